This is an optimization exercise on Yosys and OpenROAD, whose aim is small area, a short achievable clock period and few clock cycles, not a production implementation. Where RTL was checked, it was by simulation tests only, not by an equivalence proof against the original. Runs are listed by start time; runs that overlapped did not see each other's results, and the first one shown may already differ from the original design. The series may have gaps, and a smaller design here may also do less where the tests do not look. No functional check of the RTL was part of runs 1 to 7, 12, 14 to 16 and 23 to 26. No activity file was given, so power comes from the tool's default toggle rates.

## flow/run.sh

```bash
#!/bin/bash
# synth_recipe.tcl (not shown) runs the flow's synth.tcl, then flattens the netlist and writes it again
# the make line also repeats each setting of config.mk as NAME=value (left out here)
make -C /OpenROAD-flow-scripts/flow DESIGN_CONFIG=/design/flow/config.mk WORK_HOME=/design/flow/orfs CLKGATE_MAP_FILE= SYNTH_SCRIPT=/design/flow/synth_recipe.tcl finish
```

## flow/config.mk

```make
export PLATFORM = sky130hd
export DESIGN_NAME = main
export DESIGN_NICKNAME = main
export VERILOG_FILES = /design/flow/design.v
export SDC_FILE = /design/flow/constraint.sdc
export NUM_CORES = 4
export LEC_CHECK = 0
export CAP_MARGIN = 20
export CORE_MARGIN = 2
export CORE_UTILIZATION = 40
export SLEW_MARGIN = 20
```

## flow/constraint.sdc

```tcl
create_clock -name core_clock -period 8.0 [get_ports {clk}]
set_input_delay 1.6000 -clock core_clock [delete_from_list [all_inputs] [get_ports {clk}]]
set_output_delay 1.6000 -clock core_clock [all_outputs]
set_load 0.01 [all_outputs]
```

## flow/design.v

```verilog
`timescale 1ns / 1ps
module GCD(input [31:0] a, input [31:0] b, input reset, input clk, output reg [31:0] gcd, output reg isDone
    );
	reg [31:0] nextInputA;
	reg [31:0] nextInputB;
	reg [31:0] inputA;
	reg [31:0] inputB;
	reg [31:0] nextExponent;
	reg [31:0] exponent;
	reg [31:0] nextGcd;
	reg nextIsDone;
	always @(posedge clk) begin
		inputA <= nextInputA;
		inputB <= nextInputB;
		exponent <= nextExponent;
		isDone <= nextIsDone;
		gcd <= nextGcd;
	end
	always @(*) begin
		nextInputA = inputA;
		nextInputB = inputB;
		nextIsDone = isDone;
		nextExponent = exponent;
		nextGcd = gcd;
		if (reset == 1) begin
			nextInputA = 0;
			nextInputB = 0;
			nextExponent = 0;
			nextIsDone = 0;
		end
		else begin
			if (inputA == 0) begin
				nextInputA = a;
				nextInputB = (b == 0) ? a : b;
			end
			else begin
				if ((inputA == inputB) & isDone == 0 & inputA > 0) begin
					nextGcd = inputA << exponent;
					nextIsDone = 1;
				end
				else begin
					if ((inputA[0] == 0) & (inputB [0] == 0)) begin
						nextExponent = exponent + 1;
						nextInputA = inputA >> 1;
						nextInputB = inputB >> 1;
					end
					else begin
						nextExponent = exponent;
						if (inputA[0] == 0) begin
							nextInputA = inputA >> 1;
						end
						else begin
							if (inputB[0] ==  0) begin
								nextInputB = inputB >> 1;
							end
							else begin
								if (inputA > inputB) begin
									nextInputA = (inputA - inputB) >> 1;
								end
								else begin
									nextInputB = (inputB - inputA) >> 1;
								end
							end
						end
					end
				end
			end
		end
	end
endmodule
`timescale 1ns / 1ps
module modBigNumbers(input reset, input clk, input start, input [63:0] exponent, input [31:0] number,
    output reg [31:0] result, output reg isDone
    );
	localparam S_IDLE = 2'd0;
	localparam S_MUL  = 2'd1;  
	localparam S_SQR  = 2'd2;  
	reg [1:0]  state;
	reg [5:0]  bitIndex;
	reg [4:0]  step;
	reg [63:0] exp_r;
	reg [31:0] base;
	reg [31:0] mulX;
	reg [31:0] mulY;
	reg [31:0] acc;
	wire [33:0] n34   = {2'b00, number};
	wire [33:0] t     = {1'b0, acc, 1'b0} + (mulY[31] ? {2'b00, mulX} : 34'd0);
	wire [33:0] t_n   = t - n34;
	wire [33:0] t_2n  = t - {n34[32:0], 1'b0};
	wire [31:0] red   = !t_2n[33] ? t_2n[31:0] : (!t_n[33] ? t_n[31:0] : t[31:0]);
	always @(posedge clk) begin
		if (reset) begin
			state  <= S_IDLE;
			isDone <= 0;
		end
		else begin
			isDone <= 0;
			case (state)
				S_IDLE: begin
					if (start) begin
						result   <= 32'd1;
						base     <= 32'd2;
						exp_r    <= exponent;
						bitIndex <= 0;
						step     <= 0;
						acc      <= 0;
						mulX     <= exponent[0] ? 32'd1 : 32'd2;
						mulY     <= 32'd2;
						state    <= exponent[0] ? S_MUL : S_SQR;
					end
				end
				S_MUL: begin
					acc  <= red;
					mulY <= mulY << 1;
					step <= step + 1;
					if (step == 5'd31) begin
						result <= red;
						acc    <= 0;
						mulX   <= base;
						mulY   <= base;
						state  <= S_SQR;
					end
				end
				S_SQR: begin
					acc  <= red;
					mulY <= mulY << 1;
					step <= step + 1;
					if (step == 5'd31) begin
						base  <= red;
						acc   <= 0;
						exp_r <= exp_r >> 1;
						bitIndex <= bitIndex + 1;
						if (bitIndex == 6'd63) begin
							isDone <= 1;
							state  <= S_IDLE;
						end
						else begin
							mulX  <= exp_r[1] ? result : red;
							mulY  <= red;
							state <= exp_r[1] ? S_MUL : S_SQR;
						end
					end
				end
				default: state <= S_IDLE;
			endcase
		end
	end
endmodule
`timescale 1ns / 1ps
module main(input clk, input rst, input start, input [31:0] n, input [63:0] exponent,
    output ready, output done, output [31:0] prime1
    );
	localparam S_IDLE = 2'd0;
	localparam S_MOD  = 2'd1;
	localparam S_GCD  = 2'd2;
	reg [1:0]  state;
	reg [31:0] n_r;
	wire        isModCalculatorDone;
	wire        isGcdCalculatorDone;
	wire [31:0] modResult;
	wire startMod = (state == S_IDLE) & start;
	wire resetGcd = rst | (state != S_GCD);
	modBigNumbers modCalculator (.reset(rst), .clk(clk), .start(startMod), .exponent(exponent), .number(n_r),
		.result(modResult), .isDone(isModCalculatorDone));
	GCD gcdCalculator (.a(n_r), .b(modResult - 32'd1), .reset(resetGcd), .clk(clk), .gcd(prime1),
		.isDone(isGcdCalculatorDone));
	assign ready = (state == S_IDLE);
	assign done  = (state == S_GCD) & isGcdCalculatorDone;
	always @(posedge clk) begin
		if (rst) begin
			state <= S_IDLE;
		end
		else begin
			case (state)
				S_IDLE: if (start) begin
					n_r   <= n;
					state <= S_MOD;
				end
				S_MOD: if (isModCalculatorDone) state <= S_GCD;
				S_GCD: if (isGcdCalculatorDone) state <= S_IDLE;
				default: state <= S_IDLE;
			endcase
		end
	end
endmodule
```

==> results of run 1 <==
layout make-up:
type | instances | area share (%)
clock inverters | 18 | 0.9002
flip-flops and latches | 400 | 33.80
well taps | 950 | 3.655
repair buffers | 179 | 5.148
clock buffers | 62 | 3.882
inverters | 167 | 1.927
multi-input cells | 2412 | 50.69
state kept, by name (all words and copies together), names as in the netlist:
register,cells
gcdCalculator.isDone,1
modCalculator.acc,32
gcdCalculator.inputA,32
gcdCalculator.gcd,32
modCalculator.result,32
modCalculator.step,5
state,2
n_r,32
gcdCalculator.exponent,32
modCalculator.state,2
modCalculator.isDone,1
modCalculator.mulX,32
modCalculator.base,32
modCalculator.bitIndex,6
modCalculator.mulY,32
modCalculator.exp_r,63
gcdCalculator.inputB,32
placed cells by master (no fill, tap or decap), types with 23 or more instances in the layout:
| cell type | count |
|---|---|
| a211oi_1 | 54 |
| a21o_1 | 82 |
| a21oi_1 | 250 |
| a222oi_1 | 29 |
| a22oi_1 | 23 |
| a31oi_1 | 28 |
| a32oi_1 | 48 |
| and2_1 | 58 |
| and3_1 | 23 |
| buf_4 | 47 |
| clkbuf_16 | 47 |
| clkdlybuf4s50_1 | 132 |
| dfxtp_1 | 100 |
| edfxtp_1 | 298 |
| ha_1 | 168 |
| inv_1 | 165 |
| mux2_2 | 81 |
| mux2i_1 | 61 |
| nand2_1 | 218 |
| nand2b_1 | 23 |
| nand3_1 | 76 |
| nand4_1 | 34 |
| nor2_1 | 343 |
| nor3_1 | 45 |
| nor4_1 | 30 |
| o21a_1 | 25 |
| o21ai_0 | 203 |
| o21bai_1 | 28 |
| xnor2_1 | 112 |
| xor2_1 | 78 |
Yosys cell counts (11+ instances only):
master | count | area, um^2
nor2_1 | 347 | 1303
edfxtp_1 | 298 | 8949
a21oi_1 | 252 | 1261
nand2_1 | 218 | 818.3
o21ai_0 | 203 | 1016
clkbuf_1 | 170 | 638.1
ha_1 | 169 | 2115
inv_1 | 165 | 619.3
xnor2_1 | 113 | 989.7
dfxtp_1 | 102 | 2042
a21o_1 | 82 | 615.6
mux2_2 | 81 | 912.1
xor2_1 | 79 | 691.9
nand3_1 | 76 | 380.4
mux2i_1 | 61 | 610.6
and2_1 | 59 | 369.1
a211oi_1 | 55 | 412.9
a32oi_1 | 48 | 420.4
nor3_1 | 47 | 235.2
nand4_1 | 34 | 212.7
nor4_1 | 30 | 187.7
a222oi_1 | 29 | 290.3
a31oi_1 | 28 | 175.2
o21bai_1 | 28 | 210.2
o21a_1 | 25 | 187.7
nand2b_1 | 24 | 150.1
a22oi_1 | 23 | 172.7
and3_1 | 23 | 143.9
o31ai_1 | 22 | 165.2
nor2b_1 | 20 | 125.1
o211ai_1 | 19 | 142.6
buf_1 | 16 | 60.06
a221oi_1 | 15 | 131.4
or3_1 | 13 | 81.33
o22ai_1 | 12 | 75.07
or2_2 | 12 | 75.07
and4_1 | 11 | 96.34
routing by layer:
layer / up-vias / wire length, um / global-route usage, %
met3: 172 / 5705 / 2.839
met1: 11916 / 40020 / 32.58
met5: - / 0 / 0
met2: 832 / 42840 / 40.02
li1: 11831 / - / -
met4: 0 / 3787 / 9.832
worst min-delay path, stage by stage, from the launching register on:
cell and delay, ns:
dfxtp_1 0.32, nand2_1 0.06, a21oi_1 0.05
logic make-up (layout without fill, tap and decap cells):
kind of cell / Yosys count / in the layout / share of synthesized area (%)
AND/OR/NAND/NOR: 949 / 949 / 15.79
XOR/XNOR: 192 / 192 / 5.853
multiplexers: 151 / 151 / 6.005
adder cells (fa/ha/maj): 174 / 174 / 7.708
buffers and inverters: 364 / 426 / 4.834
AO/OA/AOI/OAI: 946 / 946 / 21.56
flip-flops: 400 / 400 / 38.25
stage by stage:
stage | total power, mW | hold WS (ns) | instances | utilization, %
floorplan | 8.290 | 0.4492 | 3176 | -
global placement | 10.48 | 0.4645 | 4108 | 43.47
detailed placement | 10.45 | 0.4663 | 4108 | 43.47
CTS | 12.72 | 0.4719 | 4188 | 45.65
global route | 13.63 | 0.5083 | 4188 | 45.65
finish | 12.83 | 0.4739 | 4188 | 45.65
power by group through the flow:
stage | Clock, mW | Combinational (mW) | Sequential, mW
2_1_floorplan | 0 | 5.18 | 3.11
3_3_place_gp | 0 | 7.25 | 3.23
3_5_place_dp | 0 | 7.22 | 3.23
4_1_cts | 2.25 | 7.28 | 3.19
5_1_grt | 2.32 | 8.07 | 3.24
6_report | 2.21 | 7.42 | 3.20
worst max path at each step:
stage | slack (ns) | to | depth (start not counted)
after floorplan | 0.54 | modCalculator.base[0]$_SDFFCE_PN0P_ | 3
after global placement | 0.81 | modCalculator.mulY[20]$_SDFFCE_PP0P_ | 23
after detailed placement | 0.78 | modCalculator.mulY[20]$_SDFFCE_PP0P_ | 23
final | 0.63 | modCalculator.mulY[20]$_SDFFCE_PP0P_ | 23
after global routing | 0.27 | modCalculator.mulY[20]$_SDFFCE_PP0P_ | 23
after CTS | 0.79 | modCalculator.mulY[20]$_SDFFCE_PP0P_ | 23
==> run summary, run 1 <==
- Post-route clock period utilization: 92.12%
- DP HPWL: 68660 um
- Largest net degree at the start of global routing: 79
- # H-tree levels: 2
- # diodes: 0
- CP most frequent cell: a21oi_1
- Hold Crit Depth: 2
- Crit. Startpoint: modCalculator.mulY[31]$_SDFFCE_PP0P_
- Comb power frac: 57.8%
- GPL Wtd Cong: 0.9881
- Post-synthesis cell area: 28730 um^2
- DP Area: 30970 um^2
- Post-cts gate resize count: 0
- Relative slew slack: 27.84%
- Die Wd: 272.0 um
- R2R depth: 23
- RSZ-0062 raised after global routing: no
- Int Power: 6.853 mW
- CP endpoint kind: register
- Worst hold endpoint: gcdCalculator.inputB[10]$_SDFFE_PP0P_
- Worst path bufs/invs: 2
- Layout Nets: 3480
- Finished Cell Area: 32520 um^2
- Top-Level Pins: 133
- Wire per inst: 22.05 um
- Pwr dens: 394.5 nW/um^2
- Number of synthesis warnings: 3
- Cells after Synth: 3176
- Global-route wire length before repair: 141000 um
- CTS Buf Count: 47
- Max Slew Vio Count: 0
- Filler cell count: 6836
- Clk Latency, worst-skew pair: 0.62 ns
- Crit-path max FO: 33
- Required @ worst endpoint: 8.34 ns
- CP Class: register to register
- CTS tree: yes
- Drt drc: 0
- Final WS setup: 0.6304 ns
- Crit path time final: 7.370 ns
- GR Overflow Total: 0
- Mean Syn Cell Area: 9.046 um^2
- Top Family by Delay on Critical Path: compound AO/OA/AOI/OAI gates
- Worst Setup Start Kind: register
- Post-CTS setup buffers: 0
- Switching Fraction: 46.58%
- Post-synthesis register bit count: 400
- Longest Clk Path Bufs: 3
- Class of the worst hold path: register to register
- Flop pwr share: 24.9%
- CTS clk-pin slew, worst paths: 0.06 ns
- First-pass iteration count of the detailed router: 9
- Setup violators final: 0
- Maximum VDD drop: 185.5 uV
- Status: timing/DRC/antenna clean
- Full die area: 73990 um^2
- Post-synth ARST share: 0%
- Worst Max-Slew Pin Slew: 1.080 ns
- Starting Density: 40.33%
- Cell chosen for the clock root: clkbuf_16
- Leakage power figure: 12.23 nW
- Core Region: 71240 um^2
- DR iter-0 viols: 2713
- Vias in the first global route: 23657
- Worst-case clock skew: 0.03706 ns
- Sequential area share after synthesis: 38.25%
- Layout area overhead: 13.19%
- Die height: 272.0 um
- Fmax: 0.1357 GHz
- Synth Flop Type: edfxtp_1
- Buffers on Ports: 132
- Vias/cell: 5.910
- Post-route ant nets: 0
- Worst r2r dst: modCalculator.mulY[20]$_SDFFCE_PP0P_
- Reported max-cap violation count: 0
- Via count: 24751
- Clock network fraction of total power: 17.3%
- GRT Overall Usage: 24.32%
- Pre-CTS WS: 0.7826 ns
- Post-CTS Hold Buffers: 0
- Share of cells above drive strength 1: 7.597%
- Origin of the critical flop-to-flop path: modCalculator.mulY[31]$_SDFFCE_PP0P_
- Netlist cell types: 85
- Syn_nets: 3449
- Antenna violations before repair: 1
- FF+latch area: 10990 um^2
- Setup TNS Final: 0 ns
- Arr. time, crit path: 7.71 ns
- Final Hold Vio Count: 0
- Largest stage delay on the critical path: 0.59 ns
- Area of the multi-input gates: 16480 um^2
- Site row count: 98
- Sw Pwr: 5.977 mW
- HP Start: gcdCalculator.inputB[10]$_SDFFE_PP0P_
- Post-Route WL: 92350 um
- R2r setup slk: 0.63 ns
- CP Cell Sequence: and2_1 -> ha_1 -> inv_1 -> fa_1 -> nand2b_1 -> a21oi_1 -> o31ai_1 -> a21oi_1 -> or2_2 -> a21oi_1 -> xnor2_1 -> ha_1 -> and3_1 -> and4_1 -> or3b_1 -> a22oi_1 -> a21oi_1 -> o21ai_1 -> xor2_4 -> buf_4 -> o21ai_0 -> o22ai_1 -> o21ai_0
- Sink Count: 400
- Slowest cell on crit path: o31ai_1
- Post-synth EDFFs: 298
==> inputs of run 2 (changes only) <==
==> flow/design.v (replaced) <==
`timescale 1ns / 1ps
`timescale 1ns / 1ps
module modBigNumbers(input [35:0] s, input [35:0] c, input xi, input [33:0] y, input [31:0] number,
    output [35:0] so, output [35:0] co
    );
	wire [35:0] xy = xi ? {2'b00, y} : 36'd0;
	wire        q  = s[0] ^ c[0] ^ (xi & y[0]);
	wire [35:0] qn = q ? {4'b0000, number} : 36'd0;
	wire [35:0] t1 = s ^ c ^ xy;
	wire [36:0] c1 = {((s & c) | (s & xy) | (c & xy)), 1'b0};
	wire [36:0] t1e = {1'b0, t1};
	wire [36:0] qne = {1'b0, qn};
	wire [36:0] t2 = t1e ^ c1 ^ qne;
	wire [37:0] c2 = {((t1e & c1) | (t1e & qne) | (c1 & qne)), 1'b0};
	assign so = t2[36:1];
	assign co = c2[36:1];
endmodule
`timescale 1ns / 1ps
module main(input clk, input rst, input start, input [31:0] n, input [63:0] exponent,
    output ready, output done, output [31:0] prime1
    );
	localparam ITER = 2;
	localparam K    = 36 / ITER;      
	localparam S_IDLE = 3'd0;
	localparam S_NORM = 3'd1;
	localparam S_DBL  = 3'd2;
	localparam S_MUL  = 3'd3;
	localparam S_CONV = 3'd4;
	localparam S_FIN  = 3'd5;
	localparam S_GCD  = 3'd6;
	reg [2:0]  state;
	reg        ready_r, done_r;
	reg [31:0] a;         
	reg [63:0] er;        
	reg [6:0]  bl;        
	reg [6:0]  cnt;
	reg [33:0] v;
	reg [35:0] S, C;      
	reg [ITER-1:0] xb;    
	assign ready  = ready_r;
	assign done   = done_r;
	assign prime1 = a;
	wire [35:0] ss [0:ITER];
	wire [35:0] cc [0:ITER];
	assign ss[0] = S;
	assign cc[0] = C;
	genvar gi;
	generate for (gi = 0; gi < ITER; gi = gi + 1) begin : it
		modBigNumbers step (.s(ss[gi]), .c(cc[gi]), .xi(xb[gi]), .y(v), .number(a),
			.so(ss[gi+1]), .co(cc[gi+1]));
	end endgenerate
	reg  [36:0] pa, pb;
	reg         pc;
	wire [36:0] sum = pa + pb + {37'd0, pc};
	always @(*) begin
		case (state)
			S_CONV:  begin pa = {1'b0, S};           pb = {1'b0, C};           pc = 1'b0; end
			S_FIN:   begin pa = 37'd0;               pb = {1'b1, ~{2'b00, v}}; pc = 1'b1; end
			S_GCD:   begin pa = {1'b0, S};           pb = ~{5'd0, a};          pc = 1'b1; end
			default: begin pa = {2'b00, v, 1'b0};    pb = ~{5'd0, a};          pc = 1'b1; end  
		endcase
	end
	wire        neg = sum[36];
	wire [33:0] v_dbl  = neg ? {v[32:0], 1'b0} : sum[33:0];
	wire [33:0] v_conv = er[63] ? {sum[32:0], 1'b0} : sum[33:0];
	wire        normdone = er[63] | (bl == 7'd5);
	wire [4:0]  P = er[63:59];
	wire [35:0] vpad = {2'b00, v};
	always @(posedge clk) begin
		if (rst) begin
			state   <= S_IDLE;
			ready_r <= 1'b1;
			done_r  <= 1'b0;
		end
		else begin
			done_r <= 1'b0;
			case (state)
				S_IDLE: begin
					a  <= n;
					er <= exponent;
					bl <= 7'd64;
					v  <= 34'd1;
					cnt <= 7'd36;
					if (start) begin
						ready_r <= 1'b0;
						state   <= S_NORM;
					end
				end
				S_NORM: begin
					if (cnt != 0) begin
						v   <= v_dbl;
						cnt <= cnt - 7'd1;
					end
					if (!normdone) begin
						er <= {er[62:0], 1'b0};
						bl <= bl - 7'd1;
					end
					else begin
						er  <= {er[58:0], 5'd0};
						bl  <= bl - 7'd5;
						cnt <= cnt - {6'd0, cnt != 0} + {2'b00, P};
						state <= S_DBL;
					end
				end
				S_DBL: begin
					if (cnt != 0) begin
						v   <= v_dbl;
						cnt <= cnt - 7'd1;
					end
					else begin
						S  <= 37'd0;
						C  <= 37'd0;
						xb <= v[ITER-1:0];
						state <= (bl == 0) ? S_FIN : S_MUL;
					end
				end
				S_MUL: begin
					S   <= ss[ITER];
					C   <= cc[ITER];
					xb  <= vpad[ITER*(cnt+1) +: ITER];
					cnt <= cnt + 7'd1;
					if (cnt == K - 1) state <= S_CONV;
				end
				S_CONV: begin
					v   <= v_conv;
					er  <= {er[62:0], 1'b0};
					bl  <= bl - 7'd1;
					S   <= 37'd0;
					C   <= 37'd0;
					cnt <= 7'd0;
					xb  <= v_conv[ITER-1:0];
					state <= (bl == 7'd1) ? S_FIN : S_MUL;
				end
				S_FIN: begin
					S <= sum[35:0];       
					state <= S_GCD;
				end
				S_GCD: begin
					if (S == 37'd0) begin
						done_r  <= 1'b1;
						ready_r <= 1'b1;
						state   <= S_IDLE;
					end
					else if (!S[0]) begin
						S <= S[1] ? {1'b0, S[35:1]} : {2'b00, S[35:2]};
					end
					else if (neg) begin           
						a <= S[31:0];
						S <= {4'd0, a};
					end
					else begin
						S <= sum[1] ? sum[36:1] : {1'b0, sum[36:2]};
					end
				end
				default: state <= S_IDLE;
			endcase
		end
	end
endmodule
==> run 2 against run 1 <==
Against the previous run:
- still clean on timing, DRC and antenna
- synthesized cell count down 37%
- sequential share of layout area shrank 4.2 points
- area after synthesis decreased by 32%
- power down 23%
- critical path depth is 6 lower
- die area decreased by 31%
- non-clock buffer count fell by 16
==> run summary, run 2 <==
- Dominant cells by area after synthesis: edfxtp_1 33%, fa_1 14%, inv_1 4.3%
- CTS Buf Count: 29
- RSZ-0062 raised after global routing: no
- Arr. time, crit path: 6.59 ns
- Reported max-cap violation count: 0
- Fin cells: 2760
- Die height: 225.7 um
- Post-route ant nets: 0
- Mean Syn Cell Area: 9.762 um^2
- Pwr dens: 440.8 nW/um^2
- Post-Route WL: 64690 um
- CP Class: register to register
- CP endpoint kind: register
- Final WS setup: 1.791 ns
- Sink Count: 223
- Most frequent cells in the layout: 225 x inv_1, 218 x edfxtp_1, 202 x nand2_1
- Setup TNS Final: 0 ns
- Post-layout util: 46.07%
- Cells after Synth: 2013
- Cell chosen for the clock root: clkbuf_16
- Post-synth ARST share: 0%
- Setup violators final: 0
- Area of the multi-input gates: 11700 um^2
- Longest Clk Path Bufs: 3
- GRT Overall Usage: 25.46%
- Slowest cell on crit path: dfxtp_1
- Fmax: 0.1611 GHz
- Largest Register: er
- Count leader, synth: inv_1
- Global-route wire length before repair: 100300 um
- Sequential area share after synthesis: 33.82%
- Most common cell after layout, fill and taps aside: inv_1
- Maximum VDD drop: 256.8 uV
- Clk Latency, worst-skew pair: 0.59 ns
- Status: timing/DRC/antenna clean
- Pre-CTS WS: 1.973 ns
- Starting Density: 40.31%
- Vias in the first global route: 16955
- Share of cells above drive strength 1: 7.777%
- Hold Crit Depth: 2
- Worst path bufs/invs: 4
- Full die area: 50920 um^2
- Worst-case clock skew: 0.02783 ns
- Die Wd: 225.7 um
- Relative slew slack: 24.67%
- Buffers on Ports: 132
- FF+latch area: 6649 um^2
- # diodes: 0
- Number of synthesis warnings: 1
- Synth top area share: 33.31%
- Layout area overhead: 14.29%
- Class of the worst hold path: register to register
- Post-CTS setup buffers: 0
- Regs by FF count: er: 64 flops, C: 36 flops, S: 36 flops
- Post-synthesis cell area: 19650 um^2
- # H-tree levels: 1
- Worst Setup Start Kind: register
- Crit path time final: 6.209 ns
- Antenna violations before repair: 1
- Post-synth EDFFs: 218
- GR Overflow Total: 0
- Core Region: 48750 um^2
- Syn_nets: 2309
- Synth Flop Type: edfxtp_1
- Max FFs per register: 64
- Netlist cell types: 78
- Layout Nets: 2370
- Post-route clock period utilization: 77.62%
- Placed Cells: 2707
- Post-cts gate resize count: 0
- Required @ worst endpoint: 8.38 ns
- Max Slew Vio Count: 0
- Leading area contributor after synthesis: edfxtp_1
- Top-Level Pins: 133
- Largest net degree at the start of global routing: 73
- DR iter-0 viols: 1506
- Post-CTS Hold Buffers: 0
- Top Family by Delay on Critical Path: compound AO/OA/AOI/OAI gates
- Leakage power figure: 9.199 nW
- R2R depth: 17
- CTS tree: yes
- CP Cell Sequence: nor2b_4 -> nand2_1 -> buf_4 -> inv_1 -> fa_1 -> inv_1 -> fa_2 -> a21o_1 -> a311o_1 -> a32oi_4 -> o31ai_2 -> a21o_1 -> o211ai_4 -> buf_4 -> nand2_4 -> or3_1 -> o311ai_1
- Hold Slack: 0.5167 ns
- Wire per inst: 23.44 um
- Largest stage delay on the critical path: 0.83 ns
- Crit-path max FO: 72
- Final Hold Vio Count: 0
- Site row count: 81
- Post-synth top cells: 225 x inv_1, 218 x edfxtp_1, 203 x nand2_1
- First-pass iteration count of the detailed router: 9
- Via count: 16610
- Drt drc: 0
- Worst Max-Slew Pin Slew: 1.127 ns
- GPL Wtd Cong: 0.9342
- DP HPWL: 44870 um
- Crit. path cell count: 17
- Post-synthesis register bit count: 223
- CTS clk-pin slew, worst paths: 0.06 ns
- Vias/cell: 6.018
- Filler cell count: 4723
## run 2: cell type report
| cell class | count | share of cell area, % |
|---|---|---|
| multi-input combinational | 1430 | 52.11 |
| sequential | 223 | 29.60 |
| timing repair buffer | 163 | 6.919 |
| inverter | 227 | 3.794 |
| tap | 664 | 3.699 |
| clock buffer | 33 | 3.298 |
| clock inverter | 20 | 0.5794 |
## run 2: final timing paths
path | slack (ns) | endpoint | start
worst max-delay path | 1.79 | S[33]$_DFFE_PP_ | state[2]$_SDFFE_PP0P_
worst min register to register | 0.52 | ready_r$_SDFFE_PP1P_ | ready_r$_SDFFE_PP1P_
worst min-delay path | 0.52 | ready_r$_SDFFE_PP1P_ | ready_r$_SDFFE_PP1P_
worst max register to register | 1.79 | S[33]$_DFFE_PP_ | state[2]$_SDFFE_PP0P_
## run 2: per-layer routing
layer / track usage (%) / part of all wire [%] / routed length (um)
met5: 0 / 0.042 / 27
met2: 42.79 / 48 / 30950
met3: 4.866 / 8.1 / 5208
met1: 33.31 / 41 / 26700
met4: 7.669 / 2.8 / 1808
## run 2: worst register-to-register path: stages, from the launching register on
cell	delay, ns
dfxtp_1	0.83
nor2b_4	0.71
nand2_1	0.12
buf_4	0.31
inv_1	0.22
fa_1	0.23
inv_1	0.07
fa_2	0.40
a21o_1	0.20
a311o_1	0.45
a32oi_4	0.33
o31ai_2	0.12
a21o_1	0.21
o211ai_4	0.18
buf_4	0.82
nand2_4	0.31
or3_1	0.43
o311ai_1	0.10
## run 2: report_power, final
| part | switching, mW | total (mW) | internal (mW) |
|---|---|---|---|
| clock | 0.567 | 1.26 | 0.693 |
| combinational | 3.96 | 6.44 | 2.48 |
| sequential | 0.453 | 2.20 | 1.75 |
| total | 4.98 | 9.90 | 4.92 |
## run 2: kinds of logic (layout without fill, tap and decap cells)
logic type / after synthesis / in the layout / share of synthesized area (%)
AND/OR/NAND/NOR: 526 / 526 / 12.72
buffers and inverters: 360 / 443 / 7.137
flip-flops: 223 / 223 / 33.82
AO/OA/AOI/OAI: 534 / 534 / 19.18
adder cells (fa/ha/maj): 198 / 198 / 17.71
XOR/XNOR: 48 / 48 / 2.216
multiplexers: 124 / 124 / 7.214
## run 2: through the flow
step	instance area (um^2)	power, mW
global placement	21590	8.395
detailed placement	21590	8.527
global route	22460	10.70
floorplan	19650	6.671
finish	22460	9.902
CTS	22460	9.851
==> inputs of run 3 (changes only) <==
==> flow/design.v (replaced) <==
`timescale 1ns / 1ps
`timescale 1ns / 1ps
module modBigNumbers(input [35:0] s, input [35:0] c, input xi, input [33:0] y, input [31:0] number,
    output [35:0] so, output [35:0] co
    );
	wire [35:0] xy = xi ? {2'b00, y} : 36'd0;
	wire        q  = s[0] ^ c[0] ^ (xi & y[0]);
	wire [35:0] qn = q ? {4'b0000, number} : 36'd0;
	wire [35:0] t1 = s ^ c ^ xy;
	wire [36:0] c1 = {((s & c) | (s & xy) | (c & xy)), 1'b0};
	wire [36:0] t1e = {1'b0, t1};
	wire [36:0] qne = {1'b0, qn};
	wire [36:0] t2 = t1e ^ c1 ^ qne;
	wire [37:0] c2 = {((t1e & c1) | (t1e & qne) | (c1 & qne)), 1'b0};
	assign so = t2[36:1];
	assign co = c2[36:1];
endmodule
`timescale 1ns / 1ps
module main(input clk, input rst, input start, input [31:0] n, input [63:0] exponent,
    output ready, output done, output [31:0] prime1
    );
	localparam ITER = 4;
	localparam K    = 36 / ITER;      
	reg st_idle, st_norm, st_dbl, st_mul, st_conv, st_fin, st_gcd;
	reg        done_r;
	reg [31:0] a;         
	reg [63:0] er;        
	reg [6:0]  bl;        
	reg [6:0]  cnt;
	reg [33:0] v;
	reg [35:0] S, C;      
	reg [ITER-1:0] xb;    
	assign ready  = st_idle;
	assign done   = done_r;
	assign prime1 = a;
	wire [35:0] ss [0:ITER];
	wire [35:0] cc [0:ITER];
	assign ss[0] = S;
	assign cc[0] = C;
	genvar gi;
	generate for (gi = 0; gi < ITER; gi = gi + 1) begin : it
		modBigNumbers step (.s(ss[gi]), .c(cc[gi]), .xi(xb[gi]), .y(v), .number(a),
			.so(ss[gi+1]), .co(cc[gi+1]));
	end endgenerate
	wire [36:0] pa = st_conv ? {1'b0, S} :
	                 st_fin  ? 37'd0 :
	                 st_gcd  ? {1'b0, S} : {2'b00, v, 1'b0};
	wire [36:0] pb = st_conv ? {1'b0, C} :
	                 st_fin  ? {1'b1, ~{2'b00, v}} : ~{5'd0, a};
	wire        pc = !st_conv;
	wire [37:0] sum2 = {pa, 1'b1} + {pb, pc};
	wire [36:0] sum  = sum2[37:1];
	wire        neg = sum[36];
	wire [33:0] v_dbl  = neg ? {v[32:0], 1'b0} : sum[33:0];
	wire [33:0] v_conv = er[63] ? {sum[32:0], 1'b0} : sum[33:0];
	wire        normdone = er[63] | (bl == 7'd5);
	wire [4:0]  P = er[63:59];
	wire [35:0] vpad = {2'b00, v};
	wire        b_eq_a = (S == {4'd0, a});
	always @(posedge clk) begin
		S <= 36'd0;
		C <= 36'd0;
		if (st_mul) begin
			S <= ss[ITER];
			C <= cc[ITER];
		end
		if (st_fin) S <= sum[35:0];       
		if (st_gcd) begin
			if (!S[0])
				S <= S[1] ? {1'b0, S[35:1]} : {2'b00, S[35:2]};
			else if (neg)                  
				S <= {4'd0, a};
			else
				S <= sum[1] ? sum[36:1] : {1'b0, sum[36:2]};
		end
		if (st_idle) begin
			a   <= n;
			er  <= exponent;
			bl  <= 7'd64;
			v   <= 34'd1;
			cnt <= 7'd36;
		end
		if (st_norm) begin
			if (cnt != 0) begin
				v   <= v_dbl;
				cnt <= cnt - 7'd1;
			end
			if (!normdone) begin
				er <= {er[62:0], 1'b0};
				bl <= bl - 7'd1;
			end
			else begin
				er  <= {er[58:0], 5'd0};
				bl  <= bl - 7'd5;
				cnt <= cnt - {6'd0, cnt != 0} + {2'b00, P};
			end
		end
		if (st_dbl) begin
			if (cnt != 0) begin
				v   <= v_dbl;
				cnt <= cnt - 7'd1;
			end
			else
				xb <= v[ITER-1:0];
		end
		if (st_mul) begin
			xb  <= vpad[ITER*(cnt+1) +: ITER];
			cnt <= cnt + 7'd1;
		end
		if (st_conv) begin
			v   <= v_conv;
			er  <= {er[62:0], 1'b0};
			bl  <= bl - 7'd1;
			cnt <= 7'd0;
			xb  <= v_conv[ITER-1:0];
		end
		if (st_gcd && S[0] && !b_eq_a && neg)
			a <= S[31:0];
		done_r <= 1'b0;
		if (rst) begin
			st_idle <= 1'b1;
			st_norm <= 1'b0;
			st_dbl  <= 1'b0;
			st_mul  <= 1'b0;
			st_conv <= 1'b0;
			st_fin  <= 1'b0;
			st_gcd  <= 1'b0;
		end
		else begin
			if (st_idle && start) begin
				st_idle <= 1'b0;
				st_norm <= 1'b1;
			end
			if (st_norm && normdone) begin
				st_norm <= 1'b0;
				st_dbl  <= 1'b1;
			end
			if (st_dbl && cnt == 0) begin
				st_dbl <= 1'b0;
				if (bl == 0) st_fin <= 1'b1;
				else         st_mul <= 1'b1;
			end
			if (st_mul && cnt == K - 1) begin
				st_mul  <= 1'b0;
				st_conv <= 1'b1;
			end
			if (st_conv) begin
				st_conv <= 1'b0;
				if (bl == 7'd1) st_fin <= 1'b1;
				else            st_mul <= 1'b1;
			end
			if (st_fin) begin
				st_fin <= 1'b0;
				st_gcd <= 1'b1;
			end
			if (st_gcd && S[0] && b_eq_a) begin
				st_gcd  <= 1'b0;
				st_idle <= 1'b1;
				done_r  <= 1'b1;
			end
		end
	end
endmodule
==> run 3 against run 2 <==
Against the previous run:
- largest cell class unchanged
- wire length is 16% higher
- via count up 19%
- largest power group unchanged
- still clean
- clock power is 12% higher
- core utilization shrank 0.82 points
- synthesized cell count rose by 31%
- fmax is 14% lower
- sequential power decreased by 23%
- die area grew 21%
- global-route usage fell by 0.94 points
- first-iteration DRC count rose by 9.6%
- area after synthesis increased by 21%
==> run summary, run 3 <==
- Status: timing/DRC/antenna clean
- First-pass iteration count of the detailed router: 6
- Worst r2r dst: S[29]$_DFF_P_
- Full die area: 61620 um^2
- GR met3 Demand/Resource: 2.543%
- Arr. time, crit path: 7.70 ns
- Switching Fraction: 50.32%
- # H-tree levels: 1
- # diodes: 0
- Synth Flop Type: dfxtp_1
- Hold Crit Depth: 2
- Flop pwr share: 17.5%
- Vias/cell: 5.723
- CP most frequent cell: fa_1
- Clk Latency, worst-skew pair: 0.60 ns
- Largest net degree at the start of global routing: 129
- Post-CTS Hold Buffers: 0
- Mean Syn Cell Area: 9.045 um^2
- Drt drc: 0
- Sink Count: 228
- R2r setup slk: 0.79 ns
- Origin of the critical flop-to-flop path: xb[0]$_DFFE_PP_
- Post-Route WL: 74760 um
- Int Power: 4.795 mW
- Grt peak-use layer: met2
- Worst Setup Start Kind: register
- Netlist cell types: 84
- Regs by FF count: er: 64 flops, C: 36 flops, S: 36 flops
- Most common cell after layout, fill and taps aside: nand2_1
- Layout area overhead: 11.92%
- Class of the worst hold path: register to register
- Relative slew slack: 20.24%
- Fmax: 0.1387 GHz
- GR Overflow Total: 0
- Via count: 19737
- CP Class: register to register
- Sequential area share after synthesis: 23.58%
- Hold Slack: 0.5466 ns
- Buffers on Ports: 132
- Filler cell count: 5762
- Worst hold endpoint: er[0]$_SDFFE_PP0P_
- HP Start: er[0]$_SDFFE_PP0P_
- Vias in the first global route: 20322
- Post-cts gate resize count: 0
- Largest stage delay on the critical path: 0.99 ns
- Worst-case clock skew: 0.01712 ns
- Die Wd: 248.2 um
- GPL Wtd Cong: 0.9644
- Longest Clk Path Bufs: 3
- Post-route clock period utilization: 90.13%
- Layout Nets: 3091
- Cell chosen for the clock root: clkbuf_16
- CP endpoint kind: register
- Sw Pwr: 4.857 mW
- Post-synth top cells: 389 x nand2_1, 265 x fa_1, 200 x o21ai_0
- Required @ worst endpoint: 8.48 ns
- Share of cells above drive strength 1: 7.362%
- Pwr dens: 361.4 nW/um^2
- Comb power frac: 67.9%
- Post-synthesis register bit count: 228
- Leakage power figure: 10.19 nW
- Maximum VDD drop: 301.7 uV
- DR iter-0 viols: 1651
- Global-route wire length before repair: 118400 um
- Post-synthesis cell area: 23860 um^2
- Most frequent cells in the layout: 387 x nand2_1, 265 x fa_1, 200 x o21ai_0
- Met2 usage: 41.38%
- GRT Overall Usage: 24.52%
- Post-synth EDFFs: 106
- Syn_nets: 3077
- CTS Buf Count: 30
- Wire per inst: 21.67 um
- Clock network fraction of total power: 14.6%
- Max Slew Vio Count: 0
- Cells after Synth: 2638
- Max FFs per register: 64
- Post-synth ARST share: 0%
- Dominant cells by area after synthesis: fa_1 22%, edfxtp_1 13%, dfxtp_1 10%
- Site row count: 89
- Slowest cell on crit path: fa_1
- DP HPWL: 53570 um
- Count leader, synth: nand2_1
- Starting Density: 40.43%
- CP Cell Sequence: buf_4 -> nand2_1 -> fa_1 -> nor2b_1 -> fa_1 -> inv_1 -> fa_1 -> nor2b_1 -> fa_1 -> inv_1 -> fa_1 -> nand2b_1 -> fa_1 -> fa_1 -> buf_4 -> nor2b_1 -> fa_1 -> a221o_1 -> a221o_1
- Number of synthesis warnings: 1
- Crit-path max FO: 34
- CTS clk-pin slew, worst paths: 0.06 ns
- Post-CTS setup buffers: 0
- Synth top area share: 22.23%
- Die height: 248.2 um
- Crit path time final: 7.211 ns
- RSZ-0062 raised after global routing: no
- Largest Register: er
- Worst Max-Slew Pin Slew: 1.191 ns
- Leading area contributor after synthesis: fa_1
- Final Hold Vio Count: 0
- Met1 Use GR: 33.17%
- Setup TNS Final: 0 ns
- Reported max-cap violation count: 0
- Antenna violations before repair: 0
- Post-route ant nets: 0
- Setup violators final: 0
- Top-Level Pins: 133
- Core Region: 59020 um^2
- R2R depth: 19
- CTS tree: yes
run 3: cell types whose count changed after synthesis, sizes merged, moves of 32 or more:
cell / before / now
edfxtp: 218 / 106
a222oi: 74 / 4
fa: 134 / 265
clkbuf: 96 / 150
and2: 41 / 86
o21ai: 110 / 204
mux2: 41 / 77
a221oi: 3 / 44
dfxtp: 5 / 122
a22o: 33 / 1
nand2b: 10 / 99
nand2: 204 / 391
run 3: how the worst max path moves through the flow:
stage | startpoint | to | depth (start not counted)
finish | xb[0]$_DFFE_PP_ | S[29]$_DFF_P_ | 19
global route | xb[0]$_DFFE_PP_ | S[14]$_DFF_P_ | 21
CTS | xb[0]$_DFFE_PP_ | S[29]$_DFF_P_ | 19
detailed placement | xb[0]$_DFFE_PP_ | S[29]$_DFF_P_ | 19
global placement | xb[0]$_DFFE_PP_ | S[29]$_DFF_P_ | 19
floorplan | S[0]$_DFF_P_ | S[29]$_DFF_P_ | 20
run 3: critical path, delay by kind of cell, from the launching register on:
family	cells	cell delay, ns
buffers and inverters	4	0.91
AO/OA/AOI/OAI	2	0.56
flip-flops	1	0.32
adder cells (fa/ha/maj)	8	4.56
AND/OR/NAND/NOR	5	0.69
run 3: through the flow:
stage / power, mW / instances / setup slack, ns / utilization (%) / instance area [um^2]
floorplan: 6.426 / 2638 / 1.548 / - / 23860
global placement: 8.083 / 3392 / 0.9330 / 43.53 / 25690
detailed placement: 8.210 / 3392 / 0.7938 / 43.53 / 25690
CTS: 9.731 / 3448 / 0.7932 / 45.19 / 26670
global route: 10.66 / 3449 / 0.4213 / 45.25 / 26710
finish: 9.651 / 3449 / 0.7894 / 45.25 / 26710
run 3: final cells by class:
type                    count  area, um^2  area share [%]
clock inverters            16       172.7          0.6465
clock buffers              40       808.3           3.026
multi-input cells        2020       16740           62.70
flip-flops and latches    228        5633           21.09
inverters                 202       758.2           2.839
repair buffers            170        1623           6.076
well taps                 773       967.2           3.621
run 3: cell families after synthesis:
family,Yosys count,share of synthesized area [%]
mux,187,9.003
xor+xnor,84,3.083
simple gates,831,16.57
fa+ha+maj,340,26.17
compound gates,578,15.10
flops,228,23.58
buf+inv,390,6.502
run 3: power groups by stage:
stage	sequential [mW]	combinational [mW]	clock [mW]
after floorplan	1.48	4.95	0
after global placement	1.70	6.38	0
after detailed placement	1.71	6.50	0
after CTS	1.68	6.62	1.43
after global routing	1.71	7.49	1.46
final	1.69	6.56	1.41
run 3: per-layer routing:
metal	up-vias	share of wire, %
met4	0	3.0
met5	-	0
met2	748	48
met1	9830	43
li1	9026	-
met3	133	6.0
==> inputs of run 4 (changes only) <==
--- a/flow/config.mk
+++ b/flow/config.mk
@@ -7,2 +7,3 @@
 export LEC_CHECK = 0
+export ABC_CLOCK_PERIOD_IN_PS = 4000
 export CAP_MARGIN = 20
@@ -10,2 +11,3 @@
 export CORE_UTILIZATION = 40
+export SETUP_SLACK_MARGIN = 3
 export SLEW_MARGIN = 20
==> run 4 against run 3 <==
Against the previous run:
- first-iteration DRC count grew 8.9%
- fmax is 15% higher
- flip-flop and latch count is the same
- wire length grew 6.8%
- via count increased by 1.3%
- area after synthesis unchanged
- synthesized cell count unchanged
- core utilization rose by 1.8 points
- hold slack improved by 0.00086 ns
==> run summary, run 4 <==
- Status: timing/DRC/antenna clean
- RSZ-0062 raised after global routing: yes
- Sequential area share after synthesis: 23.58%
- R2r setup slk: 1.71 ns
- Share of cells above drive strength 1: 11.52%
- Flop pwr share: 13.9%
- Sw Pwr: 5.952 mW
- Clock network fraction of total power: 13.1%
- CTS Buf Count: 34
- Worst hold endpoint: er[0]$_SDFFE_PP0P_
- Full die area: 61620 um^2
- Layout Nets: 3129
- Setup violators final: 0
- First-pass iteration count of the detailed router: 6
- Drt drc: 0
- Largest Register: er
- GRT Overall Usage: 26.17%
- Arr. time, crit path: 6.72 ns
- GR Overflow Total: 0
- Filler cell count: 5665
- Vias in the first global route: 20643
- CP Class: register to register
- Mean Syn Cell Area: 9.045 um^2
- CTS tree: yes
- Origin of the critical flop-to-flop path: xb[0]$_DFFE_PP_
- Antenna violations before repair: 1
- Post-CTS Hold Buffers: 0
- Synth Flop Type: dfxtp_1
- Largest net degree at the start of global routing: 129
- Crit path time final: 6.287 ns
- Regs by FF count: er: 64 flops, C: 36 flops, S: 36 flops
- Leading area contributor after synthesis: fa_1
- Post-synthesis cell area: 23860 um^2
- R2R depth: 19
- CTS clk-pin slew, worst paths: 0.06 ns
- Layout area overhead: 16.42%
- Worst-case clock skew: 0.02599 ns
- Pwr dens: 439.5 nW/um^2
- Count leader, synth: nand2_1
- Clk Latency, worst-skew pair: 0.56 ns
- Core Region: 59020 um^2
- Setup TNS Final: 0 ns
- HP Start: er[0]$_SDFFE_PP0P_
- Pre-CTS WS: 1.006 ns
- # diodes: 0
- Post-synth EDFFs: 106
- Die height: 248.2 um
- Synth top area share: 22.23%
- Maximum VDD drop: 1014 uV
- Post-layout util: 47.07%
- Most frequent cells in the layout: 385 x nand2_1, 243 x fa_1, 198 x inv_1
- Post-route ant nets: 0
- Top-Level Pins: 133
- Buffers on Ports: 132
- Vias/cell: 5.729
- Cells after Synth: 2638
- Longest Clk Path Bufs: 3
- Sink Count: 228
- Starting Density: 40.43%
- Class of the worst hold path: register to register
- Post-route clock period utilization: 78.58%
- GPL Wtd Cong: 0.9509
- Final WS setup: 1.713 ns
- Post-synth ARST share: 0%
- Die Wd: 248.2 um
- Switching Fraction: 48.75%
- Global-route wire length before repair: 123600 um
- Post-Route WL: 79800 um
- Syn_nets: 3077
- Reported max-cap violation count: 0
- Max FFs per register: 64
- Total power: 12.21 mW
- Worst r2r dst: S[29]$_DFF_P_
- Fmax: 0.1591 GHz
- DP HPWL: 54200 um
- Hold Slack: 0.5474 ns
- Most common cell after layout, fill and taps aside: nand2_1
- Cell chosen for the clock root: clkbuf_16
- Crit-path max FO: 8
- Int Power: 6.258 mW
- Post-synthesis register bit count: 228
- Worst Max-Slew Pin Slew: 1.161 ns
- Netlist cell types: 84
- Crit. Startpoint: xb[0]$_DFFE_PP_
- Post-synth top cells: 389 x nand2_1, 265 x fa_1, 200 x o21ai_0
- Comb power frac: 73.1%
- DR iter-0 viols: 1798
- Number of synthesis warnings: 1
- Wire per inst: 22.87 um
- Site row count: 89
- Final Hold Vio Count: 0
- CP endpoint kind: register
- Max Slew Vio Count: 0
- Worst Setup Start Kind: register
- Dominant cells by area after synthesis: fa_1 22%, edfxtp_1 13%, dfxtp_1 10%
- Relative slew slack: 22.25%
- # H-tree levels: 2
- Hold Crit Depth: 2
- Via count: 19988
- Leakage power figure: 10.67 nW
- Required @ worst endpoint: 8.44 ns
==> run 4: stage by stage <==
step           instances  area (um^2)
6_report            3489        27780
3_5_place_dp        3393        25740
4_1_cts             3476        27520
3_3_place_gp        3393        25740
5_1_grt             3489        27780
2_1_floorplan       2638        23930
==> run 4: how the worst max path moves through the flow <==
stage	cells past startpoint	to
after floorplan	20	S[29]$_DFF_P_
final	19	S[29]$_DFF_P_
after global routing	21	S[23]$_DFF_P_
after CTS	19	S[29]$_DFF_P_
after detailed placement	21	S[14]$_DFF_P_
after global placement	21	S[14]$_DFF_P_
==> run 4: area by class of cell <==
cell class | count | area, um^2 | share of cell area (%)
well taps | 773 | 967.2 | 3.482
clock inverters | 14 | 214.0 | 0.7702
multi-input cells | 2021 | 17130 | 61.67
flip-flops and latches | 228 | 5640 | 20.30
clock buffers | 48 | 923.4 | 3.324
inverters | 202 | 762.0 | 2.743
repair buffers | 203 | 2141 | 7.706
==> run 4: kinds of logic after synthesis <==
| kind of cell | Yosys count | share of synthesized area (%) |
|---|---|---|
| and+or+nand+nor | 831 | 16.57 |
| DFF | 228 | 23.58 |
| muxes | 187 | 9.003 |
| adders and majority gates | 340 | 26.17 |
| buffers and inverters | 390 | 6.502 |
| xor gates and xnor gates | 84 | 3.083 |
| AOI/OAI and AO/OA | 578 | 15.10 |
==> run 4: per-layer routing <==
metal	wire, um	track usage (%)	vias up
met1	32980	34.10	9889
met2	38000	44.00	832
li1	-	-	9117
met4	2958	8.894	0
met5	0	0	-
met3	5864	4.374	150
==> run 4: timing repair <==
| item | CTS | global route |
|---|---|---|
| hold endpoints to repair | 0 | 0 |
| endpoints found under the setup margin | 146 | 132 |
| pin swaps | 37 | 9 |
| buffers inserted | 16 | 11 |
| gates cloned | 5 | 1 |
| resized for setup | 104 | 23 |
==> run 4: worst max-delay path, stage by stage, from the launching register on <==
cell and delay, ns:
edfxtp_1 0.49, buf_12 0.18, and2_4 0.15, fa_1 0.45, fa_1 0.50, inv_1 0.05
fa_2 0.59, nor2b_2 0.07, fa_1 0.52, inv_1 0.06, fa_2 0.55, nand2b_4 0.13
fa_1 0.43, fa_2 0.64, buf_12 0.18, buf_4 0.14, nor2b_4 0.04, fa_1 0.43
a221o_1 0.32, a221o_1 0.26
==> run 4: power groups by stage <==
stage | Clock, mW | Combinational [mW] | Sequential, mW
after floorplan | 0 | 5.10 | 1.48
after global placement | 0 | 6.48 | 1.70
after detailed placement | 0 | 6.60 | 1.71
after CTS | 1.62 | 8.19 | 1.69
after global routing | 1.66 | 9.85 | 1.71
final | 1.59 | 8.92 | 1.69
==> inputs of run 5 (changes only) <==
--- a/flow/config.mk
+++ b/flow/config.mk
@@ -7,3 +7,2 @@
 export LEC_CHECK = 0
-export ABC_CLOCK_PERIOD_IN_PS = 4000
 export CAP_MARGIN = 20
==> run 5 against run 4 <==
Against the previous run:
- wire length unchanged
- first-iteration DRC count unchanged
- hold slack stayed put
- register-to-register slack barely moved
- critical endpoint unchanged
- highest routed layer unchanged
==> run summary, run 5 <==
- Class of the worst hold path: register to register
- Post-CTS Hold Buffers: 0
- Cells after Synth: 2638
- Post-layout util: 47.07%
- Share of cells above drive strength 1: 11.52%
- Antenna violations before repair: 1
- GPL Wtd Cong: 0.9509
- Max Slew Vio Count: 0
- GRT Overall Usage: 26.17%
- Arr. time, crit path: 6.72 ns
- Layout Nets: 3129
- Count leader, synth: nand2_1
- CTS clk-pin slew, worst paths: 0.06 ns
- First-pass iteration count of the detailed router: 6
- Largest net degree at the start of global routing: 129
- CP Class: register to register
- Max FFs per register: 64
- Regs by FF count: er: 64 flops, C: 36 flops, S: 36 flops
- RSZ-0062 raised after global routing: yes
- Global-route wire length before repair: 123600 um
- Sink Count: 228
- Mean Syn Cell Area: 9.045 um^2
- Worst Max-Slew Pin Slew: 1.161 ns
- Post-synthesis register bit count: 228
- Top-Level Pins: 133
- Relative slew slack: 22.25%
- GR Overflow Total: 0
- Worst Setup Start Kind: register
- Buffers on Ports: 132
- Drt drc: 0
- Post-Route WL: 79800 um
- Number of synthesis warnings: 1
- Post-synth EDFFs: 106
- Setup TNS Final: 0 ns
- Post-synth top cells: 389 x nand2_1, 265 x fa_1, 200 x o21ai_0
- Status: timing/DRC/antenna clean
- Via count: 19988
- Reported max-cap violation count: 0
- Site row count: 89
- Die height: 248.2 um
- # H-tree levels: 2
- Longest Clk Path Bufs: 3
- DP Area: 25740 um^2
- CTS Buf Count: 34
- Post-synth ARST share: 0%
- Post-route ant nets: 0
- Clk Latency, worst-skew pair: 0.56 ns
- Setup violators final: 0
- Worst-case clock skew: 0.02599 ns
- CP endpoint kind: register
- CTS tree: yes
- Wire per inst: 22.87 um
- Most common cell after layout, fill and taps aside: nand2_1
- Crit path time final: 6.287 ns
- Sequential area share after synthesis: 23.58%
- Vias in the first global route: 20643
- Largest Register: er
- Dominant cells by area after synthesis: fa_1 22%, edfxtp_1 13%, dfxtp_1 10%
- DP HPWL: 54200 um
- DR iter-0 viols: 1798
- Required @ worst endpoint: 8.44 ns
- # diodes: 0
- Pwr dens: 439.5 nW/um^2
- Post-route clock period utilization: 78.58%
- Starting Density: 40.43%
- Leakage power figure: 10.67 nW
- Leading area contributor after synthesis: fa_1
- Most frequent cells in the layout: 385 x nand2_1, 243 x fa_1, 198 x inv_1
- Synth Flop Type: dfxtp_1
- Die Wd: 248.2 um
- Syn_nets: 3077
- Crit-path max FO: 8
- Layout area overhead: 16.42%
- Final Hold Vio Count: 0
- Fmax: 0.1591 GHz
- Full die area: 61620 um^2
- Netlist cell types: 84
- Maximum VDD drop: 1014 uV
- Core Region: 59020 um^2
- Post-synthesis cell area: 23860 um^2
- Finished Cell Area: 27780 um^2
- Synth top area share: 22.23%
- Vias/cell: 5.729
- Cell chosen for the clock root: clkbuf_16
run 5: cell counts after synthesis:
No cell type changed its count.
run 5: per-layer routing:
| metal | up-vias | part of all wire [%] | GRT usage, % | wire length (um) |
|---|---|---|---|---|
| met5 | - | 0 | 0 | 0 |
| met4 | 0 | 3.7 | 8.894 | 2958 |
| met3 | 150 | 7.3 | 4.374 | 5864 |
| met2 | 832 | 48 | 44.00 | 38000 |
| met1 | 9889 | 41 | 34.10 | 32980 |
| li1 | 9117 | - | - | - |
run 5: final cells by class:
cell class / count / area, um^2
Tap cell: 773 / 967.2
Clock inverter: 14 / 214.0
Fill cell: 5665 / 31240
Timing Repair Buffer: 203 / 2141
Multi-Input combinational cell: 2021 / 17130
Sequential cell: 228 / 5640
Inverter: 202 / 762.0
Clock buffer: 48 / 923.4
run 5: kinds of logic (layout without fill, tap and decap cells):
logic type,after synthesis,count (layout),synth area share [%]
AO/OA/AOI/OAI,578,578,15.10
AND/OR/NAND/NOR,831,832,16.57
flip-flops,228,228,23.58
buffers and inverters,390,467,6.502
multiplexers,187,187,9.003
adder cells (fa/ha/maj),340,340,26.17
XOR/XNOR,84,84,3.083
run 5: critical path, stage by stage, from the launching register on:
cell	delay, ns
edfxtp_1	0.49
buf_12	0.18
and2_4	0.15
fa_1	0.45
fa_1	0.50
inv_1	0.05
fa_2	0.59
nor2b_2	0.07
fa_1	0.52
inv_1	0.06
fa_2	0.55
nand2b_4	0.13
fa_1	0.43
fa_2	0.64
buf_12	0.18
buf_4	0.14
nor2b_4	0.04
fa_1	0.43
a221o_1	0.32
a221o_1	0.26
run 5: repair_timing:
item | in CTS | in global routing
cloned | 5 | 1
buffers inserted | 16 | 11
resized for setup | 104 | 23
pin swaps | 37 | 9
setup endpoints to repair | 146 | 132
run 5: path summary, 6_finish.rpt:
| kind | startpoint | to | slack (ns) | cells after the start |
|---|---|---|---|---|
| worst max-delay path | xb[0]$_DFFE_PP_ | S[29]$_DFF_P_ | 1.71 | 19 |
| worst min register to register | er[0]$_SDFFE_PP0P_ | er[0]$_SDFFE_PP0P_ | 0.55 | 2 |
| worst min-delay path | er[0]$_SDFFE_PP0P_ | er[0]$_SDFFE_PP0P_ | 0.55 | 2 |
| worst max register to register | xb[0]$_DFFE_PP_ | S[29]$_DFF_P_ | 1.71 | 19 |
run 5: metrics by stage:
stage	cells	power (mW)	worst slack, ns	hold slack [ns]
global placement	3393	8.185	1.156	0.5193
floorplan	2638	6.574	1.804	0.4826
global route	3489	13.22	1.595	0.5685
detailed placement	3393	8.312	1.006	0.5476
finish	3489	12.21	1.713	0.5474
CTS	3476	11.50	1.850	0.5471
run 5: power breakdown:
group	switching (mW)	total, mW	internal, mW
registers	0.314	1.69	1.38
clock network	0.622	1.59	0.972
logic	5.02	8.92	3.91
total	5.95	12.2	6.26
==> inputs of run 6 (changes only) <==
--- a/flow/design.v
+++ b/flow/design.v
@@ -2,16 +2,46 @@
 `timescale 1ns / 1ps
-module modBigNumbers(input [35:0] s, input [35:0] c, input xi, input [33:0] y, input [31:0] number,
-    output [35:0] so, output [35:0] co
+module modBigNumbers(input [35:0] s, input [35:0] c, input cin, input [3:0] x, input [33:0] y,
+    input [31:0] number, output [35:0] so, output [35:0] co, output cout
     );
-	wire [35:0] xy = xi ? {2'b00, y} : 36'd0;
-	wire        q  = s[0] ^ c[0] ^ (xi & y[0]);
-	wire [35:0] qn = q ? {4'b0000, number} : 36'd0;
-	wire [35:0] t1 = s ^ c ^ xy;
-	wire [36:0] c1 = {((s & c) | (s & xy) | (c & xy)), 1'b0};
-	wire [36:0] t1e = {1'b0, t1};
-	wire [36:0] qne = {1'b0, qn};
-	wire [36:0] t2 = t1e ^ c1 ^ qne;
-	wire [37:0] c2 = {((t1e & c1) | (t1e & qne) | (c1 & qne)), 1'b0};
-	assign so = t2[36:1];
-	assign co = c2[36:1];
+	reg [3:0] t;
+	reg [3:0] q;
+	integer j;
+	always @(*) begin
+		t = s[3:0] + c[3:0] + {3'd0, cin};
+		for (j = 0; j < 4; j = j + 1)
+			if (x[j]) t = t + (y[3:0] << j);
+		for (j = 0; j < 4; j = j + 1) begin
+			q[j] = t[j];
+			if (t[j]) t = t + (number[3:0] << j);
+		end
+	end
+	wire [38:0] yr0 = x[0] ? ({5'd0, y} << 0) : 39'd0;
+	wire [38:0] yr1 = x[1] ? ({4'd0, y, 1'b0}) | {38'd0, cin} : {38'd0, cin};
+	wire [38:0] yr2 = x[2] ? ({5'd0, y} << 2) : 39'd0;
+	wire [38:0] yr3 = x[3] ? ({5'd0, y} << 3) : 39'd0;
+	wire [38:0] nr0 = q[0] ? ({7'd0, number} << 0) : 39'd0;
+	wire [38:0] nr1 = q[1] ? ({7'd0, number} << 1) : 39'd0;
+	wire [38:0] nr2 = q[2] ? ({7'd0, number} << 2) : 39'd0;
+	wire [38:0] nr3 = q[3] ? ({7'd0, number} << 3) : 39'd0;
+	wire [38:0] v1 = {3'd0, s} ^ {3'd0, c} ^ yr0;
+	wire [38:0] v2 = {(({3'd0, s} & {3'd0, c}) | ({3'd0, s} & yr0) | ({3'd0, c} & yr0)), 1'b0};
+	wire [38:0] v3 = yr1 ^ yr2 ^ yr3;
+	wire [38:0] v4 = {((yr1 & yr2) | (yr1 & yr3) | (yr2 & yr3)), 1'b0};
+	wire [38:0] v5 = v1 ^ v2 ^ v3;
+	wire [38:0] v6 = {((v1 & v2) | (v1 & v3) | (v2 & v3)), 1'b0};
+	wire [38:0] v7 = v4 ^ v5 ^ v6;
+	wire [38:0] v8 = {((v4 & v5) | (v4 & v6) | (v5 & v6)), 1'b0};
+	wire [38:0] v9 = nr0 ^ nr1 ^ nr2;
+	wire [38:0] v10 = {((nr0 & nr1) | (nr0 & nr2) | (nr1 & nr2)), 1'b0};
+	wire [38:0] v11 = nr3 ^ v7 ^ v8;
+	wire [38:0] v12 = {((nr3 & v7) | (nr3 & v8) | (v7 & v8)), 1'b0};
+	wire [38:0] v13 = v9 ^ v10 ^ v11;
+	wire [38:0] v14 = {((v9 & v10) | (v9 & v11) | (v10 & v11)), 1'b0};
+	wire [38:0] v15 = v12 ^ v13 ^ v14;
+	wire [38:0] v16 = {((v12 & v13) | (v12 & v14) | (v13 & v14)), 1'b0};
+	wire [38:0] sf = v15;
+	wire [38:0] cf = v16;
+	assign cout = |{sf[3:0], cf[3:0]};
+	assign so = {1'd0, sf[38:4]};
+	assign co = {1'd0, cf[38:4]};
 endmodule
@@ -29,2 +59,3 @@
 	reg [6:0]  cnt;
+	reg        first;     
 	reg [33:0] v;
@@ -35,13 +66,9 @@
 	assign prime1 = a;
-	wire [35:0] ss [0:ITER];
-	wire [35:0] cc [0:ITER];
-	assign ss[0] = S;
-	assign cc[0] = C;
-	genvar gi;
-	generate for (gi = 0; gi < ITER; gi = gi + 1) begin : it
-		modBigNumbers step (.s(ss[gi]), .c(cc[gi]), .xi(xb[gi]), .y(v), .number(a),
-			.so(ss[gi+1]), .co(cc[gi+1]));
-	end endgenerate
+	reg         cin;      
+	wire [35:0] s_nx, c_nx;
+	wire        cin_nx;
+	modBigNumbers mont (.s(S), .c(C), .cin(cin), .x(xb), .y(v), .number(a),
+		.so(s_nx), .co(c_nx), .cout(cin_nx));
 	wire [36:0] pa = st_conv ? {1'b0, S} :
-	                 st_fin  ? 37'd0 :
+	                 (st_fin | first) ? 37'd0 :
 	                 st_gcd  ? {1'b0, S} : {2'b00, v, 1'b0};
@@ -49,3 +76,3 @@
 	                 st_fin  ? {1'b1, ~{2'b00, v}} : ~{5'd0, a};
-	wire        pc = !st_conv;
+	wire        pc = st_conv ? cin : 1'b1;
 	wire [37:0] sum2 = {pa, 1'b1} + {pb, pc};
@@ -59,8 +86,25 @@
 	wire        b_eq_a = (S == {4'd0, a});
+	reg  [31:0] mask;
+	reg  [6:0]  cnt0;     
+	integer     bi;
+	always @(*) begin
+		mask = 32'd0;
+		cnt0 = 7'd36;
+		for (bi = 0; bi < 32; bi = bi + 1)
+			if (a[bi]) begin
+				mask = {32{1'b1}} >> (31 - bi);
+				cnt0 = 7'd35 - bi[6:0];
+			end
+	end
+	wire [33:0] v_init = {2'b00, sum[31:0] & mask};
+	wire        dbl_now = !first && cnt != 0;
+	wire [6:0]  cnt_cur = first ? cnt0 : cnt;
 	always @(posedge clk) begin
-		S <= 36'd0;
-		C <= 36'd0;
+		S   <= 36'd0;
+		C   <= 36'd0;
+		cin <= 1'b0;
 		if (st_mul) begin
-			S <= ss[ITER];
-			C <= cc[ITER];
+			S   <= s_nx;
+			C   <= c_nx;
+			cin <= cin_nx;
 		end
@@ -79,7 +123,11 @@
 			bl  <= 7'd64;
-			v   <= 34'd1;
-			cnt <= 7'd36;
+			first <= 1'b1;
 		end
 		if (st_norm) begin
-			if (cnt != 0) begin
+			first <= 1'b0;
+			if (first) begin
+				v   <= v_init;
+				cnt <= cnt0;
+			end
+			else if (cnt != 0) begin
 				v   <= v_dbl;
@@ -94,3 +142,3 @@
 				bl  <= bl - 7'd5;
-				cnt <= cnt - {6'd0, cnt != 0} + {2'b00, P};
+				cnt <= cnt_cur - {6'd0, dbl_now} + {2'b00, P};
 			end
--- a/flow/config.mk
+++ b/flow/config.mk
@@ -10,3 +10,2 @@
 export CORE_UTILIZATION = 40
-export SETUP_SLACK_MARGIN = 3
 export SLEW_MARGIN = 20
==> run 6 against run 5 <==
Against the previous run:
- still clean on timing, DRC and antenna
- via count is 13% higher
- design area grew 5.2%
- register-to-register slack worse by 1.6 ns
- sequential share of layout area shrank 0.95 points
- fmax fell by 20%
- sequential power increased by 9%
- first-iteration DRC count is 23% higher
- power decreased by 9.8%
- critical endpoint is now S[18]$_DFF_P_
- largest cell class unchanged
- largest power group unchanged
==> run summary, run 6 <==
- Finished Cell Area: 29230 um^2
- Largest stage delay on the critical path: 0.55 ns
- Starting Density: 40.22%
- Synth Area in Adders: 24.71%
- CTS Buf Count: 34
- Post-synth ARST share: 0%
- Origin of the critical flop-to-flop path: S[0]$_DFF_P_
- Worst Setup Start Kind: register
- GR Overflow Total: 0
- Die Wd: 257.7 um
- Syn_nets: 3420
- Post-synthesis cell area: 25740 um^2
- Max Slew Vio Count: 0
- Maximum VDD drop: 544.1 uV
- Synth Area in Compound Gates: 16.70%
- Largest Register: er
- Most frequent cells in the layout: 374 x nand2_1, 257 x fa_1, 241 x inv_1
- Fin cells: 3876
- Longest Clk Path Bufs: 3
- DR iter-0 viols: 2219
- Top-Level Pins: 133
- Netlist cell types: 85
- First-pass iteration count of the detailed router: 6
- Via count: 22647
- Core Region: 64000 um^2
- CP endpoint: S[18]$_DFF_P_
- Post-CTS Hold Buffers: 0
- Crit. Startpoint: S[0]$_DFF_P_
- Final WS setup: 0.1489 ns
- Wire per inst: 23.36 um
- CP Class: register to register
- Post-synth top cells: 383 x nand2_1, 269 x fa_1, 243 x inv_1
- Clk Latency, worst-skew pair: 0.60 ns
- Post-synthesis xor/xnor area fraction: 3.504%
- Layout area overhead: 13.54%
- Largest net degree at the start of global routing: 71
- Pwr dens: 377.0 nW/um^2
- GPL Wtd Cong: 0.9893
- Layout Nets: 3441
- Reported max-cap violation count: 0
- Required @ worst endpoint: 8.49 ns
- Full die area: 66400 um^2
- Crit-path max FO: 7
- Fmax: 0.1274 GHz
- Worst Max-Slew Pin Slew: 1.147 ns
- Buffers on Ports: 132
- Synth top area share: 20.92%
- Global-route wire length before repair: 138700 um
- Die height: 257.7 um
- Dominant cells by area after synthesis: fa_1 21%, edfxtp_1 12%, dfxtp_1 9.6%
- Cells after Synth: 2974
- Pre-CTS WS: 0.02295 ns
- Slowest cell on crit path: fa_2
- DP HPWL: 63970 um
- R2R depth: 32
- Count leader, synth: nand2_1
- Cell chosen for the clock root: clkbuf_16
- Sink Count: 229
- R2r setup slk: 0.15 ns
- Worst r2r dst: S[18]$_DFF_P_
- Area share of and/or/nand/nor cells after synthesis: 17.66%
- Most common cell after layout, fill and taps aside: nand2_1
- RSZ-0062 raised after global routing: yes
- Vias in the first global route: 23173
- CP endpoint kind: register
- # H-tree levels: 2
- Synth Flop Type: dfxtp_1
- Post-route ant nets: 0
- Placed Cells: 3803
- Post-Route WL: 90540 um
- Regs by FF count: er: 64 flops, S: 36 flops, C: 35 flops
- Post-route clock period utilization: 98.14%
- Relative slew slack: 22.57%
- GRT Overall Usage: 26.90%
- Number of synthesis warnings: 2
- Post-synth EDFFs: 106
- Post-synthesis mux area share: 8.457%
- Mean Syn Cell Area: 8.656 um^2
- Final Hold Vio Count: 0
- Max FFs per register: 64
- Vias/cell: 5.843
- Drt drc: 0
- DP Area: 27830 um^2
- Leading area contributor after synthesis: fa_1
- Setup violators final: 0
- Post-layout util: 45.67%
- Antenna violations before repair: 1
- Class of the worst hold path: register to register
- Sequential area share after synthesis: 21.93%
- Site row count: 93
- Status: timing/DRC/antenna clean
- CTS tree: yes
- Total power: 11.02 mW
- Crit path time final: 7.851 ns
- Post-synthesis register bit count: 229
- Leakage power figure: 11.42 nW
- CTS clk-pin slew, worst paths: 0.06 ns
- # diodes: 0
- Arr. time, crit path: 8.34 ns
- Main combinational cell family by area after synthesis: adder cells
- Share of cells above drive strength 1: 9.699%
- Worst-case clock skew: 0.05330 ns
-- run 6: metal layers --
metal / global-route usage [%] / up-vias / share of wire, %
met4: 10.58 / 2 / 4.3
met5: 0 / - / 0.011
li1: - / 10163 / -
met3: 4.967 / 197 / 7.9
met1: 35.55 / 11245 / 42
met2: 43.70 / 1040 / 46
-- run 6: worst min-delay path by stage --
stage                     depth (start not counted)            endpoint  slack [ns]          startpoint
after floorplan                                   2  er[0]$_SDFFE_PP0P_        0.48  er[0]$_SDFFE_PP0P_
after global routing                              2  er[0]$_SDFFE_PP0P_        0.57  er[0]$_SDFFE_PP0P_
final                                             2  er[0]$_SDFFE_PP0P_        0.55  er[0]$_SDFFE_PP0P_
after CTS                                         2  er[0]$_SDFFE_PP0P_        0.56  er[0]$_SDFFE_PP0P_
after global placement                            2  er[0]$_SDFFE_PP0P_        0.52  er[0]$_SDFFE_PP0P_
after detailed placement                          2  er[0]$_SDFFE_PP0P_        0.54  er[0]$_SDFFE_PP0P_
-- run 6: logic make-up (layout without fill, tap and decap cells) --
family / after synthesis / in the layout
AO/OA/AOI/OAI: 672 / 672
XOR/XNOR: 103 / 103
adder cells (fa/ha/maj): 347 / 347
buffers and inverters: 466 / 513
flip-flops: 229 / 229
multiplexers: 199 / 199
AND/OR/NAND/NOR: 958 / 958
-- run 6: area by class of cell --
type,instances,area [um^2]
inverters,248,930.9
fillers,6252,34770
repair buffers,203,1917
multi-input cells,2279,18560
clock inverters,18,162.7
well taps,855,1070
flip-flops and latches,229,5657
clock buffers,44,928.4
-- run 6: where the power goes --
group	total, mW	internal, mW	leakage, nW	switching (mW)
clock	1.50	0.837	0.521	0.659
sequential	1.85	1.41	2.09	0.443
combinational	7.67	3.37	8.82	4.30
-- run 6: through the flow --
stage                     hold WS, ns  TNS [ns]
after CTS                      0.5567         0
after global routing           0.5714    -1.763
final                          0.5489         0
after global placement         0.5220         0
after detailed placement       0.5432         0
after floorplan                0.4825         0
-- run 6: repair_timing --
item,4_1_cts,5_1_grt
pin swaps,9,75
endpoints found under the setup margin,5,31
gates resized for setup,12,43
hold endpoints to repair,0,0
gates cloned,1,1
setup buffers,5,5
-- run 6: critical path: cells and delay by family, from the launching register on --
kind,cells,cell delay [ns]
buffers and inverters,5,0.53
muxes,3,0.69
adders and majority gates,11,4.33
AOI/OAI and AO/OA,4,0.54
and+or+nand+nor,3,0.29
xor gates and xnor gates,6,1.04
DFF,1,0.33
==> inputs of run 7 (changes only) <==
--- a/flow/config.mk
+++ b/flow/config.mk
@@ -10,2 +10,3 @@
 export CORE_UTILIZATION = 40
+export SETUP_SLACK_MARGIN = 4
 export SLEW_MARGIN = 20
==> run 7 against run 6 <==
Against the previous run:
- area after synthesis unchanged
- combinational power up 15%
- cell count up 5.1%
- setup slack better by 0.028 ns
- non-clock buffer count up 197
- synthesized cell count unchanged
- clock power up 5%
- sequential power about the same
- wire length up 14%
- sequential share of layout area down 2.4 points
- die area unchanged
- register-to-register slack better by 0.03 ns
==> run summary, run 7 <==
- Flop pwr share: 15.1%
- Finished Cell Area: 33380 um^2
- Max FFs per register: 64
- Reported max-cap violation count: 0
- Count leader, synth: nand2_1
- Drt drc: 0
- CP endpoint kind: register
- Largest stage delay on the critical path: 0.54 ns
- Post-synth ARST share: 0%
- Sequential area share after synthesis: 21.93%
- Post-layout util: 52.16%
- Post-route clock period utilization: 97.79%
- Cells after Synth: 2974
- Worst-case clock skew: 0.02524 ns
- Largest Register: er
- Pwr dens: 367.5 nW/um^2
- Relative slew slack: 21.47%
- Filler cell count: 5854
- Netlist cell types: 85
- CTS Buf Count: 31
- Regs by FF count: er: 64 flops, S: 36 flops, C: 35 flops
- DR iter-0 viols: 2647
- Number of synthesis warnings: 2
- Layout Nets: 3640
- Mean Syn Cell Area: 8.656 um^2
- Class of the worst hold path: register to register
- Max Slew Vio Count: 0
- Vias/cell: 6.043
- Syn_nets: 3420
- Worst Max-Slew Pin Slew: 1.166 ns
- Final Hold Vio Count: 0
- Post-Route WL: 103500 um
- Post-synthesis cell area: 25740 um^2
- Share of cells above drive strength 1: 22.86%
- Starting Density: 40.22%
- Final WS setup: 0.1765 ns
- GRT Overall Usage: 30.30%
- Sw Pwr: 5.884 mW
- # H-tree levels: 1
- Site row count: 93
- Comb power frac: 72.1%
- Leakage power figure: 13.21 nW
- Fmax: 0.1278 GHz
- Most frequent cells in the layout: 345 x nand2_1, 235 x inv_1, 229 x fa_1
- Synth Flop Type: dfxtp_1
- Via count: 24621
- CP Class: register to register
- Required @ worst endpoint: 8.52 ns
- Buffers on Ports: 132
- Post-route ant nets: 0
- R2r setup slk: 0.18 ns
- Arr. time, crit path: 8.34 ns
- Full die area: 66400 um^2
- Global-route wire length before repair: 153800 um
- Status: timing/DRC/antenna clean
- DP HPWL: 64640 um
- Leading area contributor after synthesis: fa_1
- Slowest cell on crit path: fa_1
- Worst Setup Start Kind: register
- Largest net degree at the start of global routing: 128
- Int Power: 6.384 mW
- Crit-path max FO: 8
- Dominant cells by area after synthesis: fa_1 21%, edfxtp_1 12%, dfxtp_1 9.6%
- Antenna violations before repair: 2
- Die Wd: 257.7 um
- Maximum VDD drop: 373.4 uV
- Pre-CTS WS: 0.1361 ns
- RSZ-0062 raised after global routing: yes
- Core Region: 64000 um^2
- Layout area overhead: 29.66%
- CTS tree: yes
- DP Area: 27990 um^2
- Switching Fraction: 47.96%
- Post-synthesis register bit count: 229
- # diodes: 0
- Clock network fraction of total power: 12.8%
- Post-synth top cells: 383 x nand2_1, 269 x fa_1, 243 x inv_1
- GPL Wtd Cong: 0.9655
- Cell chosen for the clock root: clkbuf_16
- Wire per inst: 25.40 um
- Crit path time final: 7.823 ns
- Most common cell after layout, fill and taps aside: nand2_1
- Clk Latency, worst-skew pair: 0.64 ns
- GR Overflow Total: 0
- Setup violators final: 0
- First-pass iteration count of the detailed router: 6
- Post-CTS Hold Buffers: 0
- Top-Level Pins: 133
- Synth top area share: 20.92%
- Vias in the first global route: 24656
- Die height: 257.7 um
- Post-synth EDFFs: 106
- Longest Clk Path Bufs: 3
- Sink Count: 229
- CTS clk-pin slew, worst paths: 0.06 ns
-- run 7: cell count changes in the layout (fill, tap and decap cells not counted), moves of 28 or more --
cell,change
buf_12,+34
fa_1,-28
buf_4,+97
mux2_4,+41
nand2_1,-29
buf_6,+36
mux2_2,-32
a21oi_1,-37
fa_2,+28
-- run 7: layer usage --
layer  vias to the layer above  routed length, um  global-route usage, %
met2                      1381              46740                  47.56
li1                      10584                  -                      -
met1                     12344              40960                  40.06
met4                         2               4990                  13.41
met5                         -                 14                      0
met3                       310              10770                  6.890
-- run 7: layout make-up --
cell class | instances | area, um^2 | share of cell area, %
tap | 855 | 1070 | 3.205
multi-input combinational | 2284 | 20140 | 60.35
clock inverter | 22 | 276.5 | 0.8284
timing repair buffer | 400 | 4457 | 13.35
inverter | 248 | 932.1 | 2.793
sequential | 229 | 5665 | 16.97
clock buffer | 36 | 834.6 | 2.500
-- run 7: worst max-delay path, delay by kind of cell (launching register included) --
family	cells	cell delay, ns
fa+ha+maj	11	4.35
xor+xnor	6	0.99
mux	3	0.69
buf+inv	5	0.52
compound gates	4	0.49
flops	1	0.33
simple gates	4	0.31
-- run 7: timing repair --
| action | CTS | global route |
|---|---|---|
| pin swaps | 118 | 113 |
| cloned | 26 | 2 |
| setup buffers | 148 | 40 |
| endpoints found under the setup margin | 174 | 209 |
| gates resized for setup | 295 | 181 |
-- run 7: cell families (layout without fill, tap and decap cells) --
family | after synthesis | in the layout | share of synthesized area, %
flops | 229 | 229 | 21.93
mux | 199 | 201 | 8.457
fa+ha+maj | 347 | 347 | 24.71
compound gates | 672 | 672 | 16.70
xor+xnor | 103 | 103 | 3.504
buf+inv | 466 | 706 | 7.033
simple gates | 958 | 961 | 17.66
-- run 7: path summary, 6_finish.rpt --
kind / startpoint / to / cells after the start
min: er[0]$_SDFFE_PP0P_ / er[0]$_SDFFE_PP0P_ / 2
max: S[0]$_DFF_P_ / S[11]$_DFF_P_ / 33
max reg2reg: S[0]$_DFF_P_ / S[11]$_DFF_P_ / 33
min reg2reg: er[0]$_SDFFE_PP0P_ / er[0]$_SDFFE_PP0P_ / 2
-- run 7: metrics by stage --
stage | total power [mW] | hold slack, ns | std cells | TNS (ns)
global route | 13.21 | 0.5847 | 4074 | -0.3389
CTS | 11.68 | 0.5563 | 4031 | 0
detailed placement | 8.926 | 0.5448 | 3799 | 0
floorplan | 7.012 | 0.4825 | 2974 | 0
global placement | 8.608 | 0.5220 | 3798 | 0
finish | 12.27 | 0.5455 | 4074 | 0
-- run 7: power groups by stage --
| stage | Clock [mW] | Combinational, mW | Sequential [mW] |
|---|---|---|---|
| floorplan | 0 | 5.47 | 1.55 |
| global placement | 0 | 6.76 | 1.85 |
| detailed placement | 0 | 7.08 | 1.85 |
| CTS | 1.57 | 8.28 | 1.83 |
| global route | 1.62 | 9.73 | 1.86 |
| finish | 1.57 | 8.85 | 1.85 |
==> inputs of run 8 (changes only) <==
--- a/flow/design.v
+++ b/flow/design.v
@@ -3,15 +3,138 @@
 module modBigNumbers(input [35:0] s, input [35:0] c, input cin, input [3:0] x, input [33:0] y,
-    input [31:0] number, output [35:0] so, output [35:0] co, output cout
+    input [3:0] xyl, input [3:0] u, input [31:0] number, output [35:0] so, output [35:0] co, output cout
     );
-	reg [3:0] t;
+	wire [3:0] t = s[3:0] + c[3:0] + xyl + {3'd0, cin};
 	reg [3:0] q;
-	integer j;
 	always @(*) begin
-		t = s[3:0] + c[3:0] + {3'd0, cin};
-		for (j = 0; j < 4; j = j + 1)
-			if (x[j]) t = t + (y[3:0] << j);
-		for (j = 0; j < 4; j = j + 1) begin
-			q[j] = t[j];
-			if (t[j]) t = t + (number[3:0] << j);
-		end
+		case ({t, u[3:1]})
+			7'h0: q = 4'h0;
+			7'h1: q = 4'h0;
+			7'h2: q = 4'h0;
+			7'h3: q = 4'h0;
+			7'h4: q = 4'h0;
+			7'h5: q = 4'h0;
+			7'h6: q = 4'h0;
+			7'h7: q = 4'h0;
+			7'h8: q = 4'h1;
+			7'h9: q = 4'h3;
+			7'ha: q = 4'h5;
+			7'hb: q = 4'h7;
+			7'hc: q = 4'h9;
+			7'hd: q = 4'hb;
+			7'he: q = 4'hd;
+			7'hf: q = 4'hf;
+			7'h10: q = 4'h2;
+			7'h11: q = 4'h6;
+			7'h12: q = 4'ha;
+			7'h13: q = 4'he;
+			7'h14: q = 4'h2;
+			7'h15: q = 4'h6;
+			7'h16: q = 4'ha;
+			7'h17: q = 4'he;
+			7'h18: q = 4'h3;
+			7'h19: q = 4'h9;
+			7'h1a: q = 4'hf;
+			7'h1b: q = 4'h5;
+			7'h1c: q = 4'hb;
+			7'h1d: q = 4'h1;
+			7'h1e: q = 4'h7;
+			7'h1f: q = 4'hd;
+			7'h20: q = 4'h4;
+			7'h21: q = 4'hc;
+			7'h22: q = 4'h4;
+			7'h23: q = 4'hc;
+			7'h24: q = 4'h4;
+			7'h25: q = 4'hc;
+			7'h26: q = 4'h4;
+			7'h27: q = 4'hc;
+			7'h28: q = 4'h5;
+			7'h29: q = 4'hf;
+			7'h2a: q = 4'h9;
+			7'h2b: q = 4'h3;
+			7'h2c: q = 4'hd;
+			7'h2d: q = 4'h7;
+			7'h2e: q = 4'h1;
+			7'h2f: q = 4'hb;
+			7'h30: q = 4'h6;
+			7'h31: q = 4'h2;
+			7'h32: q = 4'he;
+			7'h33: q = 4'ha;
+			7'h34: q = 4'h6;
+			7'h35: q = 4'h2;
+			7'h36: q = 4'he;
+			7'h37: q = 4'ha;
+			7'h38: q = 4'h7;
+			7'h39: q = 4'h5;
+			7'h3a: q = 4'h3;
+			7'h3b: q = 4'h1;
+			7'h3c: q = 4'hf;
+			7'h3d: q = 4'hd;
+			7'h3e: q = 4'hb;
+			7'h3f: q = 4'h9;
+			7'h40: q = 4'h8;
+			7'h41: q = 4'h8;
+			7'h42: q = 4'h8;
+			7'h43: q = 4'h8;
+			7'h44: q = 4'h8;
+			7'h45: q = 4'h8;
+			7'h46: q = 4'h8;
+			7'h47: q = 4'h8;
+			7'h48: q = 4'h9;
+			7'h49: q = 4'hb;
+			7'h4a: q = 4'hd;
+			7'h4b: q = 4'hf;
+			7'h4c: q = 4'h1;
+			7'h4d: q = 4'h3;
+			7'h4e: q = 4'h5;
+			7'h4f: q = 4'h7;
+			7'h50: q = 4'ha;
+			7'h51: q = 4'he;
+			7'h52: q = 4'h2;
+			7'h53: q = 4'h6;
+			7'h54: q = 4'ha;
+			7'h55: q = 4'he;
+			7'h56: q = 4'h2;
+			7'h57: q = 4'h6;
+			7'h58: q = 4'hb;
+			7'h59: q = 4'h1;
+			7'h5a: q = 4'h7;
+			7'h5b: q = 4'hd;
+			7'h5c: q = 4'h3;
+			7'h5d: q = 4'h9;
+			7'h5e: q = 4'hf;
+			7'h5f: q = 4'h5;
+			7'h60: q = 4'hc;
+			7'h61: q = 4'h4;
+			7'h62: q = 4'hc;
+			7'h63: q = 4'h4;
+			7'h64: q = 4'hc;
+			7'h65: q = 4'h4;
+			7'h66: q = 4'hc;
+			7'h67: q = 4'h4;
+			7'h68: q = 4'hd;
+			7'h69: q = 4'h7;
+			7'h6a: q = 4'h1;
+			7'h6b: q = 4'hb;
+			7'h6c: q = 4'h5;
+			7'h6d: q = 4'hf;
+			7'h6e: q = 4'h9;
+			7'h6f: q = 4'h3;
+			7'h70: q = 4'he;
+			7'h71: q = 4'ha;
+			7'h72: q = 4'h6;
+			7'h73: q = 4'h2;
+			7'h74: q = 4'he;
+			7'h75: q = 4'ha;
+			7'h76: q = 4'h6;
+			7'h77: q = 4'h2;
+			7'h78: q = 4'hf;
+			7'h79: q = 4'hd;
+			7'h7a: q = 4'hb;
+			7'h7b: q = 4'h9;
+			7'h7c: q = 4'h7;
+			7'h7d: q = 4'h5;
+			7'h7e: q = 4'h3;
+			7'h7f: q = 4'h1;
+			default: q = 4'h0;
+		endcase
 	end
@@ -33,6 +156,6 @@
 	wire [38:0] v8 = {((v4 & v5) | (v4 & v6) | (v5 & v6)), 1'b0};
-	wire [38:0] v9 = nr0 ^ nr1 ^ nr2;
-	wire [38:0] v10 = {((nr0 & nr1) | (nr0 & nr2) | (nr1 & nr2)), 1'b0};
-	wire [38:0] v11 = nr3 ^ v7 ^ v8;
-	wire [38:0] v12 = {((nr3 & v7) | (nr3 & v8) | (v7 & v8)), 1'b0};
+	wire [38:0] v9 = v7 ^ v8 ^ nr0;
+	wire [38:0] v10 = {((v7 & v8) | (v7 & nr0) | (v8 & nr0)), 1'b0};
+	wire [38:0] v11 = nr1 ^ nr2 ^ nr3;
+	wire [38:0] v12 = {((nr1 & nr2) | (nr1 & nr3) | (nr2 & nr3)), 1'b0};
 	wire [38:0] v13 = v9 ^ v10 ^ v11;
@@ -46,2 +169,17 @@
 	assign co = {1'd0, cf[38:4]};
+endmodule
+module montInv(input [3:0] n, output reg [3:0] u);
+	always @(*) begin
+		case (n[3:1])
+			3'h0: u = 4'hf;
+			3'h1: u = 4'h5;
+			3'h2: u = 4'h3;
+			3'h3: u = 4'h9;
+			3'h4: u = 4'h7;
+			3'h5: u = 4'hd;
+			3'h6: u = 4'hb;
+			3'h7: u = 4'h1;
+			default: u = 4'h0;
+		endcase
+	end
 endmodule
@@ -63,2 +201,4 @@
 	reg [ITER-1:0] xb;    
+	reg [ITER-1:0] xyl;   
+	reg [ITER-1:0] u;     
 	assign ready  = st_idle;
@@ -69,4 +209,6 @@
 	wire        cin_nx;
-	modBigNumbers mont (.s(S), .c(C), .cin(cin), .x(xb), .y(v), .number(a),
+	modBigNumbers mont (.s(S), .c(C), .cin(cin), .x(xb), .y(v), .xyl(xyl), .u(u), .number(a),
 		.so(s_nx), .co(c_nx), .cout(cin_nx));
+	wire [ITER-1:0] u_nx;
+	montInv minv (.n(n[ITER-1:0]), .u(u_nx));
 	wire [36:0] pa = st_conv ? {1'b0, S} :
@@ -101,3 +243,8 @@
 	wire [6:0]  cnt_cur = first ? cnt0 : cnt;
+	wire [ITER-1:0] xb_nx = st_conv ? v_conv[ITER-1:0] : st_mul ? vpad[ITER*(cnt+1) +: ITER] : v[ITER-1:0];
+	wire [ITER-1:0] yl_nx = st_conv ? v_conv[ITER-1:0] : v[ITER-1:0];
+	wire [ITER-1:0] xyl_nx = xb_nx * yl_nx;
 	always @(posedge clk) begin
+		xb  <= xb_nx;
+		xyl <= xyl_nx;
 		S   <= 36'd0;
@@ -121,2 +268,3 @@
 			a   <= n;
+			u   <= u_nx;
 			er  <= exponent;
@@ -150,7 +298,4 @@
 			end
-			else
-				xb <= v[ITER-1:0];
 		end
 		if (st_mul) begin
-			xb  <= vpad[ITER*(cnt+1) +: ITER];
 			cnt <= cnt + 7'd1;
@@ -162,3 +307,2 @@
 			cnt <= 7'd0;
-			xb  <= v_conv[ITER-1:0];
 		end
--- a/flow/config.mk
+++ b/flow/config.mk
@@ -10,3 +10,2 @@
 export CORE_UTILIZATION = 40
-export SETUP_SLACK_MARGIN = 4
 export SLEW_MARGIN = 20
==> run 8 against run 7 <==
Against the previous run:
- largest power group unchanged
- sequential share of layout area rose by 3.2 points
- hold slack improved by 0.022 ns
- combinational power fell by 46%
- still clean on timing, DRC and antenna
- wire length fell by 5.8%
- core utilization fell by 7.3 points
- first-iteration DRC count fell by 7.7%
- power fell by 33%
- fmax rose by 34%
- non-clock buffer count fell by 213
==> run summary, run 8 <==
- Drt drc: 0
- Via count: 23003
- Origin of the critical flop-to-flop path: st_gcd$_SDFFE_PP0P_
- RSZ-0062 raised after global routing: no
- Finished Cell Area: 28740 um^2
- Syn_nets: 3405
- Int Power: 4.200 mW
- Synth top area share: 20.76%
- Setup violators final: 0
- R2R depth: 15
- Mean Syn Cell Area: 8.712 um^2
- Clock network fraction of total power: 17.7%
- R2r setup slk: 2.16 ns
- Worst Max-Slew Pin Slew: 1.134 ns
- Most frequent cells in the layout: 417 x nand2_1, 267 x fa_1, 250 x inv_1
- # H-tree levels: 1
- Hold Crit Depth: 2
- Met2 usage: 48.44%
- Worst r2r dst: a[25]$_DFFE_PP_
- Post-synthesis register bit count: 236
- DP HPWL: 67430 um
- Post-synth top cells: 418 x nand2_1, 267 x fa_1, 250 x inv_1
- CP endpoint: a[25]$_DFFE_PP_
- Share of cells above drive strength 1: 6.720%
- Hold Slack: 0.5676 ns
- Post-synthesis cell area: 25740 um^2
- GR met3 Demand/Resource: 3.239%
- CTS clk-pin slew, worst paths: 0.06 ns
- Global-route wire length before repair: 147900 um
- Setup TNS Final: 0 ns
- # diodes: 0
- Layout Nets: 3401
- DP Area: 27710 um^2
- CTS Buf Count: 31
- Total power: 8.237 mW
- Starting Density: 40.22%
- CTS tree: yes
- Post-layout util: 44.90%
- Post-cts gate resize count: 0
- Site row count: 93
- Die height: 257.7 um
- Sink Count: 236
- Layout area overhead: 11.62%
- Vias/cell: 6.004
- Final Hold Vio Count: 0
- Final WS setup: 2.156 ns
- Post-CTS setup buffers: 0
- Reported max-cap violation count: 0
- Max FFs per register: 64
- First-pass iteration count of the detailed router: 7
- DR iter-0 viols: 2442
- Leakage power figure: 12.17 nW
- Maximum VDD drop: 177.9 uV
- Post-Route WL: 97490 um
- Met1 Use GR: 37.87%
- GR Overflow Total: 0
- Fin cells: 3831
- Comb power frac: 57.6%
- Full die area: 66400 um^2
- Post-synth ARST share: 0%
- Longest Clk Path Bufs: 3
- Count leader, synth: nand2_1
- Worst-case clock skew: 0.01408 ns
- Worst Setup Start Kind: register
- CP Class: register to register
- Wire per inst: 25.45 um
- Fmax: 0.1711 GHz
- Post-route clock period utilization: 73.04%
- Netlist cell types: 90
- Filler cell count: 6235
- Leading area contributor after synthesis: fa_1
- GPL Wtd Cong: 0.9762
- Post-CTS Hold Buffers: 0
- Cells after Synth: 2955
- Status: timing/DRC/antenna clean
- Max Slew Vio Count: 0
- Dominant cells by area after synthesis: fa_1 21%, edfxtp_1 12%, dfxtp_1 10%
- Class of the worst hold path: register to register
- Placed Cells: 3773
- Number of synthesis warnings: 3
- Post-route ant nets: 0
- Largest net degree at the start of global routing: 129
- Core Region: 64000 um^2
- Flop pwr share: 24.7%
- Cell chosen for the clock root: clkbuf_16
- Grt peak-use layer: met2
- Pre-CTS WS: 2.189 ns
- Vias in the first global route: 23708
- Regs by FF count: er: 64 flops, S: 36 flops, C: 35 flops
- Die Wd: 257.7 um
- Relative slew slack: 24.12%
- Crit. Startpoint: st_gcd$_SDFFE_PP0P_
- Most common cell after layout, fill and taps aside: nand2_1
- Required @ worst endpoint: 8.25 ns
- Crit-path max FO: 35
- Crit path time final: 5.844 ns
- Antenna violations before repair: 1
- Switching Fraction: 49.01%
- Synth Flop Type: dfxtp_1
- Sw Pwr: 4.037 mW
- Buffers on Ports: 132
- Top-Level Pins: 133
- Pwr dens: 286.6 nW/um^2
- Post-synth EDFFs: 105
- Arr. time, crit path: 6.09 ns
- GRT Overall Usage: 29.05%
- Clk Latency, worst-skew pair: 0.62 ns
- Sequential area share after synthesis: 22.43%
- CP endpoint kind: register
- Largest Register: er
run 8: power by group through the flow:
stage / combinational, mW / sequential, mW / clock [mW]
after floorplan: 3.59 / 1.61 / 0
after global placement: 4.53 / 2.03 / 0
after detailed placement: 4.68 / 2.03 / 0
after CTS: 4.72 / 2.01 / 1.48
after global routing: 5.33 / 2.04 / 1.52
final: 4.74 / 2.03 / 1.46
run 8: how the worst min path moves through the flow:
stage / startpoint / slack (ns) / endpoint
5_1_grt: bl[6]$_DFFE_PP_ / 0.65 / bl[6]$_DFFE_PP_
3_3_place_gp: er[0]$_SDFFE_PP0P_ / 0.54 / er[0]$_SDFFE_PP0P_
3_5_place_dp: er[0]$_SDFFE_PP0P_ / 0.58 / er[0]$_SDFFE_PP0P_
6_report: er[0]$_SDFFE_PP0P_ / 0.57 / er[0]$_SDFFE_PP0P_
4_1_cts: er[0]$_SDFFE_PP0P_ / 0.58 / er[0]$_SDFFE_PP0P_
2_1_floorplan: st_mul$_SDFF_PP0_ / 0.46 / st_conv$_SDFF_PP0_
run 8: cell type report:
class                   count  area [um^2]  area share, %
clock buffers              39        815.8          2.839
multi-input cells        2245        18160          63.21
inverters                 250        938.4          3.266
flip-flops and latches    236         5788          20.14
clock inverters            19        201.4         0.7010
repair buffers            187         1759          6.122
well taps                 855         1070          3.723
run 8: routing by layer:
metal,vias to the layer above,wire length (um),part of all wire (%)
met4,0,5121,5.3
met3,328,7713,7.9
met5,-,0,0
li1,10034,-,-
met2,1237,45770,47
met1,11404,38880,40
run 8: logic make-up (layout without fill, tap and decap cells):
group	after synthesis	after routing	share of synthesized area, %
xor+xnor	102	102	3.470
mux	207	207	8.603
compound gates	660	660	16.31
flops	236	236	22.43
fa+ha+maj	351	351	24.85
buf+inv	474	495	7.383
simple gates	925	925	16.95
run 8: worst max-delay path: stages, from the launching register on:
cell and delay [ns]:
dfxtp_2 0.74, or2_2 0.85, nand2_1 0.17, a21oi_1 0.20, ha_1 0.34, a21oi_1 0.30, o21ai_0 0.15, a211oi_1 0.30
a2bb2oi_1 0.32, a21oi_2 0.12, o21ai_0 0.33, a21boi_4 0.13, nor2_4 0.20, nand2_4 0.37, nand2_1 0.36, buf_4 0.50
Testbench counts for the RTL of run 8, summed over its fixed seeds: cycles 98,748.
==> inputs of run 9 (changes only) <==
--- a/flow/config.mk
+++ b/flow/config.mk
@@ -10,2 +10,3 @@
 export CORE_UTILIZATION = 40
+export SETUP_SLACK_MARGIN = 2
 export SLEW_MARGIN = 20
==> run 9 against run 8 <==
Against the previous run:
- setup slack improved by 0.15 ns
- register-to-register slack improved by 0.15 ns
- area after synthesis did not move
- clock skew rose by 0.0018 ns
- design area barely moved
- core utilization barely moved
- power barely moved
- first-iteration DRC count fell by 2.9%
- via count barely moved
- fmax rose by 2.7%
- critical endpoint is now S[23]$_DFF_P_
- largest cell class unchanged
- highest routed layer unchanged
==> run summary, run 9 <==
- Top-Level Pins: 133
- First-pass iteration count of the detailed router: 6
- Worst-case clock skew: 0.01588 ns
- Netlist cell types: 90
- Setup TNS Final: 0 ns
- Number of synthesis warnings: 3
- Largest Register: er
- Buffers on Ports: 132
- Post-synthesis cell area: 25740 um^2
- Fmax: 0.1758 GHz
- DR iter-0 viols: 2372
- Cells after Synth: 2955
- Vias/cell: 6.005
- Die height: 257.7 um
- Class of the worst hold path: register to register
- Met2 usage: 48.44%
- Leading area contributor after synthesis: fa_1
- GRT Overall Usage: 29.05%
- Synth top area share: 20.76%
- Post-synth top cells: 418 x nand2_1, 267 x fa_1, 250 x inv_1
- Most frequent cells in the layout: 417 x nand2_1, 267 x fa_1, 250 x inv_1
- Crit-path max FO: 32
- Crit path time final: 5.689 ns
- Site row count: 93
- Setup violators final: 0
- CP endpoint kind: register
- Full die area: 66400 um^2
- Hold Crit Depth: 2
- Most common cell after layout, fill and taps aside: nand2_1
- Vias in the first global route: 23708
- Post-route clock period utilization: 71.12%
- Count leader, synth: nand2_1
- Post-layout util: 44.92%
- Layout Nets: 3401
- GR met3 Demand/Resource: 3.239%
- Maximum VDD drop: 177.8 uV
- Syn_nets: 3405
- Global-route wire length before repair: 147900 um
- Sequential area share after synthesis: 22.43%
- CTS Buf Count: 31
- Drt drc: 0
- Die Wd: 257.7 um
- Share of cells above drive strength 1: 6.754%
- Arr. time, crit path: 6.20 ns
- Post-CTS Hold Buffers: 0
- Final Hold Vio Count: 0
- Reported max-cap violation count: 0
- Sink Count: 236
- Core Region: 64000 um^2
- CTS clk-pin slew, worst paths: 0.07 ns
- Mean Syn Cell Area: 8.712 um^2
- GPL Wtd Cong: 0.9762
- Post-synth ARST share: 0%
- Layout area overhead: 11.68%
- Wire per inst: 25.45 um
- Starting Density: 40.22%
- Grt peak-use layer: met2
- GR Overflow Total: 0
- Pwr dens: 286.3 nW/um^2
- Clk Latency, worst-skew pair: 0.62 ns
- Worst Max-Slew Pin Slew: 1.140 ns
- Filler cell count: 6233
- Leakage power figure: 12.18 nW
- Dominant cells by area after synthesis: fa_1 21%, edfxtp_1 12%, dfxtp_1 10%
- Max Slew Vio Count: 0
- Antenna violations before repair: 1
- Via count: 23010
- CTS tree: yes
- Met1 Use GR: 37.87%
- Relative slew slack: 23.77%
- Post-synth EDFFs: 105
- Area of the multi-input gates: 18170 um^2
- CP Class: register to register
- Largest net degree at the start of global routing: 129
- Worst Setup Start Kind: register
- R2R depth: 19
- Status: timing/DRC/antenna clean
- RSZ-0062 raised after global routing: no
- Total power: 8.233 mW
- Regs by FF count: er: 64 flops, S: 36 flops, C: 35 flops
- Max FFs per register: 64
- Post-route ant nets: 0
- FF+latch area: 5788 um^2
- Synth Flop Type: dfxtp_1
- DP HPWL: 67430 um
- Required @ worst endpoint: 8.51 ns
- Longest Clk Path Bufs: 3
- Cell chosen for the clock root: clkbuf_16
- # H-tree levels: 1
- Post-Route WL: 97520 um
- Post-synthesis register bit count: 236
## run 9: cell type report
class,instances,area share [%]
timing repair buffer,187,6.132
inverter,250,3.264
clock inverter,19,0.7006
multi-input combinational,2245,63.21
sequential,236,20.13
tap,855,3.721
antenna,1,0.008704
clock buffer,39,2.837
## run 9: cell families (layout without fill, tap and decap cells)
family                     after synthesis  count (layout)  share of synthesized area [%]
xor gates and xnor gates               102             102                          3.470
DFF                                    236             236                          22.43
muxes                                  207             207                          8.603
AOI/OAI and AO/OA                      660             660                          16.31
and+or+nand+nor                        925             925                          16.95
adders and majority gates              351             351                          24.85
buffers and inverters                  474             495                          7.383
other                                    0               1                              0
## run 9: repair_timing
| item | 4_1_cts | 5_1_grt |
|---|---|---|
| setup buffers | 0 | 0 |
| gates resized for setup | 0 | 3 |
| endpoints found under the setup margin | 0 | 39 |
## run 9: critical path: stages, from the launching register on
cell and delay, ns:
dfxtp_1 0.36, fa_1 0.58, ha_2 0.19, inv_1 0.06
fa_1 0.47, xor2_2 0.40, xor2_1 0.19, nand2_1 0.08
xor2_1 0.14, a21oi_1 0.24, xnor2_2 0.14, buf_4 0.48
nand2_1 0.18, fa_1 0.54, fa_1 0.55, inv_1 0.05
fa_1 0.44, a221oi_1 0.27, a21oi_1 0.07, o21a_1 0.13
## run 9: routing by layer
metal  vias up  share of wire, %
met5         -                 0
met1     11441                40
met3       303               7.6
met4         0               5.1
li1      10025                 -
met2      1241                47
## run 9: path summary, 6_finish.rpt
path                            from            endpoint  slack, ns
setup reg to reg     C[0]$_SDFF_PN0_       S[23]$_DFF_P_       2.31
hold / removal    er[0]$_SDFFE_PP0P_  er[0]$_SDFFE_PP0P_       0.57
hold reg to reg   er[0]$_SDFFE_PP0P_  er[0]$_SDFFE_PP0P_       0.57
setup / recovery     C[0]$_SDFF_PN0_       S[23]$_DFF_P_       2.31
## run 9: through the flow
step                      setup WS (ns)  hold WS (ns)  instances  area [um^2]
after floorplan                   2.984        0.4648       2955        25740
after global placement            2.185        0.5371       3773        27710
final                             2.311        0.5693       3832        28750
after detailed placement          2.189        0.5754       3773        27710
after global routing              2.014        0.6503       3831        28750
after CTS                         2.172        0.5834       3831        28730
## run 9: report_power, final
part,switching [mW],internal [mW],total [mW]
sequential,0.574,1.46,2.03
combinational,2.84,1.89,4.74
clock,0.615,0.847,1.46
==> inputs of run 10 (changes only) <==
--- a/flow/config.mk
+++ b/flow/config.mk
@@ -10,3 +10,3 @@
 export CORE_UTILIZATION = 40
-export SETUP_SLACK_MARGIN = 2
+export SETUP_SLACK_MARGIN = 3
 export SLEW_MARGIN = 20
==> run 10 against run 9 <==
Against the previous run:
- sequential power about the same
- area after synthesis did not move
- design area rose by 2.8%
- clock skew barely moved
- power rose by 4.6%
- die area stayed put
- global-route usage rose by 0.83 points
- synthesized cell count did not move
- fmax grew 14%
- critical path type unchanged
- highest routed layer unchanged
==> run summary, run 10 <==
- Status: timing/DRC/antenna clean
- Reported max-cap violation count: 0
- Max FFs per register: 64
- Post-synth top cells: 418 x nand2_1, 267 x fa_1, 250 x inv_1
- Starting Density: 40.22%
- Leakage power figure: 12.52 nW
- Global-route wire length before repair: 151400 um
- Via count: 23509
- Layout Nets: 3425
- # H-tree levels: 1
- Required @ worst endpoint: 8.48 ns
- GR Overflow Total: 0
- RSZ-0062 raised after global routing: yes
- Antenna violations before repair: 2
- GPL Wtd Cong: 0.9704
- Vias in the first global route: 24113
- Sequential area share after synthesis: 22.43%
- Regs by FF count: er: 64 flops, S: 36 flops, C: 35 flops
- Cell chosen for the clock root: clkbuf_16
- Die Wd: 257.7 um
- Core Region: 64000 um^2
- Crit path time final: 5.006 ns
- Post-synth ARST share: 0%
- Netlist cell types: 90
- Largest stage delay on the critical path: 0.60 ns
- Synth top area share: 20.76%
- Post-synthesis register bit count: 236
- Pwr dens: 291.4 nW/um^2
- Share of cells above drive strength 1: 10.14%
- CP Class: register to register
- Clk Latency, worst-skew pair: 0.61 ns
- R2r setup slk: 2.99 ns
- DR iter-0 viols: 2527
- Post-synth EDFFs: 105
- CP most frequent cell: fa_1
- Site row count: 93
- DP Area: 27700 um^2
- Setup TNS Final: 0 ns
- Syn_nets: 3405
- Fmax: 0.1998 GHz
- Slowest cell on crit path: fa_1
- Number of synthesis warnings: 3
- Final Hold Vio Count: 0
- Largest net degree at the start of global routing: 130
- Sink Count: 236
- Relative slew slack: 21.69%
- Class of the worst hold path: register to register
- Post-route clock period utilization: 62.58%
- Top-Level Pins: 133
- Most frequent cells in the layout: 396 x nand2_1, 263 x fa_1, 243 x inv_1
- Hold Slack: 0.5373 ns
- Layout area overhead: 14.85%
- Most common cell after layout, fill and taps aside: nand2_1
- Arr. time, crit path: 5.49 ns
- Synth Flop Type: dfxtp_1
- Worst path bufs/invs: 5
- Longest Clk Path Bufs: 3
- Vias/cell: 6.098
- GRT Overall Usage: 29.88%
- Worst-case clock skew: 0.01595 ns
- Leading area contributor after synthesis: fa_1
- Dominant cells by area after synthesis: fa_1 21%, edfxtp_1 12%, dfxtp_1 10%
- Post-Route WL: 100700 um
- Buffers on Ports: 132
- CTS tree: yes
- Maximum VDD drop: 190.1 uV
- CP endpoint kind: register
- Top Family by Delay on Critical Path: adder cells
- Post-synthesis cell area: 25740 um^2
- Max Slew Vio Count: 0
- Post-route ant nets: 0
- Worst Max-Slew Pin Slew: 1.171 ns
- Cells after Synth: 2955
- Wire per inst: 26.12 um
- Crit-path max FO: 8
- First-pass iteration count of the detailed router: 6
- Setup violators final: 0
- CP Cell Sequence: fa_1 -> ha_4 -> inv_2 -> fa_2 -> xor2_1 -> nand2_1 -> xor2_1 -> a21oi_2 -> xnor2_2 -> buf_6 -> buf_12 -> buf_16 -> nand2_4 -> fa_1 -> fa_2 -> inv_2 -> fa_1 -> a221oi_2 -> a221oi_2
- Mean Syn Cell Area: 8.712 um^2
- Drt drc: 0
- Die height: 257.7 um
- Worst Setup Start Kind: register
- CTS clk-pin slew, worst paths: 0.06 ns
- Full die area: 66400 um^2
- DP HPWL: 65470 um
- Count leader, synth: nand2_1
- Finished Cell Area: 29570 um^2
- Post-layout util: 46.20%
- Largest Register: er
- CTS Buf Count: 31
## run 10: cell counts after synthesis
No cell type changed its count.
## run 10: stage by stage
stage | power (mW) | cells | setup WS, ns
2_1_floorplan | 5.201 | 2955 | 3.035
4_1_cts | 8.326 | 3843 | 2.940
3_3_place_gp | 6.536 | 3771 | 2.370
3_5_place_dp | 6.648 | 3771 | 2.314
5_1_grt | 9.257 | 3854 | 2.890
6_report | 8.615 | 3855 | 2.994
## run 10: area by class of cell
cell class,instances,area (um^2)
clock buffers,36,804.5
flip-flops and latches,236,5801
clock inverters,21,160.2
fillers,6178,34430
multi-input cells,2246,18550
inverters,250,938.4
repair buffers,210,2238
diodes,1,2.502
well taps,855,1070
## run 10: cells by family (layout without fill, tap and decap cells)
logic type / after synthesis / count (layout) / share of synthesized area, %
other: 0 / 1 / 0
DFF: 236 / 236 / 22.43
muxes: 207 / 207 / 8.603
xor gates and xnor gates: 102 / 102 / 3.470
and+or+nand+nor: 925 / 926 / 16.95
AOI/OAI and AO/OA: 660 / 660 / 16.31
adders and majority gates: 351 / 351 / 24.85
buffers and inverters: 474 / 517 / 7.383
## run 10: path summary, 6_finish.rpt
kind	start	cells after the start	end
setup / recovery	C[0]$_SDFF_PN0_	19	S[27]$_DFF_P_
hold reg to reg	st_mul$_SDFF_PP0_	2	st_conv$_SDFF_PP0_
setup reg to reg	C[0]$_SDFF_PN0_	19	S[27]$_DFF_P_
hold / removal	st_mul$_SDFF_PP0_	2	st_conv$_SDFF_PP0_
## run 10: per-layer routing
metal	track usage, %	wire length, um	vias up
li1	-	-	10088
met3	5.055	9796	358
met2	48.58	46130	1422
met5	0	0	-
met1	38.36	38730	11641
met4	15.29	6050	0
## run 10: what timing repair did
action / in CTS / in global routing
buffers inserted: 9 / 8
hold buffers: 0 / 0
pin swaps: 14 / 132
cloned: 6 / 2
gates resized for setup: 31 / 95
endpoints found under the setup margin: 167 / 128
## run 10: worst reg2reg max path: cells and delay by family, from the launching register on
family	cells	cell delay [ns]
flops	1	0.35
fa+ha+maj	6	2.87
xor+xnor	3	0.49
compound gates	3	0.48
buf+inv	5	0.55
simple gates	2	0.15
## run 10: power by group
group          leakage (nW)  total, mW  internal, mW  switching, mW
clock                 0.475       1.39         0.779          0.613
combinational          9.89       5.19          2.13           3.06
sequential             2.15       2.03          1.46          0.573
==> inputs of run 11 (changes only) <==
--- a/flow/config.mk
+++ b/flow/config.mk
@@ -10,3 +10,3 @@
 export CORE_UTILIZATION = 40
-export SETUP_SLACK_MARGIN = 3
+export SETUP_SLACK_MARGIN = 3.5
 export SLEW_MARGIN = 20
==> run 11 against run 10 <==
Against the previous run:
- via count increased by 1.9%
- critical path type unchanged
- global-route usage increased by 1.1 points
- largest power group unchanged
- largest cell class unchanged
- flip-flop and latch count is the same
- clock skew up 0.0012 ns
- power grew 8.2%
==> run summary, run 11 <==
- Post-synthesis xor/xnor area fraction: 3.470%
- Crit. Startpoint: C[0]$_SDFF_PN0_
- Die Wd: 257.7 um
- Largest Register: er
- Worst Setup Start Kind: register
- HP Start: st_mul$_SDFF_PP0_
- Count leader, synth: nand2_1
- Via count: 23952
- Post-synth EDFFs: 105
- Netlist cell types: 90
- Met2 usage: 49.99%
- GPL Wtd Cong: 0.9799
- Max FFs per register: 64
- Leakage power figure: 13.15 nW
- Area of the multi-input gates: 19060 um^2
- Drt drc: 0
- Most frequent cells in the layout: 386 x nand2_1, 232 x fa_1, 228 x inv_1
- Leading area contributor after synthesis: fa_1
- Origin of the critical flop-to-flop path: C[0]$_SDFF_PN0_
- Layout Nets: 3515
- DP HPWL: 68700 um
- # H-tree levels: 1
- CTS clk-pin slew, worst paths: 0.06 ns
- Dominant cells by area after synthesis: fa_1 21%, edfxtp_1 12%, dfxtp_1 10%
- CTS tree: yes
- DR iter-0 viols: 2582
- Filler cell count: 6076
- Post-Route WL: 105700 um
- Longest Clk Path Bufs: 3
- Vias/cell: 6.073
- Regs by FF count: er: 64 flops, S: 36 flops, C: 35 flops
- Worst r2r dst: S[23]$_DFF_P_
- Synth top area share: 20.76%
- GRT Overall Usage: 30.93%
- Relative slew slack: 19.15%
- Synth Area in Compound Gates: 16.31%
- Reported max-cap violation count: 0
- Int Power: 4.788 mW
- First-pass iteration count of the detailed router: 6
- CP most frequent cell: fa_1
- Setup TNS Final: 0 ns
- R2r setup slk: 3.05 ns
- GR Overflow Total: 0
- Class of the worst hold path: register to register
- Largest net degree at the start of global routing: 119
- Share of cells above drive strength 1: 16.32%
- CP Class: register to register
- Setup violators final: 0
- Post-synthesis mux area share: 8.603%
- Max Slew Vio Count: 0
- Most common cell after layout, fill and taps aside: nand2_1
- Sequential area share after synthesis: 22.43%
- CP endpoint: S[23]$_DFF_P_
- Global-route wire length before repair: 155000 um
- Mean Syn Cell Area: 8.712 um^2
- CP Cell Sequence: fa_1 -> ha_4 -> inv_2 -> fa_2 -> xor2_1 -> nand2_1 -> xor2_1 -> a21oi_2 -> xnor2_2 -> buf_6 -> buf_16 -> buf_12 -> nand2_4 -> fa_1 -> fa_1 -> inv_1 -> fa_2 -> a221oi_2 -> a21oi_1 -> o21a_1
- Area share of and/or/nand/nor cells after synthesis: 16.95%
- Slowest cell on crit path: fa_1
- Syn_nets: 3405
- Worst Max-Slew Pin Slew: 1.209 ns
- Clock network fraction of total power: 15.3%
- GR met3 Demand/Resource: 6.360%
- Cells after Synth: 2955
- Sw Pwr: 4.537 mW
- Worst-case clock skew: 0.01714 ns
- Status: timing/DRC/antenna clean
- RSZ-0062 raised after global routing: yes
- Synth Area in Adders: 24.85%
- Site row count: 93
- Hold Slack: 0.5138 ns
- Largest stage delay on the critical path: 0.59 ns
- Post-synth ARST share: 0%
- Post-route ant nets: 0
- Post-synthesis cell area: 25740 um^2
- CTS Buf Count: 31
- Clk Latency, worst-skew pair: 0.62 ns
- Flop pwr share: 21.1%
- Full die area: 66400 um^2
- Vias in the first global route: 24351
- Layout area overhead: 20.11%
- Arr. time, crit path: 5.46 ns
- R2R depth: 20
- Crit-path max FO: 8
- Wire per inst: 26.80 um
- Comb power frac: 63.6%
- Final Hold Vio Count: 0
- FF+latch area: 5807 um^2
- Maximum VDD drop: 174.1 uV
- # diodes: 0
- Post-CTS Hold Buffers: 0
- Synth Flop Type: dfxtp_1
- Post-synth top cells: 418 x nand2_1, 267 x fa_1, 250 x inv_1
- Switching Fraction: 48.65%
- Antenna violations before repair: 0
- Required @ worst endpoint: 8.51 ns
- Grt peak-use layer: met2
- Pwr dens: 301.6 nW/um^2
- Buffers on Ports: 132
- Sink Count: 236
- CP endpoint kind: register
- Die height: 257.7 um
- Main combinational cell family by area after synthesis: adder cells
- Crit path time final: 4.949 ns
- Post-synthesis register bit count: 236
- Number of synthesis warnings: 3
- Post-route clock period utilization: 61.86%
- Starting Density: 40.22%
- Core Region: 64000 um^2
- Fmax: 0.2021 GHz
- Met1 Use GR: 38.48%
- Cell chosen for the clock root: clkbuf_16
- Top-Level Pins: 133
run 11: cell counts after synthesis:
No cell type changed its count.
run 11: power by group through the flow:
stage | combinational (mW) | clock (mW) | sequential (mW)
5_1_grt | 6.49 | 1.48 | 1.97
6_report | 5.93 | 1.42 | 1.97
4_1_cts | 5.53 | 1.44 | 1.96
2_1_floorplan | 3.70 | 0 | 1.61
3_3_place_gp | 4.84 | 0 | 1.98
3_5_place_dp | 4.93 | 0 | 1.98
run 11: what timing repair did:
item	CTS	global route
gates resized for setup	150	122
pin swaps	121	98
cloned	9	4
setup buffers	42	56
setup endpoints to repair	171	169
run 11: how the worst min path moves through the flow:
stage	endpoint	slack [ns]	cells past startpoint
after floorplan	st_conv$_SDFF_PP0_	0.46	2
after global placement	st_conv$_SDFF_PP0_	0.50	2
after detailed placement	st_conv$_SDFF_PP0_	0.50	2
after CTS	st_conv$_SDFF_PP0_	0.51	2
after global routing	st_conv$_SDFF_PP0_	0.55	2
final	st_conv$_SDFF_PP0_	0.51	2
run 11: critical path: cells and delay by family (launching register included):
kind                       cells  cell delay (ns)
DFF                            1             0.36
xor gates and xnor gates       3             0.48
and+or+nand+nor                2             0.12
buffers and inverters          5             0.60
adders and majority gates      6             2.66
AOI/OAI and AO/OA              4             0.60
run 11: metrics by stage:
stage	utilization, %	setup WS [ns]	power, mW	instance area (um^2)	cells
after floorplan	-	3.378	5.306	25890	2955
after global placement	43.50	2.631	6.816	27840	3775
after detailed placement	43.52	2.569	6.917	27850	3776
after CTS	46.78	3.071	8.922	29940	3884
after global routing	48.31	2.873	9.945	30920	3944
final	48.31	3.051	9.325	30920	3944
run 11: per-layer routing:
layer	vias to the layer above	share of wire, %
li1	10262	-
met2	1431	45
met5	-	0
met3	426	9.6
met4	0	7.2
met1	11833	38
run 11: cell families after synthesis:
group,count (synthesis)
adder cells (fa/ha/maj),351
AND/OR/NAND/NOR,925
XOR/XNOR,102
multiplexers,207
flip-flops,236
AO/OA/AOI/OAI,660
buffers and inverters,474
run 11: final cells by class:
class | count | share of cell area, %
well taps | 855 | 3.460
clock inverters | 9 | 0.3278
repair buffers | 297 | 9.866
inverters | 250 | 3.035
multi-input cells | 2249 | 61.65
clock buffers | 48 | 2.877
flip-flops and latches | 236 | 18.78
==> inputs of run 12 (changes only) <==
==> flow/design.v (replaced) <==
`timescale 1ns / 1ps
`timescale 1ns / 1ps
module modBigNumbers(input [35:0] s, input [35:0] c, input cin, input [3:0] x, input [33:0] y,
    input [3:0] xyl, input [3:0] u, input [31:0] number, input [33:0] n3, output [35:0] so, output [35:0] co, output cout
    );
	wire [3:0] ts = s[3:0] ^ c[3:0] ^ xyl;
	wire [3:0] tc = {(s[2:0] & c[2:0]) | (s[2:0] & xyl[2:0]) | (c[2:0] & xyl[2:0]), cin};
	reg [3:0] q;
	always @(*) begin
		case ({ts, tc, u[3:1]})
			11'h0: q = 4'h0;
			11'h1: q = 4'h0;
			11'h2: q = 4'h0;
			11'h3: q = 4'h0;
			11'h4: q = 4'h0;
			11'h5: q = 4'h0;
			11'h6: q = 4'h0;
			11'h7: q = 4'h0;
			11'h8: q = 4'h1;
			11'h9: q = 4'h3;
			11'ha: q = 4'h5;
			11'hb: q = 4'h7;
			11'hc: q = 4'h9;
			11'hd: q = 4'hb;
			11'he: q = 4'hd;
			11'hf: q = 4'hf;
			11'h10: q = 4'h2;
			11'h11: q = 4'h6;
			11'h12: q = 4'ha;
			11'h13: q = 4'he;
			11'h14: q = 4'h2;
			11'h15: q = 4'h6;
			11'h16: q = 4'ha;
			11'h17: q = 4'he;
			11'h18: q = 4'h3;
			11'h19: q = 4'h9;
			11'h1a: q = 4'hf;
			11'h1b: q = 4'h5;
			11'h1c: q = 4'hb;
			11'h1d: q = 4'h1;
			11'h1e: q = 4'h7;
			11'h1f: q = 4'hd;
			11'h20: q = 4'h4;
			11'h21: q = 4'hc;
			11'h22: q = 4'h4;
			11'h23: q = 4'hc;
			11'h24: q = 4'h4;
			11'h25: q = 4'hc;
			11'h26: q = 4'h4;
			11'h27: q = 4'hc;
			11'h28: q = 4'h5;
			11'h29: q = 4'hf;
			11'h2a: q = 4'h9;
			11'h2b: q = 4'h3;
			11'h2c: q = 4'hd;
			11'h2d: q = 4'h7;
			11'h2e: q = 4'h1;
			11'h2f: q = 4'hb;
			11'h30: q = 4'h6;
			11'h31: q = 4'h2;
			11'h32: q = 4'he;
			11'h33: q = 4'ha;
			11'h34: q = 4'h6;
			11'h35: q = 4'h2;
			11'h36: q = 4'he;
			11'h37: q = 4'ha;
			11'h38: q = 4'h7;
			11'h39: q = 4'h5;
			11'h3a: q = 4'h3;
			11'h3b: q = 4'h1;
			11'h3c: q = 4'hf;
			11'h3d: q = 4'hd;
			11'h3e: q = 4'hb;
			11'h3f: q = 4'h9;
			11'h40: q = 4'h8;
			11'h41: q = 4'h8;
			11'h42: q = 4'h8;
			11'h43: q = 4'h8;
			11'h44: q = 4'h8;
			11'h45: q = 4'h8;
			11'h46: q = 4'h8;
			11'h47: q = 4'h8;
			11'h48: q = 4'h9;
			11'h49: q = 4'hb;
			11'h4a: q = 4'hd;
			11'h4b: q = 4'hf;
			11'h4c: q = 4'h1;
			11'h4d: q = 4'h3;
			11'h4e: q = 4'h5;
			11'h4f: q = 4'h7;
			11'h50: q = 4'ha;
			11'h51: q = 4'he;
			11'h52: q = 4'h2;
			11'h53: q = 4'h6;
			11'h54: q = 4'ha;
			11'h55: q = 4'he;
			11'h56: q = 4'h2;
			11'h57: q = 4'h6;
			11'h58: q = 4'hb;
			11'h59: q = 4'h1;
			11'h5a: q = 4'h7;
			11'h5b: q = 4'hd;
			11'h5c: q = 4'h3;
			11'h5d: q = 4'h9;
			11'h5e: q = 4'hf;
			11'h5f: q = 4'h5;
			11'h60: q = 4'hc;
			11'h61: q = 4'h4;
			11'h62: q = 4'hc;
			11'h63: q = 4'h4;
			11'h64: q = 4'hc;
			11'h65: q = 4'h4;
			11'h66: q = 4'hc;
			11'h67: q = 4'h4;
			11'h68: q = 4'hd;
			11'h69: q = 4'h7;
			11'h6a: q = 4'h1;
			11'h6b: q = 4'hb;
			11'h6c: q = 4'h5;
			11'h6d: q = 4'hf;
			11'h6e: q = 4'h9;
			11'h6f: q = 4'h3;
			11'h70: q = 4'he;
			11'h71: q = 4'ha;
			11'h72: q = 4'h6;
			11'h73: q = 4'h2;
			11'h74: q = 4'he;
			11'h75: q = 4'ha;
			11'h76: q = 4'h6;
			11'h77: q = 4'h2;
			11'h78: q = 4'hf;
			11'h79: q = 4'hd;
			11'h7a: q = 4'hb;
			11'h7b: q = 4'h9;
			11'h7c: q = 4'h7;
			11'h7d: q = 4'h5;
			11'h7e: q = 4'h3;
			11'h7f: q = 4'h1;
			11'h80: q = 4'h1;
			11'h81: q = 4'h3;
			11'h82: q = 4'h5;
			11'h83: q = 4'h7;
			11'h84: q = 4'h9;
			11'h85: q = 4'hb;
			11'h86: q = 4'hd;
			11'h87: q = 4'hf;
			11'h88: q = 4'h2;
			11'h89: q = 4'h6;
			11'h8a: q = 4'ha;
			11'h8b: q = 4'he;
			11'h8c: q = 4'h2;
			11'h8d: q = 4'h6;
			11'h8e: q = 4'ha;
			11'h8f: q = 4'he;
			11'h90: q = 4'h3;
			11'h91: q = 4'h9;
			11'h92: q = 4'hf;
			11'h93: q = 4'h5;
			11'h94: q = 4'hb;
			11'h95: q = 4'h1;
			11'h96: q = 4'h7;
			11'h97: q = 4'hd;
			11'h98: q = 4'h4;
			11'h99: q = 4'hc;
			11'h9a: q = 4'h4;
			11'h9b: q = 4'hc;
			11'h9c: q = 4'h4;
			11'h9d: q = 4'hc;
			11'h9e: q = 4'h4;
			11'h9f: q = 4'hc;
			11'ha0: q = 4'h5;
			11'ha1: q = 4'hf;
			11'ha2: q = 4'h9;
			11'ha3: q = 4'h3;
			11'ha4: q = 4'hd;
			11'ha5: q = 4'h7;
			11'ha6: q = 4'h1;
			11'ha7: q = 4'hb;
			11'ha8: q = 4'h6;
			11'ha9: q = 4'h2;
			11'haa: q = 4'he;
			11'hab: q = 4'ha;
			11'hac: q = 4'h6;
			11'had: q = 4'h2;
			11'hae: q = 4'he;
			11'haf: q = 4'ha;
			11'hb0: q = 4'h7;
			11'hb1: q = 4'h5;
			11'hb2: q = 4'h3;
			11'hb3: q = 4'h1;
			11'hb4: q = 4'hf;
			11'hb5: q = 4'hd;
			11'hb6: q = 4'hb;
			11'hb7: q = 4'h9;
			11'hb8: q = 4'h8;
			11'hb9: q = 4'h8;
			11'hba: q = 4'h8;
			11'hbb: q = 4'h8;
			11'hbc: q = 4'h8;
			11'hbd: q = 4'h8;
			11'hbe: q = 4'h8;
			11'hbf: q = 4'h8;
			11'hc0: q = 4'h9;
			11'hc1: q = 4'hb;
			11'hc2: q = 4'hd;
			11'hc3: q = 4'hf;
			11'hc4: q = 4'h1;
			11'hc5: q = 4'h3;
			11'hc6: q = 4'h5;
			11'hc7: q = 4'h7;
			11'hc8: q = 4'ha;
			11'hc9: q = 4'he;
			11'hca: q = 4'h2;
			11'hcb: q = 4'h6;
			11'hcc: q = 4'ha;
			11'hcd: q = 4'he;
			11'hce: q = 4'h2;
			11'hcf: q = 4'h6;
			11'hd0: q = 4'hb;
			11'hd1: q = 4'h1;
			11'hd2: q = 4'h7;
			11'hd3: q = 4'hd;
			11'hd4: q = 4'h3;
			11'hd5: q = 4'h9;
			11'hd6: q = 4'hf;
			11'hd7: q = 4'h5;
			11'hd8: q = 4'hc;
			11'hd9: q = 4'h4;
			11'hda: q = 4'hc;
			11'hdb: q = 4'h4;
			11'hdc: q = 4'hc;
			11'hdd: q = 4'h4;
			11'hde: q = 4'hc;
			11'hdf: q = 4'h4;
			11'he0: q = 4'hd;
			11'he1: q = 4'h7;
			11'he2: q = 4'h1;
			11'he3: q = 4'hb;
			11'he4: q = 4'h5;
			11'he5: q = 4'hf;
			11'he6: q = 4'h9;
			11'he7: q = 4'h3;
			11'he8: q = 4'he;
			11'he9: q = 4'ha;
			11'hea: q = 4'h6;
			11'heb: q = 4'h2;
			11'hec: q = 4'he;
			11'hed: q = 4'ha;
			11'hee: q = 4'h6;
			11'hef: q = 4'h2;
			11'hf0: q = 4'hf;
			11'hf1: q = 4'hd;
			11'hf2: q = 4'hb;
			11'hf3: q = 4'h9;
			11'hf4: q = 4'h7;
			11'hf5: q = 4'h5;
			11'hf6: q = 4'h3;
			11'hf7: q = 4'h1;
			11'hf8: q = 4'h0;
			11'hf9: q = 4'h0;
			11'hfa: q = 4'h0;
			11'hfb: q = 4'h0;
			11'hfc: q = 4'h0;
			11'hfd: q = 4'h0;
			11'hfe: q = 4'h0;
			11'hff: q = 4'h0;
			11'h100: q = 4'h2;
			11'h101: q = 4'h6;
			11'h102: q = 4'ha;
			11'h103: q = 4'he;
			11'h104: q = 4'h2;
			11'h105: q = 4'h6;
			11'h106: q = 4'ha;
			11'h107: q = 4'he;
			11'h108: q = 4'h3;
			11'h109: q = 4'h9;
			11'h10a: q = 4'hf;
			11'h10b: q = 4'h5;
			11'h10c: q = 4'hb;
			11'h10d: q = 4'h1;
			11'h10e: q = 4'h7;
			11'h10f: q = 4'hd;
			11'h110: q = 4'h4;
			11'h111: q = 4'hc;
			11'h112: q = 4'h4;
			11'h113: q = 4'hc;
			11'h114: q = 4'h4;
			11'h115: q = 4'hc;
			11'h116: q = 4'h4;
			11'h117: q = 4'hc;
			11'h118: q = 4'h5;
			11'h119: q = 4'hf;
			11'h11a: q = 4'h9;
			11'h11b: q = 4'h3;
			11'h11c: q = 4'hd;
			11'h11d: q = 4'h7;
			11'h11e: q = 4'h1;
			11'h11f: q = 4'hb;
			11'h120: q = 4'h6;
			11'h121: q = 4'h2;
			11'h122: q = 4'he;
			11'h123: q = 4'ha;
			11'h124: q = 4'h6;
			11'h125: q = 4'h2;
			11'h126: q = 4'he;
			11'h127: q = 4'ha;
			11'h128: q = 4'h7;
			11'h129: q = 4'h5;
			11'h12a: q = 4'h3;
			11'h12b: q = 4'h1;
			11'h12c: q = 4'hf;
			11'h12d: q = 4'hd;
			11'h12e: q = 4'hb;
			11'h12f: q = 4'h9;
			11'h130: q = 4'h8;
			11'h131: q = 4'h8;
			11'h132: q = 4'h8;
			11'h133: q = 4'h8;
			11'h134: q = 4'h8;
			11'h135: q = 4'h8;
			11'h136: q = 4'h8;
			11'h137: q = 4'h8;
			11'h138: q = 4'h9;
			11'h139: q = 4'hb;
			11'h13a: q = 4'hd;
			11'h13b: q = 4'hf;
			11'h13c: q = 4'h1;
			11'h13d: q = 4'h3;
			11'h13e: q = 4'h5;
			11'h13f: q = 4'h7;
			11'h140: q = 4'ha;
			11'h141: q = 4'he;
			11'h142: q = 4'h2;
			11'h143: q = 4'h6;
			11'h144: q = 4'ha;
			11'h145: q = 4'he;
			11'h146: q = 4'h2;
			11'h147: q = 4'h6;
			11'h148: q = 4'hb;
			11'h149: q = 4'h1;
			11'h14a: q = 4'h7;
			11'h14b: q = 4'hd;
			11'h14c: q = 4'h3;
			11'h14d: q = 4'h9;
			11'h14e: q = 4'hf;
			11'h14f: q = 4'h5;
			11'h150: q = 4'hc;
			11'h151: q = 4'h4;
			11'h152: q = 4'hc;
			11'h153: q = 4'h4;
			11'h154: q = 4'hc;
			11'h155: q = 4'h4;
			11'h156: q = 4'hc;
			11'h157: q = 4'h4;
			11'h158: q = 4'hd;
			11'h159: q = 4'h7;
			11'h15a: q = 4'h1;
			11'h15b: q = 4'hb;
			11'h15c: q = 4'h5;
			11'h15d: q = 4'hf;
			11'h15e: q = 4'h9;
			11'h15f: q = 4'h3;
			11'h160: q = 4'he;
			11'h161: q = 4'ha;
			11'h162: q = 4'h6;
			11'h163: q = 4'h2;
			11'h164: q = 4'he;
			11'h165: q = 4'ha;
			11'h166: q = 4'h6;
			11'h167: q = 4'h2;
			11'h168: q = 4'hf;
			11'h169: q = 4'hd;
			11'h16a: q = 4'hb;
			11'h16b: q = 4'h9;
			11'h16c: q = 4'h7;
			11'h16d: q = 4'h5;
			11'h16e: q = 4'h3;
			11'h16f: q = 4'h1;
			11'h170: q = 4'h0;
			11'h171: q = 4'h0;
			11'h172: q = 4'h0;
			11'h173: q = 4'h0;
			11'h174: q = 4'h0;
			11'h175: q = 4'h0;
			11'h176: q = 4'h0;
			11'h177: q = 4'h0;
			11'h178: q = 4'h1;
			11'h179: q = 4'h3;
			11'h17a: q = 4'h5;
			11'h17b: q = 4'h7;
			11'h17c: q = 4'h9;
			11'h17d: q = 4'hb;
			11'h17e: q = 4'hd;
			11'h17f: q = 4'hf;
			11'h180: q = 4'h3;
			11'h181: q = 4'h9;
			11'h182: q = 4'hf;
			11'h183: q = 4'h5;
			11'h184: q = 4'hb;
			11'h185: q = 4'h1;
			11'h186: q = 4'h7;
			11'h187: q = 4'hd;
			11'h188: q = 4'h4;
			11'h189: q = 4'hc;
			11'h18a: q = 4'h4;
			11'h18b: q = 4'hc;
			11'h18c: q = 4'h4;
			11'h18d: q = 4'hc;
			11'h18e: q = 4'h4;
			11'h18f: q = 4'hc;
			11'h190: q = 4'h5;
			11'h191: q = 4'hf;
			11'h192: q = 4'h9;
			11'h193: q = 4'h3;
			11'h194: q = 4'hd;
			11'h195: q = 4'h7;
			11'h196: q = 4'h1;
			11'h197: q = 4'hb;
			11'h198: q = 4'h6;
			11'h199: q = 4'h2;
			11'h19a: q = 4'he;
			11'h19b: q = 4'ha;
			11'h19c: q = 4'h6;
			11'h19d: q = 4'h2;
			11'h19e: q = 4'he;
			11'h19f: q = 4'ha;
			11'h1a0: q = 4'h7;
			11'h1a1: q = 4'h5;
			11'h1a2: q = 4'h3;
			11'h1a3: q = 4'h1;
			11'h1a4: q = 4'hf;
			11'h1a5: q = 4'hd;
			11'h1a6: q = 4'hb;
			11'h1a7: q = 4'h9;
			11'h1a8: q = 4'h8;
			11'h1a9: q = 4'h8;
			11'h1aa: q = 4'h8;
			11'h1ab: q = 4'h8;
			11'h1ac: q = 4'h8;
			11'h1ad: q = 4'h8;
			11'h1ae: q = 4'h8;
			11'h1af: q = 4'h8;
			11'h1b0: q = 4'h9;
			11'h1b1: q = 4'hb;
			11'h1b2: q = 4'hd;
			11'h1b3: q = 4'hf;
			11'h1b4: q = 4'h1;
			11'h1b5: q = 4'h3;
			11'h1b6: q = 4'h5;
			11'h1b7: q = 4'h7;
			11'h1b8: q = 4'ha;
			11'h1b9: q = 4'he;
			11'h1ba: q = 4'h2;
			11'h1bb: q = 4'h6;
			11'h1bc: q = 4'ha;
			11'h1bd: q = 4'he;
			11'h1be: q = 4'h2;
			11'h1bf: q = 4'h6;
			11'h1c0: q = 4'hb;
			11'h1c1: q = 4'h1;
			11'h1c2: q = 4'h7;
			11'h1c3: q = 4'hd;
			11'h1c4: q = 4'h3;
			11'h1c5: q = 4'h9;
			11'h1c6: q = 4'hf;
			11'h1c7: q = 4'h5;
			11'h1c8: q = 4'hc;
			11'h1c9: q = 4'h4;
			11'h1ca: q = 4'hc;
			11'h1cb: q = 4'h4;
			11'h1cc: q = 4'hc;
			11'h1cd: q = 4'h4;
			11'h1ce: q = 4'hc;
			11'h1cf: q = 4'h4;
			11'h1d0: q = 4'hd;
			11'h1d1: q = 4'h7;
			11'h1d2: q = 4'h1;
			11'h1d3: q = 4'hb;
			11'h1d4: q = 4'h5;
			11'h1d5: q = 4'hf;
			11'h1d6: q = 4'h9;
			11'h1d7: q = 4'h3;
			11'h1d8: q = 4'he;
			11'h1d9: q = 4'ha;
			11'h1da: q = 4'h6;
			11'h1db: q = 4'h2;
			11'h1dc: q = 4'he;
			11'h1dd: q = 4'ha;
			11'h1de: q = 4'h6;
			11'h1df: q = 4'h2;
			11'h1e0: q = 4'hf;
			11'h1e1: q = 4'hd;
			11'h1e2: q = 4'hb;
			11'h1e3: q = 4'h9;
			11'h1e4: q = 4'h7;
			11'h1e5: q = 4'h5;
			11'h1e6: q = 4'h3;
			11'h1e7: q = 4'h1;
			11'h1e8: q = 4'h0;
			11'h1e9: q = 4'h0;
			11'h1ea: q = 4'h0;
			11'h1eb: q = 4'h0;
			11'h1ec: q = 4'h0;
			11'h1ed: q = 4'h0;
			11'h1ee: q = 4'h0;
			11'h1ef: q = 4'h0;
			11'h1f0: q = 4'h1;
			11'h1f1: q = 4'h3;
			11'h1f2: q = 4'h5;
			11'h1f3: q = 4'h7;
			11'h1f4: q = 4'h9;
			11'h1f5: q = 4'hb;
			11'h1f6: q = 4'hd;
			11'h1f7: q = 4'hf;
			11'h1f8: q = 4'h2;
			11'h1f9: q = 4'h6;
			11'h1fa: q = 4'ha;
			11'h1fb: q = 4'he;
			11'h1fc: q = 4'h2;
			11'h1fd: q = 4'h6;
			11'h1fe: q = 4'ha;
			11'h1ff: q = 4'he;
			11'h200: q = 4'h4;
			11'h201: q = 4'hc;
			11'h202: q = 4'h4;
			11'h203: q = 4'hc;
			11'h204: q = 4'h4;
			11'h205: q = 4'hc;
			11'h206: q = 4'h4;
			11'h207: q = 4'hc;
			11'h208: q = 4'h5;
			11'h209: q = 4'hf;
			11'h20a: q = 4'h9;
			11'h20b: q = 4'h3;
			11'h20c: q = 4'hd;
			11'h20d: q = 4'h7;
			11'h20e: q = 4'h1;
			11'h20f: q = 4'hb;
			11'h210: q = 4'h6;
			11'h211: q = 4'h2;
			11'h212: q = 4'he;
			11'h213: q = 4'ha;
			11'h214: q = 4'h6;
			11'h215: q = 4'h2;
			11'h216: q = 4'he;
			11'h217: q = 4'ha;
			11'h218: q = 4'h7;
			11'h219: q = 4'h5;
			11'h21a: q = 4'h3;
			11'h21b: q = 4'h1;
			11'h21c: q = 4'hf;
			11'h21d: q = 4'hd;
			11'h21e: q = 4'hb;
			11'h21f: q = 4'h9;
			11'h220: q = 4'h8;
			11'h221: q = 4'h8;
			11'h222: q = 4'h8;
			11'h223: q = 4'h8;
			11'h224: q = 4'h8;
			11'h225: q = 4'h8;
			11'h226: q = 4'h8;
			11'h227: q = 4'h8;
			11'h228: q = 4'h9;
			11'h229: q = 4'hb;
			11'h22a: q = 4'hd;
			11'h22b: q = 4'hf;
			11'h22c: q = 4'h1;
			11'h22d: q = 4'h3;
			11'h22e: q = 4'h5;
			11'h22f: q = 4'h7;
			11'h230: q = 4'ha;
			11'h231: q = 4'he;
			11'h232: q = 4'h2;
			11'h233: q = 4'h6;
			11'h234: q = 4'ha;
			11'h235: q = 4'he;
			11'h236: q = 4'h2;
			11'h237: q = 4'h6;
			11'h238: q = 4'hb;
			11'h239: q = 4'h1;
			11'h23a: q = 4'h7;
			11'h23b: q = 4'hd;
			11'h23c: q = 4'h3;
			11'h23d: q = 4'h9;
			11'h23e: q = 4'hf;
			11'h23f: q = 4'h5;
			11'h240: q = 4'hc;
			11'h241: q = 4'h4;
			11'h242: q = 4'hc;
			11'h243: q = 4'h4;
			11'h244: q = 4'hc;
			11'h245: q = 4'h4;
			11'h246: q = 4'hc;
			11'h247: q = 4'h4;
			11'h248: q = 4'hd;
			11'h249: q = 4'h7;
			11'h24a: q = 4'h1;
			11'h24b: q = 4'hb;
			11'h24c: q = 4'h5;
			11'h24d: q = 4'hf;
			11'h24e: q = 4'h9;
			11'h24f: q = 4'h3;
			11'h250: q = 4'he;
			11'h251: q = 4'ha;
			11'h252: q = 4'h6;
			11'h253: q = 4'h2;
			11'h254: q = 4'he;
			11'h255: q = 4'ha;
			11'h256: q = 4'h6;
			11'h257: q = 4'h2;
			11'h258: q = 4'hf;
			11'h259: q = 4'hd;
			11'h25a: q = 4'hb;
			11'h25b: q = 4'h9;
			11'h25c: q = 4'h7;
			11'h25d: q = 4'h5;
			11'h25e: q = 4'h3;
			11'h25f: q = 4'h1;
			11'h260: q = 4'h0;
			11'h261: q = 4'h0;
			11'h262: q = 4'h0;
			11'h263: q = 4'h0;
			11'h264: q = 4'h0;
			11'h265: q = 4'h0;
			11'h266: q = 4'h0;
			11'h267: q = 4'h0;
			11'h268: q = 4'h1;
			11'h269: q = 4'h3;
			11'h26a: q = 4'h5;
			11'h26b: q = 4'h7;
			11'h26c: q = 4'h9;
			11'h26d: q = 4'hb;
			11'h26e: q = 4'hd;
			11'h26f: q = 4'hf;
			11'h270: q = 4'h2;
			11'h271: q = 4'h6;
			11'h272: q = 4'ha;
			11'h273: q = 4'he;
			11'h274: q = 4'h2;
			11'h275: q = 4'h6;
			11'h276: q = 4'ha;
			11'h277: q = 4'he;
			11'h278: q = 4'h3;
			11'h279: q = 4'h9;
			11'h27a: q = 4'hf;
			11'h27b: q = 4'h5;
			11'h27c: q = 4'hb;
			11'h27d: q = 4'h1;
			11'h27e: q = 4'h7;
			11'h27f: q = 4'hd;
			11'h280: q = 4'h5;
			11'h281: q = 4'hf;
			11'h282: q = 4'h9;
			11'h283: q = 4'h3;
			11'h284: q = 4'hd;
			11'h285: q = 4'h7;
			11'h286: q = 4'h1;
			11'h287: q = 4'hb;
			11'h288: q = 4'h6;
			11'h289: q = 4'h2;
			11'h28a: q = 4'he;
			11'h28b: q = 4'ha;
			11'h28c: q = 4'h6;
			11'h28d: q = 4'h2;
			11'h28e: q = 4'he;
			11'h28f: q = 4'ha;
			11'h290: q = 4'h7;
			11'h291: q = 4'h5;
			11'h292: q = 4'h3;
			11'h293: q = 4'h1;
			11'h294: q = 4'hf;
			11'h295: q = 4'hd;
			11'h296: q = 4'hb;
			11'h297: q = 4'h9;
			11'h298: q = 4'h8;
			11'h299: q = 4'h8;
			11'h29a: q = 4'h8;
			11'h29b: q = 4'h8;
			11'h29c: q = 4'h8;
			11'h29d: q = 4'h8;
			11'h29e: q = 4'h8;
			11'h29f: q = 4'h8;
			11'h2a0: q = 4'h9;
			11'h2a1: q = 4'hb;
			11'h2a2: q = 4'hd;
			11'h2a3: q = 4'hf;
			11'h2a4: q = 4'h1;
			11'h2a5: q = 4'h3;
			11'h2a6: q = 4'h5;
			11'h2a7: q = 4'h7;
			11'h2a8: q = 4'ha;
			11'h2a9: q = 4'he;
			11'h2aa: q = 4'h2;
			11'h2ab: q = 4'h6;
			11'h2ac: q = 4'ha;
			11'h2ad: q = 4'he;
			11'h2ae: q = 4'h2;
			11'h2af: q = 4'h6;
			11'h2b0: q = 4'hb;
			11'h2b1: q = 4'h1;
			11'h2b2: q = 4'h7;
			11'h2b3: q = 4'hd;
			11'h2b4: q = 4'h3;
			11'h2b5: q = 4'h9;
			11'h2b6: q = 4'hf;
			11'h2b7: q = 4'h5;
			11'h2b8: q = 4'hc;
			11'h2b9: q = 4'h4;
			11'h2ba: q = 4'hc;
			11'h2bb: q = 4'h4;
			11'h2bc: q = 4'hc;
			11'h2bd: q = 4'h4;
			11'h2be: q = 4'hc;
			11'h2bf: q = 4'h4;
			11'h2c0: q = 4'hd;
			11'h2c1: q = 4'h7;
			11'h2c2: q = 4'h1;
			11'h2c3: q = 4'hb;
			11'h2c4: q = 4'h5;
			11'h2c5: q = 4'hf;
			11'h2c6: q = 4'h9;
			11'h2c7: q = 4'h3;
			11'h2c8: q = 4'he;
			11'h2c9: q = 4'ha;
			11'h2ca: q = 4'h6;
			11'h2cb: q = 4'h2;
			11'h2cc: q = 4'he;
			11'h2cd: q = 4'ha;
			11'h2ce: q = 4'h6;
			11'h2cf: q = 4'h2;
			11'h2d0: q = 4'hf;
			11'h2d1: q = 4'hd;
			11'h2d2: q = 4'hb;
			11'h2d3: q = 4'h9;
			11'h2d4: q = 4'h7;
			11'h2d5: q = 4'h5;
			11'h2d6: q = 4'h3;
			11'h2d7: q = 4'h1;
			11'h2d8: q = 4'h0;
			11'h2d9: q = 4'h0;
			11'h2da: q = 4'h0;
			11'h2db: q = 4'h0;
			11'h2dc: q = 4'h0;
			11'h2dd: q = 4'h0;
			11'h2de: q = 4'h0;
			11'h2df: q = 4'h0;
			11'h2e0: q = 4'h1;
			11'h2e1: q = 4'h3;
			11'h2e2: q = 4'h5;
			11'h2e3: q = 4'h7;
			11'h2e4: q = 4'h9;
			11'h2e5: q = 4'hb;
			11'h2e6: q = 4'hd;
			11'h2e7: q = 4'hf;
			11'h2e8: q = 4'h2;
			11'h2e9: q = 4'h6;
			11'h2ea: q = 4'ha;
			11'h2eb: q = 4'he;
			11'h2ec: q = 4'h2;
			11'h2ed: q = 4'h6;
			11'h2ee: q = 4'ha;
			11'h2ef: q = 4'he;
			11'h2f0: q = 4'h3;
			11'h2f1: q = 4'h9;
			11'h2f2: q = 4'hf;
			11'h2f3: q = 4'h5;
			11'h2f4: q = 4'hb;
			11'h2f5: q = 4'h1;
			11'h2f6: q = 4'h7;
			11'h2f7: q = 4'hd;
			11'h2f8: q = 4'h4;
			11'h2f9: q = 4'hc;
			11'h2fa: q = 4'h4;
			11'h2fb: q = 4'hc;
			11'h2fc: q = 4'h4;
			11'h2fd: q = 4'hc;
			11'h2fe: q = 4'h4;
			11'h2ff: q = 4'hc;
			11'h300: q = 4'h6;
			11'h301: q = 4'h2;
			11'h302: q = 4'he;
			11'h303: q = 4'ha;
			11'h304: q = 4'h6;
			11'h305: q = 4'h2;
			11'h306: q = 4'he;
			11'h307: q = 4'ha;
			11'h308: q = 4'h7;
			11'h309: q = 4'h5;
			11'h30a: q = 4'h3;
			11'h30b: q = 4'h1;
			11'h30c: q = 4'hf;
			11'h30d: q = 4'hd;
			11'h30e: q = 4'hb;
			11'h30f: q = 4'h9;
			11'h310: q = 4'h8;
			11'h311: q = 4'h8;
			11'h312: q = 4'h8;
			11'h313: q = 4'h8;
			11'h314: q = 4'h8;
			11'h315: q = 4'h8;
			11'h316: q = 4'h8;
			11'h317: q = 4'h8;
			11'h318: q = 4'h9;
			11'h319: q = 4'hb;
			11'h31a: q = 4'hd;
			11'h31b: q = 4'hf;
			11'h31c: q = 4'h1;
			11'h31d: q = 4'h3;
			11'h31e: q = 4'h5;
			11'h31f: q = 4'h7;
			11'h320: q = 4'ha;
			11'h321: q = 4'he;
			11'h322: q = 4'h2;
			11'h323: q = 4'h6;
			11'h324: q = 4'ha;
			11'h325: q = 4'he;
			11'h326: q = 4'h2;
			11'h327: q = 4'h6;
			11'h328: q = 4'hb;
			11'h329: q = 4'h1;
			11'h32a: q = 4'h7;
			11'h32b: q = 4'hd;
			11'h32c: q = 4'h3;
			11'h32d: q = 4'h9;
			11'h32e: q = 4'hf;
			11'h32f: q = 4'h5;
			11'h330: q = 4'hc;
			11'h331: q = 4'h4;
			11'h332: q = 4'hc;
			11'h333: q = 4'h4;
			11'h334: q = 4'hc;
			11'h335: q = 4'h4;
			11'h336: q = 4'hc;
			11'h337: q = 4'h4;
			11'h338: q = 4'hd;
			11'h339: q = 4'h7;
			11'h33a: q = 4'h1;
			11'h33b: q = 4'hb;
			11'h33c: q = 4'h5;
			11'h33d: q = 4'hf;
			11'h33e: q = 4'h9;
			11'h33f: q = 4'h3;
			11'h340: q = 4'he;
			11'h341: q = 4'ha;
			11'h342: q = 4'h6;
			11'h343: q = 4'h2;
			11'h344: q = 4'he;
			11'h345: q = 4'ha;
			11'h346: q = 4'h6;
			11'h347: q = 4'h2;
			11'h348: q = 4'hf;
			11'h349: q = 4'hd;
			11'h34a: q = 4'hb;
			11'h34b: q = 4'h9;
			11'h34c: q = 4'h7;
			11'h34d: q = 4'h5;
			11'h34e: q = 4'h3;
			11'h34f: q = 4'h1;
			11'h350: q = 4'h0;
			11'h351: q = 4'h0;
			11'h352: q = 4'h0;
			11'h353: q = 4'h0;
			11'h354: q = 4'h0;
			11'h355: q = 4'h0;
			11'h356: q = 4'h0;
			11'h357: q = 4'h0;
			11'h358: q = 4'h1;
			11'h359: q = 4'h3;
			11'h35a: q = 4'h5;
			11'h35b: q = 4'h7;
			11'h35c: q = 4'h9;
			11'h35d: q = 4'hb;
			11'h35e: q = 4'hd;
			11'h35f: q = 4'hf;
			11'h360: q = 4'h2;
			11'h361: q = 4'h6;
			11'h362: q = 4'ha;
			11'h363: q = 4'he;
			11'h364: q = 4'h2;
			11'h365: q = 4'h6;
			11'h366: q = 4'ha;
			11'h367: q = 4'he;
			11'h368: q = 4'h3;
			11'h369: q = 4'h9;
			11'h36a: q = 4'hf;
			11'h36b: q = 4'h5;
			11'h36c: q = 4'hb;
			11'h36d: q = 4'h1;
			11'h36e: q = 4'h7;
			11'h36f: q = 4'hd;
			11'h370: q = 4'h4;
			11'h371: q = 4'hc;
			11'h372: q = 4'h4;
			11'h373: q = 4'hc;
			11'h374: q = 4'h4;
			11'h375: q = 4'hc;
			11'h376: q = 4'h4;
			11'h377: q = 4'hc;
			11'h378: q = 4'h5;
			11'h379: q = 4'hf;
			11'h37a: q = 4'h9;
			11'h37b: q = 4'h3;
			11'h37c: q = 4'hd;
			11'h37d: q = 4'h7;
			11'h37e: q = 4'h1;
			11'h37f: q = 4'hb;
			11'h380: q = 4'h7;
			11'h381: q = 4'h5;
			11'h382: q = 4'h3;
			11'h383: q = 4'h1;
			11'h384: q = 4'hf;
			11'h385: q = 4'hd;
			11'h386: q = 4'hb;
			11'h387: q = 4'h9;
			11'h388: q = 4'h8;
			11'h389: q = 4'h8;
			11'h38a: q = 4'h8;
			11'h38b: q = 4'h8;
			11'h38c: q = 4'h8;
			11'h38d: q = 4'h8;
			11'h38e: q = 4'h8;
			11'h38f: q = 4'h8;
			11'h390: q = 4'h9;
			11'h391: q = 4'hb;
			11'h392: q = 4'hd;
			11'h393: q = 4'hf;
			11'h394: q = 4'h1;
			11'h395: q = 4'h3;
			11'h396: q = 4'h5;
			11'h397: q = 4'h7;
			11'h398: q = 4'ha;
			11'h399: q = 4'he;
			11'h39a: q = 4'h2;
			11'h39b: q = 4'h6;
			11'h39c: q = 4'ha;
			11'h39d: q = 4'he;
			11'h39e: q = 4'h2;
			11'h39f: q = 4'h6;
			11'h3a0: q = 4'hb;
			11'h3a1: q = 4'h1;
			11'h3a2: q = 4'h7;
			11'h3a3: q = 4'hd;
			11'h3a4: q = 4'h3;
			11'h3a5: q = 4'h9;
			11'h3a6: q = 4'hf;
			11'h3a7: q = 4'h5;
			11'h3a8: q = 4'hc;
			11'h3a9: q = 4'h4;
			11'h3aa: q = 4'hc;
			11'h3ab: q = 4'h4;
			11'h3ac: q = 4'hc;
			11'h3ad: q = 4'h4;
			11'h3ae: q = 4'hc;
			11'h3af: q = 4'h4;
			11'h3b0: q = 4'hd;
			11'h3b1: q = 4'h7;
			11'h3b2: q = 4'h1;
			11'h3b3: q = 4'hb;
			11'h3b4: q = 4'h5;
			11'h3b5: q = 4'hf;
			11'h3b6: q = 4'h9;
			11'h3b7: q = 4'h3;
			11'h3b8: q = 4'he;
			11'h3b9: q = 4'ha;
			11'h3ba: q = 4'h6;
			11'h3bb: q = 4'h2;
			11'h3bc: q = 4'he;
			11'h3bd: q = 4'ha;
			11'h3be: q = 4'h6;
			11'h3bf: q = 4'h2;
			11'h3c0: q = 4'hf;
			11'h3c1: q = 4'hd;
			11'h3c2: q = 4'hb;
			11'h3c3: q = 4'h9;
			11'h3c4: q = 4'h7;
			11'h3c5: q = 4'h5;
			11'h3c6: q = 4'h3;
			11'h3c7: q = 4'h1;
			11'h3c8: q = 4'h0;
			11'h3c9: q = 4'h0;
			11'h3ca: q = 4'h0;
			11'h3cb: q = 4'h0;
			11'h3cc: q = 4'h0;
			11'h3cd: q = 4'h0;
			11'h3ce: q = 4'h0;
			11'h3cf: q = 4'h0;
			11'h3d0: q = 4'h1;
			11'h3d1: q = 4'h3;
			11'h3d2: q = 4'h5;
			11'h3d3: q = 4'h7;
			11'h3d4: q = 4'h9;
			11'h3d5: q = 4'hb;
			11'h3d6: q = 4'hd;
			11'h3d7: q = 4'hf;
			11'h3d8: q = 4'h2;
			11'h3d9: q = 4'h6;
			11'h3da: q = 4'ha;
			11'h3db: q = 4'he;
			11'h3dc: q = 4'h2;
			11'h3dd: q = 4'h6;
			11'h3de: q = 4'ha;
			11'h3df: q = 4'he;
			11'h3e0: q = 4'h3;
			11'h3e1: q = 4'h9;
			11'h3e2: q = 4'hf;
			11'h3e3: q = 4'h5;
			11'h3e4: q = 4'hb;
			11'h3e5: q = 4'h1;
			11'h3e6: q = 4'h7;
			11'h3e7: q = 4'hd;
			11'h3e8: q = 4'h4;
			11'h3e9: q = 4'hc;
			11'h3ea: q = 4'h4;
			11'h3eb: q = 4'hc;
			11'h3ec: q = 4'h4;
			11'h3ed: q = 4'hc;
			11'h3ee: q = 4'h4;
			11'h3ef: q = 4'hc;
			11'h3f0: q = 4'h5;
			11'h3f1: q = 4'hf;
			11'h3f2: q = 4'h9;
			11'h3f3: q = 4'h3;
			11'h3f4: q = 4'hd;
			11'h3f5: q = 4'h7;
			11'h3f6: q = 4'h1;
			11'h3f7: q = 4'hb;
			11'h3f8: q = 4'h6;
			11'h3f9: q = 4'h2;
			11'h3fa: q = 4'he;
			11'h3fb: q = 4'ha;
			11'h3fc: q = 4'h6;
			11'h3fd: q = 4'h2;
			11'h3fe: q = 4'he;
			11'h3ff: q = 4'ha;
			11'h400: q = 4'h8;
			11'h401: q = 4'h8;
			11'h402: q = 4'h8;
			11'h403: q = 4'h8;
			11'h404: q = 4'h8;
			11'h405: q = 4'h8;
			11'h406: q = 4'h8;
			11'h407: q = 4'h8;
			11'h408: q = 4'h9;
			11'h409: q = 4'hb;
			11'h40a: q = 4'hd;
			11'h40b: q = 4'hf;
			11'h40c: q = 4'h1;
			11'h40d: q = 4'h3;
			11'h40e: q = 4'h5;
			11'h40f: q = 4'h7;
			11'h410: q = 4'ha;
			11'h411: q = 4'he;
			11'h412: q = 4'h2;
			11'h413: q = 4'h6;
			11'h414: q = 4'ha;
			11'h415: q = 4'he;
			11'h416: q = 4'h2;
			11'h417: q = 4'h6;
			11'h418: q = 4'hb;
			11'h419: q = 4'h1;
			11'h41a: q = 4'h7;
			11'h41b: q = 4'hd;
			11'h41c: q = 4'h3;
			11'h41d: q = 4'h9;
			11'h41e: q = 4'hf;
			11'h41f: q = 4'h5;
			11'h420: q = 4'hc;
			11'h421: q = 4'h4;
			11'h422: q = 4'hc;
			11'h423: q = 4'h4;
			11'h424: q = 4'hc;
			11'h425: q = 4'h4;
			11'h426: q = 4'hc;
			11'h427: q = 4'h4;
			11'h428: q = 4'hd;
			11'h429: q = 4'h7;
			11'h42a: q = 4'h1;
			11'h42b: q = 4'hb;
			11'h42c: q = 4'h5;
			11'h42d: q = 4'hf;
			11'h42e: q = 4'h9;
			11'h42f: q = 4'h3;
			11'h430: q = 4'he;
			11'h431: q = 4'ha;
			11'h432: q = 4'h6;
			11'h433: q = 4'h2;
			11'h434: q = 4'he;
			11'h435: q = 4'ha;
			11'h436: q = 4'h6;
			11'h437: q = 4'h2;
			11'h438: q = 4'hf;
			11'h439: q = 4'hd;
			11'h43a: q = 4'hb;
			11'h43b: q = 4'h9;
			11'h43c: q = 4'h7;
			11'h43d: q = 4'h5;
			11'h43e: q = 4'h3;
			11'h43f: q = 4'h1;
			11'h440: q = 4'h0;
			11'h441: q = 4'h0;
			11'h442: q = 4'h0;
			11'h443: q = 4'h0;
			11'h444: q = 4'h0;
			11'h445: q = 4'h0;
			11'h446: q = 4'h0;
			11'h447: q = 4'h0;
			11'h448: q = 4'h1;
			11'h449: q = 4'h3;
			11'h44a: q = 4'h5;
			11'h44b: q = 4'h7;
			11'h44c: q = 4'h9;
			11'h44d: q = 4'hb;
			11'h44e: q = 4'hd;
			11'h44f: q = 4'hf;
			11'h450: q = 4'h2;
			11'h451: q = 4'h6;
			11'h452: q = 4'ha;
			11'h453: q = 4'he;
			11'h454: q = 4'h2;
			11'h455: q = 4'h6;
			11'h456: q = 4'ha;
			11'h457: q = 4'he;
			11'h458: q = 4'h3;
			11'h459: q = 4'h9;
			11'h45a: q = 4'hf;
			11'h45b: q = 4'h5;
			11'h45c: q = 4'hb;
			11'h45d: q = 4'h1;
			11'h45e: q = 4'h7;
			11'h45f: q = 4'hd;
			11'h460: q = 4'h4;
			11'h461: q = 4'hc;
			11'h462: q = 4'h4;
			11'h463: q = 4'hc;
			11'h464: q = 4'h4;
			11'h465: q = 4'hc;
			11'h466: q = 4'h4;
			11'h467: q = 4'hc;
			11'h468: q = 4'h5;
			11'h469: q = 4'hf;
			11'h46a: q = 4'h9;
			11'h46b: q = 4'h3;
			11'h46c: q = 4'hd;
			11'h46d: q = 4'h7;
			11'h46e: q = 4'h1;
			11'h46f: q = 4'hb;
			11'h470: q = 4'h6;
			11'h471: q = 4'h2;
			11'h472: q = 4'he;
			11'h473: q = 4'ha;
			11'h474: q = 4'h6;
			11'h475: q = 4'h2;
			11'h476: q = 4'he;
			11'h477: q = 4'ha;
			11'h478: q = 4'h7;
			11'h479: q = 4'h5;
			11'h47a: q = 4'h3;
			11'h47b: q = 4'h1;
			11'h47c: q = 4'hf;
			11'h47d: q = 4'hd;
			11'h47e: q = 4'hb;
			11'h47f: q = 4'h9;
			11'h480: q = 4'h9;
			11'h481: q = 4'hb;
			11'h482: q = 4'hd;
			11'h483: q = 4'hf;
			11'h484: q = 4'h1;
			11'h485: q = 4'h3;
			11'h486: q = 4'h5;
			11'h487: q = 4'h7;
			11'h488: q = 4'ha;
			11'h489: q = 4'he;
			11'h48a: q = 4'h2;
			11'h48b: q = 4'h6;
			11'h48c: q = 4'ha;
			11'h48d: q = 4'he;
			11'h48e: q = 4'h2;
			11'h48f: q = 4'h6;
			11'h490: q = 4'hb;
			11'h491: q = 4'h1;
			11'h492: q = 4'h7;
			11'h493: q = 4'hd;
			11'h494: q = 4'h3;
			11'h495: q = 4'h9;
			11'h496: q = 4'hf;
			11'h497: q = 4'h5;
			11'h498: q = 4'hc;
			11'h499: q = 4'h4;
			11'h49a: q = 4'hc;
			11'h49b: q = 4'h4;
			11'h49c: q = 4'hc;
			11'h49d: q = 4'h4;
			11'h49e: q = 4'hc;
			11'h49f: q = 4'h4;
			11'h4a0: q = 4'hd;
			11'h4a1: q = 4'h7;
			11'h4a2: q = 4'h1;
			11'h4a3: q = 4'hb;
			11'h4a4: q = 4'h5;
			11'h4a5: q = 4'hf;
			11'h4a6: q = 4'h9;
			11'h4a7: q = 4'h3;
			11'h4a8: q = 4'he;
			11'h4a9: q = 4'ha;
			11'h4aa: q = 4'h6;
			11'h4ab: q = 4'h2;
			11'h4ac: q = 4'he;
			11'h4ad: q = 4'ha;
			11'h4ae: q = 4'h6;
			11'h4af: q = 4'h2;
			11'h4b0: q = 4'hf;
			11'h4b1: q = 4'hd;
			11'h4b2: q = 4'hb;
			11'h4b3: q = 4'h9;
			11'h4b4: q = 4'h7;
			11'h4b5: q = 4'h5;
			11'h4b6: q = 4'h3;
			11'h4b7: q = 4'h1;
			11'h4b8: q = 4'h0;
			11'h4b9: q = 4'h0;
			11'h4ba: q = 4'h0;
			11'h4bb: q = 4'h0;
			11'h4bc: q = 4'h0;
			11'h4bd: q = 4'h0;
			11'h4be: q = 4'h0;
			11'h4bf: q = 4'h0;
			11'h4c0: q = 4'h1;
			11'h4c1: q = 4'h3;
			11'h4c2: q = 4'h5;
			11'h4c3: q = 4'h7;
			11'h4c4: q = 4'h9;
			11'h4c5: q = 4'hb;
			11'h4c6: q = 4'hd;
			11'h4c7: q = 4'hf;
			11'h4c8: q = 4'h2;
			11'h4c9: q = 4'h6;
			11'h4ca: q = 4'ha;
			11'h4cb: q = 4'he;
			11'h4cc: q = 4'h2;
			11'h4cd: q = 4'h6;
			11'h4ce: q = 4'ha;
			11'h4cf: q = 4'he;
			11'h4d0: q = 4'h3;
			11'h4d1: q = 4'h9;
			11'h4d2: q = 4'hf;
			11'h4d3: q = 4'h5;
			11'h4d4: q = 4'hb;
			11'h4d5: q = 4'h1;
			11'h4d6: q = 4'h7;
			11'h4d7: q = 4'hd;
			11'h4d8: q = 4'h4;
			11'h4d9: q = 4'hc;
			11'h4da: q = 4'h4;
			11'h4db: q = 4'hc;
			11'h4dc: q = 4'h4;
			11'h4dd: q = 4'hc;
			11'h4de: q = 4'h4;
			11'h4df: q = 4'hc;
			11'h4e0: q = 4'h5;
			11'h4e1: q = 4'hf;
			11'h4e2: q = 4'h9;
			11'h4e3: q = 4'h3;
			11'h4e4: q = 4'hd;
			11'h4e5: q = 4'h7;
			11'h4e6: q = 4'h1;
			11'h4e7: q = 4'hb;
			11'h4e8: q = 4'h6;
			11'h4e9: q = 4'h2;
			11'h4ea: q = 4'he;
			11'h4eb: q = 4'ha;
			11'h4ec: q = 4'h6;
			11'h4ed: q = 4'h2;
			11'h4ee: q = 4'he;
			11'h4ef: q = 4'ha;
			11'h4f0: q = 4'h7;
			11'h4f1: q = 4'h5;
			11'h4f2: q = 4'h3;
			11'h4f3: q = 4'h1;
			11'h4f4: q = 4'hf;
			11'h4f5: q = 4'hd;
			11'h4f6: q = 4'hb;
			11'h4f7: q = 4'h9;
			11'h4f8: q = 4'h8;
			11'h4f9: q = 4'h8;
			11'h4fa: q = 4'h8;
			11'h4fb: q = 4'h8;
			11'h4fc: q = 4'h8;
			11'h4fd: q = 4'h8;
			11'h4fe: q = 4'h8;
			11'h4ff: q = 4'h8;
			11'h500: q = 4'ha;
			11'h501: q = 4'he;
			11'h502: q = 4'h2;
			11'h503: q = 4'h6;
			11'h504: q = 4'ha;
			11'h505: q = 4'he;
			11'h506: q = 4'h2;
			11'h507: q = 4'h6;
			11'h508: q = 4'hb;
			11'h509: q = 4'h1;
			11'h50a: q = 4'h7;
			11'h50b: q = 4'hd;
			11'h50c: q = 4'h3;
			11'h50d: q = 4'h9;
			11'h50e: q = 4'hf;
			11'h50f: q = 4'h5;
			11'h510: q = 4'hc;
			11'h511: q = 4'h4;
			11'h512: q = 4'hc;
			11'h513: q = 4'h4;
			11'h514: q = 4'hc;
			11'h515: q = 4'h4;
			11'h516: q = 4'hc;
			11'h517: q = 4'h4;
			11'h518: q = 4'hd;
			11'h519: q = 4'h7;
			11'h51a: q = 4'h1;
			11'h51b: q = 4'hb;
			11'h51c: q = 4'h5;
			11'h51d: q = 4'hf;
			11'h51e: q = 4'h9;
			11'h51f: q = 4'h3;
			11'h520: q = 4'he;
			11'h521: q = 4'ha;
			11'h522: q = 4'h6;
			11'h523: q = 4'h2;
			11'h524: q = 4'he;
			11'h525: q = 4'ha;
			11'h526: q = 4'h6;
			11'h527: q = 4'h2;
			11'h528: q = 4'hf;
			11'h529: q = 4'hd;
			11'h52a: q = 4'hb;
			11'h52b: q = 4'h9;
			11'h52c: q = 4'h7;
			11'h52d: q = 4'h5;
			11'h52e: q = 4'h3;
			11'h52f: q = 4'h1;
			11'h530: q = 4'h0;
			11'h531: q = 4'h0;
			11'h532: q = 4'h0;
			11'h533: q = 4'h0;
			11'h534: q = 4'h0;
			11'h535: q = 4'h0;
			11'h536: q = 4'h0;
			11'h537: q = 4'h0;
			11'h538: q = 4'h1;
			11'h539: q = 4'h3;
			11'h53a: q = 4'h5;
			11'h53b: q = 4'h7;
			11'h53c: q = 4'h9;
			11'h53d: q = 4'hb;
			11'h53e: q = 4'hd;
			11'h53f: q = 4'hf;
			11'h540: q = 4'h2;
			11'h541: q = 4'h6;
			11'h542: q = 4'ha;
			11'h543: q = 4'he;
			11'h544: q = 4'h2;
			11'h545: q = 4'h6;
			11'h546: q = 4'ha;
			11'h547: q = 4'he;
			11'h548: q = 4'h3;
			11'h549: q = 4'h9;
			11'h54a: q = 4'hf;
			11'h54b: q = 4'h5;
			11'h54c: q = 4'hb;
			11'h54d: q = 4'h1;
			11'h54e: q = 4'h7;
			11'h54f: q = 4'hd;
			11'h550: q = 4'h4;
			11'h551: q = 4'hc;
			11'h552: q = 4'h4;
			11'h553: q = 4'hc;
			11'h554: q = 4'h4;
			11'h555: q = 4'hc;
			11'h556: q = 4'h4;
			11'h557: q = 4'hc;
			11'h558: q = 4'h5;
			11'h559: q = 4'hf;
			11'h55a: q = 4'h9;
			11'h55b: q = 4'h3;
			11'h55c: q = 4'hd;
			11'h55d: q = 4'h7;
			11'h55e: q = 4'h1;
			11'h55f: q = 4'hb;
			11'h560: q = 4'h6;
			11'h561: q = 4'h2;
			11'h562: q = 4'he;
			11'h563: q = 4'ha;
			11'h564: q = 4'h6;
			11'h565: q = 4'h2;
			11'h566: q = 4'he;
			11'h567: q = 4'ha;
			11'h568: q = 4'h7;
			11'h569: q = 4'h5;
			11'h56a: q = 4'h3;
			11'h56b: q = 4'h1;
			11'h56c: q = 4'hf;
			11'h56d: q = 4'hd;
			11'h56e: q = 4'hb;
			11'h56f: q = 4'h9;
			11'h570: q = 4'h8;
			11'h571: q = 4'h8;
			11'h572: q = 4'h8;
			11'h573: q = 4'h8;
			11'h574: q = 4'h8;
			11'h575: q = 4'h8;
			11'h576: q = 4'h8;
			11'h577: q = 4'h8;
			11'h578: q = 4'h9;
			11'h579: q = 4'hb;
			11'h57a: q = 4'hd;
			11'h57b: q = 4'hf;
			11'h57c: q = 4'h1;
			11'h57d: q = 4'h3;
			11'h57e: q = 4'h5;
			11'h57f: q = 4'h7;
			11'h580: q = 4'hb;
			11'h581: q = 4'h1;
			11'h582: q = 4'h7;
			11'h583: q = 4'hd;
			11'h584: q = 4'h3;
			11'h585: q = 4'h9;
			11'h586: q = 4'hf;
			11'h587: q = 4'h5;
			11'h588: q = 4'hc;
			11'h589: q = 4'h4;
			11'h58a: q = 4'hc;
			11'h58b: q = 4'h4;
			11'h58c: q = 4'hc;
			11'h58d: q = 4'h4;
			11'h58e: q = 4'hc;
			11'h58f: q = 4'h4;
			11'h590: q = 4'hd;
			11'h591: q = 4'h7;
			11'h592: q = 4'h1;
			11'h593: q = 4'hb;
			11'h594: q = 4'h5;
			11'h595: q = 4'hf;
			11'h596: q = 4'h9;
			11'h597: q = 4'h3;
			11'h598: q = 4'he;
			11'h599: q = 4'ha;
			11'h59a: q = 4'h6;
			11'h59b: q = 4'h2;
			11'h59c: q = 4'he;
			11'h59d: q = 4'ha;
			11'h59e: q = 4'h6;
			11'h59f: q = 4'h2;
			11'h5a0: q = 4'hf;
			11'h5a1: q = 4'hd;
			11'h5a2: q = 4'hb;
			11'h5a3: q = 4'h9;
			11'h5a4: q = 4'h7;
			11'h5a5: q = 4'h5;
			11'h5a6: q = 4'h3;
			11'h5a7: q = 4'h1;
			11'h5a8: q = 4'h0;
			11'h5a9: q = 4'h0;
			11'h5aa: q = 4'h0;
			11'h5ab: q = 4'h0;
			11'h5ac: q = 4'h0;
			11'h5ad: q = 4'h0;
			11'h5ae: q = 4'h0;
			11'h5af: q = 4'h0;
			11'h5b0: q = 4'h1;
			11'h5b1: q = 4'h3;
			11'h5b2: q = 4'h5;
			11'h5b3: q = 4'h7;
			11'h5b4: q = 4'h9;
			11'h5b5: q = 4'hb;
			11'h5b6: q = 4'hd;
			11'h5b7: q = 4'hf;
			11'h5b8: q = 4'h2;
			11'h5b9: q = 4'h6;
			11'h5ba: q = 4'ha;
			11'h5bb: q = 4'he;
			11'h5bc: q = 4'h2;
			11'h5bd: q = 4'h6;
			11'h5be: q = 4'ha;
			11'h5bf: q = 4'he;
			11'h5c0: q = 4'h3;
			11'h5c1: q = 4'h9;
			11'h5c2: q = 4'hf;
			11'h5c3: q = 4'h5;
			11'h5c4: q = 4'hb;
			11'h5c5: q = 4'h1;
			11'h5c6: q = 4'h7;
			11'h5c7: q = 4'hd;
			11'h5c8: q = 4'h4;
			11'h5c9: q = 4'hc;
			11'h5ca: q = 4'h4;
			11'h5cb: q = 4'hc;
			11'h5cc: q = 4'h4;
			11'h5cd: q = 4'hc;
			11'h5ce: q = 4'h4;
			11'h5cf: q = 4'hc;
			11'h5d0: q = 4'h5;
			11'h5d1: q = 4'hf;
			11'h5d2: q = 4'h9;
			11'h5d3: q = 4'h3;
			11'h5d4: q = 4'hd;
			11'h5d5: q = 4'h7;
			11'h5d6: q = 4'h1;
			11'h5d7: q = 4'hb;
			11'h5d8: q = 4'h6;
			11'h5d9: q = 4'h2;
			11'h5da: q = 4'he;
			11'h5db: q = 4'ha;
			11'h5dc: q = 4'h6;
			11'h5dd: q = 4'h2;
			11'h5de: q = 4'he;
			11'h5df: q = 4'ha;
			11'h5e0: q = 4'h7;
			11'h5e1: q = 4'h5;
			11'h5e2: q = 4'h3;
			11'h5e3: q = 4'h1;
			11'h5e4: q = 4'hf;
			11'h5e5: q = 4'hd;
			11'h5e6: q = 4'hb;
			11'h5e7: q = 4'h9;
			11'h5e8: q = 4'h8;
			11'h5e9: q = 4'h8;
			11'h5ea: q = 4'h8;
			11'h5eb: q = 4'h8;
			11'h5ec: q = 4'h8;
			11'h5ed: q = 4'h8;
			11'h5ee: q = 4'h8;
			11'h5ef: q = 4'h8;
			11'h5f0: q = 4'h9;
			11'h5f1: q = 4'hb;
			11'h5f2: q = 4'hd;
			11'h5f3: q = 4'hf;
			11'h5f4: q = 4'h1;
			11'h5f5: q = 4'h3;
			11'h5f6: q = 4'h5;
			11'h5f7: q = 4'h7;
			11'h5f8: q = 4'ha;
			11'h5f9: q = 4'he;
			11'h5fa: q = 4'h2;
			11'h5fb: q = 4'h6;
			11'h5fc: q = 4'ha;
			11'h5fd: q = 4'he;
			11'h5fe: q = 4'h2;
			11'h5ff: q = 4'h6;
			11'h600: q = 4'hc;
			11'h601: q = 4'h4;
			11'h602: q = 4'hc;
			11'h603: q = 4'h4;
			11'h604: q = 4'hc;
			11'h605: q = 4'h4;
			11'h606: q = 4'hc;
			11'h607: q = 4'h4;
			11'h608: q = 4'hd;
			11'h609: q = 4'h7;
			11'h60a: q = 4'h1;
			11'h60b: q = 4'hb;
			11'h60c: q = 4'h5;
			11'h60d: q = 4'hf;
			11'h60e: q = 4'h9;
			11'h60f: q = 4'h3;
			11'h610: q = 4'he;
			11'h611: q = 4'ha;
			11'h612: q = 4'h6;
			11'h613: q = 4'h2;
			11'h614: q = 4'he;
			11'h615: q = 4'ha;
			11'h616: q = 4'h6;
			11'h617: q = 4'h2;
			11'h618: q = 4'hf;
			11'h619: q = 4'hd;
			11'h61a: q = 4'hb;
			11'h61b: q = 4'h9;
			11'h61c: q = 4'h7;
			11'h61d: q = 4'h5;
			11'h61e: q = 4'h3;
			11'h61f: q = 4'h1;
			11'h620: q = 4'h0;
			11'h621: q = 4'h0;
			11'h622: q = 4'h0;
			11'h623: q = 4'h0;
			11'h624: q = 4'h0;
			11'h625: q = 4'h0;
			11'h626: q = 4'h0;
			11'h627: q = 4'h0;
			11'h628: q = 4'h1;
			11'h629: q = 4'h3;
			11'h62a: q = 4'h5;
			11'h62b: q = 4'h7;
			11'h62c: q = 4'h9;
			11'h62d: q = 4'hb;
			11'h62e: q = 4'hd;
			11'h62f: q = 4'hf;
			11'h630: q = 4'h2;
			11'h631: q = 4'h6;
			11'h632: q = 4'ha;
			11'h633: q = 4'he;
			11'h634: q = 4'h2;
			11'h635: q = 4'h6;
			11'h636: q = 4'ha;
			11'h637: q = 4'he;
			11'h638: q = 4'h3;
			11'h639: q = 4'h9;
			11'h63a: q = 4'hf;
			11'h63b: q = 4'h5;
			11'h63c: q = 4'hb;
			11'h63d: q = 4'h1;
			11'h63e: q = 4'h7;
			11'h63f: q = 4'hd;
			11'h640: q = 4'h4;
			11'h641: q = 4'hc;
			11'h642: q = 4'h4;
			11'h643: q = 4'hc;
			11'h644: q = 4'h4;
			11'h645: q = 4'hc;
			11'h646: q = 4'h4;
			11'h647: q = 4'hc;
			11'h648: q = 4'h5;
			11'h649: q = 4'hf;
			11'h64a: q = 4'h9;
			11'h64b: q = 4'h3;
			11'h64c: q = 4'hd;
			11'h64d: q = 4'h7;
			11'h64e: q = 4'h1;
			11'h64f: q = 4'hb;
			11'h650: q = 4'h6;
			11'h651: q = 4'h2;
			11'h652: q = 4'he;
			11'h653: q = 4'ha;
			11'h654: q = 4'h6;
			11'h655: q = 4'h2;
			11'h656: q = 4'he;
			11'h657: q = 4'ha;
			11'h658: q = 4'h7;
			11'h659: q = 4'h5;
			11'h65a: q = 4'h3;
			11'h65b: q = 4'h1;
			11'h65c: q = 4'hf;
			11'h65d: q = 4'hd;
			11'h65e: q = 4'hb;
			11'h65f: q = 4'h9;
			11'h660: q = 4'h8;
			11'h661: q = 4'h8;
			11'h662: q = 4'h8;
			11'h663: q = 4'h8;
			11'h664: q = 4'h8;
			11'h665: q = 4'h8;
			11'h666: q = 4'h8;
			11'h667: q = 4'h8;
			11'h668: q = 4'h9;
			11'h669: q = 4'hb;
			11'h66a: q = 4'hd;
			11'h66b: q = 4'hf;
			11'h66c: q = 4'h1;
			11'h66d: q = 4'h3;
			11'h66e: q = 4'h5;
			11'h66f: q = 4'h7;
			11'h670: q = 4'ha;
			11'h671: q = 4'he;
			11'h672: q = 4'h2;
			11'h673: q = 4'h6;
			11'h674: q = 4'ha;
			11'h675: q = 4'he;
			11'h676: q = 4'h2;
			11'h677: q = 4'h6;
			11'h678: q = 4'hb;
			11'h679: q = 4'h1;
			11'h67a: q = 4'h7;
			11'h67b: q = 4'hd;
			11'h67c: q = 4'h3;
			11'h67d: q = 4'h9;
			11'h67e: q = 4'hf;
			11'h67f: q = 4'h5;
			11'h680: q = 4'hd;
			11'h681: q = 4'h7;
			11'h682: q = 4'h1;
			11'h683: q = 4'hb;
			11'h684: q = 4'h5;
			11'h685: q = 4'hf;
			11'h686: q = 4'h9;
			11'h687: q = 4'h3;
			11'h688: q = 4'he;
			11'h689: q = 4'ha;
			11'h68a: q = 4'h6;
			11'h68b: q = 4'h2;
			11'h68c: q = 4'he;
			11'h68d: q = 4'ha;
			11'h68e: q = 4'h6;
			11'h68f: q = 4'h2;
			11'h690: q = 4'hf;
			11'h691: q = 4'hd;
			11'h692: q = 4'hb;
			11'h693: q = 4'h9;
			11'h694: q = 4'h7;
			11'h695: q = 4'h5;
			11'h696: q = 4'h3;
			11'h697: q = 4'h1;
			11'h698: q = 4'h0;
			11'h699: q = 4'h0;
			11'h69a: q = 4'h0;
			11'h69b: q = 4'h0;
			11'h69c: q = 4'h0;
			11'h69d: q = 4'h0;
			11'h69e: q = 4'h0;
			11'h69f: q = 4'h0;
			11'h6a0: q = 4'h1;
			11'h6a1: q = 4'h3;
			11'h6a2: q = 4'h5;
			11'h6a3: q = 4'h7;
			11'h6a4: q = 4'h9;
			11'h6a5: q = 4'hb;
			11'h6a6: q = 4'hd;
			11'h6a7: q = 4'hf;
			11'h6a8: q = 4'h2;
			11'h6a9: q = 4'h6;
			11'h6aa: q = 4'ha;
			11'h6ab: q = 4'he;
			11'h6ac: q = 4'h2;
			11'h6ad: q = 4'h6;
			11'h6ae: q = 4'ha;
			11'h6af: q = 4'he;
			11'h6b0: q = 4'h3;
			11'h6b1: q = 4'h9;
			11'h6b2: q = 4'hf;
			11'h6b3: q = 4'h5;
			11'h6b4: q = 4'hb;
			11'h6b5: q = 4'h1;
			11'h6b6: q = 4'h7;
			11'h6b7: q = 4'hd;
			11'h6b8: q = 4'h4;
			11'h6b9: q = 4'hc;
			11'h6ba: q = 4'h4;
			11'h6bb: q = 4'hc;
			11'h6bc: q = 4'h4;
			11'h6bd: q = 4'hc;
			11'h6be: q = 4'h4;
			11'h6bf: q = 4'hc;
			11'h6c0: q = 4'h5;
			11'h6c1: q = 4'hf;
			11'h6c2: q = 4'h9;
			11'h6c3: q = 4'h3;
			11'h6c4: q = 4'hd;
			11'h6c5: q = 4'h7;
			11'h6c6: q = 4'h1;
			11'h6c7: q = 4'hb;
			11'h6c8: q = 4'h6;
			11'h6c9: q = 4'h2;
			11'h6ca: q = 4'he;
			11'h6cb: q = 4'ha;
			11'h6cc: q = 4'h6;
			11'h6cd: q = 4'h2;
			11'h6ce: q = 4'he;
			11'h6cf: q = 4'ha;
			11'h6d0: q = 4'h7;
			11'h6d1: q = 4'h5;
			11'h6d2: q = 4'h3;
			11'h6d3: q = 4'h1;
			11'h6d4: q = 4'hf;
			11'h6d5: q = 4'hd;
			11'h6d6: q = 4'hb;
			11'h6d7: q = 4'h9;
			11'h6d8: q = 4'h8;
			11'h6d9: q = 4'h8;
			11'h6da: q = 4'h8;
			11'h6db: q = 4'h8;
			11'h6dc: q = 4'h8;
			11'h6dd: q = 4'h8;
			11'h6de: q = 4'h8;
			11'h6df: q = 4'h8;
			11'h6e0: q = 4'h9;
			11'h6e1: q = 4'hb;
			11'h6e2: q = 4'hd;
			11'h6e3: q = 4'hf;
			11'h6e4: q = 4'h1;
			11'h6e5: q = 4'h3;
			11'h6e6: q = 4'h5;
			11'h6e7: q = 4'h7;
			11'h6e8: q = 4'ha;
			11'h6e9: q = 4'he;
			11'h6ea: q = 4'h2;
			11'h6eb: q = 4'h6;
			11'h6ec: q = 4'ha;
			11'h6ed: q = 4'he;
			11'h6ee: q = 4'h2;
			11'h6ef: q = 4'h6;
			11'h6f0: q = 4'hb;
			11'h6f1: q = 4'h1;
			11'h6f2: q = 4'h7;
			11'h6f3: q = 4'hd;
			11'h6f4: q = 4'h3;
			11'h6f5: q = 4'h9;
			11'h6f6: q = 4'hf;
			11'h6f7: q = 4'h5;
			11'h6f8: q = 4'hc;
			11'h6f9: q = 4'h4;
			11'h6fa: q = 4'hc;
			11'h6fb: q = 4'h4;
			11'h6fc: q = 4'hc;
			11'h6fd: q = 4'h4;
			11'h6fe: q = 4'hc;
			11'h6ff: q = 4'h4;
			11'h700: q = 4'he;
			11'h701: q = 4'ha;
			11'h702: q = 4'h6;
			11'h703: q = 4'h2;
			11'h704: q = 4'he;
			11'h705: q = 4'ha;
			11'h706: q = 4'h6;
			11'h707: q = 4'h2;
			11'h708: q = 4'hf;
			11'h709: q = 4'hd;
			11'h70a: q = 4'hb;
			11'h70b: q = 4'h9;
			11'h70c: q = 4'h7;
			11'h70d: q = 4'h5;
			11'h70e: q = 4'h3;
			11'h70f: q = 4'h1;
			11'h710: q = 4'h0;
			11'h711: q = 4'h0;
			11'h712: q = 4'h0;
			11'h713: q = 4'h0;
			11'h714: q = 4'h0;
			11'h715: q = 4'h0;
			11'h716: q = 4'h0;
			11'h717: q = 4'h0;
			11'h718: q = 4'h1;
			11'h719: q = 4'h3;
			11'h71a: q = 4'h5;
			11'h71b: q = 4'h7;
			11'h71c: q = 4'h9;
			11'h71d: q = 4'hb;
			11'h71e: q = 4'hd;
			11'h71f: q = 4'hf;
			11'h720: q = 4'h2;
			11'h721: q = 4'h6;
			11'h722: q = 4'ha;
			11'h723: q = 4'he;
			11'h724: q = 4'h2;
			11'h725: q = 4'h6;
			11'h726: q = 4'ha;
			11'h727: q = 4'he;
			11'h728: q = 4'h3;
			11'h729: q = 4'h9;
			11'h72a: q = 4'hf;
			11'h72b: q = 4'h5;
			11'h72c: q = 4'hb;
			11'h72d: q = 4'h1;
			11'h72e: q = 4'h7;
			11'h72f: q = 4'hd;
			11'h730: q = 4'h4;
			11'h731: q = 4'hc;
			11'h732: q = 4'h4;
			11'h733: q = 4'hc;
			11'h734: q = 4'h4;
			11'h735: q = 4'hc;
			11'h736: q = 4'h4;
			11'h737: q = 4'hc;
			11'h738: q = 4'h5;
			11'h739: q = 4'hf;
			11'h73a: q = 4'h9;
			11'h73b: q = 4'h3;
			11'h73c: q = 4'hd;
			11'h73d: q = 4'h7;
			11'h73e: q = 4'h1;
			11'h73f: q = 4'hb;
			11'h740: q = 4'h6;
			11'h741: q = 4'h2;
			11'h742: q = 4'he;
			11'h743: q = 4'ha;
			11'h744: q = 4'h6;
			11'h745: q = 4'h2;
			11'h746: q = 4'he;
			11'h747: q = 4'ha;
			11'h748: q = 4'h7;
			11'h749: q = 4'h5;
			11'h74a: q = 4'h3;
			11'h74b: q = 4'h1;
			11'h74c: q = 4'hf;
			11'h74d: q = 4'hd;
			11'h74e: q = 4'hb;
			11'h74f: q = 4'h9;
			11'h750: q = 4'h8;
			11'h751: q = 4'h8;
			11'h752: q = 4'h8;
			11'h753: q = 4'h8;
			11'h754: q = 4'h8;
			11'h755: q = 4'h8;
			11'h756: q = 4'h8;
			11'h757: q = 4'h8;
			11'h758: q = 4'h9;
			11'h759: q = 4'hb;
			11'h75a: q = 4'hd;
			11'h75b: q = 4'hf;
			11'h75c: q = 4'h1;
			11'h75d: q = 4'h3;
			11'h75e: q = 4'h5;
			11'h75f: q = 4'h7;
			11'h760: q = 4'ha;
			11'h761: q = 4'he;
			11'h762: q = 4'h2;
			11'h763: q = 4'h6;
			11'h764: q = 4'ha;
			11'h765: q = 4'he;
			11'h766: q = 4'h2;
			11'h767: q = 4'h6;
			11'h768: q = 4'hb;
			11'h769: q = 4'h1;
			11'h76a: q = 4'h7;
			11'h76b: q = 4'hd;
			11'h76c: q = 4'h3;
			11'h76d: q = 4'h9;
			11'h76e: q = 4'hf;
			11'h76f: q = 4'h5;
			11'h770: q = 4'hc;
			11'h771: q = 4'h4;
			11'h772: q = 4'hc;
			11'h773: q = 4'h4;
			11'h774: q = 4'hc;
			11'h775: q = 4'h4;
			11'h776: q = 4'hc;
			11'h777: q = 4'h4;
			11'h778: q = 4'hd;
			11'h779: q = 4'h7;
			11'h77a: q = 4'h1;
			11'h77b: q = 4'hb;
			11'h77c: q = 4'h5;
			11'h77d: q = 4'hf;
			11'h77e: q = 4'h9;
			11'h77f: q = 4'h3;
			11'h780: q = 4'hf;
			11'h781: q = 4'hd;
			11'h782: q = 4'hb;
			11'h783: q = 4'h9;
			11'h784: q = 4'h7;
			11'h785: q = 4'h5;
			11'h786: q = 4'h3;
			11'h787: q = 4'h1;
			11'h788: q = 4'h0;
			11'h789: q = 4'h0;
			11'h78a: q = 4'h0;
			11'h78b: q = 4'h0;
			11'h78c: q = 4'h0;
			11'h78d: q = 4'h0;
			11'h78e: q = 4'h0;
			11'h78f: q = 4'h0;
			11'h790: q = 4'h1;
			11'h791: q = 4'h3;
			11'h792: q = 4'h5;
			11'h793: q = 4'h7;
			11'h794: q = 4'h9;
			11'h795: q = 4'hb;
			11'h796: q = 4'hd;
			11'h797: q = 4'hf;
			11'h798: q = 4'h2;
			11'h799: q = 4'h6;
			11'h79a: q = 4'ha;
			11'h79b: q = 4'he;
			11'h79c: q = 4'h2;
			11'h79d: q = 4'h6;
			11'h79e: q = 4'ha;
			11'h79f: q = 4'he;
			11'h7a0: q = 4'h3;
			11'h7a1: q = 4'h9;
			11'h7a2: q = 4'hf;
			11'h7a3: q = 4'h5;
			11'h7a4: q = 4'hb;
			11'h7a5: q = 4'h1;
			11'h7a6: q = 4'h7;
			11'h7a7: q = 4'hd;
			11'h7a8: q = 4'h4;
			11'h7a9: q = 4'hc;
			11'h7aa: q = 4'h4;
			11'h7ab: q = 4'hc;
			11'h7ac: q = 4'h4;
			11'h7ad: q = 4'hc;
			11'h7ae: q = 4'h4;
			11'h7af: q = 4'hc;
			11'h7b0: q = 4'h5;
			11'h7b1: q = 4'hf;
			11'h7b2: q = 4'h9;
			11'h7b3: q = 4'h3;
			11'h7b4: q = 4'hd;
			11'h7b5: q = 4'h7;
			11'h7b6: q = 4'h1;
			11'h7b7: q = 4'hb;
			11'h7b8: q = 4'h6;
			11'h7b9: q = 4'h2;
			11'h7ba: q = 4'he;
			11'h7bb: q = 4'ha;
			11'h7bc: q = 4'h6;
			11'h7bd: q = 4'h2;
			11'h7be: q = 4'he;
			11'h7bf: q = 4'ha;
			11'h7c0: q = 4'h7;
			11'h7c1: q = 4'h5;
			11'h7c2: q = 4'h3;
			11'h7c3: q = 4'h1;
			11'h7c4: q = 4'hf;
			11'h7c5: q = 4'hd;
			11'h7c6: q = 4'hb;
			11'h7c7: q = 4'h9;
			11'h7c8: q = 4'h8;
			11'h7c9: q = 4'h8;
			11'h7ca: q = 4'h8;
			11'h7cb: q = 4'h8;
			11'h7cc: q = 4'h8;
			11'h7cd: q = 4'h8;
			11'h7ce: q = 4'h8;
			11'h7cf: q = 4'h8;
			11'h7d0: q = 4'h9;
			11'h7d1: q = 4'hb;
			11'h7d2: q = 4'hd;
			11'h7d3: q = 4'hf;
			11'h7d4: q = 4'h1;
			11'h7d5: q = 4'h3;
			11'h7d6: q = 4'h5;
			11'h7d7: q = 4'h7;
			11'h7d8: q = 4'ha;
			11'h7d9: q = 4'he;
			11'h7da: q = 4'h2;
			11'h7db: q = 4'h6;
			11'h7dc: q = 4'ha;
			11'h7dd: q = 4'he;
			11'h7de: q = 4'h2;
			11'h7df: q = 4'h6;
			11'h7e0: q = 4'hb;
			11'h7e1: q = 4'h1;
			11'h7e2: q = 4'h7;
			11'h7e3: q = 4'hd;
			11'h7e4: q = 4'h3;
			11'h7e5: q = 4'h9;
			11'h7e6: q = 4'hf;
			11'h7e7: q = 4'h5;
			11'h7e8: q = 4'hc;
			11'h7e9: q = 4'h4;
			11'h7ea: q = 4'hc;
			11'h7eb: q = 4'h4;
			11'h7ec: q = 4'hc;
			11'h7ed: q = 4'h4;
			11'h7ee: q = 4'hc;
			11'h7ef: q = 4'h4;
			11'h7f0: q = 4'hd;
			11'h7f1: q = 4'h7;
			11'h7f2: q = 4'h1;
			11'h7f3: q = 4'hb;
			11'h7f4: q = 4'h5;
			11'h7f5: q = 4'hf;
			11'h7f6: q = 4'h9;
			11'h7f7: q = 4'h3;
			11'h7f8: q = 4'he;
			11'h7f9: q = 4'ha;
			11'h7fa: q = 4'h6;
			11'h7fb: q = 4'h2;
			11'h7fc: q = 4'he;
			11'h7fd: q = 4'ha;
			11'h7fe: q = 4'h6;
			11'h7ff: q = 4'h2;
			default: q = 4'h0;
		endcase
	end
	wire [38:0] yr0 = x[0] ? ({5'd0, y} << 0) : 39'd0;
	wire [38:0] yr1 = x[1] ? ({4'd0, y, 1'b0}) | {38'd0, cin} : {38'd0, cin};
	wire [38:0] yr2 = x[2] ? ({5'd0, y} << 2) : 39'd0;
	wire [38:0] yr3 = x[3] ? ({5'd0, y} << 3) : 39'd0;
	reg [38:0] nr0;
	always @(*)
		case (q[1:0])
			2'd0: nr0 = 39'd0;
			2'd1: nr0 = {7'd0, number} << 0;
			2'd2: nr0 = {7'd0, number} << 1;
			default: nr0 = {5'd0, n3} << 0;
		endcase
	reg [38:0] nr1;
	always @(*)
		case (q[3:2])
			2'd0: nr1 = 39'd0;
			2'd1: nr1 = {7'd0, number} << 2;
			2'd2: nr1 = {7'd0, number} << 3;
			default: nr1 = {5'd0, n3} << 2;
		endcase
	wire [38:0] v1 = {3'd0, s} ^ {3'd0, c} ^ yr0;
	wire [38:0] v2 = {(({3'd0, s} & {3'd0, c}) | ({3'd0, s} & yr0) | ({3'd0, c} & yr0)), 1'b0};
	wire [38:0] v3 = yr1 ^ yr2 ^ yr3;
	wire [38:0] v4 = {((yr1 & yr2) | (yr1 & yr3) | (yr2 & yr3)), 1'b0};
	wire [38:0] v5 = v1 ^ v2 ^ v3;
	wire [38:0] v6 = {((v1 & v2) | (v1 & v3) | (v2 & v3)), 1'b0};
	wire [38:0] v7 = v4 ^ v5 ^ v6;
	wire [38:0] v8 = {((v4 & v5) | (v4 & v6) | (v5 & v6)), 1'b0};
	wire [38:0] v9 = v7 ^ v8 ^ nr0;
	wire [38:0] v10 = {((v7 & v8) | (v7 & nr0) | (v8 & nr0)), 1'b0};
	wire [38:0] v11 = nr1 ^ v9 ^ v10;
	wire [38:0] v12 = {((nr1 & v9) | (nr1 & v10) | (v9 & v10)), 1'b0};
	wire [38:0] sf = v11;
	wire [38:0] cf = v12;
	assign cout = |{sf[3:0], cf[3:0]};
	assign so = {1'd0, sf[38:4]};
	assign co = {1'd0, cf[38:4]};
endmodule
module montInv(input [3:0] n, output reg [3:0] u);
	always @(*) begin
		case (n[3:1])
			3'h0: u = 4'hf;
			3'h1: u = 4'h5;
			3'h2: u = 4'h3;
			3'h3: u = 4'h9;
			3'h4: u = 4'h7;
			3'h5: u = 4'hd;
			3'h6: u = 4'hb;
			3'h7: u = 4'h1;
			default: u = 4'h0;
		endcase
	end
endmodule
`timescale 1ns / 1ps
module main(input clk, input rst, input start, input [31:0] n, input [63:0] exponent,
    output ready, output done, output [31:0] prime1
    );
	localparam ITER = 4;
	localparam K    = 36 / ITER;      
	reg st_idle, st_norm, st_dbl, st_mul, st_conv, st_fin, st_gcd;
	reg        done_r;
	reg [31:0] a;         
	reg [63:0] er;        
	reg [6:0]  bl;        
	reg [6:0]  cnt;
	reg        first;     
	reg [33:0] v;
	reg [35:0] S, C;      
	reg [ITER-1:0] xb;    
	reg [ITER-1:0] xyl;   
	reg [ITER-1:0] u;     
	reg [33:0] n3;        
	assign ready  = st_idle;
	assign done   = done_r;
	assign prime1 = a;
	reg         cin;      
	wire [35:0] s_nx, c_nx;
	wire        cin_nx;
	modBigNumbers mont (.s(S), .c(C), .cin(cin), .x(xb), .y(v), .xyl(xyl), .u(u), .number(a), .n3(n3),
		.so(s_nx), .co(c_nx), .cout(cin_nx));
	wire [ITER-1:0] u_nx;
	montInv minv (.n(n[ITER-1:0]), .u(u_nx));
	wire        dbl_last = st_dbl & (cnt == 7'd0);
	wire [36:0] pa = st_conv ? {1'b0, S} :
	                 (st_fin | first) ? 37'd0 :
	                 st_gcd  ? {1'b0, S} :
	                 dbl_last ? {4'd0, a, 1'b0} : {2'b00, v, 1'b0};
	wire [36:0] pb = st_conv ? {1'b0, C} :
	                 st_fin  ? {1'b1, ~{2'b00, v}} :
	                 dbl_last ? {5'd0, a} : ~{5'd0, a};
	wire        pc = st_conv ? cin : !dbl_last;
	wire [37:0] sum2 = {pa, 1'b1} + {pb, pc};
	wire [36:0] sum  = sum2[37:1];
	wire        neg = sum[36];
	wire [33:0] v_dbl  = neg ? {v[32:0], 1'b0} : sum[33:0];
	wire [33:0] v_conv = er[63] ? {sum[32:0], 1'b0} : sum[33:0];
	wire        normdone = er[63] | (bl == 7'd5);
	wire [4:0]  P = er[63:59];
	wire [35:0] vpad = {2'b00, v};
	wire        b_eq_a = (S == {4'd0, a});
	reg  [31:0] mask;
	reg  [6:0]  cnt0;     
	integer     bi;
	always @(*) begin
		mask = 32'd0;
		cnt0 = 7'd36;
		for (bi = 0; bi < 32; bi = bi + 1)
			if (a[bi]) begin
				mask = {32{1'b1}} >> (31 - bi);
				cnt0 = 7'd35 - bi[6:0];
			end
	end
	wire [33:0] v_init = {2'b00, sum[31:0] & mask};
	wire        dbl_now = !first && cnt != 0;
	wire [6:0]  cnt_cur = first ? cnt0 : cnt;
	wire [ITER-1:0] xb_nx = st_conv ? v_conv[ITER-1:0] : st_mul ? vpad[ITER*(cnt+1) +: ITER] : v[ITER-1:0];
	wire [ITER-1:0] yl_nx = st_conv ? v_conv[ITER-1:0] : v[ITER-1:0];
	wire [ITER-1:0] xyl_nx = xb_nx * yl_nx;
	always @(posedge clk) begin
		xb  <= xb_nx;
		xyl <= xyl_nx;
		S   <= 36'd0;
		C   <= 36'd0;
		cin <= 1'b0;
		if (st_fin) S <= sum[35:0];       
		if (st_gcd) begin
			if (!S[0])
				S <= S[1] ? {1'b0, S[35:1]} : {2'b00, S[35:2]};
			else if (neg)                  
				S <= {4'd0, a};
			else
				S <= sum[1] ? sum[36:1] : {1'b0, sum[36:2]};
		end
		if (st_mul) begin
			S   <= s_nx;
			C   <= c_nx;
			cin <= cin_nx;
		end
		if (st_idle) begin
			a   <= n;
			u   <= u_nx;
			er  <= exponent;
			bl  <= 7'd64;
			first <= 1'b1;
		end
		if (st_norm) begin
			first <= 1'b0;
			if (first) begin
				v   <= v_init;
				cnt <= cnt0;
			end
			else if (cnt != 0) begin
				v   <= v_dbl;
				cnt <= cnt - 7'd1;
			end
			if (!normdone) begin
				er <= {er[62:0], 1'b0};
				bl <= bl - 7'd1;
			end
			else begin
				er  <= {er[58:0], 5'd0};
				bl  <= bl - 7'd5;
				cnt <= cnt_cur - {6'd0, dbl_now} + {2'b00, P};
			end
		end
		if (st_dbl) begin
			if (cnt != 0) begin
				v   <= v_dbl;
				cnt <= cnt - 7'd1;
			end
			else
				n3  <= sum[33:0];
		end
		if (st_mul) begin
			cnt <= cnt + 7'd1;
		end
		if (st_conv) begin
			v   <= v_conv;
			er  <= {er[62:0], 1'b0};
			bl  <= bl - 7'd1;
			cnt <= 7'd0;
		end
		if (st_gcd && S[0] && !b_eq_a && neg)
			a <= S[31:0];
		done_r <= 1'b0;
		if (rst) begin
			st_idle <= 1'b1;
			st_norm <= 1'b0;
			st_dbl  <= 1'b0;
			st_mul  <= 1'b0;
			st_conv <= 1'b0;
			st_fin  <= 1'b0;
			st_gcd  <= 1'b0;
		end
		else begin
			if (st_idle && start) begin
				st_idle <= 1'b0;
				st_norm <= 1'b1;
			end
			if (st_norm && normdone) begin
				st_norm <= 1'b0;
				st_dbl  <= 1'b1;
			end
			if (st_dbl && cnt == 0) begin
				st_dbl <= 1'b0;
				if (bl == 0) st_fin <= 1'b1;
				else         st_mul <= 1'b1;
			end
			if (st_mul && cnt == K - 1) begin
				st_mul  <= 1'b0;
				st_conv <= 1'b1;
			end
			if (st_conv) begin
				st_conv <= 1'b0;
				if (bl == 7'd1) st_fin <= 1'b1;
				else            st_mul <= 1'b1;
			end
			if (st_fin) begin
				st_fin <= 1'b0;
				st_gcd <= 1'b1;
			end
			if (st_gcd && S[0] && b_eq_a) begin
				st_gcd  <= 1'b0;
				st_idle <= 1'b1;
				done_r  <= 1'b1;
			end
		end
	end
endmodule
--- a/flow/config.mk
+++ b/flow/config.mk
@@ -10,3 +10,4 @@
 export CORE_UTILIZATION = 40
-export SETUP_SLACK_MARGIN = 3.5
+export SETUP_SLACK_MARGIN = 4
 export SLEW_MARGIN = 20
+export SYNTH_MEMORY_MAX_BITS = 65536
==> run 12 against run 11 <==
Against the previous run:
- still clean
- synthesized cell count increased by 4.9%
- die area increased by 4.0%
- flip-flop and latch count increased by 34
- wire length increased by 9.0%
- sequential power increased by 18%
- core utilization increased by 3.7 points
- clock skew increased by 0.018 ns
- cell count increased by 6.6%
- critical endpoint is now v[2]$_DFF_P_
- largest cell class unchanged
- highest routed layer is now met5
==> run summary, run 12 <==
- Status: timing/DRC/antenna clean
- Largest stage delay on the critical path: 0.43 ns
- Antenna violations before repair: 2
- Global-route wire length before repair: 170200 um
- Post-synthesis cell area: 26800 um^2
- Post-synth ARST share: 0%
- Core Region: 66100 um^2
- Clk Latency, worst-skew pair: 0.60 ns
- Crit path time final: 4.738 ns
- Vias in the first global route: 26375
- CTS Buf Count: 37
- Max FFs per register: 64
- Post-Route WL: 115200 um
- Final Hold Vio Count: 0
- Leakage power figure: 13.64 nW
- CP endpoint kind: register
- CTS tree: yes
- Synth top area share: 15.58%
- CP Class: register to register
- Relative slew slack: 23.45%
- Syn_nets: 3480
- Switching Fraction: 46.84%
- DP HPWL: 70250 um
- Sw Pwr: 4.710 mW
- Pwr dens: 292.5 nW/um^2
- Maximum VDD drop: 207.1 uV
- Most frequent cells in the layout: 254 x nand2_1, 253 x a21oi_1, 237 x inv_1
- Filler cell count: 6021
- Mean Syn Cell Area: 8.641 um^2
- Via count: 26851
- Class of the worst hold path: register to register
- Post-CTS Hold Buffers: 0
- Top-Level Pins: 133
- # H-tree levels: 2
- Dominant cells by area after synthesis: edfxtp_1 16%, fa_1 15%, dfxtp_1 9.8%
- DP Area: 28870 um^2
- Wire per inst: 27.40 um
- Share of cells above drive strength 1: 20.65%
- Clock network fraction of total power: 17.4%
- Full die area: 69080 um^2
- Slowest cell on crit path: nor4_4
- Sequential area share after synthesis: 25.36%
- Post-synthesis register bit count: 270
- Post-synth top cells: 294 x a21oi_1, 265 x nand2_1, 246 x inv_1
- Layout Nets: 3694
- Worst Max-Slew Pin Slew: 1.138 ns
- Post-synth EDFFs: 139
- GRT Overall Usage: 32.15%
- RSZ-0062 raised after global routing: yes
- Buffers on Ports: 132
- Post-route clock period utilization: 59.22%
- Die height: 262.8 um
- Comb power frac: 59.5%
- Longest Clk Path Bufs: 3
- Largest Register: er
- Layout area overhead: 28.30%
- GR Overflow Total: 0
- Number of synthesis warnings: 3
- Vias/cell: 6.385
- Synth Flop Type: edfxtp_1
- Site row count: 94
- Crit-path max FO: 5
- Setup violators final: 0
- Sink Count: 270
- Finished Cell Area: 34380 um^2
- First-pass iteration count of the detailed router: 8
- Regs by FF count: er: 64 flops, S: 36 flops, C: 35 flops
- Die Wd: 262.8 um
- Most common cell after layout, fill and taps aside: nand2_1
- Worst Setup Start Kind: register
- Netlist cell types: 91
- Leading area contributor after synthesis: edfxtp_1
- Drt drc: 0
- Worst-case clock skew: 0.03484 ns
- Count leader, synth: a21oi_1
- GPL Wtd Cong: 0.9939
- Fmax: 0.2111 GHz
- Reported max-cap violation count: 0
- Arr. time, crit path: 5.23 ns
- CP most frequent cell: buf_6
- CTS clk-pin slew, worst paths: 0.06 ns
- Flop pwr share: 23.1%
- Cells after Synth: 3101
- Max Slew Vio Count: 0
- Setup TNS Final: 0 ns
- Required @ worst endpoint: 8.49 ns
- # diodes: 0
- Cell chosen for the clock root: clkbuf_16
- Starting Density: 40.54%
- Largest net degree at the start of global routing: 79
- Int Power: 5.346 mW
- DR iter-0 viols: 3265
- Post-route ant nets: 0
## run 12: cells by family after synthesis
family,Yosys count,share of synthesized area (%)
buffers and inverters,496,7.228
XOR/XNOR,133,4.375
AO/OA/AOI/OAI,955,23.05
AND/OR/NAND/NOR,800,14.39
multiplexers,165,6.672
adder cells (fa/ha/maj),282,18.92
flip-flops,270,25.36
## run 12: final cells by class
cell class                      instances  area, um^2  share of cell area [%]
Timing Repair Buffer                  422        4573                   13.30
Multi-Input combinational cell       2336       19690                   57.28
Tap cell                              864        1081                   3.144
Clock buffer                           52        1022                   2.973
Sequential cell                       270        6845                   19.91
Clock inverter                         13       217.7                  0.6333
Inverter                              248       948.4                   2.759
## run 12: power groups by stage
stage                     clock [mW]  sequential, mW  combinational (mW)
after floorplan                    0            1.85                3.36
after global placement             0            2.32                4.35
after detailed placement           0            2.33                4.43
after CTS                       1.76            2.28                5.41
after global routing            1.81            2.33                6.41
final                           1.75            2.32                5.99
## run 12: final timing paths
| path | depth (start not counted) | slack, ns | endpoint | startpoint |
|---|---|---|---|---|
| setup / recovery | 26 | 3.26 | v[2]$_DFF_P_ | cnt[0]$_SDFF_PP0_ |
| hold / removal | 2 | 0.54 | er[0]$_SDFFE_PP0P_ | er[0]$_SDFFE_PP0P_ |
| setup reg to reg | 26 | 3.26 | v[2]$_DFF_P_ | cnt[0]$_SDFF_PP0_ |
| hold reg to reg | 2 | 0.54 | er[0]$_SDFFE_PP0P_ | er[0]$_SDFFE_PP0P_ |
## run 12: layer usage
metal	wire (um)	vias to the layer above	global-route usage [%]	part of all wire [%]
met5	31	-	0	0.027
met4	6935	4	16.86	6.0
met3	11830	423	5.688	10
met2	50320	1730	49.39	44
met1	46100	13258	43.32	40
li1	-	11436	-	-
## run 12: worst max-delay path: cells and delay by family, from the launching register on
kind                     cells  cell delay, ns
AND/OR/NAND/NOR              7            1.52
buffers and inverters        9            1.21
AO/OA/AOI/OAI                7            0.91
adder cells (fa/ha/maj)      2            0.50
flip-flops                   1            0.35
XOR/XNOR                     1            0.13
## run 12: what timing repair did
action,CTS,global route
gates cloned,18,5
buffers inserted,154,64
setup endpoints to repair,215,186
pin swaps,119,76
resized for setup,298,133
## run 12: per-stage QoR
step	worst slack (ns)	hold slack, ns	utilization, %	cells	power [mW]
global route	3.102	0.5978	52.01	4205	10.55
floorplan	3.388	0.4837	-	3101	5.205
detailed placement	1.636	0.5412	43.68	3899	6.756
CTS	3.416	0.5497	50.22	4136	9.449
global placement	1.785	0.5036	43.63	3898	6.668
finish	3.262	0.5417	52.01	4205	10.06
==> inputs of run 13 (changes only) <==
--- a/flow/design.v
+++ b/flow/design.v
@@ -2120,3 +2120,3 @@
 	localparam K    = 36 / ITER;      
-	reg st_idle, st_norm, st_dbl, st_mul, st_conv, st_fin, st_gcd;
+	reg st_idle, st_norm, st_dbl, st_n3, st_mul, st_conv, st_fin, st_gcd;
 	reg        done_r;
@@ -2143,3 +2143,2 @@
 	montInv minv (.n(n[ITER-1:0]), .u(u_nx));
-	wire        dbl_last = st_dbl & (cnt == 7'd0);
 	wire [36:0] pa = st_conv ? {1'b0, S} :
@@ -2147,7 +2146,7 @@
 	                 st_gcd  ? {1'b0, S} :
-	                 dbl_last ? {4'd0, a, 1'b0} : {2'b00, v, 1'b0};
+	                 st_n3   ? {4'd0, a, 1'b0} : {2'b00, v, 1'b0};
 	wire [36:0] pb = st_conv ? {1'b0, C} :
 	                 st_fin  ? {1'b1, ~{2'b00, v}} :
-	                 dbl_last ? {5'd0, a} : ~{5'd0, a};
-	wire        pc = st_conv ? cin : !dbl_last;
+	                 st_n3   ? {5'd0, a} : ~{5'd0, a};
+	wire        pc = st_conv ? cin : !st_n3;
 	wire [37:0] sum2 = {pa, 1'b1} + {pb, pc};
@@ -2157,4 +2156,4 @@
 	wire [33:0] v_conv = er[63] ? {sum[32:0], 1'b0} : sum[33:0];
-	wire        normdone = er[63] | (bl == 7'd5);
-	wire [4:0]  P = er[63:59];
+	wire        normdone = er[63] | (bl == 7'd4);
+	wire [3:0]  P = er[63:60];
 	wire [35:0] vpad = {2'b00, v};
@@ -2221,5 +2220,5 @@
 			else begin
-				er  <= {er[58:0], 5'd0};
-				bl  <= bl - 7'd5;
-				cnt <= cnt_cur - {6'd0, dbl_now} + {2'b00, P};
+				er  <= {er[59:0], 4'd0};
+				bl  <= bl - 7'd4;
+				cnt <= cnt_cur - {6'd0, dbl_now} + {3'b000, P};
 			end
@@ -2231,5 +2230,5 @@
 			end
-			else
-				n3  <= sum[33:0];
 		end
+		if (st_n3)
+			n3  <= sum[33:0];
 		if (st_mul) begin
@@ -2250,2 +2249,3 @@
 			st_dbl  <= 1'b0;
+			st_n3   <= 1'b0;
 			st_mul  <= 1'b0;
@@ -2264,4 +2264,8 @@
 			end
-			if (st_dbl && cnt == 0) begin
+			if (st_dbl && cnt[6:1] == 6'd0) begin
 				st_dbl <= 1'b0;
+				st_n3  <= 1'b1;
+			end
+			if (st_n3) begin
+				st_n3  <= 1'b0;
 				if (bl == 0) st_fin <= 1'b1;
--- a/flow/config.mk
+++ b/flow/config.mk
@@ -10,3 +10,3 @@
 export CORE_UTILIZATION = 40
-export SETUP_SLACK_MARGIN = 4
+export SETUP_SLACK_MARGIN = 3.5
 export SLEW_MARGIN = 20
==> run 13 against run 12 <==
Against the previous run:
- non-clock buffer count down 137
- first-iteration DRC count down 4.2%
- clock skew about the same
- power down 6.4%
- sequential share of layout area up 1.7 points
- core utilization down 4.6 points
- cell count down 2.4%
- via count down 3.1%
- die area up 0.41%
==> run summary, run 13 <==
- Status: timing/DRC/antenna clean
- Final WS setup: 3.433 ns
- Crit-path max FO: 19
- Relative slew slack: 14.03%
- Core Region: 66920 um^2
- Full die area: 69360 um^2
- DR iter-0 viols: 3128
- Leakage power figure: 12.38 nW
- Sequential area share after synthesis: 25.33%
- Max FFs per register: 64
- Clk Latency, worst-skew pair: 0.58 ns
- Top-Level Pins: 133
- Slowest cell on crit path: nand2_1
- Synth Flop Type: edfxtp_1
- CTS clk-pin slew, worst paths: 0.06 ns
- Crit. Startpoint: cnt[0]$_SDFF_PP0_
- Post-synthesis mux area share: 7.435%
- CP endpoint kind: register
- CP Cell Sequence: inv_1 -> ha_1 -> nand2_1 -> or2_2 -> nand2_1 -> nand2b_1 -> o21ai_0 -> and2_1 -> a2111oi_0 -> nor3_1
- Reported max-cap violation count: 0
- Layout Nets: 3581
- Crit path time final: 4.567 ns
- Drt drc: 0
- Share of cells above drive strength 1: 12.23%
- Cell chosen for the clock root: clkbuf_16
- Site row count: 95
- Longest Clk Path Bufs: 3
- CP Class: register to register
- Post-Route WL: 108500 um
- Filler cell count: 6352
- Synth top area share: 15.51%
- GR Overflow Total: 0
- CTS tree: yes
- CP most frequent cell: nand2_1
- Buffers on Ports: 132
- Die height: 263.4 um
- Post-synthesis register bit count: 271
- CP endpoint: v[33]$_DFF_P_
- Leading area contributor after synthesis: edfxtp_1
- Setup TNS Final: 0 ns
- First-pass iteration count of the detailed router: 7
- Main combinational cell family by area after synthesis: compound AO/OA/AOI/OAI gates
- Post-route clock period utilization: 57.09%
- Largest net degree at the start of global routing: 84
- Most common cell after layout, fill and taps aside: inv_1
- Arr. time, crit path: 5.00 ns
- R2r setup slk: 3.43 ns
- R2R depth: 10
- Maximum VDD drop: 152.6 uV
- Layout area overhead: 17.84%
- Post-synth ARST share: 0%
- Cells after Synth: 3127
- RSZ-0062 raised after global routing: yes
- Origin of the critical flop-to-flop path: cnt[0]$_SDFF_PP0_
- Required @ worst endpoint: 8.43 ns
- Worst r2r dst: v[33]$_DFF_P_
- Dominant cells by area after synthesis: edfxtp_1 16%, fa_1 15%, dfxtp_1 9.8%
- DP HPWL: 69210 um
- Fmax: 0.2189 GHz
- Sink Count: 271
- GPL Wtd Cong: 1.028
- Starting Density: 40.21%
- Area share of and/or/nand/nor cells after synthesis: 14.78%
- Post-synth top cells: 251 x a21oi_1, 247 x inv_1, 246 x nor2_1
- Synth Area in Compound Gates: 22.07%
- CTS Buf Count: 37
- Max Slew Vio Count: 0
- Vias/cell: 6.335
- Mean Syn Cell Area: 8.605 um^2
- Worst-case clock skew: 0.03454 ns
- Post-synth EDFFs: 139
- Pre-CTS WS: 2.414 ns
- Final Hold Vio Count: 0
- Number of synthesis warnings: 3
- Die Wd: 263.4 um
- Worst Setup Start Kind: register
- Largest stage delay on the critical path: 0.78 ns
- Post-synthesis cell area: 26910 um^2
- Post-CTS Hold Buffers: 0
- Class of the worst hold path: register to register
- Regs by FF count: er: 64 flops, S: 36 flops, C: 35 flops
- Netlist cell types: 90
- Setup violators final: 0
- HP Start: er[2]$_DFFE_PP_
- Post-route ant nets: 0
- Worst Max-Slew Pin Slew: 1.285 ns
- Largest Register: er
- Wire per inst: 26.43 um
- # H-tree levels: 2
- Via count: 26013
- Antenna violations before repair: 3
- Global-route wire length before repair: 161600 um
- Vias in the first global route: 25681
- Syn_nets: 3507
- Synth Area in Adders: 18.85%
- GRT Overall Usage: 30.25%
- Most frequent cells in the layout: 243 x inv_1, 239 x a21oi_1, 239 x nor2_1
- Post-synthesis xor/xnor area fraction: 4.301%
- Pwr dens: 297.0 nW/um^2
- Count leader, synth: a21oi_1
==> run 13: kinds of logic after synthesis <==
group           count (synthesis)
compound gates                926
xor+xnor                      128
fa+ha+maj                     282
buf+inv                       502
flops                         271
mux                           184
simple gates                  834
==> run 13: worst min-delay path by stage <==
stage / slack [ns] / depth (start not counted) / end
global route: 0.61 / 1 / er[3]$_DFFE_PP_
floorplan: 0.48 / 2 / er[0]$_SDFFE_PP0P_
CTS: 0.58 / 1 / er[3]$_DFFE_PP_
detailed placement: 0.57 / 2 / S[34]$_SDFF_PP0_
finish: 0.58 / 1 / er[3]$_DFFE_PP_
global placement: 0.56 / 2 / cnt[6]$_SDFF_PP0_
==> run 13: what timing repair did <==
item | 4_1_cts | 5_1_grt
resized for setup | 68 | 65
pin swaps | 14 | 20
endpoints found under the setup margin | 187 | 138
gates cloned | 7 | 5
buffers inserted | 42 | 60
==> run 13: per-stage QoR <==
stage	instance area [um^2]	total power, mW	hold slack [ns]	cells	util [%]
after global placement	28810	7.094	0.5614	3921	43.05
final	31710	9.418	0.5807	4106	47.38
after floorplan	26940	5.559	0.4848	3127	-
after detailed placement	28820	7.202	0.5727	3921	43.06
after global routing	31710	10.12	0.6078	4106	47.38
after CTS	30820	9.209	0.5815	4038	46.05
==> run 13: layer usage <==
layer  vias to the layer above  part of all wire (%)  global-route usage [%]
met5                         -                     0                       0
met4                         0                   5.4                   14.46
met3                       336                    10                   5.369
met2                      1581                    45                   47.97
met1                     12886                    40                   40.07
li1                      11210                     -                       -
==> run 13: critical path: cells and delay by family, from the launching register on <==
family          cells  cell delay, ns
simple gates        6            2.49
compound gates      2            0.86
flops               1            0.60
fa+ha+maj           1            0.30
buf+inv             1            0.18
==> run 13: final cells by class <==
| cell class | instances | area (um^2) | share of cell area [%] |
|---|---|---|---|
| multi-input combinational | 2356 | 18760 | 59.15 |
| sequential | 271 | 6852 | 21.61 |
| timing repair buffer | 285 | 2850 | 8.989 |
| tap | 873 | 1092 | 3.445 |
| clock buffer | 51 | 1030 | 3.247 |
| inverter | 249 | 953.4 | 3.007 |
| clock inverter | 17 | 162.7 | 0.5130 |
| antenna | 3 | 7.507 | 0.02368 |
| timing repair inverter | 1 | 5.005 | 0.01578 |
==> run 13: report_power, final <==
part / switching, mW / total [mW] / internal, mW
Sequential: 0.621 / 2.30 / 1.68
Combinational: 3.13 / 5.42 / 2.30
Clock: 0.720 / 1.69 / 0.971
Total: 4.47 / 9.42 / 4.95
Testbench counts for the RTL of run 13, summed over its fixed seeds: cycles 98,636.
==> inputs of run 14 (changes only) <==
--- a/flow/design.v
+++ b/flow/design.v
@@ -2120,5 +2120,5 @@
 	localparam K    = 36 / ITER;      
-	reg st_idle, st_norm, st_dbl, st_n3, st_mul, st_conv, st_fin, st_gcd;
+	reg st_idle, st_norm, st_dbl, st_n3, st_mul, st_conv, st_fin, st_gcd, st_neg;
 	reg        done_r;
-	reg [31:0] a;         
+	reg [32:0] a;         
 	reg [63:0] er;        
@@ -2128,3 +2128,5 @@
 	reg [33:0] v;
-	reg [35:0] S, C;      
+	reg [36:0] S;         
+	reg [35:0] C;         
+	reg        cin;       
 	reg [ITER-1:0] xb;    
@@ -2135,18 +2137,20 @@
 	assign done   = done_r;
-	assign prime1 = a;
-	reg         cin;      
+	assign prime1 = a[31:0];
 	wire [35:0] s_nx, c_nx;
 	wire        cin_nx;
-	modBigNumbers mont (.s(S), .c(C), .cin(cin), .x(xb), .y(v), .xyl(xyl), .u(u), .number(a), .n3(n3),
-		.so(s_nx), .co(c_nx), .cout(cin_nx));
+	modBigNumbers mont (.s(S[35:0]), .c(C), .cin(cin), .x(xb), .y(v), .xyl(xyl), .u(u), .number(a[31:0]),
+		.n3(n3), .so(s_nx), .co(c_nx), .cout(cin_nx));
 	wire [ITER-1:0] u_nx;
 	montInv minv (.n(n[ITER-1:0]), .u(u_nx));
-	wire [36:0] pa = st_conv ? {1'b0, S} :
-	                 (st_fin | first) ? 37'd0 :
-	                 st_gcd  ? {1'b0, S} :
-	                 st_n3   ? {4'd0, a, 1'b0} : {2'b00, v, 1'b0};
+	wire        same = (S[36] == a[32]);
+	wire [36:0] a_x  = {{4{a[32]}}, a};
+	wire [36:0] pa = st_conv ? {1'b0, S[35:0]} :
+	                 st_gcd  ? S :
+	                 st_n3   ? {a_x[35:0], 1'b0} :
+	                 (first | st_neg) ? 37'd0 : {2'b00, v, 1'b0};
 	wire [36:0] pb = st_conv ? {1'b0, C} :
-	                 st_fin  ? {1'b1, ~{2'b00, v}} :
-	                 st_n3   ? {5'd0, a} : ~{5'd0, a};
-	wire        pc = st_conv ? cin : !st_n3;
+	                 st_gcd  ? (!S[0] ? 37'd0 : same ? ~a_x : a_x) :
+	                 st_n3   ? a_x : ~a_x;
+	wire        pc = st_conv ? cin :
+	                 st_gcd  ? (S[0] & same) : !st_n3;
 	wire [37:0] sum2 = {pa, 1'b1} + {pb, pc};
@@ -2155,3 +2159,7 @@
 	wire [33:0] v_dbl  = neg ? {v[32:0], 1'b0} : sum[33:0];
-	wire [33:0] v_conv = er[63] ? {sum[32:0], 1'b0} : sum[33:0];
+	wire [33:0] v_conv = er[59] ? {sum[32:0], 1'b0} : sum[33:0];
+	wire [36:0] b_nx = sum[1] ? {sum[36], sum[36:1]} : {{2{sum[36]}}, sum[36:2]};
+	wire        d_zero = (sum == 37'd0);
+	wire        d_flip = S[0] & (sum[36] != S[36]);    
+	wire        a_neg  = d_flip ? S[36] : a[32];       
 	wire        normdone = er[63] | (bl == 7'd4);
@@ -2159,3 +2167,2 @@
 	wire [35:0] vpad = {2'b00, v};
-	wire        b_eq_a = (S == {4'd0, a});
 	reg  [31:0] mask;
@@ -2181,16 +2188,11 @@
 		xyl <= xyl_nx;
-		S   <= 36'd0;
+		S   <= 37'd0;
 		C   <= 36'd0;
 		cin <= 1'b0;
-		if (st_fin) S <= sum[35:0];       
-		if (st_gcd) begin
-			if (!S[0])
-				S <= S[1] ? {1'b0, S[35:1]} : {2'b00, S[35:2]};
-			else if (neg)                  
-				S <= {4'd0, a};
-			else
-				S <= sum[1] ? sum[36:1] : {1'b0, sum[36:2]};
-		end
+		if (st_fin)
+			S <= {1'b1, 2'b00, v};      
+		if (st_gcd)
+			S <= b_nx;
 		if (st_mul) begin
-			S   <= s_nx;
+			S   <= {1'b0, s_nx};
 			C   <= c_nx;
@@ -2199,3 +2201,3 @@
 		if (st_idle) begin
-			a   <= n;
+			a   <= {1'b0, n};
 			u   <= u_nx;
@@ -2220,3 +2222,2 @@
 			else begin
-				er  <= {er[59:0], 4'd0};
 				bl  <= bl - 7'd4;
@@ -2242,4 +2243,6 @@
 		end
-		if (st_gcd && S[0] && !b_eq_a && neg)
-			a <= S[31:0];
+		if (st_gcd && d_flip)
+			a <= S[32:0];
+		if (st_neg)
+			a <= sum[32:0];
 		done_r <= 1'b0;
@@ -2254,2 +2257,3 @@
 			st_gcd  <= 1'b0;
+			st_neg  <= 1'b0;
 		end
@@ -2286,4 +2290,13 @@
 			end
-			if (st_gcd && S[0] && b_eq_a) begin
+			if (st_gcd && d_zero) begin
 				st_gcd  <= 1'b0;
+				if (a_neg)
+					st_neg  <= 1'b1;
+				else begin
+					st_idle <= 1'b1;
+					done_r  <= 1'b1;
+				end
+			end
+			if (st_neg) begin
+				st_neg  <= 1'b0;
 				st_idle <= 1'b1;
--- a/flow/config.mk
+++ b/flow/config.mk
@@ -7,5 +7,6 @@
 export LEC_CHECK = 0
+export ABC_AREA = 1
 export CAP_MARGIN = 20
 export CORE_MARGIN = 2
-export CORE_UTILIZATION = 40
+export CORE_UTILIZATION = 55
 export SETUP_SLACK_MARGIN = 3.5
==> run 14 against run 13 <==
Against the previous run:
- sequential power shrank 3%
- first-iteration DRC count grew 41%
- count of clock-buffer cells in the layout decreased by 2
- wire length increased by 3.0%
- hold slack worse by 0.12 ns
- power increased by 19%
- fmax is 7.4% lower
- via count is 13% higher
- die area decreased by 28%
- setup slack got worse by 0.37 ns
- design area grew 2.6%
- critical path type unchanged
- largest cell class unchanged
- highest routed layer is now met5
==> run summary, run 14 <==
- Post-Route WL: 111800 um
- RSZ-0062 raised after global routing: yes
- Max Slew Vio Count: 0
- GR Overflow Total: 0
- Cell chosen for the clock root: clkbuf_16
- DP HPWL: 70450 um
- Worst Setup Start Kind: register
- Setup TNS Final: 0 ns
- Antenna violations before repair: 3
- Class of the worst hold path: register to register
- Post-route ant nets: 0
- Die Wd: 223.5 um
- CP endpoint kind: register
- Worst-case clock skew: 0.01930 ns
- Wire length on met2: 47340 um
- Clk Latency, worst-skew pair: 0.58 ns
- CTS clk-pin slew, worst paths: 0.06 ns
- Reported max-cap violation count: 0
- Longest Clk Path Bufs: 3
- Largest stage delay on the critical path: 0.42 ns
- Comb power frac: 65.6%
- Arr. time, crit path: 5.37 ns
- Most frequent cells in the layout: 787 x nand2_1, 631 x inv_1, 232 x o21ai_0
- Cells after Synth: 3813
- Max FFs per register: 64
- Layout Nets: 4326
- Netlist cell types: 64
- Post-synth ARST share: 0%
- DP Area: 27800 um^2
- Slowest cell on crit path: edfxtp_1
- Final WS setup: 3.066 ns
- Drt drc: 0
- Relative slew slack: 22.61%
- Full die area: 49970 um^2
- Wire per inst: 24.36 um
- Buffers on Ports: 132
- Largest Register: er
- Share of cells above drive strength 1: 14.45%
- Sequential area share after synthesis: 23.60%
- Sw Pwr: 5.842 mW
- Post-synthesis register bit count: 274
- Final Hold Vio Count: 0
- Mean Syn Cell Area: 6.952 um^2
- Required @ worst endpoint: 8.43 ns
- First-pass iteration count of the detailed router: 12
- Most common cell after layout, fill and taps aside: nand2_1
- Flop pwr share: 19.8%
- Highest Signal Layer: met5
- Post-CTS Hold Buffers: 0
- Number of synthesis warnings: 3
- Crit-path max FO: 2
- Fmax: 0.2027 GHz
- Maximum VDD drop: 334.9 uV
- DR iter-0 viols: 4420
- Worst Max-Slew Pin Slew: 1.154 ns
- Leakage power figure: 15.49 nW
- GPL Wtd Cong: 0.9847
- Starting Density: 55.64%
- Core Region: 47650 um^2
- Finished Cell Area: 32520 um^2
- Post-synth top cells: 834 x nand2_1, 661 x inv_1, 326 x o21ai_0
- Pre-CTS WS: 1.452 ns
- Switching Fraction: 51.94%
- Via count: 29329
- Synth top area share: 15.56%
- Global-route wire length before repair: 159900 um
- CTS Buf Count: 34
- Die height: 223.5 um
- Site row count: 80
- Post-route clock period utilization: 61.68%
- # H-tree levels: 2
- CP Class: register to register
- Post-synthesis cell area: 26510 um^2
- Top-Level Pins: 133
- GRT Overall Usage: 41.71%
- Synth Flop Type: dfxtp_1
- Vias/cell: 6.393
- Dominant cells by area after synthesis: fa_1 16%, dfxtp_1 15%, nand2_1 12%
- Status: timing/DRC/antenna clean
- Sink Count: 274
- Pwr dens: 345.8 nW/um^2
- Post-synth EDFFs: 77
- Layout area overhead: 22.69%
- CP most frequent cell: nand2_1
- Leading area contributor after synthesis: fa_1
- Regs by FF count: er: 64 flops, S: 37 flops, C: 35 flops
- Vias in the first global route: 27091
- DR WL met3: 16340 um
- Clock network fraction of total power: 14.7%
- Largest net degree at the start of global routing: 129
- CTS tree: yes
- Setup violators final: 0
- Met1 WL: 40990 um
- Post-layout util: 68.26%
- Syn_nets: 4194
- Crit path time final: 4.934 ns
- Count leader, synth: nand2_1
- Int Power: 5.405 mW
[run 14: cell types whose count changed after synthesis, moves of 62 or more]
cell      before  now
edfxtp_1     139   77
inv_1        247  661
dfxtp_1      132  197
o211ai_1      43  163
xnor2_1       80    8
nand2_1      237  834
o21ai_0      173  326
o22ai_1      142   70
mux2i_1      120    0
and2_1       180    6
nand3_1       29  133
[run 14: per-layer routing]
| metal | vias to the layer above | global-route usage, % |
|---|---|---|
| met5 | - | 0 |
| met4 | 4 | 20.11 |
| met3 | 570 | 11.24 |
| met2 | 2369 | 62.93 |
| met1 | 13713 | 55.62 |
| li1 | 12673 | - |
[run 14: worst max-delay path, delay by kind of cell (launching register included)]
kind | cells | cell delay, ns
AOI/OAI and AO/OA | 9 | 1.05
adders and majority gates | 3 | 0.83
buffers and inverters | 2 | 0.14
DFF | 1 | 0.42
and+or+nand+nor | 32 | 2.33
[run 14: cell type report]
cell class / instances / area (um^2)
antenna: 2 / 5.005
clock buffer: 49 / 1021
clock inverter: 13 / 135.1
fill: 4118 / 15120
inverter: 679 / 2636
multi-input combinational: 2591 / 17740
sequential: 274 / 6287
tap: 615 / 769.5
timing repair buffer: 361 / 3871
timing repair inverter: 4 / 56.30
[run 14: cells by family (layout without fill, tap and decap cells)]
kind of cell / Yosys count / count (layout) / synth area share (%)
AO/OA/AOI/OAI: 971 / 971 / 22.05
XOR/XNOR: 32 / 32 / 1.086
adder cells (fa/ha/maj): 282 / 282 / 19.14
buffers and inverters: 952 / 1106 / 14.11
flip-flops: 274 / 274 / 23.60
other: 0 / 2 / 0
AND/OR/NAND/NOR: 1302 / 1306 / 20.01
[run 14: worst paths after layout]
kind                                  startpoint           endpoint  slack (ns)  depth (start not counted)
worst max register to register    a[1]$_DFFE_PP_  cnt[6]$_SDFF_PP0_        3.07                         46
worst min-delay path            er[0]$_SDFF_PP0_   er[0]$_SDFF_PP0_        0.46                          2
worst min register to register  er[0]$_SDFF_PP0_   er[0]$_SDFF_PP0_        0.46                          2
worst max-delay path              a[1]$_DFFE_PP_  cnt[6]$_SDFF_PP0_        3.07                         46
[run 14: stage by stage]
| step | instances | power (mW) | hold WS (ns) |
|---|---|---|---|
| 2_1_floorplan | 3813 | 6.452 | 0.4286 |
| 6_report | 4588 | 11.25 | 0.4618 |
| 4_1_cts | 4480 | 10.36 | 0.4652 |
| 5_1_grt | 4586 | 12.08 | 0.4852 |
| 3_3_place_gp | 4329 | 8.239 | 0.4492 |
| 3_5_place_dp | 4329 | 8.415 | 0.4565 |
[run 14: repair_timing]
action                                  in CTS  in global routing
endpoints found under the setup margin     201                143
pin swaps                                   42                144
gates cloned                                10                 17
gates resized for setup                    183                295
buffers inserted                            79                 89
[run 14: power groups by stage]
stage	Sequential, mW	Combinational, mW	Clock, mW
6_report	2.23	7.37	1.65
5_1_grt	2.23	8.15	1.70
4_1_cts	2.18	6.54	1.65
3_5_place_dp	2.21	6.20	0
3_3_place_gp	2.21	6.03	0
2_1_floorplan	1.77	4.68	0
==> inputs of run 15 (changes only) <==
--- a/flow/config.mk
+++ b/flow/config.mk
@@ -7,3 +7,2 @@
 export LEC_CHECK = 0
-export ABC_AREA = 1
 export CAP_MARGIN = 20
==> run 15 against run 14 <==
Against the previous run:
- still clean
- highest routed layer unchanged
- critical endpoint is now st_idle$_SDFF_PP1_
- power is 13% lower
- core utilization is 1.5 points lower
- design area is 0.15% lower
- hold slack better by 0.024 ns
- fmax is 1.5% higher
- critical path type unchanged
- cell count is 13% lower
- non-clock buffer count is 9 lower
==> run summary, run 15 <==
- Wire per inst: 25.74 um
- Post-route clock period utilization: 60.79%
- GRT Overall Usage: 39.54%
- R2R depth: 24
- CP endpoint kind: register
- Starting Density: 55.28%
- Relative slew slack: 17.66%
- Global-route wire length before repair: 153100 um
- CP Class: register to register
- Final Hold Vio Count: 0
- DP HPWL: 68870 um
- Met1 Use GR: 53.23%
- Post-synth top cells: 286 x inv_1, 258 x nor2_1, 254 x nand2_1
- Met2 usage: 62.16%
- First-pass iteration count of the detailed router: 9
- Sequential area share after synthesis: 23.27%
- Setup TNS Final: 0 ns
- Die Wd: 225.1 um
- Layout Nets: 3722
- Post-CTS Hold Buffers: 0
- Cell chosen for the clock root: clkbuf_16
- Largest net degree at the start of global routing: 131
- Grt peak-use layer: met2
- Leading area contributor after synthesis: fa_1
- Share of cells above drive strength 1: 15.74%
- Post-synth EDFFs: 77
- Arr. time, crit path: 5.36 ns
- DR iter-0 viols: 3110
- Required @ worst endpoint: 8.50 ns
- CTS clk-pin slew, worst paths: 0.06 ns
- HP Start: er[58]$_DFF_P_
- Hold Crit Depth: 2
- Largest stage delay on the critical path: 0.48 ns
- Hold Slack: 0.4855 ns
- Post-Route WL: 102700 um
- Setup violators final: 0
- GR met3 Demand/Resource: 7.940%
- Syn_nets: 3629
- CP Cell Sequence: buf_6 -> xnor2_4 -> buf_12 -> buf_12 -> xnor2_2 -> o221ai_1 -> o21a_1 -> ha_4 -> a21oi_4 -> o21ai_2 -> o31ai_2 -> xor2_1 -> buf_4 -> buf_4 -> buf_4 -> buf_4 -> buf_4 -> nand4_1 -> or4_4 -> nand4b_1 -> nor4b_4 -> nand4_1 -> buf_4 -> o21ai_2
- Most frequent cells in the layout: 276 x inv_1, 249 x nor2_1, 245 x nand2_1
- Site row count: 81
- Clk Latency, worst-skew pair: 0.57 ns
- # H-tree levels: 2
- Post-layout util: 66.76%
- GR Overflow Total: 0
- Fmax: 0.2056 GHz
- Core Region: 48650 um^2
- Regs by FF count: er: 64 flops, S: 37 flops, C: 35 flops
- Worst hold endpoint: er[59]$_DFF_P_
- Leakage power figure: 13.44 nW
- Synth Flop Type: dfxtp_1
- Status: timing/DRC/antenna clean
- Via count: 26130
- CP most frequent cell: buf_4
- CTS tree: yes
- Mean Syn Cell Area: 8.279 um^2
- Maximum VDD drop: 201.4 uV
- Top-Level Pins: 133
- Full die area: 50670 um^2
- Die height: 225.1 um
- Worst-case clock skew: 0.01204 ns
- GPL Wtd Cong: 1.052
- Crit path time final: 4.863 ns
- Longest Clk Path Bufs: 3
- CTS Buf Count: 35
- Most common cell after layout, fill and taps aside: inv_1
- Worst r2r dst: st_idle$_SDFF_PP1_
- Max FFs per register: 64
- Buffers on Ports: 132
- Total power: 9.835 mW
- Top Family by Delay on Critical Path: simple AND/OR/NAND/NOR gates
- Origin of the critical flop-to-flop path: a[32]$_DFFE_PP_
- R2r setup slk: 3.14 ns
- Number of synthesis warnings: 3
- Class of the worst hold path: register to register
- Drt drc: 0
- Pwr dens: 302.8 nW/um^2
- Worst Setup Start Kind: register
- Antenna violations before repair: 1
- Synth top area share: 15.34%
- # diodes: 0
- Post-route ant nets: 0
- Slowest cell on crit path: or4_4
- Max Slew Vio Count: 0
- Worst path bufs/invs: 9
- Crit-path max FO: 6
- Vias in the first global route: 25183
- RSZ-0062 raised after global routing: yes
- Dominant cells by area after synthesis: fa_1 15%, dfxtp_1 15%, edfxtp_1 8.6%
- Post-synth ARST share: 0%
- Largest Register: er
- Worst Max-Slew Pin Slew: 1.231 ns
- Netlist cell types: 90
- Post-synthesis register bit count: 274
- Reported max-cap violation count: 0
- Cells after Synth: 3248
- Vias/cell: 6.549
- Count leader, synth: inv_1
- Post-synthesis cell area: 26890 um^2
- Layout area overhead: 20.78%
- Sink Count: 274
-- run 15: kinds of logic after synthesis --
kind of cell	count (synthesis)	synth area share [%]
AOI/OAI and AO/OA	889	21.52
DFF	274	23.27
buffers and inverters	591	8.813
and+or+nand+nor	901	16.10
adders and majority gates	283	18.91
muxes	179	6.994
xor gates and xnor gates	131	4.402
-- run 15: worst max path at each step --
stage	startpoint	to	cells after the start
2_1_floorplan	a[32]$_DFFE_PP_	xyl[3]$_DFF_P_	22
3_3_place_gp	st_gcd$_SDFFE_PP0P_	a[9]$_DFFE_PP_	14
6_report	a[32]$_DFFE_PP_	st_idle$_SDFF_PP1_	24
3_5_place_dp	st_gcd$_SDFFE_PP0P_	a[16]$_DFFE_PP_	16
4_1_cts	a[32]$_DFFE_PP_	v[32]$_DFF_P_	21
5_1_grt	a[32]$_DFFE_PP_	st_idle$_SDFF_PP1_	24
-- run 15: layer usage --
layer,vias to the layer above,part of all wire (%),wire (um)
li1,11371,-,-
met1,12736,40,40570
met2,1696,45,46000
met3,325,11,11360
met4,2,4.6,4735
met5,-,0.016,16
-- run 15: worst min-delay path: cells and delay by family (launching register included) --
kind | cells | cell delay [ns]
simple gates | 1 | 0.09
flops | 1 | 0.31
compound gates | 1 | 0.04
-- run 15: cell type report --
type | count | area [um^2]
Clock buffer | 48 | 996.0
Clock inverter | 16 | 155.1
Fill cell | 4028 | 16170
Inverter | 289 | 1107
Multi-Input combinational cell | 2389 | 19730
Sequential cell | 274 | 6285
Tap cell | 622 | 778.2
Timing Repair Buffer | 352 | 3428
-- run 15: repair_timing --
item / in CTS / in global routing
endpoints found under the hold margin: 0 / 0
endpoints found under the setup margin: 168 / 140
pin swaps: 74 / 78
gates resized for setup: 191 / 145
buffers inserted: 107 / 50
cloned: 7 / 5
-- run 15: power by group --
group / internal [mW] / total [mW] / leakage (nW) / switching, mW
Sequential: 1.65 / 2.29 / 2.37 / 0.642
Clock: 0.921 / 1.62 / 0.566 / 0.701
Combinational: 2.46 / 5.92 / 10.5 / 3.46
-- run 15: metrics by stage --
stage / std cells / cell area (um^2) / setup slack, ns
CTS: 3934 / 31300 / 3.306
global route: 3990 / 32480 / 3.057
finish: 3990 / 32480 / 3.137
floorplan: 3248 / 27060 / 3.506
global placement: 3756 / 28340 / 1.977
detailed placement: 3756 / 28340 / 1.792
==> inputs of run 16 (changes only) <==
--- a/flow/design.v
+++ b/flow/design.v
@@ -2161,3 +2161,3 @@
 	wire [36:0] b_nx = sum[1] ? {sum[36], sum[36:1]} : {{2{sum[36]}}, sum[36:2]};
-	wire        d_zero = (sum == 37'd0);
+	wire        d_zero = same ? (S == a_x) : ((S ^ a_x) == {(S[35:0] | a_x[35:0]), 1'b0});
 	wire        d_flip = S[0] & (sum[36] != S[36]);    
==> run 16 against run 15 <==
Against the previous run:
- design area shrank 3.5%
- synthesized cell count down 1.6%
- combinational power about the same
- sequential share of layout area up 0.70 points
- first-iteration DRC count increased by 4.2%
- clock skew grew 0.025 ns
- highest routed layer unchanged
- area after synthesis shrank 0.98%
- hold slack worse by 0.0058 ns
- core utilization shrank 1.1 points
- largest cell class unchanged
- die area decreased by 0.96%
- flip-flop and latch count unchanged
==> run summary, run 16 <==
- Die Wd: 224.0 um
- Clk Latency, worst-skew pair: 0.58 ns
- First-pass iteration count of the detailed router: 6
- Post-synthesis xor/xnor area fraction: 5.846%
- CTS tree: yes
- Most common cell after layout, fill and taps aside: inv_1
- Antenna violations before repair: 2
- Setup TNS Final: 0 ns
- RSZ-0062 raised after global routing: yes
- Via count: 25081
- Wire per inst: 25.06 um
- Cells after Synth: 3197
- Number of synthesis warnings: 3
- CP endpoint kind: register
- Highest Signal Layer: met5
- Crit path time final: 4.721 ns
- Largest net degree at the start of global routing: 130
- Class of the worst hold path: register to register
- # H-tree levels: 2
- Post-synthesis cell area: 26630 um^2
- CP most frequent cell: buf_12
- GPL Wtd Cong: 1.044
- Netlist cell types: 79
- Required @ worst endpoint: 8.30 ns
- Mean Syn Cell Area: 8.329 um^2
- CP Class: register to register
- Pwr dens: 313.5 nW/um^2
- Regs by FF count: er: 64 flops, S: 37 flops, C: 35 flops
- Post-synth top cells: 329 x inv_1, 295 x a21oi_1, 288 x nor2_1
- Largest stage delay on the critical path: 0.38 ns
- Max Slew Vio Count: 0
- Die height: 224.0 um
- Synth top area share: 15.49%
- Slowest cell on crit path: or2_4
- Layout area overhead: 17.65%
- R2R depth: 21
- Fmax: 0.2118 GHz
- GR Overflow Total: 0
- CP Cell Sequence: buf_8 -> or2_4 -> buf_4 -> a221oi_1 -> a21oi_1 -> ha_4 -> nand3_1 -> nor2_4 -> nand4_1 -> a211oi_4 -> nor3_2 -> buf_4 -> o41ai_4 -> xnor2_2 -> buf_12 -> xnor2_4 -> nand3_4 -> buf_12 -> buf_12 -> mux2i_1 -> o21ai_1
- CTS Buf Count: 35
- Post-route ant nets: 0
- Buffers on Ports: 132
- Top-Level Pins: 133
- Sink Count: 274
- CTS clk-pin slew, worst paths: 0.06 ns
- Crit-path max FO: 41
- Post-Route WL: 97560 um
- Post-layout util: 65.61%
- Vias in the first global route: 24211
- Post-CTS Hold Buffers: 0
- Largest Register: er
- Fin cells: 3893
- Top Family by Delay on Critical Path: simple AND/OR/NAND/NOR gates
- Most frequent cells in the layout: 327 x inv_1, 281 x nor2_1, 280 x a21oi_1
- Status: timing/DRC/antenna clean
- Filler cell count: 4072
- Post-route clock period utilization: 59.01%
- Max FFs per register: 64
- Reported max-cap violation count: 0
- Site row count: 80
- Drt drc: 0
- Syn_nets: 3614
- Post-synth EDFFs: 77
- Cell chosen for the clock root: clkbuf_16
- Worst Setup Start Kind: register
- Total power: 9.821 mW
- DP HPWL: 67760 um
- Maximum VDD drop: 223.7 uV
- Worst path bufs/invs: 6
- Placed Cells: 3714
- Full die area: 50190 um^2
- Final Hold Vio Count: 0
- Crit. path cell count: 21
- Sequential area share after synthesis: 23.50%
- Share of cells above drive strength 1: 11.90%
- Hold Crit Depth: 2
- Finished Cell Area: 31330 um^2
- R2r setup slk: 3.28 ns
- Layout Nets: 3667
- Leakage power figure: 13.34 nW
- Worst Max-Slew Pin Slew: 1.115 ns
- Post-synth ARST share: 0%
- Synth Area in Adders: 20.79%
- DR WL met3: 9630 um
- Count leader, synth: inv_1
- Arr. time, crit path: 5.02 ns
- Synth Area in Compound Gates: 20.39%
- Relative slew slack: 25.61%
- Starting Density: 55.77%
- Worst-case clock skew: 0.03661 ns
- Leading area contributor after synthesis: fa_1
- Met1 WL: 39310 um
- DP Area: 28010 um^2
- Core Region: 47750 um^2
- Wire length on met2: 43310 um
- Post-synthesis mux area share: 5.855%
- Vias/cell: 6.443
- Post-synthesis register bit count: 274
- Synth Flop Type: dfxtp_1
- DR iter-0 viols: 3242
- Area share of and/or/nand/nor cells after synthesis: 14.41%
- Longest Clk Path Bufs: 3
- Main combinational cell family by area after synthesis: adder cells
- Global-route wire length before repair: 147800 um
- GRT Overall Usage: 38.46%
- Dominant cells by area after synthesis: fa_1 15%, dfxtp_1 15%, edfxtp_1 8.7%
- Setup violators final: 0
## run 16: cell types whose count changed after synthesis, sizes merged, moves of 27 or more
cell    delta
mux2i     -31
nor2      +29
a21oi     +61
a221oi    +27
o21ai     -32
nand2     -65
inv       +43
ha        +36
## run 16: cells by family (layout without fill, tap and decap cells)
| group | count (synthesis) | in the layout |
|---|---|---|
| compound gates | 858 | 858 |
| xor+xnor | 173 | 173 |
| fa+ha+maj | 319 | 319 |
| buf+inv | 611 | 687 |
| flops | 274 | 274 |
| mux | 149 | 149 |
| other cells | 0 | 1 |
| simple gates | 813 | 817 |
## run 16: path summary, 6_finish.rpt
| path | startpoint | to |
|---|---|---|
| max | st_gcd$_SDFFE_PP0P_ | a[1]$_DFFE_PP_ |
| min | er[9]$_DFF_P_ | er[10]$_DFF_P_ |
| max reg2reg | st_gcd$_SDFFE_PP0P_ | a[1]$_DFFE_PP_ |
| min reg2reg | er[9]$_DFF_P_ | er[10]$_DFF_P_ |
## run 16: worst reg2reg max path, cell delays in order, from the launching register on
cell and delay (ns):
dfxtp_2 0.34, buf_8 0.19, or2_4 0.41, buf_4 0.18
a221oi_1 0.21, a21oi_1 0.11, ha_4 0.35, nand3_1 0.18
nor2_4 0.16, nand4_1 0.22, a211oi_4 0.31, nor3_2 0.07
buf_4 0.16, o41ai_4 0.29, xnor2_2 0.15, buf_12 0.18
xnor2_4 0.20, nand3_4 0.14, buf_12 0.19, buf_12 0.15
mux2i_1 0.19, o21ai_1 0.09
## run 16: final cells by class
cell class | count | area [um^2] | share of cell area (%)
antenna | 1 | 2.502 | 0.007988
inverter | 330 | 1251 | 3.994
tap | 615 | 769.5 | 2.456
sequential | 274 | 6281 | 20.05
clock buffer | 48 | 1017 | 3.247
multi-input combinational | 2316 | 18880 | 60.27
timing repair buffer | 293 | 2952 | 9.422
clock inverter | 16 | 172.7 | 0.5512
## run 16: timing repair
item,CTS,global route
pin swaps,48,57
buffers inserted,74,29
resized for setup,143,80
setup endpoints to repair,205,145
cloned,10,1
## run 16: power breakdown
group          total, mW  switching, mW  internal [mW]
Combinational       5.91           3.46           2.45
Sequential          2.23          0.578           1.65
Clock               1.68          0.688          0.992
Total               9.82           4.73           5.09
## run 16: per-stage QoR
stage | hold WS (ns) | worst slack, ns
floorplan | 0.4359 | 3.510
global placement | 0.4711 | 1.463
detailed placement | 0.4781 | 1.353
CTS | 0.4843 | 3.255
global route | 0.4953 | 3.140
finish | 0.4797 | 3.279
## run 16: per-layer routing
layer	global-route usage (%)	vias up
li1	-	11064
met1	52.52	12171
met2	59.70	1505
met3	6.716	339
met4	17.59	2
met5	0	-
==> inputs of run 17 (changes only) <==
==> flow/design.v: back to that of run 13 <==
==> run 17 against run 16 <==
Against the previous run:
- combinational power down 9.0%
- cell count down 0.95%
- sequential share of layout area up 1.8 points
- power down 5.3%
==> run summary, run 17 <==
- Status: timing/DRC/antenna clean
- GR Overflow Total: 0
- CP Class: register to register
- Netlist cell types: 90
- Share of cells above drive strength 1: 11.97%
- Post-synth top cells: 251 x a21oi_1, 247 x inv_1, 246 x nor2_1
- Synth Flop Type: edfxtp_1
- Via count: 26179
- Arr. time, crit path: 4.71 ns
- Fmax: 0.2274 GHz
- Post-CTS Hold Buffers: 0
- Final Hold Vio Count: 0
- # H-tree levels: 2
- Post-synthesis cell area: 26910 um^2
- Setup violators final: 0
- Core Region: 48650 um^2
- Top-Level Pins: 133
- Worst Max-Slew Pin Slew: 1.188 ns
- Post-layout util: 64.46%
- DP Area: 28470 um^2
- Worst r2r dst: a[22]$_DFFE_PP_
- CTS clk-pin slew, worst paths: 0.06 ns
- Class of the worst hold path: register to register
- HP Start: er[0]$_SDFFE_PP0P_
- Most frequent cells in the layout: 245 x inv_1, 240 x a21oi_1, 238 x nor2_1
- Max Slew Vio Count: 0
- Layout area overhead: 16.54%
- Full die area: 50710 um^2
- Post-synth EDFFs: 139
- Die height: 225.2 um
- R2r setup slk: 3.60 ns
- GPL Wtd Cong: 0.9994
- Fin cells: 3856
- DR iter-0 viols: 3317
- Final WS setup: 3.603 ns
- Placed Cells: 3673
- Cells after Synth: 3127
- RSZ-0062 raised after global routing: yes
- Hold Crit Depth: 2
- Cell chosen for the clock root: clkbuf_16
- Hold Slack: 0.5231 ns
- CP most frequent cell: a21oi_1
- Pwr dens: 296.5 nW/um^2
- Top Family by Delay on Critical Path: compound AO/OA/AOI/OAI gates
- DP HPWL: 68130 um
- Clk Latency, worst-skew pair: 0.57 ns
- Count leader, synth: a21oi_1
- Drt drc: 0
- Global-route wire length before repair: 154400 um
- Relative slew slack: 20.77%
- Sink Count: 271
- Layout Nets: 3589
- Finished Cell Area: 31360 um^2
- Largest stage delay on the critical path: 0.85 ns
- Syn_nets: 3507
- Vias in the first global route: 24931
- Setup TNS Final: 0 ns
- Max FFs per register: 64
- Crit-path max FO: 16
- GRT Overall Usage: 40.23%
- Wire per inst: 27.71 um
- Regs by FF count: er: 64 flops, S: 36 flops, C: 35 flops
- Post-synth ARST share: 0%
- Worst hold endpoint: er[0]$_SDFFE_PP0P_
- Slowest cell on crit path: edfxtp_1
- Total power: 9.299 mW
- CP endpoint kind: register
- CP Cell Sequence: mux2i_1 -> a211oi_1 -> ha_1 -> a21oi_1 -> o21bai_1 -> a21oi_1 -> o21ai_1 -> o31ai_1 -> a21oi_4 -> xor2_1 -> buf_6 -> nand3_4 -> buf_16 -> mux2_2
- Number of synthesis warnings: 3
- Crit path time final: 4.397 ns
- Die Wd: 225.2 um
- First-pass iteration count of the detailed router: 7
- CTS tree: yes
- Worst-case clock skew: 0.01741 ns
- Pre-CTS WS: 2.267 ns
- Maximum VDD drop: 203.4 uV
- Required @ worst endpoint: 8.31 ns
- Reported max-cap violation count: 0
- CTS Buf Count: 35
- Largest net degree at the start of global routing: 84
- Buffers on Ports: 132
- Mean Syn Cell Area: 8.605 um^2
- Site row count: 81
- Post-route ant nets: 0
- Post-Route WL: 106900 um
- Leading area contributor after synthesis: edfxtp_1
- R2R depth: 14
- Starting Density: 55.31%
- Worst Setup Start Kind: register
- Longest Clk Path Bufs: 3
- Most common cell after layout, fill and taps aside: inv_1
- Sequential area share after synthesis: 25.33%
- Leakage power figure: 12.39 nW
- Largest Register: er
- Worst path bufs/invs: 2
- Dominant cells by area after synthesis: edfxtp_1 16%, fa_1 15%, dfxtp_1 9.8%
- Antenna violations before repair: 3
- # diodes: 0
- Origin of the critical flop-to-flop path: a[24]$_DFFE_PP_
- Vias/cell: 6.789
- Synth top area share: 15.51%
- Post-synthesis register bit count: 271
- Post-route clock period utilization: 54.96%
-- run 17: cell types whose count changed after synthesis, moves of 40 or more --
| cell | change |
|---|---|
| a21oi_1 | -44 |
| a221oi_1 | -51 |
| dfxtp_1 | -65 |
| edfxtp_1 | +62 |
| inv_1 | -82 |
| mux2_2 | +40 |
| nand2_1 | +47 |
| nor2_1 | -42 |
| o22ai_1 | +126 |
-- run 17: worst max-delay path by stage --
stage,slack [ns],to,startpoint,cells past startpoint
final,3.60,a[22]$_DFFE_PP_,a[24]$_DFFE_PP_,14
after CTS,3.49,v[28]$_DFF_P_,st_fin$_SDFF_PP0_,18
after detailed placement,2.27,a[25]$_DFFE_PP_,st_conv$_SDFF_PP0_,16
after global routing,3.42,xyl[3]$_DFF_P_,st_conv$_SDFF_PP0_,19
after global placement,2.36,a[25]$_DFFE_PP_,st_fin$_SDFF_PP0_,18
after floorplan,3.53,a[10]$_DFFE_PP_,st_n3$_SDFF_PP0_,17
-- run 17: layout make-up --
class	instances	area (um^2)
clock buffer	55	1054
clock inverter	7	90.09
fill	4165	17290
inverter	249	949.7
multi-input combinational	2357	18630
sequential	271	6852
tap	622	778.2
timing repair buffer	295	3002
-- run 17: repair_timing --
item | 4_1_cts | 5_1_grt
setup buffers | 42 | 65
pin swaps | 13 | 17
gates cloned | 4 | 10
resized for setup | 74 | 61
setup endpoints to repair | 189 | 133
-- run 17: cells by family after synthesis --
logic type | share of synthesized area (%)
buf+inv | 7.231
flops | 25.33
compound gates | 22.07
simple gates | 14.78
xor+xnor | 4.301
fa+ha+maj | 18.85
mux | 7.435
-- run 17: routing by layer --
layer,vias to the layer above,wire [um],track usage [%]
met2,1807,47040,62.51
met3,429,12220,8.083
li1,11223,-,-
met4,8,6684,18.46
met5,-,55,0
met1,12712,40850,54.22
-- run 17: worst min-delay path: cells and delay by family, from the launching register on --
kind,cells,cell delay (ns)
DFF,1,0.35
and+or+nand+nor,1,0.07
muxes,1,0.07
-- run 17: report_power, final --
group | total, mW | switching (mW) | internal (mW)
clock network | 1.64 | 0.675 | 0.968
registers | 2.28 | 0.598 | 1.68
logic | 5.38 | 3.10 | 2.28
Testbench counts for the RTL of run 17, summed over its fixed seeds: cycles 98,636.
==> inputs of run 18 (changes only) <==
==> flow/flow/run.sh (new file) <==
#!/bin/bash
set -euo pipefail
export BUFFER_PORTS_ARGS="-buffer_cell sky130_fd_sc_hd__buf_1"
bash standard.sh > standard.log 2>&1
==> flow/standard.sh (new file) <==
#!/bin/bash
# synth_recipe.tcl (not shown) runs the flow's synth.tcl, then flattens the netlist and writes it again
# the make line also repeats each setting of config.mk as NAME=value (left out here)
make -C /OpenROAD-flow-scripts/flow DESIGN_CONFIG=/design/flow/config.mk WORK_HOME=/design/flow/orfs CLKGATE_MAP_FILE= SYNTH_SCRIPT=/design/flow/synth_recipe.tcl "${@:-finish}"
removed: flow/run.sh
==> run 18 against run 17 <==
Against the previous run:
- cell count down 0.60%
- fmax decreased by 2.2%
- combinational power shrank 2%
- wire length is 4.9% lower
- critical path depth increased by 2
- non-clock buffer count fell by 25
- clock skew is 0.010 ns higher
- still clean
- count of clock-buffer cells in the layout decreased by 9
- core utilization fell by 2.2 points
- design area decreased by 3.5%
- largest power group unchanged
- die area did not move
- critical endpoint is now a[7]$_DFFE_PP_
==> run summary, run 18 <==
- Layout Nets: 3564
- Full die area: 50710 um^2
- Final WS setup: 3.505 ns
- Dominant cells by area after synthesis: edfxtp_1 16%, fa_1 15%, dfxtp_1 9.8%
- Core Region: 48650 um^2
- Cell chosen for the clock root: clkbuf_16
- Leakage power figure: 11.91 nW
- HP Start: er[0]$_SDFFE_PP0P_
- Worst hold endpoint: er[0]$_SDFFE_PP0P_
- Arr. time, crit path: 4.73 ns
- Vias in the first global route: 24734
- Post-route ant nets: 0
- Antenna violations before repair: 0
- Post-synthesis register bit count: 271
- CTS Buf Count: 35
- Via count: 25604
- Fmax: 0.2225 GHz
- Relative slew slack: 20.46%
- First-pass iteration count of the detailed router: 7
- Starting Density: 55.31%
- DP HPWL: 67750 um
- CTS tree: yes
- Required @ worst endpoint: 8.24 ns
- Post-synth EDFFs: 139
- CTS clk-pin slew, worst paths: 0.06 ns
- Most common cell after layout, fill and taps aside: inv_1
- Reported max-cap violation count: 0
- GRT Overall Usage: 39.05%
- Longest Clk Path Bufs: 3
- Regs by FF count: er: 64 flops, S: 36 flops, C: 35 flops
- Mean Syn Cell Area: 8.605 um^2
- Drt drc: 0
- Synth Flop Type: edfxtp_1
- Die Wd: 225.2 um
- Worst Setup Start Kind: register
- Synth top area share: 15.51%
- Clk Latency, worst-skew pair: 0.57 ns
- CP Cell Sequence: buf_16 -> xnor2_1 -> o21ai_0 -> a21oi_1 -> ha_2 -> and3_4 -> nor2b_1 -> a221o_1 -> or3_4 -> o22ai_4 -> a21oi_4 -> xor2_1 -> buf_4 -> nand3_4 -> buf_6 -> nand2_8
- Max FFs per register: 64
- Most frequent cells in the layout: 246 x inv_1, 239 x nor2_1, 237 x a21oi_1
- Status: timing/DRC/antenna clean
- Setup TNS Final: 0 ns
- Worst r2r dst: a[7]$_DFFE_PP_
- R2r setup slk: 3.50 ns
- GR Overflow Total: 0
- Post-route clock period utilization: 56.19%
- Top-Level Pins: 133
- Max Slew Vio Count: 0
- Worst-case clock skew: 0.02742 ns
- Share of cells above drive strength 1: 11.62%
- Class of the worst hold path: register to register
- CP Class: register to register
- Vias/cell: 6.680
- Slowest cell on crit path: dfxtp_4
- Largest Register: er
- Sink Count: 271
- Post-CTS Hold Buffers: 0
- Post-synthesis cell area: 26910 um^2
- Worst path bufs/invs: 3
- RSZ-0062 raised after global routing: yes
- Wire per inst: 26.50 um
- Netlist cell types: 90
- # H-tree levels: 2
- Leading area contributor after synthesis: edfxtp_1
- Syn_nets: 3507
- Count leader, synth: a21oi_1
- Origin of the critical flop-to-flop path: st_n3$_SDFF_PP0_
- Global-route wire length before repair: 150700 um
- CP endpoint kind: register
- Top Family by Delay on Critical Path: simple AND/OR/NAND/NOR gates
- Crit-path max FO: 31
- Crit path time final: 4.495 ns
- R2R depth: 16
- DR iter-0 viols: 3121
- Buffers on Ports: 132
- Post-synth ARST share: 0%
- Number of synthesis warnings: 3
- Crit. Startpoint: st_n3$_SDFF_PP0_
- Setup violators final: 0
- Post-Route WL: 101600 um
- Sequential area share after synthesis: 25.33%
- Die height: 225.2 um
- Final Hold Vio Count: 0
- Hold Crit Depth: 2
- Largest net degree at the start of global routing: 72
- GPL Wtd Cong: 0.9745
- Maximum VDD drop: 205.7 uV
- Cells after Synth: 3127
- Post-synth top cells: 251 x a21oi_1, 247 x inv_1, 246 x nor2_1
- Worst Max-Slew Pin Slew: 1.192 ns
- Pwr dens: 304.6 nW/um^2
- Layout area overhead: 12.48%
- Site row count: 81
- Largest stage delay on the critical path: 0.47 ns
- Pre-CTS WS: 2.322 ns
-- run 18: what timing repair did --
action / 4_1_cts / 5_1_grt
resized for setup: 62 / 71
cloned: 3 / 4
setup endpoints to repair: 182 / 126
buffers inserted: 35 / 49
endpoints found under the hold margin: 0 / 0
pin swaps: 14 / 23
-- run 18: worst register-to-register path: stages (launching register included) --
cell,delay (ns)
dfxtp_4,0.47
buf_16,0.25
xnor2_1,0.20
o21ai_0,0.11
a21oi_1,0.20
ha_2,0.36
and3_4,0.21
nor2b_1,0.14
a221o_1,0.35
or3_4,0.35
o22ai_4,0.23
a21oi_4,0.15
xor2_1,0.17
buf_4,0.29
nand3_4,0.22
buf_6,0.24
nand2_8,0.23
-- run 18: cells by family (layout without fill, tap and decap cells) --
kind of cell               Yosys count  after routing  share of synthesized area, %
muxes                              184            184                         7.435
buffers and inverters              502            582                         7.231
DFF                                271            271                         25.33
and+or+nand+nor                    834            836                         14.78
xor gates and xnor gates           128            129                         4.301
AOI/OAI and AO/OA                  926            926                         22.07
adders and majority gates          282            282                         18.85
other                                0              1                             0
-- run 18: per-layer routing --
layer | track usage, % | part of all wire [%] | vias to the layer above
met5 | 0 | 0 | -
li1 | - | - | 11180
met3 | 6.480 | 9.8 | 306
met1 | 52.82 | 40 | 12630
met4 | 16.81 | 4.7 | 0
met2 | 61.99 | 45 | 1488
-- run 18: report_power, final --
| group | switching, mW | internal (mW) |
|---|---|---|
| combinational | 3.06 | 2.21 |
| clock | 0.692 | 0.974 |
| sequential | 0.598 | 1.68 |
-- run 18: cell type report --
| class | count | area, um^2 |
|---|---|---|
| Tap cell | 622 | 778.2 |
| Clock inverter | 17 | 180.2 |
| Timing Repair Buffer | 270 | 1847 |
| Multi-Input combinational cell | 2357 | 18670 |
| Inverter | 249 | 945.9 |
| Antenna cell | 1 | 2.502 |
| Clock buffer | 46 | 989.7 |
| Sequential cell | 271 | 6850 |
| Fill cell | 4298 | 18380 |
-- run 18: worst max path at each step --
stage / cells after the start / end
floorplan: 17 / a[10]$_DFFE_PP_
global placement: 15 / v[19]$_DFF_P_
detailed placement: 17 / a[22]$_DFFE_PP_
CTS: 23 / cnt[6]$_SDFF_PP0_
global route: 17 / v[27]$_DFF_P_
finish: 16 / a[7]$_DFFE_PP_
-- run 18: through the flow --
| step | power, mW | instances | hold slack, ns | cell area (um^2) | util, % |
|---|---|---|---|---|---|
| global route | 9.876 | 3832 | 0.6071 | 30260 | 62.21 |
| floorplan | 5.559 | 3127 | 0.4848 | 26940 | - |
| CTS | 8.953 | 3779 | 0.5822 | 29460 | 60.56 |
| finish | 9.220 | 3833 | 0.5776 | 30270 | 62.22 |
| global placement | 6.992 | 3678 | 0.5073 | 27690 | 56.91 |
| detailed placement | 7.110 | 3678 | 0.5248 | 27690 | 56.92 |
==> inputs of run 19 (changes only) <==
--- a/flow/config.mk
+++ b/flow/config.mk
@@ -10,3 +10,3 @@
 export CORE_UTILIZATION = 55
-export SETUP_SLACK_MARGIN = 3.5
+export SETUP_SLACK_MARGIN = 4
 export SLEW_MARGIN = 20
==> run 19 against run 18 <==
Against the previous run:
- critical path depth increased by 2
- combinational power increased by 24%
- highest routed layer is now met5
- global-route usage increased by 5.3 points
- flip-flop and latch count unchanged
- largest cell class unchanged
- design area increased by 13%
- still clean on timing, DRC and antenna
- sequential share of layout area decreased by 2.6 points
- core utilization increased by 8.3 points
- critical path type unchanged
==> run summary, run 19 <==
- GPL Wtd Cong: 0.9975
- Sequential area share after synthesis: 25.33%
- Synth Flop Type: edfxtp_1
- Status: timing/DRC/antenna clean
- CP endpoint: v[16]$_DFF_P_
- DR iter-0 viols: 3894
- Longest Clk Path Bufs: 3
- Largest stage delay on the critical path: 0.65 ns
- Largest Register: er
- Top-Level Pins: 133
- Mean Syn Cell Area: 8.605 um^2
- Max Slew Vio Count: 0
- Largest net degree at the start of global routing: 73
- Pwr dens: 307.1 nW/um^2
- Most common cell after layout, fill and taps aside: inv_1
- CTS clk-pin slew, worst paths: 0.06 ns
- Crit. Startpoint: v[16]$_DFF_P_
- CP Class: register to register
- Post-synthesis register bit count: 271
- First-pass iteration count of the detailed router: 6
- Clk Latency, worst-skew pair: 0.58 ns
- FF+latch area: 6865 um^2
- # H-tree levels: 2
- Buffers on Ports: 132
- Post-route ant nets: 0
- Arr. time, crit path: 4.87 ns
- Reported max-cap violation count: 0
- Regs by FF count: er: 64 flops, S: 36 flops, C: 35 flops
- Share of cells above drive strength 1: 22.05%
- Sink Count: 271
- Post-Route WL: 117200 um
- Worst Max-Slew Pin Slew: 1.250 ns
- Required @ worst endpoint: 8.46 ns
- CTS Buf Count: 36
- Syn_nets: 3507
- Filler cell count: 3799
- Worst r2r dst: v[16]$_DFF_P_
- Full die area: 50710 um^2
- Global-route wire length before repair: 167600 um
- GR Overflow Total: 0
- Die Wd: 225.2 um
- Wire per inst: 29.08 um
- R2r setup slk: 3.59 ns
- Die height: 225.2 um
- Post-CTS Hold Buffers: 0
- Setup TNS Final: 0 ns
- Starting Density: 55.31%
- Antenna violations before repair: 5
- Class of the worst hold path: register to register
- Layout Nets: 3758
- Slowest cell on crit path: dfxtp_1
- Layout area overhead: 27.40%
- Setup violators final: 0
- Area of the multi-input gates: 20100 um^2
- Maximum VDD drop: 229.0 uV
- R2R depth: 18
- Origin of the critical flop-to-flop path: v[16]$_DFF_P_
- Vias/cell: 6.876
- Cells after Synth: 3127
- Post-synth ARST share: 0%
- Post-synth EDFFs: 139
- Crit-path max FO: 9
- Relative slew slack: 16.69%
- Crit. path cell count: 18
- Top Family by Delay on Critical Path: compound AO/OA/AOI/OAI gates
- Post-route clock period utilization: 55.14%
- Site row count: 81
- Max FFs per register: 64
- Fmax: 0.2267 GHz
- Drt drc: 0
- Most frequent cells in the layout: 240 x inv_1, 232 x nor2_1, 221 x nand2_1
- Number of synthesis warnings: 3
- Core Region: 48650 um^2
- CP most frequent cell: buf_12
- GRT Overall Usage: 44.36%
- Via count: 27702
- Worst path bufs/invs: 5
- Netlist cell types: 90
- Pre-CTS WS: 2.325 ns
- Leading area contributor after synthesis: edfxtp_1
- Cell chosen for the clock root: clkbuf_16
- Vias in the first global route: 26455
- Dominant cells by area after synthesis: edfxtp_1 16%, fa_1 15%, dfxtp_1 9.8%
- Final Hold Vio Count: 0
- DP HPWL: 66980 um
- Count leader, synth: a21oi_1
- Worst Setup Start Kind: register
- Leakage power figure: 13.58 nW
- CP endpoint kind: register
- RSZ-0062 raised after global routing: yes
- Synth top area share: 15.51%
- Final WS setup: 3.589 ns
- CP Cell Sequence: mux2i_1 -> a211oi_2 -> ha_2 -> a21oi_2 -> o21ai_2 -> or2_4 -> or3_4 -> o22ai_4 -> a21oi_4 -> buf_12 -> xnor2_4 -> buf_12 -> buf_8 -> buf_12 -> buf_16 -> mux2_2 -> a221oi_2 -> a21oi_1
- CTS tree: yes
- Crit path time final: 4.411 ns
- Post-synthesis cell area: 26910 um^2
- Post-layout util: 70.47%
- Worst-case clock skew: 0.02132 ns
- Post-synth top cells: 251 x a21oi_1, 247 x inv_1, 246 x nor2_1
-- run 19: changes by cell type in the layout (fill, tap and decap cells not counted), moves of 16 or more --
cell	before	now
buf_12	10	41
o21ai_0	166	136
a211oi_1	37	21
a21oi_2	15	32
buf_4	108	217
buf_16	3	22
o21ai_1	12	28
a21oi_1	237	218
mux2_4	0	19
o2bb2ai_1	33	11
-- run 19: worst min-delay path, stage by stage, from the launching register on --
cell     delay [ns]
dfxtp_1        0.35
mux2i_1        0.08
nor2_1         0.08
-- run 19: cell type report --
type | instances | share of cell area (%)
repair buffers | 462 | 12.81
flip-flops and latches | 271 | 20.03
multi-input cells | 2358 | 58.62
clock buffers | 48 | 2.967
clock inverters | 18 | 0.5438
diodes | 1 | 0.007300
inverters | 249 | 2.756
well taps | 622 | 2.270
-- run 19: layer usage --
layer	vias up	GRT usage, %	share of wire, %
met5	-	0	0.067
met4	6	25.89	7.4
met3	582	13.13	14
met2	2101	65.95	43
met1	13436	57.40	36
li1	11577	-	-
-- run 19: per-stage QoR --
| step | instance area [um^2] | hold slack (ns) | cells | power [mW] |
|---|---|---|---|---|
| 2_1_floorplan | 27150 | 0.4848 | 3127 | 5.605 |
| 3_3_place_gp | 27710 | 0.5055 | 3668 | 7.002 |
| 3_5_place_dp | 27720 | 0.5234 | 3668 | 7.134 |
| 4_1_cts | 32380 | 0.5395 | 3938 | 9.811 |
| 5_1_grt | 34280 | 0.5589 | 4028 | 11.15 |
| 6_report | 34280 | 0.5343 | 4029 | 10.53 |
-- run 19: kinds of logic (layout without fill, tap and decap cells) --
group | Yosys count | count (layout) | synth area share [%]
buffers and inverters | 502 | 777 | 7.231
AO/OA/AOI/OAI | 926 | 926 | 22.07
AND/OR/NAND/NOR | 834 | 838 | 14.78
flip-flops | 271 | 271 | 25.33
adder cells (fa/ha/maj) | 282 | 282 | 18.85
multiplexers | 184 | 184 | 7.435
XOR/XNOR | 128 | 128 | 4.301
other | 0 | 1 | 0
-- run 19: timing repair --
| item | in CTS | in global routing |
|---|---|---|
| cloned | 28 | 6 |
| pin swaps | 104 | 117 |
| endpoints found under the setup margin | 205 | 150 |
| buffers inserted | 176 | 84 |
| resized for setup | 291 | 190 |
-- run 19: where the power goes --
group	internal (mW)	leakage, nW	total (mW)	switching (mW)
registers	1.68	2.45	2.25	0.567
clock network	0.998	0.589	1.73	0.733
logic	2.88	10.5	6.55	3.66
-- run 19: worst min-delay path by stage --
stage | startpoint | cells past startpoint | endpoint
after floorplan | er[0]$_SDFFE_PP0P_ | 2 | er[0]$_SDFFE_PP0P_
after global routing | er[0]$_SDFFE_PP0P_ | 2 | er[0]$_SDFFE_PP0P_
after detailed placement | er[0]$_SDFFE_PP0P_ | 2 | er[0]$_SDFFE_PP0P_
after global placement | er[0]$_SDFFE_PP0P_ | 2 | er[0]$_SDFFE_PP0P_
final | er[0]$_SDFFE_PP0P_ | 2 | er[0]$_SDFFE_PP0P_
after CTS | er[0]$_SDFFE_PP0P_ | 2 | er[0]$_SDFFE_PP0P_
==> inputs of run 20 (changes only) <==
--- a/flow/design.v
+++ b/flow/design.v
@@ -2155,3 +2155,3 @@
 	wire [33:0] v_dbl  = neg ? {v[32:0], 1'b0} : sum[33:0];
-	wire [33:0] v_conv = er[63] ? {sum[32:0], 1'b0} : sum[33:0];
+	wire [33:0] v_conv = er[59] ? {sum[32:0], 1'b0} : sum[33:0];
 	wire        normdone = er[63] | (bl == 7'd4);
@@ -2220,3 +2220,2 @@
 			else begin
-				er  <= {er[59:0], 4'd0};
 				bl  <= bl - 7'd4;
--- a/flow/config.mk
+++ b/flow/config.mk
@@ -7,7 +7,8 @@
 export LEC_CHECK = 0
-export CAP_MARGIN = 20
+export CAP_MARGIN = 10
 export CORE_MARGIN = 2
 export CORE_UTILIZATION = 55
-export SETUP_SLACK_MARGIN = 4
-export SLEW_MARGIN = 20
+export CTS_BUF_LIST = sky130_fd_sc_hd__clkbuf_4 sky130_fd_sc_hd__clkbuf_8
+export SETUP_SLACK_MARGIN = 3.5
+export SLEW_MARGIN = 10
 export SYNTH_MEMORY_MAX_BITS = 65536
==> run 20 against run 19 <==
Against the previous run:
- still clean on timing, DRC and antenna
- critical path type unchanged
- flip-flop and latch count unchanged
- area after synthesis decreased by 2.3%
- global-route usage decreased by 4.9 points
- critical endpoint is now cnt[5]$_SDFF_PP0_
- hold slack got worse by 0.052 ns
==> run summary, run 20 <==
- Relative slew slack: 21.82%
- Status: timing/DRC/antenna clean
- DR iter-0 viols: 2834
- Setup violators final: 0
- Vias/cell: 6.413
- Arr. time, crit path: 4.99 ns
- Buffers on Ports: 132
- Largest net degree at the start of global routing: 131
- Post-synth EDFFs: 76
- Post-synth ARST share: 0%
- Share of cells above drive strength 1: 11.35%
- GRT Overall Usage: 39.47%
- Netlist cell types: 83
- Post-route ant nets: 0
- Die height: 222.6 um
- Fmax: 0.2237 GHz
- Pre-CTS WS: 1.770 ns
- Worst-case clock skew: 0.05307 ns
- CTS Buf Count: 53
- Sequential area share after synthesis: 23.53%
- Pwr dens: 444.4 nW/um^2
- Post-synthesis register bit count: 271
- Setup TNS Final: 0 ns
- Syn_nets: 3520
- Core Region: 47450 um^2
- Layout Nets: 3587
- Count leader, synth: nor2_1
- Most common cell after layout, fill and taps aside: nor2_1
- Starting Density: 55.41%
- Mean Syn Cell Area: 8.373 um^2
- Max FFs per register: 64
- Post-Route WL: 99770 um
- Via count: 24805
- Synth Flop Type: dfxtp_1
- Clk Latency, worst-skew pair: 0.69 ns
- GR Overflow Total: 0
- Crit path time final: 4.470 ns
- Post-synth top cells: 315 x nor2_1, 257 x nand2_1, 247 x inv_1
- Reported max-cap violation count: 0
- Leading area contributor after synthesis: fa_1
- Worst Max-Slew Pin Slew: 1.173 ns
- Final WS setup: 3.530 ns
- Synth top area share: 15.69%
- Longest Clk Path Bufs: 3
- Worst Setup Start Kind: register
- Full die area: 49570 um^2
- Post-layout util: 62.47%
- # H-tree levels: 2
- Wire per inst: 25.79 um
- CTS tree: yes
- Crit-path max FO: 3
- Class of the worst hold path: register to register
- Number of synthesis warnings: 3
- RSZ-0062 raised after global routing: yes
- Largest Register: er
- Cells after Synth: 3140
- Regs by FF count: er: 64 flops, S: 36 flops, C: 35 flops
- GPL Wtd Cong: 0.9869
- Antenna violations before repair: 3
- Required @ worst endpoint: 8.52 ns
- Cell chosen for the clock root: clkbuf_8
- Leakage power figure: 12.19 nW
- Die Wd: 222.6 um
- Sink Count: 271
- Post-route clock period utilization: 55.88%
- DP HPWL: 66530 um
- Site row count: 80
- Vias in the first global route: 24446
- Final Hold Vio Count: 0
- Global-route wire length before repair: 149300 um
- CTS clk-pin slew, worst paths: 0.06 ns
- Drt drc: 0
- CP Class: register to register
- First-pass iteration count of the detailed router: 6
- Maximum VDD drop: 378.3 uV
- CP endpoint kind: register
- R2r setup slk: 3.53 ns
- Dominant cells by area after synthesis: fa_1 16%, dfxtp_1 15%, edfxtp_1 8.7%
- Max Slew Vio Count: 0
- Post-synthesis cell area: 26290 um^2
- Top-Level Pins: 133
- Layout area overhead: 12.74%
- Most frequent cells in the layout: 310 x nor2_1, 250 x nand2_1, 245 x inv_1
==> run 20: timing repair <==
| action | in CTS | in global routing |
|---|---|---|
| gates cloned | 3 | 5 |
| pin swaps | 6 | 16 |
| setup buffers | 47 | 22 |
| resized for setup | 64 | 87 |
| endpoints found under the setup margin | 194 | 126 |
| hold buffers | 0 | 0 |
==> run 20: cell type report <==
class | instances | area (um^2)
antenna | 1 | 2.502
clock buffer | 78 | 992.2
clock inverter | 22 | 232.7
fill | 4241 | 17810
inverter | 250 | 942.2
multi-input combinational | 2377 | 18670
sequential | 271 | 6232
tap | 615 | 769.5
timing repair buffer | 254 | 1802
==> run 20: final timing paths <==
check,start,end,depth (start not counted)
setup / recovery,a[4]$_DFFE_PP_,cnt[5]$_SDFF_PP0_,20
hold / removal,er[43]$_DFF_P_,er[44]$_DFF_P_,2
hold reg to reg,er[43]$_DFF_P_,er[44]$_DFF_P_,2
setup reg to reg,a[4]$_DFFE_PP_,cnt[5]$_SDFF_PP0_,20
==> run 20: cell families (layout without fill, tap and decap cells) <==
kind of cell | after synthesis | after routing | synth area share, %
AOI/OAI and AO/OA | 788 | 788 | 18.81
xor gates and xnor gates | 127 | 127 | 4.302
adders and majority gates | 283 | 283 | 19.33
buffers and inverters | 494 | 604 | 7.348
DFF | 271 | 271 | 23.53
muxes | 249 | 249 | 10.15
other | 0 | 1 | 0
and+or+nand+nor | 928 | 930 | 16.53
==> run 20: critical path: stages (launching register included) <==
cell,delay [ns]
edfxtp_1,0.48
nor2_2,0.24
o31ai_1,0.13
a211oi_2,0.29
o31ai_2,0.10
a211oi_2,0.34
o31ai_2,0.13
a211oi_2,0.29
o22ai_2,0.15
a21oi_1,0.23
ha_1,0.27
inv_1,0.10
ha_1,0.24
a21o_1,0.15
a21o_1,0.20
a21o_1,0.18
a21oi_1,0.19
xnor2_1,0.12
o221a_2,0.23
nor3_1,0.17
a211oi_1,0.07
==> run 20: where the power goes <==
group	leakage (nW)	total (mW)	internal (mW)	switching, mW
sequential	2.35	2.33	1.65	0.677
clock	0.643	1.64	0.935	0.704
combinational	9.20	9.20	3.91	5.29
==> run 20: through the flow <==
step / instances / total power, mW / hold WS [ns] / area, um^2
CTS: 3839 / 12.86 / 0.4840 / 29000
detailed placement: 3689 / 10.82 / 0.4769 / 27010
finish: 3868 / 13.17 / 0.4823 / 29640
floorplan: 3140 / 8.165 / 0.4650 / 26310
global route: 3867 / 14.43 / 0.4990 / 29640
global placement: 3689 / 10.59 / 0.4688 / 27010
==> run 20: per-layer routing <==
metal,up-vias,part of all wire [%],global-route usage [%],wire length (um)
met1,12101,40,52.01,39680
met3,314,10,8.186,10140
li1,10946,-,-,-
met4,4,4.7,16.97,4735
met5,-,0.020,0,20
met2,1440,45,63.02,45200
Testbench counts for the RTL of run 20, summed over its fixed seeds: cycles 98,636.
==> inputs of run 21 (changes only) <==
--- a/flow/config.mk
+++ b/flow/config.mk
@@ -7,8 +7,7 @@
 export LEC_CHECK = 0
-export CAP_MARGIN = 10
+export CAP_MARGIN = 20
 export CORE_MARGIN = 2
 export CORE_UTILIZATION = 55
-export CTS_BUF_LIST = sky130_fd_sc_hd__clkbuf_4 sky130_fd_sc_hd__clkbuf_8
 export SETUP_SLACK_MARGIN = 3.5
-export SLEW_MARGIN = 10
+export SLEW_MARGIN = 20
 export SYNTH_MEMORY_MAX_BITS = 65536
==> run 21 against run 20 <==
Against the previous run:
- still clean on timing, DRC and antenna
- cell count fell by 0.96%
- fmax rose by 0.23%
- count of clock-buffer cells in the layout fell by 34
- hold slack improved by 0.0022 ns
- critical path depth fell by 4
- register-to-register slack barely moved
- power fell by 0.24%
- via count rose by 0.53%
- largest power group unchanged
- highest routed layer unchanged
==> run summary, run 21 <==
- Hold Crit Depth: 2
- Drt drc: 0
- Worst r2r dst: v[21]$_DFF_P_
- Sw Pwr: 6.688 mW
- DP HPWL: 66420 um
- Total power: 13.14 mW
- CP Cell Sequence: buf_12 -> buf_8 -> xnor2_1 -> o21ai_0 -> a21oi_1 -> ha_1 -> and3_2 -> and4_1 -> a32oi_1 -> a31oi_1 -> o41ai_1 -> xor2_1 -> inv_1 -> mux2i_1 -> o22ai_1 -> o21a_1
- # H-tree levels: 2
- Buffers on Ports: 132
- Max Slew Vio Count: 0
- Core Region: 47450 um^2
- Share of cells above drive strength 1: 10.20%
- Largest stage delay on the critical path: 0.51 ns
- Worst Max-Slew Pin Slew: 1.138 ns
- R2r setup slk: 3.54 ns
- Top-Level Pins: 133
- Worst-case clock skew: 0.02634 ns
- Die Wd: 222.6 um
- Leakage power figure: 12.09 nW
- Antenna violations before repair: 2
- Arr. time, crit path: 4.94 ns
- Starting Density: 55.41%
- Worst Setup Start Kind: register
- Fmax: 0.2242 GHz
- Full die area: 49570 um^2
- Regs by FF count: er: 64 flops, S: 36 flops, C: 35 flops
- Longest Clk Path Bufs: 3
- Status: timing/DRC/antenna clean
- DR iter-0 viols: 2745
- Post-route clock period utilization: 55.75%
- CP Class: register to register
- Most frequent cells in the layout: 309 x nor2_1, 250 x nand2_1, 245 x inv_1
- Reported max-cap violation count: 0
- Sequential area share after synthesis: 23.53%
- Pwr dens: 445.2 nW/um^2
- Count leader, synth: nor2_1
- Vias/cell: 6.509
- Comb power frac: 70.3%
- Post-synthesis register bit count: 271
- Crit path time final: 4.460 ns
- Netlist cell types: 83
- Clock network fraction of total power: 12.0%
- Via count: 24937
- Die height: 222.6 um
- Site row count: 80
- R2R depth: 16
- FF+latch area: 6230 um^2
- CTS Buf Count: 34
- GPL Wtd Cong: 0.9869
- Synth top area share: 15.69%
- Post-synthesis cell area: 26290 um^2
- Clk Latency, worst-skew pair: 0.59 ns
- Setup TNS Final: 0 ns
- Highest Signal Layer: met5
- Required @ worst endpoint: 8.48 ns
- RSZ-0062 raised after global routing: yes
- Max FFs per register: 64
- Number of synthesis warnings: 3
- Synth Flop Type: dfxtp_1
- Post-Route WL: 99880 um
- Relative slew slack: 24.12%
- Mean Syn Cell Area: 8.373 um^2
- Most common cell after layout, fill and taps aside: nor2_1
- Flop pwr share: 17.7%
- First-pass iteration count of the detailed router: 5
- Worst hold endpoint: er[44]$_DFF_P_
- Filler cell count: 4250
- Placed Cells: 3689
- Maximum VDD drop: 422.3 uV
- Vias in the first global route: 24143
- Largest Register: er
- Post-synth top cells: 315 x nor2_1, 257 x nand2_1, 247 x inv_1
- Switching Fraction: 50.89%
- Origin of the critical flop-to-flop path: st_n3$_SDFF_PP0_
- Hold Slack: 0.4845 ns
- Post-route ant nets: 0
- Area of the multi-input gates: 18660 um^2
- Setup violators final: 0
- GRT Overall Usage: 39.39%
- Post-CTS Hold Buffers: 0
- Post-synth ARST share: 0%
- Cell chosen for the clock root: clkbuf_16
- Wire length on met2: 44970 um
- CTS tree: yes
- Met1 WL: 39600 um
- Layout Nets: 3571
- DR WL met3: 10160 um
- Global-route wire length before repair: 149000 um
- Cells after Synth: 3140
- Slowest cell on crit path: xor2_1
- Leading area contributor after synthesis: fa_1
- CP endpoint kind: register
- Layout area overhead: 12.26%
- Syn_nets: 3520
- Sink Count: 271
- Post-synth EDFFs: 76
- # diodes: 0
- Int Power: 6.453 mW
- GR Overflow Total: 0
- Wire per inst: 26.07 um
- CTS clk-pin slew, worst paths: 0.07 ns
- Crit-path max FO: 19
- Class of the worst hold path: register to register
- Dominant cells by area after synthesis: fa_1 16%, dfxtp_1 15%, edfxtp_1 8.7%
- HP Start: er[43]$_DFF_P_
- Largest net degree at the start of global routing: 131
- Fin cells: 3831
- Final Hold Vio Count: 0
==> run 21: changes by cell type in the layout (fill, tap and decap cells not counted), moves of 3 or more <==
cell | before | now
clkinv_1 | 7 | 4
clkbuf_1 | 0 | 5
clkbuf_4 | 13 | 0
buf_4 | 85 | 88
bufinv_16 | 4 | 1
clkbuf_16 | 4 | 38
clkbuf_8 | 68 | 7
==> run 21: power by group through the flow <==
stage          logic [mW]  clock network, mW  registers, mW
2_1_floorplan        6.34                  0           1.82
3_3_place_gp         8.26                  0           2.33
3_5_place_dp         8.48                  0           2.33
4_1_cts              8.92               1.59           2.30
5_1_grt              10.4               1.64           2.34
6_report             9.24               1.58           2.32
==> run 21: kinds of logic (layout without fill, tap and decap cells) <==
logic type               Yosys count  count (layout)  share of synthesized area (%)
AO/OA/AOI/OAI                    788             788                          18.81
XOR/XNOR                         127             127                          4.302
adder cells (fa/ha/maj)          283             283                          19.33
buffers and inverters            494             567                          7.348
flip-flops                       271             271                          23.53
multiplexers                     249             249                          10.15
AND/OR/NAND/NOR                  928             931                          16.53
==> run 21: how the worst max path moves through the flow <==
| stage | startpoint | slack (ns) | cells past startpoint | endpoint |
|---|---|---|---|---|
| 6_report | st_n3$_SDFF_PP0_ | 3.54 | 16 | v[21]$_DFF_P_ |
| 5_1_grt | a[1]$_DFFE_PP_ | 3.41 | 22 | cnt[6]$_SDFF_PP0_ |
| 4_1_cts | st_conv$_SDFF_PP0_ | 3.51 | 19 | xyl[3]$_DFF_P_ |
| 3_5_place_dp | st_conv$_SDFF_PP0_ | 1.77 | 17 | a[29]$_DFFE_PP_ |
| 3_3_place_gp | st_conv$_SDFF_PP0_ | 1.91 | 17 | a[27]$_DFFE_PP_ |
| 2_1_floorplan | st_n3$_SDFF_PP0_ | 3.50 | 17 | a[0]$_DFFE_PP_ |
==> run 21: repair_timing <==
item                       in CTS  in global routing
gates cloned                    3                  6
gates resized for setup        62                 82
buffers inserted               49                 23
pin swaps                       8                 16
setup endpoints to repair     194                121
==> run 21: area by class of cell <==
type / instances / area share [%]
Sequential cell: 271 / 21.11
Clock buffer: 44 / 3.179
Inverter: 250 / 3.192
Timing Repair Buffer: 256 / 6.151
Clock inverter: 17 / 0.5257
Multi-Input combinational cell: 2378 / 63.24
Tap cell: 615 / 2.607
==> run 21: critical path, delay by kind of cell (launching register included) <==
kind / cells / cell delay (ns)
AO/OA/AOI/OAI: 7 / 1.69
XOR/XNOR: 2 / 0.65
buffers and inverters: 3 / 0.61
AND/OR/NAND/NOR: 2 / 0.48
flip-flops: 1 / 0.38
adder cells (fa/ha/maj): 1 / 0.33
multiplexers: 1 / 0.19
==> run 21: through the flow <==
stage          setup WS [ns]  area [um^2]  util, %
3_3_place_gp           1.910        27010    56.94
3_5_place_dp           1.774        27020    56.94
5_1_grt                3.413        29510    62.21
2_1_floorplan          3.504        26310        -
4_1_cts                3.506        28880    60.87
6_report               3.540        29510    62.21
==> run 21: layer usage <==
layer  track usage (%)  vias to the layer above
li1                  -                    10899
met1             52.91                    12229
met2             62.75                     1529
met3             7.154                      278
met4             16.35                        2
met5                 0                        -
==> inputs of run 22 (changes only) <==
--- a/flow/config.mk
+++ b/flow/config.mk
@@ -10,3 +10,3 @@
 export CORE_UTILIZATION = 55
-export SETUP_SLACK_MARGIN = 3.5
+export SETUP_SLACK_MARGIN = 3.0
 export SLEW_MARGIN = 20
==> run 22 against run 21 <==
Against the previous run:
- cell count fell by 1.1%
- combinational power fell by 6.0%
- global-route usage fell by 0.16 points
- sequential power barely moved
- die area did not move
- wire length fell by 1.6%
- count of clock-buffer cells in the layout rose by 4
- critical endpoint is now S[29]$_DFF_P_
- first-iteration DRC count rose by 0.36%
- setup slack got worse by 0.47 ns
- critical path type unchanged
- still clean
==> run summary, run 22 <==
- Status: timing/DRC/antenna clean
- Largest Register: er
- Sink Count: 271
- R2r setup slk: 3.07 ns
- DP HPWL: 66910 um
- Mean Syn Cell Area: 8.373 um^2
- Top-Level Pins: 133
- Layout Nets: 3529
- Share of cells above drive strength 1: 7.782%
- Post-synth ARST share: 0%
- CP Class: register to register
- Leakage power figure: 11.80 nW
- Slowest cell on crit path: xnor2_1
- Cell chosen for the clock root: clkbuf_16
- Post-synth EDFFs: 76
- Synth Flop Type: dfxtp_1
- Final Hold Vio Count: 0
- Most common cell after layout, fill and taps aside: nor2_1
- Fmax: 0.2027 GHz
- Post-route clock period utilization: 61.68%
- Wire per inst: 25.93 um
- Origin of the critical flop-to-flop path: st_fin$_SDFF_PP0_
- Worst r2r dst: S[29]$_DFF_P_
- Global-route wire length before repair: 148300 um
- Clk Latency, worst-skew pair: 0.58 ns
- Largest net degree at the start of global routing: 131
- Core Region: 47450 um^2
- Max FFs per register: 64
- Synth top area share: 15.69%
- Vias in the first global route: 24255
- Placed Cells: 3683
- Post-synthesis cell area: 26290 um^2
- GRT Overall Usage: 39.22%
- Crit. Startpoint: st_fin$_SDFF_PP0_
- Cells after Synth: 3140
- Worst Setup Start Kind: register
- Setup violators final: 0
- # H-tree levels: 2
- Die height: 222.6 um
- Worst Max-Slew Pin Slew: 1.230 ns
- Post-synthesis register bit count: 271
- Netlist cell types: 83
- Post-Route WL: 98260 um
- Dominant cells by area after synthesis: fa_1 16%, dfxtp_1 15%, edfxtp_1 8.7%
- Max Slew Vio Count: 0
- Reported max-cap violation count: 0
- Required @ worst endpoint: 8.50 ns
- R2R depth: 14
- RSZ-0062 raised after global routing: yes
- Crit path time final: 4.934 ns
- Full die area: 49570 um^2
- Fin cells: 3789
- Leading area contributor after synthesis: fa_1
- CP endpoint: S[29]$_DFF_P_
- Syn_nets: 3520
- Post-synth top cells: 315 x nor2_1, 257 x nand2_1, 247 x inv_1
- Number of synthesis warnings: 3
- Crit-path max FO: 41
- Maximum VDD drop: 327.2 uV
- CTS Buf Count: 34
- Starting Density: 55.41%
- CTS tree: yes
- Drt drc: 0
- # diodes: 0
- Pwr dens: 440.6 nW/um^2
- CP endpoint kind: register
- Relative slew slack: 16.99%
- Antenna violations before repair: 2
- Class of the worst hold path: register to register
- Via count: 24527
- GPL Wtd Cong: 1.002
- Most frequent cells in the layout: 311 x nor2_1, 253 x nand2_1, 247 x inv_1
- Longest Clk Path Bufs: 3
- Regs by FF count: er: 64 flops, S: 36 flops, C: 35 flops
- Layout area overhead: 9.613%
- Buffers on Ports: 132
- DR iter-0 viols: 2755
- Die Wd: 222.6 um
- Worst-case clock skew: 0.02162 ns
- Setup TNS Final: 0 ns
- First-pass iteration count of the detailed router: 6
- Post-route ant nets: 0
- Site row count: 80
- GR Overflow Total: 0
- Largest stage delay on the critical path: 0.81 ns
- Vias/cell: 6.473
- Sequential area share after synthesis: 23.53%
- CTS clk-pin slew, worst paths: 0.06 ns
- CP Cell Sequence: buf_4 -> nand2_1 -> o21ai_0 -> a21oi_1 -> ha_1 -> nand4_1 -> nor4_1 -> nand3_1 -> a21oi_1 -> nor3_1 -> xnor2_1 -> nand2_1 -> a311o_1 -> a2bb2oi_1
- Arr. time, crit path: 5.43 ns
- Count leader, synth: nor2_1
==> run 22: worst min path at each step <==
| stage | from | endpoint | slack, ns | depth (start not counted) |
|---|---|---|---|---|
| finish | er[40]$_DFF_P_ | er[41]$_DFF_P_ | 0.48 | 2 |
| global route | er[40]$_DFF_P_ | er[41]$_DFF_P_ | 0.50 | 2 |
| CTS | er[37]$_DFF_P_ | er[38]$_DFF_P_ | 0.48 | 2 |
| floorplan | er[9]$_DFF_P_ | er[10]$_DFF_P_ | 0.46 | 2 |
| global placement | er[29]$_DFF_P_ | er[30]$_DFF_P_ | 0.47 | 2 |
| detailed placement | er[40]$_DFF_P_ | er[41]$_DFF_P_ | 0.48 | 2 |
==> run 22: where the power goes <==
part / internal [mW] / switching, mW / total, mW / leakage [nW]
clock: 0.965 / 0.700 / 1.66 / 0.575
sequential: 1.65 / 0.695 / 2.34 / 2.35
combinational: 3.60 / 5.09 / 8.69 / 8.88
total: 6.21 / 6.49 / 12.7 / 11.8
==> run 22: repair_timing <==
action                                  in CTS  in global routing
setup buffers                                8                 32
gates cloned                                 3                  2
hold buffers                                 0                  0
endpoints found under the setup margin     167                137
resized for setup                           25                 36
pin swaps                                    2                  3
==> run 22: per-stage QoR <==
stage	power [mW]	util (%)	setup WS (ns)	area (um^2)	hold slack, ns
global placement	10.52	56.89	2.036	26990	0.4688
floorplan	8.165	-	3.148	26300	0.4650
detailed placement	10.72	56.89	1.863	26990	0.4778
CTS	12.52	59.77	2.937	28360	0.4846
finish	12.70	60.74	3.066	28820	0.4838
global route	13.97	60.74	2.981	28820	0.4955
==> run 22: cell families (layout without fill, tap and decap cells) <==
family                     after synthesis  in the layout  synth area share (%)
adders and majority gates              283            283                 19.33
buffers and inverters                  494            524                 7.348
xor gates and xnor gates               127            127                 4.302
DFF                                    271            271                 23.53
AOI/OAI and AO/OA                      788            788                 18.81
muxes                                  249            249                 10.15
and+or+nand+nor                        928            932                 16.53
==> run 22: worst max-delay path, delay by kind of cell, from the launching register on <==
kind            cells  cell delay (ns)
compound gates      5             0.97
xor+xnor            1             0.81
fa+ha+maj           1             0.53
buf+inv             1             0.52
flops               1             0.58
simple gates        6             1.38
==> run 22: area by class of cell <==
class                           count  area, um^2
Fill cell                        4284       18630
Multi-Input combinational cell   2379       18480
Sequential cell                   271        6213
Timing Repair Buffer              213        1247
Clock buffer                       48       983.4
Inverter                          250       944.7
Tap cell                          615       769.5
Clock inverter                     13       178.9
==> run 22: per-layer routing <==
metal | wire (um) | track usage, % | share of wire [%] | vias up
li1 | - | - | - | 10837
met1 | 39290 | 51.92 | 40 | 12029
met2 | 44530 | 62.16 | 45 | 1364
met3 | 9531 | 7.921 | 9.7 | 293
met4 | 4876 | 17.62 | 5.0 | 4
met5 | 27 | 0 | 0.027 | -
==> inputs of run 23 (changes only) <==
--- a/flow/design.v
+++ b/flow/design.v
@@ -2144,3 +2144,3 @@
 	wire [36:0] pa = st_conv ? {1'b0, S} :
-	                 (st_fin | first) ? 37'd0 :
+	                 st_fin  ? 37'd0 :
 	                 st_gcd  ? {1'b0, S} :
@@ -2172,3 +2172,3 @@
 	end
-	wire [33:0] v_init = {2'b00, sum[31:0] & mask};
+	wire [33:0] v_init = {2'b00, (~a & mask) | 32'd1};
 	wire        dbl_now = !first && cnt != 0;
--- a/flow/config.mk
+++ b/flow/config.mk
@@ -10,3 +10,3 @@
 export CORE_UTILIZATION = 55
-export SETUP_SLACK_MARGIN = 3.0
+export SETUP_SLACK_MARGIN = 3.5
 export SLEW_MARGIN = 20
==> run 23 against run 22 <==
Against the previous run:
- still clean on timing, DRC and antenna
- clock power decreased by 7%
- critical path depth up 5
- flip-flop and latch count stayed put
- critical path type unchanged
- critical endpoint is now cnt[6]$_SDFF_PP0_
- largest power group unchanged
==> run summary, run 23 <==
- Status: timing/DRC/antenna clean
- Starting Density: 55.59%
- Post-synth ARST share: 0%
- Sink Count: 271
- Post-route clock period utilization: 55.46%
- Crit. Startpoint: a[8]$_DFFE_PP_
- Reported max-cap violation count: 0
- Worst-case clock skew: 0.01985 ns
- Drt drc: 0
- Die Wd: 223.2 um
- Sequential area share after synthesis: 23.40%
- Post-CTS Hold Buffers: 0
- Required @ worst endpoint: 8.48 ns
- Relative slew slack: 25.88%
- Maximum VDD drop: 355.6 uV
- Post-synth top cells: 295 x nor2_1, 249 x a21oi_1, 246 x inv_1
- Synth Flop Type: dfxtp_1
- Post-synthesis cell area: 26430 um^2
- CTS clk-pin slew, worst paths: 0.06 ns
- Leading area contributor after synthesis: fa_1
- Total power: 13.45 mW
- Number of synthesis warnings: 3
- Synth top area share: 15.60%
- Longest Clk Path Bufs: 3
- Largest Register: er
- # H-tree levels: 2
- Antenna violations before repair: 0
- First-pass iteration count of the detailed router: 8
- Layout Nets: 3540
- Global-route wire length before repair: 146300 um
- DR iter-0 viols: 3012
- Layout area overhead: 11.09%
- Crit-path max FO: 13
- Share of cells above drive strength 1: 10.95%
- Worst Max-Slew Pin Slew: 1.112 ns
- Wire per inst: 25.87 um
- Filler cell count: 4160
- CTS Buf Count: 35
- Fmax: 0.2254 GHz
- Class of the worst hold path: register to register
- Setup TNS Final: 0 ns
- Pwr dens: 457.9 nW/um^2
- CP Cell Sequence: nor4_2 -> o21ai_0 -> a21boi_0 -> o21ai_0 -> nand2_1 -> nand2_1 -> a21boi_0 -> ha_1 -> inv_1 -> ha_1 -> a21oi_1 -> nor2_1 -> nor2_2 -> o21bai_1 -> a21oi_2 -> xor2_1 -> o221ai_1 -> o211ai_1 -> a221oi_2
- RSZ-0062 raised after global routing: yes
- Mean Syn Cell Area: 8.452 um^2
- Largest stage delay on the critical path: 0.66 ns
- Post-synth EDFFs: 76
- Regs by FF count: er: 64 flops, S: 36 flops, C: 35 flops
- Most frequent cells in the layout: 290 x nor2_1, 244 x inv_1, 243 x a21oi_1
- Core Region: 47550 um^2
- Worst Setup Start Kind: register
- Count leader, synth: nor2_1
- Slowest cell on crit path: edfxtp_1
- Most common cell after layout, fill and taps aside: nor2_1
- Buffers on Ports: 132
- Top Family by Delay on Critical Path: compound AO/OA/AOI/OAI gates
- Clk Latency, worst-skew pair: 0.57 ns
- Dominant cells by area after synthesis: fa_1 16%, dfxtp_1 15%, edfxtp_1 8.6%
- Worst path bufs/invs: 1
- Top-Level Pins: 133
- GPL Wtd Cong: 1.010
- CP endpoint kind: register
- Setup violators final: 0
- Netlist cell types: 96
- Cells after Synth: 3127
- Crit path time final: 4.437 ns
- Full die area: 49820 um^2
- HP Start: er[11]$_DFF_P_
- Vias in the first global route: 23927
- Max FFs per register: 64
- Origin of the critical flop-to-flop path: a[8]$_DFFE_PP_
- DP HPWL: 65540 um
- Post-route ant nets: 0
- Arr. time, crit path: 4.91 ns
- Vias/cell: 6.473
- Largest net degree at the start of global routing: 131
- Post-Route WL: 98380 um
- Die height: 223.2 um
- CTS tree: yes
- Post-synthesis register bit count: 271
- Via count: 24615
- Leakage power figure: 12.05 nW
- GR Overflow Total: 0
- Final Hold Vio Count: 0
- GRT Overall Usage: 38.44%
- Cell chosen for the clock root: clkbuf_16
- Site row count: 80
- CP Class: register to register
- Max Slew Vio Count: 0
- Syn_nets: 3507
==> run 23: cell count changes in the layout (fill, tap and decap cells not counted), sizes merged, moves of 17 or more <==
cell | before | now
buf | 211 | 236
a22oi | 6 | 34
mux2i | 190 | 152
nand2 | 257 | 240
o2bb2ai | 1 | 35
nor2 | 315 | 296
mux2 | 50 | 82
==> run 23: logic make-up after synthesis <==
kind of cell               count (synthesis)  synth area share, %
AOI/OAI and AO/OA                        815                19.56
buffers and inverters                    497                7.366
DFF                                      271                23.40
and+or+nand+nor                          892                16.03
xor gates and xnor gates                 130                4.407
muxes                                    240                10.05
adders and majority gates                282                19.19
==> run 23: final timing paths <==
| check | to | slack, ns | depth (start not counted) |
|---|---|---|---|
| setup / recovery | cnt[6]$_SDFF_PP0_ | 3.56 | 19 |
| hold / removal | er[12]$_DFF_P_ | 0.48 | 2 |
| setup reg to reg | cnt[6]$_SDFF_PP0_ | 3.56 | 19 |
| hold reg to reg | er[12]$_DFF_P_ | 0.48 | 2 |
==> run 23: per-layer routing <==
layer | wire [um] | vias up | GRT usage, %
met1 | 39240 | 12023 | 50.93
met2 | 44760 | 1411 | 61.44
met5 | 0 | - | 0
met3 | 9410 | 311 | 6.756
met4 | 4962 | 0 | 17.80
li1 | - | 10870 | -
==> run 23: tightest hold or removal path: stages (launching register included) <==
cell     delay (ns)
dfxtp_1        0.30
nor2_1         0.09
a21oi_1        0.04
==> run 23: report_power, final <==
group / internal [mW] / switching (mW) / total, mW
Clock: 0.847 / 0.694 / 1.54
Combinational: 3.89 / 5.67 / 9.55
Sequential: 1.69 / 0.664 / 2.35
==> run 23: timing repair <==
item                                    in CTS  in global routing
cloned                                       2                  5
endpoints found under the setup margin     181                108
buffers inserted                            24                 44
gates resized for setup                     55                 43
pin swaps                                    3                 22
endpoints found under the hold margin        0                  0
==> run 23: metrics by stage <==
stage | instances | worst slack [ns] | cell area [um^2] | hold slack (ns) | utilization, %
after detailed placement | 3663 | 2.241 | 27110 | 0.4763 | 57.02
after global placement | 3663 | 2.260 | 27100 | 0.4692 | 57.01
after CTS | 3753 | 3.444 | 28690 | 0.4837 | 60.34
final | 3803 | 3.563 | 29360 | 0.4815 | 61.76
after floorplan | 3127 | 3.601 | 26450 | 0.4611 | -
after global routing | 3802 | 3.281 | 29360 | 0.4961 | 61.75
==> run 23: layout make-up <==
type | count | area [um^2] | area share [%]
multi-input cells | 2360 | 18680 | 63.62
flip-flops and latches | 271 | 6227 | 21.21
repair buffers | 242 | 1669 | 5.685
clock buffers | 48 | 954.7 | 3.251
inverters | 250 | 944.7 | 3.217
well taps | 615 | 769.5 | 2.621
clock inverters | 16 | 115.1 | 0.3920
diodes | 1 | 2.502 | 0.008523
==> inputs of run 24 (changes only) <==
--- a/flow/config.mk
+++ b/flow/config.mk
@@ -10,3 +10,3 @@
 export CORE_UTILIZATION = 55
-export SETUP_SLACK_MARGIN = 3.5
+export SETUP_SLACK_MARGIN = 3.7
 export SLEW_MARGIN = 20
==> run 24 against run 23 <==
Against the previous run:
- power increased by 6.0%
- area after synthesis unchanged
- critical path type unchanged
- global-route usage increased by 1.7 points
- cell count increased by 2.2%
- critical path depth unchanged
- clock power increased by 18%
- setup slack improved by 0.038 ns
- non-clock buffer count increased by 73
- still clean on timing, DRC and antenna
- hold slack improved by 0.0010 ns
- wire length increased by 6.5%
- first-iteration DRC count increased by 0.46%
- clock skew increased by 0.0073 ns
==> run summary, run 24 <==
- Via count: 25668
- Core Region: 47550 um^2
- Max Slew Vio Count: 0
- Crit-path max FO: 7
- Arr. time, crit path: 4.73 ns
- HP Start: er[37]$_DFF_P_
- Total power: 14.26 mW
- GPL Wtd Cong: 1.003
- Site row count: 80
- Status: timing/DRC/antenna clean
- Vias in the first global route: 24523
- GR Overflow Total: 0
- Hold Crit Depth: 2
- CTS clk-pin slew, worst paths: 0.06 ns
- Post-route ant nets: 0
- Largest Register: er
- CTS tree: yes
- Count leader, synth: nor2_1
- Post-layout util: 64.74%
- Pwr dens: 463.2 nW/um^2
- Leading area contributor after synthesis: fa_1
- Wire length on met2: 45500 um
- Post-route clock period utilization: 54.98%
- Cell chosen for the clock root: clkbuf_16
- R2R depth: 19
- Fmax: 0.2273 GHz
- Worst Setup Start Kind: register
- Int Power: 7.010 mW
- Regs by FF count: er: 64 flops, S: 36 flops, C: 35 flops
- Synth top area share: 15.60%
- Worst Max-Slew Pin Slew: 1.146 ns
- Die height: 223.2 um
- Sw Pwr: 7.248 mW
- Comb power frac: 70.9%
- DR iter-0 viols: 3026
- Wire per inst: 26.97 um
- Filler cell count: 4048
- Final Hold Vio Count: 0
- GRT Overall Usage: 40.13%
- Starting Density: 55.59%
- R2r setup slk: 3.60 ns
- Crit. Startpoint: st_n3$_SDFF_PP0_
- Leakage power figure: 12.65 nW
- Post-synth top cells: 295 x nor2_1, 249 x a21oi_1, 246 x inv_1
- Post-synth EDFFs: 76
- Met1 WL: 40170 um
- Required @ worst endpoint: 8.33 ns
- Layout area overhead: 16.46%
- # H-tree levels: 2
- CTS Buf Count: 37
- Max FFs per register: 64
- Number of synthesis warnings: 3
- DP HPWL: 66780 um
- Post-Route WL: 104800 um
- CP Class: register to register
- Highest Signal Layer: met5
- Synth Flop Type: dfxtp_1
- Most frequent cells in the layout: 290 x nor2_1, 244 x inv_1, 237 x nand2_1
- Worst r2r dst: a[27]$_DFFE_PP_
- Switching Fraction: 50.83%
- Flop pwr share: 16.3%
- Clk Latency, worst-skew pair: 0.59 ns
- CP endpoint kind: register
- Global-route wire length before repair: 151800 um
- First-pass iteration count of the detailed router: 8
- Crit path time final: 4.399 ns
- Die Wd: 223.2 um
- Setup TNS Final: 0 ns
- Netlist cell types: 96
- Top-Level Pins: 133
- Full die area: 49820 um^2
- Worst-case clock skew: 0.02719 ns
- Sequential area share after synthesis: 23.40%
- Sink Count: 271
- Post-CTS Hold Buffers: 0
- Layout Nets: 3615
- Clock network fraction of total power: 12.8%
- Mean Syn Cell Area: 8.452 um^2
- Post-synth ARST share: 0%
- Hold Slack: 0.4826 ns
- Class of the worst hold path: register to register
- Post-synthesis register bit count: 271
- DR WL met3: 12100 um
- Relative slew slack: 23.52%
- Syn_nets: 3507
- Buffers on Ports: 132
- Drt drc: 0
- Dominant cells by area after synthesis: fa_1 16%, dfxtp_1 15%, edfxtp_1 8.6%
- Share of cells above drive strength 1: 14.65%
- Largest net degree at the start of global routing: 131
- Worst hold endpoint: er[38]$_DFF_P_
- Setup violators final: 0
- Antenna violations before repair: 5
- Origin of the critical flop-to-flop path: st_n3$_SDFF_PP0_
- Most common cell after layout, fill and taps aside: nor2_1
- Vias/cell: 6.607
- Post-synthesis cell area: 26430 um^2
- Longest Clk Path Bufs: 3
- Maximum VDD drop: 344.3 uV
- RSZ-0062 raised after global routing: yes
- Cells after Synth: 3127
- Reported max-cap violation count: 0
-- run 24: cell counts after synthesis --
No cell type changed its count.
-- run 24: repair_timing --
item / CTS / global route
setup buffers: 47 / 87
pin swaps: 15 / 45
cloned: 6 / 6
gates resized for setup: 80 / 116
endpoints found under the setup margin: 189 / 134
-- run 24: cell type report --
cell class / count / area (um^2) / share of cell area (%)
Antenna cell: 7 / 17.52 / 0.05691
Clock buffer: 56 / 1100 / 3.573
Clock inverter: 11 / 217.7 / 0.7073
Inverter: 250 / 952.2 / 3.093
Multi-Input combinational cell: 2360 / 18980 / 61.65
Sequential cell: 271 / 6228 / 20.23
Tap cell: 615 / 769.5 / 2.500
Timing Repair Buffer: 315 / 2519 / 8.182
-- run 24: worst max-delay path: stages (launching register included) --
cell and delay [ns]:
dfxtp_4 0.40, buf_6 0.16, buf_6 0.12, clkbuf_16 0.15, buf_6 0.12, xnor2_2 0.12
o21ai_1 0.12, a21oi_1 0.09, ha_1 0.38, a21o_1 0.19, a21o_1 0.19, a22oi_2 0.32
nand3_4 0.16, a21oi_4 0.23, o21ai_4 0.14, xnor2_4 0.21, nor3_4 0.26, buf_6 0.23
buf_16 0.18, mux2_2 0.35
-- run 24: power groups by stage --
| stage | sequential (mW) | clock (mW) | combinational [mW] |
|---|---|---|---|
| 2_1_floorplan | 1.85 | 0 | 6.54 |
| 3_3_place_gp | 2.35 | 0 | 8.53 |
| 3_5_place_dp | 2.36 | 0 | 8.68 |
| 4_1_cts | 2.32 | 1.82 | 9.28 |
| 5_1_grt | 2.32 | 1.87 | 11.0 |
| 6_report | 2.32 | 1.82 | 10.1 |
-- run 24: worst max path at each step --
| stage | to | slack [ns] | cells past startpoint |
|---|---|---|---|
| 4_1_cts | cnt[5]$_SDFF_PP0_ | 3.70 | 22 |
| 2_1_floorplan | a[0]$_DFFE_PP_ | 3.70 | 17 |
| 3_3_place_gp | S[28]$_DFF_P_ | 2.50 | 16 |
| 3_5_place_dp | a[28]$_DFFE_PP_ | 2.42 | 15 |
| 6_report | a[27]$_DFFE_PP_ | 3.60 | 19 |
| 5_1_grt | cnt[5]$_SDFF_PP0_ | 3.53 | 22 |
-- run 24: routing by layer --
layer,track usage [%],vias up
li1,-,11041
met1,53.04,12397
met2,61.93,1788
met3,8.244,440
met4,21.76,2
met5,0,-
-- run 24: kinds of logic after synthesis --
| family | synth area share, % |
|---|---|
| flops | 23.40 |
| compound gates | 19.56 |
| xor+xnor | 4.407 |
| simple gates | 16.03 |
| mux | 10.05 |
| fa+ha+maj | 19.19 |
| buf+inv | 7.366 |
-- run 24: through the flow --
step | setup slack, ns | instances | area, um^2
finish | 3.601 | 3885 | 30780
global route | 3.528 | 3878 | 30760
global placement | 2.502 | 3665 | 27140
detailed placement | 2.421 | 3665 | 27140
floorplan | 3.704 | 3127 | 26460
CTS | 3.705 | 3785 | 29340
==> inputs of run 25 (changes only) <==
--- a/flow/design.v
+++ b/flow/design.v
@@ -2166,7 +2166,6 @@
 		cnt0 = 7'd36;
-		for (bi = 0; bi < 32; bi = bi + 1)
-			if (a[bi]) begin
-				mask = {32{1'b1}} >> (31 - bi);
-				cnt0 = 7'd35 - bi[6:0];
-			end
+		for (bi = 0; bi < 32; bi = bi + 1) begin
+			if (a[bi]) mask = {32{1'b1}} >> (31 - bi);
+			if (n[bi]) cnt0 = 7'd35 - bi[6:0];
+		end
 	end
@@ -2174,3 +2173,2 @@
 	wire        dbl_now = !first && cnt != 0;
-	wire [6:0]  cnt_cur = first ? cnt0 : cnt;
 	wire [ITER-1:0] xb_nx = st_conv ? v_conv[ITER-1:0] : st_mul ? vpad[ITER*(cnt+1) +: ITER] : v[ITER-1:0];
@@ -2204,2 +2202,3 @@
 			first <= 1'b1;
+			cnt <= cnt0;
 		end
@@ -2207,6 +2206,4 @@
 			first <= 1'b0;
-			if (first) begin
+			if (first)
 				v   <= v_init;
-				cnt <= cnt0;
-			end
 			else if (cnt != 0) begin
@@ -2221,3 +2218,3 @@
 				bl  <= bl - 7'd4;
-				cnt <= cnt_cur - {6'd0, dbl_now} + {3'b000, P};
+				cnt <= cnt - {6'd0, dbl_now} + {3'b000, P};
 			end
--- a/flow/config.mk
+++ b/flow/config.mk
@@ -10,3 +10,3 @@
 export CORE_UTILIZATION = 55
-export SETUP_SLACK_MARGIN = 3.7
+export SETUP_SLACK_MARGIN = 3.5
 export SLEW_MARGIN = 20
==> run 25 against run 24 <==
Against the previous run:
- wire length fell by 4.8%
- count of clock-buffer cells in the layout down 11
- setup slack got worse by 0.14 ns
- critical endpoint is now S[30]$_DFF_P_
- largest power group unchanged
- highest routed layer unchanged
==> run summary, run 25 <==
- Post-route ant nets: 0
- Syn_nets: 3519
- Layout Nets: 3563
- Drt drc: 0
- Die Wd: 223.0 um
- GPL Wtd Cong: 0.9980
- Post-CTS Hold Buffers: 0
- Full die area: 49720 um^2
- Synth Flop Type: dfxtp_1
- Longest Clk Path Bufs: 3
- Cell chosen for the clock root: clkbuf_16
- Pwr dens: 428.9 nW/um^2
- Mean Syn Cell Area: 8.409 um^2
- Fmax: 0.2205 GHz
- Relative slew slack: 22.55%
- Largest Register: er
- Filler cell count: 4285
- Post-synth EDFFs: 76
- Reported max-cap violation count: 0
- Worst hold endpoint: er[52]$_DFF_P_
- Max Slew Vio Count: 0
- Vias/cell: 6.495
- Regs by FF count: er: 64 flops, S: 36 flops, C: 35 flops
- R2r setup slk: 3.46 ns
- First-pass iteration count of the detailed router: 6
- # H-tree levels: 2
- Sequential area share after synthesis: 23.46%
- CTS clk-pin slew, worst paths: 0.07 ns
- Worst r2r dst: S[30]$_DFF_P_
- FF+latch area: 6218 um^2
- CTS tree: yes
- Top Family by Delay on Critical Path: compound AO/OA/AOI/OAI gates
- CP endpoint kind: register
- Setup violators final: 0
- CTS Buf Count: 35
- Slowest cell on crit path: o41ai_1
- Setup TNS Final: 0 ns
- Vias in the first global route: 24328
- CP Cell Sequence: buf_16 -> mux2_2 -> a22oi_1 -> o21ai_0 -> ha_1 -> nand4_1 -> nor2_1 -> and2_1 -> o32a_1 -> o311ai_2 -> o41ai_1 -> xnor2_2 -> a221oi_1 -> a2bb2oi_1
- Maximum VDD drop: 271.2 uV
- Site row count: 80
- Antenna violations before repair: 1
- Starting Density: 55.47%
- Global-route wire length before repair: 149900 um
- Synth top area share: 15.64%
- GRT Overall Usage: 39.72%
- Arr. time, crit path: 5.00 ns
- Die height: 223.0 um
- Layout area overhead: 11.12%
- Final Hold Vio Count: 0
- DR iter-0 viols: 3173
- Largest stage delay on the critical path: 0.69 ns
- Buffers on Ports: 132
- Worst-case clock skew: 0.02110 ns
- Crit path time final: 4.536 ns
- Post-Route WL: 99740 um
- Origin of the critical flop-to-flop path: st_n3$_SDFF_PP0_
- Required @ worst endpoint: 8.47 ns
- Worst Max-Slew Pin Slew: 1.153 ns
- Top-Level Pins: 133
- Crit-path max FO: 26
- Via count: 24818
- Share of cells above drive strength 1: 9.735%
- Post-synthesis cell area: 26370 um^2
- Number of synthesis warnings: 3
- Cells after Synth: 3136
- Total power: 12.57 mW
- Post-synth ARST share: 0%
- CP Class: register to register
- RSZ-0062 raised after global routing: yes
- Worst Setup Start Kind: register
- Class of the worst hold path: register to register
- HP Start: er[51]$_DFF_P_
- Core Region: 47550 um^2
- Post-layout util: 61.63%
- Post-route clock period utilization: 56.70%
- Hold Crit Depth: 2
- Most common cell after layout, fill and taps aside: nor2_1
- Most frequent cells in the layout: 315 x nor2_1, 253 x inv_1, 244 x a21oi_1
- Max FFs per register: 64
- Dominant cells by area after synthesis: fa_1 16%, dfxtp_1 15%, edfxtp_1 8.7%
- Count leader, synth: nor2_1
- Netlist cell types: 87
- Post-synth top cells: 319 x nor2_1, 255 x inv_1, 248 x a21oi_1
- Worst path bufs/invs: 1
- Post-synthesis register bit count: 271
- Leading area contributor after synthesis: fa_1
- Leakage power figure: 12.20 nW
- Sink Count: 271
- R2R depth: 14
- Clk Latency, worst-skew pair: 0.58 ns
- Wire per inst: 26.10 um
- GR Overflow Total: 0
- Area of the multi-input gates: 18580 um^2
- Largest net degree at the start of global routing: 128
- Status: timing/DRC/antenna clean
- DP HPWL: 67980 um
==> run 25: cell types whose count changed after synthesis, sizes merged, moves of 7 or more <==
cell    change
clkbuf     -20
xnor2       -9
inv         +9
nor3       +12
nor2       +25
mux2       -15
nor2b       -7
o21ai      +12
==> run 25: report_power, final <==
part	internal [mW]	switching, mW	total [mW]
Combinational	3.37	5.21	8.58
Clock	1.02	0.709	1.73
Sequential	1.68	0.591	2.27
Total	6.06	6.51	12.6
==> run 25: layer usage <==
metal | GRT usage (%) | share of wire, % | up-vias | wire (um)
li1 | - | - | 10907 | -
met1 | 52.44 | 39 | 12023 | 39280
met2 | 62.04 | 44 | 1560 | 44290
met3 | 9.667 | 11 | 324 | 11420
met4 | 17.45 | 4.7 | 4 | 4683
met5 | 1.075 | 0.074 | - | 74
==> run 25: worst reg2reg max path, stage by stage, from the launching register on <==
cell	delay [ns]
dfxtp_4	0.47
buf_16	0.23
mux2_2	0.41
a22oi_1	0.14
o21ai_0	0.10
ha_1	0.43
nand4_1	0.20
nor2_1	0.33
and2_1	0.23
o32a_1	0.18
o311ai_2	0.15
o41ai_1	0.69
xnor2_2	0.35
a221oi_1	0.39
a2bb2oi_1	0.11
==> run 25: repair_timing <==
item	4_1_cts	5_1_grt
pin swaps	5	4
endpoints found under the setup margin	187	108
gates resized for setup	35	36
buffers inserted	19	45
gates cloned	3	0
==> run 25: cell type report <==
| type | count | area share [%] |
|---|---|---|
| multi-input combinational | 2379 | 63.39 |
| tap | 615 | 2.626 |
| clock buffer | 45 | 3.395 |
| antenna | 1 | 0.008540 |
| timing repair buffer | 237 | 5.290 |
| clock inverter | 17 | 0.7643 |
| inverter | 256 | 3.305 |
| sequential | 271 | 21.22 |
==> run 25: cells by family after synthesis <==
group | after synthesis | share of synthesized area [%]
XOR/XNOR | 126 | 4.270
AO/OA/AOI/OAI | 819 | 19.73
multiplexers | 231 | 9.755
AND/OR/NAND/NOR | 917 | 16.18
adder cells (fa/ha/maj) | 284 | 19.34
flip-flops | 271 | 23.46
buffers and inverters | 488 | 7.269
==> run 25: worst max path at each step <==
stage	end	depth (start not counted)	from
detailed placement	S[16]$_DFF_P_	14	st_fin$_SDFF_PP0_
global placement	S[16]$_DFF_P_	14	st_fin$_SDFF_PP0_
global route	S[24]$_DFF_P_	14	st_n3$_SDFF_PP0_
floorplan	a[0]$_DFFE_PP_	17	st_n3$_SDFF_PP0_
CTS	cin$_SDFF_PN0_	14	S[0]$_DFF_P_
finish	S[30]$_DFF_P_	14	st_n3$_SDFF_PP0_
==> run 25: stage by stage <==
stage	hold slack [ns]	std cells	cell area [um^2]	worst slack, ns
6_report	0.4815	3821	29300	3.464
5_1_grt	0.4976	3820	29300	3.375
3_3_place_gp	0.4686	3690	27120	2.428
3_5_place_dp	0.4776	3691	27150	2.253
2_1_floorplan	0.4650	3136	26390	3.507
4_1_cts	0.4874	3775	28780	3.478
==> inputs of run 26 (changes only) <==
--- a/flow/config.mk
+++ b/flow/config.mk
@@ -10,2 +10,3 @@
 export CORE_UTILIZATION = 55
+export PLACE_DENSITY = 0.75
 export SETUP_SLACK_MARGIN = 3.5
==> run 26 against run 25 <==
Against the previous run:
- wire length down 1.7%
- fmax is 0.79% higher
- setup slack better by 0.036 ns
- non-clock buffer count is 20 lower
- die area unchanged
- critical path type unchanged
- largest cell class unchanged
- largest power group unchanged
==> run summary, run 26 <==
- Maximum VDD drop: 320.2 uV
- Setup violators final: 0
- Die height: 223.0 um
- GPL Wtd Cong: 1.030
- Clock network fraction of total power: 12.2%
- CP most frequent cell: a2bb2oi_1
- Post-route ant nets: 0
- Synth Area in Adders: 19.34%
- Status: timing/DRC/antenna clean
- Post-synthesis xor/xnor area fraction: 4.270%
- Top-Level Pins: 133
- CTS clk-pin slew, worst paths: 0.06 ns
- CTS tree: yes
- Int Power: 5.926 mW
- Count leader, synth: nor2_1
- Share of cells above drive strength 1: 8.874%
- Buffers on Ports: 132
- Most common cell after layout, fill and taps aside: nor2_1
- Sequential area share after synthesis: 23.46%
- Cells after Synth: 3136
- Pre-CTS WS: 1.958 ns
- Worst Setup Start Kind: register
- Full die area: 49720 um^2
- Longest Clk Path Bufs: 3
- Slowest cell on crit path: a21oi_1
- Netlist cell types: 87
- Largest stage delay on the critical path: 0.52 ns
- Crit path time final: 4.500 ns
- Layout area overhead: 10.16%
- Mean Syn Cell Area: 8.409 um^2
- Die Wd: 223.0 um
- Post-synthesis register bit count: 271
- Setup TNS Final: 0 ns
- CP Cell Sequence: inv_1 -> nor2_4 -> buf_4 -> a211oi_1 -> ha_1 -> nand2_1 -> a2bb2oi_1 -> a21oi_1 -> o32a_1 -> o311ai_4 -> o41ai_1 -> xnor2_2 -> a221oi_1 -> a2bb2oi_1
- Number of synthesis warnings: 3
- Wire per inst: 25.77 um
- Class of the worst hold path: register to register
- Final WS setup: 3.500 ns
- Reported max-cap violation count: 0
- CTS Buf Count: 34
- Largest net degree at the start of global routing: 74
- Layout Nets: 3546
- CP endpoint kind: register
- # diodes: 0
- Largest Register: er
- Dominant cells by area after synthesis: fa_1 16%, dfxtp_1 15%, edfxtp_1 8.7%
- Post-synthesis cell area: 26370 um^2
- Post-synthesis mux area share: 9.755%
- Post-synth top cells: 319 x nor2_1, 255 x inv_1, 248 x a21oi_1
- DP HPWL: 64630 um
- First-pass iteration count of the detailed router: 8
- Synth Area in Compound Gates: 19.73%
- Synth Flop Type: dfxtp_1
- Arr. time, crit path: 4.93 ns
- Vias/cell: 6.673
- Post-layout util: 61.10%
- GR Overflow Total: 0
- Fin cells: 3804
- Synth top area share: 15.64%
- Cell chosen for the clock root: clkbuf_16
- Post-synth EDFFs: 76
- Sw Pwr: 6.471 mW
- Vias in the first global route: 24842
- # H-tree levels: 2
- Post-route clock period utilization: 56.25%
- Via count: 25384
- Post-Route WL: 98020 um
- Comb power frac: 69.5%
- Worst Max-Slew Pin Slew: 1.200 ns
- Core Region: 47550 um^2
- Max FFs per register: 64
- Clk Latency, worst-skew pair: 0.57 ns
- Fmax: 0.2222 GHz
- RSZ-0062 raised after global routing: yes
- Drt drc: 0
- Max Slew Vio Count: 0
- Leakage power figure: 12.02 nW
- Final Hold Vio Count: 0
- Pwr dens: 426.7 nW/um^2
- Post-CTS Hold Buffers: 0
- Regs by FF count: er: 64 flops, S: 36 flops, C: 35 flops
- Crit-path max FO: 14
- Antenna violations before repair: 2
- Syn_nets: 3519
- Required @ worst endpoint: 8.43 ns
- Leading area contributor after synthesis: fa_1
- CP Class: register to register
- Post-synth ARST share: 0%
- Starting Density: 55.47%
- GRT Overall Usage: 38.35%
- Sink Count: 271
- DR iter-0 viols: 3603
- Site row count: 80
- Area share of and/or/nand/nor cells after synthesis: 16.18%
- Worst-case clock skew: 0.02360 ns
- Flop pwr share: 18.3%
- Relative slew slack: 19.62%
- Global-route wire length before repair: 146200 um
- Switching Fraction: 52.20%
- Placed Cells: 3689
- Main combinational cell family by area after synthesis: compound AO/OA/AOI/OAI gates
- Most frequent cells in the layout: 316 x nor2_1, 252 x inv_1, 244 x a21oi_1
==> run 26: changes by cell type in the layout (fill, tap and decap cells not counted), moves of 3 or more <==
cell and change:
clkbuf_1 +11, nand2_8 +4, inv_6 +3, buf_4 -18
==> run 26: what timing repair did <==
action / in CTS / in global routing
endpoints found under the setup margin: 186 / 131
gates resized for setup: 30 / 40
setup buffers: 11 / 34
pin swaps: 3 / 10
gates cloned: 5 / 3
==> run 26: cell type report <==
class,instances,area (um^2)
tap,615,769.5
sequential,271,6215
fill,4019,18490
multi-input combinational,2383,18630
inverter,256,996.0
clock buffer,51,944.7
clock inverter,11,101.3
timing repair buffer,217,1398
==> run 26: critical path: cells and delay by family, from the launching register on <==
family / cells / cell delay, ns
XOR/XNOR: 1 / 0.31
AND/OR/NAND/NOR: 2 / 0.37
buffers and inverters: 2 / 0.45
flip-flops: 1 / 0.51
AO/OA/AOI/OAI: 8 / 2.27
adder cells (fa/ha/maj): 1 / 0.44
==> run 26: path summary, 6_finish.rpt <==
| check | slack [ns] | cells past startpoint | endpoint | start |
|---|---|---|---|---|
| setup reg to reg | 3.50 | 14 | S[30]$_DFF_P_ | st_fin$_SDFF_PP0_ |
| setup / recovery | 3.50 | 14 | S[30]$_DFF_P_ | st_fin$_SDFF_PP0_ |
| hold reg to reg | 0.48 | 2 | er[59]$_DFF_P_ | er[58]$_DFF_P_ |
| hold / removal | 0.48 | 2 | er[59]$_DFF_P_ | er[58]$_DFF_P_ |
==> run 26: cells by family after synthesis <==
family                   Yosys count
adder cells (fa/ha/maj)          284
XOR/XNOR                         126
AND/OR/NAND/NOR                  917
buffers and inverters            488
flip-flops                       271
multiplexers                     231
AO/OA/AOI/OAI                    819
==> run 26: power by group through the flow <==
| stage | registers, mW | logic, mW | clock network, mW |
|---|---|---|---|
| detailed placement | 2.26 | 7.94 | 0 |
| finish | 2.27 | 8.61 | 1.52 |
| CTS | 2.23 | 8.17 | 1.52 |
| floorplan | 1.85 | 5.92 | 0 |
| global route | 2.28 | 9.37 | 1.56 |
| global placement | 2.25 | 7.69 | 0 |
==> run 26: routing by layer <==
metal	GRT usage, %	part of all wire, %	up-vias
met5	0	0.011	-
met3	10.25	14	487
met2	59.22	43	1896
li1	-	-	10869
met4	21.63	6.6	2
met1	48.81	37	12130
==> run 26: stage by stage <==
step,area (um^2),hold slack (ns),total power [mW]
final,29050,0.4828,12.40
after global routing,29050,0.4989,13.22
after CTS,28520,0.4860,11.91
after detailed placement,27110,0.4774,10.19
after global placement,27110,0.4687,9.934
after floorplan,26390,0.4650,7.772
==> inputs of run 27 (changes only) <==
--- a/flow/design.v
+++ b/flow/design.v
@@ -2146,7 +2146,7 @@
 	                 st_gcd  ? {1'b0, S} :
-	                 st_n3   ? {4'd0, a, 1'b0} : {2'b00, v, 1'b0};
+	                 st_n3   ? {3'd0, a, 2'b00} : {2'b00, v, 1'b0};
 	wire [36:0] pb = st_conv ? {1'b0, C} :
 	                 st_fin  ? {1'b1, ~{2'b00, v}} :
-	                 st_n3   ? {5'd0, a} : ~{5'd0, a};
-	wire        pc = st_conv ? cin : !st_n3;
+	                 ~{5'd0, a};
+	wire        pc = st_conv ? cin : 1'b1;
 	wire [37:0] sum2 = {pa, 1'b1} + {pb, pc};
==> run 27 against run 26 <==
Against the previous run:
- highest routed layer unchanged
- global-route usage barely moved
- sequential power is essentially flat
- area after synthesis fell by 1.9%
- first-iteration DRC count decreased by 5.3%
- combinational power is 12% higher
- hold slack worse by 0.00065 ns
- flip-flop and latch count is the same
- wire length up 0.48%
==> run summary, run 27 <==
- Starting Density: 55.67%
- Relative slew slack: 14.06%
- Via count: 24836
- Syn_nets: 3400
- Filler cell count: 3942
- Wire per inst: 26.77 um
- Max FFs per register: 64
- Arr. time, crit path: 5.04 ns
- Share of cells above drive strength 1: 10.64%
- FF+latch area: 6231 um^2
- Area of the multi-input gates: 18250 um^2
- Final Hold Vio Count: 0
- Crit-path max FO: 24
- Most common cell after layout, fill and taps aside: nor2_1
- Worst path bufs/invs: 1
- Number of synthesis warnings: 3
- Int Power: 6.239 mW
- Post-CTS Hold Buffers: 0
- Worst-case clock skew: 0.02076 ns
- Hold Slack: 0.4822 ns
- CP Class: register to register
- DR iter-0 viols: 3413
- Fmax: 0.2231 GHz
- Die Wd: 220.8 um
- Synth Flop Type: dfxtp_1
- # H-tree levels: 1
- Largest net degree at the start of global routing: 130
- Post-route ant nets: 0
- Most frequent cells in the layout: 269 x nor2_1, 255 x inv_1, 215 x o21ai_0
- Post-synthesis register bit count: 271
- Required @ worst endpoint: 8.56 ns
- GRT Overall Usage: 38.35%
- Top-Level Pins: 133
- Dominant cells by area after synthesis: fa_1 16%, dfxtp_1 15%, edfxtp_1 8.8%
- CTS Buf Count: 31
- Slowest cell on crit path: xnor2_1
- Comb power frac: 71.8%
- Placed Cells: 3561
- Top Family by Delay on Critical Path: compound AO/OA/AOI/OAI gates
- Count leader, synth: nor2_1
- R2r setup slk: 3.52 ns
- CP endpoint kind: register
- Clock network fraction of total power: 11.0%
- Clk Latency, worst-skew pair: 0.63 ns
- Largest Register: er
- Final WS setup: 3.517 ns
- Post-Route WL: 98500 um
- Regs by FF count: er: 64 flops, S: 36 flops, C: 35 flops
- Layout Nets: 3431
- DP HPWL: 65010 um
- Sink Count: 271
- Layout area overhead: 11.04%
- Cell chosen for the clock root: clkbuf_16
- Post-layout util: 61.81%
- Class of the worst hold path: register to register
- Synth top area share: 15.95%
- Post-synth top cells: 272 x nor2_1, 255 x inv_1, 222 x o21ai_0
- Global-route wire length before repair: 145100 um
- Maximum VDD drop: 367.6 uV
- CTS clk-pin slew, worst paths: 0.07 ns
- Pwr dens: 466.1 nW/um^2
- Drt drc: 0
- Worst Max-Slew Pin Slew: 1.277 ns
- CP Cell Sequence: buf_12 -> mux2_2 -> o21ai_0 -> ha_1 -> nand4_1 -> nor3_1 -> nand3_1 -> o21ai_2 -> a21o_1 -> a21oi_1 -> xnor2_1 -> mux2_2 -> a221oi_1 -> a21oi_1
- Largest stage delay on the critical path: 0.74 ns
- Leakage power figure: 11.81 nW
- Site row count: 79
- Post-synth EDFFs: 76
- Max Slew Vio Count: 0
- Full die area: 48770 um^2
- Crit path time final: 4.483 ns
- Die height: 220.8 um
- GPL Wtd Cong: 1.073
- Mean Syn Cell Area: 8.569 um^2
- Sw Pwr: 7.145 mW
- Setup violators final: 0
- Reported max-cap violation count: 0
- Longest Clk Path Bufs: 3
- Post-synth ARST share: 0%
- Fin cells: 3680
- Leading area contributor after synthesis: fa_1
- Status: timing/DRC/antenna clean
- Netlist cell types: 80
- Core Region: 46460 um^2
- Sequential area share after synthesis: 23.92%
- Vias in the first global route: 24067
- Buffers on Ports: 132
- Post-synthesis cell area: 25860 um^2
- Worst Setup Start Kind: register
- Post-route clock period utilization: 56.04%
- First-pass iteration count of the detailed router: 9
- Antenna violations before repair: 1
- RSZ-0062 raised after global routing: yes
- Pre-CTS WS: 2.013 ns
- Flop pwr share: 17.2%
- Setup TNS Final: 0 ns
- CTS tree: yes
- GR Overflow Total: 0
- Switching Fraction: 53.39%
- Cells after Synth: 3018
- Vias/cell: 6.749
==> run 27: cell types whose count changed after synthesis, sizes merged, moves of 20 or more <==
cell / before / now
nand2: 245 / 202
xnor2: 82 / 54
mux2: 67 / 94
nor2: 321 / 273
mux2i: 158 / 178
a21oi: 249 / 217
a22oi: 34 / 10
o221ai: 30 / 8
a211oi: 33 / 60
==> run 27: stage by stage <==
stage	total power [mW]	instance area [um^2]
2_1_floorplan	8.155	25900
3_3_place_gp	10.75	26620
3_5_place_dp	11.08	26620
4_1_cts	12.79	28120
5_1_grt	14.32	28710
6_report	13.38	28720
==> run 27: layer usage <==
layer | share of wire, % | vias to the layer above | global-route usage [%]
met5 | 0.14 | - | 1.955
met1 | 37 | 11867 | 50.82
li1 | - | 10559 | -
met3 | 14 | 450 | 10.80
met2 | 42 | 1958 | 56.63
met4 | 7.0 | 2 | 20.70
==> run 27: kinds of logic after synthesis <==
kind of cell,count (synthesis),share of synthesized area (%)
XOR/XNOR,100,3.387
flip-flops,271,23.92
adder cells (fa/ha/maj),283,19.67
AO/OA/AOI/OAI,772,18.89
multiplexers,278,11.51
buffers and inverters,486,7.189
AND/OR/NAND/NOR,828,15.44
==> run 27: power groups by stage <==
stage / combinational, mW / sequential, mW / clock [mW]
CTS: 9.04 / 2.26 / 1.48
global route: 10.5 / 2.30 / 1.52
detailed placement: 8.78 / 2.30 / 0
finish: 9.61 / 2.30 / 1.48
global placement: 8.46 / 2.28 / 0
floorplan: 6.31 / 1.85 / 0
==> run 27: path summary, 6_finish.rpt <==
path / start / depth (start not counted) / end
worst max register to register: st_fin$_SDFF_PP0_ / 14 / v[29]$_DFF_P_
worst max-delay path: st_fin$_SDFF_PP0_ / 14 / v[29]$_DFF_P_
worst min register to register: er[36]$_DFF_P_ / 2 / er[37]$_DFF_P_
worst min-delay path: er[36]$_DFF_P_ / 2 / er[37]$_DFF_P_
==> run 27: cell type report <==
class / instances / share of cell area [%]
diodes: 1 / 0.008715
clock buffers: 47 / 3.233
clock inverters: 9 / 0.3094
inverters: 257 / 3.359
multi-input cells: 2266 / 63.56
flip-flops and latches: 271 / 21.70
well taps: 607 / 2.645
repair buffers: 222 / 5.185
==> run 27: tightest hold or removal path: stages (launching register included) <==
cell,delay (ns)
dfxtp_1,0.31
nor2_1,0.09
a21oi_1,0.04
==> run 27: timing repair <==
action / 4_1_cts / 5_1_grt
cloned: 5 / 5
setup endpoints to repair: 148 / 126
setup buffers: 16 / 36
pin swaps: 8 / 10
resized for setup: 50 / 47
Testbench counts for the RTL of run 27, summed over its fixed seeds: cycles 98,636.
==> inputs of run 28 (changes only) <==
--- a/flow/config.mk
+++ b/flow/config.mk
@@ -10,3 +10,2 @@
 export CORE_UTILIZATION = 55
-export PLACE_DENSITY = 0.75
 export SETUP_SLACK_MARGIN = 3.5
==> run 28 against run 27 <==
Against the previous run:
- clock power barely moved
- sequential power hardly changed
- synthesized cell count stayed put
- critical path type unchanged
- critical endpoint is now v[11]$_DFF_P_
- largest power group unchanged
==> run summary, run 28 <==
- CP Class: register to register
- CP endpoint kind: register
- Pwr dens: 468.3 nW/um^2
- Max Slew Vio Count: 0
- Cells after Synth: 3018
- Post-synth ARST share: 0%
- Hold Crit Depth: 2
- Class of the worst hold path: register to register
- Setup TNS Final: 0 ns
- Worst Max-Slew Pin Slew: 1.148 ns
- Synth top area share: 15.95%
- Drt drc: 0
- Post-synthesis cell area: 25860 um^2
- Required @ worst endpoint: 8.48 ns
- Met1 Use GR: 55.59%
- Hold Slack: 0.4850 ns
- Leading area contributor after synthesis: fa_1
- Met2 usage: 62.00%
- Finished Cell Area: 28960 um^2
- Buffers on Ports: 132
- Sink Count: 271
- Mean Syn Cell Area: 8.569 um^2
- Grt peak-use layer: met2
- GR met3 Demand/Resource: 7.343%
- CTS clk-pin slew, worst paths: 0.07 ns
- Starting Density: 55.67%
- Count leader, synth: nor2_1
- Clk Latency, worst-skew pair: 0.62 ns
- Max FFs per register: 64
- Worst Setup Start Kind: register
- Largest Register: er
- Sequential area share after synthesis: 23.92%
- Origin of the critical flop-to-flop path: st_fin$_SDFF_PP0_
- Fmax: 0.2261 GHz
- Largest net degree at the start of global routing: 130
- Wire per inst: 27.35 um
- # H-tree levels: 1
- Full die area: 48770 um^2
- Vias/cell: 6.616
- Die Wd: 220.8 um
- Syn_nets: 3400
- GR Overflow Total: 0
- Arr. time, crit path: 4.90 ns
- Longest Clk Path Bufs: 3
- GRT Overall Usage: 40.34%
- Worst hold endpoint: er[52]$_DFF_P_
- Post-synth EDFFs: 76
- Most common cell after layout, fill and taps aside: nor2_1
- HP Start: er[51]$_DFF_P_
- CTS tree: yes
- Top-Level Pins: 133
- DP HPWL: 68750 um
- Worst-case clock skew: 0.01705 ns
- Vias in the first global route: 23896
- Post-route ant nets: 0
- Die height: 220.8 um
- Relative slew slack: 23.45%
- Leakage power figure: 12.01 nW
- Maximum VDD drop: 562.5 uV
- DP Area: 26680 um^2
- Site row count: 79
- Fin cells: 3716
- Most frequent cells in the layout: 266 x nor2_1, 254 x inv_1, 214 x o21ai_0
- R2r setup slk: 3.58 ns
- Cell chosen for the clock root: clkbuf_16
- Netlist cell types: 80
- Global-route wire length before repair: 150800 um
- Post-Route WL: 101600 um
- Setup violators final: 0
- Synth Flop Type: dfxtp_1
- RSZ-0062 raised after global routing: yes
- Post-synthesis register bit count: 271
- Status: timing/DRC/antenna clean
- Post-route clock period utilization: 55.30%
- Final Hold Vio Count: 0
- Antenna violations before repair: 0
- First-pass iteration count of the detailed router: 8
- Core Region: 46460 um^2
- R2R depth: 15
- Post-layout util: 62.33%
- CTS Buf Count: 31
- Regs by FF count: er: 64 flops, S: 36 flops, C: 35 flops
- Layout Nets: 3466
- Worst r2r dst: v[11]$_DFF_P_
- Number of synthesis warnings: 3
- Reported max-cap violation count: 0
- Post-synth top cells: 272 x nor2_1, 255 x inv_1, 222 x o21ai_0
- Layout area overhead: 11.97%
- Crit-path max FO: 21
- Filler cell count: 4099
- Crit path time final: 4.424 ns
- Post-CTS Hold Buffers: 0
- GPL Wtd Cong: 1.036
- Share of cells above drive strength 1: 11.71%
- Dominant cells by area after synthesis: fa_1 16%, dfxtp_1 15%, edfxtp_1 8.8%
- Placed Cells: 3570
- DR iter-0 viols: 3205
- Via count: 24586
run 28: cell counts after synthesis:
Identical to the previous run, type by type.
run 28: power breakdown:
| part | total (mW) | internal (mW) | switching (mW) |
|---|---|---|---|
| combinational | 9.77 | 3.79 | 5.98 |
| sequential | 2.30 | 1.68 | 0.618 |
| clock | 1.49 | 0.847 | 0.647 |
| total | 13.6 | 6.32 | 7.24 |
run 28: metrics by stage:
stage               total power [mW]  worst slack [ns]
CTS                            12.99             3.505
global route                   14.60             3.483
floorplan                      8.155             3.501
finish                         13.56             3.576
global placement               11.04             1.786
detailed placement             11.25             1.591
run 28: worst max-delay path by stage:
| stage | start | end | slack (ns) | cells past startpoint |
|---|---|---|---|---|
| after global routing | C[0]$_SDFF_PN0_ | S[26]$_DFF_P_ | 3.48 | 16 |
| after global placement | st_conv$_SDFF_PP0_ | a[14]$_DFFE_PP_ | 1.79 | 16 |
| after floorplan | st_n3$_SDFF_PP0_ | a[24]$_DFFE_PP_ | 3.50 | 18 |
| after detailed placement | st_conv$_SDFF_PP0_ | a[14]$_DFFE_PP_ | 1.59 | 16 |
| after CTS | S[1]$_DFF_P_ | S[26]$_DFF_P_ | 3.50 | 14 |
| final | st_fin$_SDFF_PP0_ | v[11]$_DFF_P_ | 3.58 | 15 |
run 28: cells by family (layout without fill, tap and decap cells):
logic type | after synthesis | count (layout) | share of synthesized area (%)
mux | 278 | 278 | 11.51
flops | 271 | 271 | 23.92
buf+inv | 486 | 571 | 7.189
xor+xnor | 100 | 100 | 3.387
compound gates | 772 | 772 | 18.89
fa+ha+maj | 283 | 283 | 19.67
other cells | 0 | 1 | 0
simple gates | 828 | 833 | 15.44
run 28: per-layer routing:
layer	share of wire (%)	wire length, um
met2	44	44290
met3	12	12640
met4	5.6	5705
met1	38	39000
met5	0	0
run 28: repair_timing:
action / in CTS / in global routing
gates cloned: 6 / 2
endpoints found under the setup margin: 187 / 134
resized for setup: 41 / 56
pin swaps: 6 / 9
setup buffers: 24 / 56
run 28: critical path, cell delays in order (launching register included):
cell and delay [ns]:
dfxtp_4 0.42, buf_12 0.23, mux2_2 0.35, o21ai_0 0.36
ha_1 0.38, and2_1 0.22, a31oi_2 0.23, o211ai_1 0.18
a21o_1 0.20, o2111ai_1 0.19, buf_4 0.23, and2_4 0.21
buf_4 0.25, mux2i_1 0.50, mux2_2 0.25, a211oi_1 0.07
run 28: area by class of cell:
type / count / area, um^2 / area share (%)
clock inverter: 18 / 181.4 / 0.6265
multi-input combinational: 2266 / 18200 / 62.86
clock buffer: 39 / 847.1 / 2.925
timing repair buffer: 257 / 1762 / 6.084
sequential: 271 / 6233 / 21.53
tap: 607 / 759.5 / 2.623
inverter: 257 / 968.4 / 3.344
antenna: 1 / 2.502 / 0.008642
==> inputs of run 29 (changes only) <==
--- a/flow/config.mk
+++ b/flow/config.mk
@@ -9,3 +9,4 @@
 export CORE_MARGIN = 2
-export CORE_UTILIZATION = 55
+export CORE_UTILIZATION = 65
+export PLACE_DENSITY = 0.8
 export SETUP_SLACK_MARGIN = 3.5
==> run 29 against run 28 <==
Against the previous run:
- core utilization increased by 10 points
- cell count decreased by 2.9%
- critical path depth increased by 4
- fmax decreased by 0.52%
- wire length decreased by 2.3%
- hold slack got worse by 0.0016 ns
- power decreased by 0.27%
- non-clock buffer count decreased by 25
- count of clock-buffer cells in the layout increased by 13
- largest power group unchanged
==> run summary, run 29 <==
- Post-synth ARST share: 0%
- Leading area contributor after synthesis: fa_1
- R2R depth: 19
- Max Slew Vio Count: 0
- Cell chosen for the clock root: clkbuf_16
- GPL Wtd Cong: 1.047
- Number of synthesis warnings: 3
- # H-tree levels: 1
- Synth Area in Compound Gates: 18.89%
- Main combinational cell family by area after synthesis: adder cells
- Sink Count: 271
- Syn_nets: 3400
- Hold Crit Depth: 2
- GRT Overall Usage: 46.71%
- Post-route ant nets: 0
- Top-Level Pins: 133
- CTS Buf Count: 31
- Vias/cell: 6.918
- Antenna violations before repair: 2
- Setup violators final: 0
- Post-synth top cells: 272 x nor2_1, 255 x inv_1, 222 x o21ai_0
- CTS clk-pin slew, worst paths: 0.06 ns
- Worst-case clock skew: 0.01480 ns
- Die height: 203.5 um
- Post-synthesis register bit count: 271
- Slowest cell on crit path: dfxtp_4
- Site row count: 73
- Post-route clock period utilization: 55.59%
- Status: timing/DRC/antenna clean
- Global-route wire length before repair: 147000 um
- Count leader, synth: nor2_1
- Class of the worst hold path: register to register
- Cells after Synth: 3018
- GR Overflow Total: 0
- CP Cell Sequence: nor2_4 -> buf_12 -> a32oi_1 -> o21ai_0 -> ha_2 -> a21o_1 -> a31o_2 -> xor2_4 -> o211ai_1 -> inv_1 -> a21oi_2 -> nor2_1 -> ha_1 -> ha_1 -> ha_1 -> xnor2_1 -> xnor2_1 -> xnor2_1 -> xnor2_1
- Area share of and/or/nand/nor cells after synthesis: 15.44%
- Hold Slack: 0.4834 ns
- Most frequent cells in the layout: 269 x nor2_1, 254 x inv_1, 212 x o21ai_0
- Largest net degree at the start of global routing: 130
- RSZ-0062 raised after global routing: yes
- Leakage power figure: 11.84 nW
- Full die area: 41400 um^2
- Synth top area share: 15.95%
- Post-synthesis mux area share: 11.51%
- Clk Latency, worst-skew pair: 0.61 ns
- Synth Flop Type: dfxtp_1
- Relative slew slack: 20.00%
- Buffers on Ports: 132
- Largest Register: er
- Post-synthesis xor/xnor area fraction: 3.387%
- Final WS setup: 3.553 ns
- Sequential area share after synthesis: 23.92%
- DP HPWL: 66610 um
- Filler cell count: 3015
- Layout area overhead: 10.61%
- Crit path time final: 4.447 ns
- Via count: 24959
- CP endpoint kind: register
- Crit-path max FO: 19
- Vias in the first global route: 24557
- Most common cell after layout, fill and taps aside: nor2_1
- Required @ worst endpoint: 8.50 ns
- Mean Syn Cell Area: 8.569 um^2
- Pwr dens: 472.8 nW/um^2
- Netlist cell types: 80
- First-pass iteration count of the detailed router: 10
- Layout Nets: 3439
- Wire per inst: 27.51 um
- Starting Density: 65.54%
- Fin cells: 3608
- Final Hold Vio Count: 0
- Core Region: 39460 um^2
- Worst Setup Start Kind: register
- Synth Area in Adders: 19.67%
- Post-Route WL: 99270 um
- Worst Max-Slew Pin Slew: 1.196 ns
- CP Class: register to register
- Die Wd: 203.5 um
- Post-layout util: 72.50%
- Regs by FF count: er: 64 flops, S: 36 flops, C: 35 flops
- Maximum VDD drop: 375.5 uV
- CTS tree: yes
- Drt drc: 0
- Arr. time, crit path: 4.95 ns
- Fmax: 0.2249 GHz
- Longest Clk Path Bufs: 3
- Pre-CTS WS: 1.433 ns
- DR iter-0 viols: 3437
- Placed Cells: 3490
- Reported max-cap violation count: 0
- Share of cells above drive strength 1: 10.97%
- Largest stage delay on the critical path: 0.42 ns
- Max FFs per register: 64
- CP most frequent cell: xnor2_1
- Setup TNS Final: 0 ns
- Dominant cells by area after synthesis: fa_1 16%, dfxtp_1 15%, edfxtp_1 8.8%
- Post-synth EDFFs: 76
- Post-synthesis cell area: 25860 um^2
[run 29: where the power goes]
group	total [mW]	switching [mW]	leakage [nW]	internal (mW)
Sequential	2.30	0.621	2.35	1.68
Combinational	9.77	6.01	9.00	3.76
Clock	1.45	0.624	0.495	0.825
[run 29: worst max-delay path: cells and delay by family, from the launching register on]
family | cells | cell delay (ns)
AO/OA/AOI/OAI | 6 | 1.02
adder cells (fa/ha/maj) | 4 | 1.09
buffers and inverters | 2 | 0.34
AND/OR/NAND/NOR | 2 | 0.32
flip-flops | 1 | 0.42
XOR/XNOR | 5 | 1.13
[run 29: stage by stage]
| stage | total power, mW | cell area (um^2) |
|---|---|---|
| finish | 13.53 | 28610 |
| global route | 14.34 | 28600 |
| CTS | 12.91 | 27990 |
| detailed placement | 11.19 | 26590 |
| global placement | 10.82 | 26590 |
| floorplan | 8.155 | 25900 |
[run 29: routing by layer]
| layer | vias up | part of all wire (%) | routed length, um | global-route usage (%) |
|---|---|---|---|---|
| met5 | - | 0.012 | 12 | 0 |
| met4 | 2 | 6.7 | 6672 | 24.97 |
| met3 | 520 | 14 | 13730 | 13.09 |
| met2 | 1948 | 43 | 42510 | 71.17 |
| met1 | 11905 | 37 | 36340 | 60.48 |
| li1 | 10584 | - | - | - |
[run 29: cell families (layout without fill, tap and decap cells)]
family	Yosys count	after routing
multiplexers	278	278
other	0	1
AND/OR/NAND/NOR	828	831
adder cells (fa/ha/maj)	283	283
XOR/XNOR	100	100
flip-flops	271	271
AO/OA/AOI/OAI	772	772
buffers and inverters	486	547
[run 29: path summary, 6_finish.rpt]
kind	startpoint	slack (ns)	end
worst min register to register	er[41]$_DFF_P_	0.48	er[42]$_DFF_P_
worst max-delay path	st_gcd$_SDFFE_PP0P_	3.55	xyl[3]$_DFF_P_
worst min-delay path	er[41]$_DFF_P_	0.48	er[42]$_DFF_P_
worst max register to register	st_gcd$_SDFFE_PP0P_	3.55	xyl[3]$_DFF_P_
[run 29: cell type report]
type                            instances  area, um^2  share of cell area [%]
Clock buffer                           52       934.6                   3.267
Sequential cell                       271        6232                   21.79
Inverter                              257       964.7                   3.372
Multi-Input combinational cell       2264       18230                   63.71
Timing Repair Buffer                  232        1515                   5.297
Clock inverter                          6       73.82                  0.2581
Tap cell                              525       656.9                   2.296
Antenna cell                            1       2.502                0.008748
[run 29: timing repair]
| item | CTS | global route |
|---|---|---|
| endpoints found under the setup margin | 176 | 137 |
| hold buffers | 0 | 0 |
| resized for setup | 46 | 53 |
| cloned | 4 | 4 |
| pin swaps | 5 | 7 |
| buffers inserted | 13 | 38 |

-- port drivers added, routing unchanged --
The flow's constraints put no driver on any port. The routed layouts listed below were extracted and timed again, unchanged, in two steps. Step 1, drivers: a clkbuf_16 drives clk and a buf_2 each remaining input, both assumed. Step 2, shift: input delay + t, output delay - t, t = (earliest + latest rising clock arrival at the registers) / 2. This alone moves slack from input paths to output paths. Three values: ideal ports, drivers, drivers and shift; two values: the first two.
run | t (ns) | setup WS [ns] | hold WS [ns] | latest minus earliest clock arrival (ns) | worst data-port slew with drivers (ns)
run 1 | 0.665 | 0.630 / 0.630 / 0.630 | 0.474 / 0.474 / 0.474 | 0.037 / 0.037 | 0.05
run 2 | 0.634 | 1.791 / 1.791 / 1.791 | 0.517 / 0.517 / 0.517 | 0.028 / 0.028 | 0.06
run 3 | 0.651 | 0.789 / 0.789 / 0.789 | 0.547 / 0.547 / 0.547 | 0.021 / 0.021 | 0.04
run 4 | 0.606 | 1.713 / 1.713 / 1.713 | 0.547 / 0.547 / 0.547 | 0.026 / 0.026 | 0.05
run 5 | 0.606 | 1.713 / 1.713 / 1.713 | 0.547 / 0.547 / 0.547 | 0.026 / 0.026 | 0.05
run 6 | 0.631 | 0.149 / 0.149 / 0.149 | 0.549 / 0.549 / 0.549 | 0.054 / 0.053 | 0.06
run 7 | 0.691 | 0.177 / 0.177 / 0.177 | 0.545 / 0.545 / 0.545 | 0.028 / 0.028 | 0.05
run 8 | 0.675 | 2.156 / 2.156 / 2.156 | 0.568 / 0.568 / 0.568 | 0.014 / 0.015 | 0.06
run 9 | 0.675 | 2.311 / 2.311 / 2.311 | 0.569 / 0.569 / 0.569 | 0.017 / 0.017 | 0.06
run 10 | 0.674 | 2.994 / 2.994 / 2.994 | 0.537 / 0.537 / 0.537 | 0.016 / 0.016 | 0.06
run 11 | 0.671 | 3.051 / 3.051 / 3.051 | 0.514 / 0.514 / 0.514 | 0.018 / 0.017 | 0.04
run 12 | 0.653 | 3.262 / 3.262 / 3.262 | 0.542 / 0.542 / 0.542 | 0.035 / 0.035 | 0.06
run 13 | 0.634 | 3.433 / 3.433 / 3.433 | 0.581 / 0.581 / 0.581 | 0.035 / 0.036 | 0.07
run 14 | 0.637 | 3.066 / 3.066 / 3.066 | 0.462 / 0.462 / 0.462 | 0.019 / 0.020 | 0.06
run 15 | 0.625 | 3.137 / 3.137 / 3.137 | 0.485 / 0.485 / 0.485 | 0.012 / 0.012 | 0.05
run 16 | 0.623 | 3.279 / 3.279 / 3.279 | 0.480 / 0.480 / 0.480 | 0.037 / 0.037 | 0.07
run 17 | 0.622 | 3.603 / 3.603 / 3.603 | 0.523 / 0.523 / 0.523 | 0.018 / 0.018 | 0.08
run 18 | 0.615 | 3.505 / 3.505 / 3.505 | 0.578 / 0.578 / 0.578 | 0.028 / 0.027 | 0.07
run 19 | 0.633 | 3.589 / 3.589 / 3.589 | 0.534 / 0.534 / 0.534 | 0.022 / 0.022 | 0.07
run 20 | 0.724 | 3.530 / 3.530 / 3.530 | 0.482 / 0.482 / 0.482 | 0.053 / 0.053 | 0.06
run 21 | 0.635 | 3.540 / 3.540 / 3.540 | 0.485 / 0.485 / 0.485 | 0.026 / 0.027 | 0.07
run 22 | 0.634 | 3.066 / 3.066 / 3.066 | 0.484 / 0.484 / 0.484 | 0.022 / 0.022 | 0.07
run 23 | 0.624 | 3.563 / 3.563 / 3.563 | 0.482 / 0.482 / 0.482 | 0.020 / 0.020 | 0.08
run 24 | 0.639 | 3.601 / 3.601 / 3.601 | 0.483 / 0.483 / 0.483 | 0.028 / 0.027 | 0.07
run 25 | 0.635 | 3.464 / 3.464 / 3.464 | 0.481 / 0.481 / 0.481 | 0.021 / 0.021 | 0.06
run 26 | 0.613 | 3.500 / 3.500 / 3.500 | 0.483 / 0.483 / 0.483 | 0.024 / 0.023 | 0.06
run 27 | 0.680 | 3.517 / 3.517 / 3.018 | 0.482 / 0.482 / 0.482 | 0.021 / 0.021 | 0.05
run 28 | 0.671 | 3.576 / 3.576 / 3.539 | 0.485 / 0.485 / 0.485 | 0.017 / 0.017 | 0.04
run 29 | 0.661 | 3.553 / 3.553 / 3.553 | 0.483 / 0.483 / 0.483 | 0.015 / 0.015 | 0.04
After both steps every run listed still meets setup and hold. For run 27, which loses most, drivers alone change the setup slack by 0.000 ns; drivers and shift together by -0.499 ns.
